Background: an optimization exercise with open tools, aiming at small area, a short achievable clock period and few clock cycles. Do not read the settings as production practice.
Where RTL was checked, it was by simulation tests only, not by an equivalence proof against the original.
Runs are listed by start time; runs that overlapped did not see each other's results, and the first one shown may already differ from the original design.
The series may have gaps, and a smaller design here may also do less where the tests do not look.
No functional check of the RTL was part of runs 3 to 5, 8, 9, 21, 22, 24, 25, 28 to 34, 36, 37 and 41.
No activity file was given, so power comes from the tool's default toggle rates.

**flow/run.sh**
```bash
#!/bin/bash
# synth_recipe.tcl (not shown) runs the flow's synth.tcl, then flattens the netlist and writes it again
# the make line also repeats each setting of config.mk as NAME=value (left out here)
make -C /OpenROAD-flow-scripts/flow DESIGN_CONFIG=/design/flow/config.mk WORK_HOME=/design/flow/orfs CLKGATE_MAP_FILE= SYNTH_SCRIPT=/design/flow/synth_recipe.tcl finish
```
**flow/config.mk**
```make
export PLATFORM = sky130hd
export DESIGN_NAME = draw_subsystem
export DESIGN_NICKNAME = draw_subsystem
export VERILOG_FILES = /design/flow/design.v
export SDC_FILE = /design/flow/constraint.sdc
export NUM_CORES = 4
export LEC_CHECK = 0
export CAP_MARGIN = 20
export CORE_MARGIN = 2
export CORE_UTILIZATION = 40
export SLEW_MARGIN = 20
```
**flow/constraint.sdc**
```tcl
create_clock -name core_clock -period 10.0 [get_ports {clk}]
set_input_delay 2.0000 -clock core_clock [delete_from_list [all_inputs] [get_ports {clk}]]
set_output_delay 2.0000 -clock core_clock [all_outputs]
set_load 0.01 [all_outputs]
```
**flow/design.v**
```verilog
`timescale 1ns / 1ps
module fifo(
clk,
rst_,
in_data,
in_rts,
in_rtr,
out_data,
out_rts,
out_rtr,
in_xfc,
out_xfc,
rd_addr, 
wr_addr
);
    parameter DATA_WIDTH    = 12;
    parameter DEPTH         = 8;
    parameter LOG2DEPTH     = 3;
    input   clk;
    input   rst_;                        
    input   [DATA_WIDTH-1:0] in_data;
    input   in_rts;                         
    output  in_rtr;                         
    output  [DATA_WIDTH-1:0] out_data;
    output  out_rts;                        
    input   out_rtr;                        
    wire [LOG2DEPTH-1:0] next_wr_addr;
    reg [DATA_WIDTH-1:0] queue [(DEPTH-1):0];
    output wire in_xfc;
    output wire out_xfc;
    output reg [LOG2DEPTH-1:0] rd_addr, wr_addr;  
    assign in_xfc   = in_rts  & in_rtr;
    assign out_xfc  = out_rts & out_rtr;
    assign out_data = queue[rd_addr]; 
    assign next_wr_addr = wr_addr + 1;
    assign in_rtr       = (next_wr_addr != rd_addr);
    assign out_rts      = (rd_addr != wr_addr);
    always @ (posedge clk or negedge rst_)
    begin
        if (!rst_)
        begin
            rd_addr <= 0;
            wr_addr <= 0;
        end
        else
        begin
            if (in_xfc)
            begin    
                queue[wr_addr] <= in_data;
                wr_addr <= next_wr_addr;
            end    
            if (out_xfc)
            begin
                rd_addr <= rd_addr + 1;
            end
        end
    end   
endmodule
`timescale 1ns / 1ps
module line_drawer (
    input clk,
    input rst_,
    input [9:0] x1_in, y1_in,
    input [9:0] x2_in, y2_in,
    input [11:0] color,
    input  in_rts,
    output in_rtr,
    output  out_rts,
    input   out_rtr,
    output reg [9:0] draw_x, draw_y,
    output reg [11:0] color_hold
);
    reg [9:0] x1_hold, y1_hold, x2_hold, y2_hold;
    wire [9:0] dx, dy;
    assign dx = (x2_hold >= x1_hold) ? (x2_hold - x1_hold) : (x1_hold - x2_hold);
    assign dy = (y2_hold >= y1_hold) ? (y2_hold - y1_hold) : (y1_hold - y2_hold);
    wire [9:0] x1, x2, y1, y2;
    assign x1 = (dx >= dy) ?
        ((x1_hold <= x2_hold)  ? (x1_hold) : (x2_hold)) :
        ((y1_hold <= y2_hold)  ? (x1_hold) : (x2_hold)) ;
    assign y1 = (dx >= dy) ?
        ((x1_hold <= x2_hold)  ? (y1_hold) : (y2_hold)) :
        ((y1_hold <= y2_hold)  ? (y1_hold) : (y2_hold)) ;
    assign x2 = (dx >= dy) ?
        ((x1_hold <= x2_hold)  ? (x2_hold) : (x1_hold)) :
        ((y1_hold <= y2_hold)  ? (x2_hold) : (x1_hold)) ;
    assign y2 = (dx >= dy) ?
        ((x1_hold <= x2_hold)  ? (y2_hold) : (y1_hold)) :
        ((y1_hold <= y2_hold)  ? (y2_hold) : (y1_hold)) ;
    reg [2:0] state;
    reg signed [9:0] error;
    wire in_xfc, out_xfc;
    assign in_xfc  = in_rts  & in_rtr;
    assign out_xfc = out_rts & out_rtr;
    assign in_rtr  = (state == 0) ? 1 : 0;
    assign out_rts = (state == 3 || state == 4) ? 1 : 0;
    always @ (posedge clk or negedge rst_)
    begin
        if (!rst_)
            state <= 0;
        else
        begin
            case (state)
                0:
                begin
                    if (in_xfc)
                        state <= 1;
                end
                1:
                    state <= 2;
                2:
                    state <= (dx >= dy) ? 3 : 4;
                3:
                begin
                    if (out_xfc)
                        state <= (draw_x < x2) ? 3 : 5;
                end
                4:
                begin
                    if (out_xfc)
                        state <= (draw_y < y2) ? 4 : 5;
                end
                5:
                    state <= 0;
                default:
                    state <= 0;
            endcase
         end
    end
    always @ (posedge clk or negedge rst_)
    begin
        if (!rst_)
        begin
            x1_hold <= 0;
            y1_hold <= 0;
            x2_hold <= 0;
            y2_hold <= 0;
            color_hold <= 0;
            draw_x <= 0;
            draw_y <= 0;
            error <= 0;
        end
        else
        begin
            case (state)
                0:
                begin
                    if (in_xfc)
                    begin
                        x1_hold <= x1_in;
                        y1_hold <= y1_in;
                        x2_hold <= x2_in;
                        y2_hold <= y2_in;
                        color_hold <= color;
                        draw_x <= 0;
                        draw_y <= 0;
                    end
                end
                1:
                begin
                    draw_y <= y1;
                    draw_x <= x1;
                end
                2:
                    error <= (dx >= dy) ? (dy - dx) : (dx - dy);
                3:
                begin
                    if (out_xfc)
                    begin
                        if (error >= 0)
                            draw_y <= (y1 >= y2) ? (draw_y - 1) : (draw_y + 1);
                        error  <= (error >= 0) ? (error - dx + dy) : (error + dy);
                        draw_x <= draw_x + 1;
                    end
                end
                4:
                begin
                    if (out_xfc)
                    begin
                        if (error >= 0)
                            draw_x <= (x1 >= x2) ? (draw_x - 1) : (draw_x + 1);
                        error  <= (error >= 0) ? (error - dy + dx) : (error + dx);
                        draw_y <= draw_y + 1;
                    end
                end
                default:
                begin
                    x1_hold <= 0;
                    y1_hold <= 0;
                    x2_hold <= 0;
                    y2_hold <= 0;
                    color_hold <= 0;
                    draw_x <= 0;
                    draw_y <= 0;
                    error <= 0;
                end
            endcase
        end
    end
endmodule
`timescale 1ns / 1ps
module line_drawing_engine(
    input clk,
    input rst_,
    input [51:0] in_op,
    input  in_rts,
    output in_rtr,
    output out_rts,
    input  out_rtr,
    input bcast_xfc,
    input [31:0] arb_data_in,
    output [31:0] arb_data_out,
    output [16:0] arb_addr_out,
    output [3:0] wr_op,
    output idle
);
    wire [51:0] current_op;
    wire fi_rts_ld, ld_rtr_fi;
    fifo #(52, 4, 2) fi (
        .clk(clk),
        .rst_(rst_),
        .in_data(in_op),
        .in_rts(in_rts),
        .in_rtr(in_rtr),
        .out_data(current_op),
        .out_rts(fi_rts_ld),
        .out_rtr(ld_rtr_fi)
    );
    wire fo_rts_ae, ae_rtr_fo;
    wire ae_rts_rmw, rmw_rtr_ae;
    assign idle = !fi_rts_ld && ld_rtr_fi && !fo_rts_ae && ae_rtr_fo && rmw_rtr_ae;
    wire [ 9:0] x_out, y_out;
    wire [31:0] f_out;
    reg [ 9:0] x1, y1, x2, y2;
    wire [11:0] color_out;
    wire ld_rts_fx, rx_rtr_ld;
    line_drawer ld (
        .clk(clk),
        .rst_(rst_),
        .x1_in(current_op[51:42]),
        .y1_in(current_op[41:32]),
        .x2_in(current_op[31:22]),
        .y2_in(current_op[21:12]),
        .color(current_op[11:0]),
        .in_rts(fi_rts_ld),
        .in_rtr(ld_rtr_fi),
        .out_rts(ld_rts_fx),
        .out_rtr(rx_rtr_ld),
        .draw_x(x_out),
        .draw_y(y_out),
        .color_hold(color_out)
    );
    fifo #(32, 32, 5) fo (
        .clk(clk),
        .rst_(rst_),
        .in_data({x_out, y_out, color_out}),
        .in_rts(ld_rts_fx),
        .in_rtr(rx_rtr_ld),
        .out_data(f_out),
        .out_rts(fo_rts_ae),
        .out_rtr(ae_rtr_fo)
    );
    wire [16:0] addr_base;
    wire [ 2:0] addr_offset;
    wire [11:0] color_rmw;
    addressing_engine ae (
        .clk(clk),
        .rst_(rst_),
        .cmd_data_origx(f_out[31:22]),
        .cmd_data_origy(f_out[21:12]),
        .in_color(f_out[11:0]),
        .init_addr(addr_base),
        .addr_offset(addr_offset),
        .out_color(color_rmw),
        .in_rts(fo_rts_ae),
        .in_rtr(ae_rtr_fo),
        .out_rts(ae_rts_rmw),
        .out_rtr(rmw_rtr_ae)
    );
    read_modify_write_engine rmw (
        .clk(clk),
        .rst_(rst_),
        .addr_base(addr_base),
        .addr_offset(addr_offset),
        .color(color_rmw),
        .addr_rts(ae_rts_rmw),
        .addr_rtr(rmw_rtr_ae),
        .in_data(arb_data_in),
        .out_data(arb_data_out),
        .out_addr(arb_addr_out),
        .arb_rts(out_rts),
        .arb_rtr(out_rtr),
        .bcast_xfc(bcast_xfc),
        .wr_op(wr_op)
    );
endmodule
`timescale 1ns / 1ps
module circle_drawer(
    input clk,
    input rst_,
    input [9:0] x0_in,
    input [9:0] y0_in,
    input [9:0] r_in,
    input [11:0] color,
    input  in_rts,
    output in_rtr,
    output  out_rts,
    input   out_rtr,
    output reg [9:0] draw_x_0, draw_x_1, draw_x_2, draw_x_3,
    output reg [9:0] draw_x_4, draw_x_5, draw_x_6, draw_x_7,
    output reg [9:0] draw_y_0, draw_y_1, draw_y_2, draw_y_3,
    output reg [9:0] draw_y_4, draw_y_5, draw_y_6, draw_y_7,
    output reg [11:0] color_hold
);
    reg [9:0] x0_hold;
    reg [9:0] y0_hold;
    reg [9:0] r_hold;
    reg [9:0] x, y;
    reg [2:0] state;
    reg signed [9:0] dx, dy;
    reg signed [9:0] error;
    wire in_xfc, out_xfc;
    assign in_xfc  = in_rts  & in_rtr;
    assign out_xfc = out_rts & out_rtr;
    assign in_rtr  = (state == 0) ? (1) : (0);
    assign out_rts = (state == 3) ? (1) : (0);
    always @ (posedge clk or negedge rst_)
    begin
        if (!rst_)
            state <= 0;
        else
        begin
            case (state)
                0:
                begin
                    if (in_xfc)
                        state <= 1;
                end
                1:
                    state <= 2;
                2:
                    state <= (x >= y) ? 3 : 5;
                3:
                begin
                    if (out_xfc)
                        state <= 4;
                end
                4:
                    state <= 2;
                5:
                    state <= 0;
            endcase
        end
    end
    always @ (posedge clk or negedge rst_)
    begin
        if (!rst_)
        begin
            x <= 0;
            y <= 0;
            dx <= 0;
            dy <= 0;
            error <= 0;
            x0_hold <= 0;
            y0_hold <= 0;
            r_hold <= 0;
            color_hold <= 0;
        end
        else
        begin
            case (state)
                0:
                begin
                    x0_hold <= x0_in;
                    y0_hold <= y0_in;
                    r_hold <= r_in;
                    color_hold <= color;
                end
                1:
                begin
                    x  <= r_hold;
                    y  <= 0;
                    dx <= 1 - (r_hold << 1);
                    dy <= 1;
                    error <= 0;
                end
                2:
                begin
                    draw_x_0 <= x0_hold + x; draw_y_0 <= y0_hold + y;
                    draw_x_1 <= x0_hold + y; draw_y_1 <= y0_hold + x;
                    draw_x_2 <= x0_hold - y; draw_y_2 <= y0_hold + x;
                    draw_x_3 <= x0_hold - x; draw_y_3 <= y0_hold + y;
                    draw_x_4 <= x0_hold - x; draw_y_4 <= y0_hold - y;
                    draw_x_5 <= x0_hold - y; draw_y_5 <= y0_hold - x;
                    draw_x_6 <= x0_hold + y; draw_y_6 <= y0_hold - x;
                    draw_x_7 <= x0_hold + x; draw_y_7 <= y0_hold - y;
                end
                4:
                begin
                    if ( (((error + dy) << 1) + dx) > 0 )
                    begin
                        x <= x - 1;
                        error <= error + dx;
                        dx <= dx + 2;
                    end
                    else
                    begin
                        y <= y + 1;
                        error <= error + dy;
                        dy <= dy + 2;
                    end
                end
            endcase
        end
    end
endmodule
`timescale 1ns / 1ps
module circle_buffer_out(
    input clk,
    input rst_,
    input [31:0] in_px_0,
    input [31:0] in_px_1,
    input [31:0] in_px_2,
    input [31:0] in_px_3,
    input [31:0] in_px_4,
    input [31:0] in_px_5,
    input [31:0] in_px_6,
    input [31:0] in_px_7,
    input in_rts,
    output in_rtr,
    output [31:0] out_data,
    output out_rts,
    input  out_rtr
);
    parameter DATA_WIDTH    = 12;
    parameter DEPTH         = 64;
    parameter LOG2DEPTH     = 6;
    reg  [LOG2DEPTH-1:0] rd_addr;
    reg  [LOG2DEPTH-1:0] wr_addr;
    wire [LOG2DEPTH-1:0] next_wr_addr_8, next_wr_addr_7, next_wr_addr_6, next_wr_addr_5;
    wire [LOG2DEPTH-1:0] next_wr_addr_4, next_wr_addr_3, next_wr_addr_2, next_wr_addr_1;
    reg [DATA_WIDTH-1:0] queue [0:(DEPTH-1)];
    wire in_xfc;
    wire out_xfc;
    assign in_xfc   = in_rtr & in_rts;
    assign out_xfc  = out_rts & out_rtr;
    assign next_wr_addr_8 = wr_addr + 8;
    assign next_wr_addr_7 = wr_addr + 7;
    assign next_wr_addr_6 = wr_addr + 6;
    assign next_wr_addr_5 = wr_addr + 5;
    assign next_wr_addr_4 = wr_addr + 4;
    assign next_wr_addr_3 = wr_addr + 3;
    assign next_wr_addr_2 = wr_addr + 2;
    assign next_wr_addr_1 = wr_addr + 1;
    assign in_rtr       = (in_rts) & ((next_wr_addr_8 != rd_addr) &
                                      (next_wr_addr_7 != rd_addr) &
                                      (next_wr_addr_6 != rd_addr) &
                                      (next_wr_addr_5 != rd_addr) &
                                      (next_wr_addr_4 != rd_addr) &
                                      (next_wr_addr_3 != rd_addr) &
                                      (next_wr_addr_2 != rd_addr) &
                                      (next_wr_addr_1 != rd_addr));
    assign out_rts      = (rd_addr != wr_addr);
    assign out_data = queue[rd_addr];
    always@(posedge clk or negedge rst_)
    begin
        if (!rst_)
        begin
            rd_addr <= 0;
            wr_addr <= 0;
        end
        else
        begin
            if (in_xfc)
            begin
                queue[wr_addr+0] <= in_px_0;
                queue[wr_addr+1] <= in_px_1;
                queue[wr_addr+2] <= in_px_2;
                queue[wr_addr+3] <= in_px_3;
                queue[wr_addr+4] <= in_px_4;
                queue[wr_addr+5] <= in_px_5;
                queue[wr_addr+6] <= in_px_6;
                queue[wr_addr+7] <= in_px_7;
                wr_addr <= next_wr_addr_8;
             end
            if (out_xfc)
                rd_addr <= rd_addr + 1;
        end
    end
endmodule
`timescale 1ns / 1ps
module circle_drawing_engine(
    input clk,
    input rst_,
    input [41:0] in_op,
    input  in_rts,
    output in_rtr,
    output out_rts,
    input  out_rtr,
    input bcast_xfc,
    input [31:0] arb_data_in,
    output [31:0] arb_data_out,
    output [16:0] arb_addr_out,
    output [3:0] wr_op,
    output idle
);
    wire [41:0] current_op;
    wire fi_rts_cd, cd_rtr_fi;
    fifo #(42, 4, 2) fi (
        .clk(clk),
        .rst_(rst_),
        .in_data(in_op),
        .in_rts(in_rts),
        .in_rtr(in_rtr),
        .out_data(current_op),
        .out_rts(fi_rts_cd),
        .out_rtr(cd_rtr_fi)
    );
    reg [11:0] color;
    always @ (posedge clk or negedge rst_)
    begin
        if (!rst_)
            color <= 0;
        else
        begin
            if (fi_rts_cd && cd_rtr_fi)
                color <= current_op[11:0];
        end
    end
    wire fo_rts_ae, ae_rtr_fo;
    wire ae_rts_rmw, rmw_rtr_ae;
    assign idle = !fi_rts_cd && cd_rtr_fi && !fo_rts_ae && ae_rtr_fo && rmw_rtr_ae;
    wire cd_rts_fx, rx_rtr_cd;
    wire [9:0] draw_x [0:7];
    wire [9:0] draw_y [0:7];
    circle_drawer cd (
        .clk(clk),
        .rst_(rst_),
        .x0_in(current_op[41:32]),
        .y0_in(current_op[31:22]),
        .r_in(current_op[21:12]),
        .color(color),
        .in_rts(fi_rts_cd),
        .in_rtr(cd_rtr_fi),
        .out_rts(cd_rts_fx),
        .out_rtr(rx_rtr_cd),
        .draw_x_0(draw_x[0]),
        .draw_x_1(draw_x[1]),
        .draw_x_2(draw_x[2]),
        .draw_x_3(draw_x[3]),
        .draw_x_4(draw_x[4]),
        .draw_x_5(draw_x[5]),
        .draw_x_6(draw_x[6]),
        .draw_x_7(draw_x[7]),
        .draw_y_0(draw_y[0]),
        .draw_y_1(draw_y[1]),
        .draw_y_2(draw_y[2]),
        .draw_y_3(draw_y[3]),
        .draw_y_4(draw_y[4]),
        .draw_y_5(draw_y[5]),
        .draw_y_6(draw_y[6]),
        .draw_y_7(draw_y[7])
    );
    wire [31:0] f_out;
    circle_buffer_out #(32, 128, 7) fo (
        .clk(clk),
        .rst_(rst_),
        .in_px_0({ draw_x[0], draw_y[0], color}),
        .in_px_1({ draw_x[1], draw_y[1], color}),
        .in_px_2({ draw_x[2], draw_y[2], color}),
        .in_px_3({ draw_x[3], draw_y[3], color}),
        .in_px_4({ draw_x[4], draw_y[4], color}),
        .in_px_5({ draw_x[5], draw_y[5], color}),
        .in_px_6({ draw_x[6], draw_y[6], color}),
        .in_px_7({ draw_x[7], draw_y[7], color}),
        .in_rts(cd_rts_fx),
        .in_rtr(rx_rtr_cd),
        .out_data(f_out),
        .out_rts(fo_rts_ae),
        .out_rtr(ae_rtr_fo)
    );
    wire [16:0] addr_base;
    wire [ 2:0] addr_offset;
    wire [11:0] color_rmw;
    addressing_engine ae (
        .clk(clk),
        .rst_(rst_),
        .cmd_data_origx(f_out[31:22]),
        .cmd_data_origy(f_out[21:12]),
        .in_color(f_out[11:0]),
        .init_addr(addr_base),
        .addr_offset(addr_offset),
        .out_color(color_rmw),
        .in_rts(fo_rts_ae),
        .in_rtr(ae_rtr_fo),
        .out_rts(ae_rts_rmw),
        .out_rtr(rmw_rtr_ae)
    );
    read_modify_write_engine rmw (
        .clk(clk),
        .rst_(rst_),
        .addr_base(addr_base),
        .addr_offset(addr_offset),
        .color(color_rmw),
        .addr_rts(ae_rts_rmw),
        .addr_rtr(rmw_rtr_ae),
        .in_data(arb_data_in),
        .out_data(arb_data_out),
        .out_addr(arb_addr_out),
        .arb_rts(out_rts),
        .arb_rtr(out_rtr),
        .bcast_xfc(bcast_xfc),
        .wr_op(wr_op)
    );
endmodule
`timescale 1ns / 1ps
module addressing_engine(
    input           clk,
    input           rst_,
    input   [9:0]  cmd_data_origx,
    input   [9:0]  cmd_data_origy,
    input   [11:0] in_color, 
    output reg [16:0] init_addr,
    output reg [ 2:0] addr_offset, 
    output reg [11:0] out_color,
    input  in_rts,
    output in_rtr, 
    output  out_rts,                       
    input   out_rtr 
);
    wire in_xfc, out_xfc;
    assign in_xfc  = in_rts  & in_rtr;
    assign out_xfc = out_rts & out_rtr;
    reg    [ 3:0]   addr_eng_state;
    reg    [31:0]   temp_addr; 
    assign in_rtr  = (addr_eng_state == 0) ? (1) : (0);
    assign out_rts = (addr_eng_state == 3) ? (1) : (0);
    reg [15:0] in_x, in_y;
    reg [11:0] in_c;
    always @(posedge clk or negedge rst_)
    begin
        if (!rst_)
        begin
            addr_eng_state <= 0;
            init_addr <= 16'h00;
            temp_addr <= 0;
            addr_offset <= 0;
            out_color <= 0;
            in_x <= 0;
            in_y <= 0;
            in_c <= 0;
        end
        else
        begin
            case (addr_eng_state)
                0:
                begin
                    if (in_xfc)
                    begin
                        addr_eng_state <= 1;
                        in_x <= cmd_data_origx;
                        in_y <= cmd_data_origy;
                        in_c <= in_color;
                    end
                end
                1:
                begin
                    temp_addr <= in_y * 640;
                    addr_eng_state <= 2;
                end
                2:
                begin
                    init_addr <= ((temp_addr + in_x) >> 3) * 3;
                    addr_offset <= (temp_addr + in_x) % 8;
                    out_color <= in_c;
                    addr_eng_state <= 3; 
                end
                3:
                begin
                    if (out_xfc) 
                        addr_eng_state <= 0;
                end
            endcase
        end
    end
endmodule
`timescale 1ns / 1ps
module read_modify_write_engine(
    input clk,
    input rst_,
    input [16:0] addr_base,
    input [ 2:0] addr_offset,
    input [11:0] color,
    input  addr_rts,
    output addr_rtr, 
    input [31:0] in_data,
    output reg [31:0] out_data,
    output reg [16:0] out_addr,
    output arb_rts,
    input  arb_rtr,
    input  bcast_xfc,
    output [3:0] wr_op   
);
    reg [ 3:0] state;
    reg [31:0] data_0, data_1, data_2;
    wire addr_xfc;
    assign addr_xfc = addr_rts & addr_rtr;
    assign addr_rtr = (state == 0);
    wire arb_xfc;
    assign arb_xfc = arb_rtr & arb_rts;
    assign arb_rts = (state == 2) || (state == 4) || (state == 6)
                  || (state == 8) || (state == 10) || (state == 12);
    assign wr_op = (state == 8 || state == 10 || state == 12) ? (4'b1111) : (4'b0000);
    reg [16:0] hold_addr_base;
    reg [ 2:0] hold_addr_offset;
    reg [11:0] hold_color;
    always @ (posedge clk or negedge rst_)
    begin
        if (!rst_)
        begin
            hold_addr_base <= 0;
            hold_addr_offset <= 0;
            hold_color <= 0;
        end
        else
        begin
            if (addr_xfc)
            begin
                hold_addr_base <= addr_base;
                hold_addr_offset <= addr_offset;
                hold_color <= color;
            end 
        end
    end
    always @ (posedge clk or negedge rst_)
    begin
        if (!rst_)
        begin
            state    <= 0;
            data_0   <= 0;
            data_1   <= 0;
            data_2   <= 0;
        end
        else
        begin
            case (state)
                0: 
                begin
                    if (addr_xfc)
                        state <= 1;
                end
                1:
                begin
                    state <= 2;
                end
                2: 
                begin
                    if (arb_xfc) 
                        state <= 3;   
                end
                3: 
                begin
                    if (bcast_xfc)
                    begin
                        state <= 4;
                        data_0 <= in_data;    
                    end
                end 
                4: 
                begin
                    if (arb_xfc) 
                        state <= 5;   
                end
                5: 
                begin
                    if (bcast_xfc)
                    begin
                        state <= 6;
                        data_1 <= in_data;    
                    end
                end
                6: 
                begin
                    if (arb_xfc) 
                        state <= 7;   
                end
                7: 
                begin
                    if (bcast_xfc)
                    begin
                        state <= 9;
                        data_2 <= in_data;    
                    end
                end
                9: 
                    state <= 8; 
                8: 
                begin
                    if (arb_xfc)
                        state <= 11;
                end
                11: 
                    state <= 10; 
                10: 
                begin   
                    if (arb_xfc)
                        state <= 13;  
                end
                13: 
                    state <= 12;
                12: 
                begin
                    if (arb_xfc)
                        state <= 14;
                end
                14: 
                    state <= 0;
            endcase
        end
    end
    always @ (posedge clk or negedge rst_)
    begin
        if (!rst_)
        begin            
            out_data <= 0;
            out_addr <= 0;
        end
        else
        begin
            case (state) 
                0: 
                    out_addr <= hold_addr_base + 0;
                1:
                    out_addr <= hold_addr_base + 0;
                3:
                begin
                    if (bcast_xfc)
                        out_addr <= hold_addr_base + 1;
                end
                4:
                    out_data <= 0;
                5:
                begin
                    if (bcast_xfc)
                        out_addr <= hold_addr_base + 2;
                end
                6:
                    out_data <= 0;
                9:
                begin
                    out_addr <= hold_addr_base + 0;
                    case (hold_addr_offset)
                        0: out_data <= (data_0 & 32'hffff_fff0) | {28'b0,hold_color[11:8]};                     
                        1: out_data <= (data_0 & 32'hffff_ff0f) | {24'b0,hold_color[11:8],4'b0};
                        2: out_data <= (data_0 & 32'hffff_f0ff) | {20'b0,hold_color[11:8],8'b0};
                        3: out_data <= (data_0 & 32'hffff_0fff) | {16'b0,hold_color[11:8],12'b0};
                        4: out_data <= (data_0 & 32'hfff0_ffff) | {12'b0,hold_color[11:8],16'b0};
                        5: out_data <= (data_0 & 32'hff0f_ffff) | {8'b0,hold_color[11:8],20'b0};
                        6: out_data <= (data_0 & 32'hf0ff_ffff) | {4'b0,hold_color[11:8],24'b0};
                        7: out_data <= (data_0 & 32'h0fff_ffff) | {hold_color[11:8],28'b0};
                    endcase
                end
                11:
                begin
                    out_addr <= hold_addr_base + 1;
                    case (hold_addr_offset)
                        0: out_data <= (data_1 & 32'hffff_fff0) | {28'b0,hold_color[7:4]};  
                        1: out_data <= (data_1 & 32'hffff_ff0f) | {24'b0,hold_color[7:4],4'b0};
                        2: out_data <= (data_1 & 32'hffff_f0ff) | {20'b0,hold_color[7:4],8'b0};
                        3: out_data <= (data_1 & 32'hffff_0fff) | {16'b0,hold_color[7:4],12'b0};
                        4: out_data <= (data_1 & 32'hfff0_ffff) | {12'b0,hold_color[7:4],16'b0};
                        5: out_data <= (data_1 & 32'hff0f_ffff) | {8'b0,hold_color[7:4],20'b0};
                        6: out_data <= (data_1 & 32'hf0ff_ffff) | {4'b0,hold_color[7:4],24'b0};
                        7: out_data <= (data_1 & 32'h0fff_ffff) | {hold_color[7:4],28'b0};
                    endcase
                end
                13:
                begin
                    out_addr <= hold_addr_base + 2;
                    case (hold_addr_offset)
                        0: out_data <= (data_2 & 32'hffff_fff0) | {28'b0,hold_color[3:0]};  
                        1: out_data <= (data_2 & 32'hffff_ff0f) | {24'b0,hold_color[3:0],4'b0};
                        2: out_data <= (data_2 & 32'hffff_f0ff) | {20'b0,hold_color[3:0],8'b0};
                        3: out_data <= (data_2 & 32'hffff_0fff) | {16'b0,hold_color[3:0],12'b0};
                        4: out_data <= (data_2 & 32'hfff0_ffff) | {12'b0,hold_color[3:0],16'b0};
                        5: out_data <= (data_2 & 32'hff0f_ffff) | {8'b0,hold_color[3:0],20'b0};
                        6: out_data <= (data_2 & 32'hf0ff_ffff) | {4'b0,hold_color[3:0],24'b0};
                        7: out_data <= (data_2 & 32'h0fff_ffff) | {hold_color[3:0],28'b0};
                    endcase
                end
            endcase
        end
    end
endmodule
`timescale 1ns / 1ps
module arbitor_v2(
    input clk,
    input rst_,
    output [31:0] bcast_data,
    output reg [2:0] bcast_xfc_out,
    input en_fetching,
    output reg [3:0] wben,
    output reg [16:0] mem_addr,
    input [31:0] mem_data_in,
    output reg [31:0] mem_data_out,
    input [16:0] fetch_addr,
    input [31:0] fetch_wrdata,
    input fetch_rts_in,
    output fetch_rtr_out,
    input [3:0] fetch_op,
    input [16:0] linedrawer_addr,
    input [31:0] linedrawer_wrdata,
    input linedrawer_rts_in,
    output linedrawer_rtr_out, 
    input [3:0] linedrawer_op,
    input [16:0] circledrawer_addr,
    input [31:0] circledrawer_wrdata,
    input circledrawer_rts_in,
    output circledrawer_rtr_out, 
    input [3:0] circledrawer_op
);
    reg [2:0] select;
    wire fetch_xfc; 
    assign fetch_rtr_out = select[0];
    assign fetch_xfc = fetch_rts_in & fetch_rtr_out; 
    wire linedrawer_xfc;
    assign linedrawer_rtr_out = select[1];
    assign linedrawer_xfc = linedrawer_rts_in & linedrawer_rtr_out;
    wire circledrawer_xfc;
    assign circledrawer_rtr_out = select[2];
    assign circledrawer_xfc = circledrawer_rts_in & circledrawer_rtr_out;
    reg [1:0] df_priority;
    reg [2-1:0] round_robin;
    assign bcast_data = mem_data_in;    
    always @ (posedge clk or negedge rst_)
    begin
        if (!rst_)
        begin
            df_priority <= 0;
            round_robin <= 2'b01;
        end
        else
        begin
            if (df_priority != 0 || fetch_rts_in != 1) 
                round_robin <= (round_robin[2-1] == 1) ? (1) : (round_robin << 1);
            df_priority <= (df_priority + 1) % 2;
        end
    end
    always @ (posedge clk or negedge rst_)
    begin      
        if (!rst_)
        begin
           select <= 0;
        end
        else
        begin
            if (df_priority == 0 && fetch_rts_in == 1)
            begin
                select <= 3'b001;
            end
            else
            begin
                case (round_robin)
                    2'b01:
                        select <= 3'b010; 
                    2'b10:
                        select <= 3'b100; 
                    default:
                        select <= 3'b000; 
                endcase 
            end 
        end                         
    end
    reg [2:0] bcast_delay_1, bcast_delay_2;
    always @ (posedge clk or negedge rst_)
    begin
        if (!rst_)
        begin
            bcast_delay_2 <= 0;
            bcast_xfc_out <= 0;
        end
        else
        begin
            bcast_delay_2 <= bcast_delay_1;
            bcast_xfc_out <= bcast_delay_2;
        end
    end
    always @ (posedge clk or negedge rst_)
        begin
            if (!rst_)
            begin
                wben <= 0;
                mem_addr <= 0;
                mem_data_out <= 0;
                bcast_delay_1 <= 0;
            end
            else
            begin
                if (fetch_xfc)
                begin
                    wben <= fetch_op;
                    mem_addr <= fetch_addr;
                    mem_data_out <= fetch_wrdata;
                    bcast_delay_1 <= 3'b001;
                end
                else if (linedrawer_xfc)
                begin
                    wben <= linedrawer_op;
                    mem_addr <= linedrawer_addr;
                    mem_data_out <= linedrawer_wrdata;
                    bcast_delay_1 <= (linedrawer_op == 4'b1111) ? 0 : 3'b010; 
                end
                else if (circledrawer_xfc)
                begin
                    wben <= circledrawer_op;
                    mem_addr <= circledrawer_addr;
                    mem_data_out <= circledrawer_wrdata;
                    bcast_delay_1 <= (circledrawer_op == 4'b1111) ? 0 : 3'b100;
                end
                 else
                 begin
                    wben <= wben;
                    mem_addr <= mem_addr;
                    mem_data_out <= mem_data_out;
                    bcast_delay_1 <= 3'b000;    
                end
            end
        end
endmodule
`timescale 1ns / 1ps
module draw_subsystem(
    input               clk,
    input               rst_,
    input  [51:0]       line_op,
    input               line_rts,
    output              line_rtr,
    input  [41:0]       circle_op,
    input               circle_rts,
    output              circle_rtr,
    output [16:0]       mem_addr,
    output [3:0]        mem_wben,
    output [31:0]       mem_wdata,
    input  [31:0]       mem_rdata,
    output              idle
    );
    wire [31:0] arb_bcast_data;
    wire [2:0] bcast_xfc;
    wire [16:0] lindrawer_arb_addr;
    wire [31:0] linedrawer_wr_data;
    wire linedrawer_rtr_out, linedrawer_rts_arb;
    wire [3:0] linedrawer_wr_op;
    wire line_idle;
    wire [16:0] circledrawer_arb_addr;
    wire [31:0] circledrawer_wr_data;
    wire circledrawer_rtr_out, circledrawer_rts_arb;
    wire [3:0] circledrawer_wr_op;
    wire circle_idle;
    assign idle = line_idle & circle_idle;
    arbitor_v2 arb(
        .clk(clk),
        .rst_(rst_),
        .en_fetching(1'b0),
        .fetch_addr(17'b0),
        .fetch_wrdata(32'b0),
        .fetch_rts_in(1'b0),
        .fetch_rtr_out(),
        .fetch_op(4'b0),
        .linedrawer_addr(lindrawer_arb_addr),
        .linedrawer_wrdata(linedrawer_wr_data),
        .linedrawer_rts_in(linedrawer_rts_arb),
        .linedrawer_rtr_out(linedrawer_rtr_out),
        .linedrawer_op(linedrawer_wr_op),
        .circledrawer_addr(circledrawer_arb_addr),
        .circledrawer_wrdata(circledrawer_wr_data),
        .circledrawer_rts_in(circledrawer_rts_arb),
        .circledrawer_rtr_out(circledrawer_rtr_out),
        .circledrawer_op(circledrawer_wr_op),
        .mem_data_in(mem_rdata),
        .wben(mem_wben),
        .mem_addr(mem_addr),
        .mem_data_out(mem_wdata),
        .bcast_data(arb_bcast_data),
        .bcast_xfc_out(bcast_xfc)
    );
    line_drawing_engine lde(
        .clk(clk),
        .rst_(rst_),
        .in_op(line_op),
        .in_rts(line_rts),
        .in_rtr(line_rtr),
        .out_rts(linedrawer_rts_arb),
        .out_rtr(linedrawer_rtr_out),
        .bcast_xfc(bcast_xfc[1]),
        .arb_data_in(arb_bcast_data),
        .arb_data_out(linedrawer_wr_data),
        .arb_addr_out(lindrawer_arb_addr),
        .wr_op(linedrawer_wr_op),
        .idle(line_idle)
    );
    circle_drawing_engine cde(
        .clk(clk),
        .rst_(rst_),
        .in_op(circle_op),
        .in_rts(circle_rts),
        .in_rtr(circle_rtr),
        .out_rts(circledrawer_rts_arb),
        .out_rtr(circledrawer_rtr_out),
        .bcast_xfc(bcast_xfc[2]),
        .arb_data_in(arb_bcast_data),
        .arb_data_out(circledrawer_wr_data),
        .arb_addr_out(circledrawer_arb_addr),
        .wr_op(circledrawer_wr_op),
        .idle(circle_idle)
    );
endmodule
```
==> metrics.md, run 1 <==
| Metric | Value |
|---|---|
| Clk slew on worst S/H paths | `0.06 ns` |
| Yosys cell types | `90` |
| IO Count | `186` |
| Worst r2r path cells | `27` |
| P_leak | `67.5 nW` |
| EDFF count, synth | `2884` |
| Most frequent CP cell | `mux2i_1` |
| Hpwl dp | `334000 um` |
| Core area | `0.396 mm2` |
| First-pass GRT wire length | `786000 um` |
| Number of buffers added on ports | `185` |
| CP Data Required Time | `10.98 ns` |
| Critical path's largest stage delay | `0.78 ns` |
| H-tree depth | `5` |
| Cell Area, Synth | `0.159 mm2` |
| Pre-antenna DRT Iters | `11` |
| Initial Util | `40.1%` |
| Sequential share of the synthesized area | `66.9%` |
| Vias per cell | `6.12` |
| Peak supply drop | `0.461 mV` |
| Pin count of the biggest net entering global routing | `104` |
| Vias | `112000` |
| NetSw | `0.0246 W` |
| Area added between synthesis and finish | `14.1%` |
| Most frequent cells in the layout | `edfxtp_1 (2884), nand2_1 (2579), dfrtp_1 (778)` |
| Initial DRC Count | `17100` |
| Worst setup SP type | `flip-flop` |
| Final count of pins violating max slew | `0` |
| Die Y-Extent | `634 um` |
| Status | `no timing/DRC/antenna violations` |
| Hold Fails Final Rpt | `0` |
| Layout cells sized above 1 | `11.7%` |
| Unrepaired setup endpoints after global routing | `false` |
| Pint | `0.0360 W` |
| Net Sw Frac | `40.6%` |
| RePlAce Congestion | `0.931` |
| Relative slew slack | `17.5%` |
| Measured slew at the worst slew-check pin | `1.24 ns` |
| Tot Pwr | `0.0606 W` |
| Hold Path Stages | `0` |
| Nets | `13200` |
| Power Density | `335 mW/mm2` |
| Minimum clock period | `8.71 ns` |
| Drt wl/cell | `30.7 um` |
| Max FO, Critical Path | `39` |
| Gr usage total | `27.2%` |
| DRC viols | `0` |
| Drt total wl | `561000 um` |
| TritonCTS Buffers | `389` |
| Postcts setup bufs | `0` |
| Endpoints failing setup | `0` |
| Async SR Flop Fraction | `21.4%` |
| Hold buffers post-CTS | `0` |
| CTS sink cnt | `3671` |
| Cell row count | `231` |
| Post_cts resized | `0` |
| Hold crit path type | `flip-flop to flip-flop` |
| Setup TNS | `0 ns` |
| Slowest CP cell | `or4_1` |
| CP arrival | `9.69 ns` |
| WS Path Type | `flip-flop to flip-flop` |
| Clock network power share | `23.8%` |
| Commonest non-fill, non-tap cell in the layout | `edfxtp_1` |
| Final Skew | `0.123 ns` |
| Maximum clock insertion buffer count | `4` |
| Clock Tree Root | `clkbuf_16` |
| Initial antenna violation count | `32` |
| CTS tree | `built` |
| Synth Warn # | `14` |
| Die area | `0.402 mm2` |
| Logic pwr share | `41.8%` |
| Number of global-route vias before repair | `105000` |
| Crit path capture type | `flip-flop` |
| Seq pwr share | `34.4%` |
| Congestion Overflow GR | `0` |
| Die W | `634 um` |
| Total nets after synthesis | `12900` |
| Prevailing post-synth register cell | `edfxtp_1` |
| Avg Cell Area, Syn | `12.8 um2` |
| Mapped Cells | `12400` |
| Max-cap viol count | `0` |
| Fmax | `115 MHz` |
| Post-synthesis register bit count | `3671` |
| Clock latency (worst-skew pair) | `1.05 ns` |
| Final ANT Viol Nets | `0` |
| Period Utilization, post-route | `87.1%` |
[per-layer routing]
layer | share of wire, % | GRT usage (%) | vias up
met2 | 44 | 41.8 | 7369
met5 | 0.095 | 0.568 | -
met4 | 5.5 | 12.2 | 38
li1 | - | - | 47100
met3 | 13 | 7.30 | 1702
met1 | 38 | 36.2 | 55400
[cells in the mapped netlist, drive strengths merged (35+ instances only)]
cell type	instances	area share [%]
edfxtp	2884	55
nand2	2584	6.1
dfrtp	786	12
nor2	693	1.6
clkbuf	610	1.4
a22oi	428	2.0
a22o	404	2.2
o21ai	390	1.2
a21oi	388	1.2
a221oi	365	2.0
mux2	357	2.5
ha	354	2.8
inv	270	0.64
a222oi	200	1.3
nand4	172	0.68
xnor2	161	0.89
nand3	153	0.48
xor2	132	0.73
buf	124	0.34
nor3	108	0.34
mux2i	96	0.61
a21o	81	0.38
a221o	74	0.47
and3	50	0.20
nand2b	48	0.19
fa	43	0.54
o21bai	42	0.20
a31oi	37	0.15
nor2b	35	0.14
[area by class of cell]
type                            count  area (um2)
Fill cell                       35000      215000
Sequential cell                  3671      106000
Multi-Input combinational cell   7727       49600
Clock buffer                      543       10800
Tap cell                         5242        6560
Timing Repair Buffer              588        5010
Clock inverter                    174        1820
Inverter                          272        1020
Antenna cell                       19        47.5
[critical path: cells and delay by family, from the launching register on]
kind | cells | cell delay, ns
flops | 1 | 0.47
simple gates | 9 | 2.91
compound gates | 7 | 2.13
fa+ha+maj | 3 | 0.98
xor+xnor | 1 | 0.51
mux | 3 | 0.65
buf+inv | 4 | 1.00
[path summary, 6_finish.rpt]
kind                                      start                   end  slack [ns]
max reg2reg                   lde.ld.y2_hold[0]      lde.ld.draw_y[8]        1.29
min                        arb.bcast_delay_2[1]  arb.bcast_xfc_out[1]        0.34
min reg2reg                arb.bcast_delay_2[1]  arb.bcast_xfc_out[1]        0.34
max in group asynchronous                  rst_       cde.cd.error[6]        6.71
max                           lde.ld.y2_hold[0]      lde.ld.draw_y[8]        1.29
min in group asynchronous                  rst_    cde.rmw.data_2[17]        0.87
[power groups by stage]
stage,combinational [W],clock [W],sequential [W]
6_report,0.0253,0.0144,0.0209
5_1_grt,0.0276,0.0151,0.0210
4_1_cts,0.0250,0.0145,0.0209
3_5_place_dp,0.0249,0,0.0212
3_3_place_gp,0.0247,0,0.0212
2_1_floorplan,0.0174,0,0.0202
[stage by stage]
stage | hold slack [ns] | cell area [um2] | util (%) | std cells | worst slack, ns
finish | 0.343 | 181000 | 45.8 | 18200 | 1.29
global route | 0.358 | 181000 | 45.8 | 18200 | 0.827
CTS | 0.350 | 181000 | 45.7 | 18200 | 1.38
detailed placement | 0.337 | 168000 | 42.6 | 17500 | 1.42
global placement | 0.332 | 168000 | 42.5 | 17500 | 1.53
floorplan | 0.331 | 159000 | - | 12400 | 2.66
[flip-flops by register name (all words and copies together) (netlist names), 168 cells and up]
name and cells:
lde.fi.queue 208, cde.fo.queue 1408, lde.fo.queue 1024, cde.fi.queue 168
[cells by family (layout without fill, tap and decap cells)]
logic type	count (synthesis)	in the layout	share of synthesized area, %
muxes	453	453	3.14
AOI/OAI and AO/OA	2584	2584	12.1
other	0	19	0
adders and majority gates	397	397	3.33
DFF	3671	3671	66.9
buffers and inverters	1006	1577	2.43
and+or+nand+nor	3999	3999	10.5
xor gates and xnor gates	294	294	1.63
Testbench counts, summed over its fixed seeds: cycles 445,008.
==> inputs of run 2 (changes only) <==
==> flow/design.v (replaced) <==
`timescale 1ns / 1ps
module line_drawer (
    input             clk,
    input             rst_,
    input      [51:0] in_op,
    input             in_rts,
    output            in_rtr,
    output            v_valid,
    output     [8:0]  v_y,
    output     [6:0]  v_xg,
    output     [7:0]  v_mask,
    output     [11:0] v_col,
    input             v_take,
    output            busy
);
    localparam S_IDLE = 2'd0, S_DIFF = 2'd1, S_ORDER = 2'd2, S_DRAW = 2'd3;
    reg [1:0]  state;
    reg [9:0]  x1, x2;
    reg [7:0]  y1, y2;
    reg [11:0] col;
    reg [7:0]  adx, ady;
    reg        xgt, xlt, ygt, ylt;
    reg        xmaj, mdec;
    reg [7:0]  cnt, m;
    reg signed [8:0] d;
    reg signed [9:0] err;
    assign in_rtr = (state == S_IDLE);
    reg        gval, gclosed;
    reg [7:0]  gy;
    reg [6:0]  gxg;
    reg [7:0]  gmask;
    reg [11:0] gcol;
    wire drawing = (state == S_DRAW);
    wire last    = (cnt == 8'd0);
    wire same    = (gy == y1) && (gxg == x1[9:3]);
    wire [7:0] pbit = 8'd1 << x1[2:0];
    wire load_new = !gval || (gclosed && v_take);
    wire pix_ok  = drawing && (load_new || (gval && !gclosed && same));
    assign v_valid = gval && gclosed;
    assign v_y     = {1'b0, gy};
    assign v_xg    = gxg;
    assign v_mask  = gmask;
    assign v_col   = gcol;
    assign busy    = (state != S_IDLE) || gval;
    wire [9:0] ddx = x2 - x1;
    wire [9:0] ndx = x1 - x2;
    wire [7:0] ddy = y2 - y1;
    wire [7:0] ndy = y1 - y2;
    wire       dxge = (adx >= ady);
    wire       swp  = dxge ? xgt : ygt;
    always @(posedge clk or negedge rst_) begin
        if (!rst_) begin
            state <= S_IDLE;
        end else begin
            case (state)
                S_IDLE:  if (in_rts) state <= S_DIFF;
                S_DIFF:  state <= S_ORDER;
                S_ORDER: state <= S_DRAW;
                S_DRAW:  if (pix_ok && last) state <= S_IDLE;
            endcase
        end
    end
    always @(posedge clk) begin
        case (state)
            S_IDLE: if (in_rts) begin
                x1  <= in_op[51:42];
                y1  <= in_op[39:32];
                x2  <= in_op[31:22];
                y2  <= in_op[19:12];
                col <= in_op[11:0];
            end
            S_DIFF: begin
                xgt <= (x1 > x2);
                xlt <= (x1 < x2);
                ygt <= (y1 > y2);
                ylt <= (y1 < y2);
                adx <= (x1 > x2) ? ndx[7:0] : ddx[7:0];
                ady <= (y1 > y2) ? ndy : ddy;
            end
            S_ORDER: begin
                xmaj <= dxge;
                if (swp) begin
                    x1 <= x2;
                    y1 <= y2;
                end
                mdec <= dxge ? (swp ? !ygt : !ylt) : (swp ? !xgt : !xlt);
                cnt  <= dxge ? adx : ady;
                m    <= dxge ? ady : adx;
                d    <= dxge ? ({1'b0, ady} - {1'b0, adx}) : ({1'b0, adx} - {1'b0, ady});
                err  <= dxge ? ({2'b0, ady} - {2'b0, adx}) : ({2'b0, adx} - {2'b0, ady});
            end
            S_DRAW: if (pix_ok && !last) begin
                cnt <= cnt - 8'd1;
                if (xmaj) begin
                    x1 <= x1 + 10'd1;
                    if (!err[9]) y1 <= mdec ? y1 - 8'd1 : y1 + 8'd1;
                end else begin
                    y1 <= y1 + 8'd1;
                    if (!err[9]) x1 <= mdec ? x1 - 10'd1 : x1 + 10'd1;
                end
                err <= err + (err[9] ? {2'b0, m} : {d[8], d});
            end
        endcase
    end
    always @(posedge clk or negedge rst_) begin
        if (!rst_) begin
            gval    <= 1'b0;
            gclosed <= 1'b0;
        end else begin
            if (pix_ok) begin
                gval    <= 1'b1;
                gclosed <= last;
            end else if (drawing && gval && !gclosed) begin
                gclosed <= 1'b1;             
            end else if (v_take) begin
                gval    <= 1'b0;
                gclosed <= 1'b0;
            end
        end
    end
    always @(posedge clk) begin
        if (pix_ok) begin
            gy  <= y1;
            gxg <= x1[9:3];
            gcol <= col;
            gmask <= load_new ? pbit : (gmask | pbit);
        end
    end
endmodule
`timescale 1ns / 1ps
module circle_drawer (
    input             clk,
    input             rst_,
    input      [41:0] in_op,
    input             in_rts,
    output            in_rtr,
    output            v_valid,
    output     [8:0]  v_y,
    output     [6:0]  v_xg,
    output     [7:0]  v_mask,
    output     [11:0] v_col,
    input             v_take,
    output            busy
);
    localparam S_IDLE = 2'd0, S_OCT = 2'd1, S_DRAW = 2'd2;
    reg [1:0]  state;
    reg [9:0]  x0;
    reg [8:0]  y0;
    reg [6:0]  r;
    reg [11:0] col;
    reg [2:0]  oct;
    reg [6:0]  cx, cy;      
    reg [6:0]  k;           
    reg signed [8:0] t;
    reg [9:0]  px;
    reg [8:0]  py;
    assign in_rtr = (state == S_IDLE);
    reg        gval, gclosed;
    reg [8:0]  gy;
    reg [6:0]  gxg;
    reg [7:0]  gmask;
    reg [11:0] gcol;
    wire drawing = (state == S_DRAW);
    wire lastpx  = (k == 7'd0);
    wire last    = lastpx && (oct == 3'd7);
    wire same    = (gy == py) && (gxg == px[9:3]);
    wire [7:0] pbit = 8'd1 << px[2:0];
    wire load_new = !gval || (gclosed && v_take);
    wire pix_ok  = drawing && (load_new || (gval && !gclosed && same));
    assign v_valid = gval && gclosed;
    assign v_y     = gy;
    assign v_xg    = gxg;
    assign v_mask  = gmask;
    assign v_col   = gcol;
    assign busy    = (state != S_IDLE) || gval;
    wire       sx_p = (oct == 3'd0) || (oct == 3'd7);
    wire       sx_m = (oct == 3'd3) || (oct == 3'd4);
    wire       sy_p = (oct == 3'd1) || (oct == 3'd2);
    wire       sy_m = (oct == 3'd5) || (oct == 3'd6);
    wire [9:0] rx   = (sx_p || sx_m) ? {3'b0, r} : 10'd0;
    wire [8:0] ry   = (sy_p || sy_m) ? {2'b0, r} : 9'd0;
    wire xdec = !t[8];
    wire mv_x  = xdec ? (oct == 3'd0 || oct == 3'd3 || oct == 3'd4 || oct == 3'd7)
                      : (oct == 3'd1 || oct == 3'd2 || oct == 3'd5 || oct == 3'd6);
    wire mv_dn = xdec ? (oct == 3'd0 || oct == 3'd1 || oct == 3'd2 || oct == 3'd7)
                      : (oct == 3'd2 || oct == 3'd4 || oct == 3'd5 || oct == 3'd7);
    always @(posedge clk or negedge rst_) begin
        if (!rst_) begin
            state <= S_IDLE;
            oct   <= 3'd0;
        end else begin
            case (state)
                S_IDLE: if (in_rts) begin
                    state <= S_OCT;
                    oct   <= 3'd0;
                end
                S_OCT: state <= S_DRAW;
                S_DRAW: if (pix_ok && lastpx) begin
                    state <= (oct == 3'd7) ? S_IDLE : S_OCT;
                    oct   <= oct + 3'd1;
                end
            endcase
        end
    end
    always @(posedge clk) begin
        case (state)
            S_IDLE: if (in_rts) begin
                x0  <= in_op[41:32];
                y0  <= in_op[30:22];
                r   <= in_op[18:12];
                col <= in_op[11:0];
            end
            S_OCT: begin
                cx <= r;
                cy <= 7'd0;
                k  <= r;
                t  <= 9'd1 - {2'b0, r};
                px <= sx_m ? x0 - rx : x0 + rx;
                py <= sy_m ? y0 - ry : y0 + ry;
            end
            S_DRAW: if (pix_ok && !lastpx) begin
                k <= k - 7'd1;
                if (xdec) begin
                    cx <= cx - 7'd1;
                    t  <= t + 9'd2 - {1'b0, cx, 1'b0};
                end else begin
                    cy <= cy + 7'd1;
                    t  <= t + {1'b0, cy, 1'b0} + 9'd3;
                end
                if (mv_x) px <= mv_dn ? px - 10'd1 : px + 10'd1;
                else      py <= mv_dn ? py - 9'd1 : py + 9'd1;
            end
            default: ;
        endcase
    end
    always @(posedge clk or negedge rst_) begin
        if (!rst_) begin
            gval    <= 1'b0;
            gclosed <= 1'b0;
        end else begin
            if (pix_ok) begin
                gval    <= 1'b1;
                gclosed <= last;
            end else if (drawing && gval && !gclosed) begin
                gclosed <= 1'b1;
            end else if (v_take) begin
                gval    <= 1'b0;
                gclosed <= 1'b0;
            end
        end
    end
    always @(posedge clk) begin
        if (pix_ok) begin
            gy   <= py;
            gxg  <= px[9:3];
            gcol <= col;
            gmask <= load_new ? pbit : (gmask | pbit);
        end
    end
endmodule
`timescale 1ns / 1ps
module read_modify_write_engine (
    input             clk,
    input             rst_,
    input             l_valid,
    input      [8:0]  l_y,
    input      [6:0]  l_xg,
    input      [7:0]  l_mask,
    input      [11:0] l_col,
    output            l_take,
    input             c_valid,
    input      [8:0]  c_y,
    input      [6:0]  c_xg,
    input      [7:0]  c_mask,
    input      [11:0] c_col,
    output            c_take,
    output reg [16:0] mem_addr,
    output reg [3:0]  mem_wben,
    output reg [31:0] mem_wdata,
    input      [31:0] mem_rdata,
    output            busy
);
    reg        nv;
    reg [16:0] nB;
    reg [7:0]  nmask;
    reg [11:0] ncol;
    reg        nrd;
    reg        prio_c;
    wire pick_c = c_valid && (prio_c || !l_valid);
    assign c_take = !nv && pick_c;
    assign l_take = !nv && l_valid && !pick_c;
    wire [8:0]  sy    = pick_c ? c_y    : l_y;
    wire [6:0]  sxg   = pick_c ? c_xg   : l_xg;
    wire [7:0]  smask = pick_c ? c_mask : l_mask;
    wire [11:0] scol  = pick_c ? c_col  : l_col;
    wire [16:0] sB    = {sy, 8'b0} - {4'b0, sy, 4'b0} + {9'b0, sxg, 1'b0} + {10'b0, sxg};
    wire        spart = (smask[0] ^ smask[1]) | (smask[2] ^ smask[3])
                      | (smask[4] ^ smask[5]) | (smask[6] ^ smask[7]);
    reg        cv;
    reg [16:0] cA;
    reg [1:0]  cidx;
    reg [7:0]  cmask;
    reg [11:0] ccol;
    reg        crd;
    reg        p0_rd;
    reg [7:0]  p0_mask;
    reg [3:0]  p0_nib;
    reg        t1_v, t2_v, t3_v;
    reg [16:0] t1_a, t2_a, t3_a;
    reg [7:0]  t1_m, t2_m, t3_m;
    reg [3:0]  t1_n, t2_n, t3_n;
    reg [31:0] rd_q;
    wire hazard = (p0_rd && mem_addr == cA) || (t1_v && t1_a == cA) || (t2_v && t2_a == cA);
    wire issue  = cv && !t3_v && !hazard;
    wire cdone  = issue && (cidx == 2'd2);
    wire cload  = nv && (!cv || cdone);
    wire [3:0] cnib = (cidx == 2'd0) ? ccol[11:8] : (cidx == 2'd1) ? ccol[7:4] : ccol[3:0];
    function [3:0] bytes_of;
        input [7:0] m;
        bytes_of = {m[7] | m[6], m[5] | m[4], m[3] | m[2], m[1] | m[0]};
    endfunction
    function [31:0] merge;
        input [31:0] old;
        input [7:0]  m;
        input [3:0]  n;
        integer i;
        begin
            for (i = 0; i < 8; i = i + 1)
                merge[4*i +: 4] = m[i] ? n : old[4*i +: 4];
        end
    endfunction
    assign busy = nv || cv || p0_rd || t1_v || t2_v || t3_v || (mem_wben != 4'b0);
    always @(posedge clk or negedge rst_) begin
        if (!rst_) begin
            nv     <= 1'b0;
            prio_c <= 1'b0;
            cv     <= 1'b0;
            p0_rd  <= 1'b0;
            t1_v   <= 1'b0;
            t2_v   <= 1'b0;
            t3_v   <= 1'b0;
            mem_wben <= 4'b0;
        end else begin
            if (!nv && (l_valid || c_valid)) begin
                nv     <= 1'b1;
                prio_c <= !pick_c;
            end else if (cload) begin
                nv <= 1'b0;
            end
            if (cload)      cv <= 1'b1;
            else if (cdone) cv <= 1'b0;
            t1_v <= p0_rd;
            t2_v <= t1_v;
            t3_v <= t2_v;
            if (t3_v) begin
                mem_wben <= bytes_of(t3_m);
                p0_rd    <= 1'b0;
            end else if (issue) begin
                mem_wben <= crd ? 4'b0 : bytes_of(cmask);
                p0_rd    <= crd;
            end else begin
                mem_wben <= 4'b0;
                p0_rd    <= 1'b0;
            end
        end
    end
    always @(posedge clk) begin
        rd_q <= mem_rdata;
        if (!nv) begin
            nB    <= sB;
            nmask <= smask;
            ncol  <= scol;
            nrd   <= spart;
        end
        if (cload) begin
            cA    <= nB;
            cidx  <= 2'd0;
            cmask <= nmask;
            ccol  <= ncol;
            crd   <= nrd;
        end else if (issue) begin
            cA    <= cA + 17'd1;
            cidx  <= cidx + 2'd1;
        end
        t1_a <= mem_addr; t1_m <= p0_mask; t1_n <= p0_nib;
        t2_a <= t1_a;     t2_m <= t1_m;    t2_n <= t1_n;
        t3_a <= t2_a;     t3_m <= t2_m;    t3_n <= t2_n;
        if (t3_v) begin
            mem_addr  <= t3_a;
            mem_wdata <= merge(rd_q, t3_m, t3_n);
        end else if (issue) begin
            mem_addr  <= cA;
            mem_wdata <= {8{cnib}};
            p0_mask   <= cmask;
            p0_nib    <= cnib;
        end
    end
endmodule
`timescale 1ns / 1ps
module draw_subsystem(
    input               clk,
    input               rst_,
    input  [51:0]       line_op,
    input               line_rts,
    output              line_rtr,
    input  [41:0]       circle_op,
    input               circle_rts,
    output              circle_rtr,
    output [16:0]       mem_addr,
    output [3:0]        mem_wben,
    output [31:0]       mem_wdata,
    input  [31:0]       mem_rdata,
    output              idle
    );
    wire        l_valid, l_take, l_busy;
    wire [8:0]  l_y;
    wire [6:0]  l_xg;
    wire [7:0]  l_mask;
    wire [11:0] l_col;
    wire        c_valid, c_take, c_busy;
    wire [8:0]  c_y;
    wire [6:0]  c_xg;
    wire [7:0]  c_mask;
    wire [11:0] c_col;
    wire        m_busy;
    assign idle = !l_busy && !c_busy && !m_busy;
    line_drawer ld (
        .clk(clk), .rst_(rst_),
        .in_op(line_op), .in_rts(line_rts), .in_rtr(line_rtr),
        .v_valid(l_valid), .v_y(l_y), .v_xg(l_xg), .v_mask(l_mask), .v_col(l_col),
        .v_take(l_take), .busy(l_busy)
    );
    circle_drawer cd (
        .clk(clk), .rst_(rst_),
        .in_op(circle_op), .in_rts(circle_rts), .in_rtr(circle_rtr),
        .v_valid(c_valid), .v_y(c_y), .v_xg(c_xg), .v_mask(c_mask), .v_col(c_col),
        .v_take(c_take), .busy(c_busy)
    );
    read_modify_write_engine rmw (
        .clk(clk), .rst_(rst_),
        .l_valid(l_valid), .l_y(l_y), .l_xg(l_xg), .l_mask(l_mask), .l_col(l_col), .l_take(l_take),
        .c_valid(c_valid), .c_y(c_y), .c_xg(c_xg), .c_mask(c_mask), .c_col(c_col), .c_take(c_take),
        .mem_addr(mem_addr), .mem_wben(mem_wben), .mem_wdata(mem_wdata), .mem_rdata(mem_rdata),
        .busy(m_busy)
    );
endmodule
==> metrics.md, run 2 <==
| Metric | Value |
|---|---|
| Status | `no timing/DRC/antenna violations (unchanged)` |
| EDFF count, synth | `400 (was 2884)` |
| Sequential share of the synthesized area | `56.3% (was 66.9%)` |
| Prevailing post-synth register cell | `edfxtp_1 (unchanged)` |
| Die W | `262 um (was 634 um)` |
| Layout cells sized above 1 | `8.27% (was 11.7%)` |
| Post_cts resized | `0 (unchanged)` |
| Final count of pins violating max slew | `0 (unchanged)` |
| Hpwl dp | `42000 um (was 334000 um)` |
| Simple-gate share of the synthesized area | `8.66% (was 10.5%)` |
| Cell row count | `94 (was 231)` |
| CTS sink cnt | `543 (was 3671)` |
| Max-cap viol count | `0 (unchanged)` |
| Pre-antenna DRT Iters | `5 (was 11)` |
| Largest regs | `rmw.mem_wdata x32, rmw.rd_q x32 (was cde.fo.queue x1408, lde.fo.queue x1024, lde.fi.queue x208)` |
| Count leader, synth | `edfxtp_1 (unchanged)` |
| Critical path's largest stage delay | `0.69 ns (was 0.78 ns)` |
| Avg Cell Area, Syn | `11.9 um2 (was 12.8 um2)` |
| Main combinational cell family by area after synthesis | `adder cells (was compound AO/OA/AOI/OAI gates)` |
| Vias per cell | `5.04 (was 6.12)` |
| Initial Util | `40.4% (was 40.1%)` |
| Fmax | `190 MHz (was 115 MHz)` |
| Gr usage total | `16.8% (was 27.2%)` |
| Worst setup SP type | `flip-flop (unchanged)` |
| Congestion Overflow GR | `0 (unchanged)` |
| Synth Warn # | `3 (was 14)` |
| Final ANT Viol Nets | `0 (unchanged)` |
| Core area | `0.0657 mm2 (was 0.396 mm2)` |
| IO Count | `186 (unchanged)` |
| Cell Area, Synth | `0.0266 mm2 (was 0.159 mm2)` |
| First-pass GRT wire length | `91600 um (was 786000 um)` |
| Mapped Cells | `2232 (was 12400)` |
| Top post-synthesis cells by count | `edfxtp_1 (400), nand2_1 (204), ha_1 (174) (was edfxtp_1 (2884), nand2_1 (2583), dfrtp_1 (786))` |
| Measured slew at the worst slew-check pin | `1.04 ns (was 1.24 ns)` |
| Postcts setup bufs | `0 (unchanged)` |
| FF-to-FF setup slack | `5.58 ns (was 1.29 ns)` |
| Utilization after layout | `47.8% (was 45.8%)` |
| Vias | `16700 (was 112000)` |
| Total nets after synthesis | `2553 (was 12900)` |
| Hold buffers post-CTS | `0 (unchanged)` |
| Mux cell area share after synthesis | `5.24% (was 3.14%)` |
| Clock latency (worst-skew pair) | `0.66 ns (was 1.05 ns)` |
| Synth Area in XOR/XNOR | `7.31% (was 1.63%)` |
| Drt total wl | `57800 um (was 561000 um)` |
| Hold Fails Final Rpt | `0 (unchanged)` |
| CP Data Required Time | `8.00 ns (was 10.98 ns)` |
| Nets | `2714 (was 13200)` |
| Period Utilization, post-route | `52.7% (was 87.1%)` |
| Family with the most delay on the worst path | `simple AND/OR/NAND/NOR gates (unchanged)` |
| CTS tree | `built (unchanged)` |
| Maximum clock insertion buffer count | `3 (was 4)` |
| Clk slew on worst S/H paths | `0.06 ns (about the same)` |
| Initial antenna violation count | `0 (was 32)` |
| DRC viols | `0 (unchanged)` |
| Number of global-route vias before repair | `17100 (was 105000)` |
| Fillers | `5836 (was 35000)` |
| Final Skew | `0.0591 ns (was 0.123 ns)` |
| Slowest CP cell | `or4b_2 (was or4_1)` |
| H-tree depth | `2 (was 5)` |
| WS Path Type | `flip-flop to primary output (was flip-flop to flip-flop)` |
| Number of buffers added on ports | `177 (was 185)` |
| Setup TNS | `0 ns (unchanged)` |
| Synth area leader | `edfxtp_1 (unchanged)` |
| Yosys cell types | `71 (was 90)` |
| Max FO, Critical Path | `6 (was 39)` |
| Endpoints failing setup | `0 (unchanged)` |
| Post-synthesis register bit count | `543 (was 3671)` |
| Synth top area cells | `edfxtp_1 (45%), dfxtp_1 (9.1%), ha_1 (8.2%), xnor2_1 (4.2%), xor2_1 (3.1%) (was edfxtp_1 (55%), dfrtp_1 (12%), nand2_1 (6.1%), ha_1 (2.8%), mux2_2 (2.5%))` |
| RePlAce Congestion | `0.874 (was 0.931)` |
| Top-area cell type share of the netlist area | `45.2% (was 54.5%)` |
| Die area | `0.0686 mm2 (was 0.402 mm2)` |
| Relative slew slack | `30.8% (was 17.5%)` |
| Sum of buffers and inverters on the critical path | `2 (was 4)` |
| Hold crit path type | `flip-flop to flip-flop (unchanged)` |
| Multi-input gate area | `0.0107 mm2 (was 0.0496 mm2)` |
| Adder-Cell Fraction of Synth Area | `9.47% (was 3.33%)` |
| Crit path capture type | `primary output (was flip-flop)` |
| CP arrival | `3.27 ns (was 9.69 ns)` |
| Area added between synthesis and finish | `18.2% (was 14.1%)` |
| Post-synthesis compound-gate area fraction | `9.35% (was 12.1%)` |
| Async SR Flop Fraction | `4.05% (was 21.4%)` |
| Drt wl/cell | `17.5 um (was 30.7 um)` |
| Most frequent cells in the layout | `edfxtp_1 (400), nand2_1 (204), clkdlybuf4s50_1 (177) (was edfxtp_1 (2884), nand2_1 (2579), dfrtp_1 (778))` |
| Commonest non-fill, non-tap cell in the layout | `edfxtp_1 (unchanged)` |
| Reg area | `0.0150 mm2 (was 0.106 mm2)` |
| Initial DRC Count | `1021 (was 17100)` |
| Die Y-Extent | `262 um (was 634 um)` |
| CP cell instances | `inv_1, ha_1, or4b_2, nor4_1, clkdlybuf4s50_1` |
| Pin count of the biggest net entering global routing | `80 (was 104)` |
| TritonCTS Buffers | `59 (was 389)` |
| Minimum clock period | `5.27 ns (was 8.71 ns)` |
| Unrepaired setup endpoints after global routing | `false (unchanged)` |
| Clock Tree Root | `clkbuf_16 (unchanged)` |
| N_diodes | `0 (was 19)` |
## run 2: layout make-up
| type | instances | share of cell area (%) |
|---|---|---|
| clock buffers | 81 | 5.56 |
| clock inverters | 31 | 1.43 |
| inverters | 149 | 1.78 |
| multi-input cells | 1448 | 34.0 |
| flip-flops and latches | 543 | 47.7 |
| well taps | 864 | 3.44 |
| repair buffers | 192 | 6.10 |
## run 2: kinds of logic (layout without fill, tap and decap cells)
family	Yosys count	count (layout)
DFF	543	543
and+or+nand+nor	495	495
AOI/OAI and AO/OA	408	408
buffers and inverters	241	453
xor gates and xnor gates	222	222
adders and majority gates	191	191
muxes	132	132
## run 2: final timing paths
check / startpoint / to / cells past startpoint
min in group asynchronous: rst_ / rmw.p0_rd / 2
worst min-delay path: rmw.t2_m[0] / rmw.t3_m[0] / 0
worst max-delay path: ld.state[0] / idle / 5
worst max register to register: ld.gclosed / rmw.nB[15] / 15
max in group asynchronous: rst_ / ld.state[0] / 2
worst min register to register: rmw.t2_m[0] / rmw.t3_m[0] / 0
## run 2: metal layers
metal	share of wire, %	up-vias	wire [um]	GRT usage (%)
li1	-	8262	-	-
met1	46	7981	26400	22.3
met2	48	327	27600	28.5
met3	3.9	94	2270	2.36
met4	2.6	0	1480	5.35
met5	0	-	0	0
## run 2: through the flow
stage / area, um2 / worst slack, ns / hold slack (ns) / std cells
finish: 31400 / 4.73 / 0.319 / 3308
global route: 31400 / 4.65 / 0.325 / 3308
CTS: 31400 / 4.72 / 0.321 / 3306
detailed placement: 29200 / 5.40 / 0.312 / 3194
global placement: 29200 / 5.45 / 0.312 / 3194
floorplan: 26600 / 5.77 / 0.310 / 2232
Testbench counts for the RTL of run 2, summed over its fixed seeds: cycles 95,429.
Power of run 2 is not shown: the default activity estimate is doubtful for this run.
==> inputs of run 3 (changes only) <==
==> flow/design.v (replaced) <==
`timescale 1ns / 1ps
module line_drawer (
    input             clk,
    input             rst_,
    input      [51:0] in_op,
    input             in_rts,
    output            in_rtr,
    output            v_valid,
    output     [16:0] v_addr,
    output     [7:0]  v_mask,
    output     [11:0] v_col,
    input             v_take,
    output            busy
);
    localparam S_DIFF = 2'd1, S_ORDER = 2'd2, S_DRAW = 2'd3;
    reg        rdy;             
    reg [1:0]  state;
    reg [9:0]  x1, x2;
    reg [7:0]  y1, y2;
    reg [11:0] col;
    reg        xgt, xlt, ygt, ylt;
    reg        xmaj, mdec;
    reg [7:0]  cnt, m;          
    reg signed [8:0] d;
    reg signed [8:0] err;
    reg        newgrp;          
    assign in_rtr = rdy;
    reg        gval, gclosed;
    reg [16:0] gaddr;
    reg [7:0]  gmask;
    reg [11:0] gcol;
    wire drawing = !rdy && (state == S_DRAW);
    wire last    = (cnt == 8'd0);
    wire [7:0] pbit = 8'd1 << x1[2:0];
    wire load_new = !gval || (gclosed && v_take);
    wire pix_ok  = drawing && (load_new || (gval && !gclosed && !newgrp));
    wire [16:0] paddr = {1'b0, y1, 8'b0} - {5'b0, y1, 4'b0} + {9'b0, x1[9:3], 1'b0} + {10'b0, x1[9:3]};
    assign v_valid = gval && gclosed;
    assign v_addr  = gaddr;
    assign v_mask  = gmask;
    assign v_col   = gcol;
    assign busy    = !rdy || gval;
    wire [9:0] ddx = x2 - x1;
    wire [9:0] ndx = x1 - x2;
    wire [7:0] ddy = y2 - y1;
    wire [7:0] ndy = y1 - y2;
    wire       dxge = (cnt >= m);
    wire       swp  = dxge ? xgt : ygt;
    always @(posedge clk or negedge rst_) begin
        if (!rst_) begin
            rdy   <= 1'b1;
            state <= S_DIFF;
        end else begin
            if (rdy) begin
                if (in_rts) begin
                    rdy   <= 1'b0;
                    state <= S_DIFF;
                end
            end else begin
                case (state)
                    S_DIFF:  state <= S_ORDER;
                    S_ORDER: state <= S_DRAW;
                    default: if (pix_ok && last) rdy <= 1'b1;
                endcase
            end
        end
    end
    always @(posedge clk) begin
        if (rdy) begin
            if (in_rts) begin
                x1  <= in_op[51:42];
                y1  <= in_op[39:32];
                x2  <= in_op[31:22];
                y2  <= in_op[19:12];
                col <= in_op[11:0];
            end
        end else begin
            case (state)
                S_DIFF: begin
                    xgt <= (x1 > x2);
                    xlt <= (x1 < x2);
                    ygt <= (y1 > y2);
                    ylt <= (y1 < y2);
                    cnt <= (x1 > x2) ? ndx[7:0] : ddx[7:0];
                    m   <= (y1 > y2) ? ndy : ddy;
                end
                S_ORDER: begin
                    xmaj <= dxge;
                    if (swp) begin
                        x1 <= x2;
                        y1 <= y2;
                    end
                    mdec <= dxge ? (swp ? !ygt : !ylt) : (swp ? !xgt : !xlt);
                    if (!dxge) begin
                        cnt <= m;
                        m   <= cnt;
                    end
                    d      <= dxge ? ({1'b0, m} - {1'b0, cnt}) : ({1'b0, cnt} - {1'b0, m});
                    err    <= dxge ? ({1'b0, m} - {1'b0, cnt}) : ({1'b0, cnt} - {1'b0, m});
                    newgrp <= 1'b1;
                end
                default: if (pix_ok && !last) begin
                    cnt <= cnt - 8'd1;
                    if (xmaj) begin
                        x1 <= x1 + 10'd1;
                        if (!err[8]) y1 <= mdec ? y1 - 8'd1 : y1 + 8'd1;
                    end else begin
                        y1 <= y1 + 8'd1;
                        if (!err[8]) x1 <= mdec ? x1 - 10'd1 : x1 + 10'd1;
                    end
                    err    <= err + (err[8] ? {1'b0, m} : d);
                    newgrp <= !xmaj || !err[8] || (x1[2:0] == 3'd7);
                end
            endcase
        end
    end
    always @(posedge clk or negedge rst_) begin
        if (!rst_) begin
            gval    <= 1'b0;
            gclosed <= 1'b0;
        end else begin
            if (pix_ok) begin
                gval    <= 1'b1;
                gclosed <= last;
            end else if (drawing && gval && !gclosed) begin
                gclosed <= 1'b1;             
            end else if (v_take) begin
                gval    <= 1'b0;
                gclosed <= 1'b0;
            end
        end
    end
    always @(posedge clk) begin
        if (pix_ok) begin
            gcol <= col;
            if (load_new) begin
                gaddr <= paddr;
                gmask <= pbit;
            end else begin
                gmask <= gmask | pbit;
            end
        end
    end
endmodule
`timescale 1ns / 1ps
module circle_drawer (
    input             clk,
    input             rst_,
    input      [41:0] in_op,
    input             in_rts,
    output            in_rtr,
    output            v_valid,
    output     [16:0] v_addr,
    output     [7:0]  v_mask,
    output     [11:0] v_col,
    input             v_take,
    output            busy
);
    reg        rdy;             
    reg        drawing;         
    reg [9:0]  x0;
    reg [8:0]  y0;
    reg [6:0]  r;
    reg [11:0] col;
    reg [2:0]  oct;
    reg [6:0]  cx, cy;          
    reg signed [8:0] t;
    reg [9:0]  px;
    reg [8:0]  py;
    reg        newgrp;
    assign in_rtr = rdy;
    reg        gval, gclosed;
    reg [16:0] gaddr;
    reg [7:0]  gmask;
    reg [11:0] gcol;
    wire draw_px = !rdy && drawing;
    wire lastpx  = (cx == cy);
    wire last    = lastpx && (oct == 3'd7);
    wire [7:0] pbit = 8'd1 << px[2:0];
    wire load_new = !gval || (gclosed && v_take);
    wire pix_ok  = draw_px && (load_new || (gval && !gclosed && !newgrp));
    wire [16:0] paddr = {py, 8'b0} - {4'b0, py, 4'b0} + {9'b0, px[9:3], 1'b0} + {10'b0, px[9:3]};
    assign v_valid = gval && gclosed;
    assign v_addr  = gaddr;
    assign v_mask  = gmask;
    assign v_col   = gcol;
    assign busy    = !rdy || gval;
    wire       sx_p = (oct == 3'd0) || (oct == 3'd7);
    wire       sx_m = (oct == 3'd3) || (oct == 3'd4);
    wire       sy_p = (oct == 3'd1) || (oct == 3'd2);
    wire       sy_m = (oct == 3'd5) || (oct == 3'd6);
    wire [9:0] rx   = (sx_p || sx_m) ? {3'b0, r} : 10'd0;
    wire [8:0] ry   = (sy_p || sy_m) ? {2'b0, r} : 9'd0;
    wire xdec = !t[8];
    wire mv_x  = xdec ? (oct == 3'd0 || oct == 3'd3 || oct == 3'd4 || oct == 3'd7)
                      : (oct == 3'd1 || oct == 3'd2 || oct == 3'd5 || oct == 3'd6);
    wire mv_dn = xdec ? (oct == 3'd0 || oct == 3'd1 || oct == 3'd2 || oct == 3'd7)
                      : (oct == 3'd2 || oct == 3'd4 || oct == 3'd5 || oct == 3'd7);
    always @(posedge clk or negedge rst_) begin
        if (!rst_) begin
            rdy     <= 1'b1;
            drawing <= 1'b0;
            oct     <= 3'd0;
        end else begin
            if (rdy) begin
                if (in_rts) begin
                    rdy     <= 1'b0;
                    drawing <= 1'b0;
                    oct     <= 3'd0;
                end
            end else if (!drawing) begin
                drawing <= 1'b1;
            end else if (pix_ok && lastpx) begin
                drawing <= 1'b0;
                oct     <= oct + 3'd1;
                if (oct == 3'd7) rdy <= 1'b1;
            end
        end
    end
    always @(posedge clk) begin
        if (rdy) begin
            if (in_rts) begin
                x0  <= in_op[41:32];
                y0  <= in_op[30:22];
                r   <= in_op[18:12];
                col <= in_op[11:0];
            end
        end else if (!drawing) begin
            cx <= r;
            cy <= 7'd0;
            t  <= 9'd1 - {2'b0, r};
            px <= sx_m ? x0 - rx : x0 + rx;
            py <= sy_m ? y0 - ry : y0 + ry;
            newgrp <= 1'b1;
        end else if (pix_ok && !lastpx) begin
            if (xdec) begin
                cx <= cx - 7'd1;
                t  <= t + 9'd2 - {1'b0, cx, 1'b0};
            end else begin
                cy <= cy + 7'd1;
                t  <= t + {1'b0, cy, 1'b0} + 9'd3;
            end
            if (mv_x) px <= mv_dn ? px - 10'd1 : px + 10'd1;
            else      py <= mv_dn ? py - 9'd1 : py + 9'd1;
            newgrp <= !mv_x || (mv_dn ? (px[2:0] == 3'd0) : (px[2:0] == 3'd7));
        end
    end
    always @(posedge clk or negedge rst_) begin
        if (!rst_) begin
            gval    <= 1'b0;
            gclosed <= 1'b0;
        end else begin
            if (pix_ok) begin
                gval    <= 1'b1;
                gclosed <= last;
            end else if (draw_px && gval && !gclosed) begin
                gclosed <= 1'b1;
            end else if (v_take) begin
                gval    <= 1'b0;
                gclosed <= 1'b0;
            end
        end
    end
    always @(posedge clk) begin
        if (pix_ok) begin
            gcol <= col;
            if (load_new) begin
                gaddr <= paddr;
                gmask <= pbit;
            end else begin
                gmask <= gmask | pbit;
            end
        end
    end
endmodule
`timescale 1ns / 1ps
module read_modify_write_engine (
    input             clk,
    input             rst_,
    input             l_valid,
    input      [16:0] l_addr,
    input      [7:0]  l_mask,
    input      [11:0] l_col,
    output            l_take,
    input             c_valid,
    input      [16:0] c_addr,
    input      [7:0]  c_mask,
    input      [11:0] c_col,
    output            c_take,
    output reg [16:0] mem_addr,
    output reg [3:0]  mem_wben,
    output reg [31:0] mem_wdata,
    input      [31:0] mem_rdata,
    output            busy
);
    reg        vval;         
    reg [2:0]  ph;           
    reg        vrd;          
    reg [7:0]  vmask;
    reg [11:0] vcol;
    reg        prio_c;
    wire free   = !vval || (ph == 3'd5);
    wire pick_c = c_valid && (prio_c || !l_valid);
    assign c_take = free && pick_c;
    assign l_take = free && l_valid && !pick_c;
    wire take   = free && (l_valid || c_valid);
    wire [7:0]  smask = pick_c ? c_mask : l_mask;
    wire [11:0] scol  = pick_c ? c_col  : l_col;
    wire [16:0] sB    = pick_c ? c_addr : l_addr;
    wire        spart = (smask[0] ^ smask[1]) | (smask[2] ^ smask[3])
                      | (smask[4] ^ smask[5]) | (smask[6] ^ smask[7]);
    wire [3:0] wnib = (ph == 3'd2) ? vcol[11:8] : (ph == 3'd3) ? vcol[7:4] : vcol[3:0];
    function [3:0] bytes_of;
        input [7:0] m;
        bytes_of = {m[7] | m[6], m[5] | m[4], m[3] | m[2], m[1] | m[0]};
    endfunction
    function [31:0] merge;
        input [31:0] old;
        input [7:0]  m;
        input [3:0]  n;
        integer i;
        begin
            for (i = 0; i < 8; i = i + 1)
                merge[4*i +: 4] = m[i] ? n : old[4*i +: 4];
        end
    endfunction
    assign busy = vval;
    always @(posedge clk or negedge rst_) begin
        if (!rst_) begin
            vval     <= 1'b0;
            ph       <= 3'd0;
            prio_c   <= 1'b0;
            mem_wben <= 4'b0;
        end else begin
            if (take) begin
                vval     <= 1'b1;
                ph       <= spart ? 3'd0 : 3'd3;
                prio_c   <= !pick_c;
                mem_wben <= spart ? 4'b0 : bytes_of(smask);
            end else if (free) begin
                vval     <= 1'b0;
                mem_wben <= 4'b0;
            end else begin
                ph       <= ph + 3'd1;
                mem_wben <= (ph >= 3'd2) ? bytes_of(vmask) : 4'b0;
            end
        end
    end
    always @(posedge clk) begin
        if (take) begin
            vrd       <= spart;
            vmask     <= smask;
            vcol      <= scol;
            mem_addr  <= sB;
            mem_wdata <= {8{scol[11:8]}};
        end else if (!free) begin
            mem_addr  <= (ph == 3'd2) ? mem_addr - 17'd2 : mem_addr + 17'd1;
            if (vrd)
                mem_wdata <= merge(mem_rdata, vmask, wnib);
            else
                mem_wdata <= {8{wnib}};
        end
    end
endmodule
`timescale 1ns / 1ps
module draw_subsystem(
    input               clk,
    input               rst_,
    input  [51:0]       line_op,
    input               line_rts,
    output              line_rtr,
    input  [41:0]       circle_op,
    input               circle_rts,
    output              circle_rtr,
    output [16:0]       mem_addr,
    output [3:0]        mem_wben,
    output [31:0]       mem_wdata,
    input  [31:0]       mem_rdata,
    output              idle
    );
    wire        l_valid, l_take, l_busy;
    wire [16:0] l_addr;
    wire [7:0]  l_mask;
    wire [11:0] l_col;
    wire        c_valid, c_take, c_busy;
    wire [16:0] c_addr;
    wire [7:0]  c_mask;
    wire [11:0] c_col;
    wire        m_busy;
    reg idle_q;
    assign idle = idle_q;
    always @(posedge clk or negedge rst_) begin
        if (!rst_)
            idle_q <= 1'b1;
        else
            idle_q <= !l_busy && !c_busy && !m_busy
                   && !(line_rts && line_rtr) && !(circle_rts && circle_rtr);
    end
    line_drawer ld (
        .clk(clk), .rst_(rst_),
        .in_op(line_op), .in_rts(line_rts), .in_rtr(line_rtr),
        .v_valid(l_valid), .v_addr(l_addr), .v_mask(l_mask), .v_col(l_col),
        .v_take(l_take), .busy(l_busy)
    );
    circle_drawer cd (
        .clk(clk), .rst_(rst_),
        .in_op(circle_op), .in_rts(circle_rts), .in_rtr(circle_rtr),
        .v_valid(c_valid), .v_addr(c_addr), .v_mask(c_mask), .v_col(c_col),
        .v_take(c_take), .busy(c_busy)
    );
    read_modify_write_engine rmw (
        .clk(clk), .rst_(rst_),
        .l_valid(l_valid), .l_addr(l_addr), .l_mask(l_mask), .l_col(l_col), .l_take(l_take),
        .c_valid(c_valid), .c_addr(c_addr), .c_mask(c_mask), .c_col(c_col), .c_take(c_take),
        .mem_addr(mem_addr), .mem_wben(mem_wben), .mem_wdata(mem_wdata), .mem_rdata(mem_rdata),
        .busy(m_busy)
    );
endmodule
==> metrics.md, run 3 <==
| Metric | Value |
|---|---|
| Postcts setup bufs | `0 (unchanged)` |
| Hold Fails Final Rpt | `0 (unchanged)` |
| Synth area leader | `edfxtp_1 (unchanged)` |
| TritonCTS Buffers | `40 (was 59)` |
| Synth top area cells | `edfxtp_1 (43%), ha_1 (12%), xnor2_1 (4.1%), mux2i_1 (3.9%), a21oi_1 (3.6%) (was edfxtp_1 (45%), dfxtp_1 (9.1%), ha_1 (8.2%), xnor2_1 (4.2%), xor2_1 (3.1%))` |
| Worst r2r path cells | `18 (was 15)` |
| Hpwl dp | `40400 um (was 42000 um)` |
| Initial Util | `40.4% (about the same)` |
| Die area | `0.0562 mm2 (was 0.0686 mm2)` |
| CTS sink cnt | `336 (was 543)` |
| DRC viols | `0 (unchanged)` |
| Setup TNS | `0 ns (unchanged)` |
| H-tree depth | `2 (unchanged)` |
| First-pass GRT wire length | `84100 um (was 91600 um)` |
| Yosys cell types | `83 (was 71)` |
| Count leader, synth | `edfxtp_1 (unchanged)` |
| Clk slew on worst S/H paths | `0.06 ns (about the same)` |
| Clock Tree Root | `clkbuf_16 (unchanged)` |
| Initial DRC Count | `1063 (was 1021)` |
| Drt total wl | `53800 um (was 57800 um)` |
| Gr usage total | `19.0% (was 16.8%)` |
| Layout cells sized above 1 | `7.46% (was 8.27%)` |
| Drt wl/cell | `18.5 um (was 17.5 um)` |
| Most flop-heavy register | `rmw.mem_wdata` |
| Post_cts resized | `0 (unchanged)` |
| Crit path capture type | `primary output (unchanged)` |
| Measured slew at the worst slew-check pin | `0.868 ns (was 1.04 ns)` |
| Clock latency (worst-skew pair) | `0.58 ns (was 0.66 ns)` |
| Nets | `2535 (was 2714)` |
| Top post-synthesis cells by count | `edfxtp_1 (314), ha_1 (203), inv_1 (179) (was edfxtp_1 (400), nand2_1 (204), ha_1 (174))` |
| Endpoints failing setup | `0 (unchanged)` |
| CP arrival | `2.13 ns (was 3.27 ns)` |
| Async SR Flop Fraction | `6.55% (was 4.05%)` |
| Number of global-route vias before repair | `15300 (was 17100)` |
| WS Path Type | `flip-flop to primary output (unchanged)` |
| Hold buffers post-CTS | `0 (unchanged)` |
| Mapped Cells | `2024 (was 2232)` |
| Final count of pins violating max slew | `0 (unchanged)` |
| Max-cap viol count | `0 (unchanged)` |
| Vias per cell | `5.32 (was 5.04)` |
| Period Utilization, post-route | `41.3% (was 52.7%)` |
| Commonest non-fill, non-tap cell in the layout | `edfxtp_1 (unchanged)` |
| CP Data Required Time | `8.00 ns (about the same)` |
| Unrepaired setup endpoints after global routing | `false (unchanged)` |
| Vias | `15500 (was 16700)` |
| Cell row count | `85 (was 94)` |
| Most frequent cells in the layout | `edfxtp_1 (314), ha_1 (202), inv_1 (178) (was edfxtp_1 (400), nand2_1 (204), clkdlybuf4s50_1 (177))` |
| Relative slew slack | `42.0% (was 30.8%)` |
| Maximum clock insertion buffer count | `3 (unchanged)` |
| Max FO, Critical Path | `37 (was 6)` |
| Largest register FFs | `32` |
| Die W | `237 um (was 262 um)` |
| Post-synthesis register bit count | `336 (was 543)` |
| Fillers | `4840 (was 5836)` |
| Total nets after synthesis | `2378 (was 2553)` |
| Minimum clock period | `4.13 ns (was 5.27 ns)` |
| Number of buffers added on ports | `177 (unchanged)` |
| CTS tree | `built (unchanged)` |
| Initial antenna violation count | `1 (was 0)` |
| Worst setup SP type | `flip-flop (unchanged)` |
| Prevailing post-synth register cell | `edfxtp_1 (unchanged)` |
| Pre-antenna DRT Iters | `5 (unchanged)` |
| Congestion Overflow GR | `0 (unchanged)` |
| Top-area cell type share of the netlist area | `43.4% (was 45.2%)` |
| Pin count of the biggest net entering global routing | `70 (was 80)` |
| Die Y-Extent | `237 um (was 262 um)` |
| Hold Path Stages | `0 (unchanged)` |
| Hold crit path type | `flip-flop to flip-flop (unchanged)` |
| RePlAce Congestion | `0.873 (was 0.874)` |
| Sequential share of the synthesized area | `46.0% (was 56.3%)` |
| Cell Area, Synth | `0.0217 mm2 (was 0.0266 mm2)` |
| Avg Cell Area, Syn | `10.7 um2 (was 11.9 um2)` |
| Final Skew | `0.0395 ns (was 0.0591 ns)` |
| Core area | `0.0537 mm2 (was 0.0657 mm2)` |
| Area added between synthesis and finish | `17.5% (was 18.2%)` |
| EDFF count, synth | `314 (was 400)` |
| IO Count | `186 (unchanged)` |
| Reg area | `0.00998 mm2 (was 0.0150 mm2)` |
| Status | `no timing/DRC/antenna violations (unchanged)` |
| Multi-input gate area | `0.0107 mm2 (about the same)` |
| Final ANT Viol Nets | `0 (unchanged)` |
| Synth Warn # | `4 (was 3)` |
| Fmax | `242 MHz (was 190 MHz)` |
run 3: cell count changes in the layout (fill, tap and decap cells not counted), moves of 20 or more:
cell	before	now
dfxtp_1	121	0
edfxtp_1	400	314
o21ai_0	111	85
xnor2_1	127	102
ha_1	173	202
clkbuf_16	64	40
inv_1	149	178
nand2_1	204	157
o21ai_1	3	23
xor2_1	95	50
run 3: critical path, stage by stage, from the launching register on:
cell and delay (ns):
dfstp_2 0.51, buf_4 0.39, clkdlybuf4s50_1 0.63
run 3: area by class of cell:
| type | instances | area share, % |
|---|---|---|
| tap | 696 | 3.41 |
| timing repair buffer | 193 | 7.43 |
| clock buffer | 48 | 4.20 |
| sequential | 336 | 39.1 |
| multi-input combinational | 1427 | 42.1 |
| antenna | 1 | 0.00981 |
| clock inverter | 24 | 0.986 |
| inverter | 183 | 2.70 |
run 3: metrics by stage:
step / utilization [%] / cells / cell area [um2] / hold slack (ns) / worst slack (ns)
5_1_grt: 47.5 / 2908 / 25500 / 0.419 / 5.61
2_1_floorplan: - / 2024 / 21700 / 0.400 / 6.14
3_5_place_dp: 45.0 / 2834 / 24200 / 0.405 / 5.97
6_report: 47.5 / 2908 / 25500 / 0.415 / 5.87
3_3_place_gp: 45.0 / 2834 / 24200 / 0.405 / 5.99
4_1_cts: 47.5 / 2906 / 25500 / 0.406 / 5.83
run 3: layer usage:
layer / track usage, % / share of wire [%]
met3: 3.04 / 4.7
met1: 25.3 / 45
met2: 31.7 / 47
met4: 5.98 / 2.6
met5: 0 / 0
run 3: path summary, 6_finish.rpt:
path	startpoint	endpoint	slack, ns
max reg2reg	cd.oct[1]	cd.px[9]	5.93
max in group asynchronous	rst_	idle_q	7.84
max	ld.rdy	line_rtr	5.87
min in group asynchronous	rst_	cd.drawing	1.84
min	cd.col[8]	cd.gcol[8]	0.41
min reg2reg	cd.col[8]	cd.gcol[8]	0.41
run 3: cell families after synthesis:
group / count (synthesis) / share of synthesized area (%)
muxes: 129 / 6.21
and+or+nand+nor: 463 / 10.2
adders and majority gates: 224 / 13.6
AOI/OAI and AO/OA: 459 / 13.2
buffers and inverters: 261 / 4.62
xor gates and xnor gates: 152 / 6.13
DFF: 336 / 46.0
Power of run 3 is not shown: the default activity estimate is doubtful for this run.
==> inputs of run 4 (changes only) <==
--- a/flow/design.v
+++ b/flow/design.v
@@ -14,11 +14,12 @@
 );
     localparam S_DIFF = 2'd1, S_ORDER = 2'd2, S_DRAW = 2'd3;
     reg        rdy;             
+    reg        fin;             
     reg [1:0]  state;
     reg [9:0]  x1, x2;
     reg [7:0]  y1, y2;
     reg [11:0] col;
-    reg        xgt, xlt, ygt, ylt;
+    reg        xgt, ygt;
     reg        xmaj, mdec;
     reg [7:0]  cnt, m;          
     reg signed [8:0] d;
@@ -28,8 +29,7 @@
     reg        gval, gclosed;
     reg [16:0] gaddr;
     reg [7:0]  gmask;
-    reg [11:0] gcol;
-    wire drawing = !rdy && (state == S_DRAW);
+    wire drawing = !rdy && !fin && (state == S_DRAW);
     wire last    = (cnt == 8'd0);
     wire [7:0] pbit = 8'd1 << x1[2:0];
     wire load_new = !gval || (gclosed && v_take);
@@ -38,7 +38,7 @@
     assign v_valid = gval && gclosed;
     assign v_addr  = gaddr;
     assign v_mask  = gmask;
-    assign v_col   = gcol;
+    assign v_col   = col;        
     assign busy    = !rdy || gval;
     wire [9:0] ddx = x2 - x1;
     wire [9:0] ndx = x1 - x2;
@@ -49,9 +49,15 @@
     always @(posedge clk or negedge rst_) begin
         if (!rst_) begin
             rdy   <= 1'b1;
+            fin   <= 1'b0;
             state <= S_DIFF;
         end else begin
-            if (rdy) begin
+            if (fin) begin
+                if (v_take) begin
+                    fin <= 1'b0;
+                    rdy <= 1'b1;
+                end
+            end else if (rdy) begin
                 if (in_rts) begin
                     rdy   <= 1'b0;
                     state <= S_DIFF;
@@ -60,7 +66,7 @@
                 case (state)
                     S_DIFF:  state <= S_ORDER;
                     S_ORDER: state <= S_DRAW;
-                    default: if (pix_ok && last) rdy <= 1'b1;
+                    default: if (pix_ok && last) fin <= 1'b1;
                 endcase
             end
         end
@@ -78,9 +84,7 @@
             case (state)
                 S_DIFF: begin
                     xgt <= (x1 > x2);
-                    xlt <= (x1 < x2);
                     ygt <= (y1 > y2);
-                    ylt <= (y1 < y2);
                     cnt <= (x1 > x2) ? ndx[7:0] : ddx[7:0];
                     m   <= (y1 > y2) ? ndy : ddy;
                 end
@@ -90,7 +94,7 @@
                         x1 <= x2;
                         y1 <= y2;
                     end
-                    mdec <= dxge ? (swp ? !ygt : !ylt) : (swp ? !xgt : !xlt);
+                    mdec <= swp ^ (dxge ? ygt : xgt);
                     if (!dxge) begin
                         cnt <= m;
                         m   <= cnt;
@@ -132,7 +136,6 @@
     end
     always @(posedge clk) begin
         if (pix_ok) begin
-            gcol <= col;
             if (load_new) begin
                 gaddr <= paddr;
                 gmask <= pbit;
@@ -157,6 +160,7 @@
     output            busy
 );
     reg        rdy;             
+    reg        fin;             
     reg        drawing;         
     reg [9:0]  x0;
     reg [8:0]  y0;
@@ -172,8 +176,7 @@
     reg        gval, gclosed;
     reg [16:0] gaddr;
     reg [7:0]  gmask;
-    reg [11:0] gcol;
-    wire draw_px = !rdy && drawing;
+    wire draw_px = !rdy && !fin && drawing;
     wire lastpx  = (cx == cy);
     wire last    = lastpx && (oct == 3'd7);
     wire [7:0] pbit = 8'd1 << px[2:0];
@@ -183,7 +186,7 @@
     assign v_valid = gval && gclosed;
     assign v_addr  = gaddr;
     assign v_mask  = gmask;
-    assign v_col   = gcol;
+    assign v_col   = col;        
     assign busy    = !rdy || gval;
     wire       sx_p = (oct == 3'd0) || (oct == 3'd7);
     wire       sx_m = (oct == 3'd3) || (oct == 3'd4);
@@ -199,10 +202,16 @@
     always @(posedge clk or negedge rst_) begin
         if (!rst_) begin
             rdy     <= 1'b1;
+            fin     <= 1'b0;
             drawing <= 1'b0;
             oct     <= 3'd0;
         end else begin
-            if (rdy) begin
+            if (fin) begin
+                if (v_take) begin
+                    fin <= 1'b0;
+                    rdy <= 1'b1;
+                end
+            end else if (rdy) begin
                 if (in_rts) begin
                     rdy     <= 1'b0;
                     drawing <= 1'b0;
@@ -213,7 +222,7 @@
             end else if (pix_ok && lastpx) begin
                 drawing <= 1'b0;
                 oct     <= oct + 3'd1;
-                if (oct == 3'd7) rdy <= 1'b1;
+                if (oct == 3'd7) fin <= 1'b1;
             end
         end
     end
@@ -263,7 +272,6 @@
     end
     always @(posedge clk) begin
         if (pix_ok) begin
-            gcol <= col;
             if (load_new) begin
                 gaddr <= paddr;
                 gmask <= pbit;
@@ -299,7 +307,7 @@
     reg [7:0]  vmask;
     reg [11:0] vcol;
     reg        prio_c;
-    wire free   = !vval || (ph == 3'd5);
+    reg        free;         
     wire pick_c = c_valid && (prio_c || !l_valid);
     assign c_take = free && pick_c;
     assign l_take = free && l_valid && !pick_c;
@@ -328,10 +336,12 @@
     always @(posedge clk or negedge rst_) begin
         if (!rst_) begin
             vval     <= 1'b0;
+            free     <= 1'b1;
             ph       <= 3'd0;
             prio_c   <= 1'b0;
             mem_wben <= 4'b0;
         end else begin
+            free <= !take && (!vval || ph == 3'd4 || ph == 3'd5);
             if (take) begin
                 vval     <= 1'b1;
                 ph       <= spart ? 3'd0 : 3'd3;
==> flow/flow/run.sh (new file) <==
#!/bin/bash
# The standard layout (standard.sh) with two repair settings changed:
#  - the port buffers are sky130_fd_sc_hd__buf_4 (buffer_ports picks
#    clkdlybuf4s50_1 by default, a slow delay cell);
set -euo pipefail
sed "s|CLKGATE_MAP_FILE= |CLKGATE_MAP_FILE= SETUP_SLACK_MARGIN=7 'BUFFER_PORTS_ARGS=-buffer_cell sky130_fd_sc_hd__buf_4' |" standard.sh > standard_tuned.sh
bash standard_tuned.sh > flow.log 2>&1
==> flow/standard.sh (new file) <==
#!/bin/bash
# synth_recipe.tcl (not shown) runs the flow's synth.tcl, then flattens the netlist and writes it again
# the make line also repeats each setting of config.mk as NAME=value (left out here)
make -C /OpenROAD-flow-scripts/flow DESIGN_CONFIG=/design/flow/config.mk WORK_HOME=/design/flow/orfs CLKGATE_MAP_FILE= SYNTH_SCRIPT=/design/flow/synth_recipe.tcl "${@:-finish}"
removed: flow/run.sh
==> metrics.md, run 4 <==
| Metric | Value |
|---|---|
| Status | `no timing/DRC/antenna violations (unchanged)` |
| Prevailing post-synth register cell | `edfxtp_1 (unchanged)` |
| Die area | `0.0542 mm2 (was 0.0562 mm2)` |
| Top sig layer | `met4 (unchanged)` |
| Routed length on met3 | `2160 um (was 2530 um)` |
| IO Count | `186 (unchanged)` |
| CTS tree | `built (unchanged)` |
| Final Skew | `0.0293 ns (was 0.0395 ns)` |
| Multi-input gate area | `0.0116 mm2 (was 0.0107 mm2)` |
| Period Utilization, post-route | `33.2% (was 41.3%)` |
| Pre-antenna DRT Iters | `6 (was 5)` |
| Clock latency (worst-skew pair) | `0.59 ns (was 0.58 ns)` |
| Synth area leader | `edfxtp_1 (unchanged)` |
| Cell Area, Synth | `0.0209 mm2 (was 0.0217 mm2)` |
| Slowest CP cell | `dfstp_2 (was clkdlybuf4s50_1)` |
| Final ANT Viol Nets | `0 (unchanged)` |
| H-tree depth | `2 (unchanged)` |
| Gr usage total | `19.6% (was 19.0%)` |
| Count leader, synth | `edfxtp_1 (unchanged)` |
| Most frequent cells in the layout | `edfxtp_1 (288), buf_4 (215), ha_1 (178) (was edfxtp_1 (314), ha_1 (202), inv_1 (178))` |
| TritonCTS Buffers | `40 (unchanged)` |
| Initial DRC Count | `808 (was 1063)` |
| Final count of pins violating max slew | `0 (unchanged)` |
| Vias per cell | `5.29 (was 5.32)` |
| DRC viols | `0 (unchanged)` |
| WL met1 | `23400 um (was 24300 um)` |
| Minimum clock period | `3.32 ns (was 4.13 ns)` |
| Reg area | `0.00929 mm2 (was 0.00998 mm2)` |
| Fmax | `301 MHz (was 242 MHz)` |
| Number of buffers added on ports | `177 (unchanged)` |
| Fillers | `4613 (was 4840)` |
| Top-area cell type share of the netlist area | `41.3% (was 43.4%)` |
| Dpl ws | `6.30 ns (was 5.97 ns)` |
| Max FO, Critical Path | `2 (was 37)` |
| Post-synthesis register bit count | `313 (was 336)` |
| Commonest non-fill, non-tap cell in the layout | `edfxtp_1 (unchanged)` |
| Drt total wl | `53800 um (about the same)` |
| Relative slew slack | `51.9% (was 42.0%)` |
| N_diodes | `0 (was 1)` |
| Area added between synthesis and finish | `25.1% (was 17.5%)` |
| CP Data Required Time | `8.00 ns (about the same)` |
| Critical path's largest stage delay | `0.55 ns (was 0.63 ns)` |
| Die Y-Extent | `233 um (was 237 um)` |
| EDFF count, synth | `288 (was 314)` |
| Initial Util | `40.7% (was 40.4%)` |
| WS Path Type | `flip-flop to primary output (unchanged)` |
| Initial antenna violation count | `0 (was 1)` |
| Maximum clock insertion buffer count | `3 (unchanged)` |
| Avg Cell Area, Syn | `10.5 um2 (was 10.7 um2)` |
| Drt wl/cell | `18.2 um (was 18.5 um)` |
| Clock Tree Root | `clkbuf_16 (unchanged)` |
| Nets | `2599 (was 2535)` |
| Cell row count | `83 (was 85)` |
| CP cell instances | `buf_12, buf_6 (was buf_4, clkdlybuf4s50_1)` |
| Hold Fails Final Rpt | `0 (unchanged)` |
| Family with the most delay on the worst path | `flip-flops (was buffers and inverters)` |
| Synth Warn # | `4 (unchanged)` |
| Hold crit path type | `flip-flop to flip-flop (unchanged)` |
| Die W | `233 um (was 237 um)` |
| CP arrival | `1.32 ns (was 2.13 ns)` |
| Pin count of the biggest net entering global routing | `76 (was 70)` |
| Top post-synthesis cells by count | `edfxtp_1 (288), ha_1 (204), inv_1 (167) (was edfxtp_1 (314), ha_1 (203), inv_1 (179))` |
| Setup TNS | `0 ns (unchanged)` |
| Crit path capture type | `primary output (unchanged)` |
| Core area | `0.0515 mm2 (was 0.0537 mm2)` |
| Clk slew on worst S/H paths | `0.06 ns (about the same)` |
| Met2 wire length | `26500 um (was 25500 um)` |
| Yosys cell types | `72 (was 83)` |
| Async SR Flop Fraction | `7.99% (was 6.55%)` |
| Most flop-heavy register | `rmw.mem_wdata (unchanged)` |
| Max-cap viol count | `0 (unchanged)` |
| First-pass GRT wire length | `83800 um (was 84100 um)` |
| Endpoints failing setup | `0 (unchanged)` |
| Synth top area cells | `edfxtp_1 (41%), ha_1 (12%), mux2i_1 (4.6%), xnor2_1 (4.0%), a21oi_1 (3.5%) (was edfxtp_1 (43%), ha_1 (12%), xnor2_1 (4.1%), mux2i_1 (3.9%), a21oi_1 (3.6%))` |
| Layout cells sized above 1 | `24.0% (was 7.46%)` |
| Sum of buffers and inverters on the critical path | `2 (unchanged)` |
| Number of global-route vias before repair | `15700 (was 15300)` |
| CTS sink cnt | `313 (was 336)` |
| Vias | `15600 (was 15500)` |
| Total nets after synthesis | `2341 (was 2378)` |
| RePlAce Congestion | `0.865 (was 0.873)` |
| Largest register FFs | `32 (unchanged)` |
| Sequential share of the synthesized area | `44.3% (was 46.0%)` |
| Hold buffers post-CTS | `0 (unchanged)` |
| Hpwl dp | `37500 um (was 40400 um)` |
| Unrepaired setup endpoints after global routing | `true (was false)` |
| Measured slew at the worst slew-check pin | `0.716 ns (was 0.868 ns)` |
| Worst setup margin | `6.68 ns (was 5.87 ns)` |
| Worst setup SP type | `flip-flop (unchanged)` |
| Mapped Cells | `1986 (was 2024)` |
| Congestion Overflow GR | `0 (unchanged)` |
==> run 4: logic make-up after synthesis <==
group,count (synthesis),share of synthesized area (%)
AOI/OAI and AO/OA,432,12.8
xor gates and xnor gates,155,6.48
adders and majority gates,225,14.2
buffers and inverters,241,4.46
DFF,313,44.3
muxes,139,6.91
and+or+nand+nor,481,10.8
==> run 4: final timing paths <==
| kind | startpoint | end | slack, ns | cells after the start |
|---|---|---|---|---|
| setup / recovery | ld.rdy | line_rtr | 6.68 | 2 |
| hold / removal | rmw.vval | rmw.free | 0.46 | 1 |
| setup reg to reg | cd.oct[1] | cd.px[9] | 6.85 | 17 |
| hold reg to reg | rmw.vval | rmw.free | 0.46 | 1 |
| max in group asynchronous | rst_ | cd.drawing | 8.34 | 1 |
| min in group asynchronous | rst_ | rmw.ph[2] | 1.33 | 1 |
==> run 4: metal layers <==
layer / up-vias / track usage, %
met5: - / 0
met4: 0 / 6.55
met3: 98 / 2.98
met2: 341 / 34.0
met1: 7505 / 24.8
li1: 7686 / -
==> run 4: stage by stage <==
| stage | util, % | area (um2) | std cells | hold slack (ns) |
|---|---|---|---|---|
| finish | 50.8 | 26200 | 2956 | 0.464 |
| global route | 50.8 | 26200 | 2956 | 0.499 |
| CTS | 49.5 | 25500 | 2925 | 0.480 |
| detailed placement | 44.7 | 23000 | 2781 | 0.469 |
| global placement | 44.7 | 23000 | 2781 | 0.464 |
| floorplan | - | 21100 | 1986 | 0.396 |
==> run 4: what timing repair did <==
item,CTS,global route
pin swaps,43,43
endpoints found under the setup margin,154,170
cloned,3,0
setup buffers,67,31
gates resized for setup,132,110
==> run 4: cell type report <==
class | instances | share of cell area [%]
Multi-Input combinational cell | 1434 | 44.2
Clock buffer | 48 | 4.09
Tap cell | 680 | 3.25
Clock inverter | 26 | 1.07
Timing Repair Buffer | 288 | 9.49
Inverter | 167 | 2.43
Sequential cell | 313 | 35.5
Power of run 4 is not shown: the default activity estimate is doubtful for this run.
==> inputs of run 5 (changes only) <==
==> flow/flow/run.sh (replaced) <==
#!/bin/bash
# The standard layout (standard.sh) with two repair settings changed:
#  - the port buffers are sky130_fd_sc_hd__buf_4 (buffer_ports picks
#    clkdlybuf4s50_1 by default, a slow delay cell);
set -euo pipefail
sed "s|CLKGATE_MAP_FILE= |CLKGATE_MAP_FILE= SETUP_SLACK_MARGIN=6 'BUFFER_PORTS_ARGS=-buffer_cell sky130_fd_sc_hd__buf_4' |" standard.sh > standard_tuned.sh
bash standard_tuned.sh > flow.log 2>&1
==> metrics.md, run 5 <==
| Metric | Value |
|---|---|
| Status | `no timing/DRC/antenna violations (unchanged)` |
| Cell Area, Synth | `0.0209 mm2 (unchanged)` |
| Post-synthesis register bit count | `313 (unchanged)` |
| Worst setup path start | `cd.oct[0] (was ld.rdy)` |
| Worst setup SP type | `flip-flop (unchanged)` |
| Final count of pins violating max slew | `0 (unchanged)` |
| Largest register FFs | `32 (unchanged)` |
| IO Count | `186 (unchanged)` |
| Worst r2r path cells | `16 (was 17)` |
| Gr usage total | `18.9% (was 19.6%)` |
| Worst path depth | `16 (was 2)` |
| Critical path's largest stage delay | `0.41 ns (was 0.55 ns)` |
| Crit path to | `cd.py[6] (was line_rtr)` |
| Slowest CP cell | `or2_2 (was dfstp_2)` |
| Most frequent CP cell | `a21oi_1` |
| Fmax | `265 MHz (was 301 MHz)` |
| Drt wl/cell | `17.9 um (was 18.2 um)` |
| Postcts setup bufs | `0 (was 67)` |
| Drt total wl | `51000 um (was 53800 um)` |
| CP Data Required Time | `10.28 ns (was 8.00 ns)` |
| Yosys cell types | `72 (unchanged)` |
| Max FO, Critical Path | `11 (was 2)` |
| Maximum clock insertion buffer count | `3 (unchanged)` |
| Setup TNS | `0 ns (unchanged)` |
| Hold buffers post-CTS | `0 (unchanged)` |
| Most frequent cells in the layout | `edfxtp_1 (288), ha_1 (203), buf_4 (189) (was edfxtp_1 (288), buf_4 (215), ha_1 (178))` |
| Total nets after synthesis | `2341 (unchanged)` |
| Congestion Overflow GR | `0 (unchanged)` |
| Initial DRC Count | `859 (was 808)` |
| Nets | `2496 (was 2599)` |
| Measured slew at the worst slew-check pin | `1.08 ns (was 0.716 ns)` |
| Vias | `15000 (was 15600)` |
| DRC viols | `0 (unchanged)` |
| RePlAce Congestion | `0.875 (was 0.865)` |
| Family with the most delay on the worst path | `simple AND/OR/NAND/NOR gates (was flip-flops)` |
| Synth Warn # | `4 (unchanged)` |
| EDFF count, synth | `288 (unchanged)` |
| Pin count of the biggest net entering global routing | `76 (unchanged)` |
| Area added between synthesis and finish | `15.9% (was 25.1%)` |
| Initial antenna violation count | `0 (unchanged)` |
| CTS tree | `built (unchanged)` |
| Die W | `233 um (unchanged)` |
| Synth top area cells | `edfxtp_1 (41%), ha_1 (12%), mux2i_1 (4.6%), xnor2_1 (4.0%), a21oi_1 (3.5%) (unchanged)` |
| Hold Path Stages | `1 (unchanged)` |
| Die area | `0.0542 mm2 (unchanged)` |
| Relative slew slack | `28.3% (was 51.9%)` |
| Endpoints failing setup | `0 (unchanged)` |
| Clock Tree Root | `clkbuf_16 (unchanged)` |
| Most flop-heavy register | `rmw.mem_wdata (unchanged)` |
| CP arrival | `4.05 ns (was 1.32 ns)` |
| TritonCTS Buffers | `38 (was 40)` |
| Number of global-route vias before repair | `15100 (was 15700)` |
| Number of buffers added on ports | `177 (unchanged)` |
| Top post-synthesis cells by count | `edfxtp_1 (288), ha_1 (204), inv_1 (167) (unchanged)` |
| Mapped Cells | `1986 (unchanged)` |
| Final Skew | `0.0174 ns (was 0.0293 ns)` |
| Pre-antenna DRT Iters | `7 (was 6)` |
| H-tree depth | `2 (unchanged)` |
| Sequential share of the synthesized area | `44.3% (unchanged)` |
| Core area | `0.0515 mm2 (unchanged)` |
| Vias per cell | `5.27 (was 5.29)` |
| CP cell instances | `inv_1, ha_1, or2_2, nand2_1, ha_1, inv_1, a211oi_1, a21oi_1, ha_1, a21oi_1, nor2b_1, nor3_1, nor2_1, or3_1, a21oi_1, a21oi_1 (was buf_12, buf_6)` |
| Sum of buffers and inverters on the critical path | `2 (unchanged)` |
| Clock latency (worst-skew pair) | `0.58 ns (was 0.59 ns)` |
| Prevailing post-synth register cell | `edfxtp_1 (unchanged)` |
| N_diodes | `0 (unchanged)` |
| Crit path capture type | `flip-flop (was primary output)` |
| Reg2Reg Launch Point | `cd.oct[0] (was cd.oct[1])` |
| Max-cap viol count | `0 (unchanged)` |
| Top-area cell type share of the netlist area | `41.3% (unchanged)` |
| Die Y-Extent | `233 um (unchanged)` |
| Hold Fails Final Rpt | `0 (unchanged)` |
| Hold crit path type | `flip-flop to flip-flop (unchanged)` |
| Minimum clock period | `3.77 ns (was 3.32 ns)` |
| WS Path Type | `flip-flop to flip-flop (was flip-flop to primary output)` |
| Period Utilization, post-route | `37.7% (was 33.2%)` |
| Layout cells sized above 1 | `14.8% (was 24.0%)` |
| Async SR Flop Fraction | `7.99% (unchanged)` |
| Synth area leader | `edfxtp_1 (unchanged)` |
| Unrepaired setup endpoints after global routing | `false (was true)` |
| Avg Cell Area, Syn | `10.5 um2 (unchanged)` |
| Count leader, synth | `edfxtp_1 (unchanged)` |
| Clk slew on worst S/H paths | `0.06 ns (about the same)` |
| FF-to-FF setup slack | `6.23 ns (was 6.85 ns)` |
| Initial Util | `40.7% (unchanged)` |
| First-pass GRT wire length | `81400 um (was 83800 um)` |
| Cell row count | `83 (unchanged)` |
| Reg-to-Reg End | `cd.py[6] (was cd.px[9])` |
| Hpwl dp | `38100 um (was 37500 um)` |
| Final ANT Viol Nets | `0 (unchanged)` |
| Commonest non-fill, non-tap cell in the layout | `edfxtp_1 (unchanged)` |
| CTS sink cnt | `313 (unchanged)` |
run 5: through the flow:
step	hold slack [ns]	setup WS [ns]	instances	utilization, %	cell area, um2
after detailed placement	0.470	5.70	2781	44.5	22900
final	0.472	6.23	2851	47.1	24300
after CTS	0.481	6.23	2851	47.1	24300
after global placement	0.463	5.73	2781	44.5	22900
after global routing	0.522	6.02	2851	47.1	24300
after floorplan	0.396	6.06	1986	-	20900
run 5: cells by family (layout without fill, tap and decap cells):
| family | count (synthesis) | count (layout) | synth area share, % |
|---|---|---|---|
| AOI/OAI and AO/OA | 432 | 432 | 12.8 |
| xor gates and xnor gates | 155 | 155 | 6.48 |
| adders and majority gates | 225 | 225 | 14.2 |
| buffers and inverters | 241 | 426 | 4.46 |
| DFF | 313 | 313 | 44.3 |
| muxes | 139 | 139 | 6.91 |
| and+or+nand+nor | 481 | 481 | 10.8 |
run 5: per-layer routing:
metal,global-route usage [%],share of wire (%),up-vias
li1,-,-,7471
met1,24.5,45,7175
met2,32.9,49,308
met3,2.40,3.9,74
met4,5.77,2.5,0
met5,0,0,-
run 5: how the worst min path moves through the flow:
stage,from,to,slack (ns)
6_report,rmw.vval,rmw.free,0.47
5_1_grt,rmw.vval,rmw.free,0.52
4_1_cts,rmw.vval,rmw.free,0.48
3_5_place_dp,rmw.vval,rmw.free,0.47
3_3_place_gp,rmw.vval,rmw.free,0.46
2_1_floorplan,rmw.vval,idle_q,0.40
run 5: cell type report:
type	count	area [um2]
fill	4823	27200
multi-input combinational	1432	10800
sequential	313	9280
timing repair buffer	189	1420
clock buffer	46	1010
tap	680	851
inverter	167	627
clock inverter	24	318
run 5: repair_timing:
item | CTS | global route
endpoints found under the setup margin | 0 | 1
gates resized for setup | 0 | 1
endpoints found under the hold margin | 0 | 0
Power of run 5 is not shown: the default activity estimate is doubtful for this run.
==> inputs of run 6 (changes only) <==
--- a/flow/design.v
+++ b/flow/design.v
@@ -168,6 +168,8 @@
     reg [11:0] col;
     reg [2:0]  oct;
     reg [6:0]  cx, cy;          
+    reg [6:0]  k;               
+    reg        skip;            
     reg signed [8:0] t;
     reg [9:0]  px;
     reg [8:0]  py;
@@ -176,8 +178,8 @@
     reg        gval, gclosed;
     reg [16:0] gaddr;
     reg [7:0]  gmask;
-    wire draw_px = !rdy && !fin && drawing;
-    wire lastpx  = (cx == cy);
+    wire draw_px = !rdy && !fin && drawing && !skip;
+    wire lastpx  = (k == 7'd0) || (swap && k == 7'd1);
     wire last    = lastpx && (oct == 3'd7);
     wire [7:0] pbit = 8'd1 << px[2:0];
     wire load_new = !gval || (gclosed && v_take);
@@ -188,17 +190,16 @@
     assign v_mask  = gmask;
     assign v_col   = col;        
     assign busy    = !rdy || gval;
-    wire       sx_p = (oct == 3'd0) || (oct == 3'd7);
-    wire       sx_m = (oct == 3'd3) || (oct == 3'd4);
-    wire       sy_p = (oct == 3'd1) || (oct == 3'd2);
-    wire       sy_m = (oct == 3'd5) || (oct == 3'd6);
-    wire [9:0] rx   = (sx_p || sx_m) ? {3'b0, r} : 10'd0;
-    wire [8:0] ry   = (sy_p || sy_m) ? {2'b0, r} : 9'd0;
-    wire xdec = !t[8];
-    wire mv_x  = xdec ? (oct == 3'd0 || oct == 3'd3 || oct == 3'd4 || oct == 3'd7)
-                      : (oct == 3'd1 || oct == 3'd2 || oct == 3'd5 || oct == 3'd6);
-    wire mv_dn = xdec ? (oct == 3'd0 || oct == 3'd1 || oct == 3'd2 || oct == 3'd7)
-                      : (oct == 3'd2 || oct == 3'd4 || oct == 3'd5 || oct == 3'd7);
+    wire       swap = oct[0];
+    wire       sxn  = oct[1];
+    wire       syn  = oct[2];
+    wire [9:0] x0pr = x0 + {3'b0, r};
+    wire [9:0] x0mr = x0 - {3'b0, r};
+    wire [8:0] y0pr = y0 + {2'b0, r};
+    wire [8:0] y0mr = y0 - {2'b0, r};
+    wire xdec  = !t[8];
+    wire mv_x  = xdec ^ swap;
+    wire mv_dn = mv_x ? (xdec ^ sxn) : (xdec ^ syn);
     always @(posedge clk or negedge rst_) begin
         if (!rst_) begin
             rdy     <= 1'b1;
@@ -219,7 +220,7 @@
                 end
             end else if (!drawing) begin
                 drawing <= 1'b1;
-            end else if (pix_ok && lastpx) begin
+            end else if ((pix_ok || skip) && lastpx) begin
                 drawing <= 1'b0;
                 oct     <= oct + 3'd1;
                 if (oct == 3'd7) fin <= 1'b1;
@@ -237,11 +238,15 @@
         end else if (!drawing) begin
             cx <= r;
             cy <= 7'd0;
+            k  <= r;
             t  <= 9'd1 - {2'b0, r};
-            px <= sx_m ? x0 - rx : x0 + rx;
-            py <= sy_m ? y0 - ry : y0 + ry;
+            px <= swap ? x0 : (sxn ? x0mr : x0pr);
+            py <= !swap ? y0 : (syn ? y0mr : y0pr);
             newgrp <= 1'b1;
-        end else if (pix_ok && !lastpx) begin
+            skip   <= !swap && syn;
+        end else if ((pix_ok || skip) && !lastpx) begin
+            skip <= 1'b0;
+            k <= k - 7'd1;
             if (xdec) begin
                 cx <= cx - 7'd1;
                 t  <= t + 9'd2 - {1'b0, cx, 1'b0};
@@ -251,7 +256,7 @@
             end
             if (mv_x) px <= mv_dn ? px - 10'd1 : px + 10'd1;
             else      py <= mv_dn ? py - 9'd1 : py + 9'd1;
-            newgrp <= !mv_x || (mv_dn ? (px[2:0] == 3'd0) : (px[2:0] == 3'd7));
+            newgrp <= skip || !mv_x || (mv_dn ? (px[2:0] == 3'd0) : (px[2:0] == 3'd7));
         end
     end
     always @(posedge clk or negedge rst_) begin
==> flow/flow/run.sh (replaced) <==
#!/bin/bash
# The standard layout (standard.sh) with two repair settings changed:
#  - the port buffers are sky130_fd_sc_hd__buf_4 (buffer_ports picks
#    clkdlybuf4s50_1 by default, a slow delay cell);
set -euo pipefail
sed "s|CLKGATE_MAP_FILE= |CLKGATE_MAP_FILE= SETUP_SLACK_MARGIN=7 'BUFFER_PORTS_ARGS=-buffer_cell sky130_fd_sc_hd__buf_4' |" standard.sh > standard_tuned.sh
bash standard_tuned.sh > flow.log 2>&1
--- a/flow/config.mk
+++ b/flow/config.mk
@@ -7,5 +7,7 @@
 export LEC_CHECK = 0
 export CAP_MARGIN = 20
 export CORE_MARGIN = 2
-export CORE_UTILIZATION = 40
+export CORE_UTILIZATION = 65
+export CTS_CLUSTER_DIAMETER = 120
+export CTS_CLUSTER_SIZE = 30
 export SLEW_MARGIN = 20
==> metrics.md, run 6 <==
| Metric | Value |
|---|---|
| Clk slew on worst S/H paths | `0.12 ns (was 0.06 ns)` |
| Critical path's largest stage delay | `0.67 ns (was 0.41 ns)` |
| WS Path Type | `flip-flop to primary output (was flip-flop to flip-flop)` |
| Count leader, synth | `edfxtp_1 (unchanged)` |
| Pin count of the biggest net entering global routing | `67 (was 76)` |
| Period Utilization, post-route | `33.0% (was 37.7%)` |
| Top-area cell type share of the netlist area | `41.1% (was 41.3%)` |
| Most frequent cells in the layout | `edfxtp_1 (296), buf_4 (260), nand2_1 (185) (was edfxtp_1 (288), ha_1 (203), buf_4 (189))` |
| FF-to-FF setup slack | `6.76 ns (was 6.23 ns)` |
| Maximum clock insertion buffer count | `3 (unchanged)` |
| Dpl ws | `6.21 ns (was 5.70 ns)` |
| Clock Tree Root | `clkbuf_16 (unchanged)` |
| Die Y-Extent | `186 um (was 233 um)` |
| Total nets after synthesis | `2448 (was 2341)` |
| Cells after DPL | `2652 (was 2781)` |
| Pre-antenna DRT Iters | `5 (was 7)` |
| Measured slew at the worst slew-check pin | `0.777 ns (was 1.08 ns)` |
| Worst Hold Launch | `rmw.vval (unchanged)` |
| Reg2Reg Launch Point | `cd.r[0] (was cd.oct[0])` |
| Fmax | `303 MHz (was 265 MHz)` |
| Nets | `2709 (was 2496)` |
| Synth Warn # | `4 (unchanged)` |
| Slowest CP cell | `dfstp_4 (was or2_2)` |
| Sequential share of the synthesized area | `44.0% (was 44.3%)` |
| Commonest non-fill, non-tap cell in the layout | `edfxtp_1 (unchanged)` |
| Final count of pins violating max slew | `0 (unchanged)` |
| Core area | `0.0326 mm2 (was 0.0515 mm2)` |
| Hpwl dp | `37100 um (was 38100 um)` |
| Hold Path Stages | `1 (unchanged)` |
| Top post-synthesis cells by count | `edfxtp_1 (296), ha_1 (201), nand2_1 (186) (was edfxtp_1 (288), ha_1 (204), inv_1 (167))` |
| CTS sink cnt | `321 (was 313)` |
| Final Non-Filler Cells | `2807 (was 2851)` |
| Worst setup margin | `6.70 ns (was 6.23 ns)` |
| Number of buffers added on ports | `177 (unchanged)` |
| Initial DRC Count | `1396 (was 859)` |
| Mapped Cells | `2096 (was 1986)` |
| RePlAce Congestion | `0.877 (was 0.875)` |
| Die W | `186 um (was 233 um)` |
| Max FO, Critical Path | `2 (was 11)` |
| Vias per cell | `6.07 (was 5.27)` |
| EDFF count, synth | `296 (was 288)` |
| Cell Area, Synth | `0.0216 mm2 (was 0.0209 mm2)` |
| Async SR Flop Fraction | `7.79% (was 7.99%)` |
| Final Skew | `0.0242 ns (was 0.0174 ns)` |
| Drt wl/cell | `19.3 um (was 17.9 um)` |
| Initial Util | `66.3% (was 40.7%)` |
| Most flop-heavy register | `rmw.mem_wdata (unchanged)` |
| Hold buffers post-CTS | `0 (unchanged)` |
| Cell row count | `66 (was 83)` |
| Largest register FFs | `32 (unchanged)` |
| Avg Cell Area, Syn | `10.3 um2 (was 10.5 um2)` |
| Fillers | `2101 (was 4823)` |
| Design Area, Final | `0.0258 mm2 (was 0.0243 mm2)` |
| Clock latency (worst-skew pair) | `0.52 ns (was 0.58 ns)` |
| CTS tree | `built (unchanged)` |
| Yosys cell types | `88 (was 72)` |
| Worst setup SP type | `flip-flop (unchanged)` |
| TritonCTS Buffers | `14 (was 38)` |
| DRC viols | `0 (unchanged)` |
| Max-cap viol count | `0 (unchanged)` |
| Worst r2r path cells | `12 (was 16)` |
| Final ANT Viol Nets | `0 (unchanged)` |
| DP Area | `0.0234 mm2 (was 0.0229 mm2)` |
| Relative slew slack | `48.2% (was 28.3%)` |
| CP arrival | `1.30 ns (was 4.05 ns)` |
| Die area | `0.0347 mm2 (was 0.0542 mm2)` |
| Hold crit path type | `flip-flop to flip-flop (unchanged)` |
| Area added between synthesis and finish | `19.4% (was 15.9%)` |
| CP Data Required Time | `8.00 ns (was 10.28 ns)` |
| Synth area leader | `edfxtp_1 (unchanged)` |
| Hold Fails Final Rpt | `0 (unchanged)` |
| Worst Hold End | `rmw.free (unchanged)` |
| Number of global-route vias before repair | `16400 (was 15100)` |
| Endpoints failing setup | `0 (unchanged)` |
| Setup TNS | `0 ns (unchanged)` |
| Prevailing post-synth register cell | `edfxtp_1 (unchanged)` |
| First-pass GRT wire length | `83600 um (was 81400 um)` |
| Unrepaired setup endpoints after global routing | `true (was false)` |
| Initial antenna violation count | `0 (unchanged)` |
| IO Count | `186 (unchanged)` |
| Synth top area cells | `edfxtp_1 (41%), ha_1 (12%), xnor2_1 (4.0%), mux2i_1 (3.7%), a21oi_1 (3.4%) (was edfxtp_1 (41%), ha_1 (12%), mux2i_1 (4.6%), xnor2_1 (4.0%), a21oi_1 (3.5%))` |
| Post-synthesis register bit count | `321 (was 313)` |
| Congestion Overflow GR | `0 (unchanged)` |
| Family with the most delay on the worst path | `flip-flops (was simple AND/OR/NAND/NOR gates)` |
| CP cell instances | `buf_6 (was inv_1, ha_1, or2_2, nand2_1, ha_1, inv_1, a211oi_1, a21oi_1, ha_1, a21oi_1, nor2b_1, nor3_1, nor2_1, or3_1, a21oi_1, a21oi_1)` |
| Gr usage total | `29.4% (was 18.9%)` |
| Vias | `17000 (was 15000)` |
| Minimum clock period | `3.30 ns (was 3.77 ns)` |
| Crit path capture type | `primary output (was flip-flop)` |
| Drt total wl | `54200 um (was 51000 um)` |
| N_diodes | `0 (unchanged)` |
| Reg-to-Reg End | `cd.py[8] (was cd.py[6])` |
| Status | `no timing/DRC/antenna violations (unchanged)` |
| Sum of buffers and inverters on the critical path | `1 (was 2)` |
| H-tree depth | `1 (was 2)` |
| Layout cells sized above 1 | `22.2% (was 14.8%)` |
==> run 6: cell types whose count changed after synthesis, moves of 9 or more <==
cell	change
nand2_1	+32
inv_1	+18
mux2i_1	-16
xor2_1	-15
a31oi_1	+12
and3_1	+12
mux2_2	-12
nor3_1	+9
o21a_1	-9
==> run 6: worst max path at each step <==
stage,startpoint,end,cells past startpoint
floorplan,line_rts,ld.col[0],2
finish,ld.rdy,line_rtr,1
global placement,cd.oct[0],cd.px[8],11
CTS,ld.rdy,line_rtr,1
detailed placement,cd.oct[0],cd.px[8],11
global route,ld.rdy,line_rtr,1
==> run 6: stage by stage <==
| step | hold slack, ns | utilization (%) |
|---|---|---|
| 6_report | 0.474 | 79.2 |
| 5_1_grt | 0.497 | 79.2 |
| 4_1_cts | 0.468 | 76.0 |
| 3_5_place_dp | 0.450 | 71.6 |
| 3_3_place_gp | 0.446 | 71.6 |
| 2_1_floorplan | 0.396 | - |
==> run 6: cell families after synthesis <==
family / share of synthesized area (%)
flip-flops: 44.0
adder cells (fa/ha/maj): 13.6
AND/OR/NAND/NOR: 12.6
AO/OA/AOI/OAI: 13.9
buffers and inverters: 4.79
multiplexers: 5.28
XOR/XNOR: 5.79
==> run 6: layout make-up <==
class	instances	area (um2)	share of cell area [%]
well taps	442	553	2.14
repair buffers	324	2740	10.6
flip-flops and latches	321	9540	36.9
clock buffers	23	415	1.61
multi-input cells	1508	11800	45.8
inverters	188	736	2.85
clock inverters	1	8.76	0.0339
==> run 6: per-layer routing <==
metal | wire length, um | part of all wire [%] | global-route usage (%)
met1 | 21800 | 40 | 38.0
met2 | 27100 | 50 | 52.2
met3 | 3590 | 6.6 | 3.39
met4 | 1710 | 3.2 | 8.71
met5 | 0 | 0 | 0
==> run 6: what timing repair did <==
item	4_1_cts	5_1_grt
pin swaps	30	57
cloned	2	0
endpoints found under the setup margin	141	136
resized for setup	115	110
setup buffers	66	62
Testbench counts for the RTL of run 6, summed over its fixed seeds: cycles 95,149.
Power of run 6 is not shown: the default activity estimate is doubtful for this run.
==> inputs of run 7 (changes only) <==
--- a/flow/config.mk
+++ b/flow/config.mk
@@ -7,7 +7,5 @@
 export LEC_CHECK = 0
 export CAP_MARGIN = 20
 export CORE_MARGIN = 2
-export CORE_UTILIZATION = 65
-export CTS_CLUSTER_DIAMETER = 120
-export CTS_CLUSTER_SIZE = 30
+export CORE_UTILIZATION = 40
 export SLEW_MARGIN = 20
==> metrics.md, run 7 <==
| Metric | Value |
|---|---|
| Crit path capture type | `primary output (unchanged)` |
| Setup TNS | `0 ns (unchanged)` |
| Top post-synthesis cells by count | `edfxtp_1 (296), ha_1 (201), nand2_1 (186) (unchanged)` |
| Nets | `2714 (was 2709)` |
| Vias per cell | `5.30 (was 6.07)` |
| Synth top area cells | `edfxtp_1 (41%), ha_1 (12%), xnor2_1 (4.0%), mux2i_1 (3.7%), a21oi_1 (3.4%) (unchanged)` |
| Total nets after synthesis | `2448 (unchanged)` |
| Final ANT Viol Nets | `0 (unchanged)` |
| Synth area leader | `edfxtp_1 (unchanged)` |
| IO Count | `186 (unchanged)` |
| Worst setup SP type | `flip-flop (unchanged)` |
| WS Path Type | `flip-flop to primary output (unchanged)` |
| Slowest CP cell | `dfstp_4 (unchanged)` |
| CTS sink cnt | `321 (unchanged)` |
| Mapped Cells | `2096 (unchanged)` |
| Initial antenna violation count | `0 (unchanged)` |
| Drt total wl | `55900 um (was 54200 um)` |
| CP cell instances | `buf_6 (unchanged)` |
| Relative slew slack | `49.4% (was 48.2%)` |
| Cell Area, Synth | `0.0216 mm2 (unchanged)` |
| Gr usage total | `19.5% (was 29.4%)` |
| Number of global-route vias before repair | `16300 (was 16400)` |
| Count leader, synth | `edfxtp_1 (unchanged)` |
| Pre-antenna DRT Iters | `5 (unchanged)` |
| Most flop-heavy register | `rmw.mem_wdata (unchanged)` |
| Clock Tree Root | `clkbuf_16 (unchanged)` |
| Number of buffers added on ports | `177 (unchanged)` |
| Fillers | `4874 (was 2101)` |
| Utilization after layout | `49.8% (was 79.2%)` |
| Avg Cell Area, Syn | `10.3 um2 (unchanged)` |
| Drt wl/cell | `18.1 um (was 19.3 um)` |
| CTS tree | `built (unchanged)` |
| RePlAce Congestion | `0.896 (was 0.877)` |
| CP Data Required Time | `8.00 ns (about the same)` |
| N_diodes | `0 (unchanged)` |
| Die area | `0.0559 mm2 (was 0.0347 mm2)` |
| Die W | `237 um (was 186 um)` |
| Prevailing post-synth register cell | `edfxtp_1 (unchanged)` |
| CP arrival | `1.30 ns (about the same)` |
| Measured slew at the worst slew-check pin | `0.754 ns (was 0.777 ns)` |
| Largest register FFs | `32 (unchanged)` |
| Hpwl dp | `40200 um (was 37100 um)` |
| DRC viols | `0 (unchanged)` |
| Die Y-Extent | `237 um (was 186 um)` |
| H-tree depth | `2 (was 1)` |
| Hold Fails Final Rpt | `0 (unchanged)` |
| Synth Warn # | `4 (unchanged)` |
| Commonest non-fill, non-tap cell in the layout | `edfxtp_1 (unchanged)` |
| Hold crit path type | `flip-flop to flip-flop (unchanged)` |
| First-pass GRT wire length | `87100 um (was 83600 um)` |
| Minimum clock period | `3.30 ns (about the same)` |
| Max-cap viol count | `0 (unchanged)` |
| Post-synthesis register bit count | `321 (unchanged)` |
| Fmax | `303 MHz (about the same)` |
| Core area | `0.0536 mm2 (was 0.0326 mm2)` |
| Clk slew on worst S/H paths | `0.06 ns (was 0.12 ns)` |
| Family with the most delay on the worst path | `flip-flops (unchanged)` |
| Most frequent cells in the layout | `edfxtp_1 (296), buf_4 (234), ha_1 (192) (was edfxtp_1 (296), buf_4 (260), nand2_1 (185))` |
| Cell row count | `85 (was 66)` |
| Clock latency (worst-skew pair) | `0.58 ns (was 0.52 ns)` |
| Initial DRC Count | `974 (was 1396)` |
| Final count of pins violating max slew | `0 (unchanged)` |
| Sum of buffers and inverters on the critical path | `1 (unchanged)` |
| Final Skew | `0.0163 ns (was 0.0242 ns)` |
| Hold buffers post-CTS | `0 (unchanged)` |
| Layout cells sized above 1 | `22.4% (was 22.2%)` |
| Period Utilization, post-route | `33.0% (about the same)` |
| Area added between synthesis and finish | `23.5% (was 19.4%)` |
| Maximum clock insertion buffer count | `3 (unchanged)` |
| Critical path's largest stage delay | `0.62 ns (was 0.67 ns)` |
| Top-area cell type share of the netlist area | `41.1% (unchanged)` |
| TritonCTS Buffers | `39 (was 14)` |
| Congestion Overflow GR | `0 (unchanged)` |
| Max FO, Critical Path | `2 (unchanged)` |
| Sequential share of the synthesized area | `44.0% (unchanged)` |
| Async SR Flop Fraction | `7.79% (unchanged)` |
| EDFF count, synth | `296 (unchanged)` |
| Vias | `16400 (was 17000)` |
| Endpoints failing setup | `0 (unchanged)` |
| Initial Util | `40.3% (was 66.3%)` |
| Pin count of the biggest net entering global routing | `67 (unchanged)` |
| Status | `no timing/DRC/antenna violations (unchanged)` |
| Unrepaired setup endpoints after global routing | `true (unchanged)` |
| Yosys cell types | `88 (unchanged)` |
run 7: area by class of cell:
class / instances / area (um2) / share of cell area, %
Multi-Input combinational cell: 1508 / 11700 / 43.8
Sequential cell: 321 / 9530 / 35.7
Timing Repair Buffer: 304 / 2620 / 9.82
Clock buffer: 49 / 1040 / 3.91
Tap cell: 696 / 871 / 3.26
Inverter: 188 / 727 / 2.72
Clock inverter: 23 / 209 / 0.782
run 7: logic make-up after synthesis:
kind of cell,count (synthesis),share of synthesized area (%)
fa+ha+maj,222,13.6
mux,110,5.28
compound gates,466,13.9
buf+inv,268,4.79
xor+xnor,143,5.79
flops,321,44.0
simple gates,566,12.6
run 7: worst paths after layout:
kind	from	depth (start not counted)	end	slack (ns)
max	ld.rdy	1	line_rtr	6.70
min	rmw.vval	1	rmw.free	0.47
max reg2reg	cd.r[0]	11	cd.py[8]	6.84
min reg2reg	rmw.vval	1	rmw.free	0.47
max in group asynchronous	rst_	1	cd.rdy	8.33
min in group asynchronous	rst_	1	rmw.mem_wben[3]	1.34
run 7: per-layer routing:
layer | global-route usage, % | wire length, um | part of all wire [%]
met1 | 24.5 | 24500 | 44
met2 | 35.1 | 28300 | 51
met3 | 2.26 | 1630 | 2.9
met4 | 5.87 | 1390 | 2.5
met5 | 0 | 0 | 0
run 7: stage by stage:
stage / cell area [um2] / hold WS [ns] / setup slack [ns] / std cells
final: 26700 / 0.467 / 6.70 / 3089
after global routing: 26700 / 0.485 / 6.68 / 3089
after CTS: 26000 / 0.456 / 6.67 / 3041
after detailed placement: 23700 / 0.460 / 6.14 / 2908
after global placement: 23700 / 0.443 / 6.25 / 2906
after floorplan: 21700 / 0.396 / 6.89 / 2096
run 7: repair_timing:
action,4_1_cts,5_1_grt
pin swaps,27,26
gates cloned,2,0
setup endpoints to repair,166,168
resized for setup,137,76
buffers inserted,59,48
Power of run 7 is not shown: the default activity estimate is doubtful for this run.
==> inputs of run 8 (changes only) <==
--- a/flow/design.v
+++ b/flow/design.v
@@ -25,7 +25,8 @@
     reg signed [8:0] d;
     reg signed [8:0] err;
     reg        newgrp;          
-    assign in_rtr = rdy;
+    reg  nrdy_o;
+    assign in_rtr = !nrdy_o;
     reg        gval, gclosed;
     reg [16:0] gaddr;
     reg [7:0]  gmask;
@@ -49,18 +50,21 @@
     always @(posedge clk or negedge rst_) begin
         if (!rst_) begin
             rdy   <= 1'b1;
+            nrdy_o <= 1'b0;
             fin   <= 1'b0;
             state <= S_DIFF;
         end else begin
             if (fin) begin
                 if (v_take) begin
-                    fin <= 1'b0;
-                    rdy <= 1'b1;
+                    fin    <= 1'b0;
+                    rdy    <= 1'b1;
+                    nrdy_o <= 1'b0;
                 end
             end else if (rdy) begin
                 if (in_rts) begin
-                    rdy   <= 1'b0;
-                    state <= S_DIFF;
+                    rdy    <= 1'b0;
+                    nrdy_o <= 1'b1;
+                    state  <= S_DIFF;
                 end
             end else begin
                 case (state)
@@ -174,7 +178,8 @@
     reg [9:0]  px;
     reg [8:0]  py;
     reg        newgrp;
-    assign in_rtr = rdy;
+    reg  nrdy_o;
+    assign in_rtr = !nrdy_o;
     reg        gval, gclosed;
     reg [16:0] gaddr;
     reg [7:0]  gmask;
@@ -203,18 +208,21 @@
     always @(posedge clk or negedge rst_) begin
         if (!rst_) begin
             rdy     <= 1'b1;
+            nrdy_o  <= 1'b0;
             fin     <= 1'b0;
             drawing <= 1'b0;
             oct     <= 3'd0;
         end else begin
             if (fin) begin
                 if (v_take) begin
-                    fin <= 1'b0;
-                    rdy <= 1'b1;
+                    fin    <= 1'b0;
+                    rdy    <= 1'b1;
+                    nrdy_o <= 1'b0;
                 end
             end else if (rdy) begin
                 if (in_rts) begin
                     rdy     <= 1'b0;
+                    nrdy_o  <= 1'b1;
                     drawing <= 1'b0;
                     oct     <= 3'd0;
                 end
@@ -363,18 +371,20 @@
     end
     always @(posedge clk) begin
         if (take) begin
-            vrd       <= spart;
-            vmask     <= smask;
-            vcol      <= scol;
-            mem_addr  <= sB;
-            mem_wdata <= {8{scol[11:8]}};
-        end else if (!free) begin
-            mem_addr  <= (ph == 3'd2) ? mem_addr - 17'd2 : mem_addr + 17'd1;
-            if (vrd)
-                mem_wdata <= merge(mem_rdata, vmask, wnib);
-            else
-                mem_wdata <= {8{wnib}};
+            vrd   <= spart;
+            vmask <= smask;
+            vcol  <= scol;
         end
+        if (take)
+            mem_addr <= sB;
+        else
+            mem_addr <= (ph == 3'd2) ? mem_addr - 17'd2 : mem_addr + 17'd1;
+        if (take)
+            mem_wdata <= {8{scol[11:8]}};
+        else if (vrd)
+            mem_wdata <= merge(mem_rdata, vmask, wnib);
+        else
+            mem_wdata <= {8{wnib}};
     end
 endmodule
 `timescale 1ns / 1ps
@@ -402,14 +412,14 @@
     wire [7:0]  c_mask;
     wire [11:0] c_col;
     wire        m_busy;
-    reg idle_q;
-    assign idle = idle_q;
+    reg busy_q;
+    assign idle = !busy_q;
     always @(posedge clk or negedge rst_) begin
         if (!rst_)
-            idle_q <= 1'b1;
+            busy_q <= 1'b0;
         else
-            idle_q <= !l_busy && !c_busy && !m_busy
-                   && !(line_rts && line_rtr) && !(circle_rts && circle_rtr);
+            busy_q <= l_busy || c_busy || m_busy
+                   || (line_rts && line_rtr) || (circle_rts && circle_rtr);
     end
     line_drawer ld (
         .clk(clk), .rst_(rst_),
==> flow/flow/run.sh (replaced) <==
#!/bin/bash
# The standard layout (standard.sh) with two repair settings changed:
#  - the port buffers are sky130_fd_sc_hd__buf_1 (buffer_ports picks
#    clkdlybuf4s50_1 by default, a slow delay cell);
set -euo pipefail
sed "s|CLKGATE_MAP_FILE= |CLKGATE_MAP_FILE= SETUP_SLACK_MARGIN=7 'BUFFER_PORTS_ARGS=-buffer_cell sky130_fd_sc_hd__buf_1' |" standard.sh > standard_tuned.sh
bash standard_tuned.sh > flow.log 2>&1
==> metrics.md, run 8 <==
| Metric | Value |
|---|---|
| Status | `no timing/DRC/antenna violations (unchanged)` |
| Unrepaired setup endpoints after global routing | `true (unchanged)` |
| Pre-antenna DRT Iters | `7 (was 5)` |
| Vias per cell | `5.27 (was 5.30)` |
| CTS tree | `built (unchanged)` |
| Sequential share of the synthesized area | `43.1% (was 44.0%)` |
| Gr usage total | `19.4% (was 19.5%)` |
| Initial Util | `40.3% (about the same)` |
| Max-cap viol count | `0 (unchanged)` |
| Post-synthesis register bit count | `323 (was 321)` |
| Crit path to | `circle_rtr (was line_rtr)` |
| CTS sink cnt | `323 (was 321)` |
| DRC viols | `0 (unchanged)` |
| Synth top area cells | `edfxtp_1 (35%), ha_1 (12%), dfxtp_1 (4.6%), xnor2_1 (4.4%), mux2i_1 (4.0%) (was edfxtp_1 (41%), ha_1 (12%), xnor2_1 (4.0%), mux2i_1 (3.7%), a21oi_1 (3.4%))` |
| Endpoints failing setup | `0 (unchanged)` |
| Cell row count | `84 (was 85)` |
| Hold buffers post-CTS | `0 (unchanged)` |
| Worst setup SP type | `flip-flop (unchanged)` |
| N_diodes | `0 (unchanged)` |
| Die W | `234 um (was 237 um)` |
| Initial antenna violation count | `1 (was 0)` |
| TritonCTS Buffers | `40 (was 39)` |
| Maximum clock insertion buffer count | `3 (unchanged)` |
| Core area | `0.0523 mm2 (was 0.0536 mm2)` |
| Prevailing post-synth register cell | `edfxtp_1 (unchanged)` |
| Clock Tree Root | `clkbuf_16 (unchanged)` |
| Final Skew | `0.0188 ns (was 0.0163 ns)` |
| Final ANT Viol Nets | `0 (unchanged)` |
| Mapped Cells | `2115 (was 2096)` |
| Reg2Reg Launch Point | `cd.r[1] (was cd.r[0])` |
| Minimum clock period | `3.15 ns (was 3.30 ns)` |
| Die area | `0.0546 mm2 (was 0.0559 mm2)` |
| Cell Area, Synth | `0.0211 mm2 (was 0.0216 mm2)` |
| Initial DRC Count | `843 (was 974)` |
| Synth Warn # | `4 (unchanged)` |
| Die Y-Extent | `234 um (was 237 um)` |
| Slowest CP cell | `dfrtp_1 (was dfstp_4)` |
| Commonest non-fill, non-tap cell in the layout | `edfxtp_1 (unchanged)` |
| Number of global-route vias before repair | `15800 (was 16300)` |
| Max FO, Critical Path | `2 (unchanged)` |
| Sum of buffers and inverters on the critical path | `2 (was 1)` |
| Pin count of the biggest net entering global routing | `90 (was 67)` |
| Number of buffers added on ports | `177 (unchanged)` |
| Vias | `16200 (was 16400)` |
| IO Count | `186 (unchanged)` |
| Final count of pins violating max slew | `0 (unchanged)` |
| Family with the most delay on the worst path | `flip-flops (unchanged)` |
| Most frequent cells in the layout | `edfxtp_1 (248), nand2_1 (203), ha_1 (188) (was edfxtp_1 (296), buf_4 (234), ha_1 (192))` |
| Total nets after synthesis | `2468 (was 2448)` |
| Critical path's largest stage delay | `0.38 ns (was 0.62 ns)` |
| Worst path depth | `2 (was 1)` |
| CP arrival | `1.15 ns (was 1.30 ns)` |
| CP Data Required Time | `8.00 ns (about the same)` |
| Congestion Overflow GR | `0 (unchanged)` |
| First-pass GRT wire length | `83900 um (was 87100 um)` |
| Top-area cell type share of the netlist area | `35.3% (was 41.1%)` |
| Hold crit path type | `flip-flop to flip-flop (unchanged)` |
| Clk slew on worst S/H paths | `0.06 ns (about the same)` |
| Hold Fails Final Rpt | `0 (unchanged)` |
| Most flop-heavy register | `rmw.mem_wdata (unchanged)` |
| Top post-synthesis cells by count | `edfxtp_1 (248), nand2_1 (206), ha_1 (202) (was edfxtp_1 (296), ha_1 (201), nand2_1 (186))` |
| Crit path capture type | `primary output (unchanged)` |
| Count leader, synth | `edfxtp_1 (unchanged)` |
| H-tree depth | `2 (unchanged)` |
| WS Path Type | `flip-flop to primary output (unchanged)` |
| Async SR Flop Fraction | `8.36% (was 7.79%)` |
| Setup TNS | `0 ns (unchanged)` |
| Drt wl/cell | `17.6 um (was 18.1 um)` |
| Avg Cell Area, Syn | `9.98 um2 (was 10.3 um2)` |
| FF-to-FF setup slack | `6.97 ns (was 6.84 ns)` |
| Worst r2r path cells | `13 (was 11)` |
| Period Utilization, post-route | `31.5% (was 33.0%)` |
| Hpwl dp | `38600 um (was 40200 um)` |
| EDFF count, synth | `248 (was 296)` |
| Reg-to-Reg End | `cd.px[9] (was cd.py[8])` |
| Clock latency (worst-skew pair) | `0.58 ns (about the same)` |
| Yosys cell types | `79 (was 88)` |
| Drt total wl | `54100 um (was 55900 um)` |
| Area added between synthesis and finish | `21.1% (was 23.5%)` |
| Worst setup path start | `cd.nrdy_o (was ld.rdy)` |
| RePlAce Congestion | `0.870 (was 0.896)` |
| Synth area leader | `edfxtp_1 (unchanged)` |
| Fmax | `318 MHz (was 303 MHz)` |
| Layout cells sized above 1 | `16.6% (was 22.4%)` |
| Relative slew slack | `47.3% (was 49.4%)` |
| Measured slew at the worst slew-check pin | `0.785 ns (was 0.754 ns)` |
| Largest register FFs | `32 (unchanged)` |
| CP cell instances | `inv_2, buf_6 (was buf_6)` |
| Nets | `2712 (was 2714)` |
-- run 8: cell families (layout without fill, tap and decap cells) --
group / after synthesis / after routing / synth area share (%)
XOR/XNOR: 154 / 154 / 6.39
AND/OR/NAND/NOR: 580 / 582 / 12.8
flip-flops: 323 / 323 / 43.1
adder cells (fa/ha/maj): 223 / 223 / 14.0
AO/OA/AOI/OAI: 476 / 477 / 14.3
multiplexers: 98 / 98 / 4.75
buffers and inverters: 261 / 534 / 4.79
-- run 8: layer usage --
metal / vias to the layer above / global-route usage, % / wire length [um]
met5: - / 0 / 10
met4: 2 / 6.27 / 1450
met3: 97 / 2.64 / 2070
met2: 311 / 33.7 / 26700
met1: 7798 / 24.8 / 23900
li1: 8031 / - / -
-- run 8: worst min-delay path by stage --
| stage | startpoint | end | slack, ns | cells after the start |
|---|---|---|---|---|
| finish | rmw.vval | rmw.free | 0.49 | 1 |
| global route | rmw.vval | rmw.free | 0.50 | 1 |
| CTS | rmw.vval | rmw.free | 0.48 | 1 |
| detailed placement | rmw.vval | rmw.free | 0.47 | 1 |
| global placement | rmw.vval | rmw.free | 0.46 | 1 |
| floorplan | rmw.vval | rmw.free | 0.40 | 1 |
-- run 8: layout make-up --
cell class / count / area [um2]
Fill cell: 4855 / 26800
Multi-Input combinational cell: 1534 / 11700
Sequential cell: 323 / 9170
Timing Repair Buffer: 275 / 1830
Clock buffer: 51 / 1060
Tap cell: 688 / 861
Inverter: 184 / 719
Clock inverter: 23 / 234
Timing Repair inverter: 1 / 7.51
-- run 8: per-stage QoR --
stage | util [%] | cell area, um2 | instances | setup WS [ns] | hold WS, ns
floorplan | - | 21200 | 2115 | 6.85 | 0.401
global placement | 42.9 | 22500 | 2912 | 6.16 | 0.464
detailed placement | 42.9 | 22500 | 2912 | 6.16 | 0.472
CTS | 47.5 | 24900 | 3042 | 6.82 | 0.482
global route | 48.8 | 25600 | 3079 | 6.79 | 0.498
finish | 48.8 | 25600 | 3079 | 6.85 | 0.490
-- run 8: what timing repair did --
action	in CTS	in global routing
setup buffers	53	36
endpoints found under the setup margin	255	147
gates cloned	3	1
pin swaps	12	44
resized for setup	197	97
Power of run 8 is not shown: the default activity estimate is doubtful for this run.
==> inputs of run 9 (changes only) <==
--- a/flow/config.mk
+++ b/flow/config.mk
@@ -5,6 +5,7 @@
 export SDC_FILE = /design/flow/constraint.sdc
 export NUM_CORES = 4
 export LEC_CHECK = 0
+export ABC_CLOCK_PERIOD_IN_PS = 2500
 export CAP_MARGIN = 20
 export CORE_MARGIN = 2
 export CORE_UTILIZATION = 40
==> metrics.md, run 9 <==
| Metric | Value |
|---|---|
| Vias | `16200 (unchanged)` |
| Crit path to | `circle_rtr (unchanged)` |
| Die W | `234 um (unchanged)` |
| Hold crit path type | `flip-flop to flip-flop (unchanged)` |
| Core area | `0.0523 mm2 (unchanged)` |
| Top-area cell type share of the netlist area | `35.3% (unchanged)` |
| Period Utilization, post-route | `31.5% (unchanged)` |
| Sequential share of the synthesized area | `43.1% (unchanged)` |
| Met2 wire length | `26700 um (unchanged)` |
| H-tree depth | `2 (unchanged)` |
| Clk slew on worst S/H paths | `0.06 ns (about the same)` |
| Number of buffers added on ports | `177 (unchanged)` |
| Count leader, synth | `edfxtp_1 (unchanged)` |
| Max-cap viol count | `0 (unchanged)` |
| Synth Warn # | `4 (unchanged)` |
| Routed length on met3 | `2070 um (unchanged)` |
| Reg area | `0.00917 mm2 (unchanged)` |
| Congestion Overflow GR | `0 (unchanged)` |
| Gr usage total | `19.4% (unchanged)` |
| Commonest non-fill, non-tap cell in the layout | `edfxtp_1 (unchanged)` |
| Worst setup SP type | `flip-flop (unchanged)` |
| Worst setup path start | `cd.nrdy_o (unchanged)` |
| N_diodes | `0 (unchanged)` |
| Prevailing post-synth register cell | `edfxtp_1 (unchanged)` |
| Number of global-route vias before repair | `15800 (unchanged)` |
| Hold Path Stages | `1 (unchanged)` |
| Mapped Cells | `2115 (unchanged)` |
| Endpoints failing setup | `0 (unchanged)` |
| Hpwl dp | `38600 um (unchanged)` |
| Most flop-heavy register | `rmw.mem_wdata (unchanged)` |
| CTS tree | `built (unchanged)` |
| Crit path capture type | `primary output (unchanged)` |
| Final Non-Filler Cells | `3079 (unchanged)` |
| Reg2Reg Launch Point | `cd.r[1] (unchanged)` |
| Status | `no timing/DRC/antenna violations (unchanged)` |
| Cell Area, Synth | `0.0211 mm2 (unchanged)` |
| Utilization after layout | `48.8% (unchanged)` |
| IO Count | `186 (unchanged)` |
| Final ANT Viol Nets | `0 (unchanged)` |
| Initial antenna violation count | `1 (unchanged)` |
| Cells after DPL | `2912 (unchanged)` |
| Async SR Flop Fraction | `8.36% (unchanged)` |
| Cell row count | `84 (unchanged)` |
| Maximum clock insertion buffer count | `3 (unchanged)` |
| Fmax | `318 MHz (unchanged)` |
| Synth top area cells | `edfxtp_1 (35%), ha_1 (12%), dfxtp_1 (4.6%), xnor2_1 (4.4%), mux2i_1 (4.0%) (unchanged)` |
| Nets | `2712 (unchanged)` |
| EDFF count, synth | `248 (unchanged)` |
| Clock Tree Root | `clkbuf_16 (unchanged)` |
| Drt total wl | `54100 um (unchanged)` |
| Relative slew slack | `47.3% (unchanged)` |
| DRC viols | `0 (unchanged)` |
| Yosys cell types | `79 (unchanged)` |
| Measured slew at the worst slew-check pin | `0.785 ns (unchanged)` |
| Fillers | `4855 (unchanged)` |
| Top post-synthesis cells by count | `edfxtp_1 (248), nand2_1 (206), ha_1 (202) (unchanged)` |
| Hold Fails Final Rpt | `0 (unchanged)` |
| Multi-input gate area | `0.0117 mm2 (unchanged)` |
| Die Y-Extent | `234 um (unchanged)` |
| Total nets after synthesis | `2468 (unchanged)` |
| Most frequent cells in the layout | `edfxtp_1 (248), nand2_1 (203), ha_1 (188) (unchanged)` |
| Pin count of the biggest net entering global routing | `90 (unchanged)` |
| Pre-antenna DRT Iters | `7 (unchanged)` |
| Initial Util | `40.3% (unchanged)` |
| Layout cells sized above 1 | `16.6% (unchanged)` |
| RePlAce Congestion | `0.870 (unchanged)` |
| Synth area leader | `edfxtp_1 (unchanged)` |
| Unrepaired setup endpoints after global routing | `true (unchanged)` |
| Final Skew | `0.0188 ns (unchanged)` |
| CTS sink cnt | `323 (unchanged)` |
| Setup TNS | `0 ns (unchanged)` |
| TritonCTS Buffers | `40 (unchanged)` |
| Initial DRC Count | `843 (unchanged)` |
| Design Area, Final | `0.0256 mm2 (unchanged)` |
| Max FO, Critical Path | `2 (unchanged)` |
| DP Area | `0.0225 mm2 (unchanged)` |
| Clock latency (worst-skew pair) | `0.58 ns (about the same)` |
| Post-synthesis register bit count | `323 (unchanged)` |
| CP Data Required Time | `8.00 ns (about the same)` |
| Die area | `0.0546 mm2 (unchanged)` |
| WL met1 | `23900 um (unchanged)` |
| Vias per cell | `5.27 (unchanged)` |
| Final count of pins violating max slew | `0 (unchanged)` |
| Worst r2r path cells | `13 (unchanged)` |
| First-pass GRT wire length | `83900 um (unchanged)` |
| Reg-to-Reg End | `cd.px[9] (unchanged)` |
| Area added between synthesis and finish | `21.1% (unchanged)` |
| Drt wl/cell | `17.6 um (unchanged)` |
| CP arrival | `1.15 ns (about the same)` |
| FF-to-FF setup slack | `6.97 ns (about the same)` |
| Top sig layer | `met5 (unchanged)` |
| Largest register FFs | `32 (unchanged)` |
| WS Path Type | `flip-flop to primary output (unchanged)` |
| Minimum clock period | `3.15 ns (unchanged)` |
| Avg Cell Area, Syn | `9.98 um2 (unchanged)` |
-- run 9: cell counts in the layout (fill, tap and decap cells not counted) --
Identical to the previous run, type by type.
-- run 9: worst min-delay path by stage --
| stage | from | slack [ns] | end |
|---|---|---|---|
| floorplan | rmw.vval | 0.40 | rmw.free |
| global placement | rmw.vval | 0.46 | rmw.free |
| detailed placement | rmw.vval | 0.47 | rmw.free |
| CTS | rmw.vval | 0.48 | rmw.free |
| global route | rmw.vval | 0.50 | rmw.free |
| finish | rmw.vval | 0.49 | rmw.free |
-- run 9: routing by layer --
layer	vias to the layer above	track usage [%]
li1	8031	-
met1	7798	24.8
met2	311	33.7
met3	97	2.64
met4	2	6.27
met5	-	0
-- run 9: cell families (layout without fill, tap and decap cells) --
kind of cell,count (synthesis),count (layout),synth area share [%]
AOI/OAI and AO/OA,476,477,14.3
xor gates and xnor gates,154,154,6.39
adders and majority gates,223,223,14.0
buffers and inverters,261,534,4.79
DFF,323,323,43.1
muxes,98,98,4.75
and+or+nand+nor,580,582,12.8
-- run 9: timing repair --
item                                    4_1_cts  5_1_grt
hold buffers                                  0        0
resized for setup                           197       97
pin swaps                                    12       44
cloned                                        3        1
endpoints found under the setup margin      255      147
setup buffers                                53       36
-- run 9: through the flow --
step	hold slack [ns]	setup WS, ns
5_1_grt	0.498	6.79
3_5_place_dp	0.472	6.16
4_1_cts	0.482	6.82
6_report	0.490	6.85
2_1_floorplan	0.401	6.85
3_3_place_gp	0.464	6.16
-- run 9: worst max-delay path: stages, from the launching register on --
cell	delay [ns]
dfrtp_1	0.38
inv_2	0.07
buf_6	0.12
-- run 9: area by class of cell --
cell class | instances | share of cell area (%)
multi-input cells | 1534 | 45.7
flip-flops and latches | 323 | 35.9
repair buffers | 275 | 7.15
clock buffers | 51 | 4.16
well taps | 688 | 3.37
inverters | 184 | 2.81
clock inverters | 23 | 0.915
repair inverters | 1 | 0.0294
Power of run 9 is not shown: the default activity estimate is doubtful for this run.
==> inputs of run 10 (changes only) <==
--- a/flow/design.v
+++ b/flow/design.v
@@ -22,8 +22,8 @@
     reg        xgt, ygt;
     reg        xmaj, mdec;
     reg [7:0]  cnt, m;          
-    reg signed [8:0] d;
-    reg signed [8:0] err;
+    wire signed [8:0] err  = x2[8:0];
+    wire [7:0]        dmag = y2;
     reg        newgrp;          
     reg  nrdy_o;
     assign in_rtr = !nrdy_o;
@@ -46,6 +46,8 @@
     wire [7:0] ddy = y2 - y1;
     wire [7:0] ndy = y1 - y2;
     wire       dxge = (cnt >= m);
+    wire [8:0] mmc  = {1'b0, m} - {1'b0, cnt};
+    wire [8:0] cmm  = {1'b0, cnt} - {1'b0, m};
     wire       swp  = dxge ? xgt : ygt;
     always @(posedge clk or negedge rst_) begin
         if (!rst_) begin
@@ -103,8 +105,8 @@
                         cnt <= m;
                         m   <= cnt;
                     end
-                    d      <= dxge ? ({1'b0, m} - {1'b0, cnt}) : ({1'b0, cnt} - {1'b0, m});
-                    err    <= dxge ? ({1'b0, m} - {1'b0, cnt}) : ({1'b0, cnt} - {1'b0, m});
+                    x2     <= {1'b0, dxge ? (mmc) : (cmm)};
+                    y2     <= dxge ? cmm[7:0] : mmc[7:0];
                     newgrp <= 1'b1;
                 end
                 default: if (pix_ok && !last) begin
@@ -116,7 +118,7 @@
                         y1 <= y1 + 8'd1;
                         if (!err[8]) x1 <= mdec ? x1 - 10'd1 : x1 + 10'd1;
                     end
-                    err    <= err + (err[8] ? {1'b0, m} : d);
+                    x2[8:0] <= err[8] ? err + {1'b0, m} : err - {1'b0, dmag};
                     newgrp <= !xmaj || !err[8] || (x1[2:0] == 3'd7);
                 end
             endcase
@@ -198,10 +200,8 @@
     wire       swap = oct[0];
     wire       sxn  = oct[1];
     wire       syn  = oct[2];
-    wire [9:0] x0pr = x0 + {3'b0, r};
-    wire [9:0] x0mr = x0 - {3'b0, r};
-    wire [8:0] y0pr = y0 + {2'b0, r};
-    wire [8:0] y0mr = y0 - {2'b0, r};
+    wire [9:0] sx0 = x0 + (({10{sxn}} ^ {3'b0, r}) & {10{!swap}}) + {9'b0, sxn && !swap};
+    wire [8:0] sy0 = y0 + (({9{syn}} ^ {2'b0, r}) & {9{swap}}) + {8'b0, syn && swap};
     wire xdec  = !t[8];
     wire mv_x  = xdec ^ swap;
     wire mv_dn = mv_x ? (xdec ^ sxn) : (xdec ^ syn);
@@ -248,8 +248,8 @@
             cy <= 7'd0;
             k  <= r;
             t  <= 9'd1 - {2'b0, r};
-            px <= swap ? x0 : (sxn ? x0mr : x0pr);
-            py <= !swap ? y0 : (syn ? y0mr : y0pr);
+            px <= sx0;
+            py <= sy0;
             newgrp <= 1'b1;
             skip   <= !swap && syn;
         end else if ((pix_ok || skip) && !lastpx) begin
==> flow/flow/run.sh (replaced) <==
#!/bin/bash
# The standard layout (standard.sh) with two repair settings changed:
#  - the port buffers are sky130_fd_sc_hd__buf_1 (buffer_ports picks
#    clkdlybuf4s50_1 by default, a slow delay cell);
set -euo pipefail
sed "s|CLKGATE_MAP_FILE= |CLKGATE_MAP_FILE= SETUP_SLACK_MARGIN=7.5 'BUFFER_PORTS_ARGS=-buffer_cell sky130_fd_sc_hd__buf_1' |" standard.sh > standard_tuned.sh
bash standard_tuned.sh > flow.log 2>&1
--- a/flow/config.mk
+++ b/flow/config.mk
@@ -5,7 +5,6 @@
 export SDC_FILE = /design/flow/constraint.sdc
 export NUM_CORES = 4
 export LEC_CHECK = 0
-export ABC_CLOCK_PERIOD_IN_PS = 2500
 export CAP_MARGIN = 20
 export CORE_MARGIN = 2
 export CORE_UTILIZATION = 40
==> metrics.md, run 10 <==
| Metric | Value |
|---|---|
| RePlAce Congestion | `0.899 (was 0.870)` |
| Status | `no timing/DRC/antenna violations (unchanged)` |
| Post-synthesis compound-gate area fraction | `14.7% (was 14.3%)` |
| Die area | `0.0533 mm2 (was 0.0546 mm2)` |
| Synth Warn # | `4 (unchanged)` |
| Crit path capture type | `primary output (unchanged)` |
| Pre-antenna DRT Iters | `5 (was 7)` |
| Slowest CP cell | `dfrtp_1 (unchanged)` |
| Congestion Overflow GR | `0 (unchanged)` |
| CTS tree | `built (unchanged)` |
| Prevailing post-synth register cell | `edfxtp_1 (unchanged)` |
| Minimum clock period | `3.19 ns (was 3.15 ns)` |
| H-tree depth | `2 (unchanged)` |
| Critical path's largest stage delay | `0.39 ns (was 0.38 ns)` |
| Drt wl/cell | `19.1 um (was 17.6 um)` |
| Die Y-Extent | `231 um (was 234 um)` |
| Max-cap viol count | `0 (unchanged)` |
| Period Utilization, post-route | `31.9% (was 31.5%)` |
| Initial DRC Count | `1073 (was 843)` |
| Total nets after synthesis | `2442 (was 2468)` |
| Post-synthesis register bit count | `305 (was 323)` |
| Die W | `231 um (was 234 um)` |
| Adder-Cell Fraction of Synth Area | `14.4% (was 14.0%)` |
| Unrepaired setup endpoints after global routing | `true (unchanged)` |
| Worst setup SP type | `flip-flop (unchanged)` |
| Maximum clock insertion buffer count | `3 (unchanged)` |
| Mapped Cells | `2088 (was 2115)` |
| Main combinational cell family by area after synthesis | `compound AO/OA/AOI/OAI gates (unchanged)` |
| Vias per cell | `5.40 (was 5.27)` |
| Final ANT Viol Nets | `0 (unchanged)` |
| Hold buffers post-CTS | `0 (unchanged)` |
| Yosys cell types | `81 (was 79)` |
| Nets | `2838 (was 2712)` |
| Core area | `0.0511 mm2 (was 0.0523 mm2)` |
| Largest register FFs | `32 (unchanged)` |
| Most frequent cells in the layout | `edfxtp_1 (230), buf_4 (207), nand2_1 (195) (was edfxtp_1 (248), nand2_1 (203), ha_1 (188))` |
| Vias | `17200 (was 16200)` |
| Max FO, Critical Path | `2 (unchanged)` |
| Clock Tree Root | `clkbuf_16 (unchanged)` |
| Number of global-route vias before repair | `16600 (was 15800)` |
| Pin count of the biggest net entering global routing | `74 (was 90)` |
| Synth area leader | `edfxtp_1 (unchanged)` |
| Fmax | `313 MHz (was 318 MHz)` |
| First-pass GRT wire length | `91000 um (was 83900 um)` |
| Final Skew | `0.0185 ns (was 0.0188 ns)` |
| Area added between synthesis and finish | `34.0% (was 21.1%)` |
| Count leader, synth | `edfxtp_1 (unchanged)` |
| CP Data Required Time | `8.00 ns (about the same)` |
| Cell Area, Synth | `0.0206 mm2 (was 0.0211 mm2)` |
| Async SR Flop Fraction | `8.85% (was 8.36%)` |
| Final count of pins violating max slew | `0 (unchanged)` |
| Endpoints failing setup | `0 (unchanged)` |
| Drt total wl | `61100 um (was 54100 um)` |
| Setup TNS | `0 ns (unchanged)` |
| Synth Area in XOR/XNOR | `7.14% (was 6.39%)` |
| Measured slew at the worst slew-check pin | `0.817 ns (was 0.785 ns)` |
| Most flop-heavy register | `rmw.mem_wdata (unchanged)` |
| CP cell instances | `inv_2, buf_6 (unchanged)` |
| Initial antenna violation count | `2 (was 1)` |
| Clk slew on worst S/H paths | `0.06 ns (about the same)` |
| Mux cell area share after synthesis | `4.76% (was 4.75%)` |
| WS Path Type | `flip-flop to primary output (unchanged)` |
| IO Count | `186 (unchanged)` |
| CTS sink cnt | `305 (was 323)` |
| Commonest non-fill, non-tap cell in the layout | `edfxtp_1 (unchanged)` |
| Top-area cell type share of the netlist area | `33.5% (was 35.3%)` |
| Synth top area cells | `edfxtp_1 (34%), ha_1 (12%), xnor2_1 (4.9%), dfxtp_1 (4.7%), mux2i_1 (4.2%) (was edfxtp_1 (35%), ha_1 (12%), dfxtp_1 (4.6%), xnor2_1 (4.4%), mux2i_1 (4.0%))` |
| Simple-gate share of the synthesized area | `12.6% (was 12.8%)` |
| Gr usage total | `21.7% (was 19.4%)` |
| DRC viols | `0 (unchanged)` |
| Relative slew slack | `45.6% (was 47.3%)` |
| Hpwl dp | `39900 um (was 38600 um)` |
| Cell row count | `83 (was 84)` |
| Hold crit path type | `flip-flop to flip-flop (unchanged)` |
| Sequential share of the synthesized area | `41.5% (was 43.1%)` |
| Utilization after layout | `54.0% (was 48.8%)` |
| Top post-synthesis cells by count | `edfxtp_1 (230), ha_1 (201), nand2_1 (201) (was edfxtp_1 (248), nand2_1 (206), ha_1 (202))` |
| Avg Cell Area, Syn | `9.86 um2 (was 9.98 um2)` |
| Sum of buffers and inverters on the critical path | `2 (unchanged)` |
| Family with the most delay on the worst path | `flip-flops (unchanged)` |
| Layout cells sized above 1 | `29.0% (was 16.6%)` |
| Number of buffers added on ports | `177 (unchanged)` |
| Clock latency (worst-skew pair) | `0.58 ns (about the same)` |
| Initial Util | `40.3% (about the same)` |
| Hold Fails Final Rpt | `0 (unchanged)` |
| CP arrival | `1.19 ns (was 1.15 ns)` |
| TritonCTS Buffers | `39 (was 40)` |
| N_diodes | `0 (unchanged)` |
| EDFF count, synth | `230 (was 248)` |
## run 10: changes by cell type after synthesis, moves of 8 or more
| cell | change |
|---|---|
| edfxtp_1 | -18 |
| inv_1 | -16 |
| o21ai_0 | +15 |
| a21oi_1 | -13 |
| xnor2_1 | +9 |
| buf_2 | +8 |
| o21a_1 | -8 |
## run 10: worst register-to-register path, stage by stage (launching register included)
cell      delay (ns)
edfxtp_1        0.52
inv_1           0.19
ha_1            0.31
a211oi_1        0.33
nor3b_1         0.14
o32a_4          0.40
buf_12          0.16
mux2i_4         0.18
xnor2_2         0.32
mux2i_1         0.12
## run 10: path summary, 6_finish.rpt
kind	from	end	slack, ns	cells past startpoint
setup / recovery	cd.nrdy_o	circle_rtr	6.81	2
hold / removal	rmw.vval	rmw.free	0.47	1
setup reg to reg	ld.y2[4]	ld.m[5]	7.04	9
hold reg to reg	rmw.vval	rmw.free	0.47	1
max in group asynchronous	rst_	cd.oct[0]	7.88	1
min in group asynchronous	rst_	rmw.mem_wben[3]	1.50	1
## run 10: routing by layer
metal | GRT usage [%] | wire, um
met1 | 28.3 | 26500
met2 | 35.9 | 29000
met3 | 4.08 | 3400
met4 | 8.04 | 2160
met5 | 0 | 22
## run 10: final cells by class
cell class | instances | area [um2]
fill | 4374 | 23500
clock inverter | 18 | 205
tap | 680 | 851
sequential | 305 | 8630
multi-input combinational | 1535 | 12900
timing repair buffer | 436 | 3300
clock buffer | 53 | 1050
inverter | 166 | 662
timing repair inverter | 1 | 5.00
## run 10: per-stage QoR
| stage | std cells | instance area, um2 | setup slack [ns] | hold slack (ns) |
|---|---|---|---|---|
| floorplan | 2088 | 21000 | 7.06 | 0.401 |
| global placement | 2866 | 22200 | 5.97 | 0.430 |
| detailed placement | 2866 | 22200 | 5.81 | 0.450 |
| CTS | 3107 | 26000 | 6.77 | 0.460 |
| global route | 3194 | 27600 | 6.76 | 0.489 |
| finish | 3194 | 27600 | 6.81 | 0.474 |
## run 10: what timing repair did
item | in CTS | in global routing
setup endpoints to repair | 277 | 243
buffers inserted | 160 | 87
gates cloned | 10 | 0
resized for setup | 304 | 195
pin swaps | 86 | 126
## run 10: logic make-up (layout without fill, tap and decap cells)
kind of cell,count (synthesis),after routing
adder cells (fa/ha/maj),224,224
AND/OR/NAND/NOR,567,572
flip-flops,305,305
AO/OA/AOI/OAI,473,475
buffers and inverters,255,674
XOR/XNOR,168,168
multiplexers,96,96
Testbench counts for the RTL of run 10, summed over its fixed seeds: cycles 95,149.
Power of run 10 is left out: the tool's default activity adds up to more than one toggle a clock period on the data nets, which glitch-free logic cannot reach.
==> inputs of run 11 (changes only) <==
==> flow/flow/run.sh (replaced) <==
#!/bin/bash
# The standard layout (standard.sh) with two repair settings changed:
#  - the port buffers are sky130_fd_sc_hd__buf_1 (buffer_ports picks
#    clkdlybuf4s50_1 by default, a slow delay cell);
set -euo pipefail
sed "s|CLKGATE_MAP_FILE= |CLKGATE_MAP_FILE= SETUP_SLACK_MARGIN=7 'BUFFER_PORTS_ARGS=-buffer_cell sky130_fd_sc_hd__buf_1' |" standard.sh > standard_tuned.sh
bash standard_tuned.sh > flow.log 2>&1
==> metrics.md, run 11 <==
| Metric | Value |
|---|---|
| CP arrival | `1.15 ns (was 1.19 ns)` |
| Die Y-Extent | `231 um (unchanged)` |
| Clock latency (worst-skew pair) | `0.57 ns (was 0.58 ns)` |
| Pin count of the biggest net entering global routing | `66 (was 74)` |
| H-tree depth | `2 (unchanged)` |
| Max FO, Critical Path | `2 (unchanged)` |
| Core area | `0.0511 mm2 (unchanged)` |
| WS Path Type | `flip-flop to primary output (unchanged)` |
| Avg Cell Area, Syn | `9.86 um2 (unchanged)` |
| Hold buffers post-CTS | `0 (unchanged)` |
| Period Utilization, post-route | `31.5% (was 31.9%)` |
| Post-synthesis register bit count | `305 (unchanged)` |
| RePlAce Congestion | `0.900 (was 0.899)` |
| Final ANT Viol Nets | `0 (unchanged)` |
| Drt wl/cell | `18.3 um (was 19.1 um)` |
| Final count of pins violating max slew | `0 (unchanged)` |
| Max-cap viol count | `0 (unchanged)` |
| Synth area leader | `edfxtp_1 (unchanged)` |
| Vias | `16300 (was 17200)` |
| Pre-antenna DRT Iters | `5 (unchanged)` |
| CP cell instances | `inv_2, buf_6 (unchanged)` |
| Largest register FFs | `32 (unchanged)` |
| CP Data Required Time | `8.00 ns (about the same)` |
| Commonest non-fill, non-tap cell in the layout | `edfxtp_1 (unchanged)` |
| Endpoints failing setup | `0 (unchanged)` |
| Adder-Cell Fraction of Synth Area | `14.4% (unchanged)` |
| Hpwl dp | `39500 um (was 39900 um)` |
| Async SR Flop Fraction | `8.85% (unchanged)` |
| Setup TNS | `0 ns (unchanged)` |
| Area added between synthesis and finish | `20.6% (was 34.0%)` |
| First-pass GRT wire length | `84900 um (was 91000 um)` |
| Status | `no timing/DRC/antenna violations (unchanged)` |
| Sequential share of the synthesized area | `41.5% (unchanged)` |
| Mapped Cells | `2088 (unchanged)` |
| Number of global-route vias before repair | `15700 (was 16600)` |
| Mux cell area share after synthesis | `4.76% (unchanged)` |
| Die area | `0.0533 mm2 (unchanged)` |
| Drt total wl | `55600 um (was 61100 um)` |
| Congestion Overflow GR | `0 (unchanged)` |
| Nets | `2680 (was 2838)` |
| Family with the most delay on the worst path | `flip-flops (unchanged)` |
| CTS sink cnt | `305 (unchanged)` |
| Hold crit path type | `flip-flop to flip-flop (unchanged)` |
| Crit path capture type | `primary output (unchanged)` |
| Cell Area, Synth | `0.0206 mm2 (unchanged)` |
| Initial DRC Count | `1052 (was 1073)` |
| Clock Tree Root | `clkbuf_16 (unchanged)` |
| Sum of buffers and inverters on the critical path | `2 (unchanged)` |
| Worst setup SP type | `flip-flop (unchanged)` |
| Initial antenna violation count | `3 (was 2)` |
| Prevailing post-synth register cell | `edfxtp_1 (unchanged)` |
| Hold Fails Final Rpt | `0 (unchanged)` |
| Minimum clock period | `3.15 ns (was 3.19 ns)` |
| Slowest CP cell | `dfrtp_1 (unchanged)` |
| Clk slew on worst S/H paths | `0.06 ns (about the same)` |
| Initial Util | `40.3% (unchanged)` |
| TritonCTS Buffers | `39 (unchanged)` |
| Unrepaired setup endpoints after global routing | `true (unchanged)` |
| Maximum clock insertion buffer count | `3 (unchanged)` |
| Synth Area in XOR/XNOR | `7.14% (unchanged)` |
| Final Skew | `0.0179 ns (was 0.0185 ns)` |
| EDFF count, synth | `230 (unchanged)` |
| Main combinational cell family by area after synthesis | `compound AO/OA/AOI/OAI gates (unchanged)` |
| Total nets after synthesis | `2442 (unchanged)` |
| Most flop-heavy register | `rmw.mem_wdata (unchanged)` |
| Fmax | `318 MHz (was 313 MHz)` |
| Synth top area cells | `edfxtp_1 (34%), ha_1 (12%), xnor2_1 (4.9%), dfxtp_1 (4.7%), mux2i_1 (4.2%) (unchanged)` |
| Post-synthesis compound-gate area fraction | `14.7% (unchanged)` |
| Gr usage total | `20.1% (was 21.7%)` |
| Vias per cell | `5.36 (was 5.40)` |
| Measured slew at the worst slew-check pin | `0.784 ns (was 0.817 ns)` |
| Cell row count | `83 (unchanged)` |
| Die W | `231 um (unchanged)` |
| Synth Warn # | `4 (unchanged)` |
| Most frequent cells in the layout | `edfxtp_1 (230), nand2_1 (199), ha_1 (194) (was edfxtp_1 (230), buf_4 (207), nand2_1 (195))` |
| N_diodes | `0 (unchanged)` |
| Top post-synthesis cells by count | `edfxtp_1 (230), ha_1 (201), nand2_1 (201) (unchanged)` |
| IO Count | `186 (unchanged)` |
| Simple-gate share of the synthesized area | `12.6% (unchanged)` |
| Relative slew slack | `47.4% (was 45.6%)` |
| Yosys cell types | `81 (unchanged)` |
| Layout cells sized above 1 | `15.9% (was 29.0%)` |
| DRC viols | `0 (unchanged)` |
| CTS tree | `built (unchanged)` |
| Critical path's largest stage delay | `0.39 ns (about the same)` |
| Number of buffers added on ports | `177 (unchanged)` |
| Count leader, synth | `edfxtp_1 (unchanged)` |
| Top-area cell type share of the netlist area | `33.5% (unchanged)` |
==> run 11: cell count changes in the layout (fill, tap and decap cells not counted), moves of 20 or more <==
cell / delta
inv_1: +26
a21oi_1: +20
ha_1: +40
o21ai_0: +22
buf_4: -110
a21oi_2: -21
inv_2: -22
buf_6: -27
ha_4: -33
==> run 11: per-layer routing <==
metal	global-route usage (%)	wire, um	up-vias
li1	-	-	7923
met1	26.6	24600	7784
met2	33.3	26200	451
met3	3.09	3000	102
met4	7.26	1710	6
met5	0	35	-
==> run 11: path summary, 6_finish.rpt <==
check                                  end  cells past startpoint       from  slack [ns]
setup / recovery                circle_rtr                      2  cd.nrdy_o        6.85
min in group asynchronous  rmw.mem_wben[2]                      1       rst_        1.50
hold / removal                    rmw.free                      1   rmw.vval        0.45
setup reg to reg              ld.gaddr[16]                     11   ld.x1[7]        7.07
max in group asynchronous        cd.oct[2]                      1       rst_        7.94
hold reg to reg                   rmw.free                      1   rmw.vval        0.45
==> run 11: timing repair <==
item                                    in CTS  in global routing
cloned                                       1                  3
hold endpoints to repair                     0                  0
endpoints found under the setup margin     192                178
gates resized for setup                    155                 95
setup buffers                               57                 38
pin swaps                                    8                 38
==> run 11: cells by family (layout without fill, tap and decap cells) <==
kind of cell	after synthesis	count (layout)
simple gates	567	569
buf+inv	255	521
flops	305	305
compound gates	473	473
xor+xnor	168	168
mux	96	96
fa+ha+maj	224	224
==> run 11: final cells by class <==
class                           instances  area [um2]
Timing Repair inverter                  1        5.00
Tap cell                              680         851
Sequential cell                       305        8630
Fill cell                            4693       26300
Clock inverter                         23         278
Inverter                              166         637
Timing Repair Buffer                  283        1870
Multi-Input combinational cell       1530       11500
Clock buffer                           48        1060
==> run 11: stage by stage <==
stage / setup WS (ns) / hold slack [ns] / instances / area, um2 / utilization (%)
finish: 6.85 / 0.450 / 3036 / 24800 / 48.6
detailed placement: 5.29 / 0.439 / 2866 / 21900 / 42.8
global route: 6.80 / 0.473 / 3036 / 24800 / 48.6
floorplan: 6.94 / 0.401 / 2088 / 20600 / -
CTS: 6.83 / 0.447 / 2995 / 24100 / 47.2
global placement: 5.44 / 0.426 / 2866 / 21900 / 42.8
Power of run 11 is left out for the same reason.
==> inputs of run 12 (changes only) <==
--- a/flow/config.mk
+++ b/flow/config.mk
@@ -8,4 +8,6 @@
 export CAP_MARGIN = 20
 export CORE_MARGIN = 2
 export CORE_UTILIZATION = 40
+export CTS_CLUSTER_DIAMETER = 100
+export CTS_CLUSTER_SIZE = 20
 export SLEW_MARGIN = 20
==> metrics.md, run 12 <==
| Metric | Value |
|---|---|
| Core area | `0.0511 mm2 (unchanged)` |
| Vias | `16100 (was 16300)` |
| Initial DRC Count | `1070 (was 1052)` |
| Slowest CP cell | `dfrtp_1 (unchanged)` |
| Mapped Cells | `2088 (unchanged)` |
| Unrepaired setup endpoints after global routing | `true (unchanged)` |
| Fmax | `317 MHz (was 318 MHz)` |
| Hpwl dp | `39500 um (unchanged)` |
| Initial Util | `40.3% (unchanged)` |
| Initial antenna violation count | `3 (unchanged)` |
| Avg Cell Area, Syn | `9.86 um2 (unchanged)` |
| Pin count of the biggest net entering global routing | `66 (unchanged)` |
| First-pass GRT wire length | `83800 um (was 84900 um)` |
| Drt total wl | `54700 um (was 55600 um)` |
| Maximum clock insertion buffer count | `3 (unchanged)` |
| Hold buffers post-CTS | `0 (unchanged)` |
| WS Path Type | `flip-flop to primary output (unchanged)` |
| Drt wl/cell | `18.2 um (was 18.3 um)` |
| Layer with the highest usage | `met2 (unchanged)` |
| Final count of pins violating max slew | `0 (unchanged)` |
| Minimum clock period | `3.15 ns (about the same)` |
| Post-synthesis register bit count | `305 (unchanged)` |
| Hold Fails Final Rpt | `0 (unchanged)` |
| CP arrival | `1.15 ns (about the same)` |
| CTS sink cnt | `305 (unchanged)` |
| Sequential share of the synthesized area | `41.5% (unchanged)` |
| Number of global-route vias before repair | `15500 (was 15700)` |
| Prevailing post-synth register cell | `edfxtp_1 (unchanged)` |
| Met1 usage | `26.4% (was 26.6%)` |
| Relative slew slack | `46.6% (was 47.4%)` |
| CP Data Required Time | `8.00 ns (about the same)` |
| Final Non-Filler Cells | `3001 (was 3036)` |
| M2 GR Usage | `32.7% (was 33.3%)` |
| Die W | `231 um (unchanged)` |
| Reg2Reg Launch Point | `ld.y2[0] (was ld.x1[7])` |
| Worst hold margin | `0.447 ns (was 0.450 ns)` |
| Top post-synthesis cells by count | `edfxtp_1 (230), ha_1 (201), nand2_1 (201) (unchanged)` |
| Worst setup path start | `cd.nrdy_o (unchanged)` |
| Area added between synthesis and finish | `17.0% (was 20.6%)` |
| Worst setup SP type | `flip-flop (unchanged)` |
| Count leader, synth | `edfxtp_1 (unchanged)` |
| Period Utilization, post-route | `31.5% (about the same)` |
| Top-area cell type share of the netlist area | `33.5% (unchanged)` |
| Cell Area, Synth | `0.0206 mm2 (unchanged)` |
| Total nets after synthesis | `2442 (unchanged)` |
| Die Y-Extent | `231 um (unchanged)` |
| Clock Tree Root | `clkbuf_16 (unchanged)` |
| Synth area leader | `edfxtp_1 (unchanged)` |
| Async SR Flop Fraction | `8.85% (unchanged)` |
| Max-cap viol count | `0 (unchanged)` |
| Clk slew on worst S/H paths | `0.09 ns (was 0.06 ns)` |
| CP cell instances | `inv_2, buf_6 (unchanged)` |
| Worst Hold Launch | `rmw.vval (unchanged)` |
| Congestion Overflow GR | `0 (unchanged)` |
| Status | `no timing/DRC/antenna violations (unchanged)` |
| Met3 Use GR | `2.93% (was 3.09%)` |
| Most flop-heavy register | `rmw.mem_wdata (unchanged)` |
| Yosys cell types | `81 (unchanged)` |
| Vias per cell | `5.38 (was 5.36)` |
| IO Count | `186 (unchanged)` |
| H-tree depth | `1 (was 2)` |
| Synth Warn # | `4 (unchanged)` |
| Critical path's largest stage delay | `0.40 ns (was 0.39 ns)` |
| Hold crit path type | `flip-flop to flip-flop (unchanged)` |
| Gr usage total | `19.7% (was 20.1%)` |
| Cells after DPL | `2866 (unchanged)` |
| Final ANT Viol Nets | `0 (unchanged)` |
| RePlAce Congestion | `0.900 (unchanged)` |
| Die area | `0.0533 mm2 (unchanged)` |
| Crit path capture type | `primary output (unchanged)` |
| CTS tree | `built (unchanged)` |
| Most frequent cells in the layout | `edfxtp_1 (230), nand2_1 (200), ha_1 (196) (was edfxtp_1 (230), nand2_1 (199), ha_1 (194))` |
| Cell row count | `83 (unchanged)` |
| DRC viols | `0 (unchanged)` |
| Largest register FFs | `32 (unchanged)` |
| Commonest non-fill, non-tap cell in the layout | `edfxtp_1 (unchanged)` |
| Synth top area cells | `edfxtp_1 (34%), ha_1 (12%), xnor2_1 (4.9%), dfxtp_1 (4.7%), mux2i_1 (4.2%) (unchanged)` |
| Number of buffers added on ports | `177 (unchanged)` |
| Layout cells sized above 1 | `14.6% (was 15.9%)` |
| Final Skew | `0.0398 ns (was 0.0179 ns)` |
| Max FO, Critical Path | `2 (unchanged)` |
| N_diodes | `0 (unchanged)` |
| Sum of buffers and inverters on the critical path | `2 (unchanged)` |
| Setup TNS | `0 ns (unchanged)` |
| Endpoints failing setup | `0 (unchanged)` |
| TritonCTS Buffers | `20 (was 39)` |
| Measured slew at the worst slew-check pin | `0.800 ns (was 0.784 ns)` |
| Nets | `2661 (was 2680)` |
| Pre-antenna DRT Iters | `5 (unchanged)` |
| Family with the most delay on the worst path | `flip-flops (unchanged)` |
| EDFF count, synth | `230 (unchanged)` |
| Clock latency (worst-skew pair) | `0.57 ns (about the same)` |
run 12: timing repair:
item | 4_1_cts | 5_1_grt
setup buffers | 52 | 43
setup endpoints to repair | 201 | 188
cloned | 1 | 3
pin swaps | 8 | 34
gates resized for setup | 154 | 91
run 12: cells by family after synthesis:
logic type	count (synthesis)	synth area share, %
compound gates	473	14.7
xor+xnor	168	7.14
fa+ha+maj	224	14.4
buf+inv	255	4.87
flops	305	41.5
mux	96	4.76
simple gates	567	12.6
run 12: final timing paths:
kind,slack [ns],depth (start not counted),end
worst max register to register,6.98,12,ld.x2[8]
max in group asynchronous,7.93,1,cd.drawing
min in group asynchronous,1.50,1,rmw.mem_wben[2]
worst min register to register,0.45,1,rmw.free
worst max-delay path,6.85,2,circle_rtr
worst min-delay path,0.45,1,rmw.free
run 12: layer usage:
layer,vias to the layer above,wire (um)
li1,7874,-
met1,7728,24400
met2,443,25600
met3,98,2890
met4,6,1720
met5,-,39
run 12: area by class of cell:
class                           instances  area, um2
Timing Repair Buffer                  283       1870
Clock inverter                          5       65.1
Multi-Input combinational cell       1530      11500
Clock buffer                           31        574
Inverter                              166        637
Fill cell                            4769      27000
Tap cell                              680        851
Timing Repair inverter                  1       5.00
Sequential cell                       305       8630
run 12: stage by stage:
step / setup slack [ns] / util [%] / area, um2
final: 6.85 / 47.2 / 24100
after CTS: 6.82 / 45.8 / 23400
after global routing: 6.78 / 47.2 / 24100
after global placement: 5.44 / 42.8 / 21900
after floorplan: 6.94 / - / 20600
after detailed placement: 5.29 / 42.8 / 21900
Power of run 12 is left out for the same reason.
==> inputs of run 13 (changes only) <==
--- a/flow/design.v
+++ b/flow/design.v
@@ -41,13 +41,13 @@
     assign v_mask  = gmask;
     assign v_col   = col;        
     assign busy    = !rdy || gval;
-    wire [9:0] ddx = x2 - x1;
-    wire [9:0] ndx = x1 - x2;
-    wire [7:0] ddy = y2 - y1;
-    wire [7:0] ndy = y1 - y2;
-    wire       dxge = (cnt >= m);
-    wire [8:0] mmc  = {1'b0, m} - {1'b0, cnt};
-    wire [8:0] cmm  = {1'b0, cnt} - {1'b0, m};
+    wire [10:0] ddx = {1'b0, x2} - {1'b0, x1};    
+    wire [9:0]  ndx = x1 - x2;
+    wire [8:0]  ddy = {1'b0, y2} - {1'b0, y1};    
+    wire [7:0]  ndy = y1 - y2;
+    wire [8:0]  mmc = {1'b0, m} - {1'b0, cnt};
+    wire [8:0]  cmm = {1'b0, cnt} - {1'b0, m};
+    wire        dxge = !cmm[8];
     wire       swp  = dxge ? xgt : ygt;
     always @(posedge clk or negedge rst_) begin
         if (!rst_) begin
@@ -89,10 +89,10 @@
         end else begin
             case (state)
                 S_DIFF: begin
-                    xgt <= (x1 > x2);
-                    ygt <= (y1 > y2);
-                    cnt <= (x1 > x2) ? ndx[7:0] : ddx[7:0];
-                    m   <= (y1 > y2) ? ndy : ddy;
+                    xgt <= ddx[10];
+                    ygt <= ddy[8];
+                    cnt <= ddx[10] ? ndx[7:0] : ddx[7:0];
+                    m   <= ddy[8] ? ndy : ddy[7:0];
                 end
                 S_ORDER: begin
                     xmaj <= dxge;
@@ -174,7 +174,6 @@
     reg [11:0] col;
     reg [2:0]  oct;
     reg [6:0]  cx, cy;          
-    reg [6:0]  k;               
     reg        skip;            
     reg signed [8:0] t;
     reg [9:0]  px;
@@ -186,7 +185,8 @@
     reg [16:0] gaddr;
     reg [7:0]  gmask;
     wire draw_px = !rdy && !fin && drawing && !skip;
-    wire lastpx  = (k == 7'd0) || (swap && k == 7'd1);
+    wire [6:0] cyp1 = cy + 7'd1;
+    wire lastpx  = (cx == cy) || (swap && cx == cyp1);
     wire last    = lastpx && (oct == 3'd7);
     wire [7:0] pbit = 8'd1 << px[2:0];
     wire load_new = !gval || (gclosed && v_take);
@@ -246,7 +246,6 @@
         end else if (!drawing) begin
             cx <= r;
             cy <= 7'd0;
-            k  <= r;
             t  <= 9'd1 - {2'b0, r};
             px <= sx0;
             py <= sy0;
@@ -254,12 +253,11 @@
             skip   <= !swap && syn;
         end else if ((pix_ok || skip) && !lastpx) begin
             skip <= 1'b0;
-            k <= k - 7'd1;
             if (xdec) begin
                 cx <= cx - 7'd1;
                 t  <= t + 9'd2 - {1'b0, cx, 1'b0};
             end else begin
-                cy <= cy + 7'd1;
+                cy <= cyp1;
                 t  <= t + {1'b0, cy, 1'b0} + 9'd3;
             end
             if (mv_x) px <= mv_dn ? px - 10'd1 : px + 10'd1;
==> metrics.md, run 13 <==
| Metric | Value |
|---|---|
| Crit path capture type | `primary output (unchanged)` |
| Count leader, synth | `edfxtp_1 (unchanged)` |
| Initial Util | `40.5% (was 40.3%)` |
| Largest register FFs | `32 (unchanged)` |
| Minimum clock period | `3.17 ns (was 3.15 ns)` |
| Avg Cell Area, Syn | `9.93 um2 (was 9.86 um2)` |
| Number of buffers added on ports | `177 (unchanged)` |
| Maximum clock insertion buffer count | `3 (unchanged)` |
| CP arrival | `1.17 ns (was 1.15 ns)` |
| WS Path Type | `flip-flop to primary output (unchanged)` |
| Top-area cell type share of the netlist area | `33.1% (was 33.5%)` |
| H-tree depth | `1 (unchanged)` |
| Worst hold margin | `0.453 ns (was 0.447 ns)` |
| Nets | `2624 (was 2661)` |
| Hold Fails Final Rpt | `0 (unchanged)` |
| Reg2Reg Launch Point | `ld.x2[0] (was ld.y2[0])` |
| Clk slew on worst S/H paths | `0.09 ns (about the same)` |
| Hold buffers post-CTS | `0 (unchanged)` |
| Cell Area, Synth | `0.0203 mm2 (was 0.0206 mm2)` |
| Hpwl dp | `39400 um (was 39500 um)` |
| Yosys cell types | `81 (unchanged)` |
| Core area | `0.0501 mm2 (was 0.0511 mm2)` |
| Congestion Overflow GR | `0 (unchanged)` |
| Sequential share of the synthesized area | `41.2% (was 41.5%)` |
| Setup TNS | `0 ns (unchanged)` |
| Relative slew slack | `32.6% (was 46.6%)` |
| Post-synthesis register bit count | `298 (was 305)` |
| Dpl ws | `5.94 ns (was 5.29 ns)` |
| Final ANT Viol Nets | `0 (unchanged)` |
| Most frequent cells in the layout | `edfxtp_1 (223), nand2_1 (190), ha_1 (189) (was edfxtp_1 (230), nand2_1 (200), ha_1 (196))` |
| Most flop-heavy register | `rmw.mem_wdata (unchanged)` |
| Async SR Flop Fraction | `9.06% (was 8.85%)` |
| Die Y-Extent | `229 um (was 231 um)` |
| Gr usage total | `19.8% (was 19.7%)` |
| Status | `no timing/DRC/antenna violations (unchanged)` |
| Worst setup path start | `cd.nrdy_o (unchanged)` |
| Drt wl/cell | `18.3 um (was 18.2 um)` |
| Cell row count | `82 (was 83)` |
| Unrepaired setup endpoints after global routing | `true (unchanged)` |
| Fmax | `315 MHz (was 317 MHz)` |
| Pre-antenna DRT Iters | `5 (unchanged)` |
| Worst Hold Launch | `rmw.vval (unchanged)` |
| Worst setup margin | `6.83 ns (was 6.85 ns)` |
| Area added between synthesis and finish | `18.2% (was 17.0%)` |
| Synth area leader | `edfxtp_1 (unchanged)` |
| Clock latency (worst-skew pair) | `0.58 ns (was 0.57 ns)` |
| Prevailing post-synth register cell | `edfxtp_1 (unchanged)` |
| Drt total wl | `54100 um (was 54700 um)` |
| EDFF count, synth | `223 (was 230)` |
| Utilization after layout | `47.8% (was 47.2%)` |
| Final count of pins violating max slew | `0 (unchanged)` |
| Max FO, Critical Path | `2 (unchanged)` |
| Synth Warn # | `4 (unchanged)` |
| Synth top area cells | `edfxtp_1 (33%), ha_1 (12%), xnor2_1 (5.2%), dfxtp_1 (4.7%), mux2i_1 (4.3%) (was edfxtp_1 (34%), ha_1 (12%), xnor2_1 (4.9%), dfxtp_1 (4.7%), mux2i_1 (4.2%))` |
| RePlAce Congestion | `0.901 (was 0.900)` |
| Layout cells sized above 1 | `15.4% (was 14.6%)` |
| Mapped Cells | `2040 (was 2088)` |
| Vias per cell | `5.37 (was 5.38)` |
| Period Utilization, post-route | `31.7% (was 31.5%)` |
| Worst r2r path cells | `12 (unchanged)` |
| Initial DRC Count | `1092 (was 1070)` |
| Pin count of the biggest net entering global routing | `78 (was 66)` |
| N_diodes | `0 (unchanged)` |
| TritonCTS Buffers | `20 (unchanged)` |
| Measured slew at the worst slew-check pin | `1.01 ns (was 0.800 ns)` |
| CP Data Required Time | `8.00 ns (about the same)` |
| Top post-synthesis cells by count | `edfxtp_1 (223), ha_1 (198), nand2_1 (194) (was edfxtp_1 (230), ha_1 (201), nand2_1 (201))` |
| Hold Path Stages | `1 (unchanged)` |
| Number of global-route vias before repair | `15400 (was 15500)` |
| Vias | `15900 (was 16100)` |
| CTS sink cnt | `298 (was 305)` |
| Hold crit path type | `flip-flop to flip-flop (unchanged)` |
| DRC viols | `0 (unchanged)` |
| Final Skew | `0.0513 ns (was 0.0398 ns)` |
| Total nets after synthesis | `2391 (was 2442)` |
| Die W | `229 um (was 231 um)` |
| Clock Tree Root | `clkbuf_16 (unchanged)` |
| Max-cap viol count | `0 (unchanged)` |
| Worst setup SP type | `flip-flop (unchanged)` |
| CTS tree | `built (unchanged)` |
| Endpoints failing setup | `0 (unchanged)` |
| Die area | `0.0525 mm2 (was 0.0533 mm2)` |
| Commonest non-fill, non-tap cell in the layout | `edfxtp_1 (unchanged)` |
| First-pass GRT wire length | `83200 um (was 83800 um)` |
| IO Count | `186 (unchanged)` |
| Initial antenna violation count | `1 (was 3)` |
[run 13: critical path: stages, from the launching register on]
cell and delay [ns]:
dfrtp_1 0.41, inv_2 0.07, buf_6 0.11
[run 13: kinds of logic after synthesis]
| group | after synthesis | share of synthesized area, % |
|---|---|---|
| AO/OA/AOI/OAI | 460 | 14.6 |
| XOR/XNOR | 176 | 7.61 |
| adder cells (fa/ha/maj) | 221 | 14.5 |
| AND/OR/NAND/NOR | 536 | 12.4 |
| multiplexers | 100 | 5.03 |
| buffers and inverters | 249 | 4.69 |
| flip-flops | 298 | 41.2 |
[run 13: repair_timing]
item / in CTS / in global routing
setup endpoints to repair: 172 / 151
gates cloned: 1 / 2
buffers inserted: 45 / 50
pin swaps: 8 / 34
resized for setup: 165 / 116
[run 13: layer usage]
layer	wire length [um]	vias to the layer above	global-route usage [%]
met1	24500	7636	27.1
li1	-	7709	-
met5	8	-	0
met2	25100	442	32.4
met3	2840	87	2.63
met4	1600	2	6.43
[run 13: worst paths after layout]
check	to	slack, ns
setup / recovery	circle_rtr	6.83
hold / removal	rmw.free	0.45
setup reg to reg	ld.cnt[7]	6.87
hold reg to reg	rmw.free	0.45
max in group asynchronous	cd.oct[0]	7.95
min in group asynchronous	rmw.mem_wben[0]	1.48
[run 13: final cells by class]
| cell class | instances | area (um2) |
|---|---|---|
| timing repair buffer | 287 | 1890 |
| multi-input combinational | 1494 | 11500 |
| sequential | 298 | 8430 |
| clock inverter | 6 | 80.1 |
| fill | 4690 | 26100 |
| inverter | 172 | 681 |
| tap | 672 | 841 |
| clock buffer | 30 | 548 |
[run 13: through the flow]
stage	std cells	area, um2
finish	2959	23900
global route	2959	23900
CTS	2907	23000
detailed placement	2825	21600
global placement	2825	21600
floorplan	2040	20300
Testbench counts for the RTL of run 13, summed over its fixed seeds: cycles 95,149.
Power of run 13 is left out for the same reason.
==> inputs of run 14 (changes only) <==
==> flow/flow/run.sh (replaced) <==
#!/bin/bash
# The standard layout (standard.sh) with two repair settings changed:
#  - the port buffers are sky130_fd_sc_hd__buf_1 (buffer_ports picks
#    clkdlybuf4s50_1 by default, a slow delay cell);
set -euo pipefail
sed "s|CLKGATE_MAP_FILE= |CLKGATE_MAP_FILE= SETUP_SLACK_MARGIN=6.5 'BUFFER_PORTS_ARGS=-buffer_cell sky130_fd_sc_hd__buf_1' |" standard.sh > standard_tuned.sh
bash standard_tuned.sh > flow.log 2>&1
==> metrics.md, run 14 <==
| Metric | Value |
|---|---|
| Status | `no timing/DRC/antenna violations (unchanged)` |
| Most frequent cells in the layout | `edfxtp_1 (223), ha_1 (197), nand2_1 (194) (was edfxtp_1 (223), nand2_1 (190), ha_1 (189))` |
| Period Utilization, post-route | `33.5% (was 31.7%)` |
| Avg Cell Area, Syn | `9.93 um2 (unchanged)` |
| IO Count | `186 (unchanged)` |
| Initial antenna violation count | `2 (was 1)` |
| Commonest non-fill, non-tap cell in the layout | `edfxtp_1 (unchanged)` |
| Drt wl/cell | `17.8 um (was 18.3 um)` |
| Core area | `0.0501 mm2 (unchanged)` |
| Mapped Cells | `2040 (unchanged)` |
| Nets | `2540 (was 2624)` |
| Initial DRC Count | `969 (was 1092)` |
| Vias per cell | `5.36 (was 5.37)` |
| Maximum clock insertion buffer count | `3 (unchanged)` |
| Clock latency (worst-skew pair) | `0.57 ns (was 0.58 ns)` |
| Clk slew on worst S/H paths | `0.09 ns (about the same)` |
| TritonCTS Buffers | `20 (unchanged)` |
| Post-synthesis register bit count | `298 (unchanged)` |
| Synth Warn # | `4 (unchanged)` |
| Hold buffers post-CTS | `0 (unchanged)` |
| Synth area leader | `edfxtp_1 (unchanged)` |
| Setup TNS | `0 ns (unchanged)` |
| Vias | `15400 (was 15900)` |
| Final ANT Viol Nets | `0 (unchanged)` |
| Congestion Overflow GR | `0 (unchanged)` |
| Synth top area cells | `edfxtp_1 (33%), ha_1 (12%), xnor2_1 (5.2%), dfxtp_1 (4.7%), mux2i_1 (4.3%) (unchanged)` |
| Die W | `229 um (unchanged)` |
| RePlAce Congestion | `0.918 (was 0.901)` |
| Endpoints failing setup | `0 (unchanged)` |
| Worst setup SP type | `flip-flop (unchanged)` |
| Sequential share of the synthesized area | `41.2% (unchanged)` |
| Clock Tree Root | `clkbuf_16 (unchanged)` |
| Async SR Flop Fraction | `9.06% (unchanged)` |
| Crit path capture type | `flip-flop (was primary output)` |
| Top-area cell type share of the netlist area | `33.1% (unchanged)` |
| Area added between synthesis and finish | `10.2% (was 18.2%)` |
| Number of buffers added on ports | `177 (unchanged)` |
| Layout cells sized above 1 | `4.63% (was 15.4%)` |
| Most flop-heavy register | `rmw.mem_wdata (unchanged)` |
| Critical path's largest stage delay | `0.63 ns (was 0.41 ns)` |
| Max FO, Critical Path | `77 (was 2)` |
| CP arrival | `3.56 ns (was 1.17 ns)` |
| Drt total wl | `51100 um (was 54100 um)` |
| CP Data Required Time | `10.21 ns (was 8.00 ns)` |
| Cell Area, Synth | `0.0203 mm2 (unchanged)` |
| Max-cap viol count | `0 (unchanged)` |
| CP cell instances | `buf_6, or4b_1, a21oi_2, nor2_1, o21ai_1, nand2_1, a21oi_1 (was inv_2, buf_6)` |
| Final Skew | `0.0329 ns (was 0.0513 ns)` |
| Hold Fails Final Rpt | `0 (unchanged)` |
| EDFF count, synth | `223 (unchanged)` |
| CTS sink cnt | `298 (unchanged)` |
| Final count of pins violating max slew | `0 (unchanged)` |
| Cell row count | `82 (unchanged)` |
| Hpwl dp | `39000 um (was 39400 um)` |
| Pin count of the biggest net entering global routing | `78 (unchanged)` |
| CTS tree | `built (unchanged)` |
| Fillers | `4883 (was 4690)` |
| Largest register FFs | `32 (unchanged)` |
| Relative slew slack | `30.2% (was 32.6%)` |
| WS Path Type | `flip-flop to flip-flop (was flip-flop to primary output)` |
| Top post-synthesis cells by count | `edfxtp_1 (223), ha_1 (198), nand2_1 (194) (unchanged)` |
| Die Y-Extent | `229 um (unchanged)` |
| Design Area, Final | `0.0223 mm2 (was 0.0239 mm2)` |
| Gr usage total | `19.2% (was 19.8%)` |
| Prevailing post-synth register cell | `edfxtp_1 (unchanged)` |
| Total nets after synthesis | `2391 (unchanged)` |
| DP Area | `0.0216 mm2 (about the same)` |
| Unrepaired setup endpoints after global routing | `true (unchanged)` |
| Slowest CP cell | `a21oi_1 (was dfrtp_1)` |
| Yosys cell types | `81 (unchanged)` |
| First-pass GRT wire length | `81300 um (was 83200 um)` |
| Count leader, synth | `edfxtp_1 (unchanged)` |
| Initial Util | `40.5% (unchanged)` |
| Pre-antenna DRT Iters | `6 (was 5)` |
| Measured slew at the worst slew-check pin | `1.05 ns (was 1.01 ns)` |
| Number of global-route vias before repair | `15100 (was 15400)` |
| H-tree depth | `1 (unchanged)` |
| Fmax | `298 MHz (was 315 MHz)` |
| Minimum clock period | `3.35 ns (was 3.17 ns)` |
| DRC viols | `0 (unchanged)` |
| N_diodes | `0 (unchanged)` |
| Utilization after layout | `44.6% (was 47.8%)` |
| Die area | `0.0525 mm2 (unchanged)` |
| Hold crit path type | `flip-flop to flip-flop (unchanged)` |
-- run 14: changes by cell type in the layout (fill, tap and decap cells not counted), moves of 7 or more --
| cell | change |
|---|---|
| dfxtp_2 | -21 |
| inv_1 | +9 |
| buf_6 | -43 |
| buf_2 | -15 |
| fa_1 | +7 |
| dfxtp_4 | -13 |
| buf_4 | -71 |
| fa_2 | -7 |
| ha_1 | +8 |
| buf_1 | +55 |
| a21oi_1 | +12 |
| dfxtp_1 | +34 |
-- run 14: path summary, 6_finish.rpt --
check | cells past startpoint | slack (ns) | end | startpoint
worst max-delay path | 7 | 6.65 | cd.cx[0] | cd.drawing
worst min register to register | 1 | 0.46 | rmw.free | rmw.vval
worst max register to register | 7 | 6.65 | cd.cx[0] | cd.drawing
worst min-delay path | 1 | 0.46 | rmw.free | rmw.vval
min in group asynchronous | 1 | 1.51 | rmw.mem_wben[0] | rst_
max in group asynchronous | 1 | 7.91 | cd.drawing | rst_
-- run 14: logic make-up after synthesis --
family | count (synthesis) | synth area share, %
xor gates and xnor gates | 176 | 7.61
DFF | 298 | 41.2
adders and majority gates | 221 | 14.5
buffers and inverters | 249 | 4.69
muxes | 100 | 5.03
and+or+nand+nor | 536 | 12.4
AOI/OAI and AO/OA | 460 | 14.6
-- run 14: routing by layer --
metal / GRT usage [%] / up-vias / part of all wire (%)
met2: 32.4 / 383 / 47
met5: 0 / - / 0.039
li1: - / 7529 / -
met3: 2.30 / 65 / 5.1
met1: 26.1 / 7430 / 46
met4: 4.83 / 4 / 2.3
-- run 14: final cells by class --
type	count	area, um2	area share, %
multi-input combinational	1493	11000	49.3
sequential	298	8340	37.4
timing repair buffer	204	872	3.91
tap	672	841	3.77
inverter	172	649	2.91
clock buffer	28	531	2.38
clock inverter	8	86.3	0.387
-- run 14: timing repair --
action | 4_1_cts | 5_1_grt
endpoints found under the setup margin | 65 | 36
resized for setup | 8 | 5
gates cloned | 0 | 0
setup buffers | 2 | 10
-- run 14: per-stage QoR --
| stage | std cells | setup slack, ns | hold WS [ns] |
|---|---|---|---|
| floorplan | 2040 | 6.52 | 0.401 |
| CTS | 2865 | 6.53 | 0.457 |
| global route | 2875 | 6.40 | 0.480 |
| detailed placement | 2827 | 5.67 | 0.445 |
| global placement | 2827 | 5.69 | 0.435 |
| finish | 2875 | 6.65 | 0.462 |
-- run 14: worst max-delay path, delay by kind of cell (launching register included) --
family | cells | cell delay [ns]
AO/OA/AOI/OAI | 3 | 1.28
buffers and inverters | 1 | 0.45
flip-flops | 1 | 0.36
AND/OR/NAND/NOR | 3 | 0.92
Power of run 14 is left out for the same reason.
==> inputs of run 15 (changes only) <==
==> flow/flow/run.sh (replaced) <==
#!/bin/bash
# The standard layout (standard.sh) with two repair settings changed:
#  - the port buffers are sky130_fd_sc_hd__buf_1 (buffer_ports picks
#    clkdlybuf4s50_1 by default, a slow delay cell);
set -euo pipefail
sed "s|CLKGATE_MAP_FILE= |CLKGATE_MAP_FILE= SETUP_SLACK_MARGIN=7 'BUFFER_PORTS_ARGS=-buffer_cell sky130_fd_sc_hd__buf_1' |" standard.sh > standard_tuned.sh
bash standard_tuned.sh > flow.log 2>&1
--- a/flow/config.mk
+++ b/flow/config.mk
@@ -11,3 +11,4 @@
 export CTS_CLUSTER_DIAMETER = 100
 export CTS_CLUSTER_SIZE = 20
 export SLEW_MARGIN = 20
+export TNS_END_PERCENT = 10
==> metrics.md, run 15 <==
| Metric | Value |
|---|---|
| TritonCTS Buffers | `20 (unchanged)` |
| Cell row count | `82 (unchanged)` |
| Number of global-route vias before repair | `15200 (was 15100)` |
| Drt wl/cell | `17.8 um (about the same)` |
| Final ANT Viol Nets | `0 (unchanged)` |
| Hpwl dp | `39400 um (was 39000 um)` |
| Die Y-Extent | `229 um (unchanged)` |
| Top-area cell type share of the netlist area | `33.1% (unchanged)` |
| CP arrival | `1.18 ns (was 3.56 ns)` |
| Worst Hold Launch | `rmw.vval (unchanged)` |
| Core area | `0.0501 mm2 (unchanged)` |
| Post-synthesis compound-gate area fraction | `14.6% (unchanged)` |
| Sequential share of the synthesized area | `41.2% (unchanged)` |
| Initial DRC Count | `916 (was 969)` |
| Final Skew | `0.0557 ns (was 0.0329 ns)` |
| DP Area | `0.0216 mm2 (about the same)` |
| FF-to-FF setup slack | `6.91 ns (was 6.65 ns)` |
| Nets | `2564 (was 2540)` |
| Mux cell area share after synthesis | `5.03% (unchanged)` |
| WS Path Type | `flip-flop to primary output (was flip-flop to flip-flop)` |
| Async SR Flop Fraction | `9.06% (unchanged)` |
| Total nets after synthesis | `2391 (unchanged)` |
| Hold Path Stages | `1 (unchanged)` |
| Initial Util | `40.5% (unchanged)` |
| Yosys cell types | `81 (unchanged)` |
| Prevailing post-synth register cell | `edfxtp_1 (unchanged)` |
| Pre-antenna DRT Iters | `7 (was 6)` |
| First-pass GRT wire length | `81600 um (was 81300 um)` |
| Synth top area cells | `edfxtp_1 (33%), ha_1 (12%), xnor2_1 (5.2%), dfxtp_1 (4.7%), mux2i_1 (4.3%) (unchanged)` |
| Max FO, Critical Path | `1 (was 77)` |
| Fmax | `315 MHz (was 298 MHz)` |
| Synth area leader | `edfxtp_1 (unchanged)` |
| Endpoints failing setup | `0 (unchanged)` |
| Worst Hold End | `rmw.free (unchanged)` |
| Gr usage total | `19.3% (was 19.2%)` |
| Commonest non-fill, non-tap cell in the layout | `edfxtp_1 (unchanged)` |
| Main combinational cell family by area after synthesis | `compound AO/OA/AOI/OAI gates (unchanged)` |
| Max-cap viol count | `0 (unchanged)` |
| Drt total wl | `51600 um (was 51100 um)` |
| Worst setup margin | `6.82 ns (was 6.65 ns)` |
| Fillers | `4846 (was 4883)` |
| Vias | `15400 (about the same)` |
| Clock Tree Root | `clkbuf_16 (unchanged)` |
| Hold Fails Final Rpt | `0 (unchanged)` |
| IO Count | `186 (unchanged)` |
| Die area | `0.0525 mm2 (unchanged)` |
| Crit path capture type | `primary output (was flip-flop)` |
| Reg2Reg Launch Point | `ld.y1[0] (was cd.drawing)` |
| Relative slew slack | `31.6% (was 30.2%)` |
| Post-synthesis register bit count | `298 (unchanged)` |
| CTS tree | `built (unchanged)` |
| Avg Cell Area, Syn | `9.93 um2 (unchanged)` |
| Final count of pins violating max slew | `0 (unchanged)` |
| RePlAce Congestion | `0.921 (was 0.918)` |
| Synth Warn # | `4 (unchanged)` |
| Synth Area in XOR/XNOR | `7.61% (unchanged)` |
| Count leader, synth | `edfxtp_1 (unchanged)` |
| CTS sink cnt | `298 (unchanged)` |
| Reg-to-Reg End | `ld.m[4] (was cd.cx[0])` |
| Initial antenna violation count | `3 (was 2)` |
| Most flop-heavy register | `rmw.mem_wdata (unchanged)` |
| Period Utilization, post-route | `31.8% (was 33.5%)` |
| Vias per cell | `5.33 (was 5.36)` |
| Layout cells sized above 1 | `7.59% (was 4.63%)` |
| Maximum clock insertion buffer count | `3 (unchanged)` |
| Cell Area, Synth | `0.0203 mm2 (unchanged)` |
| Dpl ws | `5.64 ns (was 5.67 ns)` |
| Simple-gate share of the synthesized area | `12.4% (unchanged)` |
| Die W | `229 um (unchanged)` |
| Pin count of the biggest net entering global routing | `78 (unchanged)` |
| Hold buffers post-CTS | `0 (unchanged)` |
| Adder-Cell Fraction of Synth Area | `14.5% (unchanged)` |
| Area added between synthesis and finish | `12.6% (was 10.2%)` |
| Setup TNS | `0 ns (unchanged)` |
| Number of buffers added on ports | `177 (unchanged)` |
| Worst setup SP type | `flip-flop (unchanged)` |
| Measured slew at the worst slew-check pin | `1.03 ns (was 1.05 ns)` |
| EDFF count, synth | `223 (unchanged)` |
| Clk slew on worst S/H paths | `0.08 ns (was 0.09 ns)` |
| H-tree depth | `1 (unchanged)` |
| Largest register FFs | `32 (unchanged)` |
| Mapped Cells | `2040 (unchanged)` |
| Worst r2r path cells | `10 (was 7)` |
| Unrepaired setup endpoints after global routing | `true (unchanged)` |
| Design Area, Final | `0.0228 mm2 (was 0.0223 mm2)` |
| Most frequent cells in the layout | `edfxtp_1 (223), ha_1 (195), nand2_1 (192) (was edfxtp_1 (223), ha_1 (197), nand2_1 (194))` |
| Worst hold margin | `0.445 ns (was 0.462 ns)` |
| DRC viols | `0 (unchanged)` |
| CP Data Required Time | `8.00 ns (was 10.21 ns)` |
| Top post-synthesis cells by count | `edfxtp_1 (223), ha_1 (198), nand2_1 (194) (unchanged)` |
| Minimum clock period | `3.18 ns (was 3.35 ns)` |
| Status | `no timing/DRC/antenna violations (unchanged)` |
| N_diodes | `0 (unchanged)` |
| Hold crit path type | `flip-flop to flip-flop (unchanged)` |
| Congestion Overflow GR | `0 (unchanged)` |
| Clock latency (worst-skew pair) | `0.57 ns (about the same)` |
run 15: cell counts after synthesis:
No cell type changed its count.
run 15: logic make-up (layout without fill, tap and decap cells):
family,after synthesis,in the layout
AOI/OAI and AO/OA,460,461
adders and majority gates,221,221
DFF,298,298
buffers and inverters,249,435
and+or+nand+nor,536,536
muxes,100,100
xor gates and xnor gates,176,176
run 15: timing repair:
item | in CTS | in global routing
cloned | 1 | 0
endpoints found under the setup margin | 190 | 197
setup buffers | 19 | 17
resized for setup | 55 | 34
pin swaps | 3 | 5
run 15: final cells by class:
type	count	area, um2	area share, %
sequential	298	8370	36.7
clock inverter	7	81.3	0.357
clock buffer	29	544	2.39
tap	672	841	3.69
timing repair buffer	227	1090	4.78
inverter	172	667	2.92
multi-input combinational	1494	11200	49.2
run 15: worst max-delay path, stage by stage (launching register included):
cell and delay, ns:
dfrtp_1 0.37, inv_1 0.12, buf_2 0.15
run 15: worst max path at each step:
stage / startpoint / end / slack, ns / depth (start not counted)
final: busy_q / idle / 6.82 / 2
after global routing: cd.nrdy_o / circle_rtr / 6.78 / 2
after CTS: cd.nrdy_o / circle_rtr / 6.81 / 2
after detailed placement: line_rts / ld.x1[0] / 5.64 / 5
after global placement: line_rts / ld.x1[2] / 5.67 / 5
after floorplan: line_rts / ld.x1[0] / 6.66 / 4
run 15: routing by layer:
| metal | part of all wire (%) | up-vias | global-route usage (%) | wire [um] |
|---|---|---|---|---|
| li1 | - | 7592 | - | - |
| met1 | 45 | 7381 | 25.8 | 23300 |
| met4 | 2.2 | 6 | 5.11 | 1150 |
| met2 | 47 | 389 | 32.6 | 24200 |
| met5 | 0.052 | - | 0 | 27 |
| met3 | 5.6 | 71 | 3.16 | 2890 |
run 15: metrics by stage:
stage | cells | util, %
after floorplan | 2040 | -
final | 2899 | 45.6
after global placement | 2826 | 43.1
after detailed placement | 2826 | 43.1
after global routing | 2899 | 45.6
after CTS | 2882 | 45.0
Power of run 15 is left out for the same reason.
==> inputs of run 16 (changes only) <==
==> flow/flow/run.sh (replaced) <==
#!/bin/bash
# The standard layout (standard.sh) with two repair settings changed:
#  - the port buffers are sky130_fd_sc_hd__buf_1 (buffer_ports picks
#    clkdlybuf4s50_1 by default, a slow delay cell);
set -euo pipefail
sed "s|CLKGATE_MAP_FILE= |CLKGATE_MAP_FILE= SETUP_SLACK_MARGIN=6.8 'BUFFER_PORTS_ARGS=-buffer_cell sky130_fd_sc_hd__buf_1' |" standard.sh > standard_tuned.sh
bash standard_tuned.sh > flow.log 2>&1
==> metrics.md, run 16 <==
| Metric | Value |
|---|---|
| Status | `no timing/DRC/antenna violations (unchanged)` |
| N_diodes | `0 (unchanged)` |
| Die Y-Extent | `229 um (unchanged)` |
| CP Data Required Time | `8.00 ns (about the same)` |
| Fmax | `304 MHz (was 315 MHz)` |
| Pin count of the biggest net entering global routing | `78 (unchanged)` |
| Layout cells sized above 1 | `5.66% (was 7.59%)` |
| Worst setup SP type | `flip-flop (unchanged)` |
| Nets | `2547 (was 2564)` |
| Minimum clock period | `3.29 ns (was 3.18 ns)` |
| Met3 Use GR | `2.24% (was 3.16%)` |
| IO Count | `186 (unchanged)` |
| DP Area | `0.0216 mm2 (about the same)` |
| Clock latency (worst-skew pair) | `0.56 ns (was 0.57 ns)` |
| Cells after DPL | `2825 (was 2826)` |
| Synth area leader | `edfxtp_1 (unchanged)` |
| H-tree depth | `1 (unchanged)` |
| Final ANT Viol Nets | `0 (unchanged)` |
| Yosys cell types | `81 (unchanged)` |
| First-pass GRT wire length | `82000 um (was 81600 um)` |
| Maximum clock insertion buffer count | `3 (unchanged)` |
| Post-synthesis register bit count | `298 (unchanged)` |
| Max-cap viol count | `0 (unchanged)` |
| Vias | `15400 (about the same)` |
| Total nets after synthesis | `2391 (unchanged)` |
| M2 GR Usage | `32.9% (was 32.6%)` |
| Core area | `0.0501 mm2 (unchanged)` |
| RePlAce Congestion | `0.935 (was 0.921)` |
| Largest register FFs | `32 (unchanged)` |
| Measured slew at the worst slew-check pin | `1.05 ns (was 1.03 ns)` |
| Hold crit path type | `flip-flop to flip-flop (unchanged)` |
| Unrepaired setup endpoints after global routing | `true (unchanged)` |
| Vias per cell | `5.34 (was 5.33)` |
| Setup TNS | `0 ns (unchanged)` |
| CP arrival | `1.29 ns (was 1.18 ns)` |
| Number of buffers added on ports | `177 (unchanged)` |
| Endpoints failing setup | `0 (unchanged)` |
| WS Path Type | `flip-flop to primary output (unchanged)` |
| Pre-antenna DRT Iters | `8 (was 7)` |
| Avg Cell Area, Syn | `9.93 um2 (unchanged)` |
| Most frequent cells in the layout | `edfxtp_1 (223), ha_1 (197), nand2_1 (193) (was edfxtp_1 (223), ha_1 (195), nand2_1 (192))` |
| Max FO, Critical Path | `8 (was 1)` |
| Relative slew slack | `30.0% (was 31.6%)` |
| Sum of buffers and inverters on the critical path | `1 (was 2)` |
| Final Non-Filler Cells | `2882 (was 2899)` |
| CP cell instances | `buf_1 (was inv_1, buf_2)` |
| Number of global-route vias before repair | `15100 (was 15200)` |
| Gr usage total | `19.3% (about the same)` |
| Count leader, synth | `edfxtp_1 (unchanged)` |
| Top-area cell type share of the netlist area | `33.1% (unchanged)` |
| Congestion Overflow GR | `0 (unchanged)` |
| Layer with the highest usage | `met2 (unchanged)` |
| Die W | `229 um (unchanged)` |
| Final Skew | `0.0422 ns (was 0.0557 ns)` |
| Period Utilization, post-route | `32.9% (was 31.8%)` |
| Clock Tree Root | `clkbuf_16 (unchanged)` |
| Initial Util | `40.5% (unchanged)` |
| Initial antenna violation count | `3 (unchanged)` |
| Most flop-heavy register | `rmw.mem_wdata (unchanged)` |
| Critical path's largest stage delay | `0.51 ns (was 0.37 ns)` |
| CTS sink cnt | `298 (unchanged)` |
| Drt total wl | `51500 um (was 51600 um)` |
| Synth Warn # | `4 (unchanged)` |
| Worst hold margin | `0.454 ns (was 0.445 ns)` |
| Top post-synthesis cells by count | `edfxtp_1 (223), ha_1 (198), nand2_1 (194) (unchanged)` |
| Drt wl/cell | `17.9 um (was 17.8 um)` |
| Async SR Flop Fraction | `9.06% (unchanged)` |
| EDFF count, synth | `223 (unchanged)` |
| Slowest CP cell | `dfxtp_1 (was dfrtp_1)` |
| Prevailing post-synth register cell | `edfxtp_1 (unchanged)` |
| DRC viols | `0 (unchanged)` |
| Mapped Cells | `2040 (unchanged)` |
| Hold Fails Final Rpt | `0 (unchanged)` |
| Hpwl dp | `39300 um (was 39400 um)` |
| Commonest non-fill, non-tap cell in the layout | `edfxtp_1 (unchanged)` |
| Area added between synthesis and finish | `10.9% (was 12.6%)` |
| CTS tree | `built (unchanged)` |
| Initial DRC Count | `1106 (was 916)` |
| Final count of pins violating max slew | `0 (unchanged)` |
| Design Area, Final | `0.0225 mm2 (was 0.0228 mm2)` |
| Crit path capture type | `primary output (unchanged)` |
| Family with the most delay on the worst path | `flip-flops (unchanged)` |
| Sequential share of the synthesized area | `41.2% (unchanged)` |
| Synth top area cells | `edfxtp_1 (33%), ha_1 (12%), xnor2_1 (5.2%), dfxtp_1 (4.7%), mux2i_1 (4.3%) (unchanged)` |
| Cell Area, Synth | `0.0203 mm2 (unchanged)` |
| Met1 usage | `26.3% (was 25.8%)` |
| TritonCTS Buffers | `20 (unchanged)` |
| Cell row count | `82 (unchanged)` |
| Clk slew on worst S/H paths | `0.09 ns (was 0.08 ns)` |
| Die area | `0.0525 mm2 (unchanged)` |
| Hold buffers post-CTS | `0 (unchanged)` |
==> run 16: metrics by stage <==
| stage | util (%) | worst slack (ns) |
|---|---|---|
| floorplan | - | 6.66 |
| global placement | 43.1 | 5.68 |
| detailed placement | 43.1 | 5.63 |
| CTS | 44.5 | 6.67 |
| global route | 44.9 | 6.57 |
| finish | 44.9 | 6.71 |
==> run 16: metal layers <==
layer	routed length (um)	vias to the layer above	share of wire, %
li1	-	7536	-
met1	23700	7407	46
met2	24300	379	47
met3	2500	65	4.9
met4	977	6	1.9
met5	44	-	0.085
==> run 16: layout make-up <==
class                           count  area [um2]
Sequential cell                   298        8350
Clock buffer                       30         541
Inverter                          172         657
Tap cell                          672         841
Timing Repair Buffer              209         911
Fill cell                        4849       27600
Clock inverter                      6        81.3
Multi-Input combinational cell   1495       11100
==> run 16: repair_timing <==
item | CTS | global route
setup buffers | 4 | 15
endpoints found under the setup margin | 112 | 117
gates resized for setup | 20 | 15
pin swaps | 2 | 6
cloned | 1 | 1
==> run 16: path summary, 6_finish.rpt <==
path / cells past startpoint / end / slack (ns) / from
worst max-delay path: 1 / mem_addr[2] / 6.71 / rmw.mem_addr[2]
min in group asynchronous: 1 / rmw.ph[1] / 1.51 / rst_
worst min register to register: 1 / rmw.free / 0.45 / rmw.vval
max in group asynchronous: 1 / cd.oct[0] / 7.91 / rst_
worst max register to register: 8 / cd.t[4] / 6.73 / cd.cy[0]
worst min-delay path: 1 / rmw.free / 0.45 / rmw.vval
==> run 16: cell families (layout without fill, tap and decap cells) <==
| group | Yosys count | in the layout | synth area share [%] |
|---|---|---|---|
| compound gates | 460 | 462 | 14.6 |
| xor+xnor | 176 | 176 | 7.61 |
| fa+ha+maj | 221 | 221 | 14.5 |
| buf+inv | 249 | 417 | 4.69 |
| flops | 298 | 298 | 41.2 |
| mux | 100 | 100 | 5.03 |
| simple gates | 536 | 536 | 12.4 |
Power of run 16 is left out for the same reason.
==> inputs of run 17 (changes only) <==
==> flow/flow/run.sh (replaced) <==
#!/bin/bash
# The standard layout (standard.sh) with two repair settings changed:
#  - the port buffers are sky130_fd_sc_hd__buf_1 (buffer_ports picks
#    clkdlybuf4s50_1 by default, a slow delay cell);
set -euo pipefail
sed "s|CLKGATE_MAP_FILE= |CLKGATE_MAP_FILE= SETUP_SLACK_MARGIN=7.2 'BUFFER_PORTS_ARGS=-buffer_cell sky130_fd_sc_hd__buf_1' |" standard.sh > standard_tuned.sh
bash standard_tuned.sh > flow.log 2>&1
==> metrics.md, run 17 <==
| Metric | Value |
|---|---|
| Status | `no timing/DRC/antenna violations (unchanged)` |
| Number of global-route vias before repair | `15200 (was 15100)` |
| Cell Area, Synth | `0.0203 mm2 (unchanged)` |
| Congestion Overflow GR | `0 (unchanged)` |
| Max FO, Critical Path | `5 (was 8)` |
| Avg Cell Area, Syn | `9.93 um2 (unchanged)` |
| CTS sink cnt | `298 (unchanged)` |
| Initial Util | `40.5% (unchanged)` |
| CP Data Required Time | `8.00 ns (about the same)` |
| Vias per cell | `5.27 (was 5.34)` |
| Die W | `229 um (unchanged)` |
| Worst setup SP type | `flip-flop (unchanged)` |
| IO Count | `186 (unchanged)` |
| Total nets after synthesis | `2391 (unchanged)` |
| First-pass GRT wire length | `82600 um (was 82000 um)` |
| Prevailing post-synth register cell | `edfxtp_1 (unchanged)` |
| Simple-gate share of the synthesized area | `12.4% (unchanged)` |
| Yosys cell types | `81 (unchanged)` |
| Final count of pins violating max slew | `0 (unchanged)` |
| Pre-antenna DRT Iters | `5 (was 8)` |
| Mux cell area share after synthesis | `5.03% (unchanged)` |
| Adder-Cell Fraction of Synth Area | `14.5% (unchanged)` |
| Async SR Flop Fraction | `9.06% (unchanged)` |
| Synth Area in XOR/XNOR | `7.61% (unchanged)` |
| Die Y-Extent | `229 um (unchanged)` |
| Hpwl dp | `39600 um (was 39300 um)` |
| Pin count of the biggest net entering global routing | `78 (unchanged)` |
| Post-synthesis compound-gate area fraction | `14.6% (unchanged)` |
| Measured slew at the worst slew-check pin | `0.814 ns (was 1.05 ns)` |
| CP arrival | `1.11 ns (was 1.29 ns)` |
| Clock Tree Root | `clkbuf_16 (unchanged)` |
| Top post-synthesis cells by count | `edfxtp_1 (223), ha_1 (198), nand2_1 (194) (unchanged)` |
| Die area | `0.0525 mm2 (unchanged)` |
| Fillers | `4805 (was 4849)` |
| Sequential share of the synthesized area | `41.2% (unchanged)` |
| Fmax | `321 MHz (was 304 MHz)` |
| Hold buffers post-CTS | `0 (unchanged)` |
| WS Path Type | `flip-flop to primary output (unchanged)` |
| Layout cells sized above 1 | `10.7% (was 5.66%)` |
| Maximum clock insertion buffer count | `3 (unchanged)` |
| Synth Warn # | `4 (unchanged)` |
| Area added between synthesis and finish | `14.7% (was 10.9%)` |
| Cell row count | `82 (unchanged)` |
| Family with the most delay on the worst path | `flip-flops (unchanged)` |
| Nets | `2599 (was 2547)` |
| Synth top area cells | `edfxtp_1 (33%), ha_1 (12%), xnor2_1 (5.2%), dfxtp_1 (4.7%), mux2i_1 (4.3%) (unchanged)` |
| CTS tree | `built (unchanged)` |
| Unrepaired setup endpoints after global routing | `true (unchanged)` |
| Drt wl/cell | `18.0 um (was 17.9 um)` |
| H-tree depth | `1 (unchanged)` |
| Largest register FFs | `32 (unchanged)` |
| EDFF count, synth | `223 (unchanged)` |
| CP cell instances | `buf_1 (unchanged)` |
| N_diodes | `0 (unchanged)` |
| Setup TNS | `0 ns (unchanged)` |
| Endpoints failing setup | `0 (unchanged)` |
| Vias | `15500 (was 15400)` |
| Most flop-heavy register | `rmw.mem_wdata (unchanged)` |
| Max-cap viol count | `0 (unchanged)` |
| Post-synthesis register bit count | `298 (unchanged)` |
| Commonest non-fill, non-tap cell in the layout | `edfxtp_1 (unchanged)` |
| Hold crit path type | `flip-flop to flip-flop (unchanged)` |
| TritonCTS Buffers | `19 (was 20)` |
| Synth area leader | `edfxtp_1 (unchanged)` |
| Final Skew | `0.0159 ns (was 0.0422 ns)` |
| Most frequent cells in the layout | `edfxtp_1 (223), nand2_1 (192), ha_1 (191) (was edfxtp_1 (223), ha_1 (197), nand2_1 (193))` |
| Relative slew slack | `45.7% (was 30.0%)` |
| Core area | `0.0501 mm2 (unchanged)` |
| Number of buffers added on ports | `177 (unchanged)` |
| Period Utilization, post-route | `31.1% (was 32.9%)` |
| Hold Fails Final Rpt | `0 (unchanged)` |
| Gr usage total | `19.6% (was 19.3%)` |
| Sum of buffers and inverters on the critical path | `1 (unchanged)` |
| Final ANT Viol Nets | `0 (unchanged)` |
| Slowest CP cell | `dfxtp_2 (was dfxtp_1)` |
| Minimum clock period | `3.11 ns (was 3.29 ns)` |
| Clk slew on worst S/H paths | `0.08 ns (was 0.09 ns)` |
| Clock latency (worst-skew pair) | `0.53 ns (was 0.56 ns)` |
| Top-area cell type share of the netlist area | `33.1% (unchanged)` |
| RePlAce Congestion | `0.888 (was 0.935)` |
| Critical path's largest stage delay | `0.41 ns (was 0.51 ns)` |
| Drt total wl | `52900 um (was 51500 um)` |
| Initial DRC Count | `972 (was 1106)` |
| Count leader, synth | `edfxtp_1 (unchanged)` |
| Crit path capture type | `primary output (unchanged)` |
| DRC viols | `0 (unchanged)` |
| Main combinational cell family by area after synthesis | `compound AO/OA/AOI/OAI gates (unchanged)` |
| Mapped Cells | `2040 (unchanged)` |
| Initial antenna violation count | `3 (unchanged)` |
| Utilization after layout | `46.4% (was 44.9%)` |
==> run 17: path summary, 6_finish.rpt <==
path	start	endpoint	slack [ns]	cells after the start
worst max-delay path	rmw.mem_addr[4]	mem_addr[4]	6.89	1
worst min-delay path	rmw.vval	rmw.free	0.45	1
worst max register to register	ld.x2[0]	ld.cnt[1]	6.94	11
worst min register to register	rmw.vval	rmw.free	0.45	1
max in group asynchronous	rst_	cd.oct[1]	7.85	1
min in group asynchronous	rst_	rmw.mem_wben[1]	1.54	1
==> run 17: final cells by class <==
type                    count  area [um2]  share of cell area (%)
clock buffers              30         537                    2.31
inverters                 172         674                    2.90
well taps                 672         841                    3.62
flip-flops and latches    298        8390                    36.1
repair buffers            263        1390                    5.97
clock inverters             4        32.5                   0.140
multi-input cells        1494       11400                    49.0
==> run 17: metal layers <==
layer	global-route usage [%]	up-vias	routed length (um)
li1	-	7664	-
met1	27.0	7369	24300
met2	32.5	347	24700
met3	2.91	65	2580
met4	4.55	6	1260
met5	0	-	34
==> run 17: metrics by stage <==
step | worst slack [ns] | hold WS, ns | area, um2 | instances
2_1_floorplan | 7.04 | 0.401 | 20300 | 2040
3_3_place_gp | 6.22 | 0.430 | 21600 | 2823
3_5_place_dp | 6.16 | 0.443 | 21600 | 2823
4_1_cts | 6.86 | 0.456 | 22600 | 2884
5_1_grt | 6.83 | 0.510 | 23200 | 2933
6_report | 6.89 | 0.448 | 23200 | 2933
==> run 17: repair_timing <==
item                                    in CTS  in global routing
gates resized for setup                     61                 73
endpoints found under the setup margin     204                226
buffers inserted                            26                 49
cloned                                       1                  0
pin swaps                                    5                 14
==> run 17: cells by family after synthesis <==
logic type      Yosys count
simple gates            536
compound gates          460
flops                   298
buf+inv                 249
fa+ha+maj               221
xor+xnor                176
mux                     100
Power of run 17 is left out for the same reason.
==> inputs of run 18 (changes only) <==
==> flow/flow/run.sh (replaced) <==
#!/bin/bash
# The standard layout (standard.sh) with two repair settings changed:
#  - the port buffers are sky130_fd_sc_hd__buf_1 (buffer_ports picks
#    clkdlybuf4s50_1 by default, a slow delay cell);
set -euo pipefail
sed "s|CLKGATE_MAP_FILE= |CLKGATE_MAP_FILE= SETUP_SLACK_MARGIN=6.8 'BUFFER_PORTS_ARGS=-buffer_cell sky130_fd_sc_hd__buf_1' |" standard.sh > standard_tuned.sh
bash standard_tuned.sh > flow.log 2>&1
--- a/flow/config.mk
+++ b/flow/config.mk
@@ -11,4 +11,3 @@
 export CTS_CLUSTER_DIAMETER = 100
 export CTS_CLUSTER_SIZE = 20
 export SLEW_MARGIN = 20
-export TNS_END_PERCENT = 10
==> metrics.md, run 18 <==
| Metric | Value |
|---|---|
| Status | `no timing/DRC/antenna violations (unchanged)` |
| Sequential share of the synthesized area | `41.2% (unchanged)` |
| CP Data Required Time | `8.00 ns (about the same)` |
| RePlAce Congestion | `0.919 (was 0.888)` |
| Synth area leader | `edfxtp_1 (unchanged)` |
| Top post-synthesis cells by count | `edfxtp_1 (223), ha_1 (198), nand2_1 (194) (unchanged)` |
| Cells after DPL | `2826 (was 2823)` |
| Pre-antenna DRT Iters | `5 (unchanged)` |
| Number of buffers added on ports | `177 (unchanged)` |
| Reg2Reg Launch Point | `ld.y2[2] (was ld.x2[0])` |
| FF-to-FF setup slack | `6.91 ns (was 6.94 ns)` |
| Measured slew at the worst slew-check pin | `1.03 ns (was 0.814 ns)` |
| Yosys cell types | `81 (unchanged)` |
| Count leader, synth | `edfxtp_1 (unchanged)` |
| Congestion Overflow GR | `0 (unchanged)` |
| H-tree depth | `1 (unchanged)` |
| Core area | `0.0501 mm2 (unchanged)` |
| Vias per cell | `5.38 (was 5.27)` |
| Relative slew slack | `31.6% (was 45.7%)` |
| Die area | `0.0525 mm2 (unchanged)` |
| Synth Warn # | `4 (unchanged)` |
| Clk slew on worst S/H paths | `0.09 ns (was 0.08 ns)` |
| Clock Tree Root | `clkbuf_16 (unchanged)` |
| Maximum clock insertion buffer count | `3 (unchanged)` |
| Final Non-Filler Cells | `2900 (was 2933)` |
| Gr usage total | `19.5% (was 19.6%)` |
| Unrepaired setup endpoints after global routing | `true (unchanged)` |
| Die Y-Extent | `229 um (unchanged)` |
| Endpoints failing setup | `0 (unchanged)` |
| DRC viols | `0 (unchanged)` |
| EDFF count, synth | `223 (unchanged)` |
| WS Path Type | `flip-flop to primary output (unchanged)` |
| Clock latency (worst-skew pair) | `0.56 ns (was 0.53 ns)` |
| Worst setup SP type | `flip-flop (unchanged)` |
| CP arrival | `1.16 ns (was 1.11 ns)` |
| Final count of pins violating max slew | `0 (unchanged)` |
| Post-synthesis register bit count | `298 (unchanged)` |
| Reg-to-Reg End | `ld.m[4] (was ld.cnt[1])` |
| Cell Area, Synth | `0.0203 mm2 (unchanged)` |
| Drt wl/cell | `17.9 um (was 18.0 um)` |
| Layout cells sized above 1 | `7.41% (was 10.7%)` |
| Most frequent cells in the layout | `edfxtp_1 (223), ha_1 (197), nand2_1 (194) (was edfxtp_1 (223), nand2_1 (192), ha_1 (191))` |
| Worst r2r path cells | `10 (was 11)` |
| Pin count of the biggest net entering global routing | `78 (unchanged)` |
| Initial antenna violation count | `2 (was 3)` |
| Fmax | `317 MHz (was 321 MHz)` |
| Minimum clock period | `3.16 ns (was 3.11 ns)` |
| Commonest non-fill, non-tap cell in the layout | `edfxtp_1 (unchanged)` |
| Max-cap viol count | `0 (unchanged)` |
| Avg Cell Area, Syn | `9.93 um2 (unchanged)` |
| Fillers | `4815 (was 4805)` |
| Top-area cell type share of the netlist area | `33.1% (unchanged)` |
| Initial Util | `40.5% (unchanged)` |
| Number of global-route vias before repair | `15300 (was 15200)` |
| Drt total wl | `52000 um (was 52900 um)` |
| Crit path capture type | `primary output (unchanged)` |
| Nets | `2565 (was 2599)` |
| Initial DRC Count | `1051 (was 972)` |
| Synth top area cells | `edfxtp_1 (33%), ha_1 (12%), xnor2_1 (5.2%), dfxtp_1 (4.7%), mux2i_1 (4.3%) (unchanged)` |
| Final Skew | `0.0473 ns (was 0.0159 ns)` |
| N_diodes | `0 (unchanged)` |
| First-pass GRT wire length | `82500 um (was 82600 um)` |
| Die W | `229 um (unchanged)` |
| IO Count | `186 (unchanged)` |
| Total nets after synthesis | `2391 (unchanged)` |
| Max FO, Critical Path | `3 (was 5)` |
| Final ANT Viol Nets | `0 (unchanged)` |
| Mapped Cells | `2040 (unchanged)` |
| Worst setup path start | `ld.nrdy_o (was rmw.mem_addr[4])` |
| Setup TNS | `0 ns (unchanged)` |
| Crit path to | `line_rtr (was mem_addr[4])` |
| TritonCTS Buffers | `20 (was 19)` |
| Vias | `15600 (was 15500)` |
| Hpwl dp | `39500 um (was 39600 um)` |
| Async SR Flop Fraction | `9.06% (unchanged)` |
| CTS tree | `built (unchanged)` |
| Prevailing post-synth register cell | `edfxtp_1 (unchanged)` |
| Cell row count | `82 (unchanged)` |
| Largest register FFs | `32 (unchanged)` |
| Area added between synthesis and finish | `12.3% (was 14.7%)` |
| Hold crit path type | `flip-flop to flip-flop (unchanged)` |
| CTS sink cnt | `298 (unchanged)` |
| Most flop-heavy register | `rmw.mem_wdata (unchanged)` |
| Period Utilization, post-route | `31.6% (was 31.1%)` |
| Hold Fails Final Rpt | `0 (unchanged)` |
[run 18: cell types whose count changed in the layout (fill, tap and decap cells not counted), sizes merged]
cell / previous run / this run
clkinvlp: 3 / 1
o21ai: 98 / 97
clkbuf: 34 / 31
clkinv: 3 / 5
inv: 170 / 173
buf: 259 / 227
[run 18: through the flow]
stage	setup WS (ns)	utilization (%)	area (um2)	hold WS, ns
global placement	5.99	43.1	21600	0.435
finish	6.84	45.4	22700	0.437
CTS	6.71	44.7	22400	0.431
global route	6.75	45.4	22700	0.456
detailed placement	5.96	43.1	21600	0.461
floorplan	6.84	-	20300	0.401
[run 18: worst min-delay path by stage]
stage,depth (start not counted),endpoint,slack (ns),from
after CTS,1,rmw.free,0.43,rmw.vval
after floorplan,1,rmw.free,0.40,rmw.vval
final,1,rmw.free,0.44,rmw.vval
after global placement,1,rmw.free,0.44,rmw.vval
after global routing,1,rmw.free,0.46,rmw.vval
after detailed placement,1,rmw.free,0.46,rmw.vval
[run 18: kinds of logic after synthesis]
family / share of synthesized area (%)
flops: 41.2
simple gates: 12.4
mux: 5.03
buf+inv: 4.69
xor+xnor: 7.61
compound gates: 14.6
fa+ha+maj: 14.5
[run 18: layout make-up]
| class | instances | area [um2] | share of cell area, % |
|---|---|---|---|
| clock buffers | 29 | 534 | 2.35 |
| flip-flops and latches | 298 | 8360 | 36.8 |
| multi-input cells | 1493 | 11100 | 48.9 |
| inverters | 172 | 658 | 2.89 |
| clock inverters | 7 | 86.3 | 0.380 |
| well taps | 672 | 841 | 3.70 |
| repair buffers | 229 | 1130 | 4.95 |
[run 18: repair_timing]
action,in CTS,in global routing
buffers inserted,11,27
pin swaps,2,5
gates resized for setup,38,37
hold buffers,0,0
setup endpoints to repair,98,108
[run 18: critical path, stage by stage (launching register included)]
cell	delay (ns)
dfrtp_1	0.40
inv_2	0.09
buf_6	0.11
[run 18: layer usage]
layer | track usage (%) | vias to the layer above | part of all wire, %
met1 | 26.8 | 7533 | 46
met3 | 2.10 | 70 | 5.2
met4 | 4.79 | 4 | 2.0
met2 | 32.7 | 403 | 47
met5 | 0 | - | 0.040
li1 | - | 7593 | -
Power of run 18 is left out for the same reason.
==> inputs of run 19 (changes only) <==
--- a/flow/design.v
+++ b/flow/design.v
@@ -186,6 +186,7 @@
     reg [7:0]  gmask;
     wire draw_px = !rdy && !fin && drawing && !skip;
     wire [6:0] cyp1 = cy + 7'd1;
+    wire [6:0] cxm1 = cx - 7'd1;
     wire lastpx  = (cx == cy) || (swap && cx == cyp1);
     wire last    = lastpx && (oct == 3'd7);
     wire [7:0] pbit = 8'd1 << px[2:0];
@@ -253,13 +254,9 @@
             skip   <= !swap && syn;
         end else if ((pix_ok || skip) && !lastpx) begin
             skip <= 1'b0;
-            if (xdec) begin
-                cx <= cx - 7'd1;
-                t  <= t + 9'd2 - {1'b0, cx, 1'b0};
-            end else begin
-                cy <= cyp1;
-                t  <= t + {1'b0, cy, 1'b0} + 9'd3;
-            end
+            t <= t + {xdec ? ~{1'b0, cxm1} : {1'b0, cyp1}, 1'b1} + {8'b0, xdec};
+            if (xdec) cx <= cxm1;
+            else      cy <= cyp1;
             if (mv_x) px <= mv_dn ? px - 10'd1 : px + 10'd1;
             else      py <= mv_dn ? py - 9'd1 : py + 9'd1;
             newgrp <= skip || !mv_x || (mv_dn ? (px[2:0] == 3'd0) : (px[2:0] == 3'd7));
@@ -377,12 +374,7 @@
             mem_addr <= sB;
         else
             mem_addr <= (ph == 3'd2) ? mem_addr - 17'd2 : mem_addr + 17'd1;
-        if (take)
-            mem_wdata <= {8{scol[11:8]}};
-        else if (vrd)
-            mem_wdata <= merge(mem_rdata, vmask, wnib);
-        else
-            mem_wdata <= {8{wnib}};
+        mem_wdata <= merge(mem_rdata, take ? smask : vmask, take ? scol[11:8] : wnib);
     end
 endmodule
 `timescale 1ns / 1ps
==> metrics.md, run 19 <==
| Metric | Value |
|---|---|
| Count leader, synth | `edfxtp_1 (unchanged)` |
| Async SR Flop Fraction | `9.09% (was 9.06%)` |
| Final count of pins violating max slew | `0 (unchanged)` |
| Synth top area cells | `edfxtp_1 (33%), ha_1 (11%), dfxtp_1 (5.7%), xnor2_1 (4.7%), nand2_1 (3.8%) (was edfxtp_1 (33%), ha_1 (12%), xnor2_1 (5.2%), dfxtp_1 (4.7%), mux2i_1 (4.3%))` |
| Avg Cell Area, Syn | `9.88 um2 (was 9.93 um2)` |
| Commonest non-fill, non-tap cell in the layout | `edfxtp_1 (unchanged)` |
| Top-area cell type share of the netlist area | `32.5% (was 33.1%)` |
| Initial Util | `40.4% (was 40.5%)` |
| Final ANT Viol Nets | `0 (unchanged)` |
| Crit path capture type | `primary output (unchanged)` |
| Worst r2r path cells | `10 (unchanged)` |
| Most flop-heavy register | `rmw.mem_wdata (unchanged)` |
| Worst setup SP type | `flip-flop (unchanged)` |
| Reg2Reg Launch Point | `cd.cy[0] (was ld.y2[2])` |
| CP Data Required Time | `8.00 ns (about the same)` |
| Minimum clock period | `3.16 ns (about the same)` |
| Relative slew slack | `30.5% (was 31.6%)` |
| Hpwl dp | `37600 um (was 39500 um)` |
| Worst Hold End | `rmw.mem_wben[2] (was rmw.free)` |
| Slowest CP cell | `dfrtp_1 (unchanged)` |
| Hold crit path type | `flip-flop to flip-flop (unchanged)` |
| Critical path's largest stage delay | `0.40 ns (about the same)` |
| WS Path Type | `flip-flop to primary output (unchanged)` |
| Mapped Cells | `2000 (was 2040)` |
| Drt total wl | `51100 um (was 52000 um)` |
| Unrepaired setup endpoints after global routing | `true (unchanged)` |
| First-pass GRT wire length | `78400 um (was 82500 um)` |
| IO Count | `186 (unchanged)` |
| Congestion Overflow GR | `0 (unchanged)` |
| Vias | `15100 (was 15600)` |
| Die W | `226 um (was 229 um)` |
| Max-cap viol count | `0 (unchanged)` |
| CTS tree | `built (unchanged)` |
| Clock Tree Root | `clkbuf_16 (unchanged)` |
| Core area | `0.0488 mm2 (was 0.0501 mm2)` |
| Measured slew at the worst slew-check pin | `1.04 ns (was 1.03 ns)` |
| Number of global-route vias before repair | `14700 (was 15300)` |
| Layout cells sized above 1 | `8.90% (was 7.41%)` |
| Pin count of the biggest net entering global routing | `74 (was 78)` |
| Worst setup path start | `ld.nrdy_o (unchanged)` |
| Multi-input gate area | `0.0108 mm2 (was 0.0111 mm2)` |
| Final Skew | `0.0418 ns (was 0.0473 ns)` |
| Maximum clock insertion buffer count | `3 (unchanged)` |
| Post-synthesis register bit count | `297 (was 298)` |
| Area added between synthesis and finish | `12.2% (was 12.3%)` |
| TritonCTS Buffers | `19 (was 20)` |
| Nets | `2509 (was 2565)` |
| CP cell instances | `inv_2, buf_6 (unchanged)` |
| Largest register FFs | `32 (unchanged)` |
| CP arrival | `1.16 ns (about the same)` |
| Worst Hold Launch | `rmw.vmask[4] (was rmw.vval)` |
| Vias per cell | `5.30 (was 5.38)` |
| Cell row count | `81 (was 82)` |
| Total nets after synthesis | `2331 (was 2391)` |
| Prevailing post-synth register cell | `edfxtp_1 (unchanged)` |
| Reg area | `0.00825 mm2 (was 0.00836 mm2)` |
| Die Y-Extent | `226 um (was 229 um)` |
| Initial antenna violation count | `2 (unchanged)` |
| Setup TNS | `0 ns (unchanged)` |
| Max FO, Critical Path | `3 (unchanged)` |
| Period Utilization, post-route | `31.6% (about the same)` |
| Fillers | `4725 (was 4815)` |
| Clock latency (worst-skew pair) | `0.55 ns (was 0.56 ns)` |
| Reg-to-Reg End | `cd.t[8] (was ld.m[4])` |
| RePlAce Congestion | `0.862 (was 0.919)` |
| Drt wl/cell | `17.9 um (about the same)` |
| DRC viols | `0 (unchanged)` |
| Hold Path Stages | `2 (was 1)` |
| Gr usage total | `19.2% (was 19.5%)` |
| Die area | `0.0512 mm2 (was 0.0525 mm2)` |
| CTS sink cnt | `297 (was 298)` |
| H-tree depth | `1 (unchanged)` |
| Hold Fails Final Rpt | `0 (unchanged)` |
| Initial DRC Count | `1000 (was 1051)` |
| Most frequent cells in the layout | `edfxtp_1 (214), nand2_1 (201), ha_1 (177) (was edfxtp_1 (223), ha_1 (197), nand2_1 (194))` |
| EDFF count, synth | `214 (was 223)` |
| Pre-antenna DRT Iters | `5 (unchanged)` |
| Endpoints failing setup | `0 (unchanged)` |
| Cell Area, Synth | `0.0198 mm2 (was 0.0203 mm2)` |
| Sequential share of the synthesized area | `41.6% (was 41.2%)` |
| Fmax | `317 MHz (about the same)` |
| Clk slew on worst S/H paths | `0.09 ns (about the same)` |
| Number of buffers added on ports | `177 (unchanged)` |
| Status | `no timing/DRC/antenna violations (unchanged)` |
| Synth Warn # | `4 (unchanged)` |
| Top post-synthesis cells by count | `edfxtp_1 (214), nand2_1 (201), ha_1 (179) (was edfxtp_1 (223), ha_1 (198), nand2_1 (194))` |
| Yosys cell types | `78 (was 81)` |
| Synth area leader | `edfxtp_1 (unchanged)` |
| FF-to-FF setup slack | `6.94 ns (was 6.91 ns)` |
run 19: worst max path at each step:
stage / to / cells past startpoint
finish: line_rtr / 2
floorplan: cd.px[8] / 12
detailed placement: cd.py[6] / 8
global route: cd.cx[4] / 8
CTS: cd.py[6] / 8
global placement: cd.py[6] / 8
run 19: kinds of logic (layout without fill, tap and decap cells):
| logic type | after synthesis | after routing | share of synthesized area [%] |
|---|---|---|---|
| AND/OR/NAND/NOR | 572 | 573 | 13.5 |
| XOR/XNOR | 169 | 169 | 7.49 |
| AO/OA/AOI/OAI | 451 | 454 | 15.0 |
| buffers and inverters | 234 | 421 | 4.81 |
| other | 0 | 1 | 0 |
| adder cells (fa/ha/maj) | 201 | 201 | 13.6 |
| multiplexers | 76 | 76 | 3.99 |
| flip-flops | 297 | 297 | 41.6 |
run 19: routing by layer:
metal  part of all wire [%]  track usage [%]  up-vias
li1                       -                -     7493
met3                    5.0             2.51       61
met5                  0.023                0        -
met1                     47             26.9     7267
met2                     46             31.1      326
met4                    2.4             5.45        2
run 19: through the flow:
| stage | setup WS (ns) | cells | hold WS [ns] | util [%] | area (um2) |
|---|---|---|---|---|---|
| 5_1_grt | 6.75 | 2855 | 0.543 | 45.4 | 22200 |
| 4_1_cts | 6.72 | 2828 | 0.512 | 44.6 | 21800 |
| 6_report | 6.84 | 2856 | 0.512 | 45.4 | 22200 |
| 3_5_place_dp | 5.92 | 2777 | 0.493 | 43.0 | 21000 |
| 2_1_floorplan | 6.82 | 2000 | 0.399 | - | 19800 |
| 3_3_place_gp | 6.04 | 2777 | 0.489 | 43.0 | 21000 |
run 19: worst max-delay path, delay by kind of cell, from the launching register on:
| kind | cells | cell delay, ns |
|---|---|---|
| buf+inv | 2 | 0.21 |
| flops | 1 | 0.40 |
run 19: layout make-up:
type,instances,share of cell area (%)
antenna,1,0.0113
clock buffer,31,2.39
timing repair buffer,226,4.79
multi-input combinational,1473,48.9
clock inverter,3,0.152
sequential,297,37.2
tap,664,3.75
inverter,161,2.78
run 19: timing repair:
action                     CTS  global route
resized for setup           46            37
buffers inserted            16            24
gates cloned                 1             3
hold endpoints to repair     0             0
hold buffers                 0             0
setup endpoints to repair  117            96
pin swaps                    5            12
Testbench counts for the RTL of run 19, summed over its fixed seeds: cycles 95,149.
Power of run 19 is left out for the same reason.
==> inputs of run 20 (changes only) <==
--- a/flow/config.mk
+++ b/flow/config.mk
@@ -7,7 +7,7 @@
 export LEC_CHECK = 0
 export CAP_MARGIN = 20
 export CORE_MARGIN = 2
-export CORE_UTILIZATION = 40
+export CORE_UTILIZATION = 55
 export CTS_CLUSTER_DIAMETER = 100
 export CTS_CLUSTER_SIZE = 20
 export SLEW_MARGIN = 20
==> metrics.md, run 20 <==
| Metric | Value |
|---|---|
| Hold Fails Final Rpt | `0 (unchanged)` |
| TritonCTS Buffers | `19 (unchanged)` |
| Setup TNS | `0 ns (unchanged)` |
| Most frequent cells in the layout | `edfxtp_1 (214), nand2_1 (201), ha_1 (177) (unchanged)` |
| Clock latency (worst-skew pair) | `0.53 ns (was 0.55 ns)` |
| RePlAce Congestion | `0.924 (was 0.862)` |
| H-tree depth | `1 (unchanged)` |
| Endpoints failing setup | `0 (unchanged)` |
| Prevailing post-synth register cell | `edfxtp_1 (unchanged)` |
| Max FO, Critical Path | `3 (unchanged)` |
| Post-synthesis register bit count | `297 (unchanged)` |
| First-pass GRT wire length | `77200 um (was 78400 um)` |
| Clock Tree Root | `clkbuf_16 (unchanged)` |
| IO Count | `186 (unchanged)` |
| Synth top area cells | `edfxtp_1 (33%), ha_1 (11%), dfxtp_1 (5.7%), xnor2_1 (4.7%), nand2_1 (3.8%) (unchanged)` |
| Max-cap viol count | `0 (unchanged)` |
| Total nets after synthesis | `2331 (unchanged)` |
| Yosys cell types | `78 (unchanged)` |
| Die W | `194 um (was 226 um)` |
| Dpl ws | `5.98 ns (was 5.92 ns)` |
| Initial Util | `55.7% (was 40.4%)` |
| Maximum clock insertion buffer count | `3 (unchanged)` |
| Hold crit path type | `flip-flop to flip-flop (unchanged)` |
| Commonest non-fill, non-tap cell in the layout | `edfxtp_1 (unchanged)` |
| Final ANT Viol Nets | `0 (unchanged)` |
| Most flop-heavy register | `rmw.mem_wdata (unchanged)` |
| Pre-antenna DRT Iters | `6 (was 5)` |
| DRC viols | `0 (unchanged)` |
| Number of global-route vias before repair | `14200 (was 14700)` |
| Sequential share of the synthesized area | `41.6% (unchanged)` |
| Synth area leader | `edfxtp_1 (unchanged)` |
| Gr usage total | `25.4% (was 19.2%)` |
| Worst setup SP type | `flip-flop (unchanged)` |
| CTS sink cnt | `297 (unchanged)` |
| Drt wl/cell | `18.2 um (was 17.9 um)` |
| Vias per cell | `5.66 (was 5.30)` |
| Cell row count | `69 (was 81)` |
| Number of buffers added on ports | `177 (unchanged)` |
| Area added between synthesis and finish | `11.2% (was 12.2%)` |
| Pin count of the biggest net entering global routing | `74 (unchanged)` |
| Fillers | `3073 (was 4725)` |
| Measured slew at the worst slew-check pin | `1.01 ns (was 1.04 ns)` |
| Reg area | `0.00825 mm2 (about the same)` |
| Congestion Overflow GR | `0 (unchanged)` |
| Count leader, synth | `edfxtp_1 (unchanged)` |
| Worst setup margin | `6.85 ns (was 6.84 ns)` |
| Top-area cell type share of the netlist area | `32.5% (unchanged)` |
| Multi-input gate area | `0.0108 mm2 (about the same)` |
| Minimum clock period | `3.15 ns (was 3.16 ns)` |
| Relative slew slack | `32.2% (was 30.5%)` |
| Cells after DPL | `2577 (was 2777)` |
| Nets | `2519 (was 2509)` |
| Final count of pins violating max slew | `0 (unchanged)` |
| Fmax | `317 MHz (about the same)` |
| CP Data Required Time | `8.00 ns (about the same)` |
| Cell Area, Synth | `0.0198 mm2 (unchanged)` |
| Mapped Cells | `2000 (unchanged)` |
| Die Y-Extent | `194 um (was 226 um)` |
| Period Utilization, post-route | `31.5% (was 31.6%)` |
| CP arrival | `1.15 ns (was 1.16 ns)` |
| Synth Warn # | `4 (unchanged)` |
| Final Non-Filler Cells | `2663 (was 2856)` |
| Status | `no timing/DRC/antenna violations (unchanged)` |
| Unrepaired setup endpoints after global routing | `true (unchanged)` |
| EDFF count, synth | `214 (unchanged)` |
| Crit path capture type | `primary output (unchanged)` |
| Largest register FFs | `32 (unchanged)` |
| Final Skew | `0.0162 ns (was 0.0418 ns)` |
| Layout cells sized above 1 | `8.81% (was 8.90%)` |
| Avg Cell Area, Syn | `9.88 um2 (unchanged)` |
| Die area | `0.0375 mm2 (was 0.0512 mm2)` |
| WS Path Type | `flip-flop to primary output (unchanged)` |
| Drt total wl | `48600 um (was 51100 um)` |
| Core area | `0.0355 mm2 (was 0.0488 mm2)` |
| CTS tree | `built (unchanged)` |
| Async SR Flop Fraction | `9.09% (unchanged)` |
| Top post-synthesis cells by count | `edfxtp_1 (214), nand2_1 (201), ha_1 (179) (unchanged)` |
| Initial DRC Count | `1009 (was 1000)` |
| Vias | `15100 (about the same)` |
| Initial antenna violation count | `1 (was 2)` |
| Hpwl dp | `36300 um (was 37600 um)` |
| Clk slew on worst S/H paths | `0.09 ns (about the same)` |
run 20: layer usage:
metal | share of wire (%) | GRT usage (%) | up-vias
met5 | 0 | 0 | -
met4 | 1.7 | 4.61 | 0
met3 | 6.1 | 3.70 | 45
met2 | 44 | 39.8 | 409
met1 | 48 | 37.8 | 7119
li1 | - | - | 7508
run 20: worst paths after layout:
path                       slack [ns]              end         start  depth (start not counted)
max                              6.85       circle_rtr     cd.nrdy_o                          2
min                              0.51  rmw.mem_wben[0]  rmw.vmask[0]                          2
max reg2reg                      6.89         cd.py[8]       cd.r[0]                         12
min reg2reg                      0.51  rmw.mem_wben[0]  rmw.vmask[0]                          2
max in group asynchronous        7.92        cd.oct[2]          rst_                          1
min in group asynchronous        1.53  rmw.mem_wben[0]          rst_                          1
run 20: final cells by class:
class | count | share of cell area (%)
Antenna cell | 1 | 0.0114
Timing Repair Buffer | 239 | 5.34
Inverter | 161 | 2.82
Multi-Input combinational cell | 1470 | 49.1
Sequential cell | 297 | 37.5
Clock inverter | 5 | 0.256
Tap cell | 461 | 2.63
Clock buffer | 29 | 2.34
run 20: stage by stage:
step	area (um2)	hold WS [ns]	util [%]
5_1_grt	22000	0.538	61.9
3_5_place_dp	20800	0.494	58.5
6_report	22000	0.508	61.9
3_3_place_gp	20800	0.491	58.5
2_1_floorplan	19800	0.399	-
4_1_cts	21500	0.508	60.7
run 20: worst max-delay path, stage by stage, from the launching register on:
cell and delay, ns:
dfrtp_1 0.42, inv_2 0.10, buf_6 0.11
run 20: cells by family (layout without fill, tap and decap cells):
kind of cell	count (synthesis)	after routing	share of synthesized area, %
xor gates and xnor gates	169	169	7.49
adders and majority gates	201	201	13.6
buffers and inverters	234	434	4.81
other	0	1	0
AOI/OAI and AO/OA	451	452	15.0
DFF	297	297	41.6
and+or+nand+nor	572	572	13.5
muxes	76	76	3.99
run 20: repair_timing:
item,in CTS,in global routing
gates resized for setup,35,37
pin swaps,3,11
hold buffers,0,0
hold endpoints to repair,0,0
cloned,0,1
endpoints found under the setup margin,109,114
setup buffers,13,37
Power of run 20 is left out for the same reason.
==> inputs of run 21 (changes only) <==
--- a/flow/design.v
+++ b/flow/design.v
@@ -35,7 +35,9 @@
     wire [7:0] pbit = 8'd1 << x1[2:0];
     wire load_new = !gval || (gclosed && v_take);
     wire pix_ok  = drawing && (load_new || (gval && !gclosed && !newgrp));
-    wire [16:0] paddr = {1'b0, y1, 8'b0} - {5'b0, y1, 4'b0} + {9'b0, x1[9:3], 1'b0} + {10'b0, x1[9:3]};
+    wire [7:0]  p3x   = {x1[9:3], 1'b0} + {1'b0, x1[9:3]};
+    wire [12:0] p15y  = {1'b0, y1, 4'b0} - {5'b0, y1};
+    wire [16:0] paddr = {p15y + {9'b0, p3x[7:4]}, p3x[3:0]};
     assign v_valid = gval && gclosed;
     assign v_addr  = gaddr;
     assign v_mask  = gmask;
@@ -192,7 +194,9 @@
     wire [7:0] pbit = 8'd1 << px[2:0];
     wire load_new = !gval || (gclosed && v_take);
     wire pix_ok  = draw_px && (load_new || (gval && !gclosed && !newgrp));
-    wire [16:0] paddr = {py, 8'b0} - {4'b0, py, 4'b0} + {9'b0, px[9:3], 1'b0} + {10'b0, px[9:3]};
+    wire [7:0]  p3x   = {px[9:3], 1'b0} + {1'b0, px[9:3]};
+    wire [12:0] p15y  = {py, 4'b0} - {4'b0, py};
+    wire [16:0] paddr = {p15y + {9'b0, p3x[7:4]}, p3x[3:0]};
     assign v_valid = gval && gclosed;
     assign v_addr  = gaddr;
     assign v_mask  = gmask;
==> flow/flow/run.sh (replaced) <==
#!/bin/bash
# The standard layout (standard.sh) with two repair settings changed:
#  - the port buffers are sky130_fd_sc_hd__buf_1 (buffer_ports picks
#    clkdlybuf4s50_1 by default, a slow delay cell);
set -euo pipefail
sed "s|CLKGATE_MAP_FILE= |CLKGATE_MAP_FILE= SETUP_SLACK_MARGIN=7 'BUFFER_PORTS_ARGS=-buffer_cell sky130_fd_sc_hd__buf_1' |" standard.sh > standard_tuned.sh
bash standard_tuned.sh > flow.log 2>&1
--- a/flow/config.mk
+++ b/flow/config.mk
@@ -7,7 +7,8 @@
 export LEC_CHECK = 0
 export CAP_MARGIN = 20
 export CORE_MARGIN = 2
-export CORE_UTILIZATION = 55
+export CORE_UTILIZATION = 40
 export CTS_CLUSTER_DIAMETER = 100
 export CTS_CLUSTER_SIZE = 20
 export SLEW_MARGIN = 20
+export TNS_END_PERCENT = 10
==> metrics.md, run 21 <==
| Metric | Value |
|---|---|
| Clock Tree Root | `clkbuf_16 (unchanged)` |
| Worst setup margin | `6.64 ns (was 6.85 ns)` |
| Max-cap viol count | `0 (unchanged)` |
| Vias per cell | `5.36 (was 5.66)` |
| N_diodes | `0 (was 1)` |
| Worst setup path start | `cd.px[4] (was cd.nrdy_o)` |
| Hold buffers post-CTS | `0 (unchanged)` |
| Cell row count | `80 (was 69)` |
| Sum of buffers and inverters on the critical path | `1 (was 2)` |
| Async SR Flop Fraction | `9.09% (unchanged)` |
| Family with the most delay on the worst path | `compound AO/OA/AOI/OAI gates (was flip-flops)` |
| Yosys cell types | `83 (was 78)` |
| Reg2Reg Launch Point | `cd.px[4] (was cd.r[0])` |
| Slowest CP cell | `edfxtp_1 (was dfrtp_1)` |
| Sequential share of the synthesized area | `42.4% (was 41.6%)` |
| H-tree depth | `1 (unchanged)` |
| Minimum clock period | `3.36 ns (was 3.15 ns)` |
| CTS sink cnt | `297 (unchanged)` |
| Layout cells sized above 1 | `8.15% (was 8.81%)` |
| Status | `no timing/DRC/antenna violations (unchanged)` |
| Setup TNS | `0 ns (unchanged)` |
| Max FO, Critical Path | `4 (was 3)` |
| Synth Warn # | `4 (unchanged)` |
| Most flop-heavy register | `rmw.mem_wdata (unchanged)` |
| Die area | `0.0503 mm2 (was 0.0375 mm2)` |
| Final Non-Filler Cells | `2812 (was 2663)` |
| Initial Util | `40.6% (was 55.7%)` |
| Largest register FFs | `32 (unchanged)` |
| Worst path depth | `14 (was 2)` |
| Fmax | `297 MHz (was 317 MHz)` |
| CP cell instances | `ha_1, a21o_1, a21oi_2, xnor2_1, ha_2, inv_1, fa_2, a21o_1, a21oi_2, nor2b_1, o21a_1, o41ai_4, o21ai_1, xnor2_1 (was inv_2, buf_6)` |
| Total nets after synthesis | `2323 (was 2331)` |
| Cell Area, Synth | `0.0194 mm2 (was 0.0198 mm2)` |
| Gr usage total | `19.9% (was 25.4%)` |
| Worst setup SP type | `flip-flop (unchanged)` |
| RePlAce Congestion | `0.907 (was 0.924)` |
| Synth area leader | `edfxtp_1 (unchanged)` |
| Die W | `224 um (was 194 um)` |
| Reg-to-Reg End | `cd.gaddr[16] (was cd.py[8])` |
| Cells after DPL | `2736 (was 2577)` |
| Congestion Overflow GR | `0 (unchanged)` |
| Endpoints failing setup | `0 (unchanged)` |
| Most frequent cells in the layout | `nand2_1 (221), edfxtp_1 (214), buf_1 (176) (was edfxtp_1 (214), nand2_1 (201), ha_1 (177))` |
| Final count of pins violating max slew | `0 (unchanged)` |
| Critical path's largest stage delay | `0.48 ns (was 0.42 ns)` |
| Hold Fails Final Rpt | `0 (unchanged)` |
| Pin count of the biggest net entering global routing | `61 (was 74)` |
| Number of buffers added on ports | `177 (unchanged)` |
| Post-synthesis register bit count | `297 (unchanged)` |
| Crit path to | `cd.gaddr[16] (was circle_rtr)` |
| Vias | `15100 (about the same)` |
| Count leader, synth | `nand2_1 (was edfxtp_1)` |
| CP arrival | `3.66 ns (was 1.15 ns)` |
| Relative slew slack | `28.7% (was 32.2%)` |
| WS Path Type | `flip-flop to flip-flop (was flip-flop to primary output)` |
| Prevailing post-synth register cell | `edfxtp_1 (unchanged)` |
| Hpwl dp | `37700 um (was 36300 um)` |
| EDFF count, synth | `214 (unchanged)` |
| Initial DRC Count | `1295 (was 1009)` |
| CTS tree | `built (unchanged)` |
| Clk slew on worst S/H paths | `0.09 ns (about the same)` |
| Drt total wl | `50900 um (was 48600 um)` |
| Unrepaired setup endpoints after global routing | `true (unchanged)` |
| CP Data Required Time | `10.29 ns (was 8.00 ns)` |
| Initial antenna violation count | `2 (was 1)` |
| Fillers | `4507 (was 3073)` |
| Maximum clock insertion buffer count | `3 (unchanged)` |
| Top-area cell type share of the netlist area | `33.1% (was 32.5%)` |
| Final Skew | `0.0449 ns (was 0.0162 ns)` |
| Final ANT Viol Nets | `0 (unchanged)` |
| Clock latency (worst-skew pair) | `0.56 ns (was 0.53 ns)` |
| Crit path capture type | `flip-flop (was primary output)` |
| Measured slew at the worst slew-check pin | `1.07 ns (was 1.01 ns)` |
| Utilization after layout | `45.7% (was 61.9%)` |
| Synth top area cells | `edfxtp_1 (33%), ha_1 (10%), dfxtp_1 (5.8%), xnor2_1 (5.1%), nand2_1 (4.3%) (was edfxtp_1 (33%), ha_1 (11%), dfxtp_1 (5.7%), xnor2_1 (4.7%), nand2_1 (3.8%))` |
| Number of global-route vias before repair | `14600 (was 14200)` |
| Core area | `0.0478 mm2 (was 0.0355 mm2)` |
| FF-to-FF setup slack | `6.64 ns (was 6.89 ns)` |
| Hold crit path type | `flip-flop to flip-flop (unchanged)` |
| Drt wl/cell | `18.1 um (was 18.2 um)` |
| Commonest non-fill, non-tap cell in the layout | `nand2_1 (was edfxtp_1)` |
| Dpl ws | `6.07 ns (was 5.98 ns)` |
| Pre-antenna DRT Iters | `5 (was 6)` |
| Die Y-Extent | `224 um (was 194 um)` |
| Mapped Cells | `2013 (was 2000)` |
| First-pass GRT wire length | `79300 um (was 77200 um)` |
| Period Utilization, post-route | `33.6% (was 31.5%)` |
| Avg Cell Area, Syn | `9.64 um2 (was 9.88 um2)` |
| Worst r2r path cells | `14 (was 12)` |
| DRC viols | `0 (unchanged)` |
| Top post-synthesis cells by count | `nand2_1 (222), edfxtp_1 (214), nor2_1 (172) (was edfxtp_1 (214), nand2_1 (201), ha_1 (179))` |
| Area added between synthesis and finish | `12.6% (was 11.2%)` |
| TritonCTS Buffers | `19 (unchanged)` |
| IO Count | `186 (unchanged)` |
| Nets | `2494 (was 2519)` |
run 21: changes by cell type after synthesis, sizes merged, moves of 6 or more:
cell and change:
a21o -10, and3 -8, buf -6, clkbuf +13
ha -17, inv -14, nand2 +21, nand3 -7
nor2 +23, o21ai +20, xnor2 +6, xor2 -11
run 21: cell families after synthesis:
group / Yosys count / share of synthesized area, %
compound gates: 469 / 15.4
xor+xnor: 164 / 7.40
fa+ha+maj: 180 / 12.3
buf+inv: 229 / 4.52
flops: 297 / 42.4
mux: 71 / 3.80
simple gates: 603 / 14.2
run 21: metrics by stage:
stage          hold slack, ns  cell area, um2
3_5_place_dp            0.497           20700
6_report                0.499           21900
3_3_place_gp            0.486           20700
4_1_cts                 0.497           21600
5_1_grt                 0.533           21900
2_1_floorplan           0.399           19500
run 21: layout make-up:
class / count / area (um2) / share of cell area [%]
Sequential cell: 297 / 8240 / 37.7
Clock buffer: 31 / 552 / 2.53
Tap cell: 615 / 769 / 3.52
Multi-Input combinational cell: 1488 / 10600 / 48.6
Inverter: 149 / 569 / 2.61
Clock inverter: 3 / 30.0 / 0.137
Timing Repair Buffer: 229 / 1070 / 4.88
run 21: routing by layer:
layer,up-vias,share of wire [%],track usage (%)
li1,7479,-,-
met1,7181,47,28.1
met2,348,45,31.9
met3,73,5.0,2.78
met4,4,2.5,5.60
met5,-,0.043,0
run 21: worst min path at each step:
| stage | cells after the start | start | slack (ns) | end |
|---|---|---|---|---|
| 2_1_floorplan | 1 | rmw.vval | 0.40 | rmw.free |
| 3_3_place_gp | 1 | rmw.vval | 0.49 | rmw.free |
| 3_5_place_dp | 1 | rmw.vval | 0.50 | rmw.free |
| 4_1_cts | 2 | rmw.vmask[0] | 0.50 | rmw.mem_wben[0] |
| 5_1_grt | 1 | rmw.prio_c | 0.53 | rmw.prio_c |
| 6_report | 2 | rmw.vmask[0] | 0.50 | rmw.mem_wben[0] |
run 21: tightest hold or removal path: stages (launching register included):
cell	delay, ns
dfxtp_1	0.32
nor2_1	0.08
o22ai_1	0.08
run 21: repair_timing:
action,CTS,global route
setup endpoints to repair,194,199
buffers inserted,25,15
pin swaps,21,30
gates cloned,1,0
gates resized for setup,32,43
Power of run 21 is not shown: the default activity estimate is doubtful for this run.
==> inputs of run 22 (changes only) <==
==> flow/flow/run.sh (replaced) <==
#!/bin/bash
# The standard layout (standard.sh) with two repair settings changed:
#  - the port buffers are sky130_fd_sc_hd__buf_1 (buffer_ports picks
#    clkdlybuf4s50_1 by default, a slow delay cell);
set -euo pipefail
sed "s|CLKGATE_MAP_FILE= |CLKGATE_MAP_FILE= SETUP_SLACK_MARGIN=6.8 'BUFFER_PORTS_ARGS=-buffer_cell sky130_fd_sc_hd__buf_1' |" standard.sh > standard_tuned.sh
bash standard_tuned.sh > flow.log 2>&1
--- a/flow/config.mk
+++ b/flow/config.mk
@@ -11,4 +11,3 @@
 export CTS_CLUSTER_DIAMETER = 100
 export CTS_CLUSTER_SIZE = 20
 export SLEW_MARGIN = 20
-export TNS_END_PERCENT = 10
==> metrics.md, run 22 <==
| Metric | Value |
|---|---|
| Final count of pins violating max slew | `0 (unchanged)` |
| H-tree depth | `1 (unchanged)` |
| Max FO, Critical Path | `4 (unchanged)` |
| Die area | `0.0503 mm2 (unchanged)` |
| Hold buffers post-CTS | `0 (unchanged)` |
| Cell row count | `80 (unchanged)` |
| Fmax | `290 MHz (was 297 MHz)` |
| First-pass GRT wire length | `79500 um (was 79300 um)` |
| Most flop-heavy register | `rmw.mem_wdata (unchanged)` |
| Hold crit path type | `flip-flop to flip-flop (unchanged)` |
| Core area | `0.0478 mm2 (unchanged)` |
| Number of buffers added on ports | `177 (unchanged)` |
| RePlAce Congestion | `0.894 (was 0.907)` |
| Clk slew on worst S/H paths | `0.09 ns (about the same)` |
| Die W | `224 um (unchanged)` |
| Largest register FFs | `32 (unchanged)` |
| Avg Cell Area, Syn | `9.64 um2 (unchanged)` |
| Worst r2r path cells | `16 (was 14)` |
| Worst setup SP type | `flip-flop (unchanged)` |
| Synth Warn # | `4 (unchanged)` |
| Measured slew at the worst slew-check pin | `1.03 ns (was 1.07 ns)` |
| Initial DRC Count | `1074 (was 1295)` |
| N_diodes | `0 (unchanged)` |
| Period Utilization, post-route | `34.5% (was 33.6%)` |
| Synth area leader | `edfxtp_1 (unchanged)` |
| Total nets after synthesis | `2323 (unchanged)` |
| Crit path capture type | `flip-flop (unchanged)` |
| CTS tree | `built (unchanged)` |
| Hold Fails Final Rpt | `0 (unchanged)` |
| WS Path Type | `flip-flop to flip-flop (unchanged)` |
| Mapped Cells | `2013 (unchanged)` |
| Relative slew slack | `31.3% (was 28.7%)` |
| Most frequent cells in the layout | `nand2_1 (221), edfxtp_1 (214), buf_1 (172) (was nand2_1 (221), edfxtp_1 (214), buf_1 (176))` |
| Multi-input gate area | `0.0107 mm2 (was 0.0106 mm2)` |
| Pin count of the biggest net entering global routing | `61 (unchanged)` |
| DRC viols | `0 (unchanged)` |
| Maximum clock insertion buffer count | `3 (unchanged)` |
| Cell Area, Synth | `0.0194 mm2 (unchanged)` |
| Setup TNS | `0 ns (unchanged)` |
| CP arrival | `3.73 ns (was 3.66 ns)` |
| Prevailing post-synth register cell | `edfxtp_1 (unchanged)` |
| Count leader, synth | `nand2_1 (unchanged)` |
| Status | `no timing/DRC/antenna violations (unchanged)` |
| Gr usage total | `19.9% (about the same)` |
| Initial Util | `40.6% (unchanged)` |
| Fillers | `4518 (was 4507)` |
| Hold Path Stages | `2 (unchanged)` |
| Drt wl/cell | `18.2 um (was 18.1 um)` |
| Post-synthesis register bit count | `297 (unchanged)` |
| Yosys cell types | `83 (unchanged)` |
| Final ANT Viol Nets | `0 (unchanged)` |
| CP Data Required Time | `10.28 ns (was 10.29 ns)` |
| Unrepaired setup endpoints after global routing | `true (unchanged)` |
| Reg area | `0.00826 mm2 (was 0.00824 mm2)` |
| Synth top area cells | `edfxtp_1 (33%), ha_1 (10%), dfxtp_1 (5.8%), xnor2_1 (5.1%), nand2_1 (4.3%) (unchanged)` |
| CTS sink cnt | `297 (unchanged)` |
| Endpoints failing setup | `0 (unchanged)` |
| Worst hold margin | `0.507 ns (was 0.499 ns)` |
| Area added between synthesis and finish | `14.5% (was 12.6%)` |
| Minimum clock period | `3.45 ns (was 3.36 ns)` |
| Clock Tree Root | `clkbuf_16 (unchanged)` |
| Sequential share of the synthesized area | `42.4% (unchanged)` |
| Max-cap viol count | `0 (unchanged)` |
| Vias per cell | `5.43 (was 5.36)` |
| TritonCTS Buffers | `19 (unchanged)` |
| Number of global-route vias before repair | `14400 (was 14600)` |
| Layout cells sized above 1 | `11.1% (was 8.15%)` |
| Final Skew | `0.0231 ns (was 0.0449 ns)` |
| Drt total wl | `51800 um (was 50900 um)` |
| EDFF count, synth | `214 (unchanged)` |
| Commonest non-fill, non-tap cell in the layout | `nand2_1 (unchanged)` |
| Initial antenna violation count | `2 (unchanged)` |
| Hpwl dp | `38200 um (was 37700 um)` |
| Top post-synthesis cells by count | `nand2_1 (222), edfxtp_1 (214), nor2_1 (172) (unchanged)` |
| Pre-antenna DRT Iters | `7 (was 5)` |
| IO Count | `186 (unchanged)` |
| Top-area cell type share of the netlist area | `33.1% (unchanged)` |
| Clock latency (worst-skew pair) | `0.54 ns (was 0.56 ns)` |
| Vias | `15400 (was 15100)` |
| Congestion Overflow GR | `0 (unchanged)` |
| Die Y-Extent | `224 um (unchanged)` |
| Nets | `2524 (was 2494)` |
| Async SR Flop Fraction | `9.09% (unchanged)` |
==> run 22: cell counts after synthesis <==
No cell type changed its count.
==> run 22: final timing paths <==
kind                                    to         start  slack [ns]
max in group asynchronous        cd.oct[2]          rst_        7.88
min in group asynchronous  rmw.mem_wben[0]          rst_        1.52
hold / removal             rmw.mem_wben[0]  rmw.vmask[0]        0.51
setup reg to reg              cd.gaddr[14]      cd.px[4]        6.55
hold reg to reg            rmw.mem_wben[0]  rmw.vmask[0]        0.51
setup / recovery              cd.gaddr[14]      cd.px[4]        6.55
==> run 22: per-stage QoR <==
| stage | worst slack, ns | instance area (um2) | util (%) | instances |
|---|---|---|---|---|
| floorplan | 6.75 | 19400 | - | 2013 |
| global placement | 6.11 | 20700 | 43.2 | 2737 |
| detailed placement | 6.05 | 20700 | 43.2 | 2737 |
| CTS | 6.52 | 21700 | 45.3 | 2799 |
| global route | 6.36 | 22200 | 46.4 | 2842 |
| finish | 6.55 | 22200 | 46.4 | 2842 |
==> run 22: area by class of cell <==
class / count / area share, %
multi-input combinational: 1488 / 48.2
inverter: 149 / 2.55
tap: 615 / 3.46
timing repair buffer: 259 / 6.13
sequential: 297 / 37.2
clock buffer: 31 / 2.34
clock inverter: 3 / 0.163
==> run 22: routing by layer <==
layer	wire [um]	up-vias	GRT usage (%)	part of all wire, %
met4	1130	4	4.89	2.2
met3	2780	65	2.95	5.4
met1	24000	7405	28.1	46
li1	-	7554	-	-
met5	33	-	0	0.064
met2	23800	390	32.2	46
==> run 22: what timing repair did <==
item,in CTS,in global routing
setup buffers,27,43
gates resized for setup,75,65
endpoints found under the setup margin,109,108
pin swaps,27,26
gates cloned,1,0
==> run 22: critical path, stage by stage, from the launching register on <==
cell      delay (ns)
edfxtp_1        0.48
ha_2            0.24
inv_2           0.05
fa_2            0.19
inv_2           0.03
a21o_1          0.18
a21oi_2         0.21
o21bai_1        0.10
a21oi_2         0.18
xnor2_2         0.08
ha_1            0.34
a21oi_2         0.18
nor2b_1         0.07
o21a_1          0.21
o41ai_4         0.38
o21ai_1         0.12
xnor2_1         0.16
==> run 22: kinds of logic after synthesis <==
kind of cell,count (synthesis),synth area share [%]
multiplexers,71,3.80
buffers and inverters,229,4.52
XOR/XNOR,164,7.40
AND/OR/NAND/NOR,603,14.2
flip-flops,297,42.4
adder cells (fa/ha/maj),180,12.3
AO/OA/AOI/OAI,469,15.4
Power of run 22 is left out: the tool's default activity adds up to more than one toggle a clock period on the data nets, which glitch-free logic cannot reach.
==> inputs of run 23 (changes only) <==
--- a/flow/design.v
+++ b/flow/design.v
@@ -35,9 +35,7 @@
     wire [7:0] pbit = 8'd1 << x1[2:0];
     wire load_new = !gval || (gclosed && v_take);
     wire pix_ok  = drawing && (load_new || (gval && !gclosed && !newgrp));
-    wire [7:0]  p3x   = {x1[9:3], 1'b0} + {1'b0, x1[9:3]};
-    wire [12:0] p15y  = {1'b0, y1, 4'b0} - {5'b0, y1};
-    wire [16:0] paddr = {p15y + {9'b0, p3x[7:4]}, p3x[3:0]};
+    wire [16:0] paddr = {1'b0, y1, 8'b0} - {5'b0, y1, 4'b0} + {9'b0, x1[9:3], 1'b0} + {10'b0, x1[9:3]};
     assign v_valid = gval && gclosed;
     assign v_addr  = gaddr;
     assign v_mask  = gmask;
@@ -194,9 +192,7 @@
     wire [7:0] pbit = 8'd1 << px[2:0];
     wire load_new = !gval || (gclosed && v_take);
     wire pix_ok  = draw_px && (load_new || (gval && !gclosed && !newgrp));
-    wire [7:0]  p3x   = {px[9:3], 1'b0} + {1'b0, px[9:3]};
-    wire [12:0] p15y  = {py, 4'b0} - {4'b0, py};
-    wire [16:0] paddr = {p15y + {9'b0, p3x[7:4]}, p3x[3:0]};
+    wire [16:0] paddr = {py, 8'b0} - {4'b0, py, 4'b0} + {9'b0, px[9:3], 1'b0} + {10'b0, px[9:3]};
     assign v_valid = gval && gclosed;
     assign v_addr  = gaddr;
     assign v_mask  = gmask;
==> flow/flow/run.sh (replaced) <==
#!/bin/bash
# The standard layout (standard.sh) with two repair settings changed:
#  - the port buffers are sky130_fd_sc_hd__buf_2 (buffer_ports picks
#    clkdlybuf4s50_1 by default, a slow delay cell);
set -euo pipefail
sed "s|CLKGATE_MAP_FILE= |CLKGATE_MAP_FILE= SETUP_SLACK_MARGIN=6.8 'BUFFER_PORTS_ARGS=-buffer_cell sky130_fd_sc_hd__buf_2' |" standard.sh > standard_tuned.sh
bash standard_tuned.sh > flow.log 2>&1
==> metrics.md, run 23 <==
| Metric | Value |
|---|---|
| Crit path capture type | `primary output (was flip-flop)` |
| Pin count of the biggest net entering global routing | `74 (was 61)` |
| Period Utilization, post-route | `31.5% (was 34.5%)` |
| First-pass GRT wire length | `78600 um (was 79500 um)` |
| Measured slew at the worst slew-check pin | `0.990 ns (was 1.03 ns)` |
| Layout cells sized above 1 | `16.9% (was 11.1%)` |
| M2 GR Usage | `31.9% (was 32.2%)` |
| Unrepaired setup endpoints after global routing | `true (unchanged)` |
| Worst setup SP type | `flip-flop (unchanged)` |
| Met1 usage | `26.8% (was 28.1%)` |
| Worst r2r path cells | `14 (was 16)` |
| Count leader, synth | `edfxtp_1 (was nand2_1)` |
| Relative slew slack | `34.0% (was 31.3%)` |
| Final ANT Viol Nets | `0 (unchanged)` |
| Initial Util | `40.4% (was 40.6%)` |
| Vias per cell | `5.29 (was 5.43)` |
| Status | `no timing/DRC/antenna violations (unchanged)` |
| Hpwl dp | `37800 um (was 38200 um)` |
| Die area | `0.0512 mm2 (was 0.0503 mm2)` |
| CTS tree | `built (unchanged)` |
| Layer with the highest usage | `met2 (unchanged)` |
| Commonest non-fill, non-tap cell in the layout | `edfxtp_1 (was nand2_1)` |
| Core area | `0.0488 mm2 (was 0.0478 mm2)` |
| Design Area, Final | `0.0225 mm2 (was 0.0222 mm2)` |
| Drt wl/cell | `17.7 um (was 18.2 um)` |
| Minimum clock period | `3.15 ns (was 3.45 ns)` |
| Setup TNS | `0 ns (unchanged)` |
| CP Data Required Time | `8.00 ns (was 10.28 ns)` |
| Prevailing post-synth register cell | `edfxtp_1 (unchanged)` |
| Mapped Cells | `2000 (was 2013)` |
| Total nets after synthesis | `2331 (was 2323)` |
| Initial antenna violation count | `3 (was 2)` |
| Fmax | `318 MHz (was 290 MHz)` |
| Top post-synthesis cells by count | `edfxtp_1 (214), nand2_1 (201), ha_1 (179) (was nand2_1 (222), edfxtp_1 (214), nor2_1 (172))` |
| Worst Hold Launch | `rmw.vmask[0] (unchanged)` |
| Post-synthesis register bit count | `297 (unchanged)` |
| RePlAce Congestion | `0.875 (was 0.894)` |
| Hold Path Stages | `2 (unchanged)` |
| Reg-to-Reg End | `cd.py[7] (was cd.gaddr[14])` |
| Sequential share of the synthesized area | `41.6% (was 42.4%)` |
| Final count of pins violating max slew | `0 (unchanged)` |
| Max FO, Critical Path | `3 (was 4)` |
| Gr usage total | `19.3% (was 19.9%)` |
| Reg2Reg Launch Point | `cd.oct[0] (was cd.px[4])` |
| Area added between synthesis and finish | `13.9% (was 14.5%)` |
| CP arrival | `1.15 ns (was 3.73 ns)` |
| Most frequent cells in the layout | `edfxtp_1 (214), nand2_1 (201), buf_2 (175) (was nand2_1 (221), edfxtp_1 (214), buf_1 (172))` |
| Yosys cell types | `78 (was 83)` |
| Endpoints failing setup | `0 (unchanged)` |
| Drt total wl | `50700 um (was 51800 um)` |
| Synth Warn # | `4 (unchanged)` |
| Pre-antenna DRT Iters | `5 (was 7)` |
| EDFF count, synth | `214 (unchanged)` |
| Met3 Use GR | `2.46% (was 2.95%)` |
| Clk slew on worst S/H paths | `0.09 ns (about the same)` |
| Clock latency (worst-skew pair) | `0.55 ns (was 0.54 ns)` |
| Hold buffers post-CTS | `0 (unchanged)` |
| Die Y-Extent | `226 um (was 224 um)` |
| Synth area leader | `edfxtp_1 (unchanged)` |
| Worst hold margin | `0.504 ns (was 0.507 ns)` |
| Clock Tree Root | `clkbuf_16 (unchanged)` |
| Largest register FFs | `32 (unchanged)` |
| IO Count | `186 (unchanged)` |
| WS Path Type | `flip-flop to primary output (was flip-flop to flip-flop)` |
| Hold Fails Final Rpt | `0 (unchanged)` |
| Final Skew | `0.0322 ns (was 0.0231 ns)` |
| Fillers | `4668 (was 4518)` |
| Avg Cell Area, Syn | `9.88 um2 (was 9.64 um2)` |
| Congestion Overflow GR | `0 (unchanged)` |
| FF-to-FF setup slack | `6.90 ns (was 6.55 ns)` |
| TritonCTS Buffers | `19 (unchanged)` |
| Vias | `15100 (was 15400)` |
| Nets | `2514 (was 2524)` |
| Worst Hold End | `rmw.mem_wben[0] (unchanged)` |
| Initial DRC Count | `1005 (was 1074)` |
| Maximum clock insertion buffer count | `3 (unchanged)` |
| Top-area cell type share of the netlist area | `32.5% (was 33.1%)` |
| Number of global-route vias before repair | `14500 (was 14400)` |
| DP Area | `0.0212 mm2 (was 0.0207 mm2)` |
| H-tree depth | `1 (unchanged)` |
| Die W | `226 um (was 224 um)` |
| Most flop-heavy register | `rmw.mem_wdata (unchanged)` |
| Synth top area cells | `edfxtp_1 (33%), ha_1 (11%), dfxtp_1 (5.7%), xnor2_1 (4.7%), nand2_1 (3.8%) (was edfxtp_1 (33%), ha_1 (10%), dfxtp_1 (5.8%), xnor2_1 (5.1%), nand2_1 (4.3%))` |
| Cell row count | `81 (was 80)` |
| Cell Area, Synth | `0.0198 mm2 (was 0.0194 mm2)` |
| Max-cap viol count | `0 (unchanged)` |
| Async SR Flop Fraction | `9.09% (unchanged)` |
| Number of buffers added on ports | `177 (unchanged)` |
| DRC viols | `0 (unchanged)` |
| CTS sink cnt | `297 (unchanged)` |
| Hold crit path type | `flip-flop to flip-flop (unchanged)` |
==> run 23: changes by cell type after synthesis, moves of 10 or more <==
cell,previous run,this run
nor2_1,172,149
o21ai_0,94,77
inv_1,145,160
xor2_1,52,63
ha_1,162,179
a21o_1,29,39
o21ai_1,17,6
clkbuf_1,62,48
nand2_1,222,201
==> run 23: timing repair <==
action,in CTS,in global routing
gates resized for setup,36,48
gates cloned,1,1
setup endpoints to repair,116,94
pin swaps,6,9
setup buffers,19,27
==> run 23: how the worst max path moves through the flow <==
stage,startpoint,to,slack (ns),cells past startpoint
4_1_cts,cd.drawing,cd.py[4],6.71,8
6_report,cd.nrdy_o,circle_rtr,6.85,2
3_5_place_dp,cd.drawing,cd.py[6],5.90,8
3_3_place_gp,cd.drawing,cd.py[6],6.03,8
2_1_floorplan,cd.oct[0],cd.px[8],6.82,12
5_1_grt,cd.drawing,cd.py[8],6.73,8
==> run 23: cell type report <==
class	instances	area, um2	share of cell area, %
timing repair buffer	233	1330	5.91
tap	664	831	3.69
multi-input combinational	1471	10900	48.5
sequential	297	8250	36.7
inverter	161	616	2.74
clock buffer	31	531	2.36
antenna	1	2.50	0.0111
clock inverter	3	33.8	0.150
==> run 23: worst max-delay path: stages, from the launching register on <==
cell and delay, ns:
dfrtp_1 0.42, inv_2 0.08, buf_6 0.10
==> run 23: layer usage <==
| layer | share of wire [%] | up-vias |
|---|---|---|
| met5 | 0.041 | - |
| met4 | 2.0 | 4 |
| met3 | 4.9 | 45 |
| met2 | 46 | 320 |
| met1 | 47 | 7257 |
| li1 | - | 7506 |
==> run 23: through the flow <==
step           cells  utilization [%]  worst slack, ns
2_1_floorplan   2000                -             6.82
3_3_place_gp    2777             43.4             6.03
3_5_place_dp    2777             43.4             5.90
4_1_cts         2831             45.1             6.71
5_1_grt         2860             46.0             6.73
6_report        2861             46.0             6.85
==> run 23: cells by family after synthesis <==
| family | count (synthesis) | synth area share, % |
|---|---|---|
| XOR/XNOR | 169 | 7.49 |
| buffers and inverters | 234 | 4.81 |
| flip-flops | 297 | 41.6 |
| adder cells (fa/ha/maj) | 201 | 13.6 |
| multiplexers | 76 | 3.99 |
| AND/OR/NAND/NOR | 572 | 13.5 |
| AO/OA/AOI/OAI | 451 | 15.0 |
Testbench counts for the RTL of run 23, summed over its fixed seeds: cycles 95,149.
Power of run 23 is left out for the same reason.
==> inputs of run 24 (changes only) <==
--- a/flow/design.v
+++ b/flow/design.v
@@ -6,7 +6,7 @@
     input             in_rts,
     output            in_rtr,
     output            v_valid,
-    output     [16:0] v_addr,
+    output     [15:0] v_grp,        
     output     [7:0]  v_mask,
     output     [11:0] v_col,
     input             v_take,
@@ -28,16 +28,15 @@
     reg  nrdy_o;
     assign in_rtr = !nrdy_o;
     reg        gval, gclosed;
-    reg [16:0] gaddr;
+    reg [15:0] ggrp;
     reg [7:0]  gmask;
     wire drawing = !rdy && !fin && (state == S_DRAW);
     wire last    = (cnt == 8'd0);
     wire [7:0] pbit = 8'd1 << x1[2:0];
     wire load_new = !gval || (gclosed && v_take);
     wire pix_ok  = drawing && (load_new || (gval && !gclosed && !newgrp));
-    wire [16:0] paddr = {1'b0, y1, 8'b0} - {5'b0, y1, 4'b0} + {9'b0, x1[9:3], 1'b0} + {10'b0, x1[9:3]};
     assign v_valid = gval && gclosed;
-    assign v_addr  = gaddr;
+    assign v_grp   = ggrp;
     assign v_mask  = gmask;
     assign v_col   = col;        
     assign busy    = !rdy || gval;
@@ -143,7 +142,7 @@
     always @(posedge clk) begin
         if (pix_ok) begin
             if (load_new) begin
-                gaddr <= paddr;
+                ggrp  <= {1'b0, y1, x1[9:3]};
                 gmask <= pbit;
             end else begin
                 gmask <= gmask | pbit;
@@ -159,7 +158,7 @@
     input             in_rts,
     output            in_rtr,
     output            v_valid,
-    output     [16:0] v_addr,
+    output     [15:0] v_grp,        
     output     [7:0]  v_mask,
     output     [11:0] v_col,
     input             v_take,
@@ -182,7 +181,7 @@
     reg  nrdy_o;
     assign in_rtr = !nrdy_o;
     reg        gval, gclosed;
-    reg [16:0] gaddr;
+    reg [15:0] ggrp;
     reg [7:0]  gmask;
     wire draw_px = !rdy && !fin && drawing && !skip;
     wire [6:0] cyp1 = cy + 7'd1;
@@ -192,9 +191,8 @@
     wire [7:0] pbit = 8'd1 << px[2:0];
     wire load_new = !gval || (gclosed && v_take);
     wire pix_ok  = draw_px && (load_new || (gval && !gclosed && !newgrp));
-    wire [16:0] paddr = {py, 8'b0} - {4'b0, py, 4'b0} + {9'b0, px[9:3], 1'b0} + {10'b0, px[9:3]};
     assign v_valid = gval && gclosed;
-    assign v_addr  = gaddr;
+    assign v_grp   = ggrp;
     assign v_mask  = gmask;
     assign v_col   = col;        
     assign busy    = !rdy || gval;
@@ -281,7 +279,7 @@
     always @(posedge clk) begin
         if (pix_ok) begin
             if (load_new) begin
-                gaddr <= paddr;
+                ggrp  <= {py, px[9:3]};
                 gmask <= pbit;
             end else begin
                 gmask <= gmask | pbit;
@@ -294,12 +292,12 @@
     input             clk,
     input             rst_,
     input             l_valid,
-    input      [16:0] l_addr,
+    input      [15:0] l_grp,
     input      [7:0]  l_mask,
     input      [11:0] l_col,
     output            l_take,
     input             c_valid,
-    input      [16:0] c_addr,
+    input      [15:0] c_grp,
     input      [7:0]  c_mask,
     input      [11:0] c_col,
     output            c_take,
@@ -322,7 +320,10 @@
     wire take   = free && (l_valid || c_valid);
     wire [7:0]  smask = pick_c ? c_mask : l_mask;
     wire [11:0] scol  = pick_c ? c_col  : l_col;
-    wire [16:0] sB    = pick_c ? c_addr : l_addr;
+    wire [15:0] sg    = pick_c ? c_grp : l_grp;
+    wire [8:0]  sy    = sg[15:7];
+    wire [6:0]  sxg   = sg[6:0];
+    wire [16:0] sB    = {sy, 8'b0} - {4'b0, sy, 4'b0} + {9'b0, sxg, 1'b0} + {10'b0, sxg};
     wire        spart = (smask[0] ^ smask[1]) | (smask[2] ^ smask[3])
                       | (smask[4] ^ smask[5]) | (smask[6] ^ smask[7]);
     wire [3:0] wnib = (ph == 3'd2) ? vcol[11:8] : (ph == 3'd3) ? vcol[7:4] : vcol[3:0];
@@ -394,11 +395,11 @@
     output              idle
     );
     wire        l_valid, l_take, l_busy;
-    wire [16:0] l_addr;
+    wire [15:0] l_grp;
     wire [7:0]  l_mask;
     wire [11:0] l_col;
     wire        c_valid, c_take, c_busy;
-    wire [16:0] c_addr;
+    wire [15:0] c_grp;
     wire [7:0]  c_mask;
     wire [11:0] c_col;
     wire        m_busy;
@@ -414,19 +415,19 @@
     line_drawer ld (
         .clk(clk), .rst_(rst_),
         .in_op(line_op), .in_rts(line_rts), .in_rtr(line_rtr),
-        .v_valid(l_valid), .v_addr(l_addr), .v_mask(l_mask), .v_col(l_col),
+        .v_valid(l_valid), .v_grp(l_grp), .v_mask(l_mask), .v_col(l_col),
         .v_take(l_take), .busy(l_busy)
     );
     circle_drawer cd (
         .clk(clk), .rst_(rst_),
         .in_op(circle_op), .in_rts(circle_rts), .in_rtr(circle_rtr),
-        .v_valid(c_valid), .v_addr(c_addr), .v_mask(c_mask), .v_col(c_col),
+        .v_valid(c_valid), .v_grp(c_grp), .v_mask(c_mask), .v_col(c_col),
         .v_take(c_take), .busy(c_busy)
     );
     read_modify_write_engine rmw (
         .clk(clk), .rst_(rst_),
-        .l_valid(l_valid), .l_addr(l_addr), .l_mask(l_mask), .l_col(l_col), .l_take(l_take),
-        .c_valid(c_valid), .c_addr(c_addr), .c_mask(c_mask), .c_col(c_col), .c_take(c_take),
+        .l_valid(l_valid), .l_grp(l_grp), .l_mask(l_mask), .l_col(l_col), .l_take(l_take),
+        .c_valid(c_valid), .c_grp(c_grp), .c_mask(c_mask), .c_col(c_col), .c_take(c_take),
         .mem_addr(mem_addr), .mem_wben(mem_wben), .mem_wdata(mem_wdata), .mem_rdata(mem_rdata),
         .busy(m_busy)
     );
==> flow/flow/run.sh (replaced) <==
#!/bin/bash
# The standard layout (standard.sh) with two repair settings changed:
#  - the port buffers are sky130_fd_sc_hd__buf_1 (buffer_ports picks
#    clkdlybuf4s50_1 by default, a slow delay cell);
set -euo pipefail
sed "s|CLKGATE_MAP_FILE= |CLKGATE_MAP_FILE= SETUP_SLACK_MARGIN=7 'BUFFER_PORTS_ARGS=-buffer_cell sky130_fd_sc_hd__buf_1' |" standard.sh > standard_tuned.sh
bash standard_tuned.sh > flow.log 2>&1
--- a/flow/config.mk
+++ b/flow/config.mk
@@ -11,3 +11,4 @@
 export CTS_CLUSTER_DIAMETER = 100
 export CTS_CLUSTER_SIZE = 20
 export SLEW_MARGIN = 20
+export TNS_END_PERCENT = 10
==> metrics.md, run 24 <==
| Metric | Value |
|---|---|
| Area added between synthesis and finish | `14.4% (was 13.9%)` |
| Worst setup path start | `ld.gval (was cd.nrdy_o)` |
| Fmax | `303 MHz (was 318 MHz)` |
| FF-to-FF setup slack | `6.70 ns (was 6.90 ns)` |
| Initial antenna violation count | `2 (was 3)` |
| Hold buffers post-CTS | `0 (unchanged)` |
| Clock latency (worst-skew pair) | `0.54 ns (was 0.55 ns)` |
| CP arrival | `3.72 ns (was 1.15 ns)` |
| Fillers | `4291 (was 4668)` |
| DRC viols | `0 (unchanged)` |
| H-tree depth | `1 (unchanged)` |
| Period Utilization, post-route | `33.0% (was 31.5%)` |
| Clk slew on worst S/H paths | `0.10 ns (was 0.09 ns)` |
| CP Data Required Time | `10.42 ns (was 8.00 ns)` |
| Top-area cell type share of the netlist area | `34.4% (was 32.5%)` |
| Max-cap viol count | `0 (unchanged)` |
| Largest register FFs | `32 (unchanged)` |
| Cell Area, Synth | `0.0184 mm2 (was 0.0198 mm2)` |
| Number of global-route vias before repair | `13900 (was 14500)` |
| Max FO, Critical Path | `7 (was 3)` |
| Core area | `0.0454 mm2 (was 0.0488 mm2)` |
| Mapped Cells | `1819 (was 2000)` |
| WL met1 | `22500 um (was 23700 um)` |
| Final Skew | `0.0273 ns (was 0.0322 ns)` |
| Hold Fails Final Rpt | `0 (unchanged)` |
| Drt total wl | `48200 um (was 50700 um)` |
| WS Path Type | `flip-flop to flip-flop (was flip-flop to primary output)` |
| Prevailing post-synth register cell | `edfxtp_1 (unchanged)` |
| Number of buffers added on ports | `177 (unchanged)` |
| Hold crit path type | `flip-flop to flip-flop (unchanged)` |
| Commonest non-fill, non-tap cell in the layout | `edfxtp_1 (unchanged)` |
| Pre-antenna DRT Iters | `5 (unchanged)` |
| Congestion Overflow GR | `0 (unchanged)` |
| Worst r2r path cells | `15 (was 14)` |
| Clock Tree Root | `clkbuf_16 (unchanged)` |
| Measured slew at the worst slew-check pin | `1.06 ns (was 0.990 ns)` |
| Maximum clock insertion buffer count | `3 (unchanged)` |
| Crit path to | `rmw.mem_addr[15] (was circle_rtr)` |
| Endpoints failing setup | `0 (unchanged)` |
| Met2 wire length | `22100 um (was 23500 um)` |
| Sequential share of the synthesized area | `44.2% (was 41.6%)` |
| Worst setup SP type | `flip-flop (unchanged)` |
| EDFF count, synth | `211 (was 214)` |
| Yosys cell types | `72 (was 78)` |
| Top sig layer | `met5 (unchanged)` |
| CTS tree | `built (unchanged)` |
| Synth area leader | `edfxtp_1 (unchanged)` |
| Count leader, synth | `edfxtp_1 (unchanged)` |
| Top post-synthesis cells by count | `edfxtp_1 (211), nand2_1 (154), ha_1 (150) (was edfxtp_1 (214), nand2_1 (201), ha_1 (179))` |
| Nets | `2311 (was 2514)` |
| Drt wl/cell | `18.4 um (was 17.7 um)` |
| Final ANT Viol Nets | `0 (unchanged)` |
| Most frequent cells in the layout | `edfxtp_1 (211), buf_1 (176), nand2_1 (153) (was edfxtp_1 (214), nand2_1 (201), buf_2 (175))` |
| Hpwl dp | `35600 um (was 37800 um)` |
| Die area | `0.0478 mm2 (was 0.0512 mm2)` |
| Synth top area cells | `edfxtp_1 (34%), ha_1 (10%), dfxtp_1 (6.1%), xnor2_1 (4.9%), mux2i_1 (3.4%) (was edfxtp_1 (33%), ha_1 (11%), dfxtp_1 (5.7%), xnor2_1 (4.7%), nand2_1 (3.8%))` |
| Gr usage total | `19.6% (was 19.3%)` |
| Relative slew slack | `29.6% (was 34.0%)` |
| Reg-to-Reg End | `rmw.mem_addr[15] (was cd.py[7])` |
| Cell row count | `78 (was 81)` |
| Die Y-Extent | `219 um (was 226 um)` |
| RePlAce Congestion | `0.893 (was 0.875)` |
| Layout cells sized above 1 | `11.6% (was 16.9%)` |
| Crit path capture type | `flip-flop (was primary output)` |
| Unrepaired setup endpoints after global routing | `true (unchanged)` |
| Status | `no timing/DRC/antenna violations (unchanged)` |
| Synth Warn # | `4 (unchanged)` |
| Vias per cell | `5.39 (was 5.29)` |
| Setup TNS | `0 ns (unchanged)` |
| Initial DRC Count | `1139 (was 1005)` |
| Avg Cell Area, Syn | `10.1 um2 (was 9.88 um2)` |
| Die W | `219 um (was 226 um)` |
| Largest regs | `rmw.mem_wdata x32, rmw.mem_addr x17, cd.ggrp x16` |
| CTS sink cnt | `294 (was 297)` |
| Minimum clock period | `3.30 ns (was 3.15 ns)` |
| Async SR Flop Fraction | `9.18% (was 9.09%)` |
| IO Count | `186 (unchanged)` |
| Initial Util | `40.6% (was 40.4%)` |
| Pin count of the biggest net entering global routing | `78 (was 74)` |
| Post-synthesis register bit count | `294 (was 297)` |
| Most flop-heavy register | `rmw.mem_wdata (unchanged)` |
| TritonCTS Buffers | `19 (unchanged)` |
| Reg2Reg Launch Point | `ld.gval (was cd.oct[0])` |
| Total nets after synthesis | `2116 (was 2331)` |
| First-pass GRT wire length | `74600 um (was 78600 um)` |
| Routed length on met3 | `2530 um (was 2470 um)` |
| Vias | `14200 (was 15100)` |
| Final count of pins violating max slew | `0 (unchanged)` |
-- run 24: cell types whose count changed in the layout (fill, tap and decap cells not counted), sizes merged, moves of 8 or more --
| cell | delta |
|---|---|
| a21o | -8 |
| a21oi | +8 |
| a31oi | -9 |
| buf | +15 |
| ha | -29 |
| inv | -36 |
| mux2 | +14 |
| nand2 | -47 |
| nand3 | -14 |
| nor2b | -11 |
| nor3 | -9 |
| o21ai | +20 |
-- run 24: cell type report --
type	instances	area [um2]	share of cell area, %
inverter	126	478	2.27
antenna	1	2.50	0.0119
sequential	294	8160	38.7
timing repair buffer	248	1230	5.82
clock buffer	28	509	2.42
tap	600	751	3.56
clock inverter	5	46.3	0.220
multi-input combinational	1325	9900	47.0
-- run 24: critical path: stages (launching register included) --
cell     delay [ns]
dfrtp_1        0.42
nand2_2        0.10
nor2_2         0.05
nor2_4         0.16
buf_6          0.17
mux2_4         0.33
fa_1           0.58
ha_4           0.23
a21oi_4        0.16
o21ai_2        0.08
a21oi_2        0.20
buf_4          0.14
o21ai_1        0.08
a41oi_2        0.19
xor2_1         0.21
a21oi_1        0.08
-- run 24: layer usage --
layer  GRT usage [%]  vias to the layer above
li1                -                     6897
met1            27.6                     6801
met2            32.0                      405
met3            2.02                       60
met4            5.65                        2
met5               0                        -
-- run 24: cell families (layout without fill, tap and decap cells) --
kind of cell    Yosys count  count (layout)  share of synthesized area (%)
simple gates            460             460                           11.5
mux                      96              96                           5.44
compound gates          442             443                           15.1
xor+xnor                159             159                           7.56
other cells               0               1                              0
buf+inv                 201             407                           4.22
flops                   294             294                           44.2
fa+ha+maj               167             167                           12.0
-- run 24: worst min path at each step --
stage                  start        to  slack (ns)  depth (start not counted)
floorplan           rmw.vval  rmw.free        0.38                          1
global placement    rmw.vval  rmw.free        0.40                          1
detailed placement  rmw.vval  rmw.free        0.42                          1
CTS                 rmw.vval  rmw.free        0.43                          1
global route        rmw.vval  rmw.free        0.46                          1
finish              rmw.vval  rmw.free        0.43                          1
-- run 24: metrics by stage --
stage                     area [um2]  worst slack, ns  std cells  utilization (%)  hold WS (ns)
final                          21100             6.70       2627             46.4         0.425
after global routing           21100             6.56       2627             46.4         0.458
after CTS                      20600             6.74       2587             45.3         0.428
after detailed placement       19700             5.70       2531             43.4         0.416
after global placement         19700             5.78       2531             43.4         0.395
after floorplan                18500             6.65       1819                -         0.385
-- run 24: what timing repair did --
item                       CTS  global route
gates cloned                 0             1
setup endpoints to repair  192           181
pin swaps                    8            22
gates resized for setup     36            58
buffers inserted            23            38
Power of run 24 is left out for the same reason.
==> inputs of run 25 (changes only) <==
==> flow/flow/run.sh (replaced) <==
#!/bin/bash
# The standard layout (standard.sh) with two repair settings changed:
#  - the port buffers are sky130_fd_sc_hd__buf_1 (buffer_ports picks
#    clkdlybuf4s50_1 by default, a slow delay cell);
set -euo pipefail
sed "s|CLKGATE_MAP_FILE= |CLKGATE_MAP_FILE= SETUP_SLACK_MARGIN=6.8 'BUFFER_PORTS_ARGS=-buffer_cell sky130_fd_sc_hd__buf_1' |" standard.sh > standard_tuned.sh
bash standard_tuned.sh > flow.log 2>&1
--- a/flow/config.mk
+++ b/flow/config.mk
@@ -11,4 +11,3 @@
 export CTS_CLUSTER_DIAMETER = 100
 export CTS_CLUSTER_SIZE = 20
 export SLEW_MARGIN = 20
-export TNS_END_PERCENT = 10
==> metrics.md, run 25 <==
| Metric | Value |
|---|---|
| Worst setup SP type | `flip-flop (unchanged)` |
| Post-synthesis compound-gate area fraction | `15.1% (unchanged)` |
| Nets | `2303 (was 2311)` |
| Commonest non-fill, non-tap cell in the layout | `edfxtp_1 (unchanged)` |
| Number of global-route vias before repair | `13700 (was 13900)` |
| Worst Hold Launch | `rmw.vval (unchanged)` |
| Clock Tree Root | `clkbuf_16 (unchanged)` |
| Cell row count | `78 (unchanged)` |
| Async SR Flop Fraction | `9.18% (unchanged)` |
| Worst Hold End | `rmw.free (unchanged)` |
| Largest regs | `rmw.mem_wdata x32, rmw.mem_addr x17, cd.ggrp x16 (unchanged)` |
| Most flop-heavy register | `rmw.mem_wdata (unchanged)` |
| Cell Area, Synth | `0.0184 mm2 (unchanged)` |
| Hold buffers post-CTS | `0 (unchanged)` |
| Total nets after synthesis | `2116 (unchanged)` |
| Max FO, Critical Path | `8 (was 7)` |
| Hpwl dp | `35400 um (was 35600 um)` |
| Maximum clock insertion buffer count | `3 (unchanged)` |
| Vias | `14000 (was 14200)` |
| Final count of pins violating max slew | `0 (unchanged)` |
| RePlAce Congestion | `0.876 (was 0.893)` |
| Clock latency (worst-skew pair) | `0.54 ns (about the same)` |
| Vias per cell | `5.34 (was 5.39)` |
| CP arrival | `3.61 ns (was 3.72 ns)` |
| Reg2Reg Launch Point | `ld.gval (unchanged)` |
| Fmax | `312 MHz (was 303 MHz)` |
| Hold crit path type | `flip-flop to flip-flop (unchanged)` |
| Slowest CP cell | `fa_1 (unchanged)` |
| Core area | `0.0454 mm2 (unchanged)` |
| Critical path's largest stage delay | `0.59 ns (was 0.58 ns)` |
| Die Y-Extent | `219 um (unchanged)` |
| Synth area leader | `edfxtp_1 (unchanged)` |
| DRC viols | `0 (unchanged)` |
| H-tree depth | `1 (unchanged)` |
| Initial Util | `40.6% (unchanged)` |
| Endpoints failing setup | `0 (unchanged)` |
| Clk slew on worst S/H paths | `0.09 ns (was 0.10 ns)` |
| Relative slew slack | `28.5% (was 29.6%)` |
| FF-to-FF setup slack | `6.80 ns (was 6.70 ns)` |
| Fillers | `4294 (was 4291)` |
| Hold Path Stages | `1 (unchanged)` |
| WS Path Type | `flip-flop to flip-flop (unchanged)` |
| Unrepaired setup endpoints after global routing | `true (unchanged)` |
| Mux cell area share after synthesis | `5.44% (unchanged)` |
| Adder-Cell Fraction of Synth Area | `12.0% (unchanged)` |
| Synth Warn # | `4 (unchanged)` |
| Drt total wl | `47400 um (was 48200 um)` |
| Layout cells sized above 1 | `12.1% (was 11.6%)` |
| Worst r2r path cells | `15 (unchanged)` |
| Prevailing post-synth register cell | `edfxtp_1 (unchanged)` |
| Congestion Overflow GR | `0 (unchanged)` |
| Setup TNS | `0 ns (unchanged)` |
| Drt wl/cell | `18.1 um (was 18.4 um)` |
| First-pass GRT wire length | `74000 um (was 74600 um)` |
| N_diodes | `0 (was 1)` |
| Most frequent CP cell | `nor2_4` |
| Synth Area in XOR/XNOR | `7.56% (unchanged)` |
| Status | `no timing/DRC/antenna violations (unchanged)` |
| Max-cap viol count | `0 (unchanged)` |
| Worst hold margin | `0.416 ns (was 0.425 ns)` |
| CP cell instances | `nand2_2, nor2_4, nor2_4, buf_12, mux2_4, fa_1, ha_4, a21oi_4, buf_6, nand2_4, o21ai_4, a21oi_2, o21ai_1, xor2_1, mux2i_1 (was nand2_2, nor2_2, nor2_4, buf_6, mux2_4, fa_1, ha_4, a21oi_4, o21ai_2, a21oi_2, buf_4, o21ai_1, a41oi_2, xor2_1, a21oi_1)` |
| Pre-antenna DRT Iters | `5 (unchanged)` |
| TritonCTS Buffers | `19 (unchanged)` |
| CP Data Required Time | `10.41 ns (was 10.42 ns)` |
| Initial antenna violation count | `1 (was 2)` |
| Top-area cell type share of the netlist area | `34.4% (unchanged)` |
| Final Skew | `0.0245 ns (was 0.0273 ns)` |
| Yosys cell types | `72 (unchanged)` |
| Number of buffers added on ports | `177 (unchanged)` |
| Reg-to-Reg End | `rmw.mem_addr[14] (was rmw.mem_addr[15])` |
| Minimum clock period | `3.20 ns (was 3.30 ns)` |
| IO Count | `186 (unchanged)` |
| Synth top area cells | `edfxtp_1 (34%), ha_1 (10%), dfxtp_1 (6.1%), xnor2_1 (4.9%), mux2i_1 (3.4%) (unchanged)` |
| Measured slew at the worst slew-check pin | `1.07 ns (was 1.06 ns)` |
| Gr usage total | `19.4% (was 19.6%)` |
| Pin count of the biggest net entering global routing | `78 (unchanged)` |
| Crit path capture type | `flip-flop (unchanged)` |
| Area added between synthesis and finish | `14.9% (was 14.4%)` |
| Avg Cell Area, Syn | `10.1 um2 (unchanged)` |
| Hold Fails Final Rpt | `0 (unchanged)` |
| Sequential share of the synthesized area | `44.2% (unchanged)` |
| Initial DRC Count | `1009 (was 1139)` |
| Post-synthesis register bit count | `294 (unchanged)` |
| Period Utilization, post-route | `32.0% (was 33.0%)` |
| EDFF count, synth | `211 (unchanged)` |
| CTS tree | `built (unchanged)` |
| Die area | `0.0478 mm2 (unchanged)` |
| Final ANT Viol Nets | `0 (unchanged)` |
| CTS sink cnt | `294 (unchanged)` |
| Count leader, synth | `edfxtp_1 (unchanged)` |
| Top post-synthesis cells by count | `edfxtp_1 (211), nand2_1 (154), ha_1 (150) (unchanged)` |
| Simple-gate share of the synthesized area | `11.5% (unchanged)` |
| Most frequent cells in the layout | `edfxtp_1 (211), buf_1 (168), nand2_1 (151) (was edfxtp_1 (211), buf_1 (176), nand2_1 (153))` |
| Largest register FFs | `32 (unchanged)` |
| Reg area | `0.00816 mm2 (about the same)` |
| Multi-input gate area | `0.00997 mm2 (was 0.00990 mm2)` |
| Die W | `219 um (unchanged)` |
| Mapped Cells | `1819 (unchanged)` |
| Main combinational cell family by area after synthesis | `compound AO/OA/AOI/OAI gates (unchanged)` |
==> run 25: critical path, delay by kind of cell (launching register included) <==
family                   cells  cell delay, ns
AND/OR/NAND/NOR              4            0.31
buffers and inverters        2            0.27
multiplexers                 2            0.43
adder cells (fa/ha/maj)      2            0.82
XOR/XNOR                     1            0.22
AO/OA/AOI/OAI                4            0.63
flip-flops                   1            0.40
==> run 25: worst max path at each step <==
stage,from,endpoint,cells past startpoint
final,ld.gval,rmw.mem_addr[14],15
after global routing,ld.gval,rmw.mem_addr[14],15
after CTS,ld.gclosed,rmw.mem_addr[15],17
after detailed placement,cd.drawing,cd.py[1],8
after global placement,cd.drawing,cd.py[1],8
after floorplan,ld.gclosed,rmw.mem_addr[11],16
==> run 25: timing repair <==
action,CTS,global route
endpoints found under the setup margin,124,42
endpoints found under the hold margin,0,0
buffers inserted,25,29
pin swaps,14,24
resized for setup,64,72
==> run 25: layout make-up <==
class / count / share of cell area [%]
multi-input combinational: 1324 / 47.1
sequential: 294 / 38.6
timing repair buffer: 241 / 5.86
tap: 600 / 3.55
clock buffer: 30 / 2.49
inverter: 126 / 2.26
clock inverter: 3 / 0.154
==> run 25: stage by stage <==
| stage | instance area (um2) | std cells | setup WS, ns | utilization, % |
|---|---|---|---|---|
| 6_report | 21200 | 2618 | 6.80 | 46.6 |
| 5_1_grt | 21200 | 2618 | 6.65 | 46.6 |
| 4_1_cts | 20700 | 2589 | 6.72 | 45.5 |
| 3_5_place_dp | 19700 | 2531 | 5.30 | 43.4 |
| 3_3_place_gp | 19700 | 2531 | 5.36 | 43.4 |
| 2_1_floorplan | 18500 | 1819 | 6.69 | - |
==> run 25: cell families after synthesis <==
| kind of cell | count (synthesis) |
|---|---|
| xor+xnor | 159 |
| buf+inv | 201 |
| simple gates | 460 |
| flops | 294 |
| compound gates | 442 |
| mux | 96 |
| fa+ha+maj | 167 |
==> run 25: metal layers <==
layer  vias up  GRT usage, %  wire length [um]
li1       6874             -                 -
met5         -             0                14
met2       367          31.9             21600
met4         2          4.44               874
met1      6674          27.1             22000
met3        51          2.57              2890
Power of run 25 is left out for the same reason.
==> inputs of run 26 (changes only) <==
--- a/flow/design.v
+++ b/flow/design.v
@@ -312,12 +312,13 @@
     reg        vrd;          
     reg [7:0]  vmask;
     reg [11:0] vcol;
-    reg        prio_c;
     reg        free;         
-    wire pick_c = c_valid && (prio_c || !l_valid);
-    assign c_take = free && pick_c;
-    assign l_take = free && l_valid && !pick_c;
-    wire take   = free && (l_valid || c_valid);
+    reg        pick_c;
+    wire sel_valid = pick_c ? c_valid : l_valid;
+    wire oth_valid = pick_c ? l_valid : c_valid;
+    assign c_take = free && pick_c && c_valid;
+    assign l_take = free && !pick_c && l_valid;
+    wire take   = free && sel_valid;
     wire [7:0]  smask = pick_c ? c_mask : l_mask;
     wire [11:0] scol  = pick_c ? c_col  : l_col;
     wire [15:0] sg    = pick_c ? c_grp : l_grp;
@@ -347,14 +348,15 @@
             vval     <= 1'b0;
             free     <= 1'b1;
             ph       <= 3'd0;
-            prio_c   <= 1'b0;
+            pick_c   <= 1'b0;
             mem_wben <= 4'b0;
         end else begin
             free <= !take && (!vval || ph == 3'd4 || ph == 3'd5);
+            if (oth_valid && (take || !sel_valid))
+                pick_c <= !pick_c;
             if (take) begin
                 vval     <= 1'b1;
                 ph       <= spart ? 3'd0 : 3'd3;
-                prio_c   <= !pick_c;
                 mem_wben <= spart ? 4'b0 : bytes_of(smask);
             end else if (free) begin
                 vval     <= 1'b0;
==> flow/flow/run.sh (replaced) <==
#!/bin/bash
# The standard layout (standard.sh) with two repair settings changed:
#  - the port buffers are sky130_fd_sc_hd__buf_1 (buffer_ports picks
#    clkdlybuf4s50_1 by default, a slow delay cell);
set -euo pipefail
sed "s|CLKGATE_MAP_FILE= |CLKGATE_MAP_FILE= SETUP_SLACK_MARGIN=7 'BUFFER_PORTS_ARGS=-buffer_cell sky130_fd_sc_hd__buf_1' |" standard.sh > standard_tuned.sh
bash standard_tuned.sh > flow.log 2>&1
==> metrics.md, run 26 <==
| Metric | Value |
|---|---|
| Status | `no timing/DRC/antenna violations (unchanged)` |
| Vias per cell | `5.33 (was 5.34)` |
| CP Data Required Time | `8.00 ns (was 10.41 ns)` |
| Reg area | `0.00821 mm2 (was 0.00816 mm2)` |
| First-pass GRT wire length | `74100 um (was 74000 um)` |
| Max FO, Critical Path | `2 (was 8)` |
| Endpoints failing setup | `0 (unchanged)` |
| Unrepaired setup endpoints after global routing | `true (unchanged)` |
| Die W | `219 um (about the same)` |
| FF-to-FF setup slack | `6.89 ns (was 6.80 ns)` |
| Worst Hold Launch | `rmw.vval (unchanged)` |
| Yosys cell types | `67 (was 72)` |
| Drt wl/cell | `18.4 um (was 18.1 um)` |
| Measured slew at the worst slew-check pin | `0.827 ns (was 1.07 ns)` |
| Most flop-heavy register | `rmw.mem_wdata (unchanged)` |
| Top-area cell type share of the netlist area | `34.3% (was 34.4%)` |
| Fillers | `4179 (was 4294)` |
| Relative slew slack | `44.9% (was 28.5%)` |
| CP arrival | `1.16 ns (was 3.61 ns)` |
| Commonest non-fill, non-tap cell in the layout | `edfxtp_1 (unchanged)` |
| Layout cells sized above 1 | `20.6% (was 12.1%)` |
| Total nets after synthesis | `2111 (was 2116)` |
| Cell row count | `78 (unchanged)` |
| Fmax | `316 MHz (was 312 MHz)` |
| Initial antenna violation count | `2 (was 1)` |
| Hold crit path type | `flip-flop to flip-flop (unchanged)` |
| Crit path capture type | `primary output (was flip-flop)` |
| Multi-input gate area | `0.0103 mm2 (was 0.00997 mm2)` |
| RePlAce Congestion | `0.881 (was 0.876)` |
| EDFF count, synth | `211 (unchanged)` |
| Max-cap viol count | `0 (unchanged)` |
| Most frequent cells in the layout | `edfxtp_1 (211), nand2_1 (155), ha_1 (136) (was edfxtp_1 (211), buf_1 (168), nand2_1 (151))` |
| Final ANT Viol Nets | `0 (unchanged)` |
| Avg Cell Area, Syn | `10.2 um2 (was 10.1 um2)` |
| IO Count | `186 (unchanged)` |
| WS Path Type | `flip-flop to primary output (was flip-flop to flip-flop)` |
| Synth area leader | `edfxtp_1 (unchanged)` |
| Final count of pins violating max slew | `0 (unchanged)` |
| Largest regs | `rmw.mem_wdata x32, rmw.mem_addr x17, cd.ggrp x16 (unchanged)` |
| Reg2Reg Launch Point | `rmw.pick_c (was ld.gval)` |
| Hold Fails Final Rpt | `0 (unchanged)` |
| Pin count of the biggest net entering global routing | `65 (was 78)` |
| Reg-to-Reg End | `rmw.mem_addr[16] (was rmw.mem_addr[14])` |
| Mapped Cells | `1813 (was 1819)` |
| Largest register FFs | `32 (unchanged)` |
| Sequential share of the synthesized area | `44.1% (was 44.2%)` |
| Number of global-route vias before repair | `13800 (was 13700)` |
| Nets | `2361 (was 2303)` |
| Synth Warn # | `4 (unchanged)` |
| Maximum clock insertion buffer count | `3 (unchanged)` |
| Top post-synthesis cells by count | `edfxtp_1 (211), nand2_1 (156), ha_1 (150) (was edfxtp_1 (211), nand2_1 (154), ha_1 (150))` |
| CTS tree | `built (unchanged)` |
| Clock latency (worst-skew pair) | `0.54 ns (about the same)` |
| Die area | `0.0479 mm2 (was 0.0478 mm2)` |
| Synth top area cells | `edfxtp_1 (34%), ha_1 (10%), dfxtp_1 (6.1%), xnor2_1 (5.1%), mux2_2 (3.7%) (was edfxtp_1 (34%), ha_1 (10%), dfxtp_1 (6.1%), xnor2_1 (4.9%), mux2i_1 (3.4%))` |
| Number of buffers added on ports | `177 (unchanged)` |
| TritonCTS Buffers | `19 (unchanged)` |
| Core area | `0.0455 mm2 (was 0.0454 mm2)` |
| Post-synthesis register bit count | `294 (unchanged)` |
| Clock Tree Root | `clkbuf_16 (unchanged)` |
| Clk slew on worst S/H paths | `0.08 ns (was 0.09 ns)` |
| Worst setup SP type | `flip-flop (unchanged)` |
| Initial DRC Count | `958 (was 1009)` |
| Cell Area, Synth | `0.0185 mm2 (was 0.0184 mm2)` |
| Prevailing post-synth register cell | `edfxtp_1 (unchanged)` |
| Count leader, synth | `edfxtp_1 (unchanged)` |
| Minimum clock period | `3.16 ns (was 3.20 ns)` |
| Die Y-Extent | `219 um (about the same)` |
| Async SR Flop Fraction | `9.18% (unchanged)` |
| DRC viols | `0 (unchanged)` |
| Vias | `14300 (was 14000)` |
| Period Utilization, post-route | `31.6% (was 32.0%)` |
| H-tree depth | `1 (unchanged)` |
| Final Skew | `0.0189 ns (was 0.0245 ns)` |
| Area added between synthesis and finish | `20.2% (was 14.9%)` |
| Worst r2r path cells | `14 (was 15)` |
| Setup TNS | `0 ns (unchanged)` |
| Pre-antenna DRT Iters | `5 (unchanged)` |
| Drt total wl | `49300 um (was 47400 um)` |
| Initial Util | `40.6% (about the same)` |
| Congestion Overflow GR | `0 (unchanged)` |
| CTS sink cnt | `294 (unchanged)` |
| Hpwl dp | `34800 um (was 35400 um)` |
| Worst Hold End | `rmw.free (unchanged)` |
| Hold Path Stages | `1 (unchanged)` |
| Gr usage total | `19.6% (was 19.4%)` |
==> run 26: changes by cell type after synthesis, sizes merged, moves of 9 or more <==
cell and change:
mux2 +28, inv +9, clkbuf -10, a211oi +9, a31oi -33
==> run 26: area by class of cell <==
cell class              instances  area share, %
multi-input cells            1317           46.2
flip-flops and latches        294           37.0
well taps                     600           3.38
diodes                          1         0.0113
repair buffers                296           8.59
clock buffers                  30           2.33
clock inverters                 3          0.152
inverters                     135           2.32
==> run 26: metrics by stage <==
stage          std cells  instance area (um2)  hold slack [ns]  utilization [%]  setup slack [ns]
2_1_floorplan       1813                18700            0.385                -              6.84
3_3_place_gp        2532                19800            0.396             43.6              6.28
3_5_place_dp        2532                19800            0.407             43.6              6.19
4_1_cts             2634                21500            0.420             47.2              6.82
5_1_grt             2676                22200            0.426             48.8              6.75
6_report            2676                22200            0.416             48.8              6.84
==> run 26: routing by layer <==
layer  up-vias  GRT usage, %  wire length (um)
li1       6966             -                 -
met1      6836          27.1             22500
met2       391          31.8             22600
met3        68          2.33              2740
met4         2          6.44              1470
met5         -             0                13
==> run 26: logic make-up after synthesis <==
logic type | synth area share (%)
AO/OA/AOI/OAI | 13.8
flip-flops | 44.1
XOR/XNOR | 7.45
buffers and inverters | 4.27
multiplexers | 6.86
adder cells (fa/ha/maj) | 12.1
AND/OR/NAND/NOR | 11.4
==> run 26: critical path: stages (launching register included) <==
cell	delay [ns]
dfrtp_1	0.41
inv_2	0.10
buf_6	0.11
==> run 26: how the worst max path moves through the flow <==
stage               cells past startpoint               end  slack, ns  startpoint
global placement                        9          ld.y1[6]       6.28      ld.rdy
global route                           14  rmw.mem_addr[16]       6.75  rmw.pick_c
CTS                                     2        circle_rtr       6.82   cd.nrdy_o
detailed placement                      9          ld.y1[6]       6.19      ld.rdy
finish                                  2        circle_rtr       6.84   cd.nrdy_o
floorplan                              16  rmw.mem_addr[15]       6.84  rmw.pick_c
==> run 26: repair_timing <==
item,CTS,global route
setup buffers,66,40
pin swaps,34,54
setup endpoints to repair,195,157
resized for setup,171,112
cloned,3,1
hold buffers,0,0
Testbench counts for the RTL of run 26, summed over its fixed seeds: cycles 95,163.
Power of run 26 is left out for the same reason.
==> inputs of run 27 (changes only) <==
==> flow/flow/run.sh (replaced) <==
#!/bin/bash
# The standard layout (standard.sh) with two repair settings changed:
#  - the port buffers are sky130_fd_sc_hd__buf_1 (buffer_ports picks
#    clkdlybuf4s50_1 by default, a slow delay cell);
set -euo pipefail
sed "s|CLKGATE_MAP_FILE= |CLKGATE_MAP_FILE= SETUP_SLACK_MARGIN=6.8 'BUFFER_PORTS_ARGS=-buffer_cell sky130_fd_sc_hd__buf_1' |" standard.sh > standard_tuned.sh
bash standard_tuned.sh > flow.log 2>&1
==> metrics.md, run 27 <==
| Metric | Value |
|---|---|
| DRC viols | `0 (unchanged)` |
| Vias | `13900 (was 14300)` |
| Cells after DPL | `2533 (was 2532)` |
| Worst setup SP type | `flip-flop (unchanged)` |
| Final ANT Viol Nets | `0 (unchanged)` |
| Initial DRC Count | `993 (was 958)` |
| Mapped Cells | `1813 (unchanged)` |
| Max FO, Critical Path | `1 (was 2)` |
| Largest regs | `rmw.mem_wdata x32, rmw.mem_addr x17, cd.ggrp x16 (unchanged)` |
| Synth Area in XOR/XNOR | `7.45% (unchanged)` |
| Most frequent cells in the layout | `edfxtp_1 (211), buf_1 (166), nand2_1 (156) (was edfxtp_1 (211), nand2_1 (155), ha_1 (136))` |
| Minimum clock period | `3.18 ns (was 3.16 ns)` |
| Nets | `2300 (was 2361)` |
| Unrepaired setup endpoints after global routing | `true (unchanged)` |
| Synth top area cells | `edfxtp_1 (34%), ha_1 (10%), dfxtp_1 (6.1%), xnor2_1 (5.1%), mux2_2 (3.7%) (unchanged)` |
| Async SR Flop Fraction | `9.18% (unchanged)` |
| Yosys cell types | `67 (unchanged)` |
| Measured slew at the worst slew-check pin | `0.835 ns (was 0.827 ns)` |
| Pre-antenna DRT Iters | `5 (unchanged)` |
| Avg Cell Area, Syn | `10.2 um2 (unchanged)` |
| Drt total wl | `46700 um (was 49300 um)` |
| Fmax | `315 MHz (was 316 MHz)` |
| Clk slew on worst S/H paths | `0.08 ns (about the same)` |
| Initial Util | `40.6% (unchanged)` |
| Post-synthesis register bit count | `294 (unchanged)` |
| Top-area cell type share of the netlist area | `34.3% (unchanged)` |
| Mux cell area share after synthesis | `6.86% (unchanged)` |
| EDFF count, synth | `211 (unchanged)` |
| Hold crit path type | `flip-flop to flip-flop (unchanged)` |
| H-tree depth | `1 (unchanged)` |
| CP arrival | `1.18 ns (was 1.16 ns)` |
| N_diodes | `0 (was 1)` |
| Maximum clock insertion buffer count | `3 (unchanged)` |
| Largest register FFs | `32 (unchanged)` |
| Post-synthesis compound-gate area fraction | `13.8% (unchanged)` |
| Initial antenna violation count | `1 (was 2)` |
| Final count of pins violating max slew | `0 (unchanged)` |
| Synth area leader | `edfxtp_1 (unchanged)` |
| Worst path depth | `2 (unchanged)` |
| Die Y-Extent | `219 um (unchanged)` |
| CTS sink cnt | `294 (unchanged)` |
| Simple-gate share of the synthesized area | `11.4% (unchanged)` |
| IO Count | `186 (unchanged)` |
| Die W | `219 um (unchanged)` |
| Final Skew | `0.0357 ns (was 0.0189 ns)` |
| Number of global-route vias before repair | `13600 (was 13800)` |
| Cell Area, Synth | `0.0185 mm2 (unchanged)` |
| Family with the most delay on the worst path | `flip-flops (unchanged)` |
| Clock Tree Root | `clkbuf_16 (unchanged)` |
| Cell row count | `78 (unchanged)` |
| Period Utilization, post-route | `31.8% (was 31.6%)` |
| Design Area, Final | `0.0211 mm2 (was 0.0222 mm2)` |
| Gr usage total | `19.1% (was 19.6%)` |
| Prevailing post-synth register cell | `edfxtp_1 (unchanged)` |
| WS Path Type | `flip-flop to primary output (unchanged)` |
| Congestion Overflow GR | `0 (unchanged)` |
| Final Non-Filler Cells | `2615 (was 2676)` |
| Count leader, synth | `edfxtp_1 (unchanged)` |
| Commonest non-fill, non-tap cell in the layout | `edfxtp_1 (unchanged)` |
| Hold Fails Final Rpt | `0 (unchanged)` |
| Synth Warn # | `4 (unchanged)` |
| Crit path capture type | `primary output (unchanged)` |
| Utilization after layout | `46.4% (was 48.8%)` |
| Top post-synthesis cells by count | `edfxtp_1 (211), nand2_1 (156), ha_1 (150) (unchanged)` |
| Slowest CP cell | `dfrtp_1 (unchanged)` |
| Sum of buffers and inverters on the critical path | `2 (unchanged)` |
| Hpwl dp | `34500 um (was 34800 um)` |
| Clock latency (worst-skew pair) | `0.55 ns (was 0.54 ns)` |
| Core area | `0.0455 mm2 (unchanged)` |
| TritonCTS Buffers | `19 (unchanged)` |
| Pin count of the biggest net entering global routing | `78 (was 65)` |
| Worst r2r path cells | `14 (unchanged)` |
| Critical path's largest stage delay | `0.43 ns (was 0.41 ns)` |
| Hold buffers post-CTS | `0 (unchanged)` |
| RePlAce Congestion | `0.873 (was 0.881)` |
| Main combinational cell family by area after synthesis | `compound AO/OA/AOI/OAI gates (unchanged)` |
| Adder-Cell Fraction of Synth Area | `12.1% (unchanged)` |
| Most flop-heavy register | `rmw.mem_wdata (unchanged)` |
| Drt wl/cell | `17.9 um (was 18.4 um)` |
| Status | `no timing/DRC/antenna violations (unchanged)` |
| Hold Path Stages | `1 (unchanged)` |
| CP Data Required Time | `8.00 ns (about the same)` |
| CP cell instances | `inv_1, buf_2 (was inv_2, buf_6)` |
| Relative slew slack | `44.3% (was 44.9%)` |
| Die area | `0.0479 mm2 (unchanged)` |
| Area added between synthesis and finish | `14.4% (was 20.2%)` |
| Number of buffers added on ports | `177 (unchanged)` |
| CTS tree | `built (unchanged)` |
| Layout cells sized above 1 | `12.5% (was 20.6%)` |
| Vias per cell | `5.32 (was 5.33)` |
| Setup TNS | `0 ns (unchanged)` |
| Sequential share of the synthesized area | `44.1% (unchanged)` |
| First-pass GRT wire length | `72500 um (was 74100 um)` |
| DP Area | `0.0198 mm2 (about the same)` |
| Total nets after synthesis | `2111 (unchanged)` |
| Max-cap viol count | `0 (unchanged)` |
| Endpoints failing setup | `0 (unchanged)` |
run 27: what timing repair did:
item / 4_1_cts / 5_1_grt
setup endpoints to repair: 114 / 76
cloned: 2 / 0
hold endpoints to repair: 0 / 0
pin swaps: 10 / 10
resized for setup: 58 / 51
buffers inserted: 25 / 20
run 27: path summary, 6_finish.rpt:
kind,from,endpoint,slack (ns)
setup / recovery,busy_q,idle,6.82
hold / removal,rmw.vval,rmw.free,0.41
setup reg to reg,rmw.pick_c,rmw.mem_addr[15],6.90
hold reg to reg,rmw.vval,rmw.free,0.41
max in group asynchronous,rst_,cd.oct[1],7.84
min in group asynchronous,rst_,ld.gval,1.54
run 27: cells by family (layout without fill, tap and decap cells):
family	Yosys count	after routing
DFF	294	294
xor gates and xnor gates	157	157
adders and majority gates	168	168
muxes	119	119
and+or+nand+nor	461	461
buffers and inverters	204	405
AOI/OAI and AO/OA	410	411
run 27: layer usage:
metal | routed length (um) | global-route usage (%) | vias up
met5 | 13 | 0 | -
met3 | 2780 | 2.52 | 55
met2 | 20900 | 31.3 | 378
li1 | - | - | 6841
met4 | 1160 | 5.25 | 2
met1 | 21800 | 26.5 | 6627
run 27: cell type report:
type                            instances  area (um2)
Sequential cell                       294        8160
Clock buffer                           29         523
Inverter                              135         513
Multi-Input combinational cell       1316        9900
Timing Repair Buffer                  236        1230
Tap cell                              600         751
Fill cell                            4297       24400
Clock inverter                          5        41.3
run 27: per-stage QoR:
step	hold WS, ns	worst slack [ns]
after CTS	0.405	6.78
final	0.407	6.82
after global routing	0.457	6.66
after floorplan	0.385	6.77
after detailed placement	0.393	6.00
after global placement	0.396	6.12
Power of run 27 is not shown: the default activity estimate is doubtful for this run.
==> inputs of run 28 (changes only) <==
--- a/flow/design.v
+++ b/flow/design.v
@@ -14,7 +14,6 @@
 );
     localparam S_DIFF = 2'd1, S_ORDER = 2'd2, S_DRAW = 2'd3;
     reg        rdy;             
-    reg        fin;             
     reg [1:0]  state;
     reg [9:0]  x1, x2;
     reg [7:0]  y1, y2;
@@ -24,22 +23,19 @@
     reg [7:0]  cnt, m;          
     wire signed [8:0] err  = x2[8:0];
     wire [7:0]        dmag = y2;
-    reg        newgrp;          
+    reg [7:0]  gmask;           
     reg  nrdy_o;
     assign in_rtr = !nrdy_o;
-    reg        gval, gclosed;
-    reg [15:0] ggrp;
-    reg [7:0]  gmask;
-    wire drawing = !rdy && !fin && (state == S_DRAW);
+    wire drawing = !rdy && (state == S_DRAW);
     wire last    = (cnt == 8'd0);
     wire [7:0] pbit = 8'd1 << x1[2:0];
-    wire load_new = !gval || (gclosed && v_take);
-    wire pix_ok  = drawing && (load_new || (gval && !gclosed && !newgrp));
-    assign v_valid = gval && gclosed;
-    assign v_grp   = ggrp;
-    assign v_mask  = gmask;
-    assign v_col   = col;        
-    assign busy    = !rdy || gval;
+    wire leave   = last || !xmaj || !err[8] || (x1[2:0] == 3'd7);
+    wire step    = drawing && (!leave || v_take);
+    assign v_valid = drawing && leave;
+    assign v_grp   = {1'b0, y1, x1[9:3]};
+    assign v_mask  = gmask | pbit;
+    assign v_col   = col;
+    assign busy    = !rdy;
     wire [10:0] ddx = {1'b0, x2} - {1'b0, x1};    
     wire [9:0]  ndx = x1 - x2;
     wire [8:0]  ddy = {1'b0, y2} - {1'b0, y1};    
@@ -50,18 +46,11 @@
     wire       swp  = dxge ? xgt : ygt;
     always @(posedge clk or negedge rst_) begin
         if (!rst_) begin
-            rdy   <= 1'b1;
+            rdy    <= 1'b1;
             nrdy_o <= 1'b0;
-            fin   <= 1'b0;
-            state <= S_DIFF;
+            state  <= S_DIFF;
         end else begin
-            if (fin) begin
-                if (v_take) begin
-                    fin    <= 1'b0;
-                    rdy    <= 1'b1;
-                    nrdy_o <= 1'b0;
-                end
-            end else if (rdy) begin
+            if (rdy) begin
                 if (in_rts) begin
                     rdy    <= 1'b0;
                     nrdy_o <= 1'b1;
@@ -71,7 +60,10 @@
                 case (state)
                     S_DIFF:  state <= S_ORDER;
                     S_ORDER: state <= S_DRAW;
-                    default: if (pix_ok && last) fin <= 1'b1;
+                    default: if (step && last) begin
+                        rdy    <= 1'b1;
+                        nrdy_o <= 1'b0;
+                    end
                 endcase
             end
         end
@@ -104,51 +96,27 @@
                         cnt <= m;
                         m   <= cnt;
                     end
-                    x2     <= {1'b0, dxge ? (mmc) : (cmm)};
-                    y2     <= dxge ? cmm[7:0] : mmc[7:0];
-                    newgrp <= 1'b1;
-                end
-                default: if (pix_ok && !last) begin
-                    cnt <= cnt - 8'd1;
-                    if (xmaj) begin
-                        x1 <= x1 + 10'd1;
-                        if (!err[8]) y1 <= mdec ? y1 - 8'd1 : y1 + 8'd1;
-                    end else begin
-                        y1 <= y1 + 8'd1;
-                        if (!err[8]) x1 <= mdec ? x1 - 10'd1 : x1 + 10'd1;
+                    x2    <= {1'b0, dxge ? (mmc) : (cmm)};
+                    y2    <= dxge ? cmm[7:0] : mmc[7:0];
+                    gmask <= 8'd0;
+                end
+                default: if (step) begin
+                    gmask <= leave ? 8'd0 : (gmask | pbit);
+                    if (!last) begin
+                        cnt <= cnt - 8'd1;
+                        if (xmaj) begin
+                            x1 <= x1 + 10'd1;
+                            if (!err[8]) y1 <= mdec ? y1 - 8'd1 : y1 + 8'd1;
+                        end else begin
+                            y1 <= y1 + 8'd1;
+                            if (!err[8]) x1 <= mdec ? x1 - 10'd1 : x1 + 10'd1;
+                        end
+                        x2[8:0] <= err[8] ? err + {1'b0, m} : err - {1'b0, dmag};
                     end
-                    x2[8:0] <= err[8] ? err + {1'b0, m} : err - {1'b0, dmag};
-                    newgrp <= !xmaj || !err[8] || (x1[2:0] == 3'd7);
                 end
             endcase
         end
     end
-    always @(posedge clk or negedge rst_) begin
-        if (!rst_) begin
-            gval    <= 1'b0;
-            gclosed <= 1'b0;
-        end else begin
-            if (pix_ok) begin
-                gval    <= 1'b1;
-                gclosed <= last;
-            end else if (drawing && gval && !gclosed) begin
-                gclosed <= 1'b1;             
-            end else if (v_take) begin
-                gval    <= 1'b0;
-                gclosed <= 1'b0;
-            end
-        end
-    end
-    always @(posedge clk) begin
-        if (pix_ok) begin
-            if (load_new) begin
-                ggrp  <= {1'b0, y1, x1[9:3]};
-                gmask <= pbit;
-            end else begin
-                gmask <= gmask | pbit;
-            end
-        end
-    end
 endmodule
 `timescale 1ns / 1ps
 module circle_drawer (
@@ -165,7 +133,6 @@
     output            busy
 );
     reg        rdy;             
-    reg        fin;             
     reg        drawing;         
     reg [9:0]  x0;
     reg [8:0]  y0;
@@ -177,25 +144,22 @@
     reg signed [8:0] t;
     reg [9:0]  px;
     reg [8:0]  py;
-    reg        newgrp;
+    reg [7:0]  gmask;           
     reg  nrdy_o;
     assign in_rtr = !nrdy_o;
-    reg        gval, gclosed;
-    reg [15:0] ggrp;
-    reg [7:0]  gmask;
-    wire draw_px = !rdy && !fin && drawing && !skip;
+    wire active  = !rdy && drawing;
+    wire draw_px = active && !skip;
     wire [6:0] cyp1 = cy + 7'd1;
     wire [6:0] cxm1 = cx - 7'd1;
     wire lastpx  = (cx == cy) || (swap && cx == cyp1);
-    wire last    = lastpx && (oct == 3'd7);
     wire [7:0] pbit = 8'd1 << px[2:0];
-    wire load_new = !gval || (gclosed && v_take);
-    wire pix_ok  = draw_px && (load_new || (gval && !gclosed && !newgrp));
-    assign v_valid = gval && gclosed;
-    assign v_grp   = ggrp;
-    assign v_mask  = gmask;
-    assign v_col   = col;        
-    assign busy    = !rdy || gval;
+    wire leave   = lastpx || !mv_x || (mv_dn ? (px[2:0] == 3'd0) : (px[2:0] == 3'd7));
+    wire step    = active && (skip || !leave || v_take);
+    assign v_valid = draw_px && leave;
+    assign v_grp   = {py, px[9:3]};
+    assign v_mask  = gmask | pbit;
+    assign v_col   = col;
+    assign busy    = !rdy;
     wire       swap = oct[0];
     wire       sxn  = oct[1];
     wire       syn  = oct[2];
@@ -208,17 +172,10 @@
         if (!rst_) begin
             rdy     <= 1'b1;
             nrdy_o  <= 1'b0;
-            fin     <= 1'b0;
             drawing <= 1'b0;
             oct     <= 3'd0;
         end else begin
-            if (fin) begin
-                if (v_take) begin
-                    fin    <= 1'b0;
-                    rdy    <= 1'b1;
-                    nrdy_o <= 1'b0;
-                end
-            end else if (rdy) begin
+            if (rdy) begin
                 if (in_rts) begin
                     rdy     <= 1'b0;
                     nrdy_o  <= 1'b1;
@@ -227,20 +184,24 @@
                 end
             end else if (!drawing) begin
                 drawing <= 1'b1;
-            end else if ((pix_ok || skip) && lastpx) begin
+            end else if (step && lastpx) begin
                 drawing <= 1'b0;
                 oct     <= oct + 3'd1;
-                if (oct == 3'd7) fin <= 1'b1;
+                if (oct == 3'd7) begin
+                    rdy    <= 1'b1;
+                    nrdy_o <= 1'b0;
+                end
             end
         end
     end
     always @(posedge clk) begin
         if (rdy) begin
             if (in_rts) begin
-                x0  <= in_op[41:32];
-                y0  <= in_op[30:22];
-                r   <= in_op[18:12];
-                col <= in_op[11:0];
+                x0    <= in_op[41:32];
+                y0    <= in_op[30:22];
+                r     <= in_op[18:12];
+                col   <= in_op[11:0];
+                gmask <= 8'd0;
             end
         end else if (!drawing) begin
             cx <= r;
@@ -248,41 +209,17 @@
             t  <= 9'd1 - {2'b0, r};
             px <= sx0;
             py <= sy0;
-            newgrp <= 1'b1;
-            skip   <= !swap && syn;
-        end else if ((pix_ok || skip) && !lastpx) begin
-            skip <= 1'b0;
-            t <= t + {xdec ? ~{1'b0, cxm1} : {1'b0, cyp1}, 1'b1} + {8'b0, xdec};
-            if (xdec) cx <= cxm1;
-            else      cy <= cyp1;
-            if (mv_x) px <= mv_dn ? px - 10'd1 : px + 10'd1;
-            else      py <= mv_dn ? py - 9'd1 : py + 9'd1;
-            newgrp <= skip || !mv_x || (mv_dn ? (px[2:0] == 3'd0) : (px[2:0] == 3'd7));
-        end
-    end
-    always @(posedge clk or negedge rst_) begin
-        if (!rst_) begin
-            gval    <= 1'b0;
-            gclosed <= 1'b0;
-        end else begin
-            if (pix_ok) begin
-                gval    <= 1'b1;
-                gclosed <= last;
-            end else if (draw_px && gval && !gclosed) begin
-                gclosed <= 1'b1;
-            end else if (v_take) begin
-                gval    <= 1'b0;
-                gclosed <= 1'b0;
-            end
-        end
-    end
-    always @(posedge clk) begin
-        if (pix_ok) begin
-            if (load_new) begin
-                ggrp  <= {py, px[9:3]};
-                gmask <= pbit;
-            end else begin
-                gmask <= gmask | pbit;
+            skip <= !swap && syn;
+        end else if (step) begin
+            if (!skip)
+                gmask <= leave ? 8'd0 : (gmask | pbit);
+            if (!lastpx) begin
+                skip <= 1'b0;
+                t <= t + {xdec ? ~{1'b0, cxm1} : {1'b0, cyp1}, 1'b1} + {8'b0, xdec};
+                if (xdec) cx <= cxm1;
+                else      cy <= cyp1;
+                if (mv_x) px <= mv_dn ? px - 10'd1 : px + 10'd1;
+                else      py <= mv_dn ? py - 9'd1 : py + 9'd1;
             end
         end
     end
==> metrics.md, run 28 <==
| Metric | Value |
|---|---|
| First-pass GRT wire length | `75700 um (was 72500 um)` |
| CTS sink cnt | `255 (was 294)` |
| Pin count of the biggest net entering global routing | `54 (was 78)` |
| Core area | `0.0442 mm2 (was 0.0455 mm2)` |
| Async SR Flop Fraction | `8.24% (was 9.18%)` |
| CTS tree | `built (unchanged)` |
| Number of global-route vias before repair | `13800 (was 13600)` |
| Initial DRC Count | `993 (unchanged)` |
| Maximum clock insertion buffer count | `3 (unchanged)` |
| Pre-antenna DRT Iters | `5 (unchanged)` |
| N_diodes | `0 (unchanged)` |
| Post-synthesis register bit count | `255 (was 294)` |
| Unrepaired setup endpoints after global routing | `true (unchanged)` |
| Count leader, synth | `edfxtp_1 (unchanged)` |
| Die area | `0.0465 mm2 (was 0.0479 mm2)` |
| Clock Tree Root | `clkbuf_16 (unchanged)` |
| Die Y-Extent | `216 um (was 219 um)` |
| Fmax | `311 MHz (was 315 MHz)` |
| Final ANT Viol Nets | `0 (unchanged)` |
| Avg Cell Area, Syn | `9.93 um2 (was 10.2 um2)` |
| Hold buffers post-CTS | `0 (unchanged)` |
| Most flop-heavy register | `rmw.mem_wdata (unchanged)` |
| Reg2Reg Launch Point | `rmw.pick_c (unchanged)` |
| Worst setup SP type | `flip-flop (unchanged)` |
| Measured slew at the worst slew-check pin | `0.861 ns (was 0.835 ns)` |
| Hold Path Stages | `1 (unchanged)` |
| Die W | `216 um (was 219 um)` |
| Final count of pins violating max slew | `0 (unchanged)` |
| WS Path Type | `flip-flop to flip-flop (was flip-flop to primary output)` |
| Number of buffers added on ports | `177 (unchanged)` |
| Yosys cell types | `74 (was 67)` |
| EDFF count, synth | `178 (was 211)` |
| RePlAce Congestion | `0.889 (was 0.873)` |
| Commonest non-fill, non-tap cell in the layout | `edfxtp_1 (unchanged)` |
| H-tree depth | `1 (unchanged)` |
| Crit path capture type | `flip-flop (was primary output)` |
| Status | `no timing/DRC/antenna violations (unchanged)` |
| Vias per cell | `5.39 (was 5.32)` |
| Largest register FFs | `32 (unchanged)` |
| Most frequent cells in the layout | `edfxtp_1 (178), buf_1 (166), mux2i_1 (156) (was edfxtp_1 (211), buf_1 (166), nand2_1 (156))` |
| Hpwl dp | `36400 um (was 34500 um)` |
| Final Skew | `0.0479 ns (was 0.0357 ns)` |
| Drt total wl | `49400 um (was 46700 um)` |
| CP arrival | `3.71 ns (was 1.18 ns)` |
| Max FO, Critical Path | `5 (was 1)` |
| TritonCTS Buffers | `18 (was 19)` |
| FF-to-FF setup slack | `6.78 ns (was 6.90 ns)` |
| Layout cells sized above 1 | `13.4% (was 12.5%)` |
| Synth top area cells | `edfxtp_1 (30%), ha_1 (10%), mux2i_1 (9.1%), dfxtp_1 (6.3%), xnor2_1 (4.9%) (was edfxtp_1 (34%), ha_1 (10%), dfxtp_1 (6.1%), xnor2_1 (5.1%), mux2_2 (3.7%))` |
| Fillers | `4218 (was 4297)` |
| Period Utilization, post-route | `32.2% (was 31.8%)` |
| Worst Hold End | `rmw.free (unchanged)` |
| Congestion Overflow GR | `0 (unchanged)` |
| Clock latency (worst-skew pair) | `0.56 ns (was 0.55 ns)` |
| Prevailing post-synth register cell | `edfxtp_1 (unchanged)` |
| Max-cap viol count | `0 (unchanged)` |
| Total nets after synthesis | `2103 (was 2111)` |
| Worst r2r path cells | `12 (was 14)` |
| Area added between synthesis and finish | `16.0% (was 14.4%)` |
| Synth Warn # | `4 (unchanged)` |
| Vias | `14000 (was 13900)` |
| Nets | `2289 (was 2300)` |
| Cell Area, Synth | `0.0179 mm2 (was 0.0185 mm2)` |
| Top-area cell type share of the netlist area | `29.8% (was 34.3%)` |
| Reg-to-Reg End | `rmw.mem_addr[15] (unchanged)` |
| Gr usage total | `20.4% (was 19.1%)` |
| Reg area | `0.00703 mm2 (was 0.00816 mm2)` |
| Drt wl/cell | `19.0 um (was 17.9 um)` |
| Endpoints failing setup | `0 (unchanged)` |
| Initial Util | `40.6% (about the same)` |
| Hold Fails Final Rpt | `0 (unchanged)` |
| Top post-synthesis cells by count | `edfxtp_1 (178), mux2i_1 (163), ha_1 (149) (was edfxtp_1 (211), nand2_1 (156), ha_1 (150))` |
| CP Data Required Time | `10.49 ns (was 8.00 ns)` |
| Largest regs | `rmw.mem_wdata x32, rmw.mem_addr x17 (was rmw.mem_wdata x32, rmw.mem_addr x17, cd.ggrp x16)` |
| Synth area leader | `edfxtp_1 (unchanged)` |
| DRC viols | `0 (unchanged)` |
| Worst Hold Launch | `rmw.vval (unchanged)` |
| Clk slew on worst S/H paths | `0.09 ns (was 0.08 ns)` |
| Cell row count | `77 (was 78)` |
| Mapped Cells | `1806 (was 1813)` |
| IO Count | `186 (unchanged)` |
| Sequential share of the synthesized area | `39.0% (was 44.1%)` |
| Minimum clock period | `3.22 ns (was 3.18 ns)` |
| Multi-input gate area | `0.0106 mm2 (was 0.00990 mm2)` |
| Initial antenna violation count | `2 (was 1)` |
| Hold crit path type | `flip-flop to flip-flop (unchanged)` |
| Setup TNS | `0 ns (unchanged)` |
| Relative slew slack | `42.4% (was 44.3%)` |
[run 28: through the flow]
| stage | setup WS [ns] | hold slack, ns | utilization, % | cells | instance area (um2) |
|---|---|---|---|---|---|
| floorplan | 6.65 | 0.385 | - | 1806 | 18000 |
| global route | 6.63 | 0.437 | 47.1 | 2596 | 20800 |
| CTS | 6.70 | 0.415 | 45.6 | 2560 | 20200 |
| detailed placement | 5.44 | 0.401 | 43.3 | 2507 | 19100 |
| global placement | 5.52 | 0.396 | 43.3 | 2507 | 19100 |
| finish | 6.78 | 0.412 | 47.1 | 2596 | 20800 |
[run 28: layout make-up]
| cell class | instances | share of cell area [%] |
|---|---|---|
| inverter | 147 | 2.92 |
| clock buffer | 26 | 2.31 |
| multi-input combinational | 1328 | 50.9 |
| sequential | 255 | 33.8 |
| timing repair inverter | 1 | 0.0361 |
| clock inverter | 6 | 0.337 |
| tap | 592 | 3.56 |
| timing repair buffer | 241 | 6.20 |
[run 28: timing repair]
item | CTS | global route
setup buffers | 21 | 33
endpoints found under the setup margin | 210 | 150
resized for setup | 88 | 80
gates cloned | 0 | 3
pin swaps | 4 | 20
[run 28: metal layers]
layer / up-vias / track usage, % / part of all wire (%)
li1: 6818 / - / -
met1: 6774 / 27.4 / 45
met2: 312 / 33.8 / 47
met3: 76 / 2.97 / 5.1
met4: 2 / 7.03 / 3.0
met5: - / 0 / 0.018
[run 28: logic make-up (layout without fill, tap and decap cells)]
family          count (synthesis)  in the layout  synth area share, %
flops                         255            255                 39.0
fa+ha+maj                     167            167                 12.4
mux                           208            208                 12.0
xor+xnor                      154            154                 7.52
compound gates                386            386                 13.3
buf+inv                       225            421                 4.97
simple gates                  411            413                 10.8
[run 28: worst max-delay path: stages (launching register included)]
cell	delay, ns
dfrtp_4	0.54
buf_8	0.16
mux2i_4	0.19
ha_4	0.29
inv_2	0.04
fa_2	0.42
a21oi_4	0.19
o21ai_2	0.09
o31ai_2	0.28
a31oi_1	0.15
or4b_4	0.49
and3_1	0.18
mux2i_1	0.13
[run 28: worst max path at each step]
stage                           from                to  slack (ns)  depth (start not counted)
after floorplan           rmw.pick_c  rmw.mem_addr[15]        6.65                         14
after global placement    rmw.pick_c  rmw.mem_addr[15]        5.52                         11
after detailed placement  rmw.pick_c  rmw.mem_addr[15]        5.44                         11
after CTS                 rmw.pick_c  rmw.mem_addr[15]        6.70                         12
after global routing      rmw.pick_c  rmw.mem_addr[13]        6.63                         14
final                     rmw.pick_c  rmw.mem_addr[15]        6.78                         12
Power of run 28 is not shown: default switching activity piles up to over one toggle a cycle in this logic, so the estimate is an artifact.
==> inputs of run 29 (changes only) <==
==> flow/flow/run.sh (replaced) <==
#!/bin/bash
# The standard layout (standard.sh) with two repair settings changed:
#  - the port buffers are sky130_fd_sc_hd__buf_1 (buffer_ports picks
#    clkdlybuf4s50_1 by default, a slow delay cell);
set -euo pipefail
sed "s|CLKGATE_MAP_FILE= |CLKGATE_MAP_FILE= SETUP_SLACK_MARGIN=7 'BUFFER_PORTS_ARGS=-buffer_cell sky130_fd_sc_hd__buf_1' |" standard.sh > standard_tuned.sh
bash standard_tuned.sh > flow.log 2>&1
==> metrics.md, run 29 <==
| Metric | Value |
|---|---|
| Utilization after layout | `49.8% (was 47.1%)` |
| Worst setup SP type | `flip-flop (unchanged)` |
| Core area | `0.0442 mm2 (unchanged)` |
| Status | `no timing/DRC/antenna violations (unchanged)` |
| Synth top area cells | `edfxtp_1 (30%), ha_1 (10%), mux2i_1 (9.1%), dfxtp_1 (6.3%), xnor2_1 (4.9%) (unchanged)` |
| Die W | `216 um (unchanged)` |
| H-tree depth | `1 (unchanged)` |
| Die Y-Extent | `216 um (unchanged)` |
| Prevailing post-synth register cell | `edfxtp_1 (unchanged)` |
| Top-area cell type share of the netlist area | `29.8% (unchanged)` |
| Most flop-heavy register | `rmw.mem_wdata (unchanged)` |
| Initial Util | `40.6% (unchanged)` |
| Max-cap viol count | `0 (unchanged)` |
| Hpwl dp | `36300 um (was 36400 um)` |
| Critical path's largest stage delay | `0.53 ns (was 0.54 ns)` |
| Crit path capture type | `flip-flop (unchanged)` |
| Vias | `14500 (was 14000)` |
| Setup TNS | `0 ns (unchanged)` |
| DRC viols | `0 (unchanged)` |
| DP Area | `0.0192 mm2 (was 0.0191 mm2)` |
| Dpl ws | `5.55 ns (was 5.44 ns)` |
| Total nets after synthesis | `2103 (unchanged)` |
| Hold buffers post-CTS | `0 (unchanged)` |
| Layout cells sized above 1 | `22.2% (was 13.4%)` |
| Final count of pins violating max slew | `0 (unchanged)` |
| Top post-synthesis cells by count | `edfxtp_1 (178), mux2i_1 (163), ha_1 (149) (unchanged)` |
| Sequential share of the synthesized area | `39.0% (unchanged)` |
| CTS tree | `built (unchanged)` |
| Most frequent cells in the layout | `edfxtp_1 (178), mux2i_1 (154), ha_1 (133) (was edfxtp_1 (178), buf_1 (166), mux2i_1 (156))` |
| Clock latency (worst-skew pair) | `0.53 ns (was 0.56 ns)` |
| Cell Area, Synth | `0.0179 mm2 (unchanged)` |
| Slowest CP cell | `dfrtp_4 (unchanged)` |
| IO Count | `186 (unchanged)` |
| First-pass GRT wire length | `78800 um (was 75700 um)` |
| Largest register FFs | `32 (unchanged)` |
| Post-synthesis register bit count | `255 (unchanged)` |
| Pre-antenna DRT Iters | `5 (unchanged)` |
| Commonest non-fill, non-tap cell in the layout | `edfxtp_1 (unchanged)` |
| Count leader, synth | `edfxtp_1 (unchanged)` |
| Hold crit path type | `flip-flop to flip-flop (unchanged)` |
| TritonCTS Buffers | `18 (unchanged)` |
| Clock Tree Root | `clkbuf_16 (unchanged)` |
| Yosys cell types | `74 (unchanged)` |
| Worst setup margin | `6.83 ns (was 6.78 ns)` |
| CTS sink cnt | `255 (unchanged)` |
| Drt total wl | `51700 um (was 49400 um)` |
| Congestion Overflow GR | `0 (unchanged)` |
| Max FO, Critical Path | `6 (was 5)` |
| Final ANT Viol Nets | `0 (unchanged)` |
| Drt wl/cell | `19.4 um (was 19.0 um)` |
| CP arrival | `3.62 ns (was 3.71 ns)` |
| Relative slew slack | `44.9% (was 42.4%)` |
| Unrepaired setup endpoints after global routing | `true (unchanged)` |
| Family with the most delay on the worst path | `adder cells (was compound AO/OA/AOI/OAI gates)` |
| CP Data Required Time | `10.46 ns (was 10.49 ns)` |
| Design Area, Final | `0.0220 mm2 (was 0.0208 mm2)` |
| Pin count of the biggest net entering global routing | `54 (unchanged)` |
| Sum of buffers and inverters on the critical path | `2 (unchanged)` |
| RePlAce Congestion | `0.883 (was 0.889)` |
| Measured slew at the worst slew-check pin | `0.821 ns (was 0.861 ns)` |
| WS Path Type | `flip-flop to flip-flop (unchanged)` |
| Maximum clock insertion buffer count | `3 (unchanged)` |
| Cell row count | `77 (unchanged)` |
| Minimum clock period | `3.17 ns (was 3.22 ns)` |
| Gr usage total | `21.2% (was 20.4%)` |
| Initial DRC Count | `1133 (was 993)` |
| Hold Fails Final Rpt | `0 (unchanged)` |
| Largest regs | `rmw.mem_wdata x32, rmw.mem_addr x17 (unchanged)` |
| Area added between synthesis and finish | `22.9% (was 16.0%)` |
| Period Utilization, post-route | `31.7% (was 32.2%)` |
| Fmax | `316 MHz (was 311 MHz)` |
| Number of global-route vias before repair | `14400 (was 13800)` |
| Mapped Cells | `1806 (unchanged)` |
| Synth area leader | `edfxtp_1 (unchanged)` |
| Synth Warn # | `4 (unchanged)` |
| CP cell instances | `buf_12, mux2i_2, ha_1, inv_2, fa_2, a21oi_4, o21ai_4, o31ai_4, a31oi_4, or4b_4, and3_4, mux2i_1 (was buf_8, mux2i_4, ha_4, inv_2, fa_2, a21oi_4, o21ai_2, o31ai_2, a31oi_1, or4b_4, and3_1, mux2i_1)` |
| Nets | `2355 (was 2289)` |
| Number of buffers added on ports | `177 (unchanged)` |
| Clk slew on worst S/H paths | `0.09 ns (about the same)` |
| EDFF count, synth | `178 (unchanged)` |
| Final Skew | `0.0213 ns (was 0.0479 ns)` |
| Async SR Flop Fraction | `8.24% (unchanged)` |
| Initial antenna violation count | `3 (was 2)` |
| Avg Cell Area, Syn | `9.93 um2 (unchanged)` |
| Die area | `0.0465 mm2 (unchanged)` |
| Endpoints failing setup | `0 (unchanged)` |
| Vias per cell | `5.44 (was 5.39)` |
[run 29: changes by cell type in the layout (fill, tap and decap cells not counted), moves of 6 or more]
cell     before  now
buf_2         5   20
buf_6         4   31
fa_2          1    9
buf_1       166  122
o21ai_0      92   81
ha_1        141  133
buf_4        55  120
dfxtp_4       0   10
inv_1       130  124
a21oi_4       3   10
dfxtp_1      42   27
a21oi_1      94   82
fa_1         17    9
[run 29: layout make-up]
type	count	area (um2)
antenna	2	5.00
clock buffer	27	527
clock inverter	5	51.3
fill	3965	22200
inverter	147	596
multi-input combinational	1327	11000
sequential	255	7070
tap	592	741
timing repair buffer	307	2020
timing repair inverter	2	23.8
[run 29: worst paths after layout]
path,start,endpoint,slack [ns],cells after the start
max reg2reg,rmw.pick_c,rmw.mem_addr[15],6.83,12
max in group asynchronous,rst_,ld.state[0],8.24,2
max,rmw.pick_c,rmw.mem_addr[15],6.83,12
min reg2reg,rmw.vval,rmw.free,0.42,1
min in group asynchronous,rst_,cd.nrdy_o,1.45,2
min,rmw.vval,rmw.free,0.42,1
[run 29: metrics by stage]
step,hold slack [ns],std cells
after floorplan,0.385,1806
after global placement,0.396,2506
after detailed placement,0.404,2506
after CTS,0.418,2617
after global routing,0.439,2663
final,0.415,2664
[run 29: routing by layer]
metal / GRT usage [%] / wire length, um / up-vias
met3: 2.97 / 2290 / 74
met4: 6.97 / 1580 / 2
met1: 28.5 / 23100 / 7124
li1: - / - / 6962
met2: 35.3 / 24700 / 332
met5: 0 / 9 / -
[run 29: logic make-up (layout without fill, tap and decap cells)]
family,count (synthesis),count (layout),synth area share [%]
AOI/OAI and AO/OA,386,386,13.3
xor gates and xnor gates,154,154,7.52
adders and majority gates,167,167,12.4
buffers and inverters,225,488,4.97
DFF,255,255,39.0
muxes,208,208,12.0
other,0,2,0
and+or+nand+nor,411,412,10.8
[run 29: worst reg2reg max path: cells and delay by family (launching register included)]
family | cells | cell delay (ns)
and+or+nand+nor | 2 | 0.66
buffers and inverters | 2 | 0.22
DFF | 1 | 0.53
muxes | 2 | 0.29
AOI/OAI and AO/OA | 4 | 0.66
adders and majority gates | 2 | 0.73
[run 29: timing repair]
item | CTS | global route
buffers inserted | 76 | 44
pin swaps | 18 | 44
gates cloned | 3 | 1
endpoints found under the setup margin | 291 | 126
gates resized for setup | 216 | 138
Power of run 29 is left out for the same reason.
==> inputs of run 30 (changes only) <==
==> flow/flow/run.sh (replaced) <==
#!/bin/bash
# The standard layout (standard.sh) with two repair settings changed:
#  - the port buffers are sky130_fd_sc_hd__buf_1 (buffer_ports picks
#    clkdlybuf4s50_1 by default, a slow delay cell);
set -euo pipefail
sed "s|CLKGATE_MAP_FILE= |CLKGATE_MAP_FILE= SETUP_SLACK_MARGIN=6.8 'BUFFER_PORTS_ARGS=-buffer_cell sky130_fd_sc_hd__buf_1' |" standard.sh > standard_tuned.sh
bash standard_tuned.sh > flow.log 2>&1
--- a/flow/config.mk
+++ b/flow/config.mk
@@ -10,4 +10,5 @@
 export CORE_UTILIZATION = 40
 export CTS_CLUSTER_DIAMETER = 100
 export CTS_CLUSTER_SIZE = 20
+export PLACE_DENSITY = 0.8
 export SLEW_MARGIN = 20
==> metrics.md, run 30 <==
| Metric | Value |
|---|---|
| CP arrival | `3.68 ns (was 3.62 ns)` |
| Number of buffers added on ports | `177 (unchanged)` |
| Pre-antenna DRT Iters | `5 (unchanged)` |
| Max FO, Critical Path | `5 (was 6)` |
| Number of global-route vias before repair | `14100 (was 14400)` |
| Layout cells sized above 1 | `12.8% (was 22.2%)` |
| Initial antenna violation count | `2 (was 3)` |
| Setup TNS | `0 ns (unchanged)` |
| Area added between synthesis and finish | `15.9% (was 22.9%)` |
| Die W | `216 um (unchanged)` |
| EDFF count, synth | `178 (unchanged)` |
| Sum of buffers and inverters on the critical path | `3 (was 2)` |
| Synth top area cells | `edfxtp_1 (30%), ha_1 (10%), mux2i_1 (9.1%), dfxtp_1 (6.3%), xnor2_1 (4.9%) (unchanged)` |
| Congestion Overflow GR | `0 (unchanged)` |
| Hpwl dp | `36000 um (was 36300 um)` |
| Total nets after synthesis | `2103 (unchanged)` |
| Fmax | `311 MHz (was 316 MHz)` |
| N_diodes | `0 (was 2)` |
| Clk slew on worst S/H paths | `0.09 ns (about the same)` |
| Final count of pins violating max slew | `0 (unchanged)` |
| Critical path's largest stage delay | `0.51 ns (was 0.53 ns)` |
| Hold buffers post-CTS | `0 (unchanged)` |
| Pin count of the biggest net entering global routing | `54 (unchanged)` |
| TritonCTS Buffers | `17 (was 18)` |
| CTS sink cnt | `255 (unchanged)` |
| Initial Util | `40.6% (unchanged)` |
| Nets | `2292 (was 2355)` |
| Status | `no timing/DRC/antenna violations (unchanged)` |
| IO Count | `186 (unchanged)` |
| Core area | `0.0442 mm2 (unchanged)` |
| Minimum clock period | `3.22 ns (was 3.17 ns)` |
| First-pass GRT wire length | `75100 um (was 78800 um)` |
| Commonest non-fill, non-tap cell in the layout | `edfxtp_1 (unchanged)` |
| Vias per cell | `5.52 (was 5.44)` |
| Die Y-Extent | `216 um (unchanged)` |
| Period Utilization, post-route | `32.2% (was 31.7%)` |
| Vias | `14300 (was 14500)` |
| Final Non-Filler Cells | `2598 (was 2664)` |
| Unrepaired setup endpoints after global routing | `true (unchanged)` |
| Relative slew slack | `45.6% (was 44.9%)` |
| Cells after DPL | `2508 (was 2506)` |
| Largest regs | `rmw.mem_wdata x32, rmw.mem_addr x17 (unchanged)` |
| Mapped Cells | `1806 (unchanged)` |
| Worst setup SP type | `flip-flop (unchanged)` |
| Final ANT Viol Nets | `0 (unchanged)` |
| Design Area, Final | `0.0208 mm2 (was 0.0220 mm2)` |
| Most flop-heavy register | `rmw.mem_wdata (unchanged)` |
| CP Data Required Time | `10.46 ns (about the same)` |
| Cell Area, Synth | `0.0179 mm2 (unchanged)` |
| Top post-synthesis cells by count | `edfxtp_1 (178), mux2i_1 (163), ha_1 (149) (unchanged)` |
| RePlAce Congestion | `0.913 (was 0.883)` |
| Hold Fails Final Rpt | `0 (unchanged)` |
| Maximum clock insertion buffer count | `3 (unchanged)` |
| Worst hold margin | `0.423 ns (was 0.415 ns)` |
| Measured slew at the worst slew-check pin | `0.817 ns (was 0.821 ns)` |
| Die area | `0.0465 mm2 (unchanged)` |
| CTS tree | `built (unchanged)` |
| Clock Tree Root | `clkbuf_16 (unchanged)` |
| WS Path Type | `flip-flop to flip-flop (unchanged)` |
| DP Area | `0.0191 mm2 (was 0.0192 mm2)` |
| Prevailing post-synth register cell | `edfxtp_1 (unchanged)` |
| Sequential share of the synthesized area | `39.0% (unchanged)` |
| Synth area leader | `edfxtp_1 (unchanged)` |
| Initial DRC Count | `1250 (was 1133)` |
| DRC viols | `0 (unchanged)` |
| Slowest CP cell | `or4b_4 (was dfrtp_4)` |
| Post-synthesis register bit count | `255 (unchanged)` |
| CP cell instances | `buf_12, buf_16, mux2i_4, fa_1, inv_1, ha_4, nand2_2, o21ai_2, o31ai_2, a31oi_2, or4b_4, and3_4, mux2i_1 (was buf_12, mux2i_2, ha_1, inv_2, fa_2, a21oi_4, o21ai_4, o31ai_4, a31oi_4, or4b_4, and3_4, mux2i_1)` |
| Gr usage total | `20.0% (was 21.2%)` |
| Crit path capture type | `flip-flop (unchanged)` |
| Endpoints failing setup | `0 (unchanged)` |
| Drt wl/cell | `19.1 um (was 19.4 um)` |
| Cell row count | `77 (unchanged)` |
| Avg Cell Area, Syn | `9.93 um2 (unchanged)` |
| Count leader, synth | `edfxtp_1 (unchanged)` |
| Family with the most delay on the worst path | `simple AND/OR/NAND/NOR gates (was adder cells)` |
| Hold crit path type | `flip-flop to flip-flop (unchanged)` |
| Largest register FFs | `32 (unchanged)` |
| Max-cap viol count | `0 (unchanged)` |
| Synth Warn # | `4 (unchanged)` |
| Yosys cell types | `74 (unchanged)` |
| Final Skew | `0.0330 ns (was 0.0213 ns)` |
| Drt total wl | `49600 um (was 51700 um)` |
| Async SR Flop Fraction | `8.24% (unchanged)` |
| H-tree depth | `1 (unchanged)` |
| Most frequent cells in the layout | `edfxtp_1 (178), buf_1 (174), mux2i_1 (155) (was edfxtp_1 (178), mux2i_1 (154), ha_1 (133))` |
| Top-area cell type share of the netlist area | `29.8% (unchanged)` |
| Clock latency (worst-skew pair) | `0.54 ns (was 0.53 ns)` |
## run 30: repair_timing
action,CTS,global route
resized for setup,83,70
setup buffers,24,31
gates cloned,2,3
pin swaps,11,11
setup endpoints to repair,191,152
## run 30: layout make-up
| type | instances | area (um2) |
|---|---|---|
| clock buffers | 27 | 463 |
| inverters | 147 | 579 |
| flip-flops and latches | 255 | 7020 |
| multi-input cells | 1327 | 10600 |
| repair buffers | 246 | 1340 |
| fillers | 3995 | 23400 |
| clock inverters | 3 | 41.3 |
| repair inverters | 1 | 7.51 |
| well taps | 592 | 741 |
## run 30: cells by family after synthesis
family	count (synthesis)	share of synthesized area (%)
xor+xnor	154	7.52
simple gates	411	10.8
flops	255	39.0
buf+inv	225	4.97
mux	208	12.0
fa+ha+maj	167	12.4
compound gates	386	13.3
## run 30: stage by stage
| stage | utilization [%] | setup slack (ns) |
|---|---|---|
| after global routing | 47.0 | 6.66 |
| after detailed placement | 43.3 | 5.63 |
| final | 47.0 | 6.78 |
| after CTS | 45.7 | 6.77 |
| after floorplan | - | 6.65 |
| after global placement | 43.3 | 5.63 |
## run 30: final timing paths
| kind | startpoint | end | slack, ns | cells past startpoint |
|---|---|---|---|---|
| worst min register to register | rmw.vval | rmw.free | 0.42 | 1 |
| worst max register to register | rmw.pick_c | rmw.mem_addr[15] | 6.78 | 13 |
| worst max-delay path | rmw.pick_c | rmw.mem_addr[15] | 6.78 | 13 |
| max in group asynchronous | rst_ | cd.rdy | 8.17 | 2 |
| worst min-delay path | rmw.vval | rmw.free | 0.42 | 1 |
| min in group asynchronous | rst_ | rmw.ph[1] | 1.51 | 2 |
## run 30: metal layers
layer	global-route usage (%)	vias up	wire, um
met1	25.4	6915	20600
met5	0	-	20
met3	2.85	112	2950
li1	-	6828	-
met4	7.24	4	1700
met2	34.6	477	24300
Power of run 30 is left out for the same reason.
==> inputs of run 31 (changes only) <==
--- a/flow/config.mk
+++ b/flow/config.mk
@@ -10,5 +10,5 @@
 export CORE_UTILIZATION = 40
 export CTS_CLUSTER_DIAMETER = 100
 export CTS_CLUSTER_SIZE = 20
-export PLACE_DENSITY = 0.8
+export GPL_TIMING_DRIVEN = 0
 export SLEW_MARGIN = 20
==> metrics.md, run 31 <==
| Metric | Value |
|---|---|
| Status | `no timing/DRC/antenna violations (unchanged)` |
| Hold crit path type | `flip-flop to flip-flop (unchanged)` |
| CTS tree | `built (unchanged)` |
| Synth Warn # | `4 (unchanged)` |
| Clock latency (worst-skew pair) | `0.53 ns (was 0.54 ns)` |
| Cells after DPL | `2576 (was 2508)` |
| DRC viols | `0 (unchanged)` |
| Die Y-Extent | `216 um (unchanged)` |
| Yosys cell types | `74 (unchanged)` |
| WS Path Type | `flip-flop to flip-flop (unchanged)` |
| Maximum clock insertion buffer count | `3 (unchanged)` |
| Initial antenna violation count | `0 (was 2)` |
| Unrepaired setup endpoints after global routing | `true (unchanged)` |
| Synth top area cells | `edfxtp_1 (30%), ha_1 (10%), mux2i_1 (9.1%), dfxtp_1 (6.3%), xnor2_1 (4.9%) (unchanged)` |
| Async SR Flop Fraction | `8.24% (unchanged)` |
| Number of global-route vias before repair | `14000 (was 14100)` |
| Nets | `2345 (was 2292)` |
| Layout cells sized above 1 | `12.9% (was 12.8%)` |
| Largest register FFs | `32 (unchanged)` |
| Measured slew at the worst slew-check pin | `0.873 ns (was 0.817 ns)` |
| Die area | `0.0465 mm2 (unchanged)` |
| Reg-to-Reg End | `rmw.mem_addr[15] (unchanged)` |
| CP arrival | `3.77 ns (was 3.68 ns)` |
| Design Area, Final | `0.0210 mm2 (was 0.0208 mm2)` |
| Hold buffers post-CTS | `0 (unchanged)` |
| Congestion Overflow GR | `0 (unchanged)` |
| Vias per cell | `5.43 (was 5.52)` |
| Synth Area in XOR/XNOR | `7.52% (unchanged)` |
| Post-synthesis register bit count | `255 (unchanged)` |
| EDFF count, synth | `178 (unchanged)` |
| Final Non-Filler Cells | `2651 (was 2598)` |
| Clk slew on worst S/H paths | `0.09 ns (about the same)` |
| Hpwl dp | `39900 um (was 36000 um)` |
| Initial Util | `40.6% (unchanged)` |
| Worst setup SP type | `flip-flop (unchanged)` |
| Drt wl/cell | `19.6 um (was 19.1 um)` |
| Fmax | `303 MHz (was 311 MHz)` |
| Adder-Cell Fraction of Synth Area | `12.4% (unchanged)` |
| Worst Hold Launch | `rmw.vval (unchanged)` |
| Die W | `216 um (unchanged)` |
| IO Count | `186 (unchanged)` |
| Simple-gate share of the synthesized area | `10.8% (unchanged)` |
| Hold Path Stages | `1 (unchanged)` |
| N_diodes | `0 (unchanged)` |
| Most frequent cells in the layout | `buf_1 (184), edfxtp_1 (178), mux2i_1 (154) (was edfxtp_1 (178), buf_1 (174), mux2i_1 (155))` |
| Initial DRC Count | `919 (was 1250)` |
| Hold Fails Final Rpt | `0 (unchanged)` |
| Pin count of the biggest net entering global routing | `22 (was 54)` |
| Cell Area, Synth | `0.0179 mm2 (unchanged)` |
| Crit path capture type | `flip-flop (unchanged)` |
| Period Utilization, post-route | `33.0% (was 32.2%)` |
| Worst r2r path cells | `15 (was 13)` |
| Most flop-heavy register | `rmw.mem_wdata (unchanged)` |
| FF-to-FF setup slack | `6.70 ns (was 6.78 ns)` |
| Setup TNS | `0 ns (unchanged)` |
| Drt total wl | `51800 um (was 49600 um)` |
| Number of buffers added on ports | `177 (unchanged)` |
| CTS sink cnt | `255 (unchanged)` |
| Sequential share of the synthesized area | `39.0% (unchanged)` |
| Reg2Reg Launch Point | `rmw.pick_c (unchanged)` |
| Relative slew slack | `41.8% (was 45.6%)` |
| Cell row count | `77 (unchanged)` |
| Final Skew | `0.0305 ns (was 0.0330 ns)` |
| Post-synthesis compound-gate area fraction | `13.3% (unchanged)` |
| Utilization after layout | `47.5% (was 47.0%)` |
| Main combinational cell family by area after synthesis | `compound AO/OA/AOI/OAI gates (unchanged)` |
| Max-cap viol count | `0 (unchanged)` |
| Top-area cell type share of the netlist area | `29.8% (unchanged)` |
| Vias | `14400 (was 14300)` |
| DP Area | `0.0194 mm2 (was 0.0191 mm2)` |
| Max FO, Critical Path | `6 (was 5)` |
| RePlAce Congestion | `0.934 (was 0.913)` |
| Clock Tree Root | `clkbuf_16 (unchanged)` |
| Synth area leader | `edfxtp_1 (unchanged)` |
| Prevailing post-synth register cell | `edfxtp_1 (unchanged)` |
| Gr usage total | `21.6% (was 20.0%)` |
| Pre-antenna DRT Iters | `5 (unchanged)` |
| CP Data Required Time | `10.47 ns (was 10.46 ns)` |
| Minimum clock period | `3.30 ns (was 3.22 ns)` |
| Worst Hold End | `rmw.free (unchanged)` |
| Largest regs | `rmw.mem_wdata x32, rmw.mem_addr x17 (unchanged)` |
| Mapped Cells | `1806 (unchanged)` |
| Count leader, synth | `edfxtp_1 (unchanged)` |
| Final ANT Viol Nets | `0 (unchanged)` |
| Area added between synthesis and finish | `17.2% (was 15.9%)` |
| Top post-synthesis cells by count | `edfxtp_1 (178), mux2i_1 (163), ha_1 (149) (unchanged)` |
| First-pass GRT wire length | `78800 um (was 75100 um)` |
| Total nets after synthesis | `2103 (unchanged)` |
| Core area | `0.0442 mm2 (unchanged)` |
| Endpoints failing setup | `0 (unchanged)` |
| TritonCTS Buffers | `17 (unchanged)` |
| Final count of pins violating max slew | `0 (unchanged)` |
| H-tree depth | `1 (unchanged)` |
| Mux cell area share after synthesis | `12.0% (unchanged)` |
| Avg Cell Area, Syn | `9.93 um2 (unchanged)` |
| Commonest non-fill, non-tap cell in the layout | `buf_1 (was edfxtp_1)` |
[run 31: worst max-delay path, cell delays in order (launching register included)]
cell       delay [ns]
dfrtp_1          0.40
buf_8            0.14
clkbuf_16        0.16
clkbuf_16        0.17
nand2_2          0.08
o21ai_4          0.09
fa_1             0.54
inv_1            0.06
ha_4             0.26
nand2_2          0.10
o21ai_4          0.08
o31ai_4          0.23
a31oi_2          0.14
or4b_4           0.50
and3_4           0.16
mux2i_1          0.11
[run 31: through the flow]
stage	hold slack (ns)	worst slack, ns
after floorplan	0.385	6.65
after global placement	0.391	6.01
after detailed placement	0.403	5.99
after CTS	0.413	6.74
after global routing	0.437	6.59
final	0.416	6.70
[run 31: logic make-up (layout without fill, tap and decap cells)]
group | after synthesis | count (layout)
AND/OR/NAND/NOR | 411 | 411
AO/OA/AOI/OAI | 386 | 386
flip-flops | 255 | 255
buffers and inverters | 225 | 478
multiplexers | 208 | 208
adder cells (fa/ha/maj) | 167 | 167
XOR/XNOR | 154 | 154
[run 31: worst max path at each step]
stage / start / to / slack, ns / cells after the start
2_1_floorplan: rmw.pick_c / rmw.mem_addr[15] / 6.65 / 14
3_3_place_gp: rmw.pick_c / rmw.mem_addr[15] / 6.01 / 15
3_5_place_dp: rmw.pick_c / rmw.mem_addr[15] / 5.99 / 15
4_1_cts: rmw.pick_c / rmw.mem_addr[15] / 6.74 / 14
5_1_grt: rmw.pick_c / rmw.mem_addr[15] / 6.59 / 13
6_report: rmw.pick_c / rmw.mem_addr[15] / 6.70 / 15
[run 31: cell type report]
type	instances	area, um2
Buffer	78	480
Clock buffer	26	469
Clock inverter	4	85.1
Fill cell	4143	23200
Inverter	147	567
Multi-Input combinational cell	1326	10600
Sequential cell	255	7010
Tap cell	592	741
Timing Repair Buffer	222	1060
Timing Repair inverter	1	7.51
[run 31: repair_timing]
action	CTS	global route
hold endpoints to repair	0	0
gates resized for setup	101	79
endpoints found under the setup margin	173	108
pin swaps	9	14
setup buffers	14	28
cloned	3	0
[run 31: layer usage]
layer,part of all wire [%],GRT usage [%],vias to the layer above
li1,-,-,6935
met1,44,29.5,6982
met2,47,35.5,406
met3,5.7,3.00,76
met4,2.9,6.53,0
met5,0,0,-
Power of run 31 is left out for the same reason.
==> inputs of run 32 (changes only) <==
--- a/flow/design.v
+++ b/flow/design.v
@@ -12,7 +12,7 @@
     input             v_take,
     output            busy
 );
-    localparam S_DIFF = 2'd1, S_ORDER = 2'd2, S_DRAW = 2'd3;
+    localparam S_DIFF = 2'd0, S_ABS = 2'd1, S_ORDER = 2'd2, S_DRAW = 2'd3;
     reg        rdy;             
     reg [1:0]  state;
     reg [9:0]  x1, x2;
@@ -36,10 +36,8 @@
     assign v_mask  = gmask | pbit;
     assign v_col   = col;
     assign busy    = !rdy;
-    wire [10:0] ddx = {1'b0, x2} - {1'b0, x1};    
-    wire [9:0]  ndx = x1 - x2;
+    wire [8:0]  ddx = x2[8:0] - x1[8:0];          
     wire [8:0]  ddy = {1'b0, y2} - {1'b0, y1};    
-    wire [7:0]  ndy = y1 - y2;
     wire [8:0]  mmc = {1'b0, m} - {1'b0, cnt};
     wire [8:0]  cmm = {1'b0, cnt} - {1'b0, m};
     wire        dxge = !cmm[8];
@@ -58,7 +56,8 @@
                 end
             end else begin
                 case (state)
-                    S_DIFF:  state <= S_ORDER;
+                    S_DIFF:  state <= S_ABS;
+                    S_ABS:   state <= S_ORDER;
                     S_ORDER: state <= S_DRAW;
                     default: if (step && last) begin
                         rdy    <= 1'b1;
@@ -80,10 +79,14 @@
         end else begin
             case (state)
                 S_DIFF: begin
-                    xgt <= ddx[10];
+                    xgt <= ddx[8];
                     ygt <= ddy[8];
-                    cnt <= ddx[10] ? ndx[7:0] : ddx[7:0];
-                    m   <= ddy[8] ? ndy : ddy[7:0];
+                    cnt <= ddx[7:0];
+                    m   <= ddy[7:0];
+                end
+                S_ABS: begin
+                    if (xgt) cnt <= 8'd0 - cnt;
+                    if (ygt) m   <= 8'd0 - m;
                 end
                 S_ORDER: begin
                     xmaj <= dxge;
--- a/flow/config.mk
+++ b/flow/config.mk
@@ -10,5 +10,4 @@
 export CORE_UTILIZATION = 40
 export CTS_CLUSTER_DIAMETER = 100
 export CTS_CLUSTER_SIZE = 20
-export GPL_TIMING_DRIVEN = 0
 export SLEW_MARGIN = 20
==> metrics.md, run 32 <==
| Metric | Value |
|---|---|
| Status | `no timing/DRC/antenna violations (unchanged)` |
| Yosys cell types | `79 (was 74)` |
| Initial antenna violation count | `1 (was 0)` |
| Family with the most delay on the worst path | `compound AO/OA/AOI/OAI gates (was simple AND/OR/NAND/NOR gates)` |
| Pin count of the biggest net entering global routing | `75 (was 22)` |
| Pre-antenna DRT Iters | `6 (was 5)` |
| Top-area cell type share of the netlist area | `31.5% (was 29.8%)` |
| Mapped Cells | `1680 (was 1806)` |
| Largest regs | `rmw.mem_wdata x32, rmw.mem_addr x17 (unchanged)` |
| Drt wl/cell | `18.5 um (was 19.6 um)` |
| Relative slew slack | `39.7% (was 41.8%)` |
| Measured slew at the worst slew-check pin | `0.905 ns (was 0.873 ns)` |
| Most frequent cells in the layout | `edfxtp_1 (178), buf_1 (175), ha_1 (131) (was buf_1 (184), edfxtp_1 (178), mux2i_1 (154))` |
| Avg Cell Area, Syn | `10.1 um2 (was 9.93 um2)` |
| Slowest CP cell | `fa_1 (unchanged)` |
| Hold Fails Final Rpt | `0 (unchanged)` |
| Area added between synthesis and finish | `15.7% (was 17.2%)` |
| CTS sink cnt | `255 (unchanged)` |
| Critical path's largest stage delay | `0.51 ns (was 0.54 ns)` |
| IO Count | `186 (unchanged)` |
| CP cell instances | `buf_12, buf_16, mux2i_2, fa_1, inv_2, ha_4, a2111o_1, o21bai_4, a311o_1, a2111oi_4, o41ai_1, a21oi_1, xor2_1, mux2i_1 (was buf_8, clkbuf_16, clkbuf_16, nand2_2, o21ai_4, fa_1, inv_1, ha_4, nand2_2, o21ai_4, o31ai_4, a31oi_2, or4b_4, and3_4, mux2i_1)` |
| Clock latency (worst-skew pair) | `0.52 ns (was 0.53 ns)` |
| Hold crit path type | `flip-flop to flip-flop (unchanged)` |
| Number of global-route vias before repair | `12700 (was 14000)` |
| TritonCTS Buffers | `17 (unchanged)` |
| Total nets after synthesis | `1962 (was 2103)` |
| Die area | `0.0441 mm2 (was 0.0465 mm2)` |
| Synth area leader | `edfxtp_1 (unchanged)` |
| Async SR Flop Fraction | `8.24% (unchanged)` |
| Number of buffers added on ports | `177 (unchanged)` |
| Congestion Overflow GR | `0 (unchanged)` |
| Final Non-Filler Cells | `2418 (was 2651)` |
| Largest register FFs | `32 (unchanged)` |
| Max-cap viol count | `0 (unchanged)` |
| Die Y-Extent | `210 um (was 216 um)` |
| CP arrival | `3.96 ns (was 3.77 ns)` |
| Prevailing post-synth register cell | `edfxtp_1 (unchanged)` |
| DP Area | `0.0182 mm2 (was 0.0194 mm2)` |
| Unrepaired setup endpoints after global routing | `true (unchanged)` |
| Gr usage total | `19.7% (was 21.6%)` |
| Period Utilization, post-route | `35.6% (was 33.0%)` |
| Clk slew on worst S/H paths | `0.09 ns (about the same)` |
| N_diodes | `0 (unchanged)` |
| Design Area, Final | `0.0196 mm2 (was 0.0210 mm2)` |
| Endpoints failing setup | `0 (unchanged)` |
| Multi-input gate area | `0.00967 mm2 (was 0.0106 mm2)` |
| Cells after DPL | `2334 (was 2576)` |
| Post-synthesis register bit count | `255 (unchanged)` |
| Hpwl dp | `32900 um (was 39900 um)` |
| Fillers | `3974 (was 4143)` |
| Cell Area, Synth | `0.0170 mm2 (was 0.0179 mm2)` |
| First-pass GRT wire length | `69000 um (was 78800 um)` |
| Count leader, synth | `edfxtp_1 (unchanged)` |
| Vias | `12900 (was 14400)` |
| Initial DRC Count | `725 (was 919)` |
| Nets | `2150 (was 2345)` |
| Max FO, Critical Path | `8 (was 6)` |
| RePlAce Congestion | `0.861 (was 0.934)` |
| Setup TNS | `0 ns (unchanged)` |
| Fmax | `281 MHz (was 303 MHz)` |
| Top post-synthesis cells by count | `edfxtp_1 (178), ha_1 (136), inv_1 (123) (was edfxtp_1 (178), mux2i_1 (163), ha_1 (149))` |
| Drt total wl | `44800 um (was 51800 um)` |
| Synth top area cells | `edfxtp_1 (31%), ha_1 (10%), dfxtp_1 (6.6%), xnor2_1 (5.8%), mux2_2 (5.4%) (was edfxtp_1 (30%), ha_1 (10%), mux2i_1 (9.1%), dfxtp_1 (6.3%), xnor2_1 (4.9%))` |
| DRC viols | `0 (unchanged)` |
| Initial Util | `40.5% (was 40.6%)` |
| CTS tree | `built (unchanged)` |
| Worst setup SP type | `flip-flop (unchanged)` |
| Reg area | `0.00702 mm2 (was 0.00701 mm2)` |
| Vias per cell | `5.35 (was 5.43)` |
| WS Path Type | `flip-flop to flip-flop (unchanged)` |
| H-tree depth | `1 (unchanged)` |
| Cell row count | `75 (was 77)` |
| Clock Tree Root | `clkbuf_16 (unchanged)` |
| CP Data Required Time | `10.40 ns (was 10.47 ns)` |
| Maximum clock insertion buffer count | `3 (unchanged)` |
| Synth Warn # | `4 (unchanged)` |
| Final ANT Viol Nets | `0 (unchanged)` |
| Most flop-heavy register | `rmw.mem_wdata (unchanged)` |
| Layout cells sized above 1 | `14.3% (was 12.9%)` |
| Sum of buffers and inverters on the critical path | `3 (was 4)` |
| Crit path capture type | `flip-flop (unchanged)` |
| Die W | `210 um (was 216 um)` |
| Final count of pins violating max slew | `0 (unchanged)` |
| Minimum clock period | `3.56 ns (was 3.30 ns)` |
| Commonest non-fill, non-tap cell in the layout | `edfxtp_1 (was buf_1)` |
| Core area | `0.0419 mm2 (was 0.0442 mm2)` |
| Final Skew | `0.0181 ns (was 0.0305 ns)` |
| EDFF count, synth | `178 (unchanged)` |
| Sequential share of the synthesized area | `41.2% (was 39.0%)` |
| Utilization after layout | `46.8% (was 47.5%)` |
-- run 32: changes by cell type in the layout (fill, tap and decap cells not counted), sizes merged, moves of 10 or more --
cell,previous run,this run
xnor2,100,112
buf,250,235
nand2,130,120
ha,149,136
inv,146,124
mux2,45,85
clkbuf,76,25
mux2i,163,50
a21oi,113,102
-- run 32: worst paths after layout --
path,from,cells after the start,slack (ns),endpoint
max,rmw.pick_c,14,6.44,rmw.mem_addr[15]
min,rmw.vval,1,0.44,rmw.free
max reg2reg,rmw.pick_c,14,6.44,rmw.mem_addr[15]
min reg2reg,rmw.vval,1,0.44,rmw.free
max in group asynchronous,rst_,2,8.25,rmw.free
min in group asynchronous,rst_,2,1.45,busy_q
-- run 32: cell families (layout without fill, tap and decap cells) --
logic type               Yosys count  after routing  synth area share [%]
AO/OA/AOI/OAI                    363            363                  13.4
buffers and inverters            195            394                  4.45
AND/OR/NAND/NOR                  415            415                  11.7
multiplexers                     135            135                  8.75
adder cells (fa/ha/maj)          152            152                  11.9
XOR/XNOR                         165            165                  8.51
flip-flops                       255            255                  41.2
-- run 32: stage by stage --
stage / hold WS (ns) / worst slack (ns)
finish: 0.438 / 6.44
global route: 0.445 / 6.27
floorplan: 0.385 / 6.40
global placement: 0.403 / 5.88
detailed placement: 0.409 / 5.87
CTS: 0.424 / 6.46
-- run 32: final cells by class --
cell class              count  area share [%]
flip-flops and latches    255            35.7
repair inverters            1          0.0382
inverters                 125            2.45
clock buffers              23            2.28
repair buffers            238            6.48
well taps                 539            3.43
multi-input cells        1230            49.2
clock inverters             7           0.376
-- run 32: per-layer routing --
metal / GRT usage (%) / vias up / part of all wire (%)
met1: 27.0 / 6262 / 45
met3: 2.41 / 41 / 4.5
met2: 33.6 / 259 / 49
met5: 0 / - / 0
li1: - / 6370 / -
met4: 4.11 / 0 / 1.8
-- run 32: timing repair --
item / in CTS / in global routing
hold buffers: 0 / 0
pin swaps: 6 / 10
gates resized for setup: 53 / 52
setup buffers: 29 / 21
cloned: 3 / 1
setup endpoints to repair: 155 / 123
-- run 32: worst register-to-register path, stage by stage (launching register included) --
cell and delay [ns]:
dfrtp_2 0.45, buf_12 0.15, buf_16 0.14, mux2i_2 0.16, fa_1 0.51, inv_2 0.05, ha_4 0.16, a2111o_1 0.42
o21bai_4 0.19, a311o_1 0.33, a2111oi_4 0.34, o41ai_1 0.12, a21oi_1 0.16, xor2_1 0.19, mux2i_1 0.09
Power of run 32 is not shown: the default activity estimate is doubtful for this run.
==> inputs of run 33 (changes only) <==
--- a/flow/config.mk
+++ b/flow/config.mk
@@ -10,4 +10,5 @@
 export CORE_UTILIZATION = 40
 export CTS_CLUSTER_DIAMETER = 100
 export CTS_CLUSTER_SIZE = 20
+export PLACE_DENSITY = 0.8
 export SLEW_MARGIN = 20
==> metrics.md, run 33 <==
| Metric | Value |
|---|---|
| Clock Tree Root | `clkbuf_16 (unchanged)` |
| Hold crit path type | `flip-flop to flip-flop (unchanged)` |
| Measured slew at the worst slew-check pin | `0.999 ns (was 0.905 ns)` |
| Yosys cell types | `79 (unchanged)` |
| Post-synthesis compound-gate area fraction | `13.4% (unchanged)` |
| Top post-synthesis cells by count | `edfxtp_1 (178), ha_1 (136), inv_1 (123) (unchanged)` |
| CTS tree | `built (unchanged)` |
| WS Path Type | `flip-flop to flip-flop (unchanged)` |
| Drt wl/cell | `18.3 um (was 18.5 um)` |
| Max FO, Critical Path | `11 (was 8)` |
| Commonest non-fill, non-tap cell in the layout | `edfxtp_1 (unchanged)` |
| Endpoints failing setup | `0 (unchanged)` |
| CTS sink cnt | `255 (unchanged)` |
| Clk slew on worst S/H paths | `0.10 ns (was 0.09 ns)` |
| Crit path capture type | `flip-flop (unchanged)` |
| Sequential share of the synthesized area | `41.2% (unchanged)` |
| Core area | `0.0419 mm2 (unchanged)` |
| Initial Util | `40.5% (unchanged)` |
| Total nets after synthesis | `1962 (unchanged)` |
| First-pass GRT wire length | `68900 um (was 69000 um)` |
| TritonCTS Buffers | `16 (was 17)` |
| Final Skew | `0.0196 ns (was 0.0181 ns)` |
| Largest regs | `rmw.mem_wdata x32, rmw.mem_addr x17 (unchanged)` |
| Prevailing post-synth register cell | `edfxtp_1 (unchanged)` |
| Number of buffers added on ports | `177 (unchanged)` |
| Mux cell area share after synthesis | `8.75% (unchanged)` |
| Cell Area, Synth | `0.0170 mm2 (unchanged)` |
| Simple-gate share of the synthesized area | `11.7% (unchanged)` |
| Mapped Cells | `1680 (unchanged)` |
| Top-area cell type share of the netlist area | `31.5% (unchanged)` |
| Hold Path Stages | `1 (unchanged)` |
| Cell row count | `75 (unchanged)` |
| Avg Cell Area, Syn | `10.1 um2 (unchanged)` |
| Pin count of the biggest net entering global routing | `75 (unchanged)` |
| Worst setup margin | `6.35 ns (was 6.44 ns)` |
| Fmax | `274 MHz (was 281 MHz)` |
| Hold buffers post-CTS | `0 (unchanged)` |
| Pre-antenna DRT Iters | `5 (was 6)` |
| Synth top area cells | `edfxtp_1 (31%), ha_1 (10%), dfxtp_1 (6.6%), xnor2_1 (5.8%), mux2_2 (5.4%) (unchanged)` |
| Vias | `13400 (was 12900)` |
| Worst setup SP type | `flip-flop (unchanged)` |
| Gr usage total | `19.3% (was 19.7%)` |
| H-tree depth | `1 (unchanged)` |
| EDFF count, synth | `178 (unchanged)` |
| Die area | `0.0441 mm2 (unchanged)` |
| Hpwl dp | `32500 um (was 32900 um)` |
| Worst hold margin | `0.423 ns (was 0.438 ns)` |
| Clock latency (worst-skew pair) | `0.51 ns (was 0.52 ns)` |
| Synth area leader | `edfxtp_1 (unchanged)` |
| Die W | `210 um (unchanged)` |
| Count leader, synth | `edfxtp_1 (unchanged)` |
| Most frequent cells in the layout | `edfxtp_1 (178), buf_1 (175), ha_1 (128) (was edfxtp_1 (178), buf_1 (175), ha_1 (131))` |
| Layout cells sized above 1 | `13.7% (was 14.3%)` |
| CP Data Required Time | `10.40 ns (about the same)` |
| Unrepaired setup endpoints after global routing | `true (unchanged)` |
| Drt total wl | `44200 um (was 44800 um)` |
| Final ANT Viol Nets | `0 (unchanged)` |
| Hold Fails Final Rpt | `0 (unchanged)` |
| Synth Warn # | `4 (unchanged)` |
| Setup TNS | `0 ns (unchanged)` |
| Max-cap viol count | `0 (unchanged)` |
| Die Y-Extent | `210 um (unchanged)` |
| Congestion Overflow GR | `0 (unchanged)` |
| IO Count | `186 (unchanged)` |
| Initial antenna violation count | `0 (was 1)` |
| Main combinational cell family by area after synthesis | `compound AO/OA/AOI/OAI gates (unchanged)` |
| Largest register FFs | `32 (unchanged)` |
| DRC viols | `0 (unchanged)` |
| Worst r2r path cells | `14 (unchanged)` |
| Post-synthesis register bit count | `255 (unchanged)` |
| Area added between synthesis and finish | `14.9% (was 15.7%)` |
| Most flop-heavy register | `rmw.mem_wdata (unchanged)` |
| Synth Area in XOR/XNOR | `8.51% (unchanged)` |
| Reg area | `0.00701 mm2 (was 0.00702 mm2)` |
| Adder-Cell Fraction of Synth Area | `11.9% (unchanged)` |
| Fillers | `3780 (was 3974)` |
| Dpl ws | `5.91 ns (was 5.87 ns)` |
| Maximum clock insertion buffer count | `3 (unchanged)` |
| CP arrival | `4.05 ns (was 3.96 ns)` |
| RePlAce Congestion | `0.924 (was 0.861)` |
| Final count of pins violating max slew | `0 (unchanged)` |
| Period Utilization, post-route | `36.5% (was 35.6%)` |
| Utilization after layout | `46.5% (was 46.8%)` |
| Async SR Flop Fraction | `8.24% (unchanged)` |
| Initial DRC Count | `1276 (was 725)` |
| Relative slew slack | `33.3% (was 39.7%)` |
| Vias per cell | `5.54 (was 5.35)` |
| Minimum clock period | `3.65 ns (was 3.56 ns)` |
| N_diodes | `0 (unchanged)` |
| Multi-input gate area | `0.00967 mm2 (about the same)` |
| Status | `no timing/DRC/antenna violations (unchanged)` |
| Nets | `2146 (was 2150)` |
| Number of global-route vias before repair | `13100 (was 12700)` |
## run 33: cell counts after synthesis
No cell type changed its count.
## run 33: layer usage
metal | GRT usage [%] | up-vias | wire [um]
met5 | 0 | - | 0
met4 | 4.33 | 0 | 1180
met3 | 2.04 | 78 | 2940
met2 | 33.2 | 485 | 21300
met1 | 26.3 | 6416 | 18700
li1 | - | 6379 | -
## run 33: area by class of cell
| cell class | count | share of cell area (%) |
|---|---|---|
| multi-input combinational | 1230 | 49.6 |
| sequential | 255 | 35.9 |
| timing repair buffer | 235 | 6.12 |
| tap | 539 | 3.46 |
| inverter | 125 | 2.46 |
| clock buffer | 27 | 2.37 |
| timing repair inverter | 1 | 0.0385 |
| clock inverter | 1 | 0.0321 |
## run 33: per-stage QoR
step / std cells / area, um2
2_1_floorplan: 1680 / 17100
3_3_place_gp: 2333 / 18200
3_5_place_dp: 2334 / 18200
4_1_cts: 2395 / 19100
5_1_grt: 2413 / 19500
6_report: 2413 / 19500
## run 33: path summary, 6_finish.rpt
| kind | startpoint | end | slack [ns] |
|---|---|---|---|
| setup / recovery | rmw.pick_c | rmw.mem_addr[15] | 6.35 |
| hold / removal | rmw.vval | rmw.free | 0.42 |
| setup reg to reg | rmw.pick_c | rmw.mem_addr[15] | 6.35 |
| hold reg to reg | rmw.vval | rmw.free | 0.42 |
| max in group asynchronous | rst_ | rmw.free | 8.22 |
| min in group asynchronous | rst_ | ld.state[0] | 1.47 |
## run 33: kinds of logic after synthesis
group / Yosys count
buffers and inverters: 195
multiplexers: 135
AO/OA/AOI/OAI: 363
flip-flops: 255
adder cells (fa/ha/maj): 152
XOR/XNOR: 165
AND/OR/NAND/NOR: 415
## run 33: repair_timing
item | 4_1_cts | 5_1_grt
endpoints found under the setup margin | 170 | 138
cloned | 3 | 0
resized for setup | 46 | 55
pin swaps | 13 | 16
buffers inserted | 30 | 18
## run 33: critical path, stage by stage (launching register included)
cell and delay (ns):
dfrtp_2 0.43, buf_12 0.15, buf_4 0.16, mux2i_2 0.16
fa_1 0.50, inv_1 0.07, ha_4 0.17, a2111o_1 0.43
o21bai_4 0.19, a311o_1 0.33, a2111oi_4 0.41, o41ai_2 0.11
a21oi_1 0.17, xor2_1 0.16, mux2i_1 0.10
Power of run 33 is not shown: the default activity estimate is doubtful for this run.
==> inputs of run 34 (changes only) <==
--- a/flow/design.v
+++ b/flow/design.v
@@ -12,9 +12,10 @@
     input             v_take,
     output            busy
 );
-    localparam S_DIFF = 2'd0, S_ABS = 2'd1, S_ORDER = 2'd2, S_DRAW = 2'd3;
+    localparam S_DIFF = 3'd0, S_ABS = 3'd1, S_ORDER = 3'd2, S_DMAG = 3'd3, S_ERR = 3'd4,
+               S_DRAW = 3'd5;
     reg        rdy;             
-    reg [1:0]  state;
+    reg [2:0]  state;
     reg [9:0]  x1, x2;
     reg [7:0]  y1, y2;
     reg [11:0] col;
@@ -38,7 +39,6 @@
     assign busy    = !rdy;
     wire [8:0]  ddx = x2[8:0] - x1[8:0];          
     wire [8:0]  ddy = {1'b0, y2} - {1'b0, y1};    
-    wire [8:0]  mmc = {1'b0, m} - {1'b0, cnt};
     wire [8:0]  cmm = {1'b0, cnt} - {1'b0, m};
     wire        dxge = !cmm[8];
     wire       swp  = dxge ? xgt : ygt;
@@ -58,7 +58,9 @@
                 case (state)
                     S_DIFF:  state <= S_ABS;
                     S_ABS:   state <= S_ORDER;
-                    S_ORDER: state <= S_DRAW;
+                    S_ORDER: state <= S_DMAG;
+                    S_DMAG:  state <= S_ERR;
+                    S_ERR:   state <= S_DRAW;
                     default: if (step && last) begin
                         rdy    <= 1'b1;
                         nrdy_o <= 1'b0;
@@ -99,10 +101,10 @@
                         cnt <= m;
                         m   <= cnt;
                     end
-                    x2    <= {1'b0, dxge ? (mmc) : (cmm)};
-                    y2    <= dxge ? cmm[7:0] : mmc[7:0];
                     gmask <= 8'd0;
                 end
+                S_DMAG: y2 <= cmm[7:0];
+                S_ERR:  x2 <= 10'd0 - {2'b0, y2};
                 default: if (step) begin
                     gmask <= leave ? 8'd0 : (gmask | pbit);
                     if (!last) begin
@@ -252,8 +254,11 @@
     reg        vrd;          
     reg [7:0]  vmask;
     reg [11:0] vcol;
-    reg        free;         
+    reg        sv;           
+    reg [8:0]  s_y;
+    reg [6:0]  s_xg;
     reg        pick_c;
+    wire free      = !sv && (!vval || ph[2]);
     wire sel_valid = pick_c ? c_valid : l_valid;
     wire oth_valid = pick_c ? l_valid : c_valid;
     assign c_take = free && pick_c && c_valid;
@@ -262,11 +267,9 @@
     wire [7:0]  smask = pick_c ? c_mask : l_mask;
     wire [11:0] scol  = pick_c ? c_col  : l_col;
     wire [15:0] sg    = pick_c ? c_grp : l_grp;
-    wire [8:0]  sy    = sg[15:7];
-    wire [6:0]  sxg   = sg[6:0];
-    wire [16:0] sB    = {sy, 8'b0} - {4'b0, sy, 4'b0} + {9'b0, sxg, 1'b0} + {10'b0, sxg};
     wire        spart = (smask[0] ^ smask[1]) | (smask[2] ^ smask[3])
                       | (smask[4] ^ smask[5]) | (smask[6] ^ smask[7]);
+    wire [16:0] sB    = {s_y, 8'b0} - {4'b0, s_y, 4'b0} + {9'b0, s_xg, 1'b0} + {10'b0, s_xg};
     wire [3:0] wnib = (ph == 3'd2) ? vcol[11:8] : (ph == 3'd3) ? vcol[7:4] : vcol[3:0];
     function [3:0] bytes_of;
         input [7:0] m;
@@ -282,23 +285,23 @@
                 merge[4*i +: 4] = m[i] ? n : old[4*i +: 4];
         end
     endfunction
-    assign busy = vval;
+    assign busy = vval || sv;
     always @(posedge clk or negedge rst_) begin
         if (!rst_) begin
             vval     <= 1'b0;
-            free     <= 1'b1;
+            sv       <= 1'b0;
             ph       <= 3'd0;
             pick_c   <= 1'b0;
             mem_wben <= 4'b0;
         end else begin
-            free <= !take && (!vval || ph == 3'd4 || ph == 3'd5);
+            sv <= take;
             if (oth_valid && (take || !sel_valid))
                 pick_c <= !pick_c;
-            if (take) begin
+            if (sv) begin
                 vval     <= 1'b1;
-                ph       <= spart ? 3'd0 : 3'd3;
-                mem_wben <= spart ? 4'b0 : bytes_of(smask);
-            end else if (free) begin
+                ph       <= vrd ? 3'd0 : 3'd3;
+                mem_wben <= vrd ? 4'b0 : bytes_of(vmask);
+            end else if (!vval || ph == 3'd5) begin
                 vval     <= 1'b0;
                 mem_wben <= 4'b0;
             end else begin
@@ -309,15 +312,17 @@
     end
     always @(posedge clk) begin
         if (take) begin
+            s_y   <= sg[15:7];
+            s_xg  <= sg[6:0];
             vrd   <= spart;
             vmask <= smask;
             vcol  <= scol;
         end
-        if (take)
+        if (sv)
             mem_addr <= sB;
         else
             mem_addr <= (ph == 3'd2) ? mem_addr - 17'd2 : mem_addr + 17'd1;
-        mem_wdata <= merge(mem_rdata, take ? smask : vmask, take ? scol[11:8] : wnib);
+        mem_wdata <= merge(mem_rdata, vmask, sv ? vcol[11:8] : wnib);
     end
 endmodule
 `timescale 1ns / 1ps
--- a/flow/config.mk
+++ b/flow/config.mk
@@ -10,5 +10,4 @@
 export CORE_UTILIZATION = 40
 export CTS_CLUSTER_DIAMETER = 100
 export CTS_CLUSTER_SIZE = 20
-export PLACE_DENSITY = 0.8
 export SLEW_MARGIN = 20
==> metrics.md, run 34 <==
| Metric | Value |
|---|---|
| IO Count | `186 (unchanged)` |
| Worst setup SP type | `flip-flop (unchanged)` |
| First-pass GRT wire length | `69500 um (was 68900 um)` |
| Die area | `0.0444 mm2 (was 0.0441 mm2)` |
| Largest register FFs | `32 (unchanged)` |
| Worst Hold Launch | `cd.col[4] (was rmw.vval)` |
| Area added between synthesis and finish | `12.5% (was 14.9%)` |
| Final Non-Filler Cells | `2409 (was 2413)` |
| Pin count of the biggest net entering global routing | `72 (was 75)` |
| Measured slew at the worst slew-check pin | `1.08 ns (was 0.999 ns)` |
| Endpoints failing setup | `0 (unchanged)` |
| Largest regs | `rmw.mem_wdata x32, rmw.mem_addr x17 (unchanged)` |
| Unrepaired setup endpoints after global routing | `true (unchanged)` |
| Worst setup margin | `6.80 ns (was 6.35 ns)` |
| Cell Area, Synth | `0.0171 mm2 (was 0.0170 mm2)` |
| Total nets after synthesis | `1951 (was 1962)` |
| Count leader, synth | `edfxtp_1 (unchanged)` |
| Number of buffers added on ports | `177 (unchanged)` |
| Commonest non-fill, non-tap cell in the layout | `edfxtp_1 (unchanged)` |
| Clk slew on worst S/H paths | `0.09 ns (was 0.10 ns)` |
| CTS sink cnt | `273 (was 255)` |
| Cell row count | `75 (unchanged)` |
| H-tree depth | `1 (unchanged)` |
| Hold crit path type | `flip-flop to flip-flop (unchanged)` |
| Final count of pins violating max slew | `0 (unchanged)` |
| DRC viols | `0 (unchanged)` |
| Congestion Overflow GR | `0 (unchanged)` |
| Maximum clock insertion buffer count | `3 (unchanged)` |
| Fillers | `4074 (was 3780)` |
| Avg Cell Area, Syn | `10.1 um2 (about the same)` |
| Initial DRC Count | `875 (was 1276)` |
| CP arrival | `3.46 ns (was 4.05 ns)` |
| Fmax | `312 MHz (was 274 MHz)` |
| Top-area cell type share of the netlist area | `35.7% (was 31.5%)` |
| Cells after DPL | `2349 (was 2334)` |
| Hpwl dp | `32900 um (was 32500 um)` |
| Setup TNS | `0 ns (unchanged)` |
| Initial Util | `40.7% (was 40.5%)` |
| Dpl ws | `6.08 ns (was 5.91 ns)` |
| Clock latency (worst-skew pair) | `0.54 ns (was 0.51 ns)` |
| Synth top area cells | `edfxtp_1 (36%), ha_1 (8.6%), dfxtp_1 (5.6%), xnor2_1 (5.4%), mux2_2 (4.2%) (was edfxtp_1 (31%), ha_1 (10%), dfxtp_1 (6.6%), xnor2_1 (5.8%), mux2_2 (5.4%))` |
| Mapped Cells | `1688 (was 1680)` |
| WS Path Type | `flip-flop to flip-flop (unchanged)` |
| TritonCTS Buffers | `19 (was 16)` |
| Minimum clock period | `3.20 ns (was 3.65 ns)` |
| Sequential share of the synthesized area | `44.5% (was 41.2%)` |
| Status | `no timing/DRC/antenna violations (unchanged)` |
| Worst hold margin | `0.548 ns (was 0.423 ns)` |
| Nets | `2120 (was 2146)` |
| Number of global-route vias before repair | `12700 (was 13100)` |
| N_diodes | `0 (unchanged)` |
| Final ANT Viol Nets | `0 (unchanged)` |
| Gr usage total | `19.8% (was 19.3%)` |
| Core area | `0.0420 mm2 (was 0.0419 mm2)` |
| Vias per cell | `5.34 (was 5.54)` |
| Relative slew slack | `27.5% (was 33.3%)` |
| Max FO, Critical Path | `9 (was 11)` |
| Final Skew | `0.0302 ns (was 0.0196 ns)` |
| Top post-synthesis cells by count | `edfxtp_1 (203), nor2_1 (147), nand2_1 (124) (was edfxtp_1 (178), ha_1 (136), inv_1 (123))` |
| Most frequent cells in the layout | `edfxtp_1 (203), buf_1 (175), nor2_1 (145) (was edfxtp_1 (178), buf_1 (175), ha_1 (128))` |
| Prevailing post-synth register cell | `edfxtp_1 (unchanged)` |
| Yosys cell types | `77 (was 79)` |
| Crit path capture type | `flip-flop (unchanged)` |
| Period Utilization, post-route | `32.0% (was 36.5%)` |
| Synth area leader | `edfxtp_1 (unchanged)` |
| Hold Fails Final Rpt | `0 (unchanged)` |
| Drt total wl | `44300 um (was 44200 um)` |
| EDFF count, synth | `203 (was 178)` |
| Layout cells sized above 1 | `10.0% (was 13.7%)` |
| Max-cap viol count | `0 (unchanged)` |
| CP Data Required Time | `10.25 ns (was 10.40 ns)` |
| Synth Warn # | `4 (unchanged)` |
| RePlAce Congestion | `0.905 (was 0.924)` |
| Die Y-Extent | `211 um (was 210 um)` |
| Drt wl/cell | `18.4 um (was 18.3 um)` |
| Post-synthesis register bit count | `273 (was 255)` |
| CTS tree | `built (unchanged)` |
| Initial antenna violation count | `1 (was 0)` |
| Clock Tree Root | `clkbuf_16 (unchanged)` |
| Most flop-heavy register | `rmw.mem_wdata (unchanged)` |
| Worst setup path start | `cd.oct[1] (was rmw.pick_c)` |
| Pre-antenna DRT Iters | `5 (unchanged)` |
| Hold buffers post-CTS | `0 (unchanged)` |
| Die W | `211 um (was 210 um)` |
| Vias | `12900 (was 13400)` |
| Reg2Reg Launch Point | `cd.oct[1] (was rmw.pick_c)` |
| Async SR Flop Fraction | `8.06% (was 8.24%)` |
run 34: cell types whose count changed after synthesis, moves of 12 or more:
| cell | change |
|---|---|
| a21oi_1 | +17 |
| ha_1 | -18 |
| nor2_1 | +29 |
| o21ai_0 | -12 |
| edfxtp_1 | +25 |
| nor3_1 | +13 |
| mux2i_1 | -16 |
| mux2_2 | -17 |
run 34: path summary, 6_finish.rpt:
check | endpoint | slack [ns] | cells after the start
max in group asynchronous | ld.rdy | 8.25 | 2
worst min-delay path | rmw.vcol[4] | 0.55 | 1
worst min register to register | rmw.vcol[4] | 0.55 | 1
worst max register to register | cd.px[8] | 6.80 | 10
worst max-delay path | cd.px[8] | 6.80 | 10
min in group asynchronous | rmw.mem_wben[0] | 1.44 | 2
run 34: layer usage:
metal  wire [um]  track usage [%]  part of all wire [%]  vias to the layer above
met5          11                0                 0.025                        -
met4        1470             5.95                   3.3                        2
met3        2190             2.77                   5.0                       73
met2       19900             32.4                    45                      311
met1       20700             27.3                    47                     6071
li1            -                -                     -                     6404
run 34: kinds of logic after synthesis:
| family | count (synthesis) | share of synthesized area, % |
|---|---|---|
| AND/OR/NAND/NOR | 459 | 12.6 |
| buffers and inverters | 181 | 4.10 |
| flip-flops | 273 | 44.5 |
| multiplexers | 97 | 6.15 |
| adder cells (fa/ha/maj) | 133 | 10.4 |
| XOR/XNOR | 159 | 8.23 |
| AO/OA/AOI/OAI | 386 | 14.0 |
run 34: final cells by class:
cell class,instances,area (um2),area share (%)
timing repair inverter,1,5.00,0.0260
clock inverter,6,65.1,0.338
timing repair buffer,211,957,4.98
clock buffer,28,509,2.65
inverter,116,439,2.28
tap,539,674,3.51
sequential,273,7630,39.7
multi-input combinational,1235,8950,46.5
run 34: through the flow:
step / utilization (%) / instance area [um2]
2_1_floorplan: - / 17100
5_1_grt: 45.7 / 19200
6_report: 45.7 / 19200
3_5_place_dp: 43.5 / 18300
3_3_place_gp: 43.5 / 18300
4_1_cts: 45.2 / 19000
run 34: critical path: stages (launching register included):
cell and delay, ns:
dfrtp_2 0.48, ha_2 0.27, fa_1 0.43, fa_1 0.41, a21o_1 0.17, a21oi_1 0.25
o21bai_1 0.13, a2111oi_1 0.39, or3_1 0.18, xor2_1 0.14, o21ai_0 0.08
run 34: repair_timing:
action,4_1_cts,5_1_grt
resized for setup,28,27
cloned,1,1
buffers inserted,10,13
setup endpoints to repair,125,128
pin swaps,5,6
Power of run 34 is not shown: the default activity estimate is doubtful for this run.
==> inputs of run 35 (changes only) <==
--- a/flow/design.v
+++ b/flow/design.v
@@ -254,11 +254,8 @@
     reg        vrd;          
     reg [7:0]  vmask;
     reg [11:0] vcol;
-    reg        sv;           
-    reg [8:0]  s_y;
-    reg [6:0]  s_xg;
+    reg        free;         
     reg        pick_c;
-    wire free      = !sv && (!vval || ph[2]);
     wire sel_valid = pick_c ? c_valid : l_valid;
     wire oth_valid = pick_c ? l_valid : c_valid;
     assign c_take = free && pick_c && c_valid;
@@ -267,9 +264,11 @@
     wire [7:0]  smask = pick_c ? c_mask : l_mask;
     wire [11:0] scol  = pick_c ? c_col  : l_col;
     wire [15:0] sg    = pick_c ? c_grp : l_grp;
+    wire [8:0]  sy    = sg[15:7];
+    wire [6:0]  sxg   = sg[6:0];
+    wire [16:0] sB    = {sy, 8'b0} - {4'b0, sy, 4'b0} + {9'b0, sxg, 1'b0} + {10'b0, sxg};
     wire        spart = (smask[0] ^ smask[1]) | (smask[2] ^ smask[3])
                       | (smask[4] ^ smask[5]) | (smask[6] ^ smask[7]);
-    wire [16:0] sB    = {s_y, 8'b0} - {4'b0, s_y, 4'b0} + {9'b0, s_xg, 1'b0} + {10'b0, s_xg};
     wire [3:0] wnib = (ph == 3'd2) ? vcol[11:8] : (ph == 3'd3) ? vcol[7:4] : vcol[3:0];
     function [3:0] bytes_of;
         input [7:0] m;
@@ -285,23 +284,23 @@
                 merge[4*i +: 4] = m[i] ? n : old[4*i +: 4];
         end
     endfunction
-    assign busy = vval || sv;
+    assign busy = vval;
     always @(posedge clk or negedge rst_) begin
         if (!rst_) begin
             vval     <= 1'b0;
-            sv       <= 1'b0;
+            free     <= 1'b1;
             ph       <= 3'd0;
             pick_c   <= 1'b0;
             mem_wben <= 4'b0;
         end else begin
-            sv <= take;
+            free <= !take && (!vval || ph == 3'd4 || ph == 3'd5);
             if (oth_valid && (take || !sel_valid))
                 pick_c <= !pick_c;
-            if (sv) begin
+            if (take) begin
                 vval     <= 1'b1;
-                ph       <= vrd ? 3'd0 : 3'd3;
-                mem_wben <= vrd ? 4'b0 : bytes_of(vmask);
-            end else if (!vval || ph == 3'd5) begin
+                ph       <= spart ? 3'd0 : 3'd3;
+                mem_wben <= spart ? 4'b0 : bytes_of(smask);
+            end else if (free) begin
                 vval     <= 1'b0;
                 mem_wben <= 4'b0;
             end else begin
@@ -312,17 +311,15 @@
     end
     always @(posedge clk) begin
         if (take) begin
-            s_y   <= sg[15:7];
-            s_xg  <= sg[6:0];
             vrd   <= spart;
             vmask <= smask;
             vcol  <= scol;
         end
-        if (sv)
+        if (take)
             mem_addr <= sB;
         else
             mem_addr <= (ph == 3'd2) ? mem_addr - 17'd2 : mem_addr + 17'd1;
-        mem_wdata <= merge(mem_rdata, vmask, sv ? vcol[11:8] : wnib);
+        mem_wdata <= merge(mem_rdata, take ? smask : vmask, take ? scol[11:8] : wnib);
     end
 endmodule
 `timescale 1ns / 1ps
==> metrics.md, run 35 <==
| Metric | Value |
|---|---|
| Status | `no timing/DRC/antenna violations (unchanged)` |
| Async SR Flop Fraction | `8.59% (was 8.06%)` |
| Sequential share of the synthesized area | `41.8% (was 44.5%)` |
| EDFF count, synth | `178 (was 203)` |
| Final ANT Viol Nets | `0 (unchanged)` |
| Avg Cell Area, Syn | `10.0 um2 (was 10.1 um2)` |
| H-tree depth | `1 (unchanged)` |
| CTS sink cnt | `256 (was 273)` |
| Synth Warn # | `4 (unchanged)` |
| Family with the most delay on the worst path | `flip-flops (was adder cells)` |
| Unrepaired setup endpoints after global routing | `true (unchanged)` |
| RePlAce Congestion | `0.882 (was 0.905)` |
| Design Area, Final | `0.0196 mm2 (was 0.0192 mm2)` |
| Reg area | `0.00704 mm2 (was 0.00763 mm2)` |
| Hold buffers post-CTS | `0 (unchanged)` |
| Fillers | `3992 (was 4074)` |
| Met3 Use GR | `2.71% (was 2.77%)` |
| Final Skew | `0.0500 ns (was 0.0302 ns)` |
| Synth area leader | `edfxtp_1 (unchanged)` |
| Die area | `0.0436 mm2 (was 0.0444 mm2)` |
| Cell row count | `75 (unchanged)` |
| Die W | `209 um (was 211 um)` |
| WS Path Type | `flip-flop to primary output (was flip-flop to flip-flop)` |
| Initial Util | `40.3% (was 40.7%)` |
| Utilization after layout | `46.9% (was 45.7%)` |
| Number of buffers added on ports | `177 (unchanged)` |
| Worst setup path start | `cd.nrdy_o (was cd.oct[1])` |
| Sum of buffers and inverters on the critical path | `2 (was 0)` |
| Reg-to-Reg End | `rmw.mem_addr[15] (was cd.px[8])` |
| Mapped Cells | `1677 (was 1688)` |
| Period Utilization, post-route | `31.6% (was 32.0%)` |
| Setup TNS | `0 ns (unchanged)` |
| Top post-synthesis cells by count | `edfxtp_1 (178), inv_1 (137), nand2_1 (125) (was edfxtp_1 (203), nor2_1 (147), nand2_1 (124))` |
| Prevailing post-synth register cell | `edfxtp_1 (unchanged)` |
| Slowest CP cell | `dfrtp_1 (was dfrtp_2)` |
| Die Y-Extent | `209 um (was 211 um)` |
| Cell Area, Synth | `0.0168 mm2 (was 0.0171 mm2)` |
| Drt total wl | `44500 um (was 44300 um)` |
| Max-cap viol count | `0 (unchanged)` |
| Vias | `13000 (was 12900)` |
| Max FO, Critical Path | `2 (was 9)` |
| Commonest non-fill, non-tap cell in the layout | `edfxtp_1 (unchanged)` |
| Layout cells sized above 1 | `14.7% (was 10.0%)` |
| Layer with the highest usage | `met2 (unchanged)` |
| Number of global-route vias before repair | `12600 (was 12700)` |
| Crit path capture type | `primary output (was flip-flop)` |
| CP cell instances | `inv_2, buf_6 (was ha_2, fa_1, fa_1, a21o_1, a21oi_1, o21bai_1, a2111oi_1, or3_1, xor2_1, o21ai_0)` |
| Area added between synthesis and finish | `16.5% (was 12.5%)` |
| Reg2Reg Launch Point | `rmw.pick_c (was cd.oct[1])` |
| Final count of pins violating max slew | `0 (unchanged)` |
| Measured slew at the worst slew-check pin | `0.900 ns (was 1.08 ns)` |
| Vias per cell | `5.36 (was 5.34)` |
| Relative slew slack | `40.0% (was 27.5%)` |
| Worst path depth | `2 (was 10)` |
| Most frequent cells in the layout | `edfxtp_1 (178), buf_1 (175), inv_1 (125) (was edfxtp_1 (203), buf_1 (175), nor2_1 (145))` |
| Crit path to | `circle_rtr (was cd.px[8])` |
| Pin count of the biggest net entering global routing | `70 (was 72)` |
| Worst r2r path cells | `12 (was 10)` |
| Met1 usage | `28.7% (was 27.3%)` |
| Drt wl/cell | `18.4 um (about the same)` |
| Core area | `0.0417 mm2 (was 0.0420 mm2)` |
| IO Count | `186 (unchanged)` |
| First-pass GRT wire length | `68500 um (was 69500 um)` |
| Yosys cell types | `74 (was 77)` |
| Maximum clock insertion buffer count | `3 (unchanged)` |
| M2 GR Usage | `31.3% (was 32.4%)` |
| Hold crit path type | `flip-flop to flip-flop (unchanged)` |
| Endpoints failing setup | `0 (unchanged)` |
| Clock latency (worst-skew pair) | `0.55 ns (was 0.54 ns)` |
| Hold Fails Final Rpt | `0 (unchanged)` |
| Largest regs | `rmw.mem_wdata x32, rmw.mem_addr x17 (unchanged)` |
| Post-synthesis register bit count | `256 (was 273)` |
| FF-to-FF setup slack | `6.86 ns (was 6.80 ns)` |
| Synth top area cells | `edfxtp_1 (32%), ha_1 (9.2%), dfxtp_1 (6.7%), xnor2_1 (5.5%), mux2_2 (4.0%) (was edfxtp_1 (36%), ha_1 (8.6%), dfxtp_1 (5.6%), xnor2_1 (5.4%), mux2_2 (4.2%))` |
| Hpwl dp | `32600 um (was 32900 um)` |
| N_diodes | `0 (unchanged)` |
| CP arrival | `1.16 ns (was 3.46 ns)` |
| Initial DRC Count | `1004 (was 875)` |
| Fmax | `316 MHz (was 312 MHz)` |
| Gr usage total | `19.7% (was 19.8%)` |
| Worst setup margin | `6.84 ns (was 6.80 ns)` |
| Nets | `2141 (was 2120)` |
| Worst Hold Launch | `rmw.vval (was cd.col[4])` |
| Most flop-heavy register | `rmw.mem_wdata (unchanged)` |
| Count leader, synth | `edfxtp_1 (unchanged)` |
| Worst setup SP type | `flip-flop (unchanged)` |
| Initial antenna violation count | `1 (unchanged)` |
| DP Area | `0.0180 mm2 (was 0.0183 mm2)` |
| Pre-antenna DRT Iters | `7 (was 5)` |
| TritonCTS Buffers | `18 (was 19)` |
| Congestion Overflow GR | `0 (unchanged)` |
| Multi-input gate area | `0.00941 mm2 (was 0.00895 mm2)` |
| DRC viols | `0 (unchanged)` |
| Top-area cell type share of the netlist area | `31.8% (was 35.7%)` |
| Largest register FFs | `32 (unchanged)` |
| CTS tree | `built (unchanged)` |
| Critical path's largest stage delay | `0.41 ns (was 0.48 ns)` |
| Total nets after synthesis | `1945 (was 1951)` |
| Clock Tree Root | `clkbuf_16 (unchanged)` |
| Dpl ws | `5.52 ns (was 6.08 ns)` |
| Minimum clock period | `3.16 ns (was 3.20 ns)` |
| Clk slew on worst S/H paths | `0.10 ns (was 0.09 ns)` |
| CP Data Required Time | `8.00 ns (was 10.25 ns)` |
run 35: how the worst min path moves through the flow:
stage / endpoint / slack [ns] / cells after the start
after floorplan: rmw.free / 0.38 / 1
after global placement: rmw.free / 0.40 / 1
after detailed placement: rmw.free / 0.41 / 1
after CTS: rmw.free / 0.42 / 1
after global routing: rmw.free / 0.44 / 1
final: rmw.free / 0.41 / 1
run 35: per-stage QoR:
| step | cells | hold WS, ns |
|---|---|---|
| finish | 2424 | 0.413 |
| floorplan | 1677 | 0.385 |
| CTS | 2401 | 0.416 |
| detailed placement | 2342 | 0.407 |
| global placement | 2342 | 0.399 |
| global route | 2424 | 0.440 |
run 35: repair_timing:
item,CTS,global route
buffers inserted,24,20
pin swaps,7,16
resized for setup,55,68
endpoints found under the setup margin,154,120
gates cloned,3,3
run 35: logic make-up (layout without fill, tap and decap cells):
| logic type | Yosys count | after routing | share of synthesized area [%] |
|---|---|---|---|
| AOI/OAI and AO/OA | 380 | 380 | 14.0 |
| xor gates and xnor gates | 155 | 155 | 8.09 |
| and+or+nand+nor | 423 | 423 | 11.9 |
| muxes | 122 | 122 | 8.49 |
| DFF | 256 | 256 | 41.8 |
| adders and majority gates | 138 | 138 | 11.0 |
| buffers and inverters | 203 | 411 | 4.82 |
run 35: cell type report:
type	count	area share [%]
tap	539	3.45
sequential	256	36.0
clock inverter	5	0.448
timing repair buffer	237	6.55
timing repair inverter	2	0.0640
clock buffer	27	2.58
multi-input combinational	1218	48.1
inverter	140	2.81
run 35: layer usage:
layer / vias up / wire length (um)
met5: - / 13
met4: 2 / 922
met3: 56 / 2690
met2: 329 / 20000
met1: 6220 / 20900
li1: 6385 / -
Testbench counts for the RTL of run 35, summed over its fixed seeds: cycles 94,772.
Power of run 35 is not shown: the default activity estimate is doubtful for this run.
==> inputs of run 36 (changes only) <==
--- a/flow/design.v
+++ b/flow/design.v
@@ -23,7 +23,7 @@
     reg        xmaj, mdec;
     reg [7:0]  cnt, m;          
     wire signed [8:0] err  = x2[8:0];
-    wire [7:0]        dmag = y2;
+    wire [8:0]        ndmag = {|y2, y2};
     reg [7:0]  gmask;           
     reg  nrdy_o;
     assign in_rtr = !nrdy_o;
@@ -104,7 +104,10 @@
                     gmask <= 8'd0;
                 end
                 S_DMAG: y2 <= cmm[7:0];
-                S_ERR:  x2 <= 10'd0 - {2'b0, y2};
+                S_ERR: begin
+                    x2 <= 10'd0 - {2'b0, y2};
+                    y2 <= 8'd0 - y2;
+                end
                 default: if (step) begin
                     gmask <= leave ? 8'd0 : (gmask | pbit);
                     if (!last) begin
@@ -116,7 +119,7 @@
                             y1 <= y1 + 8'd1;
                             if (!err[8]) x1 <= mdec ? x1 - 10'd1 : x1 + 10'd1;
                         end
-                        x2[8:0] <= err[8] ? err + {1'b0, m} : err - {1'b0, dmag};
+                        x2[8:0] <= err + (err[8] ? {1'b0, m} : ndmag);
                     end
                 end
             endcase
==> metrics.md, run 36 <==
| Metric | Value |
|---|---|
| Status | `no timing/DRC/antenna violations (unchanged)` |
| Initial DRC Count | `809 (was 1004)` |
| CTS tree | `built (unchanged)` |
| Sequential share of the synthesized area | `42.3% (was 41.8%)` |
| DP Area | `0.0179 mm2 (was 0.0180 mm2)` |
| Maximum clock insertion buffer count | `3 (unchanged)` |
| Number of buffers added on ports | `177 (unchanged)` |
| Max-cap viol count | `0 (unchanged)` |
| Clk slew on worst S/H paths | `0.09 ns (was 0.10 ns)` |
| DRC viols | `0 (unchanged)` |
| IO Count | `186 (unchanged)` |
| Cell Area, Synth | `0.0166 mm2 (was 0.0168 mm2)` |
| Post-synthesis register bit count | `256 (unchanged)` |
| Final Skew | `0.0286 ns (was 0.0500 ns)` |
| Fmax | `313 MHz (was 316 MHz)` |
| Initial antenna violation count | `1 (unchanged)` |
| Largest register FFs | `32 (unchanged)` |
| M2 GR Usage | `33.8% (was 31.3%)` |
| Hold crit path type | `flip-flop to flip-flop (unchanged)` |
| Measured slew at the worst slew-check pin | `1.05 ns (was 0.900 ns)` |
| Pre-antenna DRT Iters | `6 (was 7)` |
| Minimum clock period | `3.20 ns (was 3.16 ns)` |
| Most frequent cells in the layout | `edfxtp_1 (178), buf_1 (174), nor2_1 (132) (was edfxtp_1 (178), buf_1 (175), inv_1 (125))` |
| Clock Tree Root | `clkbuf_16 (unchanged)` |
| Top post-synthesis cells by count | `edfxtp_1 (178), nor2_1 (134), inv_1 (126) (was edfxtp_1 (178), inv_1 (137), nand2_1 (125))` |
| Total nets after synthesis | `1916 (was 1945)` |
| Design Area, Final | `0.0194 mm2 (was 0.0196 mm2)` |
| Synth Warn # | `4 (unchanged)` |
| Unrepaired setup endpoints after global routing | `true (unchanged)` |
| Largest regs | `rmw.mem_wdata x32, rmw.mem_addr x17 (unchanged)` |
| WS Path Type | `flip-flop to primary output (unchanged)` |
| Synth area leader | `edfxtp_1 (unchanged)` |
| Final ANT Viol Nets | `0 (unchanged)` |
| Hpwl dp | `32100 um (was 32600 um)` |
| Drt total wl | `43900 um (was 44500 um)` |
| N_diodes | `0 (unchanged)` |
| H-tree depth | `1 (unchanged)` |
| Initial Util | `40.6% (was 40.3%)` |
| Die W | `208 um (was 209 um)` |
| Synth top area cells | `edfxtp_1 (32%), ha_1 (9.3%), dfxtp_1 (6.8%), mux2_2 (6.2%), xnor2_1 (5.8%) (was edfxtp_1 (32%), ha_1 (9.2%), dfxtp_1 (6.7%), xnor2_1 (5.5%), mux2_2 (4.0%))` |
| Count leader, synth | `edfxtp_1 (unchanged)` |
| Crit path capture type | `primary output (unchanged)` |
| Die area | `0.0431 mm2 (was 0.0436 mm2)` |
| Number of global-route vias before repair | `12800 (was 12600)` |
| Worst setup SP type | `flip-flop (unchanged)` |
| Core area | `0.0408 mm2 (was 0.0417 mm2)` |
| Congestion Overflow GR | `0 (unchanged)` |
| Commonest non-fill, non-tap cell in the layout | `edfxtp_1 (unchanged)` |
| Yosys cell types | `71 (was 74)` |
| Layout cells sized above 1 | `15.7% (was 14.7%)` |
| Layer with the highest usage | `met2 (unchanged)` |
| CP Data Required Time | `8.00 ns (about the same)` |
| EDFF count, synth | `178 (unchanged)` |
| Cell row count | `74 (was 75)` |
| Final count of pins violating max slew | `0 (unchanged)` |
| Mapped Cells | `1648 (was 1677)` |
| TritonCTS Buffers | `18 (unchanged)` |
| Top-area cell type share of the netlist area | `32.2% (was 31.8%)` |
| Avg Cell Area, Syn | `10.1 um2 (was 10.0 um2)` |
| Async SR Flop Fraction | `8.59% (unchanged)` |
| Met1 usage | `26.7% (was 28.7%)` |
| Area added between synthesis and finish | `16.8% (was 16.5%)` |
| Endpoints failing setup | `0 (unchanged)` |
| Drt wl/cell | `18.3 um (was 18.4 um)` |
| Setup TNS | `0 ns (unchanged)` |
| Vias | `12800 (was 13000)` |
| Relative slew slack | `29.7% (was 40.0%)` |
| Die Y-Extent | `208 um (was 209 um)` |
| Nets | `2119 (was 2141)` |
| Max FO, Critical Path | `2 (unchanged)` |
| CTS sink cnt | `256 (unchanged)` |
| Vias per cell | `5.36 (about the same)` |
| Most flop-heavy register | `rmw.mem_wdata (unchanged)` |
| CP arrival | `1.20 ns (was 1.16 ns)` |
| Reg area | `0.00704 mm2 (about the same)` |
| Clock latency (worst-skew pair) | `0.55 ns (about the same)` |
| Pin count of the biggest net entering global routing | `61 (was 70)` |
| First-pass GRT wire length | `68900 um (was 68500 um)` |
| Multi-input gate area | `0.00934 mm2 (was 0.00941 mm2)` |
| Period Utilization, post-route | `32.0% (was 31.6%)` |
| Utilization after layout | `47.4% (was 46.9%)` |
| Met3 Use GR | `2.54% (was 2.71%)` |
| RePlAce Congestion | `0.902 (was 0.882)` |
| Fillers | `3848 (was 3992)` |
| Prevailing post-synth register cell | `edfxtp_1 (unchanged)` |
| Hold Fails Final Rpt | `0 (unchanged)` |
| Worst hold margin | `0.492 ns (was 0.413 ns)` |
| Gr usage total | `19.9% (was 19.7%)` |
==> run 36: area by class of cell <==
cell class / instances / area share (%)
repair buffers: 245 / 6.60
well taps: 532 / 3.44
flip-flops and latches: 256 / 36.4
clock inverters: 5 / 0.355
clock buffers: 27 / 2.50
inverters: 127 / 2.51
multi-input cells: 1203 / 48.2
==> run 36: stage by stage <==
step           setup WS, ns  std cells
5_1_grt                6.67       2395
4_1_cts                6.78       2367
3_3_place_gp           6.03       2302
2_1_floorplan          6.71       1648
3_5_place_dp           5.94       2302
6_report               6.80       2395
==> run 36: worst paths after layout <==
check | from | cells past startpoint | slack [ns] | endpoint
worst max-delay path | cd.nrdy_o | 2 | 6.80 | circle_rtr
worst min-delay path | rmw.vmask[0] | 2 | 0.49 | rmw.mem_wben[0]
worst max register to register | rmw.pick_c | 13 | 6.83 | rmw.mem_addr[16]
worst min register to register | rmw.vmask[0] | 2 | 0.49 | rmw.mem_wben[0]
max in group asynchronous | rst_ | 2 | 8.23 | rmw.free
min in group asynchronous | rst_ | 2 | 1.44 | ld.state[2]
==> run 36: kinds of logic after synthesis <==
kind of cell,synth area share (%)
buffers and inverters,4.44
flip-flops,42.3
adder cells (fa/ha/maj),11.1
multiplexers,8.29
AND/OR/NAND/NOR,11.5
AO/OA/AOI/OAI,13.9
XOR/XNOR,8.40
==> run 36: what timing repair did <==
action | in CTS | in global routing
gates cloned | 2 | 2
resized for setup | 60 | 45
setup buffers | 31 | 26
hold buffers | 0 | 0
pin swaps | 16 | 15
endpoints found under the setup margin | 163 | 101
==> run 36: metal layers <==
metal,wire (um),share of wire (%),vias to the layer above
met4,1270,2.9,2
li1,-,-,6303
met3,2480,5.6,64
met1,19500,44,6138
met5,16,0.036,-
met2,20700,47,339
==> run 36: critical path, stage by stage (launching register included) <==
cell     delay (ns)
dfrtp_2        0.49
inv_2          0.08
buf_6          0.09
Power of run 36 is not shown: the default activity estimate is doubtful for this run.
==> inputs of run 37 (changes only) <==
--- a/flow/design.v
+++ b/flow/design.v
@@ -257,8 +257,11 @@
     reg        vrd;          
     reg [7:0]  vmask;
     reg [11:0] vcol;
-    reg        free;         
+    reg        sv;           
+    reg [8:0]  s_y;
+    reg [6:0]  s_xg;
     reg        pick_c;
+    wire free      = !sv && (!vval || ph[2]);
     wire sel_valid = pick_c ? c_valid : l_valid;
     wire oth_valid = pick_c ? l_valid : c_valid;
     assign c_take = free && pick_c && c_valid;
@@ -267,11 +270,9 @@
     wire [7:0]  smask = pick_c ? c_mask : l_mask;
     wire [11:0] scol  = pick_c ? c_col  : l_col;
     wire [15:0] sg    = pick_c ? c_grp : l_grp;
-    wire [8:0]  sy    = sg[15:7];
-    wire [6:0]  sxg   = sg[6:0];
-    wire [16:0] sB    = {sy, 8'b0} - {4'b0, sy, 4'b0} + {9'b0, sxg, 1'b0} + {10'b0, sxg};
     wire        spart = (smask[0] ^ smask[1]) | (smask[2] ^ smask[3])
                       | (smask[4] ^ smask[5]) | (smask[6] ^ smask[7]);
+    wire [16:0] sB    = {s_y, 8'b0} - {4'b0, s_y, 4'b0} + {9'b0, s_xg, 1'b0} + {10'b0, s_xg};
     wire [3:0] wnib = (ph == 3'd2) ? vcol[11:8] : (ph == 3'd3) ? vcol[7:4] : vcol[3:0];
     function [3:0] bytes_of;
         input [7:0] m;
@@ -287,23 +288,23 @@
                 merge[4*i +: 4] = m[i] ? n : old[4*i +: 4];
         end
     endfunction
-    assign busy = vval;
+    assign busy = vval || sv;
     always @(posedge clk or negedge rst_) begin
         if (!rst_) begin
             vval     <= 1'b0;
-            free     <= 1'b1;
+            sv       <= 1'b0;
             ph       <= 3'd0;
             pick_c   <= 1'b0;
             mem_wben <= 4'b0;
         end else begin
-            free <= !take && (!vval || ph == 3'd4 || ph == 3'd5);
+            sv <= take;
             if (oth_valid && (take || !sel_valid))
                 pick_c <= !pick_c;
-            if (take) begin
+            if (sv) begin
                 vval     <= 1'b1;
-                ph       <= spart ? 3'd0 : 3'd3;
-                mem_wben <= spart ? 4'b0 : bytes_of(smask);
-            end else if (free) begin
+                ph       <= vrd ? 3'd0 : 3'd3;
+                mem_wben <= vrd ? 4'b0 : bytes_of(vmask);
+            end else if (!vval || ph == 3'd5) begin
                 vval     <= 1'b0;
                 mem_wben <= 4'b0;
             end else begin
@@ -314,15 +315,17 @@
     end
     always @(posedge clk) begin
         if (take) begin
+            s_y   <= sg[15:7];
+            s_xg  <= sg[6:0];
             vrd   <= spart;
             vmask <= smask;
             vcol  <= scol;
         end
-        if (take)
+        if (sv)
             mem_addr <= sB;
         else
             mem_addr <= (ph == 3'd2) ? mem_addr - 17'd2 : mem_addr + 17'd1;
-        mem_wdata <= merge(mem_rdata, take ? smask : vmask, take ? scol[11:8] : wnib);
+        mem_wdata <= merge(mem_rdata, vmask, sv ? vcol[11:8] : wnib);
     end
 endmodule
 `timescale 1ns / 1ps
==> metrics.md, run 37 <==
| Metric | Value |
|---|---|
| First-pass GRT wire length | `70600 um (was 68900 um)` |
| Minimum clock period | `3.15 ns (was 3.20 ns)` |
| Post-synthesis register bit count | `273 (was 256)` |
| CTS sink cnt | `273 (was 256)` |
| CTS tree | `built (unchanged)` |
| Largest regs | `rmw.mem_wdata x32, rmw.mem_addr x17 (unchanged)` |
| Critical path's largest stage delay | `0.42 ns (was 0.49 ns)` |
| CP arrival | `1.15 ns (was 1.20 ns)` |
| Clock Tree Root | `clkbuf_16 (unchanged)` |
| Initial Util | `40.4% (was 40.6%)` |
| Reg2Reg Launch Point | `cd.cy[0] (was rmw.pick_c)` |
| Relative slew slack | `38.7% (was 29.7%)` |
| DRC viols | `0 (unchanged)` |
| IO Count | `186 (unchanged)` |
| Family with the most delay on the worst path | `flip-flops (unchanged)` |
| Worst r2r path cells | `7 (was 13)` |
| Mapped Cells | `1716 (was 1648)` |
| Max-cap viol count | `0 (unchanged)` |
| Sum of buffers and inverters on the critical path | `1 (was 2)` |
| Avg Cell Area, Syn | `10.1 um2 (about the same)` |
| Initial DRC Count | `824 (was 809)` |
| Yosys cell types | `80 (was 71)` |
| Clock latency (worst-skew pair) | `0.53 ns (was 0.55 ns)` |
| Vias | `13500 (was 12800)` |
| Worst Hold Launch | `ld.col[8] (was rmw.vmask[0])` |
| Worst path depth | `1 (was 2)` |
| Fmax | `318 MHz (was 313 MHz)` |
| WS Path Type | `flip-flop to primary output (unchanged)` |
| Drt wl/cell | `18.2 um (was 18.3 um)` |
| Layout cells sized above 1 | `10.1% (was 15.7%)` |
| Hold Fails Final Rpt | `0 (unchanged)` |
| Cell row count | `76 (was 74)` |
| Prevailing post-synth register cell | `edfxtp_1 (unchanged)` |
| Slowest CP cell | `dfxtp_2 (was dfrtp_2)` |
| Dpl ws | `6.01 ns (was 5.94 ns)` |
| Total nets after synthesis | `1979 (was 1916)` |
| Worst setup path start | `rmw.mem_addr[9] (was cd.nrdy_o)` |
| CP Data Required Time | `8.00 ns (about the same)` |
| Core area | `0.0430 mm2 (was 0.0408 mm2)` |
| Synth area leader | `edfxtp_1 (unchanged)` |
| Die W | `212 um (was 208 um)` |
| Synth top area cells | `edfxtp_1 (35%), ha_1 (8.5%), dfxtp_1 (5.5%), xnor2_1 (4.6%), mux2_2 (4.3%) (was edfxtp_1 (32%), ha_1 (9.3%), dfxtp_1 (6.8%), mux2_2 (6.2%), xnor2_1 (5.8%))` |
| Nets | `2145 (was 2119)` |
| Period Utilization, post-route | `31.5% (was 32.0%)` |
| Hold crit path type | `flip-flop to flip-flop (unchanged)` |
| Maximum clock insertion buffer count | `3 (unchanged)` |
| Cell Area, Synth | `0.0174 mm2 (was 0.0166 mm2)` |
| Die Y-Extent | `212 um (was 208 um)` |
| Commonest non-fill, non-tap cell in the layout | `edfxtp_1 (unchanged)` |
| Setup TNS | `0 ns (unchanged)` |
| Top-area cell type share of the netlist area | `35.1% (was 32.2%)` |
| Gr usage total | `19.9% (about the same)` |
| H-tree depth | `1 (unchanged)` |
| Final count of pins violating max slew | `0 (unchanged)` |
| Count leader, synth | `edfxtp_1 (unchanged)` |
| Drt total wl | `45200 um (was 43900 um)` |
| CP cell instances | `buf_1 (was inv_2, buf_6)` |
| Utilization after layout | `45.2% (was 47.4%)` |
| Pin count of the biggest net entering global routing | `54 (was 61)` |
| Synth Warn # | `4 (unchanged)` |
| Measured slew at the worst slew-check pin | `0.920 ns (was 1.05 ns)` |
| Hpwl dp | `33800 um (was 32100 um)` |
| Hold Path Stages | `1 (was 2)` |
| Final Skew | `0.0136 ns (was 0.0286 ns)` |
| EDFF count, synth | `203 (was 178)` |
| RePlAce Congestion | `0.880 (was 0.902)` |
| Sequential share of the synthesized area | `43.8% (was 42.3%)` |
| Unrepaired setup endpoints after global routing | `true (unchanged)` |
| Max FO, Critical Path | `8 (was 2)` |
| Worst setup margin | `6.85 ns (was 6.80 ns)` |
| Async SR Flop Fraction | `8.06% (was 8.59%)` |
| Hold buffers post-CTS | `0 (unchanged)` |
| Largest register FFs | `32 (unchanged)` |
| Worst setup SP type | `flip-flop (unchanged)` |
| Top post-synthesis cells by count | `edfxtp_1 (203), nor2_1 (147), nand2_1 (130) (was edfxtp_1 (178), nor2_1 (134), inv_1 (126))` |
| Initial antenna violation count | `0 (was 1)` |
| N_diodes | `0 (unchanged)` |
| Number of buffers added on ports | `177 (unchanged)` |
| Area added between synthesis and finish | `12.0% (was 16.8%)` |
| Die area | `0.0451 mm2 (was 0.0431 mm2)` |
| Endpoints failing setup | `0 (unchanged)` |
| Vias per cell | `5.43 (was 5.36)` |
| TritonCTS Buffers | `18 (unchanged)` |
| Status | `no timing/DRC/antenna violations (unchanged)` |
| Pre-antenna DRT Iters | `5 (was 6)` |
| Crit path capture type | `primary output (unchanged)` |
| Number of global-route vias before repair | `13000 (was 12800)` |
| Congestion Overflow GR | `0 (unchanged)` |
| Final ANT Viol Nets | `0 (unchanged)` |
| Clk slew on worst S/H paths | `0.08 ns (was 0.09 ns)` |
| Most flop-heavy register | `rmw.mem_wdata (unchanged)` |
| Most frequent cells in the layout | `edfxtp_1 (203), buf_1 (173), nor2_1 (145) (was edfxtp_1 (178), buf_1 (174), nor2_1 (132))` |
==> run 37: cell count changes after synthesis, moves of 10 or more <==
cell,change
nor2_1,+13
nand2_1,+18
o21a_1,+19
inv_1,-18
mux2_2,-26
nor3_1,+17
nand4_1,+10
a211oi_1,+11
xnor2_1,-18
o211ai_1,+15
edfxtp_1,+25
a21oi_1,-24
==> run 37: what timing repair did <==
| item | 4_1_cts | 5_1_grt |
|---|---|---|
| setup endpoints to repair | 125 | 107 |
| pin swaps | 0 | 1 |
| gates cloned | 0 | 2 |
| buffers inserted | 10 | 5 |
| resized for setup | 27 | 12 |
==> run 37: path summary, 6_finish.rpt <==
kind | to | slack [ns]
max | mem_addr[9] | 6.85
min reg2reg | rmw.vcol[8] | 0.55
max in group asynchronous | cd.oct[0] | 8.01
min | rmw.vcol[8] | 0.55
min in group asynchronous | ld.state[0] | 1.50
max reg2reg | cd.cx[5] | 6.88
==> run 37: through the flow <==
stage / instances / hold slack, ns / cell area, um2
2_1_floorplan: 1716 / 0.515 / 17400
3_3_place_gp: 2429 / 0.534 / 18600
3_5_place_dp: 2430 / 0.538 / 18600
4_1_cts: 2472 / 0.557 / 19300
5_1_grt: 2479 / 0.568 / 19400
6_report: 2479 / 0.550 / 19400
==> run 37: layout make-up <==
cell class	instances	area, um2
Inverter	113	435
Clock inverter	4	31.3
Timing Repair Buffer	208	902
Timing Repair inverter	1	7.51
Sequential cell	273	7630
Multi-Input combinational cell	1267	9170
Clock buffer	28	531
Tap cell	585	732
Fill cell	4186	23500
==> run 37: layer usage <==
layer	wire length, um	GRT usage, %	share of wire (%)	vias to the layer above
li1	-	-	-	6584
met1	19600	26.0	43	6447
met2	21500	33.4	48	363
met3	2400	2.63	5.3	69
met4	1690	7.98	3.7	0
met5	0	0	0	-
==> run 37: cell families after synthesis <==
kind of cell / Yosys count / synth area share, %
adder cells (fa/ha/maj): 133 / 10.2
multiplexers: 96 / 6.01
buffers and inverters: 177 / 3.90
XOR/XNOR: 141 / 7.11
AND/OR/NAND/NOR: 474 / 13.1
AO/OA/AOI/OAI: 422 / 15.8
flip-flops: 273 / 43.8
Power of run 37 is not shown: the default activity estimate is doubtful for this run.
==> inputs of run 38 (changes only) <==
--- a/flow/design.v
+++ b/flow/design.v
@@ -150,11 +150,19 @@
     reg [6:0]  cx, cy;          
     reg        skip;            
     reg signed [8:0] t;
-    reg [9:0]  px;
-    reg [8:0]  py;
     reg [7:0]  gmask;           
     reg  nrdy_o;
     assign in_rtr = !nrdy_o;
+    wire       swap = oct[0];
+    wire       sxn  = oct[1];
+    wire       syn  = oct[2];
+    wire [6:0] ax = swap ? cy : cx;
+    wire [6:0] ay = swap ? cx : cy;
+    wire [9:0] px = x0 + ({10{sxn}} ^ {3'b0, ax}) + {9'b0, sxn};
+    wire [8:0] py = y0 + ({9{syn}} ^ {2'b0, ay}) + {8'b0, syn};
+    wire xdec  = !t[8];
+    wire mv_x  = xdec ^ swap;
+    wire mv_dn = mv_x ? (xdec ^ sxn) : (xdec ^ syn);
     wire active  = !rdy && drawing;
     wire draw_px = active && !skip;
     wire [6:0] cyp1 = cy + 7'd1;
@@ -168,14 +176,6 @@
     assign v_mask  = gmask | pbit;
     assign v_col   = col;
     assign busy    = !rdy;
-    wire       swap = oct[0];
-    wire       sxn  = oct[1];
-    wire       syn  = oct[2];
-    wire [9:0] sx0 = x0 + (({10{sxn}} ^ {3'b0, r}) & {10{!swap}}) + {9'b0, sxn && !swap};
-    wire [8:0] sy0 = y0 + (({9{syn}} ^ {2'b0, r}) & {9{swap}}) + {8'b0, syn && swap};
-    wire xdec  = !t[8];
-    wire mv_x  = xdec ^ swap;
-    wire mv_dn = mv_x ? (xdec ^ sxn) : (xdec ^ syn);
     always @(posedge clk or negedge rst_) begin
         if (!rst_) begin
             rdy     <= 1'b1;
@@ -215,8 +215,6 @@
             cx <= r;
             cy <= 7'd0;
             t  <= 9'd1 - {2'b0, r};
-            px <= sx0;
-            py <= sy0;
             skip <= !swap && syn;
         end else if (step) begin
             if (!skip)
@@ -226,8 +224,6 @@
                 t <= t + {xdec ? ~{1'b0, cxm1} : {1'b0, cyp1}, 1'b1} + {8'b0, xdec};
                 if (xdec) cx <= cxm1;
                 else      cy <= cyp1;
-                if (mv_x) px <= mv_dn ? px - 10'd1 : px + 10'd1;
-                else      py <= mv_dn ? py - 9'd1 : py + 9'd1;
             end
         end
     end
==> flow/flow/run.sh (replaced) <==
#!/bin/bash
# The standard layout (standard.sh) with two repair settings changed:
#  - the port buffers are sky130_fd_sc_hd__buf_1 (buffer_ports picks
#    clkdlybuf4s50_1 by default, a slow delay cell);
set -euo pipefail
sed "s|CLKGATE_MAP_FILE= |CLKGATE_MAP_FILE= SETUP_SLACK_MARGIN=7 'BUFFER_PORTS_ARGS=-buffer_cell sky130_fd_sc_hd__buf_1' |" standard.sh > standard_tuned.sh
bash standard_tuned.sh > flow.log 2>&1
==> metrics.md, run 38 <==
| Metric | Value |
|---|---|
| Congestion Overflow GR | `0 (unchanged)` |
| Layer with the highest usage | `met2 (unchanged)` |
| Commonest non-fill, non-tap cell in the layout | `edfxtp_1 (unchanged)` |
| Clock Tree Root | `clkbuf_16 (unchanged)` |
| Sum of buffers and inverters on the critical path | `2 (was 1)` |
| Synth top area cells | `edfxtp_1 (35%), ha_1 (8.1%), dfxtp_1 (6.1%), xnor2_1 (4.9%), mux2_2 (4.6%) (was edfxtp_1 (35%), ha_1 (8.5%), dfxtp_1 (5.5%), xnor2_1 (4.6%), mux2_2 (4.3%))` |
| Drt wl/cell | `18.4 um (was 18.2 um)` |
| Fillers | `3662 (was 4186)` |
| RePlAce Congestion | `0.904 (was 0.880)` |
| CTS tree | `built (unchanged)` |
| Initial antenna violation count | `0 (unchanged)` |
| Nets | `2005 (was 2145)` |
| Reg area | `0.00710 mm2 (was 0.00763 mm2)` |
| Endpoints failing setup | `0 (unchanged)` |
| Worst setup path start | `ld.nrdy_o (was rmw.mem_addr[9])` |
| Reg2Reg Launch Point | `cd.cy[0] (unchanged)` |
| Post-synthesis register bit count | `254 (was 273)` |
| Die W | `203 um (was 212 um)` |
| Top-area cell type share of the netlist area | `34.9% (was 35.1%)` |
| H-tree depth | `1 (unchanged)` |
| Top post-synthesis cells by count | `edfxtp_1 (184), inv_1 (110), nor2_1 (109) (was edfxtp_1 (203), nor2_1 (147), nand2_1 (130))` |
| Setup TNS | `0 ns (unchanged)` |
| Async SR Flop Fraction | `8.66% (was 8.06%)` |
| Relative slew slack | `42.5% (was 38.7%)` |
| Crit path to | `line_rtr (was mem_addr[9])` |
| Family with the most delay on the worst path | `flip-flops (unchanged)` |
| Avg Cell Area, Syn | `10.3 um2 (was 10.1 um2)` |
| Worst r2r path cells | `11 (was 7)` |
| First-pass GRT wire length | `66200 um (was 70600 um)` |
| Worst setup margin | `6.91 ns (was 6.85 ns)` |
| Fmax | `324 MHz (was 318 MHz)` |
| Reg-to-Reg End | `cd.t[8] (was cd.cx[5])` |
| Final Skew | `0.0265 ns (was 0.0136 ns)` |
| Clk slew on worst S/H paths | `0.09 ns (was 0.08 ns)` |
| Final count of pins violating max slew | `0 (unchanged)` |
| Prevailing post-synth register cell | `edfxtp_1 (unchanged)` |
| Most frequent cells in the layout | `edfxtp_1 (184), buf_1 (120), inv_1 (106) (was edfxtp_1 (203), buf_1 (173), nor2_1 (145))` |
| Core area | `0.0388 mm2 (was 0.0430 mm2)` |
| FF-to-FF setup slack | `6.91 ns (was 6.88 ns)` |
| Slowest CP cell | `dfrtp_1 (was dfxtp_2)` |
| Largest regs | `rmw.mem_wdata x32, rmw.mem_addr x17 (unchanged)` |
| Mapped Cells | `1542 (was 1716)` |
| Number of global-route vias before repair | `12100 (was 13000)` |
| IO Count | `186 (unchanged)` |
| Hold Path Stages | `1 (unchanged)` |
| N_diodes | `0 (unchanged)` |
| Synth area leader | `edfxtp_1 (unchanged)` |
| Most flop-heavy register | `rmw.mem_wdata (unchanged)` |
| Dpl ws | `5.63 ns (was 6.01 ns)` |
| Largest register FFs | `32 (unchanged)` |
| Period Utilization, post-route | `30.9% (was 31.5%)` |
| Initial Util | `40.8% (was 40.4%)` |
| Hold Fails Final Rpt | `0 (unchanged)` |
| M2 GR Usage | `33.2% (was 33.4%)` |
| Number of buffers added on ports | `177 (unchanged)` |
| Measured slew at the worst slew-check pin | `0.862 ns (was 0.920 ns)` |
| Layout cells sized above 1 | `19.0% (was 10.1%)` |
| Hpwl dp | `30800 um (was 33800 um)` |
| TritonCTS Buffers | `17 (was 18)` |
| Worst hold margin | `0.556 ns (was 0.550 ns)` |
| Worst path depth | `2 (was 1)` |
| CP cell instances | `inv_2, buf_6 (was buf_1)` |
| Met1 usage | `27.8% (was 26.0%)` |
| Final Non-Filler Cells | `2291 (was 2479)` |
| DRC viols | `0 (unchanged)` |
| Status | `no timing/DRC/antenna violations (unchanged)` |
| Hold crit path type | `flip-flop to flip-flop (unchanged)` |
| Initial DRC Count | `876 (was 824)` |
| CTS sink cnt | `254 (was 273)` |
| Yosys cell types | `83 (was 80)` |
| Max FO, Critical Path | `2 (was 8)` |
| EDFF count, synth | `184 (was 203)` |
| Count leader, synth | `edfxtp_1 (unchanged)` |
| Worst setup SP type | `flip-flop (unchanged)` |
| Vias per cell | `5.40 (was 5.43)` |
| Vias | `12400 (was 13500)` |
| Cells after DPL | `2188 (was 2430)` |
| Synth Warn # | `4 (unchanged)` |
| WS Path Type | `flip-flop to primary output (unchanged)` |
| Total nets after synthesis | `1785 (was 1979)` |
| Minimum clock period | `3.09 ns (was 3.15 ns)` |
| Met3 Use GR | `3.03% (was 2.63%)` |
| Unrepaired setup endpoints after global routing | `true (unchanged)` |
| Multi-input gate area | `0.00853 mm2 (was 0.00917 mm2)` |
| Crit path capture type | `primary output (unchanged)` |
| Area added between synthesis and finish | `19.2% (was 12.0%)` |
| Sequential share of the synthesized area | `44.5% (was 43.8%)` |
| CP Data Required Time | `8.00 ns (about the same)` |
| Cell Area, Synth | `0.0158 mm2 (was 0.0174 mm2)` |
| Maximum clock insertion buffer count | `3 (unchanged)` |
| Pin count of the biggest net entering global routing | `50 (was 54)` |
| Clock latency (worst-skew pair) | `0.53 ns (about the same)` |
| CP arrival | `1.09 ns (was 1.15 ns)` |
| Cell row count | `72 (was 76)` |
| Final ANT Viol Nets | `0 (unchanged)` |
| Drt total wl | `42200 um (was 45200 um)` |
| Gr usage total | `20.2% (was 19.9%)` |
| Die Y-Extent | `203 um (was 212 um)` |
| Die area | `0.0412 mm2 (was 0.0451 mm2)` |
| Max-cap viol count | `0 (unchanged)` |
| Pre-antenna DRT Iters | `6 (was 5)` |
| Critical path's largest stage delay | `0.38 ns (was 0.42 ns)` |
==> run 38: worst min-delay path by stage <==
stage | startpoint | endpoint | slack, ns
final | cd.col[4] | rmw.vcol[4] | 0.56
after global routing | ld.col[7] | rmw.vcol[7] | 0.56
after global placement | cd.col[4] | rmw.vcol[4] | 0.53
after CTS | cd.col[4] | rmw.vcol[4] | 0.55
after detailed placement | cd.col[4] | rmw.vcol[4] | 0.53
after floorplan | rmw.vrd | rmw.ph[0] | 0.51
==> run 38: cells by family after synthesis <==
logic type                 after synthesis  synth area share [%]
xor gates and xnor gates               137                  7.63
and+or+nand+nor                        392                  12.2
buffers and inverters                  174                  4.33
AOI/OAI and AO/OA                      362                  14.4
muxes                                  110                  7.47
adders and majority gates              113                  9.46
DFF                                    254                  44.5
==> run 38: timing repair <==
item                       CTS  global route
setup endpoints to repair  239           178
gates resized for setup    153            61
buffers inserted            53            17
pin swaps                   26            25
hold buffers                 0             0
cloned                       3             0
hold endpoints to repair     0             0
==> run 38: per-layer routing <==
layer / share of wire, % / routed length [um]
met1: 45 / 19100
met3: 5.8 / 2450
met2: 47 / 19700
met4: 2.1 / 888
met5: 0 / 0
==> run 38: final cells by class <==
type | count | area share, %
multi-input combinational | 1115 | 45.2
tap | 518 | 3.44
timing repair buffer | 262 | 8.69
sequential | 254 | 37.6
clock buffer | 27 | 2.56
inverter | 111 | 2.25
timing repair inverter | 1 | 0.0398
clock inverter | 3 | 0.192
==> run 38: per-stage QoR <==
step | utilization, % | area [um2]
6_report | 48.6 | 18900
5_1_grt | 48.6 | 18900
4_1_cts | 47.7 | 18500
3_5_place_dp | 43.9 | 17000
3_3_place_gp | 43.9 | 17000
2_1_floorplan | - | 15900
Testbench counts for the RTL of run 38, summed over its fixed seeds: cycles 94,780.
Power of run 38 is not shown: the default activity estimate is doubtful for this run.
==> inputs of run 39 (changes only) <==
==> flow/flow/run.sh (replaced) <==
#!/bin/bash
# The standard layout (standard.sh) with two repair settings changed:
#  - the port buffers are sky130_fd_sc_hd__buf_1 (buffer_ports picks
#    clkdlybuf4s50_1 by default, a slow delay cell);
set -euo pipefail
sed "s|CLKGATE_MAP_FILE= |CLKGATE_MAP_FILE= SETUP_SLACK_MARGIN=6.8 'BUFFER_PORTS_ARGS=-buffer_cell sky130_fd_sc_hd__buf_1' |" standard.sh > standard_tuned.sh
bash standard_tuned.sh > flow.log 2>&1
==> metrics.md, run 39 <==
| Metric | Value |
|---|---|
| Status | `no timing/DRC/antenna violations (unchanged)` |
| Reg2Reg Launch Point | `cd.oct[0] (was cd.cy[0])` |
| Clock latency (worst-skew pair) | `0.53 ns (about the same)` |
| Clk slew on worst S/H paths | `0.09 ns (about the same)` |
| Endpoints failing setup | `0 (unchanged)` |
| Prevailing post-synth register cell | `edfxtp_1 (unchanged)` |
| Largest register FFs | `32 (unchanged)` |
| Sum of buffers and inverters on the critical path | `0 (was 2)` |
| FF-to-FF setup slack | `6.83 ns (was 6.91 ns)` |
| DP Area | `0.0170 mm2 (about the same)` |
| Gr usage total | `19.5% (was 20.2%)` |
| Worst Hold End | `rmw.vcol[6] (was rmw.vcol[4])` |
| Top post-synthesis cells by count | `edfxtp_1 (184), inv_1 (110), nor2_1 (109) (unchanged)` |
| M2 GR Usage | `32.1% (was 33.2%)` |
| Synth top area cells | `edfxtp_1 (35%), ha_1 (8.1%), dfxtp_1 (6.1%), xnor2_1 (4.9%), mux2_2 (4.6%) (unchanged)` |
| Hold crit path type | `flip-flop to flip-flop (unchanged)` |
| Total nets after synthesis | `1785 (unchanged)` |
| Unrepaired setup endpoints after global routing | `true (unchanged)` |
| First-pass GRT wire length | `63800 um (was 66200 um)` |
| Commonest non-fill, non-tap cell in the layout | `edfxtp_1 (unchanged)` |
| Number of buffers added on ports | `177 (unchanged)` |
| Minimum clock period | `3.17 ns (was 3.09 ns)` |
| Pre-antenna DRT Iters | `5 (was 6)` |
| CP arrival | `3.37 ns (was 1.09 ns)` |
| EDFF count, synth | `184 (unchanged)` |
| Count leader, synth | `edfxtp_1 (unchanged)` |
| Final count of pins violating max slew | `0 (unchanged)` |
| Family with the most delay on the worst path | `compound AO/OA/AOI/OAI gates (was flip-flops)` |
| Synth Warn # | `4 (unchanged)` |
| DRC viols | `0 (unchanged)` |
| N_diodes | `0 (unchanged)` |
| Hold Path Stages | `1 (unchanged)` |
| Core area | `0.0388 mm2 (unchanged)` |
| Initial antenna violation count | `1 (was 0)` |
| Top-area cell type share of the netlist area | `34.9% (unchanged)` |
| Synth area leader | `edfxtp_1 (unchanged)` |
| Layout cells sized above 1 | `12.2% (was 19.0%)` |
| Final Skew | `0.0363 ns (was 0.0265 ns)` |
| Pin count of the biggest net entering global routing | `46 (was 50)` |
| Worst setup SP type | `flip-flop (unchanged)` |
| Largest regs | `rmw.mem_wdata x32, rmw.mem_addr x17 (unchanged)` |
| Die Y-Extent | `203 um (unchanged)` |
| Die W | `203 um (unchanged)` |
| Reg-to-Reg End | `cd.cx[6] (was cd.t[8])` |
| CTS sink cnt | `254 (unchanged)` |
| Drt wl/cell | `18.4 um (about the same)` |
| Worst Hold Launch | `cd.col[6] (was cd.col[4])` |
| CP cell instances | `mux2i_4, mux2_4, fa_2, xor2_4, nor3_2, a21oi_2, nand2_1, a211o_4, o21a_1, nor2_4 (was inv_2, buf_6)` |
| Layer with the highest usage | `met2 (unchanged)` |
| Crit path capture type | `flip-flop (was primary output)` |
| WS Path Type | `flip-flop to flip-flop (was flip-flop to primary output)` |
| RePlAce Congestion | `0.913 (was 0.904)` |
| Post-synthesis register bit count | `254 (unchanged)` |
| Max FO, Critical Path | `7 (was 2)` |
| Most flop-heavy register | `rmw.mem_wdata (unchanged)` |
| Design Area, Final | `0.0181 mm2 (was 0.0189 mm2)` |
| Sequential share of the synthesized area | `44.5% (unchanged)` |
| Critical path's largest stage delay | `0.48 ns (was 0.38 ns)` |
| Cell Area, Synth | `0.0158 mm2 (unchanged)` |
| Die area | `0.0412 mm2 (unchanged)` |
| Fmax | `315 MHz (was 324 MHz)` |
| Max-cap viol count | `0 (unchanged)` |
| Vias per cell | `5.38 (was 5.40)` |
| Maximum clock insertion buffer count | `3 (unchanged)` |
| Met1 usage | `27.5% (was 27.8%)` |
| Async SR Flop Fraction | `8.66% (unchanged)` |
| Drt total wl | `41400 um (was 42200 um)` |
| Setup TNS | `0 ns (unchanged)` |
| Cell row count | `72 (unchanged)` |
| H-tree depth | `1 (unchanged)` |
| Met3 Use GR | `2.54% (was 3.03%)` |
| IO Count | `186 (unchanged)` |
| Clock Tree Root | `clkbuf_16 (unchanged)` |
| Period Utilization, post-route | `31.7% (was 30.9%)` |
| Initial Util | `40.8% (unchanged)` |
| TritonCTS Buffers | `17 (unchanged)` |
| Measured slew at the worst slew-check pin | `0.826 ns (was 0.862 ns)` |
| Slowest CP cell | `dfrtp_4 (was dfrtp_1)` |
| Nets | `1965 (was 2005)` |
| Mapped Cells | `1542 (unchanged)` |
| Avg Cell Area, Syn | `10.3 um2 (unchanged)` |
| Relative slew slack | `44.9% (was 42.5%)` |
| Initial DRC Count | `880 (was 876)` |
| CTS tree | `built (unchanged)` |
| Area added between synthesis and finish | `14.1% (was 19.2%)` |
| Most frequent cells in the layout | `edfxtp_1 (184), buf_1 (173), inv_1 (107) (was edfxtp_1 (184), buf_1 (120), inv_1 (106))` |
| Worst setup path start | `cd.oct[0] (was ld.nrdy_o)` |
| Vias | `12100 (was 12400)` |
| Worst r2r path cells | `10 (was 11)` |
| Congestion Overflow GR | `0 (unchanged)` |
| Worst hold margin | `0.540 ns (was 0.556 ns)` |
| CP Data Required Time | `10.19 ns (was 8.00 ns)` |
| Number of global-route vias before repair | `11600 (was 12100)` |
| Hpwl dp | `30600 um (was 30800 um)` |
| Hold Fails Final Rpt | `0 (unchanged)` |
| Final ANT Viol Nets | `0 (unchanged)` |
| Yosys cell types | `83 (unchanged)` |
run 39: cell counts after synthesis:
No cell type changed its count.
run 39: cell families (layout without fill, tap and decap cells):
| logic type | Yosys count | count (layout) | synth area share (%) |
|---|---|---|---|
| buf+inv | 174 | 364 | 4.33 |
| flops | 254 | 254 | 44.5 |
| fa+ha+maj | 113 | 113 | 9.46 |
| compound gates | 362 | 362 | 14.4 |
| mux | 110 | 110 | 7.47 |
| xor+xnor | 137 | 137 | 7.63 |
| simple gates | 392 | 393 | 12.2 |
run 39: layout make-up:
cell class / instances / area (um2)
Tap cell: 518 / 648
Timing Repair Buffer: 222 / 1090
Clock buffer: 26 / 479
Multi-Input combinational cell: 1115 / 8320
Timing Repair inverter: 1 / 7.51
Fill cell: 3670 / 20800
Inverter: 111 / 424
Sequential cell: 254 / 7060
Clock inverter: 4 / 35.0
run 39: through the flow:
step | utilization (%) | std cells | setup WS, ns
6_report | 46.5 | 2251 | 6.83
3_3_place_gp | 43.8 | 2187 | 5.70
3_5_place_dp | 43.8 | 2187 | 5.64
2_1_floorplan | - | 1542 | 6.72
5_1_grt | 46.5 | 2251 | 6.71
4_1_cts | 45.7 | 2230 | 6.80
run 39: worst register-to-register path, delay by kind of cell (launching register included):
kind | cells | cell delay (ns)
simple gates | 3 | 0.37
xor+xnor | 1 | 0.22
flops | 1 | 0.48
mux | 2 | 0.60
compound gates | 3 | 0.70
fa+ha+maj | 1 | 0.46
run 39: worst max-delay path by stage:
stage | cells past startpoint | end
floorplan | 12 | rmw.s_xg[0]
global placement | 9 | rmw.vcol[0]
detailed placement | 9 | rmw.vcol[8]
CTS | 1 | mem_addr[7]
global route | 10 | cd.cx[6]
finish | 10 | cd.cx[6]
run 39: per-layer routing:
layer  vias up  routed length [um]
met3        32                2340
met5         -                   0
met2       383               19300
met4         0                 719
met1      5757               19000
li1       5937                   -
run 39: what timing repair did:
item | 4_1_cts | 5_1_grt
cloned | 1 | 1
setup buffers | 12 | 20
pin swaps | 4 | 12
hold buffers | 0 | 0
resized for setup | 26 | 32
endpoints found under the setup margin | 126 | 157
Power of run 39 is not shown: the default activity estimate is doubtful for this run.
==> inputs of run 40 (changes only) <==
==> flow/flow/run.sh (replaced) <==
#!/bin/bash
# The standard layout (standard.sh) with two repair settings changed:
#  - the port buffers are sky130_fd_sc_hd__buf_1 (buffer_ports picks
#    clkdlybuf4s50_1 by default, a slow delay cell);
set -euo pipefail
sed "s|CLKGATE_MAP_FILE= |CLKGATE_MAP_FILE= SETUP_SLACK_MARGIN=6.6 'BUFFER_PORTS_ARGS=-buffer_cell sky130_fd_sc_hd__buf_1' |" standard.sh > standard_tuned.sh
bash standard_tuned.sh > flow.log 2>&1
==> metrics.md, run 40 <==
| Metric | Value |
|---|---|
| Status | `no timing/DRC/antenna violations (unchanged)` |
| Minimum clock period | `3.30 ns (was 3.17 ns)` |
| CP arrival | `3.51 ns (was 3.37 ns)` |
| Sum of buffers and inverters on the critical path | `0 (unchanged)` |
| Hold Path Stages | `1 (unchanged)` |
| Post-synthesis register bit count | `254 (unchanged)` |
| Met2 wire length | `18700 um (was 19300 um)` |
| Cell row count | `72 (unchanged)` |
| N_diodes | `0 (unchanged)` |
| Area added between synthesis and finish | `12.4% (was 14.1%)` |
| Count leader, synth | `edfxtp_1 (unchanged)` |
| Initial DRC Count | `892 (was 880)` |
| Clock Tree Root | `clkbuf_16 (unchanged)` |
| Fillers | `3658 (was 3670)` |
| First-pass GRT wire length | `63500 um (was 63800 um)` |
| Max-cap viol count | `0 (unchanged)` |
| WL met1 | `18600 um (was 19000 um)` |
| CP cell instances | `mux2i_4, mux2_2, fa_2, xor2_4, nor3_1, a21oi_1, nand2_1, a211o_2, o21a_1, nor2_4 (was mux2i_4, mux2_4, fa_2, xor2_4, nor3_2, a21oi_2, nand2_1, a211o_4, o21a_1, nor2_4)` |
| Pin count of the biggest net entering global routing | `50 (was 46)` |
| Top-area cell type share of the netlist area | `34.9% (unchanged)` |
| Most flop-heavy register | `rmw.mem_wdata (unchanged)` |
| Top post-synthesis cells by count | `edfxtp_1 (184), inv_1 (110), nor2_1 (109) (unchanged)` |
| Initial antenna violation count | `0 (was 1)` |
| Core area | `0.0388 mm2 (unchanged)` |
| Setup TNS | `0 ns (unchanged)` |
| CTS tree | `built (unchanged)` |
| Hold crit path type | `flip-flop to flip-flop (unchanged)` |
| Final count of pins violating max slew | `0 (unchanged)` |
| Avg Cell Area, Syn | `10.3 um2 (unchanged)` |
| IO Count | `186 (unchanged)` |
| Prevailing post-synth register cell | `edfxtp_1 (unchanged)` |
| Crit path capture type | `flip-flop (unchanged)` |
| Design Area, Final | `0.0178 mm2 (was 0.0181 mm2)` |
| Nets | `1950 (was 1965)` |
| WS Path Type | `flip-flop to flip-flop (unchanged)` |
| Die W | `203 um (unchanged)` |
| Worst path depth | `10 (unchanged)` |
| Die Y-Extent | `203 um (unchanged)` |
| Top sig layer | `met4 (unchanged)` |
| Async SR Flop Fraction | `8.66% (unchanged)` |
| Critical path's largest stage delay | `0.51 ns (was 0.48 ns)` |
| Number of buffers added on ports | `177 (unchanged)` |
| Initial Util | `40.8% (unchanged)` |
| Hpwl dp | `30500 um (was 30600 um)` |
| Largest register FFs | `32 (unchanged)` |
| Endpoints failing setup | `0 (unchanged)` |
| Maximum clock insertion buffer count | `3 (unchanged)` |
| Routed length on met3 | `2170 um (was 2340 um)` |
| Congestion Overflow GR | `0 (unchanged)` |
| Hold Fails Final Rpt | `0 (unchanged)` |
| Most frequent cells in the layout | `edfxtp_1 (184), buf_1 (177), inv_1 (110) (was edfxtp_1 (184), buf_1 (173), inv_1 (107))` |
| Family with the most delay on the worst path | `compound AO/OA/AOI/OAI gates (unchanged)` |
| H-tree depth | `1 (unchanged)` |
| Die area | `0.0412 mm2 (unchanged)` |
| Gr usage total | `19.3% (was 19.5%)` |
| Total nets after synthesis | `1785 (unchanged)` |
| Drt total wl | `40300 um (was 41400 um)` |
| Final Skew | `0.0172 ns (was 0.0363 ns)` |
| Clock latency (worst-skew pair) | `0.53 ns (about the same)` |
| RePlAce Congestion | `0.904 (was 0.913)` |
| Largest regs | `rmw.mem_wdata x32, rmw.mem_addr x17 (unchanged)` |
| Commonest non-fill, non-tap cell in the layout | `edfxtp_1 (unchanged)` |
| Drt wl/cell | `18.0 um (was 18.4 um)` |
| EDFF count, synth | `184 (unchanged)` |
| Pre-antenna DRT Iters | `5 (unchanged)` |
| Worst setup SP type | `flip-flop (unchanged)` |
| Cell Area, Synth | `0.0158 mm2 (unchanged)` |
| Vias | `12000 (was 12100)` |
| TritonCTS Buffers | `17 (unchanged)` |
| Number of global-route vias before repair | `11500 (was 11600)` |
| Worst setup margin | `6.70 ns (was 6.83 ns)` |
| Synth top area cells | `edfxtp_1 (35%), ha_1 (8.1%), dfxtp_1 (6.1%), xnor2_1 (4.9%), mux2_2 (4.6%) (unchanged)` |
| Hold buffers post-CTS | `0 (unchanged)` |
| DRC viols | `0 (unchanged)` |
| Period Utilization, post-route | `33.0% (was 31.7%)` |
| Relative slew slack | `43.4% (was 44.9%)` |
| Yosys cell types | `83 (unchanged)` |
| Layout cells sized above 1 | `9.55% (was 12.2%)` |
| Final ANT Viol Nets | `0 (unchanged)` |
| Synth area leader | `edfxtp_1 (unchanged)` |
| Max FO, Critical Path | `7 (unchanged)` |
| Clk slew on worst S/H paths | `0.09 ns (about the same)` |
| Fmax | `303 MHz (was 315 MHz)` |
| DP Area | `0.0170 mm2 (about the same)` |
| Slowest CP cell | `edfxtp_1 (was dfrtp_4)` |
| Synth Warn # | `4 (unchanged)` |
| Measured slew at the worst slew-check pin | `0.849 ns (was 0.826 ns)` |
| CTS sink cnt | `254 (unchanged)` |
| Dpl ws | `5.31 ns (was 5.64 ns)` |
| CP Data Required Time | `10.20 ns (was 10.19 ns)` |
| Worst r2r path cells | `10 (unchanged)` |
| Vias per cell | `5.36 (was 5.38)` |
| Cells after DPL | `2188 (was 2187)` |
| Sequential share of the synthesized area | `44.5% (unchanged)` |
| Mapped Cells | `1542 (unchanged)` |
| Unrepaired setup endpoints after global routing | `true (unchanged)` |
| Final Non-Filler Cells | `2236 (was 2251)` |
run 40: cell types whose count changed in the layout (fill, tap and decap cells not counted), moves of 3 or more:
cell,delta
buf_1,+4
dfxtp_2,-14
inv_1,+3
buf_4,-14
dfxtp_1,+14
run 40: stage by stage:
stage	utilization, %	hold slack [ns]
global route	45.8	0.575
global placement	43.8	0.538
CTS	45.5	0.557
finish	45.8	0.552
detailed placement	43.8	0.534
floorplan	-	0.515
run 40: what timing repair did:
item | in CTS | in global routing
buffers inserted | 10 | 7
resized for setup | 13 | 6
endpoints found under the hold margin | 0 | 0
endpoints found under the setup margin | 109 | 83
pin swaps | 3 | 5
gates cloned | 1 | 0
run 40: cell type report:
type,count,area [um2],share of cell area (%)
timing repair buffer,208,947,5.33
tap,518,648,3.64
inverter,111,417,2.34
clock inverter,5,43.8,0.246
sequential,254,7040,39.6
clock buffer,25,455,2.56
multi-input combinational,1115,8230,46.3
run 40: worst paths after layout:
| check | startpoint | endpoint | slack [ns] |
|---|---|---|---|
| min in group asynchronous | rst_ | rmw.vval | 1.47 |
| setup reg to reg | cd.cx[0] | cd.cx[6] | 6.70 |
| hold / removal | cd.col[5] | rmw.vcol[5] | 0.55 |
| max in group asynchronous | rst_ | ld.rdy | 8.22 |
| hold reg to reg | cd.col[5] | rmw.vcol[5] | 0.55 |
| setup / recovery | cd.cx[0] | cd.cx[6] | 6.70 |
run 40: worst reg2reg max path: stages (launching register included):
cell      delay, ns
edfxtp_1       0.51
mux2i_4        0.26
mux2_2         0.38
fa_2           0.44
xor2_4         0.24
nor3_1         0.08
a21oi_1        0.19
nand2_1        0.08
a211o_2        0.35
o21a_1         0.21
nor2_4         0.23
run 40: cells by family after synthesis:
| family | after synthesis | synth area share, % |
|---|---|---|
| xor gates and xnor gates | 137 | 7.63 |
| AOI/OAI and AO/OA | 362 | 14.4 |
| and+or+nand+nor | 392 | 12.2 |
| DFF | 254 | 44.5 |
| buffers and inverters | 174 | 4.33 |
| adders and majority gates | 113 | 9.46 |
| muxes | 110 | 7.47 |
run 40: metal layers:
layer	up-vias	GRT usage, %
met5	-	0
met4	0	4.30
met3	46	2.94
met2	344	31.7
met1	5672	27.0
li1	5915	-
Power of run 40 is not shown: the default activity estimate is doubtful for this run.
==> inputs of run 41 (changes only) <==
--- a/flow/design.v
+++ b/flow/design.v
@@ -268,7 +268,9 @@
     wire [15:0] sg    = pick_c ? c_grp : l_grp;
     wire        spart = (smask[0] ^ smask[1]) | (smask[2] ^ smask[3])
                       | (smask[4] ^ smask[5]) | (smask[6] ^ smask[7]);
-    wire [16:0] sB    = {s_y, 8'b0} - {4'b0, s_y, 4'b0} + {9'b0, s_xg, 1'b0} + {10'b0, s_xg};
+    wire [1:0]  woff  = sv ? 2'd0 : {ph == 3'd1 || ph == 3'd4, ph == 3'd0 || ph == 3'd3};
+    wire [16:0] sB    = {s_y, 8'b0} - {4'b0, s_y, 4'b0} + {9'b0, s_xg, 1'b0} + {10'b0, s_xg}
+                      + {15'b0, woff};
     wire [3:0] wnib = (ph == 3'd2) ? vcol[11:8] : (ph == 3'd3) ? vcol[7:4] : vcol[3:0];
     function [3:0] bytes_of;
         input [7:0] m;
@@ -317,10 +319,7 @@
             vmask <= smask;
             vcol  <= scol;
         end
-        if (sv)
-            mem_addr <= sB;
-        else
-            mem_addr <= (ph == 3'd2) ? mem_addr - 17'd2 : mem_addr + 17'd1;
+        mem_addr <= sB;
         mem_wdata <= merge(mem_rdata, vmask, sv ? vcol[11:8] : wnib);
     end
 endmodule
==> flow/flow/run.sh (replaced) <==
#!/bin/bash
# The standard layout (standard.sh) with two repair settings changed:
#  - the port buffers are sky130_fd_sc_hd__buf_1 (buffer_ports picks
#    clkdlybuf4s50_1 by default, a slow delay cell);
set -euo pipefail
sed "s|CLKGATE_MAP_FILE= |CLKGATE_MAP_FILE= SETUP_SLACK_MARGIN=6.8 'BUFFER_PORTS_ARGS=-buffer_cell sky130_fd_sc_hd__buf_1' |" standard.sh > standard_tuned.sh
bash standard_tuned.sh > flow.log 2>&1
==> metrics.md, run 41 <==
| Metric | Value |
|---|---|
| Top-area cell type share of the netlist area | `36.1% (was 34.9%)` |
| Crit path capture type | `flip-flop (unchanged)` |
| Commonest non-fill, non-tap cell in the layout | `edfxtp_1 (unchanged)` |
| Hpwl dp | `29600 um (was 30500 um)` |
| Synth Warn # | `4 (unchanged)` |
| Minimum clock period | `3.38 ns (was 3.30 ns)` |
| Layout cells sized above 1 | `12.9% (was 9.55%)` |
| Worst setup SP type | `flip-flop (unchanged)` |
| Initial DRC Count | `720 (was 892)` |
| Endpoints failing setup | `0 (unchanged)` |
| Max FO, Critical Path | `3 (was 7)` |
| Yosys cell types | `71 (was 83)` |
| IO Count | `186 (unchanged)` |
| Measured slew at the worst slew-check pin | `0.805 ns (was 0.849 ns)` |
| Multi-input gate area | `0.00801 mm2 (was 0.00823 mm2)` |
| Mapped Cells | `1435 (was 1542)` |
| Count leader, synth | `edfxtp_1 (unchanged)` |
| Drt wl/cell | `18.2 um (was 18.0 um)` |
| Synth top area cells | `edfxtp_1 (36%), ha_1 (9.6%), dfxtp_1 (6.4%), xnor2_1 (5.2%), mux2_2 (5.1%) (was edfxtp_1 (35%), ha_1 (8.1%), dfxtp_1 (6.1%), xnor2_1 (4.9%), mux2_2 (4.6%))` |
| Largest regs | `rmw.mem_wdata x32, rmw.mem_addr x17 (unchanged)` |
| Gr usage total | `19.5% (was 19.3%)` |
| Period Utilization, post-route | `33.8% (was 33.0%)` |
| Clock latency (worst-skew pair) | `0.52 ns (was 0.53 ns)` |
| Drt total wl | `39300 um (was 40300 um)` |
| Final ANT Viol Nets | `0 (unchanged)` |
| Unrepaired setup endpoints after global routing | `true (unchanged)` |
| DRC viols | `0 (unchanged)` |
| EDFF count, synth | `183 (was 184)` |
| Top sig layer | `met5 (was met4)` |
| Avg Cell Area, Syn | `10.6 um2 (was 10.3 um2)` |
| Area added between synthesis and finish | `16.1% (was 12.4%)` |
| Relative slew slack | `46.3% (was 43.4%)` |
| Maximum clock insertion buffer count | `3 (unchanged)` |
| Reg area | `0.00704 mm2 (about the same)` |
| Fillers | `3553 (was 3658)` |
| Pin count of the biggest net entering global routing | `46 (was 50)` |
| Cell Area, Synth | `0.0152 mm2 (was 0.0158 mm2)` |
| Async SR Flop Fraction | `8.66% (unchanged)` |
| Initial antenna violation count | `1 (was 0)` |
| N_diodes | `0 (unchanged)` |
| Post-synthesis register bit count | `254 (unchanged)` |
| Total nets after synthesis | `1693 (was 1785)` |
| CP arrival | `3.82 ns (was 3.51 ns)` |
| Clk slew on worst S/H paths | `0.08 ns (was 0.09 ns)` |
| Most flop-heavy register | `rmw.mem_wdata (unchanged)` |
| Nets | `1896 (was 1950)` |
| Die Y-Extent | `199 um (was 203 um)` |
| First-pass GRT wire length | `60100 um (was 63500 um)` |
| WL met1 | `17900 um (was 18600 um)` |
| Vias | `11500 (was 12000)` |
| WS Path Type | `flip-flop to flip-flop (unchanged)` |
| Sequential share of the synthesized area | `46.1% (was 44.5%)` |
| Setup TNS | `0 ns (unchanged)` |
| Number of global-route vias before repair | `11200 (was 11500)` |
| H-tree depth | `1 (unchanged)` |
| Max-cap viol count | `0 (unchanged)` |
| Met2 wire length | `18200 um (was 18700 um)` |
| Cell row count | `71 (was 72)` |
| Most frequent cells in the layout | `edfxtp_1 (183), buf_1 (174), nor2_1 (111), ha_1 (111), a21oi_1 (100) (was edfxtp_1 (184), buf_1 (177), inv_1 (110))` |
| TritonCTS Buffers | `17 (unchanged)` |
| Vias per cell | `5.32 (was 5.36)` |
| CTS sink cnt | `254 (unchanged)` |
| Routed length on met3 | `2150 um (was 2170 um)` |
| Die W | `199 um (was 203 um)` |
| Congestion Overflow GR | `0 (unchanged)` |
| Core area | `0.0376 mm2 (was 0.0388 mm2)` |
| Initial Util | `40.5% (was 40.8%)` |
| Final Skew | `0.0201 ns (was 0.0172 ns)` |
| Clock Tree Root | `clkbuf_16 (unchanged)` |
| Hold Fails Final Rpt | `0 (unchanged)` |
| Hold buffers post-CTS | `0 (unchanged)` |
| Die area | `0.0397 mm2 (was 0.0412 mm2)` |
| Hold crit path type | `flip-flop to flip-flop (unchanged)` |
| Fmax | `296 MHz (was 303 MHz)` |
| Synth area leader | `edfxtp_1 (unchanged)` |
| Prevailing post-synth register cell | `edfxtp_1 (unchanged)` |
| Number of buffers added on ports | `177 (unchanged)` |
| CP Data Required Time | `10.44 ns (was 10.20 ns)` |
| RePlAce Congestion | `0.854 (was 0.904)` |
| Final count of pins violating max slew | `0 (unchanged)` |
| Top post-synthesis cells by count | `edfxtp_1 (183), ha_1 (117), nor2_1 (115) (was edfxtp_1 (184), inv_1 (110), nor2_1 (109))` |
| Largest register FFs | `32 (unchanged)` |
| Pre-antenna DRT Iters | `5 (unchanged)` |
| CTS tree | `built (unchanged)` |
| Status | `no timing/DRC/antenna violations (unchanged)` |
-- run 41: changes by cell type in the layout (fill, tap and decap cells not counted), sizes merged, moves of 7 or more --
cell,delta
a21boi,-9
o31ai,-7
buf,+18
nand3,-22
ha,+15
a21oi,+10
a211oi,-7
inv,-11
o21ai,-26
mux2i,-7
nor2b,-7
-- run 41: worst paths after layout --
path                           start          endpoint  slack, ns  cells past startpoint
min reg2reg                  rmw.vrd         rmw.ph[0]       0.50                      1
min                          rmw.vrd         rmw.ph[0]       0.50                      1
max                        rmw.ph[0]  rmw.mem_addr[15]       6.62                     17
max reg2reg                rmw.ph[0]  rmw.mem_addr[15]       6.62                     17
min in group asynchronous       rst_   rmw.mem_wben[2]       1.47                      2
max in group asynchronous       rst_            ld.rdy       8.23                      2
-- run 41: cells by family after synthesis --
family	Yosys count	share of synthesized area, %
adders and majority gates	128	11.1
DFF	254	46.1
AOI/OAI and AO/OA	320	12.9
buffers and inverters	147	3.70
and+or+nand+nor	344	10.8
muxes	108	7.69
xor gates and xnor gates	134	7.70
-- run 41: what timing repair did --
action / 4_1_cts / 5_1_grt
setup endpoints to repair: 125 / 105
buffers inserted: 17 / 22
pin swaps: 8 / 8
resized for setup: 30 / 26
cloned: 1 / 1
-- run 41: layout make-up --
class	count	area share [%]
flip-flops and latches	254	39.8
multi-input cells	1035	45.3
inverters	103	2.21
clock inverters	6	0.248
repair buffers	227	6.33
well taps	511	3.62
clock buffers	24	2.55
-- run 41: metrics by stage --
| stage | setup slack (ns) | utilization (%) | hold WS, ns | std cells | instance area, um2 |
|---|---|---|---|---|---|
| finish | 6.62 | 47.1 | 0.499 | 2160 | 17700 |
| global route | 6.50 | 47.1 | 0.510 | 2160 | 17700 |
| CTS | 6.70 | 46.3 | 0.503 | 2137 | 17400 |
| detailed placement | 6.26 | 44.1 | 0.471 | 2089 | 16600 |
| global placement | 6.32 | 44.1 | 0.466 | 2089 | 16600 |
| floorplan | 6.76 | - | 0.446 | 1435 | 15400 |
-- run 41: worst max-delay path, stage by stage, from the launching register on --
cell,delay (ns)
dfrtp_2,0.43
buf_4,0.15
ha_4,0.15
mux2i_1,0.12
or2_4,0.14
ha_4,0.20
ha_4,0.26
inv_2,0.04
ha_4,0.15
inv_2,0.05
fa_2,0.22
nor2b_2,0.05
o31a_1,0.28
nor4_4,0.31
o41ai_4,0.11
a221o_1,0.36
a21oi_2,0.14
xnor2_1,0.13
-- run 41: routing by layer --
layer / up-vias / track usage, %
met4: 2 / 5.44
met5: - / 0
li1: 5592 / -
met1: 5483 / 26.4
met2: 344 / 32.8
met3: 61 / 2.78
Power of run 41 is not shown: the default activity estimate is doubtful for this run.
==> inputs of run 42 (changes only) <==
--- a/flow/design.v
+++ b/flow/design.v
@@ -151,6 +151,7 @@
     reg        skip;            
     reg signed [8:0] t;
     reg [7:0]  gmask;           
+    reg [2:0]  pxl;             
     reg  nrdy_o;
     assign in_rtr = !nrdy_o;
     wire       swap = oct[0];
@@ -168,8 +169,8 @@
     wire [6:0] cyp1 = cy + 7'd1;
     wire [6:0] cxm1 = cx - 7'd1;
     wire lastpx  = (cx == cy) || (swap && cx == cyp1);
-    wire [7:0] pbit = 8'd1 << px[2:0];
-    wire leave   = lastpx || !mv_x || (mv_dn ? (px[2:0] == 3'd0) : (px[2:0] == 3'd7));
+    wire [7:0] pbit = 8'd1 << pxl;
+    wire leave   = lastpx || !mv_x || (mv_dn ? (pxl == 3'd0) : (pxl == 3'd7));
     wire step    = active && (skip || !leave || v_take);
     assign v_valid = draw_px && leave;
     assign v_grp   = {py, px[9:3]};
@@ -215,6 +216,7 @@
             cx <= r;
             cy <= 7'd0;
             t  <= 9'd1 - {2'b0, r};
+            pxl <= x0[2:0] + (({3{sxn}} ^ r[2:0]) & {3{!swap}}) + {2'b0, sxn && !swap};
             skip <= !swap && syn;
         end else if (step) begin
             if (!skip)
@@ -224,6 +226,7 @@
                 t <= t + {xdec ? ~{1'b0, cxm1} : {1'b0, cyp1}, 1'b1} + {8'b0, xdec};
                 if (xdec) cx <= cxm1;
                 else      cy <= cyp1;
+                if (mv_x) pxl <= pxl + {{2{mv_dn}}, 1'b1};
             end
         end
     end
@@ -268,9 +271,7 @@
     wire [15:0] sg    = pick_c ? c_grp : l_grp;
     wire        spart = (smask[0] ^ smask[1]) | (smask[2] ^ smask[3])
                       | (smask[4] ^ smask[5]) | (smask[6] ^ smask[7]);
-    wire [1:0]  woff  = sv ? 2'd0 : {ph == 3'd1 || ph == 3'd4, ph == 3'd0 || ph == 3'd3};
-    wire [16:0] sB    = {s_y, 8'b0} - {4'b0, s_y, 4'b0} + {9'b0, s_xg, 1'b0} + {10'b0, s_xg}
-                      + {15'b0, woff};
+    wire [16:0] sB    = {s_y, 8'b0} - {4'b0, s_y, 4'b0} + {9'b0, s_xg, 1'b0} + {10'b0, s_xg};
     wire [3:0] wnib = (ph == 3'd2) ? vcol[11:8] : (ph == 3'd3) ? vcol[7:4] : vcol[3:0];
     function [3:0] bytes_of;
         input [7:0] m;
@@ -319,7 +320,10 @@
             vmask <= smask;
             vcol  <= scol;
         end
-        mem_addr <= sB;
+        if (sv)
+            mem_addr <= sB;
+        else
+            mem_addr <= (ph == 3'd2) ? mem_addr - 17'd2 : mem_addr + 17'd1;
         mem_wdata <= merge(mem_rdata, vmask, sv ? vcol[11:8] : wnib);
     end
 endmodule
==> metrics.md, run 42 <==
| Metric | Value |
|---|---|
| Status | `no timing/DRC/antenna violations (unchanged)` |
| Drt total wl | `42700 um (was 39300 um)` |
| Hold crit path type | `flip-flop to flip-flop (unchanged)` |
| Final Non-Filler Cells | `2273 (was 2160)` |
| Worst setup SP type | `flip-flop (unchanged)` |
| Yosys cell types | `79 (was 71)` |
| FF-to-FF setup slack | `6.96 ns (was 6.62 ns)` |
| Cell Area, Synth | `0.0161 mm2 (was 0.0152 mm2)` |
| Final ANT Viol Nets | `0 (unchanged)` |
| First-pass GRT wire length | `66600 um (was 60100 um)` |
| Cells after DPL | `2218 (was 2089)` |
| CP Data Required Time | `8.00 ns (was 10.44 ns)` |
| Initial DRC Count | `750 (was 720)` |
| Avg Cell Area, Syn | `10.3 um2 (was 10.6 um2)` |
| Synth Warn # | `4 (unchanged)` |
| Drt wl/cell | `18.8 um (was 18.2 um)` |
| Vias | `12300 (was 11500)` |
| Die area | `0.0420 mm2 (was 0.0397 mm2)` |
| Relative slew slack | `27.1% (was 46.3%)` |
| Die Y-Extent | `205 um (was 199 um)` |
| CTS sink cnt | `257 (was 254)` |
| Hold Path Stages | `1 (unchanged)` |
| IO Count | `186 (unchanged)` |
| Number of buffers added on ports | `177 (unchanged)` |
| Maximum clock insertion buffer count | `3 (unchanged)` |
| Post-synthesis register bit count | `257 (was 254)` |
| Crit path capture type | `primary output (was flip-flop)` |
| Utilization after layout | `45.4% (was 47.1%)` |
| Worst Hold End | `rmw.vcol[9] (was rmw.ph[0])` |
| WS Path Type | `flip-flop to primary output (was flip-flop to flip-flop)` |
| Count leader, synth | `edfxtp_1 (unchanged)` |
| Die W | `205 um (was 199 um)` |
| Initial antenna violation count | `1 (unchanged)` |
| RePlAce Congestion | `0.894 (was 0.854)` |
| Core area | `0.0397 mm2 (was 0.0376 mm2)` |
| Sum of buffers and inverters on the critical path | `1 (was 3)` |
| Period Utilization, post-route | `31.5% (was 33.8%)` |
| Max FO, Critical Path | `6 (was 3)` |
| Synth area leader | `edfxtp_1 (unchanged)` |
| Clock Tree Root | `clkbuf_16 (unchanged)` |
| Hold buffers post-CTS | `0 (unchanged)` |
| Sequential share of the synthesized area | `44.2% (was 46.1%)` |
| EDFF count, synth | `187 (was 183)` |
| Layout cells sized above 1 | `11.0% (was 12.9%)` |
| Synth top area cells | `edfxtp_1 (35%), ha_1 (8.0%), dfxtp_1 (6.0%), xnor2_1 (4.9%), mux2_2 (4.7%) (was edfxtp_1 (36%), ha_1 (9.6%), dfxtp_1 (6.4%), xnor2_1 (5.2%), mux2_2 (5.1%))` |
| Reg-to-Reg End | `rmw.s_y[6] (was rmw.mem_addr[15])` |
| Unrepaired setup endpoints after global routing | `true (unchanged)` |
| Congestion Overflow GR | `0 (unchanged)` |
| CTS tree | `built (unchanged)` |
| Async SR Flop Fraction | `8.56% (was 8.66%)` |
| Area added between synthesis and finish | `11.9% (was 16.1%)` |
| Max-cap viol count | `0 (unchanged)` |
| Setup TNS | `0 ns (unchanged)` |
| DP Area | `0.0173 mm2 (was 0.0166 mm2)` |
| Endpoints failing setup | `0 (unchanged)` |
| Hpwl dp | `31900 um (was 29600 um)` |
| Final Skew | `0.0213 ns (was 0.0201 ns)` |
| Vias per cell | `5.39 (was 5.32)` |
| Clock latency (worst-skew pair) | `0.53 ns (was 0.52 ns)` |
| Cell row count | `73 (was 71)` |
| Hold Fails Final Rpt | `0 (unchanged)` |
| H-tree depth | `1 (unchanged)` |
| Worst path depth | `1 (was 17)` |
| Mapped Cells | `1570 (was 1435)` |
| CP arrival | `1.15 ns (was 3.82 ns)` |
| DRC viols | `0 (unchanged)` |
| Family with the most delay on the worst path | `flip-flops (was adder cells)` |
| Pin count of the biggest net entering global routing | `53 (was 46)` |
| Number of global-route vias before repair | `12000 (was 11200)` |
| Largest regs | `rmw.mem_wdata x32, rmw.mem_addr x17 (unchanged)` |
| Initial Util | `40.6% (was 40.5%)` |
| Worst r2r path cells | `11 (was 17)` |
| Measured slew at the worst slew-check pin | `1.09 ns (was 0.805 ns)` |
| TritonCTS Buffers | `17 (unchanged)` |
| Total nets after synthesis | `1816 (was 1693)` |
| Critical path's largest stage delay | `0.42 ns (was 0.43 ns)` |
| CP cell instances | `buf_1 (was buf_4, ha_4, mux2i_1, or2_4, ha_4, ha_4, inv_2, ha_4, inv_2, fa_2, nor2b_2, o31a_1, nor4_4, o41ai_4, a221o_1, a21oi_2, xnor2_1)` |
| N_diodes | `0 (unchanged)` |
| Slowest CP cell | `dfxtp_1 (was dfrtp_2)` |
| Gr usage total | `20.1% (was 19.5%)` |
| Fillers | `3831 (was 3553)` |
| Prevailing post-synth register cell | `edfxtp_1 (unchanged)` |
| Design Area, Final | `0.0181 mm2 (was 0.0177 mm2)` |
| Pre-antenna DRT Iters | `7 (was 5)` |
| Reg2Reg Launch Point | `cd.cx[0] (was rmw.ph[0])` |
| Most flop-heavy register | `rmw.mem_wdata (unchanged)` |
| Most frequent cells in the layout | `edfxtp_1 (187), buf_1 (175), inv_1 (117) (was edfxtp_1 (183), buf_1 (174), nor2_1 (111), ha_1 (111), a21oi_1 (100))` |
| Nets | `1983 (was 1896)` |
| Clk slew on worst S/H paths | `0.08 ns (about the same)` |
| Commonest non-fill, non-tap cell in the layout | `edfxtp_1 (unchanged)` |
| Fmax | `318 MHz (was 296 MHz)` |
| Minimum clock period | `3.15 ns (was 3.38 ns)` |
| Final count of pins violating max slew | `0 (unchanged)` |
| Worst Hold Launch | `cd.col[9] (was rmw.vrd)` |
| Top post-synthesis cells by count | `edfxtp_1 (187), inv_1 (122), ha_1 (103) (was edfxtp_1 (183), ha_1 (117), nor2_1 (115))` |
| Top-area cell type share of the netlist area | `34.8% (was 36.1%)` |
| Largest register FFs | `32 (unchanged)` |
-- run 42: worst max path at each step --
stage,start,end,slack (ns)
floorplan,circle_rts,cd.gmask[0],6.77
global placement,line_rts,ld.x1[0],5.99
detailed placement,line_rts,ld.x1[0],5.99
CTS,rmw.mem_addr[9],mem_addr[9],6.80
global route,cd.cx[3],rmw.s_xg[6],6.79
finish,rmw.mem_addr[13],mem_addr[13],6.85
-- run 42: cells by family after synthesis --
family                   Yosys count  synth area share, %
AND/OR/NAND/NOR                  400                 12.3
AO/OA/AOI/OAI                    355                 13.9
flip-flops                       257                 44.2
buffers and inverters            189                 4.82
XOR/XNOR                         141                 7.70
adder cells (fa/ha/maj)          116                 9.60
multiplexers                     112                 7.51
-- run 42: area by class of cell --
cell class	instances	area, um2	area share [%]
clock inverter	5	41.3	0.229
tap	525	657	3.64
timing repair buffer	213	962	5.33
clock buffer	25	455	2.52
sequential	257	7150	39.6
multi-input combinational	1124	8310	46.0
inverter	123	473	2.62
timing repair inverter	1	5.00	0.0277
-- run 42: repair_timing --
item / in CTS / in global routing
endpoints found under the setup margin: 72 / 85
gates cloned: 1 / 0
pin swaps: 3 / 1
resized for setup: 10 / 13
setup buffers: 6 / 18
-- run 42: routing by layer --
| layer | share of wire [%] | track usage [%] | vias to the layer above |
|---|---|---|---|
| met5 | 0.037 | 0 | - |
| met4 | 2.4 | 5.46 | 2 |
| met3 | 5.7 | 2.74 | 59 |
| met2 | 46 | 32.5 | 340 |
| met1 | 46 | 28.3 | 5877 |
| li1 | - | - | 5983 |
-- run 42: per-stage QoR --
stage          hold slack (ns)  worst slack [ns]
2_1_floorplan            0.515              6.77
3_5_place_dp             0.534              5.99
3_3_place_gp             0.535              5.99
5_1_grt                  0.567              6.79
6_report                 0.558              6.85
4_1_cts                  0.556              6.80
Testbench counts for the RTL of run 42, summed over its fixed seeds: cycles 94,780.
Power of run 42 is not shown: the default activity estimate is doubtful for this run.
==> inputs of run 43 (changes only) <==
==> flow/flow/run.sh (replaced) <==
#!/bin/bash
# The standard layout (standard.sh) with two repair settings changed:
#  - the port buffers are sky130_fd_sc_hd__buf_1 (buffer_ports picks
#    clkdlybuf4s50_1 by default, a slow delay cell);
set -euo pipefail
sed "s|CLKGATE_MAP_FILE= |CLKGATE_MAP_FILE= SETUP_SLACK_MARGIN=6.9 'BUFFER_PORTS_ARGS=-buffer_cell sky130_fd_sc_hd__buf_1' |" standard.sh > standard_tuned.sh
bash standard_tuned.sh > flow.log 2>&1
==> metrics.md, run 43 <==
| Metric | Value |
|---|---|
| Area added between synthesis and finish | `13.7% (was 11.9%)` |
| Synth Warn # | `4 (unchanged)` |
| Async SR Flop Fraction | `8.56% (unchanged)` |
| Sum of buffers and inverters on the critical path | `2 (was 1)` |
| CP arrival | `1.09 ns (was 1.15 ns)` |
| Power Density | `364 mW/mm2` |
| Congestion Overflow GR | `0 (unchanged)` |
| Total nets after synthesis | `1816 (unchanged)` |
| CP cell instances | `inv_2, buf_6 (was buf_1)` |
| Layer with the highest usage | `met2 (unchanged)` |
| Max-cap viol count | `0 (unchanged)` |
| CP Data Required Time | `8.00 ns (about the same)` |
| Final ANT Viol Nets | `0 (unchanged)` |
| Peak supply drop | `0.137 mV` |
| Die area | `0.0420 mm2 (unchanged)` |
| Largest regs | `rmw.mem_wdata x32, rmw.mem_addr x17 (unchanged)` |
| Post-synthesis register bit count | `257 (unchanged)` |
| Avg Cell Area, Syn | `10.3 um2 (unchanged)` |
| Worst setup path start | `cd.nrdy_o (was rmw.mem_addr[13])` |
| Hold Fails Final Rpt | `0 (unchanged)` |
| Maximum clock insertion buffer count | `3 (unchanged)` |
| Met1 usage | `27.8% (was 28.3%)` |
| Initial antenna violation count | `1 (unchanged)` |
| Core area | `0.0397 mm2 (unchanged)` |
| DRC viols | `0 (unchanged)` |
| Worst hold margin | `0.556 ns (was 0.558 ns)` |
| Worst Hold End | `rmw.vcol[11] (was rmw.vcol[9])` |
| Worst r2r path cells | `11 (unchanged)` |
| Initial Util | `40.6% (unchanged)` |
| Layout cells sized above 1 | `13.7% (was 11.0%)` |
| Met3 Use GR | `3.72% (was 2.74%)` |
| RePlAce Congestion | `0.863 (was 0.894)` |
| Reg-to-Reg End | `rmw.s_y[8] (was rmw.s_y[6])` |
| FF-to-FF setup slack | `7.02 ns (was 6.96 ns)` |
| Die Y-Extent | `205 um (unchanged)` |
| Reg2Reg Launch Point | `cd.oct[0] (was cd.cx[0])` |
| EDFF count, synth | `187 (unchanged)` |
| Die W | `205 um (unchanged)` |
| Fmax | `324 MHz (was 318 MHz)` |
| Setup TNS | `0 ns (unchanged)` |
| Pin count of the biggest net entering global routing | `53 (unchanged)` |
| Pre-antenna DRT Iters | `5 (was 7)` |
| Top post-synthesis cells by count | `edfxtp_1 (187), inv_1 (122), ha_1 (103) (unchanged)` |
| Final Non-Filler Cells | `2287 (was 2273)` |
| P_leak | `6.94 nW` |
| Worst Hold Launch | `cd.col[11] (was cd.col[9])` |
| Mapped Cells | `1570 (unchanged)` |
| Final count of pins violating max slew | `0 (unchanged)` |
| Clock Tree Root | `clkbuf_16 (unchanged)` |
| Period Utilization, post-route | `30.9% (was 31.5%)` |
| Critical path's largest stage delay | `0.40 ns (was 0.42 ns)` |
| Gr usage total | `20.0% (was 20.1%)` |
| Cells after DPL | `2220 (was 2218)` |
| Cell row count | `73 (unchanged)` |
| Drt total wl | `43200 um (was 42700 um)` |
| Family with the most delay on the worst path | `flip-flops (unchanged)` |
| Hpwl dp | `31700 um (was 31900 um)` |
| M2 GR Usage | `31.7% (was 32.5%)` |
| Measured slew at the worst slew-check pin | `0.871 ns (was 1.09 ns)` |
| Max FO, Critical Path | `2 (was 6)` |
| Crit path capture type | `primary output (unchanged)` |
| Nets | `1997 (was 1983)` |
| Endpoints failing setup | `0 (unchanged)` |
| WS Path Type | `flip-flop to primary output (unchanged)` |
| Vias per cell | `5.39 (about the same)` |
| Sequential share of the synthesized area | `44.2% (unchanged)` |
| Worst path depth | `2 (was 1)` |
| Final Skew | `0.0252 ns (was 0.0213 ns)` |
| Utilization after layout | `46.2% (was 45.4%)` |
| Drt wl/cell | `18.9 um (was 18.8 um)` |
| Slowest CP cell | `dfrtp_1 (was dfxtp_1)` |
| N_diodes | `0 (unchanged)` |
| Top-area cell type share of the netlist area | `34.8% (unchanged)` |
| IO Count | `186 (unchanged)` |
| Worst setup SP type | `flip-flop (unchanged)` |
| Count leader, synth | `edfxtp_1 (unchanged)` |
| First-pass GRT wire length | `66000 um (was 66600 um)` |
| Synth top area cells | `edfxtp_1 (35%), ha_1 (8.0%), dfxtp_1 (6.0%), xnor2_1 (4.9%), mux2_2 (4.7%) (unchanged)` |
| Number of buffers added on ports | `177 (unchanged)` |
| Vias | `12300 (about the same)` |
| Number of global-route vias before repair | `12000 (about the same)` |
| Prevailing post-synth register cell | `edfxtp_1 (unchanged)` |
| Status | `no timing/DRC/antenna violations (unchanged)` |
| Cell Area, Synth | `0.0161 mm2 (unchanged)` |
| Commonest non-fill, non-tap cell in the layout | `edfxtp_1 (unchanged)` |
| Minimum clock period | `3.09 ns (was 3.15 ns)` |
| Synth area leader | `edfxtp_1 (unchanged)` |
| Unrepaired setup endpoints after global routing | `true (unchanged)` |
| Initial DRC Count | `834 (was 750)` |
| Most flop-heavy register | `rmw.mem_wdata (unchanged)` |
| Clock latency (worst-skew pair) | `0.52 ns (was 0.53 ns)` |
| Hold crit path type | `flip-flop to flip-flop (unchanged)` |
| Most frequent cells in the layout | `edfxtp_1 (187), buf_1 (161), inv_1 (115) (was edfxtp_1 (187), buf_1 (175), inv_1 (117))` |
| CTS tree | `built (unchanged)` |
| Relative slew slack | `41.9% (was 27.1%)` |
| CTS sink cnt | `257 (unchanged)` |
| TritonCTS Buffers | `17 (unchanged)` |
| H-tree depth | `1 (unchanged)` |
| Clk slew on worst S/H paths | `0.08 ns (about the same)` |
| Largest register FFs | `32 (unchanged)` |
| Hold Path Stages | `1 (unchanged)` |
| Yosys cell types | `79 (unchanged)` |
run 43: cell counts after synthesis:
Identical to the previous run, type by type.
run 43: cell families after synthesis:
group	share of synthesized area, %
and+or+nand+nor	12.3
AOI/OAI and AO/OA	13.9
DFF	44.2
buffers and inverters	4.82
xor gates and xnor gates	7.70
adders and majority gates	9.60
muxes	7.51
run 43: worst register-to-register path, stage by stage (launching register included):
cell and delay, ns:
dfrtp_2 0.39, buf_12 0.16, mux2i_4 0.32, mux2_4 0.35, fa_1 0.42, a21o_1 0.21, a21oi_2 0.16, nand2b_1 0.12
a21oi_1 0.09, o41ai_2 0.26, xnor2_1 0.11, and2_1 0.15
run 43: area by class of cell:
type | instances | area, um2
clock buffer | 25 | 475
timing repair inverter | 2 | 12.5
timing repair buffer | 226 | 1130
clock inverter | 5 | 48.8
multi-input combinational | 1124 | 8370
sequential | 257 | 7170
tap | 525 | 657
inverter | 123 | 473
fill | 3755 | 21400
run 43: timing repair:
item / 4_1_cts / 5_1_grt
endpoints found under the setup margin: 96 / 92
gates cloned: 2 / 1
gates resized for setup: 48 / 26
pin swaps: 3 / 3
buffers inserted: 12 / 22
hold buffers: 0 / 0
run 43: per-layer routing:
layer	wire [um]	part of all wire (%)
met5	9	0.021
met4	1300	3.0
met3	2770	6.4
met2	19400	45
met1	19700	46
run 43: through the flow:
| stage | power [W] | setup slack [ns] | area, um2 |
|---|---|---|---|
| finish | 0.00667 | 6.91 | 18300 |
| global route | 0.00725 | 6.70 | 18300 |
| CTS | 0.00662 | 6.86 | 18100 |
| detailed placement | 0.00577 | 5.93 | 17300 |
| global placement | 0.00567 | 5.96 | 17300 |
| floorplan | 0.00484 | 6.77 | 16200 |
run 43: report_power, final:
group / internal, W / switching [W] / total (W)
sequential: 0.00176 / 0.000374 / 0.00214
clock: 0.000351 / 0.000383 / 0.000734
combinational: 0.00170 / 0.00211 / 0.00380
run 43: worst max-delay path by stage:
stage / to
2_1_floorplan: cd.gmask[0]
3_3_place_gp: cd.gmask[2]
3_5_place_dp: cd.gmask[5]
4_1_cts: rmw.s_y[5]
5_1_grt: ld.x2[8]
6_report: circle_rtr

==> what the ideal ports hide <==
The flow's constraints put no driver on any port. The routed layouts listed below were extracted and timed again, unchanged, in two steps. Step 1 (the two cells are an assumption about what drives the block):
set clk [get_ports {clk}]
set_driving_cell -lib_cell sky130_fd_sc_hd__clkbuf_16 $clk
set_driving_cell -lib_cell sky130_fd_sc_hd__buf_2 [delete_from_list [all_inputs] $clk]
Step 2 adds t to the input delays and takes it off the output delays; t is the mean of the earliest and latest rising clock arrival at the registers after step 1. Input paths then give back, and output paths get back, about the clock's delay inside the block. a / b / c = ideal ports / drivers / drivers and shift; a / b = the first two.
| run | t, ns | setup slack, ns | worst register clock-pin slew, ns |
|---|---|---|---|
| run 1 | 1.118 | 1.288 / 1.288 / 1.288 | 0.07 / 0.07 |
| run 2 | 0.692 | 4.733 / 4.673 / 5.365 | 0.07 / 0.07 |
| run 3 | 0.613 | 5.868 / 5.813 / 5.934 | 0.07 / 0.07 |
| run 4 | 0.628 | 6.678 / 6.620 / 6.550 | 0.06 / 0.06 |
| run 5 | 0.621 | 6.228 / 6.228 / 5.769 | 0.07 / 0.07 |
| run 6 | 0.568 | 6.702 / 6.648 / 6.562 | 0.12 / 0.12 |
| run 7 | 0.624 | 6.705 / 6.649 / 6.787 | 0.06 / 0.06 |
| run 8 | 0.626 | 6.853 / 6.795 / 6.444 | 0.06 / 0.06 |
| run 9 | 0.626 | 6.853 / 6.795 / 6.444 | 0.06 / 0.06 |
| run 10 | 0.631 | 6.808 / 6.751 / 6.792 | 0.06 / 0.06 |
| run 11 | 0.625 | 6.853 / 6.793 / 6.435 | 0.06 / 0.06 |
| run 12 | 0.609 | 6.848 / 6.791 / 6.492 | 0.10 / 0.10 |
| run 13 | 0.618 | 6.830 / 6.768 / 6.579 | 0.10 / 0.10 |
| run 14 | 0.609 | 6.646 / 6.646 / 6.291 | 0.09 / 0.09 |
| run 15 | 0.612 | 6.825 / 6.760 / 6.503 | 0.09 / 0.09 |
| run 16 | 0.603 | 6.710 / 6.652 / 6.332 | 0.10 / 0.10 |
| run 17 | 0.583 | 6.887 / 6.828 / 6.718 | 0.09 / 0.09 |
| run 18 | 0.603 | 6.841 / 6.786 / 6.273 | 0.10 / 0.10 |
| run 19 | 0.591 | 6.843 / 6.786 / 6.309 | 0.10 / 0.10 |
| run 20 | 0.573 | 6.847 / 6.795 / 6.401 | 0.09 / 0.09 |
| run 21 | 0.593 | 6.638 / 6.629 / 6.332 | 0.10 / 0.10 |
| run 22 | 0.589 | 6.548 / 6.548 / 6.311 | 0.10 / 0.10 |
| run 23 | 0.592 | 6.852 / 6.795 / 6.386 | 0.10 / 0.10 |
| run 24 | 0.583 | 6.703 / 6.703 / 6.444 | 0.10 / 0.10 |
| run 25 | 0.580 | 6.795 / 6.775 / 6.375 | 0.10 / 0.10 |
| run 26 | 0.583 | 6.837 / 6.784 / 6.450 | 0.10 / 0.10 |
| run 27 | 0.586 | 6.823 / 6.772 / 6.415 | 0.10 / 0.10 |
| run 28 | 0.591 | 6.783 / 6.768 / 6.390 | 0.09 / 0.09 |
| run 29 | 0.575 | 6.835 / 6.818 / 6.490 | 0.09 / 0.09 |
| run 30 | 0.576 | 6.784 / 6.779 / 6.356 | 0.10 / 0.10 |
| run 31 | 0.578 | 6.696 / 6.696 / 6.356 | 0.10 / 0.10 |
| run 32 | 0.571 | 6.443 / 6.443 / 6.443 | 0.09 / 0.09 |
| run 33 | 0.547 | 6.345 / 6.345 / 6.345 | 0.10 / 0.10 |
| run 34 | 0.580 | 6.797 / 6.797 / 6.523 | 0.09 / 0.09 |
| run 35 | 0.575 | 6.837 / 6.787 / 6.473 | 0.10 / 0.10 |
| run 36 | 0.585 | 6.802 / 6.751 / 6.286 | 0.11 / 0.11 |
| run 37 | 0.577 | 6.852 / 6.797 / 6.375 | 0.09 / 0.09 |
| run 38 | 0.574 | 6.909 / 6.856 / 6.604 | 0.09 / 0.09 |
| run 39 | 0.569 | 6.826 / 6.806 / 6.431 | 0.09 / 0.09 |
| run 40 | 0.570 | 6.696 / 6.685 / 6.229 | 0.09 / 0.09 |
| run 41 | 0.565 | 6.624 / 6.624 / 6.376 | 0.09 / 0.09 |
| run 42 | 0.567 | 6.852 / 6.803 / 6.424 | 0.10 / 0.10 |
| run 43 | 0.566 | 6.912 / 6.856 / 6.492 | 0.10 / 0.10 |
After both steps every run listed still meets setup and hold. For run 18, which loses most, drivers alone change the setup slack by -0.055 ns; drivers and shift together by -0.568 ns.
